Source: an optimization exercise on an open RTL-to-GDS flow (aim: small area). Production flows keep margins and buffers that such runs may drop. RTL that was checked went through simulation tests only; none was proved equivalent to the original. Order is by start time. A run may have started before the one above it ended, and the first run may already hold edits. Some runs may be left out. An edit can pass the tests and still lose a function that they never use. Only the layout flow was run in runs 1 to 5, 10, 18, 19, 23, 31 to 38 and 40 to 42; the RTL was not checked for function there.

`flow/config.mk`:
```
export PLATFORM = sky130hd
export DESIGN_NAME = Multiplier32Bit
export DESIGN_NICKNAME = Multiplier32Bit
export VERILOG_FILES = /design/flow/design.v
export SDC_FILE = /design/flow/constraint.sdc
export NUM_CORES = 4
export LEC_CHECK = 0
export CAP_MARGIN = 20
export CORE_MARGIN = 2
export CORE_UTILIZATION = 40
export SLEW_MARGIN = 20
```
`flow/constraint.sdc`:
```
create_clock -name core_clock -period 10.0 [get_ports {clk}]
set_input_delay 2.0000 -clock core_clock [delete_from_list [all_inputs] [get_ports {clk}]]
set_output_delay 2.0000 -clock core_clock [all_outputs]
set_load 0.01 [all_outputs]
```
`flow/design.v`:
```
module Multiplier32Bit (
	input[31:0] multiplicand,
	input[31:0] multiplier,
	input clk,
	input enable,
	input reset_n,
	output[31:0] aBus,
	output valid
);
	wire[63:0] first, second;
	assign first = { { 32{multiplicand[31] } }, multiplicand };
	assign second = { { 32{multiplier[31] } }, multiplier };
	wire[63:0] resultFull;
	reg[31:0] resultHold;
	reg outputResult;
	reg validOutput;
	reg[2:0] delayCounter;
	assign resultFull = first * second;
	always @(posedge clk) begin
		if (enable) begin
			resultHold <= resultFull[31:0];
		end else if (delayCounter == 1) begin
			resultHold <= resultFull[31:0];
		end else begin
			resultHold <= resultHold;
		end
	end
	always @(posedge clk, negedge reset_n) begin
		if (reset_n == 0) begin
			outputResult <= 0;
		end else if (enable) begin
			outputResult <= 0;
		end else if (delayCounter == 1) begin
			outputResult <= 1;
		end else begin
			outputResult <= 0;
		end
	end
	always @(posedge clk, negedge reset_n) begin
		if (reset_n == 0) begin
			validOutput <= 0;
		end else begin
			if (validOutput == 0 && enable == 1) begin
				validOutput <= 1'b1;
			end else if (validOutput == 1 && delayCounter == 0) begin 
				validOutput <= 1'b0;
			end else begin
				validOutput <= validOutput;
			end
		end
	end
	always @(posedge clk, negedge reset_n) begin
		if (reset_n == 0) begin
			delayCounter <= 0;
		end else if (enable) begin
			if (multiplier[31:8] == 0 || multiplier[31:8] == 24'hFFFFFF) begin
				delayCounter <= 1;
			end else if (multiplier[31:16] == 0 || multiplier[31:16] == 16'hFFFF) begin
				delayCounter <= 2;
			end else if (multiplier[31:24] == 0 || multiplier[31:24] == 8'hFF) begin
				delayCounter <= 3;
			end else begin
				delayCounter <= 4;
			end 
		end else if (delayCounter != 0) begin
			delayCounter <= delayCounter - 1;
		end else begin
			delayCounter <= delayCounter;
		end
	end
	assign aBus = resultHold;
	assign valid = outputResult && delayCounter == 0;
endmodule
```
`flow/run.sh`:
```
#!/bin/bash
# synth_recipe.tcl (not shown) runs the flow's synth.tcl, then flattens the netlist and writes it again
# the make line also repeats each setting of config.mk as NAME=value (left out here)
make -C /OpenROAD-flow-scripts/flow DESIGN_CONFIG=/design/flow/config.mk WORK_HOME=/design/flow/orfs CLKGATE_MAP_FILE= SYNTH_SCRIPT=/design/flow/synth_recipe.tcl finish
```
==> run notes, run 1 <==
status=timing/DRC/antenna clean; DR vias/cell=4.90; commonest non-fill, non-tap cell in the layout=inv_1; number of flops mapped to enable cells by yosys=32; area occupied by multi-input gates=0.0147 mm2; vias in the first global route=13900; setup_tns=0 ns; FF-to-FF End=resultHold[22]; Synth Flop Type=edfxtp_1; Clock Latency Late Sink=0.32 ns; Final ANT Viol Nets=0; floorplan row count=76; Hold-fix buffers, CTS=0; Total Wirelength=46.0 mm; Slew @ Worst Pin=1.03 ns; io pins=100; dpl hpwl=38.9 mm; WL per Instance=18.2 um; DRC=0; post-CTS resize count=0; reg2reg path depth=4; CP Class=in2reg; Hold Fails Final Rpt=0; minimum clock period=9.17 ns; R2R setup slack=8.11 ns; period utilization=91.7%; largest net degree at the start of global routing=33; die height=214 um; Ys Warns=1; CTS tree=yes; slew margin rel.=31.2%; crit path DAT=9.22 ns; Setup Skew=0.0145 ns; Mapped Avg Cell Area=9.35 um2; CTS buffer count=5; Largest stage delay, worst path=0.89 ns; Max Clk Rate=109 MHz; most frequent cells in the layout=427 x inv_1, 408 x fa_1, 350 x and2_1, 188 x nand2_1, 153 x ha_1; die area=0.0458 mm2; Worst R2R Start=delayCounter[1]; Syn Nets=2516; Clock Tree Root=clkbuf_16; # Post-CTS Setup Buffers=0; register area=0.00106 mm2; synth-to-layout area growth=10.4%; via count=12400; most used cell, CP=fa_1; post-synthesis sequential area ratio=6.01%; die extent in x=214 um; Worst-path clk slew=0.08 ns; initial antenna violation count=1; share of cells above drive strength 1=2.88%; cells after synthesis=1888; Netlist Area Pre-Place=0.0177 mm2; grt ovf=0; final layout net count=2572; CP max-delay cell=clkdlybuf4s50_1; clk sinks=36; critical path startpoint=multiplier[5]; H-Tree Depth=2; Seq cells post-synth=36; maxcap violations=0; # fillers=4281; Final Cell Area=0.0195 mm2; CP max FO=19; Initial DRC Count=564; Max Root-Sink Buffers=2; Slew Limit Fails=0; I/O Buffers=99; CP required=10.05 ns; Critical Path End=resultHold[30]; gr usage total=21.1%; Cell variety after synth=43; drt pass-1 iters=5; final setup fails=0; RSZ-0062 raised after global routing=no; placed cell areas=0.0194 mm2; placer congestion estimate=0.831; Hold Crit Class=reg2reg; ys async rst share=11.1%; first-pass GRT wire length=75.7 mm; core area=0.0434 mm2; CP endpoint kind=flip-flop; critical path, cell by cell=clkdlybuf4s50_1, and2_1, fa_1, fa_1, inv_1, fa_1, fa_1, inv_1, ha_1, ha_1, fa_1, inv_1, fa_1, inv_1, ha_1, a2111oi_2, nand4_1, a31o_2, a31oi_4, o21a_1, o31ai_1, xor2_1; Initial Utilization=40.7%; CP Launch Type=input port
==> worst min path at each step <==
stage / start / end / slack [ns] / cells after the start
finish: delayCounter[1] / delayCounter[1] / 0.54 / 2
detailed placement: delayCounter[1] / delayCounter[1] / 0.53 / 2
global placement: delayCounter[1] / delayCounter[1] / 0.49 / 2
global route: delayCounter[1] / delayCounter[1] / 0.58 / 2
floorplan: delayCounter[1] / delayCounter[1] / 0.47 / 2
CTS: delayCounter[1] / delayCounter[1] / 0.55 / 2
==> critical path, delay by kind of cell <==
kind            cells  cell delay (ns)
compound gates      5             1.46
xor+xnor            1             0.16
fa+ha+maj           9             3.82
buf+inv             5             1.07
simple gates        2             0.67
==> per-stage QoR <==
step                std cells  hold WS [ns]  util [%]  worst slack (ns)
finish                   2531         0.540      45.0             0.828
global route             2531         0.582      45.0             0.461
CTS                      2530         0.549      45.0             0.833
detailed placement       2522         0.530      44.6             0.519
global placement         2522         0.490      44.6             0.646
floorplan                1888         0.472         -              1.68
==> logic make-up after synthesis <==
kind of cell	Yosys count	share of synthesized area, %
XOR/XNOR	84	4.17
AND/OR/NAND/NOR	610	18.6
buffers and inverters	519	11.1
AO/OA/AOI/OAI	78	3.05
adder cells (fa/ha/maj)	561	57.1
flip-flops	36	6.01
==> sequential cells by signal, summed over array words and instances (netlist names) <==
name and cells:
outputResult 1, delayCounter 3, resultHold 32
==> cell type report <==
type,count,area share [%]
antenna,1,0.0128
clock buffer,5,0.642
timing repair buffer,141,6.70
tap,585,3.75
sequential,36,5.44
multi-input combinational,1333,75.2
clock inverter,3,0.0706
inverter,427,8.22
==> metal layers <==
metal / GRT usage, % / part of all wire, % / vias up / routed length [um]
met5: 0 / 0 / - / 0
met3: 2.95 / 4.3 / 65 / 2000
met1: 27.4 / 43 / 6480 / 19700
met2: 37.1 / 50 / 243 / 23200
met4: 5.28 / 2.4 / 0 / 1090
li1: - / - / 5625 / -
==> cell usage after synthesis, drive strengths merged, types with 2 or more instances <==
| cell | number | area [um2] |
|---|---|---|
| nor2 | 17 | 63.8 |
| nor2b | 4 | 25.0 |
| nand2 | 188 | 706 |
| clkbuf | 88 | 330 |
| xor2 | 20 | 175 |
| a21oi | 25 | 125 |
| a221oi | 2 | 17.5 |
| and3 | 4 | 25.0 |
| o21bai | 5 | 37.5 |
| or4 | 2 | 15.0 |
| a21o | 11 | 82.6 |
| nand4 | 11 | 68.8 |
| nor4 | 6 | 37.5 |
| dfrtp | 4 | 100 |
| edfxtp | 32 | 961 |
| a211oi | 3 | 22.5 |
| ha | 153 | 1910 |
| nand3 | 5 | 25.0 |
| xnor2 | 64 | 561 |
| inv | 427 | 1600 |
| or3 | 2 | 12.5 |
| and2 | 350 | 2190 |
| nand2b | 5 | 31.3 |
| a2111oi | 2 | 30.0 |
| o31ai | 3 | 36.3 |
| a31oi | 4 | 40.0 |
| fa | 408 | 8170 |
| o21a | 4 | 30.0 |
| o21ai | 14 | 70.1 |
| nor3 | 14 | 75.1 |
| buf | 4 | 18.8 |
Power of run 1 is left out: the tool's default activity adds up to more than one toggle a clock period on the data nets, which glitch-free logic cannot reach.
==> run 2: changes to the inputs <==
==> flow/design.v (replaced) <==
module Multiplier32Bit (
	input[31:0] multiplicand,
	input[31:0] multiplier,
	input clk,
	input enable,
	input reset_n,
	output[31:0] aBus,
	output valid
);
	reg[31:0] acc;
	reg[2:0] cnt;      
	reg vld;
	wire[31:0] mc = multiplicand;
	wire[31:0] mp = multiplier;
	wire z1 = (mp[31:8] == 24'h0) || (mp[31:8] == 24'hFFFFFF);
	wire z2 = (mp[31:16] == 16'h0) || (mp[31:16] == 16'hFFFF);
	wire z3 = (mp[31:24] == 8'h0) || (mp[31:24] == 8'hFF);
	wire[2:0] d = z1 ? 3'd1 : z2 ? 3'd2 : z3 ? 3'd3 : 3'd4;
	wire[2:0] j = enable ? d : cnt - 3'd1;
	reg[6:0] w;
	always @(*) begin
		case (j)
			3'd0: w = {mp[5:0], 1'b0};
			3'd1: w = mp[11:5];
			3'd2: w = mp[17:11];
			3'd3: w = mp[23:17];
			default: w = mp[29:23];
		endcase
	end
	wire d3 = (d == 3'd3);
	wire d4 = (d == 3'd4);
	wire cp = d3 & mp[23] & ~mp[24];    
	wire cm = d3 & ~mp[23] & mp[24];    
	wire[1:0] v = {mp[31] ^ (mp[30] & mp[29]), mp[30] ^ mp[29]};
	wire[1:0] init4 = d4 ? {(mc[1] & v[0]) ^ (mc[0] & v[1]), mc[0] & v[0]} : 2'b0;
	wire[7:0] init3 = ({8{cp}} & mc[7:0]) | ({8{cm}} & ~mc[7:0]);
	wire[7:0] init = init3 | {6'd0, init4};
	wire[31:0] prev = enable ? {24'd0, init} : acc;
	wire cin = enable & cm;
	wire[32:0] mcx = {mc, 1'b0};
	wire[31:0] r0, r1, r2;
	wire n0, n1, n2;
	booth_row #(32) b0 (.mcx(mcx[32:0]), .b(w[2:0]), .row(r0), .neg(n0));
	booth_row #(30) b1 (.mcx(mcx[30:0]), .b(w[4:2]), .row(r1[31:2]), .neg(n1));
	booth_row #(28) b2 (.mcx(mcx[28:0]), .b(w[6:4]), .row(r2[31:4]), .neg(n2));
	assign r1[1:0] = 2'b0;
	assign r2[3:0] = 4'b0;
	wire[31:0] next = {prev[25:0], 6'd0} + r0 + r1 + r2 + {25'd0, cin, 1'b0, n2, 1'b0, n1, 1'b0, n0};
	always @(posedge clk) begin
		acc <= next;
	end
	always @(posedge clk, negedge reset_n) begin
		if (reset_n == 0) begin
			cnt <= 0;
			vld <= 0;
		end else if (enable) begin
			cnt <= d;
			vld <= 0;
		end else if (cnt != 0) begin
			cnt <= cnt - 3'd1;
			vld <= (cnt == 3'd1);
		end else begin
			vld <= 0;
		end
	end
	assign aBus = acc;
	assign valid = vld;
endmodule
module booth_row #(parameter W = 32) (
	input[W:0] mcx,
	input[2:0] b,
	output[W-1:0] row,
	output neg
);
	wire one = b[1] ^ b[0];
	wire two = (b[2] & ~b[1] & ~b[0]) | (~b[2] & b[1] & b[0]);
	assign neg = b[2];
	genvar i;
	generate
		for (i = 0; i < W; i = i + 1) begin : g
			assign row[i] = ((one & mcx[i+1]) | (two & mcx[i])) ^ neg;
		end
	endgenerate
endmodule
==> run notes, run 2 <==
die extent in x=142 um (-34%); most used cell, CP=fa_1; die area=0.0202 mm2 (-56%); most frequent cells in the layout=117 x inv_1, 104 x o21ai_0, 98 x clkdlybuf4s50_1, 88 x a21oi_1, 64 x ha_1; post-synthesis compound-gate area fraction=33.1% (+30 points); WL per Instance=18.4 um (+1.0%); slew margin rel.=42.5% (+11 points); clk sinks=36 (unchanged); H-Tree Depth=2 (unchanged); gr usage total=24.1% (+3.1 points); worst setup margin=0.444 ns (-0.384 ns); CP max FO=14 (-5); CTS buffer count=5 (unchanged); Cell variety after synth=79 (+84%); I/O Buffers=99 (unchanged); CTS tree=yes; initial antenna violation count=0 (-1); Clock Tree Root=clkbuf_16; grt ovf=0 (unchanged); post-synthesis sequential area ratio=9.68% (+3.7 points); Slew @ Worst Pin=0.862 ns (-0.170 ns); final non-filler cell total=1310 (-48%); status=timing/DRC/antenna clean; Seq cells post-synth=36 (unchanged); Max Clk Rate=105 MHz (-4.0%); Synth Flop Type=dfxtp_1; largest registers=acc x32, cnt x3, vld x1; CP Class=in2reg; Most flops, register=acc; Post-Synth Simple-Gate Area=12.7% (-5.9 points); drt pass-1 iters=5 (unchanged); Ys Warns=1 (unchanged); final layout net count=1260 (-51%); Post-Place Cells=1302 (-48%); Hold Fails Final Rpt=0 (unchanged); largest family of logic cells by synthesized area=compound AO/OA/AOI/OAI gates; Final ANT Viol Nets=0 (unchanged); DR vias/cell=5.80 (+18%); Initial DRC Count=691 (+23%); io pins=100 (unchanged); n_diodes=0 (-1); RSZ-0062 raised after global routing=no; dpl hpwl=18.7 mm (-52%); crit path DAT=9.73 ns (+0.51 ns); cell taking the most area after synthesis=fa_1; commonest non-fill, non-tap cell in the layout=inv_1; list of most frequent post-synthesis cells=117 x inv_1, 104 x o21ai_0, 88 x a21oi_1; final setup fails=0 (unchanged); period utilization=95.6% (+3.8 points); CP required=10.17 ns (+0.12 ns); minimum clock period=9.56 ns (+0.384 ns); area occupied by multi-input gates=0.00616 mm2 (-58%); Setup Skew=0.0114 ns (-0.00310 ns); cells after synthesis=1001 (-47%); placed cell areas=0.00898 mm2 (-54%); via count=7596 (-39%); Synth Area in XOR/XNOR=4.76% (+0.59 points); vias in the first global route=7167 (-48%); register area=741 um2 (-30%); Syn Nets=1186 (-53%); most frequent cell after synthesis=inv_1; setup_tns=0 ns (unchanged); Netlist Area Pre-Place=0.00765 mm2 (-57%); Final Cell Area=0.00914 mm2 (-53%); Synth Area in Adders=24.6% (-32 points); floorplan row count=50 (-34%); Total Wirelength=24.1 mm (-48%); maxcap violations=0 (unchanged); Mapped Avg Cell Area=7.64 um2 (-18%); largest cells by area after synthesis=fa_1 14%, ha_1 10%, dfxtp_1 8.4%, o21ai_0 6.8%, a21oi_1 5.8%; core area=0.0187 mm2 (-57%); Slew Limit Fails=0 (unchanged); CP endpoint kind=flip-flop; max FFs per register=32 (unchanged); die height=142 um (-34%); dpl ws=-0.0134 ns (-0.532 ns); ys async rst share=11.1% (unchanged); share of cells above drive strength 1=10.3% (+7.4 points); Initial Utilization=40.9% (+0.17 points); # fillers=1876 (-56%); placer congestion estimate=0.919 (+11%); CP Launch Type=input port; DRC=0 (unchanged); Worst-path clk slew=0.06 ns (-0.02 ns); Clock Latency Late Sink=0.30 ns (-0.02 ns); Largest stage delay, worst path=0.56 ns (-0.33 ns); largest net degree at the start of global routing=33 (unchanged); Synth top area share=14.1% (-32 points); Hold-fix buffers, CTS=0 (unchanged); CP max-delay cell=clkdlybuf4s50_1; first-pass GRT wire length=38.5 mm (-49%); Hold Crit Class=reg2reg; Max Root-Sink Buffers=2 (unchanged); post-synthesis mux area share=4.99% (+5.0 points); synth-to-layout area growth=19.4%; number of flops mapped to enable cells by yosys=0 (-100%); # Post-CTS Setup Buffers=0 (unchanged)
run 2: cell families after synthesis:
| logic type | after synthesis |
|---|---|
| adders and majority gates | 118 |
| and+or+nand+nor | 193 |
| DFF | 36 |
| muxes | 35 |
| buffers and inverters | 200 |
| xor gates and xnor gates | 40 |
| AOI/OAI and AO/OA | 379 |
run 2: per-stage QoR:
step                      hold WS [ns]  util (%)
after floorplan                  0.460         -
after global placement           0.480      48.0
after detailed placement         0.477      48.0
after CTS                        0.491      48.8
after global routing             0.526      48.8
final                            0.491      48.8
run 2: layout make-up:
class	count	area share [%]
Inverter	118	4.85
Tap cell	234	3.20
Sequential cell	36	8.11
Multi-Input combinational cell	765	67.4
Timing Repair Buffer	149	14.9
Clock inverter	3	0.205
Clock buffer	5	1.37
run 2: repair_timing:
item | 4_1_cts | 5_1_grt
endpoints found under the setup margin | 0 | 1
resized for setup | 0 | 3
endpoints found under the hold margin | 0 | 0
run 2: layer usage:
metal	vias up	track usage [%]	share of wire (%)
met5	-	0	0
met4	0	5.42	1.6
met3	22	2.83	6.7
met2	263	39.2	45
met1	3590	34.5	47
li1	3721	-	-
run 2: final timing paths:
kind / slack [ns] / to / start / depth (start not counted)
worst max-delay path: 0.44 / acc[31] / multiplier[24] / 29
worst min-delay path: 0.49 / cnt[1] / cnt[1] / 1
worst max register to register: 2.38 / acc[31] / cnt[0] / 28
worst min register to register: 0.49 / cnt[1] / cnt[1] / 1
max in group asynchronous: 7.91 / cnt[0] / reset_n / 1
min in group asynchronous: 1.91 / cnt[1] / reset_n / 1
run 2: worst max-delay path, delay by kind of cell:
kind / cells / cell delay [ns]
buffers and inverters: 4 / 0.91
adder cells (fa/ha/maj): 4 / 1.69
AO/OA/AOI/OAI: 14 / 3.03
XOR/XNOR: 2 / 0.53
AND/OR/NAND/NOR: 4 / 1.31
multiplexers: 1 / 0.24
Power of run 2 is left out for the same reason.
==> run 3: changes to the inputs <==
==> flow/flow/run.sh (new file) <==
#!/bin/bash
cp standard.sh standard_sh_copy.log
export BUFFER_PORTS_ARGS="-buffer_cell sky130_fd_sc_hd__buf_1"
bash standard.sh > standard.log 2>&1
==> flow/standard.sh (new file) <==
#!/bin/bash
# synth_recipe.tcl (not shown) runs the flow's synth.tcl, then flattens the netlist and writes it again
# the make line also repeats each setting of config.mk as NAME=value (left out here)
make -C /OpenROAD-flow-scripts/flow DESIGN_CONFIG=/design/flow/config.mk WORK_HOME=/design/flow/orfs CLKGATE_MAP_FILE= SYNTH_SCRIPT=/design/flow/synth_recipe.tcl "${@:-finish}"
removed: flow/run.sh
==> run notes, run 3 <==
status=timing/DRC/antenna clean; clk sinks=36 (unchanged); list of most frequent post-synthesis cells=117 x inv_1, 104 x o21ai_0, 88 x a21oi_1; core area=0.0187 mm2 (unchanged); register area=741 um2 (unchanged); slew margin rel.=34.7% (-7.8 points); period utilization=93.9% (-1.6 points); die area=0.0202 mm2 (unchanged); Netlist Area Pre-Place=0.00765 mm2 (unchanged); Mapped Avg Cell Area=7.64 um2 (unchanged); drt pass-1 iters=5 (unchanged); final setup fails=0 (unchanged); maxcap violations=0 (unchanged); Clock Latency Late Sink=0.30 ns (about the same); Setup Skew=0.0138 ns (+0.00243 ns); CP Class=in2reg; Slew @ Worst Pin=0.972 ns (+0.110 ns); DR vias/cell=5.87 (+1.2%); cell taking the most area after synthesis=fa_1; CP Launch Type=input port; Hold-fix buffers, CTS=0 (unchanged); largest registers=acc x32, cnt x3, vld x1; floorplan row count=50 (unchanged); Total Wirelength=23.8 mm (-1.3%); number of flops mapped to enable cells by yosys=0 (unchanged); post-synthesis sequential area ratio=9.68% (unchanged); synth-to-layout area growth=10.1%; Clock Tree Root=clkbuf_16; via count=7574 (-0.29%); dpl hpwl=18.5 mm (-1.3%); grt ovf=0 (unchanged); crit path DAT=9.56 ns (-0.17 ns); CTS buffer count=5 (unchanged); die height=142 um (unchanged); CP required=10.17 ns (about the same); max FFs per register=32 (unchanged); cells after synthesis=1001 (unchanged); most frequent cells in the layout=117 x inv_1, 104 x o21ai_0, 98 x buf_1, 88 x a21oi_1, 64 x ha_1; Hold Fails Final Rpt=0 (unchanged); CTS tree=yes; I/O Buffers=99 (unchanged); Syn Nets=1186 (unchanged); initial antenna violation count=0 (unchanged); WL per Instance=18.4 um (+0.16%); Largest stage delay, worst path=0.55 ns (about the same); Most flops, register=acc; n_diodes=0 (unchanged); Max Root-Sink Buffers=2 (unchanged); die extent in x=142 um (unchanged); Cell variety after synth=79 (unchanged); DRC=0 (unchanged); share of cells above drive strength 1=8.80% (-1.5 points); Max Clk Rate=106 MHz (+1.7%); largest net degree at the start of global routing=33 (unchanged); Synth top area share=14.1% (unchanged); CP max FO=15 (+1); Seq cells post-synth=36 (unchanged); first-pass GRT wire length=38.1 mm (-1.1%); CP max-delay cell=fa_1; setup_tns=0 ns (unchanged); Initial DRC Count=666 (-3.6%); final layout net count=1241 (-1.5%); placer congestion estimate=0.873 (-4.9%); Final ANT Viol Nets=0 (unchanged); area occupied by multi-input gates=0.00616 mm2 (about the same); largest cells by area after synthesis=fa_1 14%, ha_1 10%, dfxtp_1 8.4%, o21ai_0 6.8%, a21oi_1 5.8%; vias in the first global route=6980 (-2.6%); # fillers=1909 (+1.8%); CP endpoint kind=flip-flop; Synth Flop Type=dfxtp_1; Slew Limit Fails=0 (unchanged); Initial Utilization=40.9% (unchanged); ys async rst share=11.1% (unchanged); Ys Warns=1 (unchanged); most frequent cell after synthesis=inv_1; RSZ-0062 raised after global routing=no; minimum clock period=9.39 ns (-0.162 ns); gr usage total=23.6% (-0.52 points); io pins=100 (unchanged); Worst-path clk slew=0.06 ns (about the same); Hold Crit Class=reg2reg; commonest non-fill, non-tap cell in the layout=inv_1; H-Tree Depth=2 (unchanged)
run 3: cell counts after synthesis:
No cell type changed its count.
run 3: area by class of cell:
| type | instances | share of cell area (%) |
|---|---|---|
| Multi-Input combinational cell | 765 | 73.1 |
| Sequential cell | 36 | 8.79 |
| Timing Repair Buffer | 130 | 7.34 |
| Inverter | 118 | 5.26 |
| Tap cell | 234 | 3.48 |
| Clock buffer | 5 | 1.49 |
| Clock inverter | 3 | 0.505 |
run 3: cell families after synthesis:
family	Yosys count	share of synthesized area, %
compound gates	379	33.1
simple gates	193	12.7
xor+xnor	40	4.76
fa+ha+maj	118	24.6
flops	36	9.68
buf+inv	200	10.2
mux	35	4.99
run 3: what timing repair did:
| action | 4_1_cts | 5_1_grt |
|---|---|---|
| endpoints found under the setup margin | 0 | 1 |
| setup buffers | 0 | 0 |
| resized for setup | 0 | 2 |
run 3: critical path: cells and delay by family:
family	cells	cell delay (ns)
compound gates	15	3.46
xor+xnor	1	0.42
fa+ha+maj	4	1.61
buf+inv	2	0.14
mux	2	0.50
simple gates	4	1.41
run 3: stage by stage:
step                setup WS (ns)  hold slack (ns)  util (%)  instance area (um2)  instances
finish                      0.606            0.490      45.0                 8420       1291
floorplan                    1.24            0.460         -                 7650       1001
global placement            0.326            0.475      44.1                 8240       1283
detailed placement          0.227            0.479      44.1                 8240       1283
global route               0.0108            0.523      45.0                 8420       1291
CTS                         0.481            0.493      45.0                 8410       1291
run 3: final timing paths:
path                           startpoint       to  slack (ns)  depth (start not counted)
max in group asynchronous         reset_n      vld        8.27                          1
min                                cnt[1]   cnt[1]        0.49                          1
max reg2reg                        cnt[0]  acc[31]        2.25                         29
min in group asynchronous         reset_n   cnt[0]        1.53                          1
min reg2reg                        cnt[1]   cnt[1]        0.49                          1
max                        multiplier[16]  acc[31]        0.61                         28
run 3: layer usage:
layer	GRT usage, %	wire length, um	vias to the layer above
met4	3.70	189	0
met2	39.3	11200	278
met3	3.63	1570	15
li1	-	-	3676
met5	0	0	-
met1	33.1	10800	3605
Power of run 3 is left out for the same reason.
==> run 4: changes to the inputs <==
==> flow/design.v (replaced) <==
module Multiplier32Bit (
	input[31:0] multiplicand,
	input[31:0] multiplier,
	input clk,
	input enable,
	input reset_n,
	output[31:0] aBus,
	output valid
);
	reg[31:0] acc;     
	reg[2:0] cnt;      
	reg vld;
	wire[31:0] mc = multiplicand;
	wire[31:0] mp = multiplier;
	wire busy = (cnt != 3'd0);
	wire z1 = (mp[31:8] == 24'h0) || (mp[31:8] == 24'hFFFFFF);
	wire z2 = (mp[31:16] == 16'h0) || (mp[31:16] == 16'hFFFF);
	wire z3 = (mp[31:24] == 8'h0) || (mp[31:24] == 8'hFF);
	wire[2:0] d = z1 ? 3'd1 : z2 ? 3'd2 : z3 ? 3'd3 : 3'd4;
	reg[6:0] w;
	always @(*) begin
		case (busy ? cnt - 3'd1 : d)
			3'd0: w = {mp[5:0], 1'b0};
			3'd1: w = mp[11:5];
			3'd2: w = mp[17:11];
			3'd3: w = mp[23:17];
			default: w = mp[29:23];
		endcase
	end
	wire d3 = (d == 3'd3);
	wire d4 = (d == 3'd4);
	wire cp = d3 & mp[23] & ~mp[24];    
	wire cm = d3 & ~mp[23] & mp[24];    
	wire[7:0] mneg;                     
	assign mneg[0] = mc[0];
	genvar i;
	generate
		for (i = 1; i < 8; i = i + 1) begin : gn
			assign mneg[i] = mc[i] ^ (|mc[i-1:0]);
		end
	endgenerate
	wire[1:0] v = {mp[31] ^ (mp[30] & mp[29]), mp[30] ^ mp[29]};
	wire[1:0] init4 = d4 ? {(mc[1] & v[0]) ^ (mc[0] & v[1]), mc[0] & v[0]} : 2'b0;
	wire[7:0] init = ({8{cp}} & mc[7:0]) | ({8{cm}} & mneg) | {6'd0, init4};
	wire[25:0] prev = busy ? acc[25:0] : {18'd0, init};
	wire one0 = w[1] ^ w[0];
	wire two0 = (w[2] & ~w[1] & ~w[0]) | (~w[2] & w[1] & w[0]);
	wire n0 = w[2];
	wire one1 = w[3] ^ w[2];
	wire two1 = (w[4] & ~w[3] & ~w[2]) | (~w[4] & w[3] & w[2]);
	wire n1 = w[4];
	wire one2 = w[5] ^ w[4];
	wire two2 = (w[6] & ~w[5] & ~w[4]) | (~w[6] & w[5] & w[4]);
	wire n2 = w[6];
	wire[31:0] r0;
	wire[29:0] r1;
	wire[27:0] r2;
	wire x0 = one0 & mc[0];
	wire k0 = n0 & ~x0;
	assign r0[0] = x0;
	assign r1[0] = (one1 & mc[0]) ^ n1;
	assign r2[0] = (one2 & mc[0]) ^ n2;
	generate
		for (i = 1; i < 32; i = i + 1) begin : g0
			assign r0[i] = ((one0 & mc[i]) | (two0 & mc[i-1])) ^ n0;
		end
		for (i = 1; i < 30; i = i + 1) begin : g1
			assign r1[i] = ((one1 & mc[i]) | (two1 & mc[i-1])) ^ n1;
		end
		for (i = 1; i < 28; i = i + 1) begin : g2
			assign r2[i] = ((one2 & mc[i]) | (two2 & mc[i-1])) ^ n2;
		end
	endgenerate
	wire[31:0] next;
	wire s1;
	wire c2;
	wire s3;
	wire c4;
	wire s5;
	wire c6;
	wire s7;
	wire c8;
	wire s9;
	wire c10;
	wire s11;
	wire c12;
	wire s13;
	wire c14;
	wire s15;
	wire c16;
	wire s17;
	wire c18;
	wire s19;
	wire c20;
	wire s21;
	wire c22;
	wire s23;
	wire c24;
	wire s25;
	wire c26;
	wire s27;
	wire c28;
	wire s29;
	wire c30;
	wire s31;
	wire c32;
	wire s33;
	wire c34;
	wire s35;
	wire c36;
	wire s37;
	wire c38;
	wire s39;
	wire c40;
	wire s41;
	wire c42;
	wire s43;
	wire c44;
	wire s45;
	wire c46;
	wire s47;
	wire c48;
	wire s49;
	wire c50;
	wire s51;
	wire c52;
	wire s53;
	wire c54;
	wire s55;
	wire s56;
	wire c57;
	wire s58;
	wire c59;
	wire s60;
	wire c61;
	wire s62;
	wire c63;
	wire s64;
	wire c65;
	wire s66;
	wire c67;
	wire s68;
	wire c69;
	wire s70;
	wire c71;
	wire s72;
	wire c73;
	wire s74;
	wire c75;
	wire s76;
	wire c77;
	wire s78;
	wire c79;
	wire s80;
	wire c81;
	wire s82;
	wire c83;
	wire s84;
	wire c85;
	wire s86;
	wire c87;
	wire s88;
	wire c89;
	wire s90;
	wire c91;
	wire s92;
	wire c93;
	wire s94;
	wire c95;
	wire s96;
	wire c97;
	wire s98;
	wire c99;
	wire s100;
	wire c101;
	wire s102;
	wire c103;
	wire s104;
	wire c105;
	wire s106;
	wire c107;
	wire s108;
	wire c109;
	wire s110;
	wire c111;
	wire s112;
	wire c113;
	wire s114;
	wire s115;
	wire c116;
	wire s117;
	wire c118;
	wire s119;
	wire c120;
	wire s121;
	wire c122;
	wire s123;
	wire c124;
	wire s125;
	wire c126;
	wire s127;
	wire c128;
	wire s129;
	wire c130;
	wire s131;
	wire c132;
	wire s133;
	wire c134;
	wire s135;
	wire c136;
	wire s137;
	wire c138;
	wire s139;
	wire c140;
	wire s141;
	wire c142;
	wire s143;
	wire c144;
	wire s145;
	wire c146;
	wire s147;
	wire c148;
	wire s149;
	wire c150;
	wire s151;
	wire c152;
	wire bc153;
	wire s154;
	wire c155;
	wire s156;
	wire c157;
	wire s158;
	wire c159;
	wire s160;
	wire c161;
	wire s162;
	wire c163;
	wire s164;
	wire c165;
	wire s166;
	wire c167;
	wire s168;
	wire c169;
	wire s170;
	wire c171;
	wire s172;
	wire c173;
	wire s174;
	wire c175;
	wire s176;
	wire c177;
	wire bc178;
	wire s179;
	wire c180;
	wire s181;
	wire c182;
	wire s183;
	wire c184;
	wire s185;
	wire c186;
	wire s187;
	wire c188;
	wire s189;
	wire c190;
	wire s191;
	wire c192;
	wire s193;
	wire c194;
	wire s195;
	wire c196;
	wire s197;
	wire c198;
	wire s199;
	wire c200;
	wire s201;
	wire c202;
	wire bc203;
	wire s204;
	wire c205;
	wire s206;
	wire c207;
	wire s208;
	wire c209;
	wire s210;
	wire c211;
	wire s212;
	wire c213;
	wire s214;
	wire s215;
	wire c216;
	wire s217;
	wire c218;
	wire s219;
	wire c220;
	wire s221;
	wire c222;
	wire s223;
	wire c224;
	wire s225;
	assign s1 = r0[4] ^ r1[2];
	assign c2 = r0[4] & r1[2];
	assign s3 = r0[5] ^ r1[3];
	assign c4 = r0[5] & r1[3];
	assign s5 = r0[6] ^ r1[4] ^ r2[2];
	assign c6 = (r0[6] & r1[4]) | (r0[6] & r2[2]) | (r1[4] & r2[2]);
	assign s7 = r0[7] ^ r1[5] ^ r2[3];
	assign c8 = (r0[7] & r1[5]) | (r0[7] & r2[3]) | (r1[5] & r2[3]);
	assign s9 = r0[8] ^ r1[6] ^ r2[4];
	assign c10 = (r0[8] & r1[6]) | (r0[8] & r2[4]) | (r1[6] & r2[4]);
	assign s11 = r0[9] ^ r1[7] ^ r2[5];
	assign c12 = (r0[9] & r1[7]) | (r0[9] & r2[5]) | (r1[7] & r2[5]);
	assign s13 = r0[10] ^ r1[8] ^ r2[6];
	assign c14 = (r0[10] & r1[8]) | (r0[10] & r2[6]) | (r1[8] & r2[6]);
	assign s15 = r0[11] ^ r1[9] ^ r2[7];
	assign c16 = (r0[11] & r1[9]) | (r0[11] & r2[7]) | (r1[9] & r2[7]);
	assign s17 = r0[12] ^ r1[10] ^ r2[8];
	assign c18 = (r0[12] & r1[10]) | (r0[12] & r2[8]) | (r1[10] & r2[8]);
	assign s19 = r0[13] ^ r1[11] ^ r2[9];
	assign c20 = (r0[13] & r1[11]) | (r0[13] & r2[9]) | (r1[11] & r2[9]);
	assign s21 = r0[14] ^ r1[12] ^ r2[10];
	assign c22 = (r0[14] & r1[12]) | (r0[14] & r2[10]) | (r1[12] & r2[10]);
	assign s23 = r0[15] ^ r1[13] ^ r2[11];
	assign c24 = (r0[15] & r1[13]) | (r0[15] & r2[11]) | (r1[13] & r2[11]);
	assign s25 = r0[16] ^ r1[14] ^ r2[12];
	assign c26 = (r0[16] & r1[14]) | (r0[16] & r2[12]) | (r1[14] & r2[12]);
	assign s27 = r0[17] ^ r1[15] ^ r2[13];
	assign c28 = (r0[17] & r1[15]) | (r0[17] & r2[13]) | (r1[15] & r2[13]);
	assign s29 = r0[18] ^ r1[16] ^ r2[14];
	assign c30 = (r0[18] & r1[16]) | (r0[18] & r2[14]) | (r1[16] & r2[14]);
	assign s31 = r0[19] ^ r1[17] ^ r2[15];
	assign c32 = (r0[19] & r1[17]) | (r0[19] & r2[15]) | (r1[17] & r2[15]);
	assign s33 = r0[20] ^ r1[18] ^ r2[16];
	assign c34 = (r0[20] & r1[18]) | (r0[20] & r2[16]) | (r1[18] & r2[16]);
	assign s35 = r0[21] ^ r1[19] ^ r2[17];
	assign c36 = (r0[21] & r1[19]) | (r0[21] & r2[17]) | (r1[19] & r2[17]);
	assign s37 = r0[22] ^ r1[20] ^ r2[18];
	assign c38 = (r0[22] & r1[20]) | (r0[22] & r2[18]) | (r1[20] & r2[18]);
	assign s39 = r0[23] ^ r1[21] ^ r2[19];
	assign c40 = (r0[23] & r1[21]) | (r0[23] & r2[19]) | (r1[21] & r2[19]);
	assign s41 = r0[24] ^ r1[22] ^ r2[20];
	assign c42 = (r0[24] & r1[22]) | (r0[24] & r2[20]) | (r1[22] & r2[20]);
	assign s43 = r0[25] ^ r1[23] ^ r2[21];
	assign c44 = (r0[25] & r1[23]) | (r0[25] & r2[21]) | (r1[23] & r2[21]);
	assign s45 = r0[26] ^ r1[24] ^ r2[22];
	assign c46 = (r0[26] & r1[24]) | (r0[26] & r2[22]) | (r1[24] & r2[22]);
	assign s47 = r0[27] ^ r1[25] ^ r2[23];
	assign c48 = (r0[27] & r1[25]) | (r0[27] & r2[23]) | (r1[25] & r2[23]);
	assign s49 = r0[28] ^ r1[26] ^ r2[24];
	assign c50 = (r0[28] & r1[26]) | (r0[28] & r2[24]) | (r1[26] & r2[24]);
	assign s51 = r0[29] ^ r1[27] ^ r2[25];
	assign c52 = (r0[29] & r1[27]) | (r0[29] & r2[25]) | (r1[27] & r2[25]);
	assign s53 = r0[30] ^ r1[28] ^ r2[26];
	assign c54 = (r0[30] & r1[28]) | (r0[30] & r2[26]) | (r1[28] & r2[26]);
	assign s55 = r0[31] ^ r1[29] ^ r2[27];
	assign s56 = r0[2] ^ r1[0];
	assign c57 = r0[2] & r1[0];
	assign s58 = r0[3] ^ r1[1];
	assign c59 = r0[3] & r1[1];
	assign s60 = s1 ^ r2[0] ^ n2;
	assign c61 = (s1 & r2[0]) | (s1 & n2) | (r2[0] & n2);
	assign s62 = s3 ^ r2[1] ^ c2;
	assign c63 = (s3 & r2[1]) | (s3 & c2) | (r2[1] & c2);
	assign s64 = s5 ^ prev[0] ^ c4;
	assign c65 = (s5 & prev[0]) | (s5 & c4) | (prev[0] & c4);
	assign s66 = s7 ^ prev[1] ^ c6;
	assign c67 = (s7 & prev[1]) | (s7 & c6) | (prev[1] & c6);
	assign s68 = s9 ^ prev[2] ^ c8;
	assign c69 = (s9 & prev[2]) | (s9 & c8) | (prev[2] & c8);
	assign s70 = s11 ^ prev[3] ^ c10;
	assign c71 = (s11 & prev[3]) | (s11 & c10) | (prev[3] & c10);
	assign s72 = s13 ^ prev[4] ^ c12;
	assign c73 = (s13 & prev[4]) | (s13 & c12) | (prev[4] & c12);
	assign s74 = s15 ^ prev[5] ^ c14;
	assign c75 = (s15 & prev[5]) | (s15 & c14) | (prev[5] & c14);
	assign s76 = s17 ^ prev[6] ^ c16;
	assign c77 = (s17 & prev[6]) | (s17 & c16) | (prev[6] & c16);
	assign s78 = s19 ^ prev[7] ^ c18;
	assign c79 = (s19 & prev[7]) | (s19 & c18) | (prev[7] & c18);
	assign s80 = s21 ^ prev[8] ^ c20;
	assign c81 = (s21 & prev[8]) | (s21 & c20) | (prev[8] & c20);
	assign s82 = s23 ^ prev[9] ^ c22;
	assign c83 = (s23 & prev[9]) | (s23 & c22) | (prev[9] & c22);
	assign s84 = s25 ^ prev[10] ^ c24;
	assign c85 = (s25 & prev[10]) | (s25 & c24) | (prev[10] & c24);
	assign s86 = s27 ^ prev[11] ^ c26;
	assign c87 = (s27 & prev[11]) | (s27 & c26) | (prev[11] & c26);
	assign s88 = s29 ^ prev[12] ^ c28;
	assign c89 = (s29 & prev[12]) | (s29 & c28) | (prev[12] & c28);
	assign s90 = s31 ^ prev[13] ^ c30;
	assign c91 = (s31 & prev[13]) | (s31 & c30) | (prev[13] & c30);
	assign s92 = s33 ^ prev[14] ^ c32;
	assign c93 = (s33 & prev[14]) | (s33 & c32) | (prev[14] & c32);
	assign s94 = s35 ^ prev[15] ^ c34;
	assign c95 = (s35 & prev[15]) | (s35 & c34) | (prev[15] & c34);
	assign s96 = s37 ^ prev[16] ^ c36;
	assign c97 = (s37 & prev[16]) | (s37 & c36) | (prev[16] & c36);
	assign s98 = s39 ^ prev[17] ^ c38;
	assign c99 = (s39 & prev[17]) | (s39 & c38) | (prev[17] & c38);
	assign s100 = s41 ^ prev[18] ^ c40;
	assign c101 = (s41 & prev[18]) | (s41 & c40) | (prev[18] & c40);
	assign s102 = s43 ^ prev[19] ^ c42;
	assign c103 = (s43 & prev[19]) | (s43 & c42) | (prev[19] & c42);
	assign s104 = s45 ^ prev[20] ^ c44;
	assign c105 = (s45 & prev[20]) | (s45 & c44) | (prev[20] & c44);
	assign s106 = s47 ^ prev[21] ^ c46;
	assign c107 = (s47 & prev[21]) | (s47 & c46) | (prev[21] & c46);
	assign s108 = s49 ^ prev[22] ^ c48;
	assign c109 = (s49 & prev[22]) | (s49 & c48) | (prev[22] & c48);
	assign s110 = s51 ^ prev[23] ^ c50;
	assign c111 = (s51 & prev[23]) | (s51 & c50) | (prev[23] & c50);
	assign s112 = s53 ^ prev[24] ^ c52;
	assign c113 = (s53 & prev[24]) | (s53 & c52) | (prev[24] & c52);
	assign s114 = s55 ^ prev[25] ^ c54;
	assign s115 = k0 ^ r0[1];
	assign c116 = k0 & r0[1];
	assign s117 = s56 ^ n1 ^ c116;
	assign c118 = (s56 & n1) | (s56 & c116) | (n1 & c116);
	assign s119 = s58 ^ c57 ^ c118;
	assign c120 = (s58 & c57) | (s58 & c118) | (c57 & c118);
	assign s121 = s60 ^ c59 ^ c120;
	assign c122 = (s60 & c59) | (s60 & c120) | (c59 & c120);
	assign s123 = s62 ^ c61 ^ c122;
	assign c124 = (s62 & c61) | (s62 & c122) | (c61 & c122);
	assign s125 = s64 ^ c63 ^ c124;
	assign c126 = (s64 & c63) | (s64 & c124) | (c63 & c124);
	assign s127 = s66 ^ c65 ^ c126;
	assign c128 = (s66 & c65) | (s66 & c126) | (c65 & c126);
	assign s129 = s68 ^ c67;
	assign c130 = s68 & c67;
	assign s131 = s70 ^ c69 ^ c130;
	assign c132 = (s70 & c69) | (s70 & c130) | (c69 & c130);
	assign s133 = s72 ^ c71 ^ c132;
	assign c134 = (s72 & c71) | (s72 & c132) | (c71 & c132);
	assign s135 = s74 ^ c73 ^ c134;
	assign c136 = (s74 & c73) | (s74 & c134) | (c73 & c134);
	assign s137 = s76 ^ c75 ^ c136;
	assign c138 = (s76 & c75) | (s76 & c136) | (c75 & c136);
	assign s139 = s78 ^ c77 ^ c138;
	assign c140 = (s78 & c77) | (s78 & c138) | (c77 & c138);
	assign s141 = ~(s68 ^ c67);
	assign c142 = s68 | c67;
	assign s143 = s70 ^ c69 ^ c142;
	assign c144 = (s70 & c69) | (s70 & c142) | (c69 & c142);
	assign s145 = s72 ^ c71 ^ c144;
	assign c146 = (s72 & c71) | (s72 & c144) | (c71 & c144);
	assign s147 = s74 ^ c73 ^ c146;
	assign c148 = (s74 & c73) | (s74 & c146) | (c73 & c146);
	assign s149 = s76 ^ c75 ^ c148;
	assign c150 = (s76 & c75) | (s76 & c148) | (c75 & c148);
	assign s151 = s78 ^ c77 ^ c150;
	assign c152 = (s78 & c77) | (s78 & c150) | (c77 & c150);
	assign s154 = s80 ^ c79;
	assign c155 = s80 & c79;
	assign s156 = s82 ^ c81 ^ c155;
	assign c157 = (s82 & c81) | (s82 & c155) | (c81 & c155);
	assign s158 = s84 ^ c83 ^ c157;
	assign c159 = (s84 & c83) | (s84 & c157) | (c83 & c157);
	assign s160 = s86 ^ c85 ^ c159;
	assign c161 = (s86 & c85) | (s86 & c159) | (c85 & c159);
	assign s162 = s88 ^ c87 ^ c161;
	assign c163 = (s88 & c87) | (s88 & c161) | (c87 & c161);
	assign s164 = s90 ^ c89 ^ c163;
	assign c165 = (s90 & c89) | (s90 & c163) | (c89 & c163);
	assign s166 = ~(s80 ^ c79);
	assign c167 = s80 | c79;
	assign s168 = s82 ^ c81 ^ c167;
	assign c169 = (s82 & c81) | (s82 & c167) | (c81 & c167);
	assign s170 = s84 ^ c83 ^ c169;
	assign c171 = (s84 & c83) | (s84 & c169) | (c83 & c169);
	assign s172 = s86 ^ c85 ^ c171;
	assign c173 = (s86 & c85) | (s86 & c171) | (c85 & c171);
	assign s174 = s88 ^ c87 ^ c173;
	assign c175 = (s88 & c87) | (s88 & c173) | (c87 & c173);
	assign s176 = s90 ^ c89 ^ c175;
	assign c177 = (s90 & c89) | (s90 & c175) | (c89 & c175);
	assign s179 = s92 ^ c91;
	assign c180 = s92 & c91;
	assign s181 = s94 ^ c93 ^ c180;
	assign c182 = (s94 & c93) | (s94 & c180) | (c93 & c180);
	assign s183 = s96 ^ c95 ^ c182;
	assign c184 = (s96 & c95) | (s96 & c182) | (c95 & c182);
	assign s185 = s98 ^ c97 ^ c184;
	assign c186 = (s98 & c97) | (s98 & c184) | (c97 & c184);
	assign s187 = s100 ^ c99 ^ c186;
	assign c188 = (s100 & c99) | (s100 & c186) | (c99 & c186);
	assign s189 = s102 ^ c101 ^ c188;
	assign c190 = (s102 & c101) | (s102 & c188) | (c101 & c188);
	assign s191 = ~(s92 ^ c91);
	assign c192 = s92 | c91;
	assign s193 = s94 ^ c93 ^ c192;
	assign c194 = (s94 & c93) | (s94 & c192) | (c93 & c192);
	assign s195 = s96 ^ c95 ^ c194;
	assign c196 = (s96 & c95) | (s96 & c194) | (c95 & c194);
	assign s197 = s98 ^ c97 ^ c196;
	assign c198 = (s98 & c97) | (s98 & c196) | (c97 & c196);
	assign s199 = s100 ^ c99 ^ c198;
	assign c200 = (s100 & c99) | (s100 & c198) | (c99 & c198);
	assign s201 = s102 ^ c101 ^ c200;
	assign c202 = (s102 & c101) | (s102 & c200) | (c101 & c200);
	assign s204 = s104 ^ c103;
	assign c205 = s104 & c103;
	assign s206 = s106 ^ c105 ^ c205;
	assign c207 = (s106 & c105) | (s106 & c205) | (c105 & c205);
	assign s208 = s108 ^ c107 ^ c207;
	assign c209 = (s108 & c107) | (s108 & c207) | (c107 & c207);
	assign s210 = s110 ^ c109 ^ c209;
	assign c211 = (s110 & c109) | (s110 & c209) | (c109 & c209);
	assign s212 = s112 ^ c111 ^ c211;
	assign c213 = (s112 & c111) | (s112 & c211) | (c111 & c211);
	assign s214 = s114 ^ c113 ^ c213;
	assign s215 = ~(s104 ^ c103);
	assign c216 = s104 | c103;
	assign s217 = s106 ^ c105 ^ c216;
	assign c218 = (s106 & c105) | (s106 & c216) | (c105 & c216);
	assign s219 = s108 ^ c107 ^ c218;
	assign c220 = (s108 & c107) | (s108 & c218) | (c107 & c218);
	assign s221 = s110 ^ c109 ^ c220;
	assign c222 = (s110 & c109) | (s110 & c220) | (c109 & c220);
	assign s223 = s112 ^ c111 ^ c222;
	assign c224 = (s112 & c111) | (s112 & c222) | (c111 & c222);
	assign s225 = s114 ^ c113 ^ c224;
	assign next[0] = x0;
	assign next[1] = s115;
	assign next[2] = s117;
	assign next[3] = s119;
	assign next[4] = s121;
	assign next[5] = s123;
	assign next[6] = s125;
	assign next[7] = s127;
	assign next[8] = c128 ? s141 : s129;
	assign next[9] = c128 ? s143 : s131;
	assign next[10] = c128 ? s145 : s133;
	assign next[11] = c128 ? s147 : s135;
	assign next[12] = c128 ? s149 : s137;
	assign next[13] = c128 ? s151 : s139;
	assign bc153 = c128 ? c152 : c140;
	assign next[14] = bc153 ? s166 : s154;
	assign next[15] = bc153 ? s168 : s156;
	assign next[16] = bc153 ? s170 : s158;
	assign next[17] = bc153 ? s172 : s160;
	assign next[18] = bc153 ? s174 : s162;
	assign next[19] = bc153 ? s176 : s164;
	assign bc178 = bc153 ? c177 : c165;
	assign next[20] = bc178 ? s191 : s179;
	assign next[21] = bc178 ? s193 : s181;
	assign next[22] = bc178 ? s195 : s183;
	assign next[23] = bc178 ? s197 : s185;
	assign next[24] = bc178 ? s199 : s187;
	assign next[25] = bc178 ? s201 : s189;
	assign bc203 = bc178 ? c202 : c190;
	assign next[26] = bc203 ? s215 : s204;
	assign next[27] = bc203 ? s217 : s206;
	assign next[28] = bc203 ? s219 : s208;
	assign next[29] = bc203 ? s221 : s210;
	assign next[30] = bc203 ? s223 : s212;
	assign next[31] = bc203 ? s225 : s214;
	always @(posedge clk) begin
		acc <= next;
	end
	always @(posedge clk, negedge reset_n) begin
		if (reset_n == 0) begin
			cnt <= 0;
			vld <= 0;
		end else if (enable) begin
			cnt <= d;
			vld <= 0;
		end else if (busy) begin
			cnt <= cnt - 3'd1;
			vld <= (cnt == 3'd1);
		end else begin
			vld <= 0;
		end
	end
	assign aBus = acc;
	assign valid = vld;
endmodule
==> flow/run.sh (new file) <==
#!/bin/bash
# synth_recipe.tcl (not shown) runs the flow's synth.tcl, then flattens the netlist and writes it again
# the make line also repeats each setting of config.mk as NAME=value (left out here)
make -C /OpenROAD-flow-scripts/flow DESIGN_CONFIG=/design/flow/config.mk WORK_HOME=/design/flow/orfs CLKGATE_MAP_FILE= SYNTH_SCRIPT=/design/flow/synth_recipe.tcl finish
--- a/flow/config.mk
+++ b/flow/config.mk
@@ -6,4 +6,5 @@
 export NUM_CORES = 4
 export LEC_CHECK = 0
+export ABC_AREA = 1
 export CAP_MARGIN = 20
 export CORE_MARGIN = 2
removed: flow/flow/run.sh
removed: flow/standard.sh
==> run notes, run 4 <==
Worst-path clk slew=0.06 ns (about the same); largest cells by area after synthesis=fa_1 17%, xor2_1 13%, dfxtp_1 9.4%, inv_1 8.3%, o22ai_2 7.3%; minimum clock period=9.28 ns (-0.110 ns); Most flops, register=acc; placer congestion estimate=0.884 (+1.2%); synth-to-layout area growth=19.9%; most frequent cell after synthesis=inv_1; Ys Warns=1 (unchanged); grt ovf=0 (unchanged); n_diodes=0 (unchanged); list of most frequent post-synthesis cells=152 x inv_1, 113 x nand2_1, 103 x xor2_1; cells after synthesis=886 (-11%); initial antenna violation count=0 (unchanged); CP Class=in2reg; gr usage total=20.5% (-3.2 points); CP required=10.19 ns (+0.02 ns); clk sinks=36 (unchanged); most used cell, CP=nand2_1; maxcap violations=0 (unchanged); # Post-CTS Setup Buffers=0 (unchanged); io pins=100 (unchanged); Slew Limit Fails=0 (unchanged); Synth top area share=16.7% (+2.5 points); first-pass GRT wire length=29.7 mm (-22%); Cell variety after synth=45 (-43%); setup_tns=0 ns (unchanged); largest registers=acc x32, cnt x3, vld x1; Total Wirelength=17.7 mm (-26%); RSZ-0062 raised after global routing=no; most frequent cells in the layout=152 x inv_1, 113 x nand2_1, 103 x xor2_1, 99 x clkdlybuf4s50_1, 59 x nor2_1; Mapped Avg Cell Area=7.72 um2 (+1.0%); vias in the first global route=6054 (-13%); Seq cells post-synth=36 (unchanged); Hold Fails Final Rpt=0 (unchanged); H-Tree Depth=2 (unchanged); Max Root-Sink Buffers=2 (unchanged); ys async rst share=11.1% (unchanged); Syn Nets=1049 (-12%); largest net degree at the start of global routing=36 (+9.1%); CP Launch Type=input port; Slew @ Worst Pin=0.594 ns (-0.378 ns); WL per Instance=14.7 um (-20%); Hold-fix buffers, CTS=0 (unchanged); max FFs per register=32 (unchanged); Post-Place Cells=1190 (-7.2%); CP max FO=18 (+3); Initial Utilization=41.1% (+0.21 points); floorplan row count=47 (-6.0%); Hold Crit Class=reg2reg; via count=5959 (-21%); Largest stage delay, worst path=0.62 ns (+0.07 ns); commonest non-fill, non-tap cell in the layout=inv_1; die area=0.0182 mm2 (-10%); post-synthesis sequential area ratio=10.8% (+1.1 points); CTS tree=yes; DR vias/cell=4.97 (-15%); CP max-delay cell=clkdlybuf4s50_1; # fillers=1653 (-13%); final layout net count=1140 (-8.1%); share of cells above drive strength 1=13.2% (+4.4 points); final setup fails=0 (unchanged); status=timing/DRC/antenna clean; area occupied by multi-input gates=0.00524 mm2 (-15%); I/O Buffers=99 (unchanged); Netlist Area Pre-Place=0.00684 mm2 (-11%); crit path DAT=9.47 ns (-0.09 ns); register area=741 um2 (unchanged); period utilization=92.8% (-1.1 points); die height=135 um (-5.3%); CP endpoint kind=flip-flop; Max Clk Rate=108 MHz (+1.2%); Setup Skew=0.00841 ns (-0.00537 ns); number of flops mapped to enable cells by yosys=0 (unchanged); Initial DRC Count=280 (-58%); slew margin rel.=60.1% (+25 points); post-CTS resize count=0 (unchanged); final non-filler cell total=1198 (-7.2%); dpl hpwl=14.3 mm (-23%); cell taking the most area after synthesis=fa_1; die extent in x=135 um (-5.3%); Clock Tree Root=clkbuf_16; Final ANT Viol Nets=0 (unchanged); Clock Latency Late Sink=0.30 ns (about the same); drt pass-1 iters=4 (-1); DRC=0 (unchanged); core area=0.0166 mm2 (-11%); Synth Flop Type=dfxtp_1; CTS buffer count=5 (unchanged)
[run 4: through the flow]
stage	util, %	area [um2]	setup WS, ns	hold slack (ns)
after floorplan	-	6840	1.42	0.503
after global placement	48.2	8030	0.477	0.527
after detailed placement	48.2	8030	0.214	0.530
after CTS	49.2	8180	0.508	0.539
after global routing	49.3	8200	0.0803	0.578
final	49.3	8200	0.716	0.535
[run 4: worst paths after layout]
kind / startpoint / endpoint / slack, ns / cells past startpoint
max reg2reg: cnt[0] / acc[31] / 1.88 / 45
min reg2reg: cnt[2] / vld / 0.53 / 1
max in group asynchronous: reset_n / cnt[2] / 7.93 / 1
min: cnt[2] / vld / 0.53 / 1
min in group asynchronous: reset_n / cnt[0] / 1.90 / 1
max: multiplier[23] / acc[31] / 0.72 / 47
[run 4: cell families (layout without fill, tap and decap cells)]
group | Yosys count | after routing | share of synthesized area, %
buffers and inverters | 205 | 297 | 12.9
AOI/OAI and AO/OA | 161 | 161 | 17.7
muxes | 3 | 3 | 0.439
adders and majority gates | 96 | 96 | 23.8
and+or+nand+nor | 268 | 268 | 19.3
DFF | 36 | 36 | 10.8
xor gates and xnor gates | 117 | 117 | 15.0
[run 4: layer usage]
layer  track usage [%]  wire length, um  share of wire, %  up-vias
met4              5.61              302               1.7        0
met5                 0                0                 0        -
met2              34.0             8360                47      119
li1                  -                -                 -     3033
met1              27.9             8370                47     2789
met3              2.85              630               3.6       18
[run 4: cell type report]
cell class / instances / area share [%]
Multi-Input combinational cell: 645 / 63.9
Timing Repair Buffer: 119 / 13.9
Sequential cell: 36 / 9.03
Inverter: 170 / 7.86
Tap cell: 220 / 3.36
Clock buffer: 8 / 1.91
[run 4: worst max-delay path: cells and delay by family]
family          cells  cell delay (ns)
fa+ha+maj           7             2.68
simple gates       24             2.41
compound gates      7             1.11
buf+inv             8             1.10
xor+xnor            1             0.16
Power of run 4 is left out for the same reason.
==> run 5: changes to the inputs <==
==> flow/flow/run.sh (new file) <==
#!/bin/bash
export BUFFER_PORTS_ARGS="-buffer_cell sky130_fd_sc_hd__buf_1"
bash standard.sh RECOVER_POWER=100 finish > standard.log 2>&1
==> flow/standard.sh (new file) <==
#!/bin/bash
# synth_recipe.tcl (not shown) runs the flow's synth.tcl, then flattens the netlist and writes it again
# the make line also repeats each setting of config.mk as NAME=value (left out here)
make -C /OpenROAD-flow-scripts/flow DESIGN_CONFIG=/design/flow/config.mk WORK_HOME=/design/flow/orfs CLKGATE_MAP_FILE= SYNTH_SCRIPT=/design/flow/synth_recipe.tcl "${@:-finish}"
removed: flow/run.sh
==> run notes, run 5 <==
status=timing/DRC/antenna clean; core area=0.0166 mm2 (unchanged); largest cells by area after synthesis=fa_1 17%, xor2_1 13%, dfxtp_1 9.4%, inv_1 8.3%, o22ai_2 7.3%; die height=135 um (unchanged); period utilization=93.1% (+0.28 points); CTS tree=yes; final non-filler cell total=1190 (-0.67%); gr busiest metal=met2; post-synthesis sequential area ratio=10.8% (unchanged); die extent in x=135 um (unchanged); first-pass GRT wire length=28.5 mm (-4.1%); GRT met2 Usage=33.3% (-0.71 points); Setup Skew=0.00782 ns (-0.000592 ns); most used cell, CP=nand2_1; cells after synthesis=886 (unchanged); most frequent cells in the layout=152 x inv_1, 114 x nand2_1, 103 x xor2_1, 97 x buf_1, 60 x nor2_1; Hold Fails Final Rpt=0 (unchanged); post-layout util=45.0% (-4.3 points); synth-to-layout area growth=9.51%; Initial DRC Count=326 (+16%); grt ovf=0 (unchanged); Clock Latency Late Sink=0.30 ns (about the same); CP required=10.22 ns (+0.03 ns); n_diodes=0 (unchanged); CTS buffer count=5 (unchanged); via count=5980 (+0.35%); Most flops, register=acc; drt pass-1 iters=4 (unchanged); floorplan row count=47 (unchanged); commonest non-fill, non-tap cell in the layout=inv_1; Total Wirelength=17.3 mm (-2.3%); cell taking the most area after synthesis=fa_1; io pins=100 (unchanged); maxcap violations=0 (unchanged); Final ANT Viol Nets=0 (unchanged); CP max FO=22 (+4); Synth Flop Type=dfxtp_1; CP endpoint kind=flip-flop; largest net degree at the start of global routing=35 (-2.8%); DR vias/cell=5.03 (+1.0%); crit path DAT=9.53 ns (+0.06 ns); Mapped Avg Cell Area=7.72 um2 (unchanged); H-Tree Depth=2 (unchanged); met1 usage=26.2% (-1.7 points); die area=0.0182 mm2 (unchanged); ys async rst share=11.1% (unchanged); Initial Utilization=41.1% (unchanged); minimum clock period=9.31 ns (+0.0280 ns); largest registers=acc x32, cnt x3, vld x1; list of most frequent post-synthesis cells=152 x inv_1, 113 x nand2_1, 103 x xor2_1; initial antenna violation count=0 (unchanged); number of flops mapped to enable cells by yosys=0 (unchanged); Max Clk Rate=107 MHz (-0.30%); Cell variety after synth=45 (unchanged); WL per Instance=14.5 um (-1.7%); vias in the first global route=5757 (-4.9%); post-CTS resize count=0 (unchanged); Hold Crit Class=reg2reg; GR Layer Usage met3=2.63% (-0.23 points); setup_tns=0 ns (unchanged); Largest stage delay, worst path=0.49 ns (-0.13 ns); max FFs per register=32 (unchanged); Post-Place Cells=1182 (-0.67%); CP max-delay cell=fa_1; # Post-CTS Setup Buffers=0 (unchanged); Hold-fix buffers, CTS=0 (unchanged); CP Launch Type=input port; Max Root-Sink Buffers=2 (unchanged); final layout net count=1132 (-0.70%); slew margin rel.=57.2% (-2.9 points); final setup fails=0 (unchanged); RSZ-0062 raised after global routing=no; CP Class=in2reg; Slew @ Worst Pin=0.637 ns (+0.0431 ns); Slew Limit Fails=0 (unchanged); share of cells above drive strength 1=12.2% (-1.0 points); Clock Tree Root=clkbuf_16; Netlist Area Pre-Place=0.00684 mm2 (unchanged); Ys Warns=1 (unchanged); Worst-path clk slew=0.06 ns (about the same); placer congestion estimate=0.952 (+7.8%); I/O Buffers=99 (unchanged); gr usage total=19.6% (-0.91 points); most frequent cell after synthesis=inv_1; DRC=0 (unchanged); clk sinks=36 (unchanged); Synth top area share=16.7% (unchanged); Syn Nets=1049 (unchanged); Seq cells post-synth=36 (unchanged); dpl hpwl=14.0 mm (-1.9%)
run 5: cell families after synthesis:
| kind of cell | count (synthesis) | share of synthesized area [%] |
|---|---|---|
| multiplexers | 3 | 0.439 |
| AO/OA/AOI/OAI | 161 | 17.7 |
| flip-flops | 36 | 10.8 |
| AND/OR/NAND/NOR | 268 | 19.3 |
| XOR/XNOR | 117 | 15.0 |
| buffers and inverters | 205 | 12.9 |
| adder cells (fa/ha/maj) | 96 | 23.8 |
run 5: critical path: cells and delay by family:
family / cells / cell delay, ns
buffers and inverters: 8 / 1.02
adders and majority gates: 7 / 2.71
xor gates and xnor gates: 2 / 0.31
and+or+nand+nor: 15 / 1.53
AOI/OAI and AO/OA: 11 / 1.94
run 5: stage by stage:
stage                     hold slack, ns  setup WS, ns  cell area [um2]
final                              0.538         0.688             7490
after global routing               0.568        0.0310             7490
after CTS                          0.546         0.695             7500
after detailed placement           0.537         0.415             7350
after global placement             0.532         0.590             7350
after floorplan                    0.503          1.42             6840
run 5: final timing paths:
| check | to | startpoint | depth (start not counted) | slack (ns) |
|---|---|---|---|---|
| hold / removal | vld | cnt[2] | 1 | 0.54 |
| hold reg to reg | vld | cnt[2] | 1 | 0.54 |
| min in group asynchronous | vld | reset_n | 1 | 1.53 |
| setup reg to reg | acc[28] | cnt[0] | 43 | 1.86 |
| max in group asynchronous | cnt[2] | reset_n | 1 | 8.28 |
| setup / recovery | acc[28] | multiplier[29] | 43 | 0.69 |
run 5: cell type report:
| cell class | instances | area [um2] |
|---|---|---|
| timing repair buffer | 111 | 462 |
| multi-input combinational | 645 | 5220 |
| tap | 220 | 275 |
| clock buffer | 8 | 156 |
| inverter | 170 | 641 |
| sequential | 36 | 741 |
| fill | 1742 | 9150 |
run 5: per-layer routing:
layer	vias to the layer above	share of wire, %
met5	-	0
met4	0	1.8
met3	16	4.0
met2	119	48
met1	2831	47
li1	3014	-
Power of run 5 is left out for the same reason.
==> run 6: too many edits to list; what changed since run 5 <==
flow/design.v: 576 -> 518 lines; modules unchanged: 0
  Multiplier32Bit: edited, 576 -> 471 lines, not shown
  booth_cell: new, 12 lines, not shown
  aoi22: new, 9 lines, not shown
  xnor2: new, 7 lines
  full_adder: new, 10 lines, not shown
  half_adder: new, 9 lines, not shown
==> module xnor2 as of run 6 <==
module xnor2 (
	input a,
	input b,
	output y
);
	assign y = ~(a ^ b);
endmodule
==> flow/flow/run.sh (replaced) <==
#!/bin/bash
export BUFFER_PORTS_ARGS="-buffer_cell sky130_fd_sc_hd__buf_1"
export POST_FLOORPLAN_TCL="$PWD/flow/downsize.tcl"
bash standard.sh RECOVER_POWER=100 finish > standard.log 2>&1
==> flow/flow/downsize.tcl (new file) <==
# Sourced after floorplanning (POST_FLOORPLAN_TCL): set every logic cell to
# the smallest drive strength of its function. Placement-stage repair and
# timing repair size up again where timing or slew needs it.
set db [ord::get_db]
set n 0
foreach inst [[ord::get_db_block] getInsts] {
  set m [[$inst getMaster] getName]
  if {![regexp {^(sky130_fd_sc_hd__[a-z0-9]+)_([0-9]+)$} $m -> base drive]} { continue }
  if {[regexp {dfxtp|dfrtp|conb|tap|fill|decap|clkbuf|clkinv|clkdly|dly} $base]} { continue }
  foreach d {0 1 2} {
    if {$d >= $drive} { break }
    set cand "${base}_$d"
    if {[$db findMaster $cand] != "NULL" && [llength [get_lib_cells -quiet $cand]] > 0 && ![sta::is_dont_use [get_lib_cells $cand]]} {
      replace_cell [$inst getName] $cand
      incr n
      break
    }
  }
}
puts "downsize: $n cells set to their smallest drive strength"
--- a/flow/config.mk
+++ b/flow/config.mk
@@ -11,2 +11,4 @@
 export CORE_UTILIZATION = 40
 export SLEW_MARGIN = 20
+export SYNTH_HIERARCHICAL = 1
+export SYNTH_MINIMUM_KEEP_SIZE = 0
==> run notes, run 6 <==
list of most frequent post-synthesis cells=635 x nand2_1, 324 x inv_1, 96 x fa_1; Synth Area in Adders=28.4% (+4.6 points); die extent in x=142 um (+5.6%); die height=142 um (+5.6%); most frequent cell after synthesis=nand2_1; Syn Nets=1481 (+41%); Synth Flop Type=dfxtp_1; post-synthesis compound-gate area fraction=3.30% (-14 points); largest family of logic cells by synthesized area=simple AND/OR/NAND/NOR gates; floorplan row count=50 (+6.4%); Log Error=Error: floorplan.tcl, 161 invalid command name "sta::is_dont_use"; Synth top area share=31.2% (+14 points); cells after synthesis=1298 (+47%); status=did not finish; Post-Synth Simple-Gate Area=39.3% (+20 points); Seq cells post-synth=36 (unchanged); number of flops mapped to enable cells by yosys=0 (unchanged); ys async rst share=11.1% (unchanged); post-synthesis mux area share=1.46% (+1.0 points); Initial Utilization=40.9% (-0.23 points); Cell variety after synth=44 (-2.2%); Synth Area in XOR/XNOR=1.15% (-14 points); Netlist Area Pre-Place=0.00765 mm2 (+12%); Ys Warns=7 (+6); Mapped Avg Cell Area=5.89 um2 (-24%); largest cells by area after synthesis=nand2_1 31%, fa_1 25%, inv_1 16%, dfxtp_1 8.4%, ha_1 3.3%; Failed at=floorplan (2_1_floorplan); post-synthesis sequential area ratio=9.69% (-1.1 points); cell taking the most area after synthesis=nand2_1
-- run 6: changes by cell type after synthesis, moves of 39 or more --
cell     before  now
xor2_1      103    5
inv_1       152  324
fa_1         57   96
o22ai_1      44    1
nand2_1     113  635
o22ai_2      40    0
-- run 6: cells by family after synthesis --
| family | count (synthesis) |
|---|---|
| AOI/OAI and AO/OA | 40 |
| muxes | 10 |
| DFF | 36 |
| adders and majority gates | 116 |
| and+or+nand+nor | 751 |
| xor gates and xnor gates | 10 |
| buffers and inverters | 335 |
-- run 6: modules after synthesis (local to each module, per instance), a selection --
| module | flops+latches | cells |
|---|---|---|
| Multiplier32Bit | 36 | 410 |
| aoi22 | 0 | 4 |
| full_adder | 0 | 1 |
| half_adder | 0 | 1 |
| xnor2 | 0 | 5 |
==> run 7: changes to the inputs <==
--- a/flow/flow/downsize.tcl
+++ b/flow/flow/downsize.tcl
@@ -11,5 +11,5 @@
     if {$d >= $drive} { break }
     set cand "${base}_$d"
-    if {[$db findMaster $cand] != "NULL" && [llength [get_lib_cells -quiet $cand]] > 0 && ![sta::is_dont_use [get_lib_cells $cand]]} {
+    if {[$db findMaster $cand] != "NULL" && [llength [get_lib_cells -quiet $cand]] > 0 && [lsearch $::env(DONT_USE_CELLS) $cand] < 0} {
       replace_cell [$inst getName] $cand
       incr n
==> run notes, run 7 <==
status=timing/DRC/antenna clean; via count=7565; Syn Nets=1481 (unchanged); first-pass GRT wire length=34.4 mm; CP max-delay cell=fa_1; reg2reg path depth=40; largest registers=acc x32, cnt x3, vld x1; most frequent cell after synthesis=nand2_1; initial antenna violation count=0; FF-to-FF End=acc[30]; io pins=100; Cell variety after synth=44 (unchanged); placer congestion estimate=0.893; CP required=10.18 ns; Clock Tree Root=clkbuf_16; largest cells by area after synthesis=nand2_1 31%, fa_1 25%, inv_1 16%, dfxtp_1 8.4%, ha_1 3.3%; Slew @ Worst Pin=0.617 ns; Max Root-Sink Buffers=2; Worst Hold Path EP=vld; hold path cells=1; Total Wirelength=20.9 mm; CP Class=in2reg; die height=142 um (unchanged); post-layout util=45.5%; final non-filler cell total=1656; CP endpoint kind=flip-flop; Hold Fails Final Rpt=0; final layout net count=1604; Most flops, register=acc; Largest stage delay, worst path=0.50 ns; Max Clk Rate=106 MHz; CP Launch Type=input port; Worst R2R Start=cnt[0]; dpl hpwl=16.8 mm; DRC=0; cell taking the most area after synthesis=nand2_1; CTS buffer count=5; most used cell, CP=nand2_1; most frequent cells in the layout=643 x nand2_1, 326 x inv_1, 96 x fa_1, 96 x buf_1, 63 x nor2_1; clk sinks=36; vias in the first global route=7047; Initial Utilization=40.9% (unchanged); Netlist Area Pre-Place=0.00765 mm2 (unchanged); crit path DAT=9.59 ns; cells after synthesis=1298 (unchanged); Seq cells post-synth=36 (unchanged); commonest non-fill, non-tap cell in the layout=nand2_1; slew margin rel.=58.9%; Hold Crit Class=reg2reg; period utilization=94.1%; die area=0.0202 mm2; Synth top area share=31.2% (unchanged); Post-Place Cells=1646; maxcap violations=0; grt ovf=0; Mapped Avg Cell Area=5.89 um2 (unchanged); Ys Warns=7 (unchanged); CP max FO=14; Final ANT Viol Nets=0; die extent in x=142 um (unchanged); DR vias/cell=4.57; I/O Buffers=99; core area=0.0187 mm2; minimum clock period=9.41 ns; H-Tree Depth=2; largest net degree at the start of global routing=58; final setup fails=0; ys async rst share=11.1% (unchanged); R2R setup slack=1.76 ns; share of cells above drive strength 1=3.02%; gr usage total=21.5%; drt pass-1 iters=5; Synth Flop Type=dfxtp_1; max FFs per register=32; n_diodes=0; floorplan row count=50 (unchanged); number of flops mapped to enable cells by yosys=0 (unchanged); post-synthesis sequential area ratio=9.69% (unchanged); WL per Instance=12.6 um; HP Start=cnt[2]; synth-to-layout area growth=11.4%; Slew Limit Fails=0; list of most frequent post-synthesis cells=635 x nand2_1, 324 x inv_1, 96 x fa_1; Initial DRC Count=396; Worst-path clk slew=0.06 ns; CTS tree=yes; Clock Latency Late Sink=0.30 ns; Setup Skew=0.00539 ns
run 7: cell counts after synthesis:
Identical to the previous run, type by type.
run 7: critical path: cells and delay by family:
kind,cells,cell delay (ns)
AND/OR/NAND/NOR,24,2.63
multiplexers,1,0.36
buffers and inverters,8,0.89
adder cells (fa/ha/maj),8,3.00
AO/OA/AOI/OAI,3,0.68
run 7: worst max-delay path by stage:
stage                     depth (start not counted)  endpoint  slack [ns]            from
after floorplan                                  35   acc[27]        0.22  multiplier[31]
after global placement                           38   acc[31]       -0.18  multiplier[24]
after detailed placement                         37   acc[30]       -0.35  multiplier[24]
after CTS                                        38   acc[30]        0.10  multiplier[24]
after global routing                             44   acc[30]       -0.02  multiplier[24]
final                                            44   acc[30]        0.59  multiplier[24]
run 7: kinds of logic after synthesis:
group / share of synthesized area [%]
simple gates: 39.3
buf+inv: 16.7
fa+ha+maj: 28.4
compound gates: 3.31
flops: 9.69
xor+xnor: 1.15
mux: 1.46
run 7: modules after synthesis (local to each module, per instance), a selection:
module / area (um2) / flops+latches / cells inside / times used
Multiplier32Bit: 2670 / 36 / 410 / 1
xnor2: 18.8 / 0 / 5 / 87
half_adder: 12.5 / 0 / 1 / 9
full_adder: 20.0 / 0 / 1 / 96
aoi22: 15.0 / 0 / 4 / 87
run 7: stage by stage:
| stage | hold WS, ns | instance area, um2 | TNS (ns) | setup slack, ns |
|---|---|---|---|---|
| 5_1_grt | 0.525 | 8520 | -0.0712 | -0.0203 |
| 4_1_cts | 0.505 | 8470 | 0 | 0.105 |
| 2_1_floorplan | 0.444 | 7650 | 0 | 0.218 |
| 3_5_place_dp | 0.491 | 8320 | -1.80 | -0.349 |
| 6_report | 0.502 | 8520 | 0 | 0.587 |
| 3_3_place_gp | 0.486 | 8320 | -0.850 | -0.177 |
run 7: area by class of cell:
cell class	count	area, um2
clock buffer	8	146
fill	2037	10200
inverter	327	1230
multi-input combinational	927	5550
sequential	36	741
tap	234	293
timing repair buffer	124	559
run 7: repair_timing:
item | in CTS | in global routing
buffers inserted | 0 | 2
hold buffers | 0 | 0
resized for setup | 1 | 8
endpoints found under the setup margin | 5 | 12
run 7: routing by layer:
| metal | vias up | routed length [um] | global-route usage [%] |
|---|---|---|---|
| met3 | 24 | 919 | 3.10 |
| met2 | 180 | 9840 | 37.0 |
| met5 | - | 0 | 0 |
| li1 | 3958 | - | - |
| met1 | 3403 | 9840 | 28.8 |
| met4 | 0 | 325 | 4.58 |
Power of run 7 is left out for the same reason.
==> run 8: changes to the inputs <==
--- a/flow/config.mk
+++ b/flow/config.mk
@@ -6,5 +6,4 @@
 export NUM_CORES = 4
 export LEC_CHECK = 0
-export ABC_AREA = 1
 export CAP_MARGIN = 20
 export CORE_MARGIN = 2
==> run notes, run 8 <==
status=timing/DRC/antenna clean; Most flops, register=acc; Hold Crit Class=reg2reg; RSZ-0062 raised after global routing=no; slew margin rel.=32.1% (-27 points); cells after synthesis=566 (-56%); Netlist Area Pre-Place=0.00648 mm2 (-15%); dpl hpwl=14.1 mm (-16%); vias in the first global route=5377 (-24%); Slew Limit Fails=0 (unchanged); maxcap violations=0 (unchanged); Mapped Avg Cell Area=11.5 um2 (+94%); share of cells above drive strength 1=6.79% (+3.8 points); most frequent cells in the layout=96 x fa_1, 96 x buf_1, 92 x xnor2_1, 88 x a22oi_1, 32 x dfxtp_1; Setup Skew=0.00806 ns (+0.00267 ns); I/O Buffers=99 (unchanged); setup_tns=0 ns (unchanged); gr usage total=19.8% (-1.7 points); Seq cells post-synth=36 (unchanged); Clock Tree Root=clkbuf_16; synth-to-layout area growth=7.72%; Total Wirelength=17.0 mm (-19%); clk sinks=36 (unchanged); CTS buffer count=5 (unchanged); number of flops mapped to enable cells by yosys=0 (unchanged); worst setup margin=0.510 ns (-0.0772 ns); Ys Warns=7 (unchanged); core area=0.0159 mm2 (-15%); CP required=10.16 ns (-0.02 ns); DRC=0 (unchanged); io pins=100 (unchanged); Hold Fails Final Rpt=0 (unchanged); R2R setup slack=1.66 ns (-0.10 ns); largest net degree at the start of global routing=31 (-47%); H-Tree Depth=2 (unchanged); Final ANT Viol Nets=0 (unchanged); dpl ws=0.0868 ns (+0.435 ns); CP Class=in2reg; drt pass-1 iters=8 (+3); post-synthesis sequential area ratio=11.4% (+1.7 points); Max Clk Rate=105 MHz (-0.81%); Worst-path clk slew=0.06 ns (about the same); Cell variety after synth=64 (+45%); minimum clock period=9.49 ns (+0.0772 ns); placer congestion estimate=0.892 (-0.15%); largest cells by area after synthesis=fa_1 30%, a22oi_2 17%, xnor2_1 13%, dfxtp_1 9.9%, ha_1 3.9%; CP Launch Type=input port; die height=131 um (-7.7%); initial antenna violation count=0 (unchanged); list of most frequent post-synthesis cells=96 x fa_1, 93 x xnor2_1, 88 x a22oi_2; CP endpoint kind=flip-flop; Slew @ Worst Pin=1.01 ns (+0.393 ns); final layout net count=874 (-46%); CP max FO=13 (-1); Max Root-Sink Buffers=2 (unchanged); period utilization=94.9% (+0.77 points); floorplan row count=46 (-8.0%); Initial DRC Count=359 (-9.3%); DR vias/cell=5.60 (+23%); max FFs per register=32 (unchanged); via count=5085 (-33%); die extent in x=131 um (-7.7%); CTS tree=yes; crit path DAT=9.66 ns (+0.07 ns); n_diodes=0 (unchanged); grt ovf=0 (unchanged); Initial Utilization=40.8% (-0.067 points); die area=0.0172 mm2 (-15%); cell taking the most area after synthesis=fa_1; final setup fails=0 (unchanged); ys async rst share=11.1% (unchanged); Syn Nets=749 (-49%); Synth Flop Type=dfxtp_1; Clock Latency Late Sink=0.29 ns (about the same); Synth top area share=29.6% (-1.5 points); most frequent cell after synthesis=fa_1; largest registers=acc x32, cnt x3, vld x1; WL per Instance=18.8 um (+49%); first-pass GRT wire length=27.8 mm (-19%)
run 8: changes by cell type in the layout (fill, tap and decap cells not counted), moves of 6 or more:
| cell | before | now |
|---|---|---|
| a21oi_1 | 5 | 11 |
| o21ai_0 | 17 | 11 |
| a22oi_1 | 1 | 88 |
| nand3_1 | 15 | 4 |
| nand2_1 | 643 | 18 |
| and2_0 | 0 | 22 |
| a211oi_1 | 1 | 7 |
| mux2_1 | 9 | 23 |
| xnor2_1 | 5 | 92 |
| nor2_1 | 63 | 15 |
| nand4_1 | 15 | 6 |
| mux2i_1 | 1 | 12 |
| inv_1 | 326 | 21 |
run 8: worst max-delay path, cell delays in order:
cell and delay, ns:
buf_1 0.26, nand4_1 0.16, nor4_1 0.28, buf_4 0.17, a211oi_1 0.08, buf_4 0.18
o311ai_0 0.42, a21oi_1 0.21, a211o_2 0.43, xnor2_2 0.54, a22oi_1 0.20, xnor2_1 0.24
fa_1 0.49, fa_1 0.46, inv_1 0.07, ha_1 0.14, inv_1 0.05, fa_1 0.39
fa_1 0.39, fa_1 0.40, fa_1 0.39, fa_1 0.40, mux2i_2 0.26, mux2i_2 0.32
mux2i_1 0.21, buf_4 0.18, mux2_1 0.33
run 8: stage by stage:
| step | instances | util, % | cell area, um2 | hold slack, ns |
|---|---|---|---|---|
| 6_report | 908 | 44.0 | 6980 | 0.559 |
| 2_1_floorplan | 566 | - | 6660 | 0.502 |
| 4_1_cts | 908 | 43.9 | 6970 | 0.563 |
| 3_5_place_dp | 900 | 42.9 | 6820 | 0.551 |
| 3_3_place_gp | 900 | 42.9 | 6820 | 0.536 |
| 5_1_grt | 908 | 44.0 | 6980 | 0.594 |
run 8: final cells by class:
type,count,area [um2]
clock buffer,6,139
tap,216,270
multi-input combinational,499,5160
timing repair buffer,128,583
inverter,21,78.8
sequential,36,741
fill,1601,8900
clock inverter,2,13.8
run 8: worst paths after layout:
| kind | startpoint | cells past startpoint | endpoint |
|---|---|---|---|
| min | cnt[2] | 1 | vld |
| max reg2reg | cnt[0] | 28 | acc[30] |
| max in group asynchronous | reset_n | 1 | cnt[2] |
| max | multiplier[25] | 27 | acc[30] |
| min reg2reg | cnt[2] | 1 | vld |
| min in group asynchronous | reset_n | 1 | vld |
run 8: cell families (layout without fill, tap and decap cells):
family          Yosys count  count (layout)  share of synthesized area, %
compound gates          157             157                          25.5
fa+ha+maj               116             116                          33.5
xor+xnor                 98              98                          13.4
simple gates             91              91                          7.91
mux                      37              37                          6.21
flops                    36              36                          11.4
buf+inv                  31             157                          2.06
run 8: routing by layer:
metal	track usage (%)	share of wire [%]
met1	26.6	45
met4	5.19	1.6
met3	1.93	4.5
met5	0	0
met2	34.3	49
run 8: modules after synthesis (local to each module, per instance), excerpt:
module	cells inside	flip-flops and latches	times used
half_adder	1	0	9
xnor2	1	0	87
full_adder	1	0	96
Multiplier32Bit	287	36	1
aoi22	1	0	87
run 8: repair_timing:
action,CTS,global route
buffers inserted,0,0
resized for setup,0,4
hold buffers,0,0
endpoints found under the setup margin,0,5
Power of run 8 is left out for the same reason.
## Run 9: large edit since run 8, in outline
flow/design.v: 518 -> 558 lines; modules unchanged: 5
  Multiplier32Bit: edited, 471 -> 481 lines, not shown
  xor2: new, 7 lines
  and2: new, 7 lines
  ao21: new, 8 lines
  inc_cell: new, 8 lines
==> module xor2 as of run 9 <==
module xor2 (
	input a,
	input b,
	output y
);
	assign y = a ^ b;
endmodule
==> module and2 as of run 9 <==
module and2 (
	input a,
	input b,
	output y
);
	assign y = a & b;
endmodule
==> module ao21 as of run 9 <==
module ao21 (
	input a1,
	input a2,
	input b,
	output y
);
	assign y = (a1 & a2) | b;
endmodule
==> module inc_cell as of run 9 <==
module inc_cell (
	input s,
	input t,
	input c,
	output y
);
	assign y = s ^ (t & c);
endmodule
==> run notes, run 9 <==
status=timing/DRC/antenna clean; vias in the first global route=5026 (-6.5%); cells after synthesis=581 (+2.7%); io pins=100 (unchanged); largest cells by area after synthesis=fa_1 26%, a22oi_2 18%, xnor2_1 17%, dfxtp_1 11%, and2_1 4.2%; Setup Skew=0.00712 ns (-0.000946 ns); CTS buffer count=5 (unchanged); Slew Limit Fails=0 (unchanged); Clock Tree Root=clkbuf_16; core area=0.0150 mm2 (-5.4%); synth-to-layout area growth=5.51%; CTS tree=yes; Max Clk Rate=105 MHz (-0.27%); share of cells above drive strength 1=4.04% (-2.8 points); register area=741 um2 (unchanged); Clock Latency Late Sink=0.28 ns (about the same); post-CTS resize count=0 (unchanged); die extent in x=127 um (-3.0%); minimum clock period=9.52 ns (+0.0257 ns); largest net degree at the start of global routing=35 (+13%); # fillers=1537 (-4.0%); Initial DRC Count=411 (+14%); Most flops, register=acc; most frequent cells in the layout=114 x xnor2_1, 97 x buf_1, 90 x a22oi_1, 78 x fa_1, 43 x and2_0; Netlist Area Pre-Place=0.00608 mm2 (-6.2%); maxcap violations=0 (unchanged); I/O Buffers=99 (unchanged); Hold Fails Final Rpt=0 (unchanged); GRT met2 Usage=35.2% (+0.87 points); CP required=10.16 ns (about the same); CP Launch Type=input port; die area=0.0162 mm2 (-6.0%); period utilization=95.2% (+0.26 points); met1 usage=26.8% (+0.19 points); Hold Crit Class=reg2reg; Cell variety after synth=57 (-11%); Final ANT Viol Nets=0 (unchanged); Synth top area share=25.7% (-4.0 points); Syn Nets=741 (-1.1%); final layout net count=853 (-2.4%); gr usage total=19.9% (+0.13 points); setup_tns=0 ns (unchanged); cell taking the most area after synthesis=fa_1; list of most frequent post-synthesis cells=115 x xnor2_1, 87 x a22oi_2, 78 x fa_1; DR vias/cell=5.68 (+1.4%); Worst-path clk slew=0.06 ns (about the same); WL per Instance=18.1 um (-3.4%); most frequent cell after synthesis=xnor2_1; final setup fails=0 (unchanged); crit path DAT=9.68 ns (+0.02 ns); clk sinks=36 (unchanged); commonest non-fill, non-tap cell in the layout=xnor2_1; grt ovf=0 (unchanged); number of flops mapped to enable cells by yosys=0 (unchanged); CP max FO=8 (-5); Max Root-Sink Buffers=2 (unchanged); Mapped Avg Cell Area=10.5 um2 (-8.6%); dpl hpwl=12.8 mm (-8.8%); H-Tree Depth=2 (unchanged); Hold-fix buffers, CTS=0 (unchanged); RSZ-0062 raised after global routing=no; n_diodes=0 (unchanged); drt pass-1 iters=6 (-2); area occupied by multi-input gates=0.00476 mm2 (-7.7%); placer congestion estimate=0.922 (+3.4%); Seq cells post-synth=36 (unchanged); floorplan row count=45 (-2.2%); max FFs per register=32 (unchanged); initial antenna violation count=0 (unchanged); R2R setup slack=1.96 ns (+0.30 ns); Ys Warns=7 (unchanged); # Post-CTS Setup Buffers=0 (unchanged); gr busiest metal=met2; Initial Utilization=40.5% (-0.34 points); die height=127 um (-3.0%); ys async rst share=11.1% (unchanged); via count=5005 (-1.6%); largest registers=acc x32, cnt x3, vld x1; slew margin rel.=36.5% (+4.4 points); GR Layer Usage met3=1.80% (-0.13 points); CP endpoint kind=flip-flop; Synth Flop Type=dfxtp_1; post-synthesis sequential area ratio=12.2% (+0.75 points); DRC=0 (unchanged); CP Class=in2reg; first-pass GRT wire length=25.8 mm (-7.0%); Slew @ Worst Pin=0.953 ns (-0.0567 ns); Total Wirelength=16.0 mm (-6.3%)
-- run 9: final timing paths --
check,to,cells past startpoint,from
setup / recovery,acc[31],26,multiplier[29]
hold / removal,cnt[0],3,cnt[0]
setup reg to reg,acc[31],26,cnt[0]
hold reg to reg,cnt[0],3,cnt[0]
max in group asynchronous,cnt[1],1,reset_n
min in group asynchronous,vld,1,reset_n
-- run 9: cells by family (layout without fill, tap and decap cells) --
| kind of cell | after synthesis | count (layout) | synth area share, % |
|---|---|---|---|
| compound gates | 161 | 161 | 26.2 |
| simple gates | 144 | 144 | 13.0 |
| xor+xnor | 122 | 122 | 17.7 |
| fa+ha+maj | 93 | 93 | 28.7 |
| flops | 36 | 36 | 12.2 |
| buf+inv | 23 | 135 | 1.83 |
| mux | 2 | 2 | 0.329 |
-- run 9: area by class of cell --
cell class	count	share of cell area, %
multi-input cells	522	74.2
flip-flops and latches	36	11.5
repair buffers	120	8.07
well taps	188	3.66
clock buffers	6	2.01
inverters	8	0.468
clock inverters	1	0.0780
-- run 9: critical path, cell delays in order --
cell,delay (ns)
buf_1,0.11
nor4_1,0.47
nand4_1,0.23
clkbuf_1,0.21
o21ai_0,0.28
a311oi_1,0.09
nor2_1,0.46
nand2b_1,0.13
mux2i_2,0.37
buf_4,0.26
a22oi_1,0.10
xnor2_1,0.21
fa_1,0.47
fa_1,0.49
ha_1,0.22
fa_1,0.39
fa_1,0.39
fa_1,0.41
fa_1,0.40
fa_1,0.40
fa_1,0.39
fa_1,0.52
and2_0,0.14
a21o_1,0.28
nand2_1,0.11
xnor2_1,0.14
-- run 9: metrics by stage --
stage / cell area [um2] / hold WS, ns / worst slack, ns / std cells / util, %
after floorplan: 6130 / 0.598 / 0.0432 / 581 / -
after global placement: 6300 / 0.655 / 0.436 / 874 / 41.9
after detailed placement: 6300 / 0.673 / 0.312 / 874 / 41.9
after CTS: 6440 / 0.679 / 0.586 / 881 / 42.8
after global routing: 6420 / 0.712 / 0.0531 / 881 / 42.7
final: 6420 / 0.673 / 0.484 / 881 / 42.7
-- run 9: per-module statistics from Yosys, one instance, submodules excluded, excerpt --
module,flops+latches,times used,cell area (um2)
Multiplier32Bit,36,1,2170
and2,0,20,6.26
ao21,0,2,7.51
aoi22,0,87,12.5
full_adder,0,78,20.0
half_adder,0,6,12.5
inc_cell,0,21,12.5
xnor2,0,87,8.76
xor2,0,3,8.76
-- run 9: per-layer routing --
layer,part of all wire (%),up-vias
li1,-,2313
met1,44,2484
met2,49,179
met3,5.4,29
met4,1.6,0
met5,0,-
Power of run 9 is left out for the same reason.
--- run 10: outline of the changes from run 9 ---
flow/design.v: 558 -> 542 lines; modules unchanged: 9
  Multiplier32Bit: edited, 481 -> 465 lines, shown in part
==> module Multiplier32Bit, changes in run 10, first 30 of 197 lines <==
@@ -287,12 +287,4 @@
 	wire t_208;
 	wire t_209;
-	wire t_210;
-	wire t_211;
-	wire t_212;
-	wire t_213;
-	wire t_214;
-	wire t_215;
-	wire t_216;
-	wire t_217;
 	half_adder ut_1 (.a(r0[5]), .b(r1[3]), .s(t_1), .co(t_2));
 	full_adder ut_3 (.a(r0[6]), .b(r1[4]), .c(r2[2]), .s(t_3), .co(t_4));
@@ -358,74 +350,66 @@
 	full_adder ut_121 (.a(t_60), .b(t_59), .c(t_120), .s(t_121), .co(t_122));
 	full_adder ut_123 (.a(t_62), .b(t_61), .c(t_122), .s(t_123), .co(t_124));
-	half_adder ut_125 (.a(t_64), .b(t_63), .s(t_125), .co(t_126));
+	full_adder ut_125 (.a(t_64), .b(t_63), .c(t_124), .s(t_125), .co(t_126));
 	full_adder ut_127 (.a(t_66), .b(t_65), .c(t_126), .s(t_127), .co(t_128));
 	full_adder ut_129 (.a(t_68), .b(t_67), .c(t_128), .s(t_129), .co(t_130));
 	full_adder ut_131 (.a(t_70), .b(t_69), .c(t_130), .s(t_131), .co(t_132));
-	full_adder ut_133 (.a(t_72), .b(t_71), .c(t_132), .s(t_133), .co(t_134));
+	half_adder ut_133 (.a(t_72), .b(t_71), .s(t_133), .co(t_134));
 	full_adder ut_135 (.a(t_74), .b(t_73), .c(t_134), .s(t_135), .co(t_136));
 	full_adder ut_137 (.a(t_76), .b(t_75), .c(t_136), .s(t_137), .co(t_138));
 	full_adder ut_139 (.a(t_78), .b(t_77), .c(t_138), .s(t_139), .co(t_140));
-	xor2 ut_141 (.a(t_125), .b(t_124), .y(t_141));
-	inc_cell ut_142 (.s(t_127), .t(t_125), .c(t_124), .y(t_142));
-	and2 ut_143 (.a(t_125), .b(t_127), .y(t_143));
-	inc_cell ut_144 (.s(t_129), .t(t_143), .c(t_124), .y(t_144));
==> run notes, run 10 <==
CP Launch Type=input port; Max Root-Sink Buffers=2 (unchanged); period utilization=97.2% (+2.0 points); status=timing/DRC/antenna clean; Ys Warns=7 (unchanged); Max Clk Rate=103 MHz (-2.1%); via count=4976 (-0.58%); commonest non-fill, non-tap cell in the layout=xnor2_1; largest registers=acc x32, cnt x3, vld x1; Setup Skew=0.00772 ns (+0.000602 ns); vias in the first global route=5128 (+2.0%); slew margin rel.=60.6% (+24 points); met1 usage=26.4% (-0.37 points); share of cells above drive strength 1=9.05% (+5.0 points); die extent in x=127 um (-0.52%); largest cells by area after synthesis=fa_1 26%, a22oi_2 18%, xnor2_1 16%, dfxtp_1 11%, and2_1 3.9%; maxcap violations=0 (unchanged); list of most frequent post-synthesis cells=112 x xnor2_1, 87 x a22oi_2, 79 x fa_1; Syn Nets=730 (-1.5%); largest net degree at the start of global routing=29 (-17%); DR vias/cell=5.58 (-1.7%); core area=0.0146 mm2 (-2.6%); die height=127 um (-0.52%); Mapped Avg Cell Area=10.6 um2 (+0.84%); n_diodes=0 (unchanged); synth-to-layout area growth=10.4%; final layout net count=867 (+1.6%); Final Cell Area=0.00664 mm2 (+3.5%); crit path DAT=9.88 ns (+0.20 ns); Largest stage delay, worst path=0.53 ns (about the same); most frequent cells in the layout=111 x xnor2_1, 98 x buf_1, 90 x a22oi_1, 79 x fa_1, 43 x buf_4; # fillers=1443 (-6.1%); most frequent cell after synthesis=xnor2_1; Final ANT Viol Nets=0 (unchanged); Hold Crit Class=reg2reg; clk sinks=36 (unchanged); Hold-fix buffers, CTS=0 (unchanged); CP max FO=10 (+2); most used cell, CP=fa_1; Worst-path clk slew=0.06 ns (about the same); Most flops, register=acc; minimum clock period=9.72 ns (+0.202 ns); Slew Limit Fails=0 (unchanged); GRT met2 Usage=36.4% (+1.2 points); dpl hpwl=13.1 mm (+2.0%); gr usage total=20.4% (+0.46 points); CP Class=in2reg; Clock Latency Late Sink=0.28 ns (about the same); Netlist Area Pre-Place=0.00602 mm2 (-1.1%); H-Tree Depth=2 (unchanged); CP endpoint kind=flip-flop; cell taking the most area after synthesis=fa_1; die area=0.0160 mm2 (-1.0%); post-synthesis sequential area ratio=12.3% (+0.13 points); max FFs per register=32 (unchanged); CTS buffer count=5 (unchanged); DRC=0 (unchanged); floorplan row count=44 (-2.2%); placed cell areas=0.00644 mm2 (+2.2%); CP max-delay cell=fa_1; Initial DRC Count=279 (-32%); CTS tree=yes; grt ovf=0 (unchanged); first-pass GRT wire length=26.4 mm (+2.0%); Hold Fails Final Rpt=0 (unchanged); Clock Tree Root=clkbuf_16; io pins=100 (unchanged); cells after synthesis=570 (-1.9%); Synth Flop Type=dfxtp_1; number of flops mapped to enable cells by yosys=0 (unchanged); Total Wirelength=16.1 mm (+1.0%); drt pass-1 iters=5 (-1); initial antenna violation count=0 (unchanged); WL per Instance=18.1 um (-0.13%); final setup fails=0 (unchanged); Initial Utilization=41.1% (+0.63 points); GR Layer Usage met3=1.86% (+0.055 points); placer congestion estimate=0.881 (-4.5%); ys async rst share=11.1% (unchanged); CP required=10.16 ns (about the same); Seq cells post-synth=36 (unchanged); Synth top area share=26.3% (+0.61 points); I/O Buffers=99 (unchanged); Slew @ Worst Pin=0.591 ns (-0.362 ns); gr busiest metal=met2; Cell variety after synth=57 (unchanged)
[run 10: kinds of logic after synthesis]
logic type / Yosys count / synth area share, %
xor gates and xnor gates: 118 / 17.3
muxes: 2 / 0.333
DFF: 36 / 12.3
AOI/OAI and AO/OA: 160 / 26.4
buffers and inverters: 23 / 1.85
adders and majority gates: 93 / 29.2
and+or+nand+nor: 138 / 12.6
[run 10: routing by layer]
| layer | vias up | part of all wire [%] | routed length, um |
|---|---|---|---|
| met4 | 0 | 2.1 | 331 |
| met1 | 2473 | 42 | 6820 |
| li1 | 2322 | - | - |
| met3 | 26 | 4.4 | 715 |
| met5 | - | 0 | 0 |
| met2 | 155 | 51 | 8270 |
[run 10: cell type report]
| type | instances | area [um2] | area share, % |
|---|---|---|---|
| multi-input cells | 511 | 4740 | 71.3 |
| repair buffers | 145 | 754 | 11.4 |
| flip-flops and latches | 36 | 741 | 11.1 |
| well taps | 184 | 230 | 3.47 |
| clock buffers | 7 | 153 | 2.30 |
| inverters | 8 | 30.0 | 0.452 |
[run 10: Yosys stat by module (local to each module, per instance), a selection]
module,cells,copies in the design
and2,1,17
ao21,1,1
xor2,1,2
aoi22,1,87
Multiplier32Bit,256,1
full_adder,1,79
half_adder,1,5
inc_cell,2,18
xnor2,1,87
[run 10: worst paths after layout]
path / from / to / slack, ns / depth (start not counted)
worst max-delay path: multiplier[24] / acc[29] / 0.28 / 29
worst max register to register: cnt[0] / acc[29] / 1.53 / 26
max in group asynchronous: reset_n / cnt[0] / 8.27 / 1
worst min-delay path: cnt[1] / cnt[1] / 0.66 / 2
worst min register to register: cnt[1] / cnt[1] / 0.66 / 2
min in group asynchronous: reset_n / vld / 1.54 / 1
[run 10: critical path, delay by kind of cell]
family                   cells  cell delay [ns]
AND/OR/NAND/NOR              5             0.83
AO/OA/AOI/OAI                6             1.13
buffers and inverters        4             0.58
XOR/XNOR                     2             0.38
adder cells (fa/ha/maj)     12             4.94
[run 10: what timing repair did]
action                                  CTS  global route
gates resized for setup                   0             7
endpoints found under the setup margin    0            10
buffers inserted                          0             2
[run 10: metrics by stage]
stage | hold slack, ns | setup WS (ns) | setup TNS (ns) | util (%) | cells
6_report | 0.665 | 0.282 | 0 | 45.4 | 891
3_5_place_dp | 0.656 | -0.239 | -2.19 | 44.0 | 882
5_1_grt | 0.702 | -0.0460 | -0.128 | 45.4 | 891
4_1_cts | 0.668 | 0.0524 | 0 | 45.1 | 889
2_1_floorplan | 0.598 | 0.0110 | 0 | - | 570
3_3_place_gp | 0.628 | -0.0334 | -0.252 | 44.0 | 882
Power of run 10 is left out for the same reason.
==> run 11: changes to the inputs <==
==> flow/design.v: back to that of run 9 <==
--- a/flow/config.mk
+++ b/flow/config.mk
@@ -9,4 +9,5 @@
 export CORE_MARGIN = 2
 export CORE_UTILIZATION = 40
+export CTS_BUF_LIST = sky130_fd_sc_hd__clkbuf_8
 export SLEW_MARGIN = 20
 export SYNTH_HIERARCHICAL = 1
==> run notes, run 11 <==
status=timing/DRC/antenna clean; cell taking the most area after synthesis=fa_1; Clock Latency Late Sink=0.30 ns (+0.02 ns); Worst-path clk slew=0.08 ns (+0.02 ns); list of most frequent post-synthesis cells=115 x xnor2_1, 87 x a22oi_2, 78 x fa_1; core area=0.0150 mm2 (+2.7%); DRC=0 (unchanged); setup_tns=0 ns (unchanged); DR vias/cell=5.62 (+0.69%); largest registers=acc x32, cnt x3, vld x1; Final ANT Viol Nets=0 (unchanged); n_diodes=0 (unchanged); Critical Path End=acc[31]; CTS buffer count=5 (unchanged); Hold-fix buffers, CTS=0 (unchanged); max FFs per register=32 (unchanged); Ys Warns=7 (unchanged); maxcap violations=0 (unchanged); Clock Tree Root=clkbuf_8; drt pass-1 iters=7 (+2); largest net degree at the start of global routing=35 (+21%); cells after synthesis=581 (+1.9%); Hold Crit Class=reg2reg; ys async rst share=11.1% (unchanged); Total Wirelength=15.9 mm (-1.6%); Worst R2R Start=cnt[0]; Max Root-Sink Buffers=2 (unchanged); CP Launch Type=input port; Syn Nets=741 (+1.5%); clk sinks=36 (unchanged); R2R setup slack=1.98 ns (+0.45 ns); initial antenna violation count=0 (unchanged); max layer used=met4; metal3 WL=898 um (+26%); kind of cell adding the most delay to the critical path=adder cells; Slew @ Worst Pin=0.949 ns (+0.358 ns); CTS tree=yes; Final Cell Area=0.00636 mm2 (-4.2%); vias in the first global route=5025 (-2.0%); Buf/Inv on CP=3 (-1); post-CTS resize count=0 (unchanged); Seq cells post-synth=36 (unchanged); period utilization=94.6% (-2.6 points); Met2 Routed Length=7.82 mm (-5.4%); slew margin rel.=36.8% (-24 points); placer congestion estimate=0.922 (+4.7%); Synth Flop Type=dfxtp_1; # Post-CTS Setup Buffers=0 (unchanged); synth-to-layout area growth=4.59%; commonest non-fill, non-tap cell in the layout=xnor2_1; final setup fails=0 (unchanged); die extent in x=127 um (+0.52%); CP max-delay cell=fa_1; Mapped Avg Cell Area=10.5 um2 (-0.83%); floorplan row count=45 (+2.3%); CP required=10.17 ns (about the same); reg2reg path depth=26 (unchanged); number of flops mapped to enable cells by yosys=0 (unchanged); grt ovf=0 (unchanged); critical path startpoint=multiplier[29]; final layout net count=853 (-1.6%); Post-Place Cells=874 (-0.91%); placed cell areas=0.00630 mm2 (-2.2%); die height=127 um (+0.52%); RSZ-0062 raised after global routing=no; HP Start=cnt[0]; Slew Limit Fails=0 (unchanged); first-pass GRT wire length=25.8 mm (-2.1%); CP endpoint kind=flip-flop; I/O Buffers=99 (unchanged); CP max FO=8 (-2); final non-filler cell total=881 (-1.1%); H-Tree Depth=2 (unchanged); die area=0.0162 mm2 (+1.0%); minimum clock period=9.46 ns (-0.257 ns); dpl hpwl=12.8 mm (-2.0%); Initial DRC Count=452 (+62%); via count=4954 (-0.44%); CP Class=in2reg; # fillers=1543 (+6.9%); Synth top area share=25.7% (-0.61 points); share of cells above drive strength 1=4.04% (-5.0 points); post-synthesis sequential area ratio=12.2% (-0.13 points); Hold Fails Final Rpt=0 (unchanged); FF-to-FF End=acc[31]; most frequent cell after synthesis=xnor2_1; largest cells by area after synthesis=fa_1 26%, a22oi_2 18%, xnor2_1 17%, dfxtp_1 11%, and2_1 4.2%; Crit path depth=26 (-10%); WL per Instance=18.0 um (-0.44%); crit path DAT=9.64 ns (-0.24 ns); Setup Skew=0.0114 ns (+0.00370 ns); most used cell, CP=fa_1; Largest stage delay, worst path=0.52 ns (about the same); Cell variety after synth=57 (unchanged); gr usage total=19.9% (-0.49 points); Initial Utilization=40.5% (-0.63 points); Most flops, register=acc; routed length on met1=6.93 mm (+1.5%); most frequent cells in the layout=114 x xnor2_1, 97 x buf_1, 90 x a22oi_1, 78 x fa_1, 43 x and2_0; io pins=100 (unchanged); Netlist Area Pre-Place=0.00608 mm2 (+1.1%); Max Clk Rate=106 MHz (+2.7%)
[run 11: stage by stage]
step	util [%]	hold slack, ns	worst slack, ns
final	42.3	0.676	0.540
after floorplan	-	0.598	0.0432
after CTS	42.5	0.682	0.605
after global placement	41.9	0.655	0.436
after global routing	42.3	0.719	0.0755
after detailed placement	41.9	0.673	0.312
[run 11: area by class of cell]
cell class / count / area (um2) / share of cell area, %
multi-input cells: 522 / 4760 / 74.8
flip-flops and latches: 36 / 741 / 11.6
repair buffers: 120 / 518 / 8.14
well taps: 188 / 235 / 3.70
clock buffers: 5 / 68.8 / 1.08
inverters: 8 / 30.0 / 0.472
clock inverters: 2 / 8.76 / 0.138
[run 11: kinds of logic (layout without fill, tap and decap cells)]
family          after synthesis  after routing  synth area share (%)
compound gates              161            161                  26.2
simple gates                144            144                  13.0
xor+xnor                    122            122                  17.7
fa+ha+maj                    93             93                  28.7
flops                        36             36                  12.2
buf+inv                      23            135                  1.83
mux                           2              2                 0.329
[run 11: routing by layer]
layer  track usage [%]  vias to the layer above
met5                 0                        -
met4              4.07                        0
met3              1.80                       18
met2              35.0                      192
met1              26.8                     2432
li1                  -                     2312
[run 11: how the worst min path moves through the flow]
stage                     slack [ns]      to  cells after the start
after global routing            0.72  cnt[1]                      2
after global placement          0.65  cnt[1]                      2
final                           0.68  cnt[0]                      3
after floorplan                 0.60  cnt[1]                      2
after detailed placement        0.67  cnt[0]                      3
after CTS                       0.68  cnt[0]                      3
[run 11: worst register-to-register path: cells and delay by family (launching register included)]
kind	cells	cell delay, ns
AOI/OAI and AO/OA	3	0.65
xor gates and xnor gates	2	0.36
adders and majority gates	11	4.43
buffers and inverters	2	0.38
DFF	1	0.44
muxes	1	0.35
and+or+nand+nor	7	1.30
[run 11: modules after synthesis, one instance, submodules excluded, a selection]
module	cells	cell area, um2	flip-flops and latches	times used
Multiplier32Bit	256	2170	36	1
ao21	1	7.51	0	2
aoi22	1	12.5	0	87
full_adder	1	20.0	0	78
half_adder	1	12.5	0	6
inc_cell	2	12.5	0	21
xnor2	1	8.76	0	87
Power of run 11 is left out for the same reason.
==> run 12: changes to the inputs <==
--- a/flow/design.v
+++ b/flow/design.v
@@ -9,49 +9,93 @@
 );
 	reg[31:0] acc;     
-	reg[2:0] cnt;      
+	reg[3:0] q;        
 	reg vld;
 	wire[31:0] mc = multiplicand;
 	wire[31:0] mp = multiplier;
-	wire busy = (cnt != 3'd0);
-	wire z1 = (mp[31:8] == 24'h0) || (mp[31:8] == 24'hFFFFFF);
-	wire z2 = (mp[31:16] == 16'h0) || (mp[31:16] == 16'hFFFF);
-	wire z3 = (mp[31:24] == 8'h0) || (mp[31:24] == 8'hFF);
-	wire[2:0] d = z1 ? 3'd1 : z2 ? 3'd2 : z3 ? 3'd3 : 3'd4;
-	wire[6:0] wi = z1 ? mp[11:5] : z2 ? mp[17:11] : z3 ? mp[23:17] : mp[29:23];
-	reg[6:0] wb;
-	always @(*) begin
-		case (cnt)
-			3'd1: wb = {mp[5:0], 1'b0};
-			3'd2: wb = mp[11:5];
-			3'd3: wb = mp[17:11];
-			default: wb = mp[23:17];
-		endcase
-	end
-	wire[6:0] w = busy ? wb : wi;
+	genvar i;
+	wire[3:1] a, o;
+	generate
+		for (i = 1; i < 4; i = i + 1) begin : gz
+			wire a_lo, a_hi, o_lo, o_hi;
+			nand4 u0 (.a(mp[8*i]), .b(mp[8*i+1]), .c(mp[8*i+2]), .d(mp[8*i+3]), .y(a_lo));
+			nand4 u1 (.a(mp[8*i+4]), .b(mp[8*i+5]), .c(mp[8*i+6]), .d(mp[8*i+7]), .y(a_hi));
+			nor2 u2 (.a(a_lo), .b(a_hi), .y(a[i]));
+			nor4 u3 (.a(mp[8*i]), .b(mp[8*i+1]), .c(mp[8*i+2]), .d(mp[8*i+3]), .y(o_lo));
+			nor4 u4 (.a(mp[8*i+4]), .b(mp[8*i+5]), .c(mp[8*i+6]), .d(mp[8*i+7]), .y(o_hi));
+			and2 u5 (.a(o_lo), .b(o_hi), .y(o[i]));
+		end
+	endgenerate
+	wire z1 = (a[3] & a[2] & a[1]) | (o[3] & o[2] & o[1]);   
+	wire z2 = (a[3] & a[2]) | (o[3] & o[2]);                 
+	wire z3 = a[3] | o[3];                                   
+	wire idle = ~|q;
+	wire busy = ~idle;
+	wire[4:0] s;
+	assign s[0] = q[0];
+	assign s[1] = q[1] | (idle & z1);
+	assign s[2] = q[2] | (idle & z2 & ~z1);
+	assign s[3] = q[3] | (idle & z3 & ~z2);
+	assign s[4] = idle & ~z3;
+	wire[6:0] w;
+	generate
+		for (i = 0; i < 7; i = i + 1) begin : gw
+			wire x, y;
+			if (i == 0) begin : b0
+				aoi22 u0 (.a1(s[1]), .a2(mp[5]), .b1(s[2]), .b2(mp[11]), .y(x));
+			end else begin : bn
+				aoi222 u0 (.a1(s[0]), .a2(mp[i-1]), .b1(s[1]), .b2(mp[i+5]), .c1(s[2]), .c2(mp[i+11]), .y(x));
+			end
+			aoi22 u1 (.a1(s[3]), .a2(mp[i+17]), .b1(s[4]), .b2(mp[i+23]), .y(y));
+			nand2 u2 (.a(x), .b(y), .y(w[i]));
+		end
+	endgenerate
 	wire d3 = ~z2 & z3;
 	wire d4 = ~z3;
-	wire cp = d3 & mp[23] & ~mp[24];    
-	wire cm = d3 & ~mp[23] & mp[24];    
-	wire[7:0] mneg;                     
+	wire cp = idle & d3 & mp[23] & ~mp[24];    
+	wire cm = idle & d3 & ~mp[23] & mp[24];    
+	wire[7:0] orc;                             
+	wire[7:0] mneg;                            
+	assign orc[1] = mc[0];
 	assign mneg[0] = mc[0];
-	genvar i;
 	generate
 		for (i = 1; i < 8; i = i + 1) begin : gn
-			assign mneg[i] = mc[i] ^ (|mc[i-1:0]);
+			if (i > 1) begin : bo
+				or2 u0 (.a(orc[i-1]), .b(mc[i-1]), .y(orc[i]));
+			end
+			xor2 u1 (.a(mc[i]), .b(orc[i]), .y(mneg[i]));
 		end
 	endgenerate
 	wire[1:0] v = {mp[31] ^ (mp[30] & mp[29]), mp[30] ^ mp[29]};
-	wire[1:0] init4 = d4 ? {(mc[1] & v[0]) ^ (mc[0] & v[1]), mc[0] & v[0]} : 2'b0;
-	wire[7:0] init = ({8{cp}} & mc[7:0]) | ({8{cm}} & mneg) | {6'd0, init4};
-	wire[25:0] prev = busy ? acc[25:0] : {18'd0, init};
-	wire one0 = w[1] ^ w[0];
-	wire two0 = (w[2] & ~w[1] & ~w[0]) | (~w[2] & w[1] & w[0]);
-	wire n0 = w[2];
-	wire one1 = w[3] ^ w[2];
-	wire two1 = (w[4] & ~w[3] & ~w[2]) | (~w[4] & w[3] & w[2]);
-	wire n1 = w[4];
-	wire one2 = w[5] ^ w[4];
-	wire two2 = (w[6] & ~w[5] & ~w[4]) | (~w[6] & w[5] & w[4]);
-	wire n2 = w[6];
+	wire[1:0] init4 = {(mc[1] & v[0]) ^ (mc[0] & v[1]), mc[0] & v[0]};
+	wire[1:0] i4_n = ~({2{idle & d4}} & init4);
+	wire[25:0] prev;
+	generate
+		for (i = 0; i < 26; i = i + 1) begin : gp
+			if (i < 8) begin : lo
+				wire x;
+				aoi222 u0 (.a1(busy), .a2(acc[i]), .b1(cp), .b2(mc[i]), .c1(cm), .c2(mneg[i]), .y(x));
+				if (i < 2) begin : b4
+					nand2 u1 (.a(x), .b(i4_n[i]), .y(prev[i]));
+				end else begin : bx
+					inv u1 (.a(x), .y(prev[i]));
+				end
+			end else begin : hi
+				and2 u0 (.a(busy), .b(acc[i]), .y(prev[i]));
+			end
+		end
+	endgenerate
+	wire[2:0] one, two, neg;
+	generate
+		for (i = 0; i < 3; i = i + 1) begin : ge
+			wire t;
+			xor2 u0 (.a(w[2*i]), .b(w[2*i+1]), .y(one[i]));
+			xnor2 u1 (.a(w[2*i+2]), .b(w[2*i+1]), .y(t));
+			nor2 u2 (.a(t), .b(one[i]), .y(two[i]));
+			assign neg[i] = w[2*i+2];
+		end
+	endgenerate
+	wire one0 = one[0], two0 = two[0], n0 = neg[0];
+	wire one1 = one[1], two1 = two[1], n1 = neg[1];
+	wire one2 = one[2], two2 = two[2], n2 = neg[2];
 	wire[31:0] r0;
 	wire[29:0] r1;
@@ -465,14 +509,12 @@
 	always @(posedge clk, negedge reset_n) begin
 		if (reset_n == 0) begin
-			cnt <= 0;
+			q <= 4'd0;
 			vld <= 0;
 		end else if (enable) begin
-			cnt <= d;
+			q <= {~z3, z3 & ~z2, z2 & ~z1, z1};
 			vld <= 0;
-		end else if (busy) begin
-			cnt <= cnt - 3'd1;
-			vld <= (cnt == 3'd1);
 		end else begin
-			vld <= 0;
+			q <= {1'b0, q[3:1]};
+			vld <= q[0];
 		end
 	end
@@ -557,2 +599,58 @@
 	assign co = a & b;
 endmodule
+module nand4 (
+	input a,
+	input b,
+	input c,
+	input d,
+	output y
+);
+	assign y = ~(a & b & c & d);
+endmodule
+module nor4 (
+	input a,
+	input b,
+	input c,
+	input d,
+	output y
+);
+	assign y = ~(a | b | c | d);
+endmodule
+module nand2 (
+	input a,
+	input b,
+	output y
+);
+	assign y = ~(a & b);
+endmodule
+module nor2 (
+	input a,
+	input b,
+	output y
+);
+	assign y = ~(a | b);
+endmodule
+module or2 (
+	input a,
+	input b,
+	output y
+);
+	assign y = a | b;
+endmodule
+module inv (
+	input a,
+	output y
+);
+	assign y = ~a;
+endmodule
+module aoi222 (
+	input a1,
+	input a2,
+	input b1,
+	input b2,
+	input c1,
+	input c2,
+	output y
+);
+	assign y = ~((a1 & a2) | (b1 & b2) | (c1 & c2));
+endmodule
==> run notes, run 12 <==
die height=123 um (-3.1%); register area=766 um2 (+3.4%); Hold-fix buffers, CTS=0 (unchanged); list of most frequent post-synthesis cells=115 x xnor2_1, 95 x a22oi_2, 78 x fa_1; Netlist Area Pre-Place=0.00570 mm2 (-6.4%); status=timing/DRC/antenna clean; area occupied by multi-input gates=0.00439 mm2 (-7.8%); GRT met2 Usage=30.8% (-4.2 points); Cell variety after synth=33 (-42%); DRC=0 (unchanged); largest cells by area after synthesis=fa_1 27%, a22oi_2 21%, xnor2_1 18%, dfxtp_1 11%, and2_1 4.9%; CP Class=in2reg; largest net degree at the start of global routing=31 (-11%); Initial DRC Count=383 (-15%); vias in the first global route=4214 (-16%); Total Wirelength=14.3 mm (-10%); cells after synthesis=498 (-14%); post-synthesis sequential area ratio=13.4% (+1.3 points); share of cells above drive strength 1=4.67% (+0.63 points); Final ANT Viol Nets=0 (unchanged); Syn Nets=650 (-12%); number of flops mapped to enable cells by yosys=0 (unchanged); Initial Utilization=41.0% (+0.56 points); setup_tns=0 ns (unchanged); Synth top area share=27.4% (+1.8 points); CP max-delay cell=fa_1; slew margin rel.=24.1% (-13 points); dpl hpwl=11.4 mm (-11%); placer congestion estimate=0.919 (-0.38%); Setup Skew=0.00901 ns (-0.00240 ns); CTS buffer count=5 (unchanged); period utilization=95.2% (+0.63 points); Hold Crit Class=reg2reg; # fillers=1415 (-8.3%); final layout net count=772 (-9.5%); Clock Tree Root=clkbuf_8; Most flops, register=acc; drt pass-1 iters=8 (+1); first-pass GRT wire length=22.1 mm (-14%); final setup fails=0 (unchanged); GR Layer Usage met3=3.83% (+2.0 points); CP Launch Type=input port; WL per Instance=17.8 um (-1.2%); # Post-CTS Setup Buffers=0 (unchanged); synth-to-layout area growth=5.60%; gr busiest metal=met2; Max Root-Sink Buffers=2 (unchanged); Ys Warns=7 (unchanged); H-Tree Depth=2 (unchanged); n_diodes=0 (unchanged); initial antenna violation count=0 (unchanged); max FFs per register=32 (unchanged); DR vias/cell=5.47 (-2.6%); minimum clock period=9.52 ns (+0.0628 ns); commonest non-fill, non-tap cell in the layout=xnor2_1; core area=0.0139 mm2 (-7.7%); CTS tree=yes; Largest stage delay, worst path=0.55 ns (+0.03 ns); Worst-path clk slew=0.08 ns (about the same); maxcap violations=0 (unchanged); io pins=100 (unchanged); die area=0.0152 mm2 (-6.2%); Slew @ Worst Pin=1.14 ns (+0.187 ns); most frequent cells in the layout=115 x xnor2_1, 97 x buf_1, 95 x a22oi_1, 78 x fa_1, 45 x and2_0; Mapped Avg Cell Area=11.4 um2 (+9.2%); CP endpoint kind=flip-flop; crit path DAT=9.72 ns (+0.08 ns); met1 usage=25.9% (-0.91 points); clk sinks=37 (+2.8%); Clock Latency Late Sink=0.31 ns (about the same); gr usage total=19.0% (-0.85 points); Slew Limit Fails=0 (unchanged); Seq cells post-synth=37 (+2.8%); Hold Fails Final Rpt=0 (unchanged); Synth Flop Type=dfxtp_1; CP max FO=17 (+9); CP required=10.20 ns (+0.03 ns); die extent in x=123 um (-3.1%); grt ovf=0 (unchanged); via count=4385 (-11%); Max Clk Rate=105 MHz (-0.66%); RSZ-0062 raised after global routing=no; ys async rst share=13.5% (+2.4 points); largest registers=acc x32, q x4, vld x1; most frequent cell after synthesis=xnor2_1; post-CTS resize count=0 (unchanged); I/O Buffers=99 (unchanged); most used cell, CP=fa_1; floorplan row count=43 (-4.4%); cell taking the most area after synthesis=fa_1
-- run 12: cell type report --
| type | instances | area share (%) |
|---|---|---|
| inverter | 6 | 0.374 |
| timing repair buffer | 116 | 8.45 |
| multi-input combinational | 454 | 73.0 |
| clock inverter | 1 | 0.0832 |
| tap | 180 | 3.74 |
| sequential | 37 | 12.7 |
| clock buffer | 7 | 1.60 |
-- run 12: worst paths after layout --
kind	startpoint	endpoint	slack (ns)	cells after the start
hold reg to reg	q[1]	q[0]	0.56	2
setup reg to reg	q[3]	acc[30]	1.57	25
max in group asynchronous	reset_n	q[2]	8.28	1
hold / removal	q[1]	q[0]	0.56	2
setup / recovery	multiplier[24]	acc[30]	0.48	29
min in group asynchronous	reset_n	q[1]	1.52	1
-- run 12: modules after synthesis (local to each module, per instance), a selection --
module           times used  cell area, um2  cells inside
Multiplier32Bit           1            1060            78
aoi22                    95            12.5             1
full_adder               78            20.0             1
nor4                      6            12.5             1
nand2                     9            3.75             1
xnor2                    90            8.76             1
inv                       6            3.75             1
and2                     41            6.26             1
aoi222                   14            10.0             1
or2                       6            6.26             1
inc_cell                 21            12.5             2
nand4                     6            6.26             1
ao21                      2            7.51             1
half_adder                6            12.5             1
xor2                     13            8.76             1
nor2                      6            3.75             1
-- run 12: cell families after synthesis --
kind of cell,count (synthesis),synth area share (%)
adder cells (fa/ha/maj),85,29.0
flip-flops,37,13.4
multiplexers,1,0.198
AND/OR/NAND/NOR,118,12.2
buffers and inverters,7,0.483
XOR/XNOR,131,20.1
AO/OA/AOI/OAI,119,24.5
-- run 12: stage by stage --
| stage | worst slack [ns] | instance area (um2) | utilization [%] | cells | hold WS, ns |
|---|---|---|---|---|---|
| 3_5_place_dp | 0.247 | 5930 | 42.7 | 793 | 0.553 |
| 3_3_place_gp | 0.307 | 5930 | 42.7 | 793 | 0.521 |
| 4_1_cts | 0.571 | 6030 | 43.4 | 801 | 0.564 |
| 5_1_grt | 0.0493 | 6010 | 43.3 | 801 | 0.595 |
| 2_1_floorplan | 0.0189 | 5820 | - | 498 | 0.489 |
| 6_report | 0.477 | 6010 | 43.3 | 801 | 0.562 |
-- run 12: critical path, delay by kind of cell --
family,cells,cell delay (ns)
simple gates,8,1.52
compound gates,5,1.15
buf+inv,3,0.61
fa+ha+maj,10,3.89
xor+xnor,3,0.56
-- run 12: metal layers --
| metal | wire (um) | vias to the layer above |
|---|---|---|
| met5 | 0 | - |
| met4 | 270 | 0 |
| met3 | 877 | 17 |
| met2 | 6900 | 155 |
| met1 | 6210 | 2167 |
| li1 | - | 2046 |
Power of run 12 is not shown: the default activity estimate is doubtful for this run.
==> run 13: changes to the inputs <==
==> flow/flow/run.sh (replaced) <==
#!/bin/bash
export BUFFER_PORTS_ARGS="-buffer_cell sky130_fd_sc_hd__buf_1"
export CTS_ARGS="-sink_clustering_enable -repair_clock_nets -dont_use_dummy_load -buf_list {sky130_fd_sc_hd__clkbuf_4 sky130_fd_sc_hd__clkbuf_8}"
export POST_FLOORPLAN_TCL="$PWD/flow/downsize.tcl"
bash standard.sh RECOVER_POWER=100 finish > standard.log 2>&1
==> run notes, run 13 <==
Clock Tree Root=clkbuf_8; die extent in x=123 um (unchanged); Most flops, register=acc; minimum clock period=9.49 ns (-0.0348 ns); clk sinks=37 (unchanged); CTS tree=yes; CP max-delay cell=fa_1; Final ANT Viol Nets=0 (unchanged); Hold-fix buffers, CTS=0 (unchanged); RSZ-0062 raised after global routing=no; Synth Flop Type=dfxtp_1; via count=4373 (-0.27%); period utilization=94.9% (-0.35 points); CP Class=in2reg; n_diodes=0 (unchanged); CP required=10.19 ns (about the same); largest cells by area after synthesis=fa_1 27%, a22oi_2 21%, xnor2_1 18%, dfxtp_1 11%, and2_1 4.9%; number of flops mapped to enable cells by yosys=0 (unchanged); Hold Crit Class=reg2reg; Seq cells post-synth=37 (unchanged); Max Root-Sink Buffers=2 (unchanged); Initial Utilization=41.0% (unchanged); CP max FO=17 (unchanged); CTS buffer count=5 (unchanged); ys async rst share=13.5% (unchanged); status=timing/DRC/antenna clean; register area=766 um2 (unchanged); Post-Place Cells=793 (unchanged); placed cell areas=0.00593 mm2 (unchanged); cell taking the most area after synthesis=fa_1; DRC=0 (unchanged); post-synthesis sequential area ratio=13.4% (unchanged); CP Launch Type=input port; drt pass-1 iters=6 (-2); Mapped Avg Cell Area=11.4 um2 (unchanged); Largest stage delay, worst path=0.55 ns (about the same); maxcap violations=0 (unchanged); Worst-path clk slew=0.07 ns (about the same); area occupied by multi-input gates=0.00440 mm2 (+0.23%); # Post-CTS Setup Buffers=0 (unchanged); most frequent cell after synthesis=xnor2_1; Clock Latency Late Sink=0.31 ns (about the same); Hold WS=0.555 ns (-0.00729 ns); crit path DAT=9.68 ns (-0.04 ns); # fillers=1422 (+0.49%); Slew Limit Fails=0 (unchanged); share of cells above drive strength 1=4.37% (-0.30 points); io pins=100 (unchanged); largest net degree at the start of global routing=31 (unchanged); Final Cell Area=0.00599 mm2 (-0.44%); Syn Nets=650 (unchanged); Synth top area share=27.4% (unchanged); post-CTS resize count=0 (unchanged); commonest non-fill, non-tap cell in the layout=xnor2_1; dpl hpwl=11.4 mm (unchanged); H-Tree Depth=2 (unchanged); Netlist Area Pre-Place=0.00570 mm2 (unchanged); Slew @ Worst Pin=1.18 ns (+0.0409 ns); Ys Warns=7 (unchanged); die height=123 um (unchanged); I/O Buffers=99 (unchanged); CP endpoint kind=flip-flop; slew margin rel.=21.4% (-2.7 points); first-pass GRT wire length=22.1 mm (-0.19%); final non-filler cell total=798 (-0.37%); setup_tns=0 ns (unchanged); Cell variety after synth=33 (unchanged); DR vias/cell=5.48 (+0.10%); final setup fails=0 (unchanged); initial antenna violation count=0 (unchanged); Total Wirelength=14.2 mm (-0.22%); floorplan row count=43 (unchanged); Hold Fails Final Rpt=0 (unchanged); synth-to-layout area growth=5.14%; Max Clk Rate=105 MHz (+0.37%); grt ovf=0 (unchanged); largest registers=acc x32, q x4, vld x1; vias in the first global route=4215 (+0.024%); final layout net count=772 (unchanged); cells after synthesis=498 (unchanged); gr usage total=19.0% (-0.059 points); most frequent cells in the layout=115 x xnor2_1, 97 x buf_1, 95 x a22oi_1, 78 x fa_1, 45 x and2_0; WL per Instance=17.8 um (+0.16%); Setup Skew=0.00912 ns (+0.000102 ns); placer congestion estimate=0.919 (unchanged); die area=0.0152 mm2 (unchanged); list of most frequent post-synthesis cells=115 x xnor2_1, 95 x a22oi_2, 78 x fa_1; core area=0.0139 mm2 (unchanged); Initial DRC Count=390 (+1.8%); most used cell, CP=fa_1; max FFs per register=32 (unchanged)
-- run 13: Yosys stat by module, one instance, submodules excluded, a selection --
module	flip-flops and latches	times used	cells
inv	0	6	1
aoi22	0	95	1
Multiplier32Bit	37	1	78
half_adder	0	6	1
inc_cell	0	21	2
nor2	0	6	1
nand4	0	6	1
ao21	0	2	1
or2	0	6	1
aoi222	0	14	1
xor2	0	13	1
and2	0	41	1
nand2	0	9	1
nor4	0	6	1
-- run 13: area by class of cell --
class / instances / share of cell area (%)
inverter: 6 / 0.376
multi-input combinational: 454 / 73.5
sequential: 37 / 12.8
tap: 180 / 3.76
clock buffer: 5 / 1.15
timing repair buffer: 116 / 8.42
-- run 13: cell families (layout without fill, tap and decap cells) --
family                     after synthesis  after routing  synth area share, %
AOI/OAI and AO/OA                      119            119                 24.5
adders and majority gates               85             85                 29.0
and+or+nand+nor                        118            118                 12.2
muxes                                    1              1                0.198
DFF                                     37             37                 13.4
buffers and inverters                    7            127                0.483
xor gates and xnor gates               131            131                 20.1
-- run 13: critical path, delay by kind of cell --
kind                     cells  cell delay (ns)
adder cells (fa/ha/maj)     10             3.90
buffers and inverters        4             0.90
XOR/XNOR                     3             0.55
AND/OR/NAND/NOR              8             1.51
AO/OA/AOI/OAI                4             0.83
-- run 13: stage by stage --
stage / worst slack, ns / utilization (%)
after global routing: 0.0577 / 43.1
final: 0.512 / 43.1
after detailed placement: 0.247 / 42.7
after CTS: 0.569 / 43.2
after global placement: 0.307 / 42.7
after floorplan: 0.0189 / -
-- run 13: path summary, 6_finish.rpt --
path                                 from       to  slack, ns  cells past startpoint
setup / recovery           multiplier[29]  acc[22]       0.51                     29
hold / removal                       q[1]     q[0]       0.55                      2
setup reg to reg                     q[3]  acc[22]       1.59                     23
hold reg to reg                      q[1]     q[0]       0.55                      2
max in group asynchronous         reset_n     q[1]       8.27                      1
min in group asynchronous         reset_n     q[3]       1.53                      1
-- run 13: routing by layer --
layer	track usage, %	vias up	wire length (um)
met5	0	-	0
met4	5.18	0	236
met3	3.83	14	914
met2	30.8	154	6920
met1	25.8	2166	6170
li1	-	2039	-
Power of run 13 is not shown: the default activity estimate is doubtful for this run.
==> run 14: changes to the inputs <==
==> flow/flow/run.sh (replaced) <==
#!/bin/bash
export BUFFER_PORTS_ARGS="-buffer_cell sky130_fd_sc_hd__buf_1"
export CTS_ARGS="-sink_clustering_enable -repair_clock_nets -dont_use_dummy_load -buf_list sky130_fd_sc_hd__clkbuf_8"
export POST_FLOORPLAN_TCL="$PWD/flow/downsize.tcl"
bash standard.sh RECOVER_POWER=100 finish > standard.log 2>&1
==> run notes, run 14 <==
status=timing/DRC/antenna clean; HP Start=q[1]; Slew @ Worst Pin=1.18 ns (unchanged); Clock Tree Root=clkbuf_8; CP Launch Type=input port; Synth top area share=27.4% (unchanged); most frequent cell after synthesis=xnor2_1; Initial Utilization=41.0% (unchanged); Max Clk Rate=105 MHz (unchanged); CP max-delay cell=fa_1; Ys Warns=7 (unchanged); ys async rst share=13.5% (unchanged); list of most frequent post-synthesis cells=115 x xnor2_1, 95 x a22oi_2, 78 x fa_1; maxcap violations=0 (unchanged); Setup Skew=0.00912 ns (unchanged); Max Root-Sink Buffers=2 (unchanged); die extent in x=123 um (unchanged); max FFs per register=32 (unchanged); grt ovf=0 (unchanged); largest cells by area after synthesis=fa_1 27%, a22oi_2 21%, xnor2_1 18%, dfxtp_1 11%, and2_1 4.9%; largest registers=acc x32, q x4, vld x1; Synth Flop Type=dfxtp_1; gr usage total=19.0% (unchanged); DRC=0 (unchanged); R2R setup slack=1.59 ns (about the same); minimum clock period=9.49 ns (unchanged); FF-to-FF End=acc[22]; Hold-fix buffers, CTS=0 (unchanged); crit path DAT=9.68 ns (about the same); reg2reg path depth=23 (unchanged); Most flops, register=acc; period utilization=94.9% (unchanged); initial antenna violation count=0 (unchanged); setup_tns=0 ns (unchanged); most used cell, CP=fa_1; most frequent cells in the layout=115 x xnor2_1, 97 x buf_1, 95 x a22oi_1, 78 x fa_1, 45 x and2_0; Hold Fails Final Rpt=0 (unchanged); drt pass-1 iters=6 (unchanged); io pins=100 (unchanged); Final ANT Viol Nets=0 (unchanged); Seq cells post-synth=37 (unchanged); Hold Crit Class=reg2reg; core area=0.0139 mm2 (unchanged); CTS tree=yes; CTS buffer count=5 (unchanged); slew margin rel.=21.4% (unchanged); RSZ-0062 raised after global routing=no; commonest non-fill, non-tap cell in the layout=xnor2_1; Largest stage delay, worst path=0.55 ns (about the same); # fillers=1422 (unchanged); post-CTS resize count=0 (unchanged); first-pass GRT wire length=22.1 mm (unchanged); final setup fails=0 (unchanged); n_diodes=0 (unchanged); number of flops mapped to enable cells by yosys=0 (unchanged); die height=123 um (unchanged); # Post-CTS Setup Buffers=0 (unchanged); gr busiest metal=met2; Worst-path clk slew=0.07 ns (about the same); Mapped Avg Cell Area=11.4 um2 (unchanged); Worst R2R Start=q[3]; CP endpoint kind=flip-flop; cells after synthesis=498 (unchanged); share of cells above drive strength 1=4.37% (unchanged); post-synthesis sequential area ratio=13.4% (unchanged); clk sinks=37 (unchanged); placer congestion estimate=0.919 (unchanged); final layout net count=772 (unchanged); CP required=10.19 ns (about the same); Cell variety after synth=33 (unchanged); die area=0.0152 mm2 (unchanged); GRT met2 Usage=30.8% (unchanged); largest net degree at the start of global routing=31 (unchanged); Netlist Area Pre-Place=0.00570 mm2 (unchanged); I/O Buffers=99 (unchanged); dpl hpwl=11.4 mm (unchanged); CP max FO=17 (unchanged); Initial DRC Count=390 (unchanged); vias in the first global route=4215 (unchanged); Total Wirelength=14.2 mm (unchanged); Slew Limit Fails=0 (unchanged); Clock Latency Late Sink=0.31 ns (about the same); via count=4373 (unchanged); WL per Instance=17.8 um (unchanged); cell taking the most area after synthesis=fa_1; Worst Hold Path EP=q[0]; DR vias/cell=5.48 (unchanged); H-Tree Depth=2 (unchanged); CP Class=in2reg; hold path cells=2 (unchanged); Syn Nets=650 (unchanged); GR Layer Usage met3=3.83% (unchanged); met1 usage=25.8% (unchanged); floorplan row count=43 (unchanged); synth-to-layout area growth=5.14% (unchanged)
==> run 14: cell counts in the layout (fill, tap and decap cells not counted) <==
Identical to the previous run, type by type.
==> run 14: logic make-up after synthesis <==
| logic type | synth area share (%) |
|---|---|
| buffers and inverters | 0.483 |
| muxes | 0.198 |
| DFF | 13.4 |
| AOI/OAI and AO/OA | 24.5 |
| xor gates and xnor gates | 20.1 |
| adders and majority gates | 29.0 |
| and+or+nand+nor | 12.2 |
==> run 14: area by class of cell <==
| class | instances | area (um2) | share of cell area [%] |
|---|---|---|---|
| Clock buffer | 5 | 68.8 | 1.15 |
| Timing Repair Buffer | 116 | 504 | 8.42 |
| Sequential cell | 37 | 766 | 12.8 |
| Tap cell | 180 | 225 | 3.76 |
| Multi-Input combinational cell | 454 | 4400 | 73.5 |
| Inverter | 6 | 22.5 | 0.376 |
==> run 14: through the flow <==
step	utilization, %	cells	hold slack (ns)	setup slack (ns)	area (um2)
floorplan	-	498	0.489	0.0189	5820
global placement	42.7	793	0.521	0.307	5930
detailed placement	42.7	793	0.553	0.247	5930
CTS	43.2	798	0.553	0.569	6000
global route	43.1	798	0.595	0.0577	5990
finish	43.1	798	0.555	0.512	5990
==> run 14: worst max path at each step <==
stage	startpoint	endpoint	slack, ns	depth (start not counted)
after global placement	multiplier[25]	acc[31]	0.31	29
final	multiplier[29]	acc[22]	0.51	29
after global routing	multiplier[24]	acc[22]	0.06	29
after floorplan	multiplier[27]	acc[31]	0.02	25
after detailed placement	multiplier[29]	acc[30]	0.25	29
after CTS	multiplier[24]	acc[30]	0.57	27
==> run 14: layer usage <==
layer	wire [um]	up-vias	share of wire (%)
li1	-	2039	-
met1	6170	2166	43
met2	6920	154	49
met3	914	14	6.4
met4	236	0	1.7
met5	0	-	0
==> run 14: critical path, delay by kind of cell <==
kind                     cells  cell delay (ns)
AO/OA/AOI/OAI                4             0.83
XOR/XNOR                     3             0.55
adder cells (fa/ha/maj)     10             3.90
buffers and inverters        4             0.90
AND/OR/NAND/NOR              8             1.51
==> run 14: Yosys stat by module (local to each module, per instance), a selection <==
module | cells | flip-flops and latches
Multiplier32Bit | 78 | 37
and2 | 1 | 0
ao21 | 1 | 0
aoi22 | 1 | 0
aoi222 | 1 | 0
full_adder | 1 | 0
nand2 | 1 | 0
nand4 | 1 | 0
nor2 | 1 | 0
or2 | 1 | 0
xor2 | 1 | 0
Power of run 14 is not shown: the default activity estimate is doubtful for this run.
==> run 15: changes to the inputs <==
==> flow/flow/run.sh (replaced) <==
#!/bin/bash
export BUFFER_PORTS_ARGS="-buffer_cell sky130_fd_sc_hd__buf_1"
export CTS_ARGS="-sink_clustering_enable -repair_clock_nets -dont_use_dummy_load -buf_list sky130_fd_sc_hd__clkbuf_8 -sink_clustering_size 20 -sink_clustering_max_diameter 300"
export POST_FLOORPLAN_TCL="$PWD/flow/downsize.tcl"
bash standard.sh RECOVER_POWER=100 finish > standard.log 2>&1
==> run notes, run 15 <==
n_diodes=0 (unchanged); CP Launch Type=input port; most frequent cell after synthesis=xnor2_1; first-pass GRT wire length=22.1 mm (unchanged); vias in the first global route=4215 (unchanged); Netlist Area Pre-Place=0.00570 mm2 (unchanged); synth-to-layout area growth=5.14% (unchanged); Worst-path clk slew=0.07 ns (about the same); Seq cells post-synth=37 (unchanged); critical path startpoint=multiplier[29]; most used cell, CP=fa_1; Clock Latency Late Sink=0.31 ns (about the same); cells after synthesis=498 (unchanged); cell taking the most area after synthesis=fa_1; setup_tns=0 ns (unchanged); CP max FO=17 (unchanged); Initial Utilization=41.0% (unchanged); CP required=10.19 ns (about the same); Ys Warns=7 (unchanged); CP endpoint kind=flip-flop; Slew Limit Fails=0 (unchanged); largest net degree at the start of global routing=31 (unchanged); dpl hpwl=11.4 mm (unchanged); post-CTS resize count=0 (unchanged); RSZ-0062 raised after global routing=no; Max Clk Rate=105 MHz (unchanged); Setup Skew=0.00912 ns (unchanged); Worst R2R Start=q[3]; placer congestion estimate=0.919 (unchanged); initial antenna violation count=0 (unchanged); H-Tree Depth=2 (unchanged); Hold Crit Class=reg2reg; final layout net count=772 (unchanged); Clock Tree Root=clkbuf_8; Critical Path End=acc[22]; Syn Nets=650 (unchanged); Mapped Avg Cell Area=11.4 um2 (unchanged); I/O Buffers=99 (unchanged); core area=0.0139 mm2 (unchanged); most frequent cells in the layout=115 x xnor2_1, 97 x buf_1, 95 x a22oi_1, 78 x fa_1, 45 x and2_0; Cell variety after synth=33 (unchanged); Synth Flop Type=dfxtp_1; Max Root-Sink Buffers=2 (unchanged); GRT met2 Usage=30.8% (unchanged); WL per Instance=17.8 um (unchanged); crit path DAT=9.68 ns (about the same); Hold Fails Final Rpt=0 (unchanged); list of most frequent post-synthesis cells=115 x xnor2_1, 95 x a22oi_2, 78 x fa_1; CP max-delay cell=fa_1; commonest non-fill, non-tap cell in the layout=xnor2_1; slew margin rel.=21.4% (unchanged); largest registers=acc x32, q x4, vld x1; clk sinks=37 (unchanged); Total Wirelength=14.2 mm (unchanged); gr busiest metal=met2; grt ovf=0 (unchanged); floorplan row count=43 (unchanged); maxcap violations=0 (unchanged); Slew @ Worst Pin=1.18 ns (unchanged); reg2reg path depth=23 (unchanged); minimum clock period=9.49 ns (unchanged); status=timing/DRC/antenna clean; Synth top area share=27.4% (unchanged); ys async rst share=13.5% (unchanged); largest cells by area after synthesis=fa_1 27%, a22oi_2 21%, xnor2_1 18%, dfxtp_1 11%, and2_1 4.9%; # Post-CTS Setup Buffers=0 (unchanged); DRC=0 (unchanged); die height=123 um (unchanged); die extent in x=123 um (unchanged); die area=0.0152 mm2 (unchanged); met1 usage=25.8% (unchanged); CP Class=in2reg; Most flops, register=acc; Hold-fix buffers, CTS=0 (unchanged); CTS tree=yes; gr usage total=19.0% (unchanged); R2R setup slack=1.59 ns (about the same); io pins=100 (unchanged); via count=4373 (unchanged); number of flops mapped to enable cells by yosys=0 (unchanged); DR vias/cell=5.48 (unchanged); post-synthesis sequential area ratio=13.4% (unchanged); CTS buffer count=5 (unchanged); share of cells above drive strength 1=4.37% (unchanged); max FFs per register=32 (unchanged); FF-to-FF End=acc[22]; Initial DRC Count=390 (unchanged); Largest stage delay, worst path=0.55 ns (about the same); drt pass-1 iters=6 (unchanged); period utilization=94.9% (unchanged); Final ANT Viol Nets=0 (unchanged); GR Layer Usage met3=3.83% (unchanged); final setup fails=0 (unchanged)
## run 15: cell counts after synthesis
Identical to the previous run, type by type.
## run 15: routing by layer
layer	wire [um]	vias up
met5	0	-
met4	236	0
met3	914	14
met2	6920	154
met1	6170	2166
li1	-	2039
## run 15: layout make-up
cell class,count,area (um2)
multi-input combinational,454,4400
fill,1422,7890
inverter,6,22.5
tap,180,225
timing repair buffer,116,504
clock buffer,5,68.8
sequential,37,766
## run 15: per-stage QoR
| stage | util (%) | cells | hold WS [ns] | setup slack, ns | cell area (um2) |
|---|---|---|---|---|---|
| 2_1_floorplan | - | 498 | 0.489 | 0.0189 | 5820 |
| 3_3_place_gp | 42.7 | 793 | 0.521 | 0.307 | 5930 |
| 3_5_place_dp | 42.7 | 793 | 0.553 | 0.247 | 5930 |
| 4_1_cts | 43.2 | 798 | 0.553 | 0.569 | 6000 |
| 5_1_grt | 43.1 | 798 | 0.595 | 0.0577 | 5990 |
| 6_report | 43.1 | 798 | 0.555 | 0.512 | 5990 |
## run 15: worst min path at each step
stage               start    to  slack, ns  cells past startpoint
floorplan            q[3]  q[2]       0.49                      1
global placement     q[1]  q[0]       0.52                      2
finish               q[1]  q[0]       0.55                      2
detailed placement   q[1]  q[0]       0.55                      2
global route         q[3]  q[2]       0.59                      1
CTS                  q[1]  q[0]       0.55                      2
## run 15: logic make-up after synthesis
family | synth area share [%]
xor+xnor | 20.1
compound gates | 24.5
simple gates | 12.2
fa+ha+maj | 29.0
flops | 13.4
buf+inv | 0.483
mux | 0.198
## run 15: critical path: cells and delay by family
kind	cells	cell delay (ns)
AOI/OAI and AO/OA	4	0.83
buffers and inverters	4	0.90
adders and majority gates	10	3.90
xor gates and xnor gates	3	0.55
and+or+nand+nor	8	1.51
## run 15: Yosys stat by module, one instance, submodules excluded, a selection
module | cell area, um2 | cells
nand4 | 6.26 | 1
aoi22 | 12.5 | 1
inc_cell | 12.5 | 2
xor2 | 8.76 | 1
Multiplier32Bit | 1060 | 78
and2 | 6.26 | 1
Power of run 15 is not shown: the default activity estimate is doubtful for this run.
==> run 16: changes to the inputs <==
==> flow/flow/run.sh (replaced) <==
#!/bin/bash
export BUFFER_PORTS_ARGS="-buffer_cell sky130_fd_sc_hd__buf_1"
export CTS_ARGS="-sink_clustering_enable -repair_clock_nets -dont_use_dummy_load -buf_list sky130_fd_sc_hd__clkbuf_16 -sink_clustering_size 40 -sink_clustering_max_diameter 400"
export POST_FLOORPLAN_TCL="$PWD/flow/downsize.tcl"
bash standard.sh RECOVER_POWER=100 finish > standard.log 2>&1
==> run notes, run 16 <==
status=timing/DRC/antenna clean; CTS tree=yes; dpl hpwl=11.4 mm (unchanged); die height=123 um (unchanged); setup_tns=0 ns (unchanged); H-Tree Depth=2 (unchanged); io pins=100 (unchanged); CP Launch Type=input port; Cell variety after synth=33 (unchanged); slew margin rel.=24.0% (+2.6 points); Syn Nets=650 (unchanged); Total Wirelength=14.3 mm (+0.35%); commonest non-fill, non-tap cell in the layout=xnor2_1; max FFs per register=32 (unchanged); most frequent cell after synthesis=xnor2_1; DR vias/cell=5.47 (-0.11%); largest net degree at the start of global routing=31 (unchanged); RSZ-0062 raised after global routing=no; post-synthesis sequential area ratio=13.4% (unchanged); Initial DRC Count=361 (-7.4%); I/O Buffers=99 (unchanged); final setup fails=0 (unchanged); DRC=0 (unchanged); number of flops mapped to enable cells by yosys=0 (unchanged); most used cell, CP=fa_1; Clock Tree Root=clkbuf_16; n_diodes=0 (unchanged); Netlist Area Pre-Place=0.00570 mm2 (unchanged); Initial Utilization=41.0% (unchanged); # Post-CTS Setup Buffers=0 (unchanged); Clock Latency Late Sink=0.29 ns (-0.02 ns); Seq cells post-synth=37 (unchanged); Hold WS=0.543 ns (-0.0118 ns); CP required=10.18 ns (about the same); Critical Path End=acc[22]; crit path DAT=9.72 ns (+0.04 ns); drt pass-1 iters=6 (unchanged); synth-to-layout area growth=6.13%; worst setup margin=0.453 ns (-0.0586 ns); Slew @ Worst Pin=1.14 ns (-0.0385 ns); CP endpoint kind=flip-flop; period utilization=95.5% (+0.59 points); minimum clock period=9.55 ns (+0.0586 ns); largest registers=acc x32, q x4, vld x1; Post-Place Cells=793 (unchanged); Setup Skew=0.00566 ns (-0.00345 ns); critical path startpoint=multiplier[24]; dpl ws=0.247 ns (unchanged); post-CTS resize count=0 (unchanged); maxcap violations=0 (unchanged); core area=0.0139 mm2 (unchanged); R2R setup slack=1.59 ns (about the same); gr usage total=19.0% (+0.049 points); final layout net count=772 (unchanged); CP Class=in2reg; vias in the first global route=4224 (+0.21%); GRT met2 Usage=31.0% (+0.17 points); Hold Crit Class=reg2reg; list of most frequent post-synthesis cells=115 x xnor2_1, 95 x a22oi_2, 78 x fa_1; Hold Fails Final Rpt=0 (unchanged); Most flops, register=acc; Hold-fix buffers, CTS=0 (unchanged); CP max FO=17 (unchanged); cell taking the most area after synthesis=fa_1; Synth Flop Type=dfxtp_1; placer congestion estimate=0.919 (unchanged); Final ANT Viol Nets=0 (unchanged); grt ovf=0 (unchanged); die extent in x=123 um (unchanged); Mapped Avg Cell Area=11.4 um2 (unchanged); CP max-delay cell=fa_1; ys async rst share=13.5% (unchanged); CTS buffer count=5 (unchanged); GR Layer Usage met3=3.97% (+0.14 points); share of cells above drive strength 1=4.37% (unchanged); initial antenna violation count=0 (unchanged); cells after synthesis=498 (unchanged); met1 usage=25.7% (-0.088 points); Worst R2R Start=q[3]; clk sinks=37 (unchanged); final non-filler cell total=798 (unchanged); Largest stage delay, worst path=0.55 ns (about the same); Slew Limit Fails=0 (unchanged); Ys Warns=7 (unchanged); most frequent cells in the layout=115 x xnor2_1, 97 x buf_1, 95 x a22oi_1, 78 x fa_1, 45 x and2_0; largest cells by area after synthesis=fa_1 27%, a22oi_2 21%, xnor2_1 18%, dfxtp_1 11%, and2_1 4.9%; WL per Instance=17.9 um (+0.35%); die area=0.0152 mm2 (unchanged); Max Root-Sink Buffers=2 (unchanged); Synth top area share=27.4% (unchanged); first-pass GRT wire length=22.1 mm (+0.15%); Worst-path clk slew=0.06 ns (about the same); gr busiest metal=met2; floorplan row count=43 (unchanged); Max Clk Rate=105 MHz (-0.61%); FF-to-FF End=acc[22]; reg2reg path depth=23 (unchanged); via count=4368 (-0.11%)
[run 16: cell counts after synthesis]
Identical to the previous run, type by type.
[run 16: cells by family (layout without fill, tap and decap cells)]
logic type / count (synthesis) / in the layout / share of synthesized area (%)
adder cells (fa/ha/maj): 85 / 85 / 29.0
buffers and inverters: 7 / 127 / 0.483
multiplexers: 1 / 1 / 0.198
XOR/XNOR: 131 / 131 / 20.1
AND/OR/NAND/NOR: 118 / 118 / 12.2
flip-flops: 37 / 37 / 13.4
AO/OA/AOI/OAI: 119 / 119 / 24.5
[run 16: critical path, delay by kind of cell]
| family | cells | cell delay [ns] |
|---|---|---|
| buffers and inverters | 4 | 0.93 |
| XOR/XNOR | 3 | 0.55 |
| AND/OR/NAND/NOR | 8 | 1.52 |
| AO/OA/AOI/OAI | 4 | 0.82 |
| adder cells (fa/ha/maj) | 10 | 3.91 |
[run 16: modules after synthesis, one instance, submodules excluded, a selection]
module           flops+latches  area, um2  times used
and2                         0       6.26          41
nor4                         0       12.5           6
Multiplier32Bit             37       1060           1
aoi222                       0       10.0          14
inc_cell                     0       12.5          21
or2                          0       6.26           6
nand4                        0       6.26           6
nand2                        0       3.75           9
inv                          0       3.75           6
half_adder                   0       12.5           6
aoi22                        0       12.5          95
xor2                         0       8.76          13
full_adder                   0       20.0          78
ao21                         0       7.51           2
[run 16: area by class of cell]
class | instances | area [um2]
inverters | 6 | 22.5
flip-flops and latches | 37 | 766
well taps | 180 | 225
fillers | 1413 | 7840
clock buffers | 5 | 125
multi-input cells | 454 | 4400
repair buffers | 116 | 504
[run 16: through the flow]
stage                     utilization, %  area [um2]
after global routing                43.5        6040
after floorplan                        -        5820
after detailed placement            42.7        5930
after CTS                           43.6        6050
final                               43.5        6040
after global placement              42.7        5930
[run 16: worst min path at each step]
| stage | start | end | slack [ns] | cells past startpoint |
|---|---|---|---|---|
| after CTS | q[1] | q[0] | 0.55 | 2 |
| after global routing | q[3] | q[2] | 0.59 | 1 |
| final | q[1] | q[0] | 0.54 | 2 |
| after global placement | q[1] | q[0] | 0.52 | 2 |
| after floorplan | q[3] | q[2] | 0.49 | 1 |
| after detailed placement | q[1] | q[0] | 0.55 | 2 |
[run 16: metal layers]
| layer | up-vias | wire length (um) |
|---|---|---|
| li1 | 2039 | - |
| met1 | 2189 | 6240 |
| met2 | 126 | 6940 |
| met3 | 14 | 874 |
| met4 | 0 | 230 |
| met5 | - | 0 |
Power of run 16 is not shown: the default activity estimate is doubtful for this run.
==> run 17: changes to the inputs <==
==> flow/flow/run.sh (replaced) <==
#!/bin/bash
export BUFFER_PORTS_ARGS="-buffer_cell sky130_fd_sc_hd__buf_1"
export CTS_ARGS="-sink_clustering_enable -repair_clock_nets -dont_use_dummy_load -buf_list sky130_fd_sc_hd__clkbuf_8"
export POST_FLOORPLAN_TCL="$PWD/flow/downsize.tcl"
bash standard.sh RECOVER_POWER=100 finish > standard.log 2>&1
==> run notes, run 17 <==
Most flops, register=acc; largest registers=acc x32, q x4, vld x1; post-synthesis sequential area ratio=13.4% (unchanged); largest cells by area after synthesis=fa_1 27%, a22oi_2 21%, xnor2_1 18%, dfxtp_1 11%, and2_1 4.9%; final setup fails=0 (unchanged); Worst R2R Start=q[3]; first-pass GRT wire length=22.1 mm (-0.15%); core area=0.0139 mm2 (unchanged); most used cell, CP=fa_1; met1 usage=25.8% (+0.088 points); RSZ-0062 raised after global routing=no; Setup Skew=0.00912 ns (+0.00345 ns); Post-Synth Simple-Gate Area=12.2% (unchanged); CP max-delay cell=fa_1; CP endpoint kind=flip-flop; dpl hpwl=11.4 mm (unchanged); grt ovf=0 (unchanged); # Post-CTS Setup Buffers=0 (unchanged); reg2reg path depth=23 (unchanged); Slew Limit Fails=0 (unchanged); Synth top area share=27.4% (unchanged); Clock Latency Late Sink=0.31 ns (+0.02 ns); Max Clk Rate=105 MHz (+0.62%); Slew @ Worst Pin=1.18 ns (+0.0385 ns); Clock Tree Root=clkbuf_8; die area=0.0152 mm2 (unchanged); vias in the first global route=4215 (-0.21%); initial antenna violation count=0 (unchanged); R2R setup slack=1.59 ns (about the same); CTS buffer count=5 (unchanged); Initial Utilization=41.0% (unchanged); die height=123 um (unchanged); largest net degree at the start of global routing=31 (unchanged); io pins=100 (unchanged); Synth Flop Type=dfxtp_1; GRT met2 Usage=30.8% (-0.17 points); WL per Instance=17.8 um (-0.35%); period utilization=94.9% (-0.59 points); Largest stage delay, worst path=0.55 ns (about the same); CP max FO=17 (unchanged); slew margin rel.=21.4% (-2.6 points); clk sinks=37 (unchanged); post-CTS resize count=0 (unchanged); Total Wirelength=14.2 mm (-0.35%); cell taking the most area after synthesis=fa_1; HP Start=q[1]; DR vias/cell=5.48 (+0.11%); number of flops mapped to enable cells by yosys=0 (unchanged); Final ANT Viol Nets=0 (unchanged); post-synthesis compound-gate area fraction=24.5% (unchanged); ys async rst share=13.5% (unchanged); Hold Fails Final Rpt=0 (unchanged); drt pass-1 iters=6 (unchanged); CTS tree=yes; Cell variety after synth=33 (unchanged); Worst-path clk slew=0.07 ns (about the same); H-Tree Depth=2 (unchanged); Mapped Avg Cell Area=11.4 um2 (unchanged); hold path cells=2 (unchanged); Max Root-Sink Buffers=2 (unchanged); commonest non-fill, non-tap cell in the layout=xnor2_1; synth-to-layout area growth=5.14%; setup_tns=0 ns (unchanged); I/O Buffers=99 (unchanged); DRC=0 (unchanged); CP Launch Type=input port; Initial DRC Count=390 (+8.0%); most frequent cells in the layout=115 x xnor2_1, 97 x buf_1, 95 x a22oi_1, 78 x fa_1, 45 x and2_0; CP Class=in2reg; Ys Warns=7 (unchanged); Hold Crit Class=reg2reg; Hold-fix buffers, CTS=0 (unchanged); maxcap violations=0 (unchanged); n_diodes=0 (unchanged); Worst Hold Path EP=q[0]; placer congestion estimate=0.919 (unchanged); final layout net count=772 (unchanged); max FFs per register=32 (unchanged); floorplan row count=43 (unchanged); Synth Area in Adders=29.0% (unchanged); GR Layer Usage met3=3.83% (-0.14 points); status=timing/DRC/antenna clean; die extent in x=123 um (unchanged); share of cells above drive strength 1=4.37% (unchanged); crit path DAT=9.68 ns (-0.04 ns); CP required=10.19 ns (about the same); minimum clock period=9.49 ns (-0.0586 ns); FF-to-FF End=acc[22]; cells after synthesis=498 (unchanged); post-synthesis mux area share=0.198% (unchanged); Seq cells post-synth=37 (unchanged); most frequent cell after synthesis=xnor2_1; Syn Nets=650 (unchanged); largest family of logic cells by synthesized area=adder cells; gr busiest metal=met2; Netlist Area Pre-Place=0.00570 mm2 (unchanged); Synth Area in XOR/XNOR=20.1% (unchanged); via count=4373 (+0.11%); list of most frequent post-synthesis cells=115 x xnor2_1, 95 x a22oi_2, 78 x fa_1; gr usage total=19.0% (-0.049 points)
==> run 17: cell counts after synthesis <==
No cell type changed its count.
==> run 17: critical path: cells and delay by family <==
family                     cells  cell delay, ns
adders and majority gates     10            3.90
buffers and inverters          4            0.90
and+or+nand+nor                8            1.51
xor gates and xnor gates       3            0.55
AOI/OAI and AO/OA              4            0.83
==> run 17: metal layers <==
layer	wire length, um	up-vias
li1	-	2039
met1	6170	2166
met2	6920	154
met3	914	14
met4	236	0
met5	0	-
==> run 17: cell type report <==
cell class	instances	area, um2
inverter	6	22.5
clock buffer	5	68.8
multi-input combinational	454	4400
fill	1422	7890
sequential	37	766
tap	180	225
timing repair buffer	116	504
==> run 17: modules after synthesis (local to each module, per instance), a selection <==
module,flip-flops and latches,cell area (um2),copies in the design
full_adder,0,20.0,78
aoi22,0,12.5,95
nor4,0,12.5,6
half_adder,0,12.5,6
xnor2,0,8.76,90
and2,0,6.26,41
nand4,0,6.26,6
nand2,0,3.75,9
nor2,0,3.75,6
==> run 17: worst max path at each step <==
stage | depth (start not counted) | from | endpoint | slack [ns]
floorplan | 25 | multiplier[27] | acc[31] | 0.02
detailed placement | 29 | multiplier[29] | acc[30] | 0.25
global placement | 29 | multiplier[25] | acc[31] | 0.31
finish | 29 | multiplier[29] | acc[22] | 0.51
global route | 29 | multiplier[24] | acc[22] | 0.06
CTS | 27 | multiplier[24] | acc[30] | 0.57
==> run 17: cells by family (layout without fill, tap and decap cells) <==
group	Yosys count	in the layout
XOR/XNOR	131	131
AO/OA/AOI/OAI	119	119
AND/OR/NAND/NOR	118	118
adder cells (fa/ha/maj)	85	85
flip-flops	37	37
buffers and inverters	7	127
multiplexers	1	1
==> run 17: per-stage QoR <==
step | instances | worst slack (ns) | hold WS [ns] | area (um2) | utilization (%)
final | 798 | 0.512 | 0.555 | 5990 | 43.1
after global routing | 798 | 0.0577 | 0.595 | 5990 | 43.1
after CTS | 798 | 0.569 | 0.553 | 6000 | 43.2
after global placement | 793 | 0.307 | 0.521 | 5930 | 42.7
after floorplan | 498 | 0.0189 | 0.489 | 5820 | -
after detailed placement | 793 | 0.247 | 0.553 | 5930 | 42.7
Power of run 17 is not shown: the default activity estimate is doubtful for this run.
--- run 18: outline of the changes from run 17 ---
flow/design.v: 656 -> 652 lines; modules unchanged: 16
  Multiplier32Bit: edited, 523 -> 519 lines, not shown
==> run notes, run 18 <==
RSZ-0062 raised after global routing=no; cells after synthesis=495 (-0.60%); minimum clock period=9.55 ns (+0.0627 ns); setup_tns=0 ns (unchanged); Netlist Area Pre-Place=0.00568 mm2 (-0.33%); die height=123 um (-0.16%); Setup Skew=0.0178 ns (+0.00868 ns); via count=4418 (+1.0%); grt ovf=0 (unchanged); Synth top area share=27.5% (+0.091 points); die extent in x=123 um (-0.16%); clk sinks=37 (unchanged); Most flops, register=acc; Clock Latency Late Sink=0.32 ns (about the same); Synth Flop Type=dfxtp_1; Ys Warns=7 (unchanged); placer congestion estimate=0.882 (-4.0%); Seq cells post-synth=37 (unchanged); Hold Fails Final Rpt=0 (unchanged); CP required=10.21 ns (+0.02 ns); final layout net count=771 (-0.13%); commonest non-fill, non-tap cell in the layout=xnor2_1; floorplan row count=43 (unchanged); I/O Buffers=99 (unchanged); # fillers=1424 (+0.14%); share of cells above drive strength 1=5.02% (+0.66 points); H-Tree Depth=2 (unchanged); DR vias/cell=5.54 (+1.2%); Total Wirelength=14.8 mm (+3.7%); cell taking the most area after synthesis=fa_1; most frequent cells in the layout=114 x xnor2_1, 97 x buf_1, 95 x a22oi_1, 78 x fa_1, 44 x and2_0; CP Class=in2reg; CP max FO=8 (-9); Final ANT Viol Nets=0 (unchanged); Mapped Avg Cell Area=11.5 um2 (+0.27%); # Post-CTS Setup Buffers=0 (unchanged); register area=766 um2 (unchanged); area occupied by multi-input gates=0.00439 mm2 (-0.28%); CP Launch Type=input port; n_diodes=0 (unchanged); CTS buffer count=5 (unchanged); vias in the first global route=4415 (+4.7%); core area=0.0139 mm2 (unchanged); number of flops mapped to enable cells by yosys=0 (unchanged); CTS tree=yes; maxcap violations=0 (unchanged); WL per Instance=18.5 um (+3.9%); max FFs per register=32 (unchanged); largest registers=acc x32, q x4, vld x1; initial antenna violation count=0 (unchanged); largest cells by area after synthesis=fa_1 28%, a22oi_2 21%, xnor2_1 18%, dfxtp_1 11%, and2_1 4.8%; CP endpoint kind=flip-flop; first-pass GRT wire length=23.7 mm (+7.2%); die area=0.0152 mm2 (-0.32%); Syn Nets=647 (-0.46%); ys async rst share=13.5% (unchanged); Slew @ Worst Pin=1.02 ns (-0.159 ns); Clock Tree Root=clkbuf_8; Initial DRC Count=324 (-17%); Post-Place Cells=792 (-0.13%); crit path DAT=9.76 ns (+0.08 ns); gr usage total=20.5% (+1.5 points); largest net degree at the start of global routing=29 (-6.5%); period utilization=95.5% (+0.63 points); list of most frequent post-synthesis cells=114 x xnor2_1, 95 x a22oi_2, 78 x fa_1; Max Clk Rate=105 MHz (-0.66%); drt pass-1 iters=6 (unchanged); Slew Limit Fails=0 (unchanged); final setup fails=0 (unchanged); dpl hpwl=12.0 mm (+5.1%); Cell variety after synth=33 (unchanged); R2R setup slack=1.65 ns (+0.06 ns); final non-filler cell total=797 (-0.13%); Hold Crit Class=reg2reg; most frequent cell after synthesis=xnor2_1; synth-to-layout area growth=5.31%; Max Root-Sink Buffers=2 (unchanged); slew margin rel.=31.7% (+10 points); Initial Utilization=40.9% (-0.14 points); post-synthesis sequential area ratio=13.5% (+0.044 points); io pins=100 (unchanged); status=timing/DRC/antenna clean; Worst-path clk slew=0.08 ns (about the same); DRC=0 (unchanged)
[run 18: cell types whose count changed after synthesis, sizes merged]
cell | previous run | this run
xnor2 | 115 | 114
and2 | 45 | 44
nand2 | 31 | 30
[run 18: final timing paths]
kind                                start       to  cells after the start
setup reg to reg                     q[3]  acc[18]                     24
max in group asynchronous         reset_n     q[3]                      1
hold reg to reg                      q[1]     q[0]                      2
min in group asynchronous         reset_n      vld                      1
hold / removal                       q[1]     q[0]                      2
setup / recovery           multiplier[24]  acc[18]                     27
[run 18: final cells by class]
class	instances	share of cell area (%)
Clock buffer	5	1.15
Tap cell	180	3.77
Timing Repair Buffer	118	8.48
Multi-Input combinational cell	451	73.4
Sequential cell	37	12.8
Inverter	6	0.377
[run 18: per-module statistics from Yosys, one instance, submodules excluded, a selection]
module           cell area [um2]  cells inside
Multiplier32Bit             1060            78
and2                        6.26             1
ao21                        7.51             1
aoi22                       12.5             1
aoi222                      10.0             1
half_adder                  12.5             1
inc_cell                    12.5             2
inv                         3.75             1
nand2                       3.75             1
nor4                        12.5             1
or2                         6.26             1
xnor2                       8.76             1
xor2                        8.76             1
[run 18: per-stage QoR]
stage	area (um2)	utilization, %	hold WS [ns]	setup slack (ns)
2_1_floorplan	5800	-	0.489	0.0161
5_1_grt	5980	43.1	0.584	0.0417
4_1_cts	5980	43.1	0.547	0.509
6_report	5980	43.1	0.553	0.449
3_3_place_gp	5910	42.6	0.524	0.329
3_5_place_dp	5910	42.6	0.536	0.179
[run 18: kinds of logic after synthesis]
| family | after synthesis | share of synthesized area [%] |
|---|---|---|
| buf+inv | 7 | 0.485 |
| xor+xnor | 130 | 20.1 |
| compound gates | 119 | 24.6 |
| fa+ha+maj | 85 | 29.1 |
| simple gates | 116 | 12.1 |
| flops | 37 | 13.5 |
| mux | 1 | 0.198 |
[run 18: what timing repair did]
| item | in CTS | in global routing |
|---|---|---|
| resized for setup | 0 | 1 |
| endpoints found under the setup margin | 0 | 1 |
| hold buffers | 0 | 0 |
[run 18: critical path: stages]
cell and delay (ns):
buf_1 0.20, nor4_1 0.08, and2_0 0.23, a22o_1 0.29, and2b_1 0.17, a21o_1 0.26
a222oi_1 0.51, nand2_2 0.17, xor2_1 0.22, nor2_2 0.31, a22oi_1 0.14, xnor2_1 0.22
fa_1 0.46, fa_1 0.44, ha_1 0.22, fa_1 0.38, fa_1 0.38, fa_1 0.40
fa_1 0.39, fa_1 0.41, fa_1 0.41, fa_1 0.55, and2_0 0.13, a21o_1 0.23
clkbuf_1 0.28, nand2_1 0.11, xnor2_1 0.14
[run 18: metal layers]
metal | share of wire, % | wire length (um) | global-route usage [%]
met5 | 0 | 0 | 0
met4 | 1.7 | 255 | 5.18
met3 | 4.8 | 709 | 4.11
met2 | 50 | 7320 | 32.7
met1 | 44 | 6480 | 28.5
Power of run 18 is not shown: the default activity estimate is doubtful for this run.
--- run 19: outline of the changes from run 18 ---
flow/design.v: 652 -> 648 lines; modules unchanged: 16
  Multiplier32Bit: edited, 519 -> 515 lines, not shown
==> run notes, run 19 <==
most used cell, CP=fa_1; initial antenna violation count=0 (unchanged); CTS tree=yes; Max Clk Rate=105 MHz (+0.36%); core area=0.0138 mm2 (-0.39%); die extent in x=123 um (-0.16%); gr busiest metal=met2; kind of cell adding the most delay to the critical path=adder cells; n_diodes=0 (unchanged); cells after synthesis=492 (-0.61%); status=timing/DRC/antenna clean; Post-Place Cells=790 (-0.25%); maxcap violations=0 (unchanged); first-pass GRT wire length=22.5 mm (-4.8%); DR vias/cell=5.61 (+1.3%); minimum clock period=9.52 ns (-0.0343 ns); I/O Buffers=99 (unchanged); CP Launch Type=input port; slew margin rel.=42.4% (+11 points); ys async rst share=13.5% (unchanged); via count=4463 (+1.0%); placed cell areas=0.00591 mm2 (about the same); Ys Warns=7 (unchanged); Hold-fix buffers, CTS=0 (unchanged); final setup fails=0 (unchanged); Seq cells post-synth=37 (unchanged); Final ANT Viol Nets=0 (unchanged); met1 usage=27.2% (-1.3 points); number of flops mapped to enable cells by yosys=0 (unchanged); GR Layer Usage met3=4.29% (+0.18 points); CP required=10.23 ns (+0.02 ns); largest net degree at the start of global routing=29 (unchanged); CP max-delay cell=fa_1; gr usage total=19.4% (-1.1 points); WL per Instance=17.8 um (-4.0%); Slew @ Worst Pin=0.857 ns (-0.159 ns); most frequent cells in the layout=113 x xnor2_1, 97 x buf_1, 95 x a22oi_1, 78 x fa_1, 43 x and2_0; crit path DAT=9.75 ns (about the same); Hold Crit Class=reg2reg; Initial DRC Count=331 (+2.2%); Slew Limit Fails=0 (unchanged); largest cells by area after synthesis=fa_1 28%, a22oi_2 21%, xnor2_1 17%, dfxtp_1 11%, and2_1 4.8%; Hold Fails Final Rpt=0 (unchanged); DRC=0 (unchanged); most frequent cell after synthesis=xnor2_1; Setup Skew=0.00814 ns (-0.00966 ns); dpl ws=0.00740 ns (-0.172 ns); share of cells above drive strength 1=5.20% (+0.18 points); drt pass-1 iters=5 (-1); Syn Nets=644 (-0.46%); cell taking the most area after synthesis=fa_1; GRT met2 Usage=30.6% (-2.1 points); clk sinks=37 (unchanged); commonest non-fill, non-tap cell in the layout=xnor2_1; RSZ-0062 raised after global routing=no; Netlist Area Pre-Place=0.00566 mm2 (-0.33%); CTS buffer count=5 (unchanged); worst setup margin=0.483 ns (+0.0343 ns); CP max FO=28 (+20); final non-filler cell total=795 (-0.25%); floorplan row count=43 (unchanged); Most flops, register=acc; largest registers=acc x32, q x4, vld x1; die height=123 um (-0.16%); Synth Flop Type=dfxtp_1; period utilization=95.2% (-0.34 points); Mapped Avg Cell Area=11.5 um2 (+0.28%); # fillers=1339 (-6.0%); CP endpoint kind=flip-flop; placer congestion estimate=0.965 (+9.4%); max FFs per register=32 (unchanged); post-CTS resize count=0 (unchanged); Final Cell Area=0.00598 mm2 (about the same); H-Tree Depth=2 (unchanged); area occupied by multi-input gates=0.00437 mm2 (-0.48%); CP Class=in2reg; register area=766 um2 (unchanged); Clock Latency Late Sink=0.31 ns (about the same); dpl hpwl=11.3 mm (-6.0%); Cell variety after synth=33 (unchanged); Synth top area share=27.6% (+0.091 points); Max Root-Sink Buffers=2 (unchanged); Total Wirelength=14.1 mm (-4.2%); Largest stage delay, worst path=0.51 ns (-0.04 ns); synth-to-layout area growth=5.71%; Buf/Inv on CP=2 (unchanged); die area=0.0151 mm2 (-0.32%); vias in the first global route=4297 (-2.7%); list of most frequent post-synthesis cells=113 x xnor2_1, 95 x a22oi_2, 78 x fa_1; # Post-CTS Setup Buffers=0 (unchanged); Clock Tree Root=clkbuf_8; Initial Utilization=40.9% (about the same); post-synthesis sequential area ratio=13.5% (+0.045 points); Worst-path clk slew=0.06 ns (-0.02 ns); io pins=100 (unchanged); final layout net count=769 (-0.26%); grt ovf=0 (unchanged); setup_tns=0 ns (unchanged)
[run 19: changes by cell type after synthesis]
cell / delta
nand2_1: -1
xnor2_1: -1
and2_1: -1
[run 19: modules after synthesis (local to each module, per instance), excerpt]
module | flip-flops and latches | times used
aoi222 | 0 | 14
half_adder | 0 | 6
nor2 | 0 | 6
ao21 | 0 | 2
nor4 | 0 | 6
nand4 | 0 | 6
or2 | 0 | 6
inv | 0 | 6
and2 | 0 | 39
xor2 | 0 | 13
Multiplier32Bit | 37 | 1
[run 19: final timing paths]
| path | startpoint | endpoint | slack (ns) | cells after the start |
|---|---|---|---|---|
| max | multiplier[29] | acc[29] | 0.48 | 27 |
| min | q[3] | q[2] | 0.55 | 1 |
| max reg2reg | q[3] | acc[29] | 1.58 | 23 |
| min reg2reg | q[3] | q[2] | 0.55 | 1 |
| max in group asynchronous | reset_n | q[3] | 8.26 | 1 |
| min in group asynchronous | reset_n | vld | 1.53 | 1 |
[run 19: area by class of cell]
class,count,share of cell area (%)
Clock buffer,5,1.15
Multi-Input combinational cell,448,73.0
Sequential cell,37,12.8
Tap cell,180,3.77
Inverter,6,0.377
Timing Repair Buffer,119,8.87
[run 19: cells by family (layout without fill, tap and decap cells)]
group           count (synthesis)  count (layout)  share of synthesized area [%]
mux                             1               1                          0.199
fa+ha+maj                      85              85                           29.1
buf+inv                         7             130                          0.486
flops                          37              37                           13.5
compound gates                119             119                           24.7
simple gates                  114             114                           12.0
xor+xnor                      129             129                           20.0
[run 19: per-stage QoR]
step | utilization, % | hold slack (ns)
2_1_floorplan | - | 0.489
3_3_place_gp | 42.8 | 0.535
3_5_place_dp | 42.8 | 0.529
4_1_cts | 43.3 | 0.542
5_1_grt | 43.3 | 0.570
6_report | 43.3 | 0.552
[run 19: metal layers]
layer | wire [um] | up-vias
li1 | - | 2023
met1 | 6180 | 2233
met2 | 6780 | 182
met3 | 970 | 25
met4 | 221 | 0
met5 | 0 | -
Power of run 19 is not shown: the default activity estimate is doubtful for this run.
==> run 20: changes to the inputs <==
==> flow/design.v: back to that of run 12 <==
==> flow/flow/run.sh (replaced) <==
#!/bin/bash
export BUFFER_PORTS_ARGS="-buffer_cell sky130_fd_sc_hd__buf_1"
export CTS_ARGS="-sink_clustering_enable -repair_clock_nets -dont_use_dummy_load -buf_list sky130_fd_sc_hd__clkbuf_4"
export POST_FLOORPLAN_TCL="$PWD/flow/downsize.tcl"
bash standard.sh RECOVER_POWER=100 finish > standard.log 2>&1
==> run notes, run 20 <==
status=timing/DRC/antenna clean; final setup fails=0 (unchanged); drt pass-1 iters=6 (+1); Worst-path clk slew=0.11 ns (+0.05 ns); CP max-delay cell=fa_1; CP max FO=17 (-39%); Total Wirelength=14.2 mm (+0.56%); most frequent cell after synthesis=xnor2_1; Max Root-Sink Buffers=2 (unchanged); CP Launch Type=input port; DRC=0 (unchanged); post-synthesis mux area share=0.198% (-0.0013 points); CP endpoint kind=flip-flop; cells after synthesis=498 (+1.2%); ys async rst share=13.5% (unchanged); Netlist Area Pre-Place=0.00570 mm2 (+0.66%); Synth Flop Type=dfxtp_1; post-synthesis sequential area ratio=13.4% (-0.089 points); via count=4356 (-2.4%); core area=0.0139 mm2 (+0.39%); largest family of logic cells by synthesized area=adder cells; die area=0.0152 mm2 (+0.64%); Slew @ Worst Pin=1.15 ns (+0.294 ns); CTS tree=yes; FF-to-FF End=acc[22]; floorplan row count=43 (unchanged); HP Start=q[1]; cell taking the most area after synthesis=fa_1; Hold Fails Final Rpt=0 (unchanged); Clock Tree Root=clkbuf_4; period utilization=94.4% (-0.78 points); Post-Synth Simple-Gate Area=12.2% (+0.27 points); Syn Nets=650 (+0.93%); WL per Instance=17.8 um (about the same); # Post-CTS Setup Buffers=0 (unchanged); placer congestion estimate=0.919 (-4.7%); reg2reg path depth=23 (unchanged); most used cell, CP=fa_1; post-CTS resize count=0 (unchanged); vias in the first global route=4209 (-2.0%); H-Tree Depth=2 (unchanged); DR vias/cell=5.45 (-2.9%); Synth Area in XOR/XNOR=20.1% (+0.18 points); share of cells above drive strength 1=4.21% (-1.0 points); kind of cell adding the most delay to the critical path=adder cells; most frequent cells in the layout=115 x xnor2_1, 97 x buf_1, 95 x a22oi_1, 78 x fa_1, 45 x and2_0; list of most frequent post-synthesis cells=115 x xnor2_1, 95 x a22oi_2, 78 x fa_1; Ys Warns=7 (unchanged); Synth top area share=27.4% (-0.18 points); Worst R2R Start=q[3]; CTS buffer count=5 (unchanged); io pins=100 (unchanged); Mapped Avg Cell Area=11.4 um2 (-0.55%); number of flops mapped to enable cells by yosys=0 (unchanged); Max Clk Rate=106 MHz (+0.82%); Synth Area in Adders=29.0% (-0.19 points); Initial DRC Count=322 (-2.7%); largest registers=acc x32, q x4, vld x1; grt ovf=0 (unchanged); initial antenna violation count=0 (unchanged); Clock Latency Late Sink=0.38 ns (+0.07 ns); max FFs per register=32 (unchanged); Hold-fix buffers, CTS=0 (unchanged); CP Class=in2reg; crit path DAT=9.71 ns (-0.04 ns); minimum clock period=9.44 ns (-0.0778 ns); R2R setup slack=1.59 ns (about the same); dpl hpwl=11.4 mm (+1.2%); Setup Skew=0.00851 ns (+0.000362 ns); hold path cells=2 (+1); Slew Limit Fails=0 (unchanged); RSZ-0062 raised after global routing=no; die height=123 um (+0.32%); Worst Hold Path EP=q[0]; Buf/Inv on CP=4 (+2); CP required=10.28 ns (+0.05 ns); largest net degree at the start of global routing=31 (+6.9%); gr usage total=18.9% (-0.45 points); slew margin rel.=23.1% (-19 points); Cell variety after synth=33 (unchanged); first-pass GRT wire length=22.0 mm (-2.2%); Hold Crit Class=reg2reg; post-synthesis compound-gate area fraction=24.5% (-0.16 points); Largest stage delay, worst path=0.55 ns (+0.04 ns); Final ANT Viol Nets=0 (unchanged); setup_tns=0 ns (unchanged); Seq cells post-synth=37 (unchanged); commonest non-fill, non-tap cell in the layout=xnor2_1; final layout net count=772 (+0.39%); I/O Buffers=99 (unchanged); maxcap violations=0 (unchanged); Initial Utilization=41.0% (+0.11 points); Most flops, register=acc; clk sinks=37 (unchanged); die extent in x=123 um (+0.32%); synth-to-layout area growth=4.59%; largest cells by area after synthesis=fa_1 27%, a22oi_2 21%, xnor2_1 18%, dfxtp_1 11%, and2_1 4.9%
==> run 20: cell count changes after synthesis, sizes merged <==
cell / change
nand2: +2
xnor2: +2
and2: +2
==> run 20: layout make-up <==
class	instances	area (um2)
Timing Repair Buffer	116	504
Sequential cell	37	766
Clock buffer	5	37.5
Multi-Input combinational cell	454	4400
Inverter	6	22.5
Tap cell	180	225
Antenna cell	1	2.50
Fill cell	1422	7920
==> run 20: per-module statistics from Yosys, one instance, submodules excluded, excerpt <==
| module | area (um2) | copies in the design | flip-flops and latches |
|---|---|---|---|
| inc_cell | 12.5 | 21 | 0 |
| ao21 | 7.51 | 2 | 0 |
| aoi222 | 10.0 | 14 | 0 |
| xnor2 | 8.76 | 90 | 0 |
| xor2 | 8.76 | 13 | 0 |
| nand4 | 6.26 | 6 | 0 |
| or2 | 6.26 | 6 | 0 |
| aoi22 | 12.5 | 95 | 0 |
| full_adder | 20.0 | 78 | 0 |
| inv | 3.75 | 6 | 0 |
| Multiplier32Bit | 1060 | 1 | 37 |
| half_adder | 12.5 | 6 | 0 |
| nor2 | 3.75 | 6 | 0 |
==> run 20: worst min-delay path, delay by kind of cell (launching register included) <==
kind	cells	cell delay (ns)
simple gates	1	0.05
flops	1	0.38
compound gates	1	0.10
==> run 20: kinds of logic (layout without fill, tap and decap cells) <==
logic type | after synthesis | after routing
compound gates | 119 | 119
xor+xnor | 131 | 131
fa+ha+maj | 85 | 85
buf+inv | 7 | 127
flops | 37 | 37
mux | 1 | 1
other cells | 0 | 1
simple gates | 118 | 118
==> run 20: metrics by stage <==
stage | instances | cell area [um2] | utilization (%) | hold slack, ns | setup WS (ns)
floorplan | 498 | 5820 | - | 0.489 | 0.0189
global placement | 793 | 5930 | 42.7 | 0.521 | 0.307
detailed placement | 793 | 5930 | 42.7 | 0.553 | 0.247
CTS | 798 | 5970 | 43.0 | 0.564 | 0.660
global route | 798 | 5950 | 42.9 | 0.606 | 0.108
finish | 799 | 5960 | 42.9 | 0.567 | 0.561
==> run 20: routing by layer <==
metal  track usage (%)  vias up  part of all wire [%]
met2              30.7      147                    48
met3              3.46       12                   5.8
met5                 0        -                     0
li1                  -     2038                     -
met4              5.18        0                   1.6
met1              26.0     2159                    44
==> run 20: worst max path at each step <==
| stage | start | end | slack, ns | cells past startpoint |
|---|---|---|---|---|
| after floorplan | multiplier[27] | acc[31] | 0.02 | 25 |
| after global placement | multiplier[25] | acc[31] | 0.31 | 29 |
| after detailed placement | multiplier[29] | acc[30] | 0.25 | 29 |
| after CTS | multiplier[24] | acc[30] | 0.66 | 27 |
| after global routing | multiplier[24] | acc[22] | 0.11 | 29 |
| final | multiplier[29] | acc[22] | 0.56 | 29 |
Power of run 20 is not shown: the default activity estimate is doubtful for this run.
==> run 21: changes to the inputs <==
==> flow/flow/run.sh (replaced) <==
#!/bin/bash
export BUFFER_PORTS_ARGS="-buffer_cell sky130_fd_sc_hd__buf_1"
export CTS_ARGS="-sink_clustering_enable -repair_clock_nets -dont_use_dummy_load -buf_list sky130_fd_sc_hd__clkbuf_8"
export POST_FLOORPLAN_TCL="$PWD/flow/downsize.tcl"
bash standard.sh RECOVER_POWER=100 finish > standard.log 2>&1
--- a/flow/config.mk
+++ b/flow/config.mk
@@ -8,5 +8,5 @@
 export CAP_MARGIN = 20
 export CORE_MARGIN = 2
-export CORE_UTILIZATION = 40
+export CORE_UTILIZATION = 60
 export CTS_BUF_LIST = sky130_fd_sc_hd__clkbuf_8
 export SLEW_MARGIN = 20
==> run notes, run 21 <==
status=timing/DRC/antenna clean; # Post-CTS Setup Buffers=0 (unchanged); post-synthesis mux area share=0.198% (unchanged); Synth top area share=27.4% (unchanged); via count=4405 (+1.1%); met1 usage=36.2% (+10 points); reg2reg path depth=25 (+8.7%); Netlist Area Pre-Place=0.00570 mm2 (unchanged); final setup fails=0 (unchanged); largest cells by area after synthesis=fa_1 27%, a22oi_2 21%, xnor2_1 18%, dfxtp_1 11%, and2_1 4.9%; Seq cells post-synth=37 (unchanged); setup_tns=0 ns (unchanged); HP Start=q[3]; FF-to-FF End=acc[24]; Synth Flop Type=dfxtp_1; WL per Instance=17.8 um (+0.21%); die height=101 um (-18%); CTS buffer count=5 (unchanged); Clock Latency Late Sink=0.29 ns (-0.09 ns); R2R setup slack=1.84 ns (+0.25 ns); ys async rst share=13.5% (unchanged); placer congestion estimate=0.964 (+5.0%); Worst-path clk slew=0.07 ns (-0.04 ns); cells after synthesis=498 (unchanged); post-synthesis compound-gate area fraction=24.5% (unchanged); die area=0.0103 mm2 (-32%); DRC=0 (unchanged); CP Launch Type=input port; Hold-fix buffers, CTS=0 (unchanged); Ys Warns=7 (unchanged); floorplan row count=35 (-19%); minimum clock period=9.53 ns (+0.0860 ns); CP Class=in2reg; list of most frequent post-synthesis cells=115 x xnor2_1, 95 x a22oi_2, 78 x fa_1; final non-filler cell total=751 (-6.0%); final layout net count=776 (+0.52%); GRT met2 Usage=45.7% (+15 points); CTS tree=yes; Synth Area in XOR/XNOR=20.1% (unchanged); H-Tree Depth=2 (unchanged); dpl hpwl=10.7 mm (-5.7%); gr busiest metal=met2; area occupied by multi-input gates=0.00441 mm2 (+0.28%); hold path cells=1 (-1); Max Root-Sink Buffers=2 (unchanged); vias in the first global route=4355 (+3.5%); Hold Crit Class=reg2reg; share of cells above drive strength 1=5.47% (+1.3 points); Worst Hold Path EP=q[2]; RSZ-0062 raised after global routing=no; I/O Buffers=99 (unchanged); drt pass-1 iters=7 (+1); Slew Limit Fails=0 (unchanged); Syn Nets=650 (unchanged); post-CTS resize count=0 (unchanged); Final ANT Viol Nets=0 (unchanged); clk sinks=37 (unchanged); Post-Place Cells=746 (-5.9%); max FFs per register=32 (unchanged); cell taking the most area after synthesis=fa_1; post-synthesis sequential area ratio=13.4% (unchanged); register area=766 um2 (unchanged); largest net degree at the start of global routing=29 (-6.5%); DR vias/cell=5.87 (+7.6%); Setup Skew=0.00828 ns (-0.000223 ns); io pins=100 (unchanged); period utilization=95.3% (+0.86 points); CP endpoint kind=flip-flop; grt ovf=0 (unchanged); Slew @ Worst Pin=0.942 ns (-0.209 ns); CP max FO=18 (+1); largest registers=acc x32, q x4, vld x1; most frequent cell after synthesis=xnor2_1; core area=0.00924 mm2 (-33%); slew margin rel.=37.0% (+14 points); most frequent cells in the layout=115 x xnor2_1, 97 x buf_1, 95 x a22oi_1, 78 x fa_1, 45 x and2_0; largest family of logic cells by synthesized area=adder cells; # fillers=817 (-43%); Mapped Avg Cell Area=11.4 um2 (unchanged); Total Wirelength=13.4 mm (-5.8%); Clock Tree Root=clkbuf_8; Initial Utilization=61.6% (+21 points); Hold Fails Final Rpt=0 (unchanged); number of flops mapped to enable cells by yosys=0 (unchanged); die extent in x=101 um (-18%); GR Layer Usage met3=3.04% (-0.42 points); n_diodes=0 (-1); Initial DRC Count=375 (+16%); maxcap violations=0 (unchanged); Worst R2R Start=q[0]; first-pass GRT wire length=21.6 mm (-1.8%); Synth Area in Adders=29.0% (unchanged); commonest non-fill, non-tap cell in the layout=xnor2_1; Max Clk Rate=105 MHz (-0.90%); gr usage total=26.7% (+7.8 points); initial antenna violation count=0 (unchanged); synth-to-layout area growth=4.79%; CP required=10.17 ns (-0.11 ns); Post-Synth Simple-Gate Area=12.2% (unchanged); crit path DAT=9.70 ns (about the same); Cell variety after synth=33 (unchanged); Most flops, register=acc
-- run 21: cell counts after synthesis --
Identical to the previous run, type by type.
-- run 21: kinds of logic after synthesis --
logic type | count (synthesis)
XOR/XNOR | 131
AO/OA/AOI/OAI | 119
AND/OR/NAND/NOR | 118
adder cells (fa/ha/maj) | 85
flip-flops | 37
buffers and inverters | 7
multiplexers | 1
-- run 21: how the worst max path moves through the flow --
stage,startpoint,endpoint,cells after the start
2_1_floorplan,multiplier[27],acc[31],25
5_1_grt,multiplier[24],acc[29],27
4_1_cts,multiplier[29],acc[29],28
3_3_place_gp,multiplier[29],acc[30],28
6_report,multiplier[29],acc[29],27
3_5_place_dp,multiplier[29],acc[29],27
-- run 21: final cells by class --
type,instances,share of cell area [%]
clock buffer,5,1.15
inverter,6,0.377
multi-input combinational,454,73.9
sequential,37,12.8
tap,129,2.70
timing repair buffer,120,9.01
-- run 21: routing by layer --
layer | share of wire (%) | wire length (um) | vias up
li1 | - | - | 2047
met1 | 42 | 5690 | 2179
met2 | 50 | 6740 | 157
met3 | 5.4 | 719 | 22
met4 | 1.9 | 255 | 0
met5 | 0 | 0 | -
-- run 21: worst max-delay path, stage by stage --
cell	delay [ns]
buf_1	0.11
nor4_1	0.32
and2_0	0.29
nor2_1	0.11
or3_1	0.44
or2b_1	0.32
a22oi_1	0.13
nand2_1	0.19
xor2_2	0.22
buf_4	0.26
buf_4	0.26
a22oi_1	0.13
xnor2_1	0.24
fa_1	0.45
fa_1	0.48
ha_1	0.23
fa_1	0.40
fa_1	0.41
fa_1	0.39
fa_1	0.41
fa_1	0.41
fa_1	0.39
fa_1	0.53
and2_0	0.13
a21o_2	0.22
nand2_1	0.09
xnor2_1	0.12
-- run 21: modules after synthesis, one instance, submodules excluded, excerpt --
module | cells inside | area [um2] | flops+latches | times used
and2 | 1 | 6.26 | 0 | 41
full_adder | 1 | 20.0 | 0 | 78
inc_cell | 2 | 12.5 | 0 | 21
inv | 1 | 3.75 | 0 | 6
nand4 | 1 | 6.26 | 0 | 6
xnor2 | 1 | 8.76 | 0 | 90
-- run 21: metrics by stage --
step                      hold slack (ns)  utilization, %  cell area [um2]  setup WS (ns)
after CTS                           0.539            64.5             5960          0.305
after detailed placement            0.518            63.8             5900         0.0147
after global placement              0.502            63.8             5900          0.108
final                               0.537            64.6             5970          0.475
after global routing                0.592            64.6             5970         0.0554
after floorplan                     0.489               -             5820         0.0189
Power of run 21 is not shown: the default activity estimate is doubtful for this run.
==> run 22: changes to the inputs <==
--- a/flow/config.mk
+++ b/flow/config.mk
@@ -8,5 +8,5 @@
 export CAP_MARGIN = 20
 export CORE_MARGIN = 2
-export CORE_UTILIZATION = 60
+export CORE_UTILIZATION = 75
 export CTS_BUF_LIST = sky130_fd_sc_hd__clkbuf_8
 export SLEW_MARGIN = 20
==> run notes, run 22 <==
most used cell, CP=fa_1; Final ANT Viol Nets=0 (unchanged); kind of cell adding the most delay to the critical path=adder cells; Hold Crit Class=reg2reg; Worst-path clk slew=0.06 ns (about the same); Final Cell Area=0.00590 mm2 (-1.2%); synth-to-layout area growth=3.54%; Clock Tree Root=clkbuf_8; Netlist Area Pre-Place=0.00570 mm2 (unchanged); share of cells above drive strength 1=5.18% (-0.29 points); die area=0.00831 mm2 (-19%); Largest stage delay, worst path=0.57 ns (+0.04 ns); largest registers=acc x32, q x4, vld x1; commonest non-fill, non-tap cell in the layout=xnor2_1; RSZ-0062 raised after global routing=no; grt ovf=0 (unchanged); crit path DAT=9.76 ns (+0.06 ns); placer congestion estimate=0.999 (+3.6%); gr usage total=33.2% (+6.5 points); Hold WS=0.565 ns (+0.0280 ns); largest cells by area after synthesis=fa_1 27%, a22oi_2 21%, xnor2_1 18%, dfxtp_1 11%, and2_1 4.9%; Synth top area share=27.4% (unchanged); post-synthesis sequential area ratio=13.4% (unchanged); CP Class=in2reg; period utilization=96.0% (+0.73 points); Slew Limit Fails=0 (unchanged); final setup fails=0 (unchanged); via count=4584 (+4.1%); Max Clk Rate=104 MHz (-0.76%); final layout net count=772 (-0.52%); cell taking the most area after synthesis=fa_1; most frequent cell after synthesis=xnor2_1; Buf/Inv on CP=1 (-2); io pins=100 (unchanged); first-pass GRT wire length=22.0 mm (+1.9%); Clock Latency Late Sink=0.30 ns (about the same); number of flops mapped to enable cells by yosys=0 (unchanged); CP Launch Type=input port; minimum clock period=9.60 ns (+0.0726 ns); drt pass-1 iters=7 (unchanged); clk sinks=37 (unchanged); cells after synthesis=498 (unchanged); dpl hpwl=10.6 mm (-0.92%); floorplan row count=31 (-11%); Hold Fails Final Rpt=0 (unchanged); # fillers=503 (-38%); die extent in x=91.1 um (-10%); ys async rst share=13.5% (unchanged); Initial DRC Count=482 (+29%); setup_tns=0 ns (unchanged); Mapped Avg Cell Area=11.4 um2 (unchanged); DR vias/cell=6.39 (+9.0%); Seq cells post-synth=37 (unchanged); Max Root-Sink Buffers=2 (unchanged); vias in the first global route=4549 (+4.5%); DRC=0 (unchanged); CP max-delay cell=fa_1; post-layout util=80.9% (+16 points); list of most frequent post-synthesis cells=115 x xnor2_1, 95 x a22oi_2, 78 x fa_1; maxcap violations=0 (unchanged); largest net degree at the start of global routing=33 (+14%); n_diodes=0 (unchanged); core area=0.00729 mm2 (-21%); Synth Flop Type=dfxtp_1; Ys Warns=7 (unchanged); max FFs per register=32 (unchanged); most frequent cells in the layout=115 x xnor2_1, 97 x buf_1, 95 x a22oi_1, 78 x fa_1, 44 x and2_0; Initial Utilization=78.1% (+16 points); Most flops, register=acc; CP max FO=10 (-8); H-Tree Depth=2 (unchanged); Total Wirelength=13.4 mm (-0.11%); die height=91.1 um (-10%); slew margin rel.=33.3% (-3.8 points); Cell variety after synth=33 (unchanged); I/O Buffers=99 (unchanged); Syn Nets=650 (unchanged); CP endpoint kind=flip-flop; WL per Instance=18.7 um (+4.6%); CP required=10.16 ns (about the same); initial antenna violation count=0 (unchanged); Setup Skew=0.0175 ns (+0.00925 ns); Slew @ Worst Pin=0.999 ns (+0.0564 ns); CTS tree=yes; placed cell areas=0.00582 mm2 (-1.4%); status=timing/DRC/antenna clean; CTS buffer count=5 (unchanged)
[run 22: cell counts after synthesis]
No cell type changed its count.
[run 22: per-stage QoR]
step	setup slack (ns)	std cells
floorplan	0.0189	498
global placement	0.0352	712
detailed placement	-0.218	712
CTS	0.0680	717
global route	0.0212	717
finish	0.402	717
[run 22: Yosys stat by module (local to each module, per instance), excerpt]
module           times used  flip-flops and latches  area (um2)  cells
nand4                     6                       0        6.26      1
full_adder               78                       0        20.0      1
Multiplier32Bit           1                      37        1060     78
nand2                     9                       0        3.75      1
inc_cell                 21                       0        12.5      2
xnor2                    90                       0        8.76      1
aoi222                   14                       0        10.0      1
aoi22                    95                       0        12.5      1
and2                     41                       0        6.26      1
[run 22: final cells by class]
type | count | area [um2] | area share [%]
Tap cell | 99 | 124 | 2.10
Clock buffer | 5 | 68.8 | 1.17
Sequential cell | 37 | 766 | 13.0
Multi-Input combinational cell | 454 | 4410 | 74.8
Timing Repair Buffer | 116 | 507 | 8.59
Inverter | 6 | 22.5 | 0.382
[run 22: routing by layer]
metal,global-route usage (%),vias up,wire length (um)
li1,-,2035,-
met1,44.1,2287,5350
met2,56.1,224,6790
met3,5.48,38,872
met4,10.2,0,373
met5,0,-,0
[run 22: worst paths after layout]
check	from	endpoint	slack, ns	cells past startpoint
min in group asynchronous	reset_n	q[2]	1.54	1
max in group asynchronous	reset_n	q[1]	8.26	1
min	q[3]	q[2]	0.56	1
min reg2reg	q[3]	q[2]	0.56	1
max reg2reg	q[3]	acc[24]	1.59	23
max	multiplier[23]	acc[24]	0.40	26
[run 22: cell families after synthesis]
kind of cell    Yosys count  synth area share [%]
buf+inv                   7                 0.483
compound gates          119                  24.5
flops                    37                  13.4
mux                       1                 0.198
xor+xnor                131                  20.1
fa+ha+maj                85                  29.0
simple gates            118                  12.2
[run 22: timing repair]
action / 4_1_cts / 5_1_grt
buffers inserted: 0 / 0
setup endpoints to repair: 0 / 15
hold buffers: 0 / 0
gates resized for setup: 0 / 7
Power of run 22 is not shown: the default activity estimate is doubtful for this run.
==> run 23: changes to the inputs <==
--- a/flow/design.v
+++ b/flow/design.v
@@ -37,15 +37,14 @@
 	assign s[3] = q[3] | (idle & z3 & ~z2);
 	assign s[4] = idle & ~z3;
-	wire[6:0] w;
+	wire[6:0] w, wx, wy;
 	generate
 		for (i = 0; i < 7; i = i + 1) begin : gw
-			wire x, y;
 			if (i == 0) begin : b0
-				aoi22 u0 (.a1(s[1]), .a2(mp[5]), .b1(s[2]), .b2(mp[11]), .y(x));
+				aoi22 u0 (.a1(s[1]), .a2(mp[5]), .b1(s[2]), .b2(mp[11]), .y(wx[i]));
 			end else begin : bn
-				aoi222 u0 (.a1(s[0]), .a2(mp[i-1]), .b1(s[1]), .b2(mp[i+5]), .c1(s[2]), .c2(mp[i+11]), .y(x));
+				aoi222 u0 (.a1(s[0]), .a2(mp[i-1]), .b1(s[1]), .b2(mp[i+5]), .c1(s[2]), .c2(mp[i+11]), .y(wx[i]));
 			end
-			aoi22 u1 (.a1(s[3]), .a2(mp[i+17]), .b1(s[4]), .b2(mp[i+23]), .y(y));
-			nand2 u2 (.a(x), .b(y), .y(w[i]));
+			aoi22 u1 (.a1(s[3]), .a2(mp[i+17]), .b1(s[4]), .b2(mp[i+23]), .y(wy[i]));
+			nand2 u2 (.a(wx[i]), .b(wy[i]), .y(w[i]));
 		end
 	endgenerate
@@ -85,12 +84,20 @@
 		end
 	endgenerate
-	wire[2:0] one, two, neg;
+	wire[2:0] one, two, neg, oneh, twoh, negh;
+	wire[6:0] wh;
 	generate
+		for (i = 0; i < 7; i = i + 1) begin : gwh
+			nand2 u (.a(wx[i]), .b(wy[i]), .y(wh[i]));
+		end
 		for (i = 0; i < 3; i = i + 1) begin : ge
-			wire t;
+			wire t, th;
 			xor2 u0 (.a(w[2*i]), .b(w[2*i+1]), .y(one[i]));
 			xnor2 u1 (.a(w[2*i+2]), .b(w[2*i+1]), .y(t));
 			nor2 u2 (.a(t), .b(one[i]), .y(two[i]));
 			assign neg[i] = w[2*i+2];
+			xor2 u3 (.a(wh[2*i]), .b(wh[2*i+1]), .y(oneh[i]));
+			xnor2 u4 (.a(wh[2*i+2]), .b(wh[2*i+1]), .y(th));
+			nor2 u5 (.a(th), .b(oneh[i]), .y(twoh[i]));
+			assign negh[i] = wh[2*i+2];
 		end
 	endgenerate
@@ -112,11 +119,11 @@
 	generate
 		for (i = 1; i < 32; i = i + 1) begin : g0
-			booth_cell u (.one(one0), .two(two0), .neg(n0), .a(mc[i]), .b(mc[i-1]), .p(r0[i]));
+			booth_cell u (.one(i < 16 ? one[0] : oneh[0]), .two(i < 16 ? two[0] : twoh[0]), .neg(i < 16 ? neg[0] : negh[0]), .a(mc[i]), .b(mc[i-1]), .p(r0[i]));
 		end
 		for (i = 1; i < 30; i = i + 1) begin : g1
-			booth_cell u (.one(one1), .two(two1), .neg(n1), .a(mc[i]), .b(mc[i-1]), .p(r1[i]));
+			booth_cell u (.one(i < 16 ? one[1] : oneh[1]), .two(i < 16 ? two[1] : twoh[1]), .neg(i < 16 ? neg[1] : negh[1]), .a(mc[i]), .b(mc[i-1]), .p(r1[i]));
 		end
 		for (i = 1; i < 28; i = i + 1) begin : g2
-			booth_cell u (.one(one2), .two(two2), .neg(n2), .a(mc[i]), .b(mc[i-1]), .p(r2[i]));
+			booth_cell u (.one(i < 16 ? one[2] : oneh[2]), .two(i < 16 ? two[2] : twoh[2]), .neg(i < 16 ? neg[2] : negh[2]), .a(mc[i]), .b(mc[i-1]), .p(r2[i]));
 		end
 	endgenerate
==> flow/flow/run.sh (replaced) <==
#!/bin/bash
export BUFFER_PORTS_ARGS="-buffer_cell sky130_fd_sc_hd__buf_1"
export CTS_ARGS="-sink_clustering_enable -repair_clock_nets -dont_use_dummy_load -buf_list sky130_fd_sc_hd__clkbuf_4"
export POST_FLOORPLAN_TCL="$PWD/flow/downsize.tcl"
bash standard.sh RECOVER_POWER=100 finish > standard.log 2>&1
--- a/flow/config.mk
+++ b/flow/config.mk
@@ -8,5 +8,5 @@
 export CAP_MARGIN = 20
 export CORE_MARGIN = 2
-export CORE_UTILIZATION = 75
+export CORE_UTILIZATION = 40
 export CTS_BUF_LIST = sky130_fd_sc_hd__clkbuf_8
 export SLEW_MARGIN = 20
==> run notes, run 23 <==
core area=0.0140 mm2 (+92%); HP Start=q[3]; critical path startpoint=multiplier[24]; synth-to-layout area growth=4.76%; Worst-path clk slew=0.11 ns (+0.05 ns); CTS tree=yes; Most flops, register=acc; Hold WS=0.547 ns (-0.0182 ns); CP Launch Type=input port; CP required=10.26 ns (+0.10 ns); Hold Fails Final Rpt=0 (unchanged); Initial Utilization=41.4% (-37 points); clk sinks=37 (unchanged); Max Clk Rate=105 MHz (+1.2%); floorplan row count=43 (+39%); Hold Crit Class=reg2reg; drt pass-1 iters=6 (-1); Max Root-Sink Buffers=2 (unchanged); cell taking the most area after synthesis=fa_1; I/O Buffers=99 (unchanged); first-pass GRT wire length=23.6 mm (+6.9%); Final ANT Viol Nets=0 (unchanged); initial antenna violation count=0 (unchanged); die height=124 um (+36%); io pins=100 (unchanged); minimum clock period=9.48 ns (-0.118 ns); CTS buffer count=5 (unchanged); via count=4527 (-1.2%); Slew Limit Fails=0 (unchanged); Synth top area share=27.0% (-0.43 points); Mapped Avg Cell Area=11.3 um2 (-1.6%); CP max FO=15 (+5); Clock Latency Late Sink=0.39 ns (+0.09 ns); die extent in x=124 um (+36%); H-Tree Depth=2 (unchanged); DR vias/cell=5.53 (-14%); final layout net count=792 (+2.6%); most frequent cells in the layout=118 x xnor2_1, 97 x buf_1, 95 x a22oi_1, 78 x fa_1, 45 x and2_0; Synth Flop Type=dfxtp_1; grt ovf=0 (unchanged); largest cells by area after synthesis=fa_1 27%, a22oi_2 21%, xnor2_1 18%, dfxtp_1 11%, and2_1 4.9%; share of cells above drive strength 1=4.23% (-0.95 points); slew margin rel.=30.6% (-2.7 points); DRC=0 (unchanged); status=timing/DRC/antenna clean; Total Wirelength=14.2 mm (+5.8%); Seq cells post-synth=37 (unchanged); post-synthesis sequential area ratio=13.2% (-0.21 points); largest registers=acc x32, q x4, vld x1; max FFs per register=32 (unchanged); period utilization=94.8% (-1.2 points); final setup fails=0 (unchanged); commonest non-fill, non-tap cell in the layout=xnor2_1; vias in the first global route=4608 (+1.3%); Clock Tree Root=clkbuf_4; list of most frequent post-synthesis cells=118 x xnor2_1, 95 x a22oi_2, 78 x fa_1; dpl ws=0.100 ns (+0.318 ns); most frequent cell after synthesis=xnor2_1; placer congestion estimate=0.864 (-13%); Worst R2R Start=q[3]; Ys Warns=7 (unchanged); RSZ-0062 raised after global routing=no; die area=0.0154 mm2 (+86%); CP Class=in2reg; gr usage total=18.7% (-15 points); Slew @ Worst Pin=1.04 ns (+0.0427 ns); number of flops mapped to enable cells by yosys=0 (unchanged); ys async rst share=13.5% (unchanged); dpl hpwl=11.2 mm (+5.6%); Setup Skew=0.0249 ns (+0.00739 ns); crit path DAT=9.74 ns (-0.02 ns); Cell variety after synth=33 (unchanged); Syn Nets=666 (+2.5%); CP endpoint kind=flip-flop; cells after synthesis=514 (+3.2%); setup_tns=0 ns (unchanged); maxcap violations=0 (unchanged); Netlist Area Pre-Place=0.00579 mm2 (+1.6%); worst setup margin=0.521 ns (+0.118 ns); largest net degree at the start of global routing=31 (-6.1%); Initial DRC Count=341 (-29%); WL per Instance=17.3 um (-7.4%)
run 23: cell types whose count changed after synthesis, sizes merged:
cell / change
nand2: +7
nor2: +3
xnor2: +3
xor2: +3
run 23: worst max-delay path: stages:
cell and delay, ns:
buf_1 0.22, nor4_1 0.09, and2_0 0.22, a22o_1 0.27, and2b_1 0.17, a21o_1 0.25, a222oi_1 0.45, nand2_1 0.17
xor2_1 0.21, nor2_1 0.20, buf_12 0.18, a22oi_1 0.09, xnor2_1 0.18, fa_1 0.51, fa_1 0.49, ha_1 0.22
fa_1 0.37, fa_1 0.39, fa_1 0.43, fa_1 0.40, fa_1 0.40, fa_1 0.39, fa_1 0.52, and2_0 0.13
a21o_1 0.22, a21o_1 0.32, nand2_1 0.11, xnor2_1 0.14
run 23: through the flow:
step / instances / utilization [%] / area, um2
after floorplan: 514 / - / 5860
after global placement: 813 / 43.0 / 6020
after detailed placement: 813 / 43.0 / 6020
after CTS: 818 / 43.3 / 6050
after global routing: 818 / 43.3 / 6060
final: 819 / 43.3 / 6060
run 23: kinds of logic (layout without fill, tap and decap cells):
kind of cell | after synthesis | after routing | share of synthesized area, %
DFF | 37 | 37 | 13.2
muxes | 1 | 1 | 0.195
xor gates and xnor gates | 137 | 137 | 20.7
AOI/OAI and AO/OA | 119 | 119 | 24.2
other | 0 | 1 | 0
buffers and inverters | 7 | 131 | 0.476
and+or+nand+nor | 128 | 128 | 12.7
adders and majority gates | 85 | 85 | 28.5
run 23: layout make-up:
class / count / area, um2
timing repair buffer: 120 / 531
fill: 1379 / 7930
multi-input combinational: 470 / 4480
tap: 180 / 225
sequential: 37 / 766
inverter: 6 / 22.5
clock buffer: 5 / 37.5
antenna: 1 / 2.50
run 23: per-module statistics from Yosys, one instance, submodules excluded, a selection:
module	flops+latches	area [um2]
aoi222	0	10.0
Multiplier32Bit	37	1060
aoi22	0	12.5
xor2	0	8.76
nand2	0	3.75
half_adder	0	12.5
nor4	0	12.5
nor2	0	3.75
inv	0	3.75
full_adder	0	20.0
run 23: what timing repair did:
action	in CTS	in global routing
resized for setup	0	2
endpoints found under the hold margin	0	0
setup buffers	0	0
hold buffers	0	0
setup endpoints to repair	0	7
run 23: layer usage:
metal,global-route usage [%],part of all wire [%]
met5,0,0
met2,30.8,47
met1,25.1,44
met4,5.88,1.8
met3,3.26,6.6
run 23: final timing paths:
kind,endpoint,slack (ns),depth (start not counted)
min reg2reg,q[2],0.55,1
max in group asynchronous,q[3],8.35,1
min,q[2],0.55,1
max reg2reg,acc[29],1.36,23
min in group asynchronous,q[2],1.44,1
max,acc[29],0.52,28
Power of run 23 is not shown: the default activity estimate is doubtful for this run.
==> run 24: changes to the inputs <==
==> flow/design.v: back to that of run 12 <==
==> flow/flow/run.sh (replaced) <==
#!/bin/bash
export BUFFER_PORTS_ARGS="-buffer_cell sky130_fd_sc_hd__buf_1"
export CTS_ARGS="-sink_clustering_enable -repair_clock_nets -dont_use_dummy_load -buf_list sky130_fd_sc_hd__clkbuf_8"
export POST_FLOORPLAN_TCL="$PWD/flow/downsize.tcl"
bash standard.sh RECOVER_POWER=100 finish > standard.log 2>&1
--- a/flow/config.mk
+++ b/flow/config.mk
@@ -10,4 +10,5 @@
 export CORE_UTILIZATION = 40
 export CTS_BUF_LIST = sky130_fd_sc_hd__clkbuf_8
+export GPL_TIMING_DRIVEN = 0
 export SLEW_MARGIN = 20
 export SYNTH_HIERARCHICAL = 1
==> run notes, run 24 <==
status=timing/DRC/antenna clean; Max Clk Rate=104 MHz (-1.2%); Worst-path clk slew=0.07 ns (-0.04 ns); CP max FO=20 (+5); initial antenna violation count=0 (unchanged); Netlist Area Pre-Place=0.00570 mm2 (-1.6%); DRC=0 (unchanged); Clock Latency Late Sink=0.30 ns (-0.09 ns); Mapped Avg Cell Area=11.4 um2 (+1.6%); most used cell, CP=fa_1; Cell variety after synth=33 (unchanged); Slew Limit Fails=0 (unchanged); gr usage total=20.0% (+1.3 points); maxcap violations=0 (unchanged); post-synthesis compound-gate area fraction=24.5% (+0.38 points); CP required=10.18 ns (-0.08 ns); Hold-fix buffers, CTS=0 (unchanged); cell taking the most area after synthesis=fa_1; Synth Area in Adders=29.0% (+0.45 points); CP max-delay cell=fa_1; placed cell areas=0.00597 mm2 (-0.73%); n_diodes=0 (-1); vias in the first global route=4546 (-1.3%); final layout net count=785 (-0.88%); crit path DAT=9.78 ns (+0.04 ns); die area=0.0152 mm2 (-1.5%); most frequent cells in the layout=112 x xnor2_1, 96 x buf_1, 94 x a22oi_1, 78 x fa_1, 44 x and2_0; I/O Buffers=99 (unchanged); die height=123 um (-0.76%); post-synthesis mux area share=0.198% (+0.0031 points); Ys Warns=7 (unchanged); post-synthesis sequential area ratio=13.4% (+0.21 points); Slew @ Worst Pin=1.31 ns (+0.273 ns); via count=4585 (+1.3%); list of most frequent post-synthesis cells=115 x xnor2_1, 95 x a22oi_2, 78 x fa_1; commonest non-fill, non-tap cell in the layout=xnor2_1; synth-to-layout area growth=9.93%; die extent in x=123 um (-0.76%); WL per Instance=18.2 um (+5.5%); Setup Skew=0.00436 ns (-0.0206 ns); Post-Synth Simple-Gate Area=12.2% (-0.46 points); final setup fails=0 (unchanged); cells after synthesis=498 (-3.1%); # fillers=1377 (-0.15%); Largest stage delay, worst path=0.51 ns (about the same); largest registers=acc x32, q x4, vld x1; slew margin rel.=12.0% (-19 points); Initial Utilization=41.0% (-0.33 points); minimum clock period=9.60 ns (+0.118 ns); Hold Fails Final Rpt=0 (unchanged); Final ANT Viol Nets=0 (unchanged); register area=766 um2 (unchanged); max FFs per register=32 (unchanged); kind of cell adding the most delay to the critical path=adder cells; largest cells by area after synthesis=fa_1 27%, a22oi_2 21%, xnor2_1 18%, dfxtp_1 11%, and2_1 4.9%; Synth Flop Type=dfxtp_1; CTS tree=yes; largest family of logic cells by synthesized area=adder cells; Max Root-Sink Buffers=2 (unchanged); Synth Area in XOR/XNOR=20.1% (-0.59 points); largest net degree at the start of global routing=31 (unchanged); Synth top area share=27.4% (+0.43 points); Hold Crit Class=reg2reg; most frequent cell after synthesis=xnor2_1; io pins=100 (unchanged); ys async rst share=13.5% (unchanged); core area=0.0139 mm2 (-0.77%); clk sinks=37 (unchanged); Seq cells post-synth=37 (unchanged); DR vias/cell=5.65 (+2.3%); grt ovf=0 (unchanged); CP Class=in2reg; Buf/Inv on CP=3 (+1); floorplan row count=43 (unchanged); Total Wirelength=14.8 mm (+4.5%); dpl hpwl=11.0 mm (-1.8%); CP Launch Type=input port; number of flops mapped to enable cells by yosys=0 (unchanged); placer congestion estimate=0.892 (+3.2%); Initial DRC Count=418 (+23%); CP endpoint kind=flip-flop; first-pass GRT wire length=23.6 mm (unchanged); Clock Tree Root=clkbuf_8; Final Cell Area=0.00626 mm2 (+3.3%); drt pass-1 iters=5 (-1); Most flops, register=acc; H-Tree Depth=2 (unchanged); CTS buffer count=5 (unchanged); share of cells above drive strength 1=8.08% (+3.9 points); area occupied by multi-input gates=0.00453 mm2 (+1.2%); Syn Nets=650 (-2.4%); period utilization=96.0% (+1.2 points)
## run 24: cell count changes after synthesis
cell / change
nand2_1: -7
nor2_1: -3
xor2_1: -3
xnor2_1: -3
## run 24: per-module statistics from Yosys (local to each module, per instance), excerpt
module           flip-flops and latches  cells inside  copies in the design  area [um2]
Multiplier32Bit                      37            78                     1        1060
and2                                  0             1                    41        6.26
ao21                                  0             1                     2        7.51
aoi22                                 0             1                    95        12.5
aoi222                                0             1                    14        10.0
half_adder                            0             1                     6        12.5
inc_cell                              0             2                    21        12.5
inv                                   0             1                     6        3.75
nand2                                 0             1                     9        3.75
nor2                                  0             1                     6        3.75
nor4                                  0             1                     6        12.5
or2                                   0             1                     6        6.26
xnor2                                 0             1                    90        8.76
## run 24: cells by family after synthesis
kind of cell,count (synthesis)
xor gates and xnor gates,131
buffers and inverters,7
AOI/OAI and AO/OA,119
and+or+nand+nor,118
muxes,1
adders and majority gates,85
DFF,37
## run 24: routing by layer
layer	part of all wire (%)	global-route usage, %	wire (um)	up-vias
met3	4.8	2.81	704	32
met2	50	33.7	7400	169
met1	43	26.4	6310	2311
met4	2.6	6.68	390	0
met5	0	0	0	-
li1	-	-	-	2073
## run 24: final timing paths
| path | depth (start not counted) | slack (ns) | to | from |
|---|---|---|---|---|
| worst max-delay path | 27 | 0.40 | acc[24] | multiplier[29] |
| worst min-delay path | 1 | 0.57 | q[2] | q[3] |
| worst max register to register | 24 | 1.56 | acc[24] | q[3] |
| worst min register to register | 1 | 0.57 | q[2] | q[3] |
| max in group asynchronous | 1 | 8.26 | q[3] | reset_n |
| min in group asynchronous | 1 | 1.53 | vld | reset_n |
## run 24: repair_timing
item	CTS	global route
setup buffers	17	3
gates resized for setup	4	6
cloned	3	0
pin swaps	6	3
setup endpoints to repair	16	16
## run 24: metrics by stage
step	instances	util [%]	setup TNS (ns)	worst slack [ns]	hold WS, ns
finish	811	45.1	0	0.403	0.569
global route	811	45.1	-0.000724	-0.000724	0.602
CTS	808	44.7	0	0.0521	0.557
detailed placement	783	43.0	-13.42	-1.02	0.535
global placement	777	41.5	-91.04	-4.39	0.506
floorplan	498	-	0	0.0189	0.489
## run 24: area by class of cell
cell class,instances,share of cell area [%]
multi-input cells,457,72.4
flip-flops and latches,37,12.2
repair buffers,125,10.3
well taps,180,3.60
clock buffers,5,1.10
inverters,6,0.360
plain buffers,1,0.0799
Power of run 24 is not shown: the default activity estimate is doubtful for this run.
==> run 25: changes to the inputs <==
==> flow/flow/run.sh (replaced) <==
#!/bin/bash
export BUFFER_PORTS_ARGS="-buffer_cell sky130_fd_sc_hd__buf_1"
export CTS_ARGS="-sink_clustering_enable -repair_clock_nets -dont_use_dummy_load -buf_list sky130_fd_sc_hd__clkbuf_4"
export POST_FLOORPLAN_TCL="$PWD/flow/downsize.tcl"
bash standard.sh RECOVER_POWER=100 finish > standard.log 2>&1
==> run notes, run 25 <==
Synth top area share=27.4% (unchanged); max FFs per register=32 (unchanged); Seq cells post-synth=37 (unchanged); status=timing/DRC/antenna clean; vias in the first global route=4574 (+0.62%); Initial Utilization=41.0% (unchanged); Final ANT Viol Nets=0 (unchanged); DR vias/cell=5.64 (-0.25%); Synth Flop Type=dfxtp_1; R2R setup slack=1.59 ns (+0.03 ns); most used cell, CP=fa_1; Worst R2R Start=q[3]; Buf/Inv on CP=5 (+2); CP required=10.26 ns (+0.08 ns); largest cells by area after synthesis=fa_1 27%, a22oi_2 21%, xnor2_1 18%, dfxtp_1 11%, and2_1 4.9%; share of cells above drive strength 1=8.04% (-0.038 points); most frequent cell after synthesis=xnor2_1; commonest non-fill, non-tap cell in the layout=xnor2_1; Cell variety after synth=33 (unchanged); reg2reg path depth=26 (+8.3%); final layout net count=788 (+0.38%); CP Launch Type=input port; Met2 Routed Length=7.41 mm (+0.18%); placed cell areas=0.00597 mm2 (unchanged); DRC=0 (unchanged); final setup fails=0 (unchanged); minimum clock period=9.57 ns (-0.0230 ns); floorplan row count=43 (unchanged); Syn Nets=650 (unchanged); Slew @ Worst Pin=1.33 ns (+0.0119 ns); max layer used=met4; drt pass-1 iters=7 (+2); core area=0.0139 mm2 (unchanged); I/O Buffers=99 (unchanged); WL per Instance=18.2 um (-0.43%); largest registers=acc x32, q x4, vld x1; ys async rst share=13.5% (unchanged); metal3 WL=871 um (+24%); H-Tree Depth=2 (unchanged); cell taking the most area after synthesis=fa_1; synth-to-layout area growth=9.67%; Hold Fails Final Rpt=0 (unchanged); kind of cell adding the most delay to the critical path=adder cells; Ys Warns=7 (unchanged); critical path startpoint=multiplier[29]; clk sinks=37 (unchanged); Clock Tree Root=clkbuf_4; # fillers=1381 (+0.29%); placer congestion estimate=0.892 (unchanged); Initial DRC Count=427 (+2.2%); Slew Limit Fails=0 (unchanged); CP Class=in2reg; Max Root-Sink Buffers=2 (unchanged); Largest stage delay, worst path=0.53 ns (+0.02 ns); die extent in x=123 um (unchanged); Critical Path End=acc[31]; FF-to-FF End=acc[31]; initial antenna violation count=1 (+1); Clock Latency Late Sink=0.36 ns (+0.06 ns); Netlist Area Pre-Place=0.00570 mm2 (unchanged); Total Wirelength=14.8 mm (about the same); RSZ-0062 raised after global routing=no; Crit path depth=29 (+7.4%); CTS buffer count=5 (unchanged); hold path cells=1 (unchanged); routed length on met1=6.12 mm (-2.9%); CP max FO=18 (-10%); Hold-fix buffers, CTS=0 (unchanged); CTS tree=yes; dpl hpwl=11.0 mm (unchanged); most frequent cells in the layout=113 x xnor2_1, 96 x buf_1, 95 x a22oi_1, 78 x fa_1, 44 x and2_0; Final Cell Area=0.00625 mm2 (-0.24%); largest net degree at the start of global routing=31 (unchanged); maxcap violations=0 (unchanged); grt ovf=0 (unchanged); die area=0.0152 mm2 (unchanged); period utilization=95.7% (-0.23 points); CP max-delay cell=fa_1; crit path DAT=9.84 ns (+0.06 ns); slew margin rel.=11.2% (-0.80 points); setup_tns=0 ns (unchanged); io pins=100 (unchanged); via count=4596 (+0.24%); die height=123 um (unchanged); cells after synthesis=498 (unchanged); Max Clk Rate=104 MHz (+0.24%); post-synthesis sequential area ratio=13.4% (unchanged); Hold Crit Class=reg2reg; Mapped Avg Cell Area=11.4 um2 (unchanged); list of most frequent post-synthesis cells=115 x xnor2_1, 95 x a22oi_2, 78 x fa_1; gr usage total=20.1% (+0.078 points); CP endpoint kind=flip-flop; Worst-path clk slew=0.11 ns (+0.04 ns); first-pass GRT wire length=23.7 mm (+0.35%); number of flops mapped to enable cells by yosys=0 (unchanged); Most flops, register=acc; Setup Skew=0.00743 ns (+0.00308 ns)
run 25: cell counts after synthesis:
No cell type changed its count.
run 25: stage by stage:
step	hold slack, ns	std cells	worst slack [ns]	util (%)
floorplan	0.489	498	0.0189	-
global placement	0.506	777	-4.39	41.5
detailed placement	0.535	783	-1.02	43.0
CTS	0.567	811	0.0349	44.6
global route	0.614	815	0.0367	45.0
finish	0.570	815	0.426	45.0
run 25: cells by family (layout without fill, tap and decap cells):
| group | Yosys count | in the layout | synth area share [%] |
|---|---|---|---|
| XOR/XNOR | 131 | 131 | 20.1 |
| AO/OA/AOI/OAI | 119 | 119 | 24.5 |
| AND/OR/NAND/NOR | 118 | 121 | 12.2 |
| adder cells (fa/ha/maj) | 85 | 85 | 29.0 |
| flip-flops | 37 | 37 | 13.4 |
| buffers and inverters | 7 | 140 | 0.483 |
| multiplexers | 1 | 1 | 0.198 |
| other | 0 | 1 | 0 |
run 25: Yosys stat by module, one instance, submodules excluded, excerpt:
module | cell area [um2] | flops+latches | cells inside | times used
and2 | 6.26 | 0 | 1 | 41
inv | 3.75 | 0 | 1 | 6
or2 | 6.26 | 0 | 1 | 6
xor2 | 8.76 | 0 | 1 | 13
nor2 | 3.75 | 0 | 1 | 6
aoi222 | 10.0 | 0 | 1 | 14
inc_cell | 12.5 | 0 | 2 | 21
nand2 | 3.75 | 0 | 1 | 9
full_adder | 20.0 | 0 | 1 | 78
xnor2 | 8.76 | 0 | 1 | 90
nor4 | 12.5 | 0 | 1 | 6
nand4 | 6.26 | 0 | 1 | 6
ao21 | 7.51 | 0 | 1 | 2
Multiplier32Bit | 1060 | 37 | 78 | 1
aoi22 | 12.5 | 0 | 1 | 95
half_adder | 12.5 | 0 | 1 | 6
run 25: cell type report:
| class | instances | area, um2 | share of cell area, % |
|---|---|---|---|
| diodes | 1 | 2.50 | 0.0401 |
| plain buffers | 1 | 5.00 | 0.0801 |
| clock buffers | 5 | 37.5 | 0.601 |
| well taps | 180 | 225 | 3.61 |
| inverters | 6 | 22.5 | 0.361 |
| flip-flops and latches | 37 | 766 | 12.3 |
| multi-input cells | 457 | 4530 | 72.5 |
| repair buffers | 128 | 658 | 10.5 |
run 25: how the worst min path moves through the flow:
stage / startpoint / end / slack [ns]
2_1_floorplan: q[3] / q[2] / 0.49
3_3_place_gp: q[3] / q[2] / 0.51
3_5_place_dp: q[3] / q[2] / 0.53
4_1_cts: q[3] / q[2] / 0.57
5_1_grt: q[3] / q[2] / 0.61
6_report: q[3] / q[2] / 0.57
run 25: metal layers:
metal	vias to the layer above	GRT usage, %
met5	-	0
met4	0	6.75
met3	30	2.86
met2	174	33.8
met1	2310	26.5
li1	2082	-
run 25: timing repair:
| action | CTS | global route |
|---|---|---|
| pin swaps | 5 | 3 |
| setup buffers | 20 | 3 |
| cloned | 3 | 0 |
| gates resized for setup | 3 | 6 |
| endpoints found under the hold margin | 0 | 0 |
| endpoints found under the setup margin | 16 | 16 |
Power of run 25 is not shown: the default activity estimate is doubtful for this run.
==> run 26: changes to the inputs <==
--- a/flow/config.mk
+++ b/flow/config.mk
@@ -10,5 +10,4 @@
 export CORE_UTILIZATION = 40
 export CTS_BUF_LIST = sky130_fd_sc_hd__clkbuf_8
-export GPL_TIMING_DRIVEN = 0
 export SLEW_MARGIN = 20
 export SYNTH_HIERARCHICAL = 1
==> run notes, run 26 <==
ys async rst share=13.5% (unchanged); final layout net count=772 (-2.0%); Netlist Area Pre-Place=0.00570 mm2 (unchanged); kind of cell adding the most delay to the critical path=adder cells; CP Class=in2reg; status=timing/DRC/antenna clean; die height=123 um (unchanged); cells after synthesis=498 (unchanged); Mapped Avg Cell Area=11.4 um2 (unchanged); H-Tree Depth=2 (unchanged); largest net degree at the start of global routing=31 (unchanged); dpl hpwl=11.4 mm (+3.2%); Syn Nets=650 (unchanged); commonest non-fill, non-tap cell in the layout=xnor2_1; vias in the first global route=4209 (-8.0%); Max Root-Sink Buffers=2 (unchanged); CTS buffer count=5 (unchanged); number of flops mapped to enable cells by yosys=0 (unchanged); Ys Warns=7 (unchanged); Final Cell Area=0.00596 mm2 (-4.6%); die extent in x=123 um (unchanged); drt pass-1 iters=6 (-1); Buf/Inv on CP=4 (-1); grt ovf=0 (unchanged); die area=0.0152 mm2 (unchanged); post-CTS resize count=0 (-3); gr usage total=18.9% (-1.2 points); Max Clk Rate=106 MHz (+1.4%); via count=4356 (-5.2%); Worst-path clk slew=0.11 ns (about the same); CP endpoint kind=flip-flop; Clock Latency Late Sink=0.38 ns (+0.02 ns); Hold Crit Class=reg2reg; most frequent cell after synthesis=xnor2_1; met1 usage=26.0% (-0.58 points); period utilization=94.4% (-1.3 points); Synth top area share=27.4% (unchanged); CP max FO=17 (-1); DRC=0 (unchanged); Largest stage delay, worst path=0.55 ns (+0.02 ns); final setup fails=0 (unchanged); synth-to-layout area growth=4.59%; most frequent cells in the layout=115 x xnor2_1, 97 x buf_1, 95 x a22oi_1, 78 x fa_1, 45 x and2_0; Initial DRC Count=322 (-25%); Seq cells post-synth=37 (unchanged); maxcap violations=0 (unchanged); share of cells above drive strength 1=4.21% (-3.8 points); list of most frequent post-synthesis cells=115 x xnor2_1, 95 x a22oi_2, 78 x fa_1; floorplan row count=43 (unchanged); Setup Skew=0.00851 ns (+0.00107 ns); RSZ-0062 raised after global routing=no; placer congestion estimate=0.919 (+3.0%); gr busiest metal=met2; CP Launch Type=input port; core area=0.0139 mm2 (unchanged); most used cell, CP=fa_1; largest registers=acc x32, q x4, vld x1; Total Wirelength=14.2 mm (-3.9%); largest cells by area after synthesis=fa_1 27%, a22oi_2 21%, xnor2_1 18%, dfxtp_1 11%, and2_1 4.9%; Cell variety after synth=33 (unchanged); slew margin rel.=23.1% (+12 points); I/O Buffers=99 (unchanged); Synth Flop Type=dfxtp_1; io pins=100 (unchanged); GR Layer Usage met3=3.46% (+0.60 points); # fillers=1422 (+3.0%); minimum clock period=9.44 ns (-0.135 ns); Hold-fix buffers, CTS=0 (unchanged); clk sinks=37 (unchanged); max FFs per register=32 (unchanged); # Post-CTS Setup Buffers=0 (-100%); Final ANT Viol Nets=0 (unchanged); Initial Utilization=41.0% (unchanged); post-synthesis sequential area ratio=13.4% (unchanged); Clock Tree Root=clkbuf_4; placed cell areas=0.00593 mm2 (-0.73%); Slew @ Worst Pin=1.15 ns (-0.176 ns); Hold Fails Final Rpt=0 (unchanged); CTS tree=yes; crit path DAT=9.71 ns (-0.13 ns); Most flops, register=acc; CP required=10.28 ns (+0.02 ns); cell taking the most area after synthesis=fa_1; CP max-delay cell=fa_1; DR vias/cell=5.45 (-3.3%); Slew Limit Fails=0 (unchanged); GRT met2 Usage=30.7% (-3.1 points); initial antenna violation count=0 (-1); first-pass GRT wire length=22.0 mm (-6.9%); setup_tns=0 ns (unchanged); WL per Instance=17.8 um (-2.0%)
-- run 26: cell types whose count changed in the layout (fill, tap and decap cells not counted), sizes merged --
cell    change
buf        -12
clkbuf      -1
nor2        -3
-- run 26: layout make-up --
class | instances | area, um2 | share of cell area, %
inverter | 6 | 22.5 | 0.378
tap | 180 | 225 | 3.78
sequential | 37 | 766 | 12.9
timing repair buffer | 116 | 504 | 8.46
clock buffer | 5 | 37.5 | 0.630
antenna | 1 | 2.50 | 0.0420
multi-input combinational | 454 | 4400 | 73.9
-- run 26: stage by stage --
stage | setup slack [ns] | hold slack, ns | util (%) | instances
2_1_floorplan | 0.0189 | 0.489 | - | 498
3_3_place_gp | 0.307 | 0.521 | 42.7 | 793
3_5_place_dp | 0.247 | 0.553 | 42.7 | 793
4_1_cts | 0.660 | 0.564 | 43.0 | 798
5_1_grt | 0.108 | 0.606 | 42.9 | 798
6_report | 0.561 | 0.567 | 42.9 | 799
-- run 26: final timing paths --
kind | slack (ns) | cells past startpoint | startpoint | to
max reg2reg | 1.59 | 23 | q[3] | acc[22]
min | 0.57 | 2 | q[1] | q[0]
min reg2reg | 0.57 | 2 | q[1] | q[0]
max in group asynchronous | 8.36 | 1 | reset_n | q[2]
min in group asynchronous | 1.44 | 1 | reset_n | q[1]
max | 0.56 | 29 | multiplier[29] | acc[22]
-- run 26: modules after synthesis (local to each module, per instance), excerpt --
module | cells inside | flops+latches | area [um2]
or2 | 1 | 0 | 6.26
nor2 | 1 | 0 | 3.75
and2 | 1 | 0 | 6.26
inc_cell | 2 | 0 | 12.5
full_adder | 1 | 0 | 20.0
ao21 | 1 | 0 | 7.51
aoi22 | 1 | 0 | 12.5
nor4 | 1 | 0 | 12.5
xor2 | 1 | 0 | 8.76
half_adder | 1 | 0 | 12.5
-- run 26: logic make-up (layout without fill, tap and decap cells) --
kind of cell | count (synthesis) | count (layout) | share of synthesized area, %
other cells | 0 | 1 | 0
compound gates | 119 | 119 | 24.5
flops | 37 | 37 | 13.4
xor+xnor | 131 | 131 | 20.1
simple gates | 118 | 118 | 12.2
fa+ha+maj | 85 | 85 | 29.0
buf+inv | 7 | 127 | 0.483
mux | 1 | 1 | 0.198
-- run 26: tightest hold or removal path, cell delays in order, from the launching register on --
cell and delay (ns):
dfrtp_1 0.38, nor2_1 0.05, a21oi_1 0.10
-- run 26: layer usage --
metal	up-vias	part of all wire, %
met3	12	5.8
met4	0	1.6
met1	2159	44
met2	147	48
met5	-	0
li1	2038	-
Power of run 26 is not shown: the default activity estimate is doubtful for this run.
==> run 27: changes to the inputs <==
==> flow/flow/run.sh (replaced) <==
#!/bin/bash
export BUFFER_PORTS_ARGS="-buffer_cell sky130_fd_sc_hd__buf_1"
export CTS_ARGS="-repair_clock_nets -dont_use_dummy_load -buf_list sky130_fd_sc_hd__clkbuf_4"
export POST_FLOORPLAN_TCL="$PWD/flow/downsize.tcl"
bash standard.sh RECOVER_POWER=100 finish > standard.log 2>&1
==> run notes, run 27 <==
Setup Skew=0.00851 ns (unchanged); Hold Crit Class=reg2reg; Total Wirelength=14.2 mm (unchanged); H-Tree Depth=2 (unchanged); Syn Nets=650 (unchanged); Hold-fix buffers, CTS=0 (unchanged); first-pass GRT wire length=22.0 mm (unchanged); Largest stage delay, worst path=0.55 ns (about the same); CP required=10.28 ns (about the same); FF-to-FF End=acc[22]; floorplan row count=43 (unchanged); R2R setup slack=1.59 ns (about the same); largest cells by area after synthesis=fa_1 27%, a22oi_2 21%, xnor2_1 18%, dfxtp_1 11%, and2_1 4.9%; Worst Hold Path EP=q[0]; reg2reg path depth=23 (unchanged); Final ANT Viol Nets=0 (unchanged); I/O Buffers=99 (unchanged); setup_tns=0 ns (unchanged); ys async rst share=13.5% (unchanged); CP max-delay cell=fa_1; DRC=0 (unchanged); Synth top area share=27.4% (unchanged); Worst-path clk slew=0.11 ns (about the same); cells after synthesis=498 (unchanged); minimum clock period=9.44 ns (unchanged); number of flops mapped to enable cells by yosys=0 (unchanged); grt ovf=0 (unchanged); largest net degree at the start of global routing=31 (unchanged); DR vias/cell=5.45 (unchanged); placer congestion estimate=0.919 (unchanged); Post-Place Cells=793 (unchanged); most frequent cell after synthesis=xnor2_1; CTS buffer count=5 (unchanged); initial antenna violation count=0 (unchanged); crit path DAT=9.71 ns (about the same); die height=123 um (unchanged); Cell variety after synth=33 (unchanged); die area=0.0152 mm2 (unchanged); dpl ws=0.247 ns (unchanged); CTS tree=yes; die extent in x=123 um (unchanged); vias in the first global route=4209 (unchanged); gr usage total=18.9% (unchanged); synth-to-layout area growth=4.59% (unchanged); list of most frequent post-synthesis cells=115 x xnor2_1, 95 x a22oi_2, 78 x fa_1; Max Root-Sink Buffers=2 (unchanged); Initial DRC Count=322 (unchanged); CP max FO=17 (unchanged); io pins=100 (unchanged); dpl hpwl=11.4 mm (unchanged); # Post-CTS Setup Buffers=0 (unchanged); post-synthesis sequential area ratio=13.4% (unchanged); drt pass-1 iters=6 (unchanged); final layout net count=772 (unchanged); Max Clk Rate=106 MHz (unchanged); maxcap violations=0 (unchanged); RSZ-0062 raised after global routing=no; Clock Tree Root=clkbuf_4; final non-filler cell total=799 (unchanged); Most flops, register=acc; most frequent cells in the layout=115 x xnor2_1, 97 x buf_1, 95 x a22oi_1, 78 x fa_1, 45 x and2_0; clk sinks=37 (unchanged); WL per Instance=17.8 um (unchanged); HP Start=q[1]; final setup fails=0 (unchanged); cell taking the most area after synthesis=fa_1; status=timing/DRC/antenna clean; largest registers=acc x32, q x4, vld x1; share of cells above drive strength 1=4.21% (unchanged); Hold Fails Final Rpt=0 (unchanged); CP Class=in2reg; slew margin rel.=23.1% (unchanged); Initial Utilization=41.0% (unchanged); core area=0.0139 mm2 (unchanged); worst setup margin=0.561 ns (unchanged); most used cell, CP=fa_1; Slew Limit Fails=0 (unchanged); Mapped Avg Cell Area=11.4 um2 (unchanged); max FFs per register=32 (unchanged); via count=4356 (unchanged); commonest non-fill, non-tap cell in the layout=xnor2_1; period utilization=94.4% (unchanged); post-CTS resize count=0 (unchanged); Ys Warns=7 (unchanged); CP Launch Type=input port; CP endpoint kind=flip-flop; Slew @ Worst Pin=1.15 ns (unchanged); hold path cells=2 (unchanged); Seq cells post-synth=37 (unchanged); Synth Flop Type=dfxtp_1; Worst R2R Start=q[3]; Clock Latency Late Sink=0.38 ns (about the same); Netlist Area Pre-Place=0.00570 mm2 (unchanged)
[run 27: cell counts after synthesis]
Identical to the previous run, type by type.
[run 27: metal layers]
metal	global-route usage [%]	share of wire (%)	up-vias
met4	5.18	1.6	0
li1	-	-	2038
met1	26.0	44	2159
met3	3.46	5.8	12
met5	0	0	-
met2	30.7	48	147
[run 27: area by class of cell]
type                    instances  area (um2)
fillers                      1422        7920
multi-input cells             454        4400
flip-flops and latches         37         766
repair buffers                116         504
well taps                     180         225
clock buffers                   5        37.5
inverters                       6        22.5
diodes                          1        2.50
[run 27: through the flow]
step                      instance area [um2]  hold slack, ns  utilization, %
after floorplan                          5820           0.489               -
after global placement                   5930           0.521            42.7
after detailed placement                 5930           0.553            42.7
after CTS                                5970           0.564            43.0
after global routing                     5950           0.606            42.9
final                                    5960           0.567            42.9
[run 27: how the worst max path moves through the flow]
stage	start	to	slack, ns	cells after the start
3_5_place_dp	multiplier[29]	acc[30]	0.25	29
5_1_grt	multiplier[24]	acc[22]	0.11	29
4_1_cts	multiplier[24]	acc[30]	0.66	27
2_1_floorplan	multiplier[27]	acc[31]	0.02	25
3_3_place_gp	multiplier[25]	acc[31]	0.31	29
6_report	multiplier[29]	acc[22]	0.56	29
[run 27: cell families (layout without fill, tap and decap cells)]
kind of cell / after synthesis / in the layout / share of synthesized area, %
XOR/XNOR: 131 / 131 / 20.1
AO/OA/AOI/OAI: 119 / 119 / 24.5
AND/OR/NAND/NOR: 118 / 118 / 12.2
adder cells (fa/ha/maj): 85 / 85 / 29.0
flip-flops: 37 / 37 / 13.4
buffers and inverters: 7 / 127 / 0.483
multiplexers: 1 / 1 / 0.198
other: 0 / 1 / 0
[run 27: modules after synthesis (local to each module, per instance), excerpt]
module      cells inside  copies in the design  flip-flops and latches
full_adder             1                    78                       0
inc_cell               2                    21                       0
aoi22                  1                    95                       0
half_adder             1                     6                       0
nor4                   1                     6                       0
aoi222                 1                    14                       0
xnor2                  1                    90                       0
xor2                   1                    13                       0
nand4                  1                     6                       0
and2                   1                    41                       0
or2                    1                     6                       0
nor2                   1                     6                       0
inv                    1                     6                       0
nand2                  1                     9                       0
[run 27: worst max-delay path, delay by kind of cell]
family	cells	cell delay, ns
AOI/OAI and AO/OA	4	0.79
xor gates and xnor gates	3	0.55
adders and majority gates	10	3.90
buffers and inverters	4	0.91
and+or+nand+nor	8	1.55
Power of run 27 is not shown: the default activity estimate is doubtful for this run.
==> run 28: changes to the inputs <==
==> flow/flow/run.sh (replaced) <==
#!/bin/bash
export BUFFER_PORTS_ARGS="-buffer_cell sky130_fd_sc_hd__buf_1"
export CTS_ARGS="-sink_clustering_enable -sink_clustering_levels 1 -repair_clock_nets -dont_use_dummy_load -buf_list sky130_fd_sc_hd__clkbuf_8"
export POST_FLOORPLAN_TCL="$PWD/flow/downsize.tcl"
bash standard.sh RECOVER_POWER=100 finish > standard.log 2>&1
==> run notes, run 28 <==
final layout net count=772 (unchanged); CP Class=in2reg; Total Wirelength=14.2 mm (about the same); Critical Path End=acc[22]; largest cells by area after synthesis=fa_1 27%, a22oi_2 21%, xnor2_1 18%, dfxtp_1 11%, and2_1 4.9%; Worst R2R Start=q[3]; first-pass GRT wire length=22.1 mm (+0.19%); kind of cell adding the most delay to the critical path=adder cells; Most flops, register=acc; # Post-CTS Setup Buffers=0 (unchanged); CP required=10.19 ns (-0.09 ns); vias in the first global route=4215 (+0.14%); die height=123 um (unchanged); slew margin rel.=21.4% (-1.7 points); largest net degree at the start of global routing=31 (unchanged); period utilization=94.9% (+0.49 points); post-synthesis sequential area ratio=13.4% (unchanged); Netlist Area Pre-Place=0.00570 mm2 (unchanged); CTS tree=yes; setup_tns=0 ns (unchanged); Largest stage delay, worst path=0.55 ns (about the same); CP Launch Type=input port; reg2reg path depth=23 (unchanged); largest registers=acc x32, q x4, vld x1; clk sinks=37 (unchanged); Synth top area share=27.4% (unchanged); Crit path depth=29 (unchanged); RSZ-0062 raised after global routing=no; Worst-path clk slew=0.07 ns (-0.04 ns); ys async rst share=13.5% (unchanged); maxcap violations=0 (unchanged); placed cell areas=0.00593 mm2 (unchanged); CP endpoint kind=flip-flop; n_diodes=0 (-1); list of most frequent post-synthesis cells=115 x xnor2_1, 95 x a22oi_2, 78 x fa_1; Hold Crit Class=reg2reg; Slew @ Worst Pin=1.18 ns (+0.0250 ns); I/O Buffers=99 (unchanged); Clock Latency Late Sink=0.31 ns (-0.07 ns); die extent in x=123 um (unchanged); initial antenna violation count=0 (unchanged); Final ANT Viol Nets=0 (unchanged); Final Cell Area=0.00599 mm2 (+0.53%); Max Root-Sink Buffers=2 (unchanged); crit path DAT=9.68 ns (-0.03 ns); Clock Tree Root=clkbuf_8; synth-to-layout area growth=5.14%; CP max-delay cell=fa_1; drt pass-1 iters=6 (unchanged); H-Tree Depth=2 (unchanged); io pins=100 (unchanged); most used cell, CP=fa_1; DR vias/cell=5.48 (+0.52%); DRC=0 (unchanged); Max Clk Rate=105 MHz (-0.52%); cell taking the most area after synthesis=fa_1; status=timing/DRC/antenna clean; Hold Fails Final Rpt=0 (unchanged); R2R setup slack=1.59 ns (about the same); final setup fails=0 (unchanged); minimum clock period=9.49 ns (+0.0493 ns); Initial Utilization=41.0% (unchanged); number of flops mapped to enable cells by yosys=0 (unchanged); grt ovf=0 (unchanged); CTS buffer count=5 (unchanged); share of cells above drive strength 1=4.37% (+0.16 points); cells after synthesis=498 (unchanged); core area=0.0139 mm2 (unchanged); Seq cells post-synth=37 (unchanged); commonest non-fill, non-tap cell in the layout=xnor2_1; dpl hpwl=11.4 mm (unchanged); WL per Instance=17.8 um (+0.18%); Syn Nets=650 (unchanged); gr usage total=19.0% (+0.049 points); Synth Flop Type=dfxtp_1; Hold-fix buffers, CTS=0 (unchanged); critical path startpoint=multiplier[29]; die area=0.0152 mm2 (unchanged); max FFs per register=32 (unchanged); Cell variety after synth=33 (unchanged); Mapped Avg Cell Area=11.4 um2 (unchanged); Ys Warns=7 (unchanged); Setup Skew=0.00912 ns (+0.000610 ns); placer congestion estimate=0.919 (unchanged); FF-to-FF End=acc[22]; most frequent cell after synthesis=xnor2_1; Slew Limit Fails=0 (unchanged); most frequent cells in the layout=115 x xnor2_1, 97 x buf_1, 95 x a22oi_1, 78 x fa_1, 45 x and2_0; CP max FO=17 (unchanged); Initial DRC Count=390 (+21%); post-CTS resize count=0 (unchanged); Buf/Inv on CP=4 (unchanged); via count=4373 (+0.39%); floorplan row count=43 (unchanged)
[run 28: cell counts after synthesis]
No cell type changed its count.
[run 28: layout make-up]
cell class	count	area (um2)
Clock buffer	5	68.8
Fill cell	1422	7890
Inverter	6	22.5
Multi-Input combinational cell	454	4400
Sequential cell	37	766
Tap cell	180	225
Timing Repair Buffer	116	504
[run 28: kinds of logic (layout without fill, tap and decap cells)]
logic type                 Yosys count  after routing  share of synthesized area, %
xor gates and xnor gates           131            131                          20.1
AOI/OAI and AO/OA                  119            119                          24.5
and+or+nand+nor                    118            118                          12.2
adders and majority gates           85             85                          29.0
DFF                                 37             37                          13.4
buffers and inverters                7            127                         0.483
muxes                                1              1                         0.198
[run 28: per-module statistics from Yosys, one instance, submodules excluded, excerpt]
module,cells inside,times used
nor2,1,6
half_adder,1,6
or2,1,6
ao21,1,2
xnor2,1,90
aoi222,1,14
aoi22,1,95
nand2,1,9
and2,1,41
[run 28: routing by layer]
layer  vias to the layer above  wire, um  GRT usage (%)
li1                       2039         -              -
met1                      2166      6170           25.8
met2                       154      6920           30.8
met3                        14       914           3.83
met4                         0       236           5.18
met5                         -         0              0
[run 28: worst min-delay path, cell delays in order (launching register included)]
cell and delay (ns):
dfrtp_1 0.37, nor2_1 0.05, a21oi_1 0.10
[run 28: worst min path at each step]
| stage | startpoint | end | slack [ns] | cells past startpoint |
|---|---|---|---|---|
| after CTS | q[1] | q[0] | 0.55 | 2 |
| after detailed placement | q[1] | q[0] | 0.55 | 2 |
| after global routing | q[3] | q[2] | 0.59 | 1 |
| after global placement | q[1] | q[0] | 0.52 | 2 |
| after floorplan | q[3] | q[2] | 0.49 | 1 |
| final | q[1] | q[0] | 0.55 | 2 |
[run 28: metrics by stage]
| step | setup slack [ns] | utilization (%) | std cells | hold slack [ns] |
|---|---|---|---|---|
| 6_report | 0.512 | 43.1 | 798 | 0.555 |
| 5_1_grt | 0.0577 | 43.1 | 798 | 0.595 |
| 4_1_cts | 0.569 | 43.2 | 798 | 0.553 |
| 3_5_place_dp | 0.247 | 42.7 | 793 | 0.553 |
| 3_3_place_gp | 0.307 | 42.7 | 793 | 0.521 |
| 2_1_floorplan | 0.0189 | - | 498 | 0.489 |
Power of run 28 is not shown: the default activity estimate is doubtful for this run.
==> run 29: changes to the inputs <==
--- a/flow/design.v
+++ b/flow/design.v
@@ -80,6 +80,8 @@
 					inv u1 (.a(x), .y(prev[i]));
 				end
-			end else begin : hi
+			end else if (i < 20) begin : mid
 				and2 u0 (.a(busy), .b(acc[i]), .y(prev[i]));
+			end else begin : hi
+				assign prev[i] = acc[i];
 			end
 		end
==> flow/flow/run.sh (replaced) <==
#!/bin/bash
export BUFFER_PORTS_ARGS="-buffer_cell sky130_fd_sc_hd__buf_1"
export CTS_ARGS="-sink_clustering_enable -repair_clock_nets -dont_use_dummy_load -root_buf sky130_fd_sc_hd__clkbuf_8 -buf_list sky130_fd_sc_hd__clkbuf_4"
export POST_FLOORPLAN_TCL="$PWD/flow/downsize.tcl"
bash standard.sh RECOVER_POWER=100 finish > standard.log 2>&1
==> run notes, run 29 <==
final non-filler cell total=792 (-0.75%); kind of cell adding the most delay to the critical path=adder cells; minimum clock period=9.53 ns (+0.0438 ns); period utilization=95.3% (+0.44 points); synth-to-layout area growth=4.19%; maxcap violations=0 (unchanged); Initial Utilization=41.1% (+0.054 points); largest registers=acc x32, q x4, vld x1; post-synthesis sequential area ratio=13.4% (-0.018 points); io pins=100 (unchanged); Synth Area in XOR/XNOR=20.1% (-0.027 points); CTS tree=yes; Largest stage delay, worst path=0.55 ns (about the same); Max Root-Sink Buffers=2 (unchanged); Cell variety after synth=34 (+3.0%); Post-Place Cells=787 (-0.76%); # fillers=1399 (-1.6%); Most flops, register=acc; post-synthesis mux area share=0.197% (-0.00026 points); Max Clk Rate=105 MHz (-0.46%); max FFs per register=32 (unchanged); Final ANT Viol Nets=0 (unchanged); # Post-CTS Setup Buffers=0 (unchanged); most used cell, CP=fa_1; Total Wirelength=14.1 mm (-0.63%); RSZ-0062 raised after global routing=no; most frequent cell after synthesis=xnor2_1; final setup fails=0 (unchanged); n_diodes=0 (unchanged); initial antenna violation count=0 (unchanged); Setup Skew=0.0112 ns (+0.00209 ns); placer congestion estimate=0.867 (-5.6%); cell taking the most area after synthesis=fa_1; CP endpoint kind=flip-flop; vias in the first global route=4421 (+4.9%); largest net degree at the start of global routing=31 (unchanged); GR Layer Usage met3=2.72% (-1.1 points); Synth Area in Adders=28.9% (-0.038 points); Initial DRC Count=359 (-7.9%); Netlist Area Pre-Place=0.00570 mm2 (+0.13%); gr usage total=19.4% (+0.36 points); die extent in x=123 um (about the same); met1 usage=26.5% (+0.67 points); Synth Flop Type=dfxtp_1; slew margin rel.=32.4% (+11 points); Post-Synth Simple-Gate Area=11.6% (-0.67 points); Slew Limit Fails=0 (unchanged); DR vias/cell=5.57 (+1.6%); gr busiest metal=met2; floorplan row count=43 (unchanged); die height=123 um (about the same); dpl hpwl=11.3 mm (-0.36%); Syn Nets=650 (unchanged); Worst-path clk slew=0.08 ns (about the same); status=timing/DRC/antenna clean; Hold Fails Final Rpt=0 (unchanged); largest cells by area after synthesis=fa_1 27%, a22oi_2 21%, xnor2_1 18%, dfxtp_1 11%, and2_1 4.3%; Ys Warns=7 (unchanged); commonest non-fill, non-tap cell in the layout=xnor2_1; post-synthesis compound-gate area fraction=24.5% (-0.032 points); most frequent cells in the layout=115 x xnor2_1, 97 x buf_1, 95 x a22oi_1, 78 x fa_1, 39 x and2_0; crit path DAT=9.73 ns (+0.05 ns); final layout net count=766 (-0.78%); clk sinks=37 (unchanged); H-Tree Depth=2 (unchanged); Seq cells post-synth=37 (unchanged); first-pass GRT wire length=22.7 mm (+2.9%); Slew @ Worst Pin=1.01 ns (-0.164 ns); CTS buffer count=5 (unchanged); WL per Instance=17.9 um (+0.13%); CP max-delay cell=fa_1; cells after synthesis=498 (unchanged); drt pass-1 iters=8 (+2); GRT met2 Usage=32.1% (+1.3 points); ys async rst share=13.5% (unchanged); Clock Latency Late Sink=0.31 ns (about the same); Buf/Inv on CP=2 (-2); Hold Crit Class=reg2reg; list of most frequent post-synthesis cells=115 x xnor2_1, 95 x a22oi_2, 78 x fa_1; I/O Buffers=99 (unchanged); setup_tns=0 ns (unchanged); Mapped Avg Cell Area=11.5 um2 (+0.13%); Synth top area share=27.4% (-0.036 points); CP required=10.19 ns (about the same); post-layout util=42.8% (-0.33 points); share of cells above drive strength 1=4.41% (+0.043 points); die area=0.0152 mm2 (+0.13%); grt ovf=0 (unchanged); core area=0.0139 mm2 (unchanged); CP Class=in2reg; CP Launch Type=input port; DRC=0 (unchanged); Clock Tree Root=clkbuf_8; CP max FO=30 (+13); number of flops mapped to enable cells by yosys=0 (unchanged); via count=4411 (+0.87%); largest family of logic cells by synthesized area=adder cells
run 29: cell type report:
class                   instances  area [um2]  area share (%)
well taps                     180         225            3.79
multi-input cells             448        4360            73.4
repair buffers                116         495            8.34
flip-flops and latches         37         766            12.9
clock buffers                   5        68.8            1.16
inverters                       6        22.5           0.379
run 29: path summary, 6_finish.rpt:
path | start | to | slack (ns) | depth (start not counted)
setup reg to reg | q[3] | acc[25] | 1.41 | 23
max in group asynchronous | reset_n | q[2] | 8.28 | 1
hold reg to reg | q[3] | q[2] | 0.56 | 1
setup / recovery | multiplier[23] | acc[25] | 0.47 | 26
min in group asynchronous | reset_n | q[3] | 1.52 | 1
hold / removal | q[3] | q[2] | 0.56 | 1
run 29: modules after synthesis, one instance, submodules excluded, excerpt:
| module | cell area [um2] | cells | flip-flops and latches | copies in the design |
|---|---|---|---|---|
| or2 | 6.26 | 1 | 0 | 6 |
| aoi22 | 12.5 | 1 | 0 | 95 |
| Multiplier32Bit | 1110 | 84 | 37 | 1 |
| inc_cell | 12.5 | 2 | 0 | 21 |
| full_adder | 20.0 | 1 | 0 | 78 |
| nor4 | 12.5 | 1 | 0 | 6 |
| nor2 | 3.75 | 1 | 0 | 6 |
| inv | 3.75 | 1 | 0 | 6 |
| and2 | 6.26 | 1 | 0 | 35 |
run 29: cells by family (layout without fill, tap and decap cells):
| family | count (synthesis) | in the layout |
|---|---|---|
| buffers and inverters | 13 | 127 |
| muxes | 1 | 1 |
| DFF | 37 | 37 |
| adders and majority gates | 85 | 85 |
| AOI/OAI and AO/OA | 119 | 119 |
| and+or+nand+nor | 112 | 112 |
| xor gates and xnor gates | 131 | 131 |
run 29: stage by stage:
stage          worst slack (ns)  instance area (um2)  hold slack, ns
2_1_floorplan            0.0189                 5830           0.489
3_3_place_gp              0.296                 5880           0.529
3_5_place_dp              0.200                 5880           0.531
4_1_cts                   0.524                 5950           0.562
5_1_grt                 0.00251                 5940           0.608
6_report                  0.468                 5940           0.560
run 29: timing repair:
| action | in CTS | in global routing |
|---|---|---|
| endpoints found under the setup margin | 0 | 4 |
| resized for setup | 0 | 1 |
| hold buffers | 0 | 0 |
run 29: metal layers:
metal / vias up / wire [um] / share of wire, %
met5: - / 0 / 0
met4: 0 / 311 / 2.2
met3: 21 / 838 / 5.9
met2: 174 / 6830 / 48
met1: 2191 / 6170 / 44
li1: 2025 / - / -
run 29: worst reg2reg max path, cell delays in order (launching register included):
cell and delay, ns:
dfrtp_1 0.41, or4_1 0.96, nor3_1 0.87, a22oi_1 0.18, nand2_2 0.19, xor2_2 0.22
buf_4 0.35, a22oi_1 0.18, xnor2_1 0.22, fa_1 0.46, fa_1 0.44, ha_1 0.22
fa_1 0.38, fa_1 0.40, fa_1 0.40, fa_1 0.40, fa_1 0.39, fa_1 0.40
fa_1 0.55, and2_0 0.13, a21o_1 0.18, a21o_1 0.30, nand2_1 0.12, xnor2_1 0.14
Power of run 29 is not shown: the default activity estimate is doubtful for this run.
==> run 30: changes to the inputs <==
==> flow/flow/run.sh (replaced) <==
#!/bin/bash
export BUFFER_PORTS_ARGS="-buffer_cell sky130_fd_sc_hd__buf_1"
export CTS_ARGS="-sink_clustering_enable -repair_clock_nets -dont_use_dummy_load -buf_list sky130_fd_sc_hd__clkbuf_8"
export POST_FLOORPLAN_TCL="$PWD/flow/downsize.tcl"
bash standard.sh RECOVER_POWER=100 finish > standard.log 2>&1
==> run notes, run 30 <==
via count=4411 (unchanged); dpl hpwl=11.3 mm (unchanged); Total Wirelength=14.1 mm (unchanged); Initial DRC Count=359 (unchanged); CP endpoint kind=flip-flop; Mapped Avg Cell Area=11.5 um2 (unchanged); HP Start=q[3]; Synth top area share=27.4% (unchanged); die extent in x=123 um (unchanged); synth-to-layout area growth=4.19% (unchanged); status=timing/DRC/antenna clean; Synth Flop Type=dfxtp_1; share of cells above drive strength 1=4.41% (unchanged); clk sinks=37 (unchanged); R2R setup slack=1.41 ns (about the same); Final ANT Viol Nets=0 (unchanged); Hold Fails Final Rpt=0 (unchanged); Seq cells post-synth=37 (unchanged); Worst Hold Path EP=q[2]; DR vias/cell=5.57 (unchanged); largest cells by area after synthesis=fa_1 27%, a22oi_2 21%, xnor2_1 18%, dfxtp_1 11%, and2_1 4.3%; final setup fails=0 (unchanged); Clock Tree Root=clkbuf_8; Slew @ Worst Pin=1.01 ns (unchanged); number of flops mapped to enable cells by yosys=0 (unchanged); Hold-fix buffers, CTS=0 (unchanged); maxcap violations=0 (unchanged); CTS tree=yes; placer congestion estimate=0.867 (unchanged); Largest stage delay, worst path=0.55 ns (about the same); Initial Utilization=41.1% (unchanged); I/O Buffers=99 (unchanged); Max Root-Sink Buffers=2 (unchanged); Buf/Inv on CP=2 (unchanged); cells after synthesis=498 (unchanged); Cell variety after synth=34 (unchanged); io pins=100 (unchanged); vias in the first global route=4421 (unchanged); post-synthesis sequential area ratio=13.4% (unchanged); drt pass-1 iters=8 (unchanged); most used cell, CP=fa_1; CP max-delay cell=fa_1; most frequent cells in the layout=115 x xnor2_1, 97 x buf_1, 95 x a22oi_1, 78 x fa_1, 39 x and2_0; final layout net count=766 (unchanged); Hold Crit Class=reg2reg; largest registers=acc x32, q x4, vld x1; CP max FO=30 (unchanged); list of most frequent post-synthesis cells=115 x xnor2_1, 95 x a22oi_2, 78 x fa_1; H-Tree Depth=2 (unchanged); kind of cell adding the most delay to the critical path=adder cells; first-pass GRT wire length=22.7 mm (unchanged); reg2reg path depth=23 (unchanged); DRC=0 (unchanged); period utilization=95.3% (unchanged); grt ovf=0 (unchanged); Setup Skew=0.0112 ns (unchanged); die area=0.0152 mm2 (unchanged); minimum clock period=9.53 ns (unchanged); Syn Nets=650 (unchanged); most frequent cell after synthesis=xnor2_1; RSZ-0062 raised after global routing=no; largest net degree at the start of global routing=31 (unchanged); max FFs per register=32 (unchanged); die height=123 um (unchanged); slew margin rel.=32.4% (unchanged); cell taking the most area after synthesis=fa_1; commonest non-fill, non-tap cell in the layout=xnor2_1; n_diodes=0 (unchanged); post-layout util=42.8% (unchanged); CP Launch Type=input port; Max Clk Rate=105 MHz (unchanged); Worst-path clk slew=0.08 ns (about the same); crit path DAT=9.73 ns (about the same); floorplan row count=43 (unchanged); initial antenna violation count=0 (unchanged); CTS buffer count=5 (unchanged); post-CTS resize count=0 (unchanged); # Post-CTS Setup Buffers=0 (unchanged); CP Class=in2reg; ys async rst share=13.5% (unchanged); setup_tns=0 ns (unchanged); core area=0.0139 mm2 (unchanged); Netlist Area Pre-Place=0.00570 mm2 (unchanged); CP required=10.19 ns (about the same); Clock Latency Late Sink=0.31 ns (about the same); Worst R2R Start=q[3]; hold path cells=1 (unchanged); Slew Limit Fails=0 (unchanged); Ys Warns=7 (unchanged); WL per Instance=17.9 um (unchanged); FF-to-FF End=acc[25]; gr usage total=19.4% (unchanged); Most flops, register=acc; Crit path depth=26 (unchanged)
[run 30: cell counts after synthesis]
No cell type changed its count.
[run 30: Yosys stat by module, one instance, submodules excluded, a selection]
| module | flops+latches | area, um2 |
|---|---|---|
| aoi22 | 0 | 12.5 |
| inc_cell | 0 | 12.5 |
| xnor2 | 0 | 8.76 |
| nand4 | 0 | 6.26 |
| nor2 | 0 | 3.75 |
| and2 | 0 | 6.26 |
[run 30: cell type report]
| class | count | area (um2) |
|---|---|---|
| clock buffers | 5 | 68.8 |
| fillers | 1399 | 7940 |
| inverters | 6 | 22.5 |
| multi-input cells | 448 | 4360 |
| flip-flops and latches | 37 | 766 |
| well taps | 180 | 225 |
| repair buffers | 116 | 495 |
[run 30: how the worst max path moves through the flow]
stage / from / end / slack, ns
after floorplan: multiplier[27] / acc[31] / 0.02
after global placement: multiplier[23] / acc[31] / 0.30
after detailed placement: multiplier[24] / acc[29] / 0.20
after CTS: multiplier[24] / acc[25] / 0.52
after global routing: multiplier[24] / acc[29] / 0.003
final: multiplier[23] / acc[25] / 0.47
[run 30: metrics by stage]
stage | instances | instance area, um2 | setup slack (ns) | hold WS (ns)
2_1_floorplan | 498 | 5830 | 0.0189 | 0.489
3_3_place_gp | 787 | 5880 | 0.296 | 0.529
3_5_place_dp | 787 | 5880 | 0.200 | 0.531
4_1_cts | 792 | 5950 | 0.524 | 0.562
5_1_grt | 792 | 5940 | 0.00251 | 0.608
6_report | 792 | 5940 | 0.468 | 0.560
[run 30: cell families after synthesis]
| family | after synthesis | share of synthesized area (%) |
|---|---|---|
| flip-flops | 37 | 13.4 |
| buffers and inverters | 13 | 1.27 |
| AND/OR/NAND/NOR | 112 | 11.6 |
| adder cells (fa/ha/maj) | 85 | 28.9 |
| AO/OA/AOI/OAI | 119 | 24.5 |
| XOR/XNOR | 131 | 20.1 |
| multiplexers | 1 | 0.197 |
[run 30: layer usage]
layer  vias to the layer above  global-route usage (%)  part of all wire [%]
met5                         -                       0                     0
met4                         0                    5.11                   2.2
met3                        21                    2.72                   5.9
met1                      2191                    26.5                    44
met2                       174                    32.1                    48
li1                       2025                       -                     -
Power of run 30 is not shown: the default activity estimate is doubtful for this run.
==> run 31: changes to the inputs <==
--- a/flow/design.v
+++ b/flow/design.v
@@ -124,4 +124,5 @@
 	endgenerate
 	wire[31:0] next;
+	wire pend_c;       
 	wire t_1;
 	wire t_2;
@@ -331,14 +332,4 @@
 	wire t_206;
 	wire t_207;
-	wire t_208;
-	wire t_209;
-	wire t_210;
-	wire t_211;
-	wire t_212;
-	wire t_213;
-	wire t_214;
-	wire t_215;
-	wire t_216;
-	wire t_217;
 	half_adder ut_1 (.a(r0[5]), .b(r1[3]), .s(t_1), .co(t_2));
 	full_adder ut_3 (.a(r0[6]), .b(r1[4]), .c(r2[2]), .s(t_3), .co(t_4));
@@ -454,24 +445,14 @@
 	half_adder ut_189 (.a(t_96), .b(t_95), .s(t_189), .co(t_190));
 	full_adder ut_191 (.a(t_98), .b(t_97), .c(t_190), .s(t_191), .co(t_192));
-	full_adder ut_193 (.a(t_100), .b(t_99), .c(t_192), .s(t_193), .co(t_194));
-	full_adder ut_195 (.a(t_102), .b(t_101), .c(t_194), .s(t_195), .co(t_196));
-	full_adder ut_197 (.a(t_104), .b(t_103), .c(t_196), .s(t_197), .co(t_198));
-	full_adder ut_199 (.a(t_106), .b(t_105), .c(t_198), .s(t_199), .co(t_200));
-	full_adder ut_201 (.a(t_108), .b(t_107), .c(t_200), .s(t_201), .co(t_202));
-	assign t_203 = t_110 ^ t_109 ^ t_202;
-	xor2 ut_204 (.a(t_189), .b(t_188), .y(t_204));
-	inc_cell ut_205 (.s(t_191), .t(t_189), .c(t_188), .y(t_205));
-	and2 ut_206 (.a(t_189), .b(t_191), .y(t_206));
-	inc_cell ut_207 (.s(t_193), .t(t_206), .c(t_188), .y(t_207));
-	and2 ut_208 (.a(t_206), .b(t_193), .y(t_208));
-	inc_cell ut_209 (.s(t_195), .t(t_208), .c(t_188), .y(t_209));
-	and2 ut_210 (.a(t_208), .b(t_195), .y(t_210));
-	inc_cell ut_211 (.s(t_197), .t(t_210), .c(t_188), .y(t_211));
-	and2 ut_212 (.a(t_210), .b(t_197), .y(t_212));
-	inc_cell ut_213 (.s(t_199), .t(t_212), .c(t_188), .y(t_213));
-	and2 ut_214 (.a(t_212), .b(t_199), .y(t_214));
-	inc_cell ut_215 (.s(t_201), .t(t_214), .c(t_188), .y(t_215));
-	and2 ut_216 (.a(t_214), .b(t_201), .y(t_216));
-	inc_cell ut_217 (.s(t_203), .t(t_216), .c(t_188), .y(t_217));
+	xor2 ut_193 (.a(t_189), .b(t_188), .y(t_193));
+	inc_cell ut_194 (.s(t_191), .t(t_189), .c(t_188), .y(t_194));
+	and2 ut_195 (.a(t_189), .b(t_191), .y(t_195));
+	ao21 ut_196 (.a1(t_195), .a2(t_188), .b(t_192), .y(t_196));
+	half_adder ut_197 (.a(t_100), .b(t_99), .s(t_197), .co(t_198));
+	full_adder ut_199 (.a(t_102), .b(t_101), .c(t_198), .s(t_199), .co(t_200));
+	full_adder ut_201 (.a(t_104), .b(t_103), .c(t_200), .s(t_201), .co(t_202));
+	full_adder ut_203 (.a(t_106), .b(t_105), .c(t_202), .s(t_203), .co(t_204));
+	full_adder ut_205 (.a(t_108), .b(t_107), .c(t_204), .s(t_205), .co(t_206));
+	assign t_207 = t_110 ^ t_109 ^ t_206;
 	assign next[0] = r0[0];
 	assign next[1] = t_111;
@@ -498,15 +479,27 @@
 	assign next[22] = t_184;
 	assign next[23] = t_186;
-	assign next[24] = t_204;
-	assign next[25] = t_205;
-	assign next[26] = t_207;
-	assign next[27] = t_209;
-	assign next[28] = t_211;
-	assign next[29] = t_213;
-	assign next[30] = t_215;
-	assign next[31] = t_217;
+	assign next[24] = t_193;
+	assign next[25] = t_194;
+	assign next[26] = t_197;
+	assign next[27] = t_199;
+	assign next[28] = t_201;
+	assign next[29] = t_203;
+	assign next[30] = t_205;
+	assign next[31] = t_207;
+	assign pend_c = t_196;
+	reg pend;
 	always @(posedge clk) begin
 		acc <= next;
+		pend <= pend_c;
 	end
+	wire[31:26] top;
+	wire[31:27] tc;
+	half_adder uh26 (.a(acc[26]), .b(pend), .s(top[26]), .co(tc[27]));
+	generate
+		for (i = 27; i < 31; i = i + 1) begin : gh
+			half_adder u (.a(acc[i]), .b(tc[i]), .s(top[i]), .co(tc[i+1]));
+		end
+	endgenerate
+	xor2 uh31 (.a(acc[31]), .b(tc[31]), .y(top[31]));
 	always @(posedge clk, negedge reset_n) begin
 		if (reset_n == 0) begin
@@ -521,5 +514,5 @@
 		end
 	end
-	assign aBus = acc;
+	assign aBus = {top, acc[25:0]};
 	assign valid = vld;
 endmodule
==> run notes, run 31 <==
core area=0.0144 mm2 (+3.5%); CP required=10.23 ns (+0.04 ns); io pins=100 (unchanged); largest cells by area after synthesis=fa_1 26%, a22oi_2 20%, xnor2_1 16%, dfxtp_1 11%, and2_1 3.6%; post-synthesis sequential area ratio=13.5% (+0.032 points); Synth top area share=26.4% (-0.98 points); minimum clock period=9.37 ns (-0.158 ns); Cell variety after synth=34 (unchanged); list of most frequent post-synthesis cells=109 x xnor2_1, 95 x a22oi_2, 77 x fa_1; setup_tns=0 ns (unchanged); dpl hpwl=11.2 mm (-1.2%); FF-to-FF End=acc[25]; Clock Tree Root=clkbuf_8; CP max FO=10 (-67%); Max Clk Rate=107 MHz (+1.7%); Post-Place Cells=782 (-0.64%); Seq cells post-synth=38 (+2.7%); max FFs per register=32 (unchanged); commonest non-fill, non-tap cell in the layout=xnor2_1; Max Root-Sink Buffers=2 (unchanged); Netlist Area Pre-Place=0.00584 mm2 (+2.4%); share of cells above drive strength 1=4.81% (+0.40 points); R2R setup slack=1.68 ns (+0.27 ns); CP max-delay cell=fa_1; Mapped Avg Cell Area=11.5 um2 (+0.16%); ys async rst share=13.2% (-0.36 points); CTS tree=yes; final layout net count=762 (-0.52%); # Post-CTS Setup Buffers=0 (unchanged); most frequent cells in the layout=109 x xnor2_1, 96 x buf_1, 95 x a22oi_1, 77 x fa_1, 34 x and2_0; cells after synthesis=509 (+2.2%); gr busiest metal=met2; Total Wirelength=14.1 mm (-0.28%); reg2reg path depth=23 (unchanged); Synth Flop Type=dfxtp_1; floorplan row count=44 (+2.3%); I/O Buffers=99 (unchanged); slew margin rel.=23.7% (-8.7 points); WL per Instance=17.9 um (+0.36%); RSZ-0062 raised after global routing=no; final non-filler cell total=787 (-0.63%); Crit path depth=27 (+3.8%); Buf/Inv on CP=2 (unchanged); DR vias/cell=5.54 (-0.51%); Most flops, register=acc; largest registers=acc x32, q x4; via count=4361 (-1.1%); Hold Fails Final Rpt=0 (unchanged); crit path DAT=9.60 ns (-0.13 ns); H-Tree Depth=2 (unchanged); CP Class=in2reg; most used cell, CP=fa_1; Worst R2R Start=q[3]; synth-to-layout area growth=1.67%; post-CTS resize count=0 (unchanged); grt ovf=0 (unchanged); critical path startpoint=multiplier[24]; largest net degree at the start of global routing=33 (+6.5%); Syn Nets=666 (+2.5%); Largest stage delay, worst path=0.53 ns (-0.02 ns); Worst-path clk slew=0.08 ns (about the same); cell taking the most area after synthesis=fa_1; met1 usage=26.1% (-0.36 points); Initial DRC Count=390 (+8.6%); kind of cell adding the most delay to the critical path=adder cells; CP Launch Type=input port; Final ANT Viol Nets=0 (unchanged); first-pass GRT wire length=23.7 mm (+4.3%); initial antenna violation count=0 (unchanged); placer congestion estimate=0.959 (+11%); Hold-fix buffers, CTS=0 (unchanged); DRC=0 (unchanged); Critical Path End=acc[25]; number of flops mapped to enable cells by yosys=0 (unchanged); Clock Latency Late Sink=0.33 ns (+0.02 ns); GRT met2 Usage=30.1% (-2.1 points); die area=0.0156 mm2 (+2.3%); Ys Warns=7 (unchanged); Initial Utilization=40.6% (-0.45 points); Hold Crit Class=reg2reg; gr usage total=18.7% (-0.64 points); CTS buffer count=5 (unchanged); Setup Skew=0.0158 ns (+0.00456 ns); die height=125 um (+1.1%); final setup fails=0 (unchanged); drt pass-1 iters=5 (-3); status=timing/DRC/antenna clean; n_diodes=0 (unchanged); maxcap violations=0 (unchanged); Slew Limit Fails=0 (unchanged); most frequent cell after synthesis=xnor2_1; die extent in x=125 um (+1.1%); period utilization=93.7% (-1.6 points); CP endpoint kind=flip-flop; GR Layer Usage met3=3.09% (+0.37 points); Slew @ Worst Pin=1.14 ns (+0.130 ns); clk sinks=38 (+2.7%); # fillers=1444 (+3.2%); vias in the first global route=4668 (+5.6%)
run 31: cell types whose count changed after synthesis:
cell / change
buf_4: +20
ha_1: +6
nand2_1: -6
xnor2_1: -6
and2_1: -5
a21o_1: +1
dfxtp_1: +1
fa_1: -1
xor2_1: +1
run 31: modules after synthesis (local to each module, per instance), a selection:
| module | times used | area (um2) | cells | flops+latches |
|---|---|---|---|---|
| and2 | 30 | 6.26 | 1 | 0 |
| ao21 | 3 | 7.51 | 1 | 0 |
| aoi222 | 14 | 10.0 | 1 | 0 |
| full_adder | 77 | 20.0 | 1 | 0 |
| nand2 | 9 | 3.75 | 1 | 0 |
| nand4 | 6 | 6.26 | 1 | 0 |
| nor4 | 6 | 12.5 | 1 | 0 |
run 31: worst min path at each step:
| stage | endpoint | cells after the start | from | slack (ns) |
|---|---|---|---|---|
| 4_1_cts | q[0] | 2 | q[1] | 0.54 |
| 2_1_floorplan | q[2] | 1 | q[3] | 0.49 |
| 3_5_place_dp | q[2] | 1 | q[3] | 0.53 |
| 6_report | q[0] | 2 | q[1] | 0.53 |
| 5_1_grt | q[2] | 1 | q[3] | 0.58 |
| 3_3_place_gp | q[0] | 2 | q[1] | 0.52 |
run 31: cells by family (layout without fill, tap and decap cells):
| kind of cell | Yosys count | count (layout) | share of synthesized area [%] |
|---|---|---|---|
| xor gates and xnor gates | 126 | 126 | 18.9 |
| AOI/OAI and AO/OA | 120 | 120 | 24.1 |
| and+or+nand+nor | 101 | 101 | 10.4 |
| adders and majority gates | 90 | 90 | 29.2 |
| DFF | 38 | 38 | 13.5 |
| buffers and inverters | 33 | 127 | 3.81 |
| muxes | 1 | 1 | 0.193 |
run 31: per-layer routing:
metal / routed length, um / vias to the layer above
li1: - / 1991
met1: 6400 / 2200
met2: 6650 / 154
met3: 832 / 16
met4: 229 / 0
met5: 0 / -
run 31: layout make-up:
cell class	count	area, um2	area share (%)
Clock buffer	5	68.8	1.16
Inverter	6	22.5	0.379
Multi-Input combinational cell	438	4330	72.9
Sequential cell	38	786	13.2
Tap cell	184	230	3.88
Timing Repair Buffer	116	499	8.41
run 31: tightest hold or removal path, stage by stage, from the launching register on:
cell	delay, ns
dfrtp_1	0.35
nor2_1	0.04
a21oi_1	0.10
run 31: stage by stage:
step	hold slack, ns	worst slack (ns)	instance area, um2	util (%)
2_1_floorplan	0.489	0.0326	5960	-
3_3_place_gp	0.518	0.427	5870	40.8
3_5_place_dp	0.530	0.368	5870	40.8
4_1_cts	0.543	0.705	5940	41.3
5_1_grt	0.582	0.202	5940	41.3
6_report	0.535	0.626	5940	41.3
Power of run 31 is not shown: the default activity estimate is doubtful for this run.
==> run 32: too many edits to list; what changed since run 31 <==
flow/design.v: 651 -> 643 lines; modules unchanged: 16
  Multiplier32Bit: edited, 518 -> 510 lines, not shown
==> run notes, run 32 <==
Setup Skew=0.0101 ns (-0.00565 ns); # Post-CTS Setup Buffers=0 (unchanged); via count=4298 (-1.4%); WL per Instance=18.2 um (+1.8%); maxcap violations=0 (unchanged); clk sinks=38 (unchanged); number of flops mapped to enable cells by yosys=0 (unchanged); placed cell areas=0.00583 mm2 (-0.64%); period utilization=95.1% (+1.4 points); Synth top area share=26.6% (+0.17 points); grt ovf=0 (unchanged); CP endpoint kind=flip-flop; Synth Area in Adders=29.4% (+0.19 points); H-Tree Depth=2 (unchanged); final layout net count=756 (-0.79%); Ys Warns=7 (unchanged); I/O Buffers=99 (unchanged); Syn Nets=660 (-0.90%); Initial DRC Count=487 (+25%); setup_tns=0 ns (unchanged); Clock Latency Late Sink=0.30 ns (-0.03 ns); die extent in x=124 um (-0.31%); CTS tree=yes; post-synthesis mux area share=0.194% (+0.0012 points); Max Root-Sink Buffers=2 (unchanged); Synth Flop Type=dfxtp_1; Netlist Area Pre-Place=0.00580 mm2 (-0.64%); core area=0.0144 mm2 (unchanged); Slew @ Worst Pin=0.888 ns (-0.253 ns); final setup fails=0 (unchanged); first-pass GRT wire length=23.3 mm (-1.5%); drt pass-1 iters=6 (+1); largest cells by area after synthesis=fa_1 27%, a22oi_2 20%, xnor2_1 16%, dfxtp_1 11%, and2_1 3.5%; minimum clock period=9.51 ns (+0.136 ns); most frequent cells in the layout=107 x xnor2_1, 97 x buf_1, 95 x a22oi_1, 77 x fa_1, 33 x dfxtp_1; commonest non-fill, non-tap cell in the layout=xnor2_1; status=timing/DRC/antenna clean; CP max-delay cell=fa_1; Seq cells post-synth=38 (unchanged); cell taking the most area after synthesis=fa_1; Hold Crit Class=reg2reg; slew margin rel.=40.8% (+17 points); Worst R2R Start=q[0]; Final Cell Area=0.00589 mm2 (-0.72%); Cell variety after synth=34 (unchanged); HP Start=q[3]; Worst-path clk slew=0.08 ns (about the same); ys async rst share=13.2% (unchanged); share of cells above drive strength 1=4.69% (-0.12 points); cells after synthesis=503 (-1.2%); placer congestion estimate=0.876 (-8.7%); crit path DAT=9.71 ns (+0.11 ns); die height=124 um (-0.31%); CP required=10.20 ns (-0.03 ns); DRC=0 (unchanged); DR vias/cell=5.50 (-0.69%); CP Class=in2reg; Mapped Avg Cell Area=11.5 um2 (+0.54%); list of most frequent post-synthesis cells=107 x xnor2_1, 95 x a22oi_2, 77 x fa_1; Most flops, register=acc; worst setup margin=0.490 ns (-0.136 ns); dpl hpwl=11.3 mm (+0.50%); vias in the first global route=4285 (-8.2%); Slew Limit Fails=0 (unchanged); critical path startpoint=multiplier[24]; # fillers=1431 (-0.90%); gr usage total=18.7% (-0.033 points); n_diodes=0 (unchanged); Hold Fails Final Rpt=0 (unchanged); CP max FO=7 (-3); Initial Utilization=40.4% (-0.26 points); Synth Area in XOR/XNOR=18.7% (-0.18 points); die area=0.0155 mm2 (-0.62%); post-synthesis sequential area ratio=13.5% (+0.087 points); post-synthesis compound-gate area fraction=24.2% (+0.16 points); largest net degree at the start of global routing=29 (-12%); CP Launch Type=input port; Clock Tree Root=clkbuf_8; largest family of logic cells by synthesized area=adder cells; post-CTS resize count=0 (unchanged); dpl ws=0.247 ns (-0.121 ns); RSZ-0062 raised after global routing=no; initial antenna violation count=0 (unchanged); CTS buffer count=5 (unchanged); synth-to-layout area growth=1.60% (about the same); floorplan row count=44 (unchanged); most used cell, CP=fa_1; Largest stage delay, worst path=0.52 ns (about the same); Max Clk Rate=105 MHz (-1.4%); most frequent cell after synthesis=xnor2_1; max FFs per register=32 (unchanged); Final ANT Viol Nets=0 (unchanged); largest registers=acc x32, q x4; Post-Synth Simple-Gate Area=10.1% (-0.28 points); Total Wirelength=14.2 mm (+1.0%); Hold-fix buffers, CTS=0 (unchanged); io pins=100 (unchanged)
==> run 32: cell count changes after synthesis <==
cell / change
and2_1: -2
nand2_1: -2
xnor2_1: -2
==> run 32: layout make-up <==
class	instances	area (um2)	area share, %
Multi-Input combinational cell	432	4290	72.7
Inverter	6	22.5	0.382
Clock buffer	5	68.8	1.17
Tap cell	184	230	3.91
Sequential cell	38	786	13.3
Timing Repair Buffer	116	499	8.47
==> run 32: logic make-up after synthesis <==
family | after synthesis
compound gates | 120
fa+ha+maj | 90
buf+inv | 33
flops | 38
xor+xnor | 124
mux | 1
simple gates | 97
==> run 32: critical path, delay by kind of cell <==
kind / cells / cell delay (ns)
compound gates: 6 / 1.68
xor+xnor: 3 / 0.58
fa+ha+maj: 10 / 4.08
buf+inv: 1 / 0.18
simple gates: 7 / 1.18
==> run 32: Yosys stat by module (local to each module, per instance), excerpt <==
module / flops+latches / cells inside
full_adder: 0 / 1
nor2: 0 / 1
nor4: 0 / 1
ao21: 0 / 1
inc_cell: 0 / 2
aoi222: 0 / 1
xor2: 0 / 1
xnor2: 0 / 1
half_adder: 0 / 1
==> run 32: final timing paths <==
path                       endpoint  slack [ns]  cells past startpoint
max                         acc[25]        0.49                     27
min                            q[2]        0.54                      1
max reg2reg                 acc[25]        1.63                     24
min reg2reg                    q[2]        0.54                      1
max in group asynchronous      q[1]        8.25                      1
min in group asynchronous       vld        1.54                      1
==> run 32: through the flow <==
step | hold slack, ns | cells | util [%]
after floorplan | 0.489 | 503 | -
after global placement | 0.519 | 776 | 40.6
after detailed placement | 0.532 | 776 | 40.6
after CTS | 0.548 | 781 | 41.1
after global routing | 0.569 | 781 | 41.0
final | 0.540 | 781 | 41.0
==> run 32: per-layer routing <==
layer  routed length, um  global-route usage, %  vias up
met4                 154                   3.64        0
met3                 865                   3.44       11
li1                    -                      -     1978
met1                6450                   26.9     2150
met5                   0                      0        -
met2                6780                   29.5      159
Power of run 32 is not shown: the default activity estimate is doubtful for this run.
==> run 33: changes to the inputs <==
--- a/flow/design.v
+++ b/flow/design.v
@@ -326,6 +326,4 @@
 	wire t_200;
 	wire t_201;
-	wire t_202;
-	wire t_203;
 	half_adder ut_1 (.a(r0[5]), .b(r1[3]), .s(t_1), .co(t_2));
 	full_adder ut_3 (.a(r0[6]), .b(r1[4]), .c(r2[2]), .s(t_3), .co(t_4));
@@ -393,6 +391,6 @@
 	full_adder ut_125 (.a(t_64), .b(t_63), .c(t_124), .s(t_125), .co(t_126));
 	full_adder ut_127 (.a(t_66), .b(t_65), .c(t_126), .s(t_127), .co(t_128));
-	half_adder ut_129 (.a(t_68), .b(t_67), .s(t_129), .co(t_130));
-	full_adder ut_131 (.a(t_70), .b(t_69), .c(t_130), .s(t_131), .co(t_132));
+	full_adder ut_129 (.a(t_68), .b(t_67), .c(t_128), .s(t_129), .co(t_130));
+	half_adder ut_131 (.a(t_70), .b(t_69), .s(t_131), .co(t_132));
 	full_adder ut_133 (.a(t_72), .b(t_71), .c(t_132), .s(t_133), .co(t_134));
 	full_adder ut_135 (.a(t_74), .b(t_73), .c(t_134), .s(t_135), .co(t_136));
@@ -401,50 +399,48 @@
 	full_adder ut_141 (.a(t_80), .b(t_79), .c(t_140), .s(t_141), .co(t_142));
 	full_adder ut_143 (.a(t_82), .b(t_81), .c(t_142), .s(t_143), .co(t_144));
-	xor2 ut_145 (.a(t_129), .b(t_128), .y(t_145));
-	inc_cell ut_146 (.s(t_131), .t(t_129), .c(t_128), .y(t_146));
-	and2 ut_147 (.a(t_129), .b(t_131), .y(t_147));
-	inc_cell ut_148 (.s(t_133), .t(t_147), .c(t_128), .y(t_148));
-	and2 ut_149 (.a(t_147), .b(t_133), .y(t_149));
-	inc_cell ut_150 (.s(t_135), .t(t_149), .c(t_128), .y(t_150));
+	full_adder ut_145 (.a(t_84), .b(t_83), .c(t_144), .s(t_145), .co(t_146));
+	xor2 ut_147 (.a(t_131), .b(t_130), .y(t_147));
+	inc_cell ut_148 (.s(t_133), .t(t_131), .c(t_130), .y(t_148));
+	and2 ut_149 (.a(t_131), .b(t_133), .y(t_149));
+	inc_cell ut_150 (.s(t_135), .t(t_149), .c(t_130), .y(t_150));
 	and2 ut_151 (.a(t_149), .b(t_135), .y(t_151));
-	inc_cell ut_152 (.s(t_137), .t(t_151), .c(t_128), .y(t_152));
+	inc_cell ut_152 (.s(t_137), .t(t_151), .c(t_130), .y(t_152));
 	and2 ut_153 (.a(t_151), .b(t_137), .y(t_153));
-	inc_cell ut_154 (.s(t_139), .t(t_153), .c(t_128), .y(t_154));
+	inc_cell ut_154 (.s(t_139), .t(t_153), .c(t_130), .y(t_154));
 	and2 ut_155 (.a(t_153), .b(t_139), .y(t_155));
-	inc_cell ut_156 (.s(t_141), .t(t_155), .c(t_128), .y(t_156));
+	inc_cell ut_156 (.s(t_141), .t(t_155), .c(t_130), .y(t_156));
 	and2 ut_157 (.a(t_155), .b(t_141), .y(t_157));
-	inc_cell ut_158 (.s(t_143), .t(t_157), .c(t_128), .y(t_158));
+	inc_cell ut_158 (.s(t_143), .t(t_157), .c(t_130), .y(t_158));
 	and2 ut_159 (.a(t_157), .b(t_143), .y(t_159));
-	ao21 ut_160 (.a1(t_159), .a2(t_128), .b(t_144), .y(t_160));
-	half_adder ut_161 (.a(t_84), .b(t_83), .s(t_161), .co(t_162));
-	full_adder ut_163 (.a(t_86), .b(t_85), .c(t_162), .s(t_163), .co(t_164));
+	inc_cell ut_160 (.s(t_145), .t(t_159), .c(t_130), .y(t_160));
+	and2 ut_161 (.a(t_159), .b(t_145), .y(t_161));
+	ao21 ut_162 (.a1(t_161), .a2(t_130), .b(t_146), .y(t_162));
+	half_adder ut_163 (.a(t_86), .b(t_85), .s(t_163), .co(t_164));
 	full_adder ut_165 (.a(t_88), .b(t_87), .c(t_164), .s(t_165), .co(t_166));
 	full_adder ut_167 (.a(t_90), .b(t_89), .c(t_166), .s(t_167), .co(t_168));
 	full_adder ut_169 (.a(t_92), .b(t_91), .c(t_168), .s(t_169), .co(t_170));
 	full_adder ut_171 (.a(t_94), .b(t_93), .c(t_170), .s(t_171), .co(t_172));
-	xor2 ut_173 (.a(t_161), .b(t_160), .y(t_173));
-	inc_cell ut_174 (.s(t_163), .t(t_161), .c(t_160), .y(t_174));
-	and2 ut_175 (.a(t_161), .b(t_163), .y(t_175));
-	inc_cell ut_176 (.s(t_165), .t(t_175), .c(t_160), .y(t_176));
-	and2 ut_177 (.a(t_175), .b(t_165), .y(t_177));
-	inc_cell ut_178 (.s(t_167), .t(t_177), .c(t_160), .y(t_178));
-	and2 ut_179 (.a(t_177), .b(t_167), .y(t_179));
-	inc_cell ut_180 (.s(t_169), .t(t_179), .c(t_160), .y(t_180));
-	and2 ut_181 (.a(t_179), .b(t_169), .y(t_181));
-	inc_cell ut_182 (.s(t_171), .t(t_181), .c(t_160), .y(t_182));
-	and2 ut_183 (.a(t_181), .b(t_171), .y(t_183));
-	ao21 ut_184 (.a1(t_183), .a2(t_160), .b(t_172), .y(t_184));
-	half_adder ut_185 (.a(t_96), .b(t_95), .s(t_185), .co(t_186));
-	full_adder ut_187 (.a(t_98), .b(t_97), .c(t_186), .s(t_187), .co(t_188));
-	xor2 ut_189 (.a(t_185), .b(t_184), .y(t_189));
-	inc_cell ut_190 (.s(t_187), .t(t_185), .c(t_184), .y(t_190));
-	and2 ut_191 (.a(t_185), .b(t_187), .y(t_191));
-	ao21 ut_192 (.a1(t_191), .a2(t_184), .b(t_188), .y(t_192));
-	half_adder ut_193 (.a(t_100), .b(t_99), .s(t_193), .co(t_194));
-	full_adder ut_195 (.a(t_102), .b(t_101), .c(t_194), .s(t_195), .co(t_196));
-	full_adder ut_197 (.a(t_104), .b(t_103), .c(t_196), .s(t_197), .co(t_198));
-	full_adder ut_199 (.a(t_106), .b(t_105), .c(t_198), .s(t_199), .co(t_200));
-	full_adder ut_201 (.a(t_108), .b(t_107), .c(t_200), .s(t_201), .co(t_202));
-	assign t_203 = t_110 ^ t_109 ^ t_202;
+	xor2 ut_173 (.a(t_163), .b(t_162), .y(t_173));
+	inc_cell ut_174 (.s(t_165), .t(t_163), .c(t_162), .y(t_174));
+	and2 ut_175 (.a(t_163), .b(t_165), .y(t_175));
+	inc_cell ut_176 (.s(t_167), .t(t_175), .c(t_162), .y(t_176));
+	and2 ut_177 (.a(t_175), .b(t_167), .y(t_177));
+	inc_cell ut_178 (.s(t_169), .t(t_177), .c(t_162), .y(t_178));
+	and2 ut_179 (.a(t_177), .b(t_169), .y(t_179));
+	inc_cell ut_180 (.s(t_171), .t(t_179), .c(t_162), .y(t_180));
+	and2 ut_181 (.a(t_179), .b(t_171), .y(t_181));
+	ao21 ut_182 (.a1(t_181), .a2(t_162), .b(t_172), .y(t_182));
+	half_adder ut_183 (.a(t_96), .b(t_95), .s(t_183), .co(t_184));
+	full_adder ut_185 (.a(t_98), .b(t_97), .c(t_184), .s(t_185), .co(t_186));
+	xor2 ut_187 (.a(t_183), .b(t_182), .y(t_187));
+	inc_cell ut_188 (.s(t_185), .t(t_183), .c(t_182), .y(t_188));
+	and2 ut_189 (.a(t_183), .b(t_185), .y(t_189));
+	ao21 ut_190 (.a1(t_189), .a2(t_182), .b(t_186), .y(t_190));
+	half_adder ut_191 (.a(t_100), .b(t_99), .s(t_191), .co(t_192));
+	full_adder ut_193 (.a(t_102), .b(t_101), .c(t_192), .s(t_193), .co(t_194));
+	full_adder ut_195 (.a(t_104), .b(t_103), .c(t_194), .s(t_195), .co(t_196));
+	full_adder ut_197 (.a(t_106), .b(t_105), .c(t_196), .s(t_197), .co(t_198));
+	full_adder ut_199 (.a(t_108), .b(t_107), .c(t_198), .s(t_199), .co(t_200));
+	assign t_201 = t_110 ^ t_109 ^ t_200;
 	assign next[0] = r0[0];
 	assign next[1] = t_111;
@@ -457,6 +453,6 @@
 	assign next[8] = t_125;
 	assign next[9] = t_127;
-	assign next[10] = t_145;
-	assign next[11] = t_146;
+	assign next[10] = t_129;
+	assign next[11] = t_147;
 	assign next[12] = t_148;
 	assign next[13] = t_150;
@@ -465,19 +461,19 @@
 	assign next[16] = t_156;
 	assign next[17] = t_158;
-	assign next[18] = t_173;
-	assign next[19] = t_174;
-	assign next[20] = t_176;
-	assign next[21] = t_178;
-	assign next[22] = t_180;
-	assign next[23] = t_182;
-	assign next[24] = t_189;
-	assign next[25] = t_190;
-	assign next[26] = t_193;
-	assign next[27] = t_195;
-	assign next[28] = t_197;
-	assign next[29] = t_199;
-	assign next[30] = t_201;
-	assign next[31] = t_203;
-	assign pend_c = t_192;
+	assign next[18] = t_160;
+	assign next[19] = t_173;
+	assign next[20] = t_174;
+	assign next[21] = t_176;
+	assign next[22] = t_178;
+	assign next[23] = t_180;
+	assign next[24] = t_187;
+	assign next[25] = t_188;
+	assign next[26] = t_191;
+	assign next[27] = t_193;
+	assign next[28] = t_195;
+	assign next[29] = t_197;
+	assign next[30] = t_199;
+	assign next[31] = t_201;
+	assign pend_c = t_190;
 	reg pend;
 	always @(posedge clk) begin
==> run notes, run 33 <==
status=timing/DRC/antenna clean; WL per Instance=18.3 um (+0.41%); Max Clk Rate=106 MHz (+1.1%); Initial DRC Count=458 (-6.0%); maxcap violations=0 (unchanged); placer congestion estimate=0.905 (+3.3%); Cell variety after synth=34 (unchanged); core area=0.0140 mm2 (-2.6%); Final ANT Viol Nets=0 (unchanged); # fillers=1386 (-3.1%); kind of cell adding the most delay to the critical path=adder cells; most used cell, CP=fa_1; largest net degree at the start of global routing=33 (+14%); n_diodes=0 (unchanged); RSZ-0062 raised after global routing=no; Initial Utilization=41.3% (+0.96 points); CP endpoint kind=flip-flop; largest cells by area after synthesis=fa_1 27%, a22oi_2 21%, xnor2_1 16%, dfxtp_1 11%, buf_4 3.4%; # Post-CTS Setup Buffers=0 (unchanged); H-Tree Depth=2 (unchanged); cell taking the most area after synthesis=fa_1; die extent in x=124 um (-0.16%); ys async rst share=13.2% (unchanged); commonest non-fill, non-tap cell in the layout=xnor2_1; clk sinks=38 (unchanged); Netlist Area Pre-Place=0.00578 mm2 (-0.32%); Synth Flop Type=dfxtp_1; Setup Skew=0.0185 ns (+0.00836 ns); CTS tree=yes; I/O Buffers=99 (unchanged); minimum clock period=9.41 ns (-0.0996 ns); worst setup margin=0.589 ns (+0.0996 ns); initial antenna violation count=0 (unchanged); first-pass GRT wire length=23.1 mm (-0.91%); CP max-delay cell=fa_1; max FFs per register=32 (unchanged); final setup fails=0 (unchanged); Clock Tree Root=clkbuf_8; final layout net count=754 (-0.26%); number of flops mapped to enable cells by yosys=0 (unchanged); Synth top area share=26.7% (+0.086 points); drt pass-1 iters=5 (-1); gr usage total=18.3% (-0.38 points); post-layout util=42.0% (+1.0 points); Ys Warns=7 (unchanged); Clock Latency Late Sink=0.31 ns (about the same); grt ovf=0 (unchanged); Hold Crit Class=reg2reg; slew margin rel.=43.6% (+2.8 points); via count=4350 (+1.2%); post-synthesis sequential area ratio=13.6% (+0.044 points); share of cells above drive strength 1=5.04% (+0.35 points); die height=124 um (-0.16%); CP max FO=32 (+25); dpl ws=0.238 ns (-0.00840 ns); Slew @ Worst Pin=0.846 ns (-0.0421 ns); CP required=10.20 ns (about the same); die area=0.0154 mm2 (-0.31%); Max Root-Sink Buffers=2 (unchanged); Buf/Inv on CP=2 (+1); CP Class=in2reg; dpl hpwl=11.2 mm (-0.86%); largest registers=acc x32, q x4; Syn Nets=657 (-0.45%); Hold-fix buffers, CTS=0 (unchanged); Seq cells post-synth=38 (unchanged); io pins=100 (unchanged); Slew Limit Fails=0 (unchanged); synth-to-layout area growth=1.69% (about the same); Mapped Avg Cell Area=11.6 um2 (+0.27%); vias in the first global route=4385 (+2.3%); post-CTS resize count=0 (unchanged); CP Launch Type=input port; DR vias/cell=5.61 (+2.0%); cells after synthesis=500 (-0.60%); Most flops, register=acc; CTS buffer count=5 (unchanged); list of most frequent post-synthesis cells=106 x xnor2_1, 95 x a22oi_2, 77 x fa_1; crit path DAT=9.62 ns (-0.09 ns); Hold Fails Final Rpt=0 (unchanged); setup_tns=0 ns (unchanged); Total Wirelength=14.2 mm (-0.36%); most frequent cell after synthesis=xnor2_1; Worst-path clk slew=0.09 ns (about the same); period utilization=94.1% (-1.0 points); DRC=0 (unchanged); floorplan row count=43 (-2.3%); most frequent cells in the layout=106 x xnor2_1, 97 x buf_1, 95 x a22oi_1, 77 x fa_1, 33 x dfxtp_1; Largest stage delay, worst path=0.53 ns (about the same); Hold WS=0.535 ns (-0.00549 ns)
-- run 33: cell types whose count changed after synthesis --
cell	previous run	this run
and2_1	32	31
nand2_1	23	22
xnor2_1	107	106
-- run 33: cell type report --
class | instances | area, um2 | area share (%)
clock buffers | 5 | 68.8 | 1.17
inverters | 6 | 22.5 | 0.383
multi-input cells | 429 | 4270 | 72.6
flip-flops and latches | 38 | 786 | 13.4
well taps | 180 | 225 | 3.83
repair buffers | 117 | 507 | 8.62
-- run 33: metal layers --
metal / wire length (um) / track usage (%)
met5: 0 / 0
met4: 259 / 4.56
met3: 744 / 2.45
met2: 7000 / 29.9
met1: 6200 / 25.7
-- run 33: worst paths after layout --
check | from | end | slack, ns | cells after the start
min | q[3] | q[2] | 0.53 | 1
max reg2reg | q[3] | acc[25] | 1.64 | 24
min reg2reg | q[3] | q[2] | 0.53 | 1
max in group asynchronous | reset_n | q[3] | 8.22 | 1
max | multiplier[24] | acc[25] | 0.59 | 27
min in group asynchronous | reset_n | vld | 1.55 | 1
-- run 33: Yosys stat by module, one instance, submodules excluded, excerpt --
| module | area, um2 | times used |
|---|---|---|
| aoi22 | 12.5 | 95 |
| xor2 | 8.76 | 14 |
| nand4 | 6.26 | 6 |
| aoi222 | 10.0 | 14 |
| Multiplier32Bit | 1280 | 1 |
| and2 | 6.26 | 27 |
| or2 | 6.26 | 6 |
| nor4 | 12.5 | 6 |
| inc_cell | 12.5 | 12 |
| nor2 | 3.75 | 6 |
-- run 33: kinds of logic (layout without fill, tap and decap cells) --
logic type	after synthesis	in the layout	synth area share (%)
buffers and inverters	33	128	3.85
AOI/OAI and AO/OA	120	120	24.3
muxes	1	1	0.195
DFF	38	38	13.6
and+or+nand+nor	95	95	9.95
adders and majority gates	90	90	29.5
xor gates and xnor gates	123	123	18.6
-- run 33: metrics by stage --
stage,cells,cell area (um2)
detailed placement,770,5820
finish,775,5880
global route,775,5880
global placement,770,5820
floorplan,500,5900
CTS,775,5890
Power of run 33 is not shown: the default activity estimate is doubtful for this run.
==> run 34: changes to the inputs <==
--- a/flow/design.v
+++ b/flow/design.v
@@ -322,8 +322,4 @@
 	wire t_196;
 	wire t_197;
-	wire t_198;
-	wire t_199;
-	wire t_200;
-	wire t_201;
 	half_adder ut_1 (.a(r0[5]), .b(r1[3]), .s(t_1), .co(t_2));
 	full_adder ut_3 (.a(r0[6]), .b(r1[4]), .c(r2[2]), .s(t_3), .co(t_4));
@@ -392,7 +388,7 @@
 	full_adder ut_127 (.a(t_66), .b(t_65), .c(t_126), .s(t_127), .co(t_128));
 	full_adder ut_129 (.a(t_68), .b(t_67), .c(t_128), .s(t_129), .co(t_130));
-	half_adder ut_131 (.a(t_70), .b(t_69), .s(t_131), .co(t_132));
+	full_adder ut_131 (.a(t_70), .b(t_69), .c(t_130), .s(t_131), .co(t_132));
 	full_adder ut_133 (.a(t_72), .b(t_71), .c(t_132), .s(t_133), .co(t_134));
-	full_adder ut_135 (.a(t_74), .b(t_73), .c(t_134), .s(t_135), .co(t_136));
+	half_adder ut_135 (.a(t_74), .b(t_73), .s(t_135), .co(t_136));
 	full_adder ut_137 (.a(t_76), .b(t_75), .c(t_136), .s(t_137), .co(t_138));
 	full_adder ut_139 (.a(t_78), .b(t_77), .c(t_138), .s(t_139), .co(t_140));
@@ -400,47 +396,43 @@
 	full_adder ut_143 (.a(t_82), .b(t_81), .c(t_142), .s(t_143), .co(t_144));
 	full_adder ut_145 (.a(t_84), .b(t_83), .c(t_144), .s(t_145), .co(t_146));
-	xor2 ut_147 (.a(t_131), .b(t_130), .y(t_147));
-	inc_cell ut_148 (.s(t_133), .t(t_131), .c(t_130), .y(t_148));
-	and2 ut_149 (.a(t_131), .b(t_133), .y(t_149));
-	inc_cell ut_150 (.s(t_135), .t(t_149), .c(t_130), .y(t_150));
-	and2 ut_151 (.a(t_149), .b(t_135), .y(t_151));
-	inc_cell ut_152 (.s(t_137), .t(t_151), .c(t_130), .y(t_152));
-	and2 ut_153 (.a(t_151), .b(t_137), .y(t_153));
-	inc_cell ut_154 (.s(t_139), .t(t_153), .c(t_130), .y(t_154));
-	and2 ut_155 (.a(t_153), .b(t_139), .y(t_155));
-	inc_cell ut_156 (.s(t_141), .t(t_155), .c(t_130), .y(t_156));
-	and2 ut_157 (.a(t_155), .b(t_141), .y(t_157));
-	inc_cell ut_158 (.s(t_143), .t(t_157), .c(t_130), .y(t_158));
-	and2 ut_159 (.a(t_157), .b(t_143), .y(t_159));
-	inc_cell ut_160 (.s(t_145), .t(t_159), .c(t_130), .y(t_160));
-	and2 ut_161 (.a(t_159), .b(t_145), .y(t_161));
-	ao21 ut_162 (.a1(t_161), .a2(t_130), .b(t_146), .y(t_162));
-	half_adder ut_163 (.a(t_86), .b(t_85), .s(t_163), .co(t_164));
-	full_adder ut_165 (.a(t_88), .b(t_87), .c(t_164), .s(t_165), .co(t_166));
-	full_adder ut_167 (.a(t_90), .b(t_89), .c(t_166), .s(t_167), .co(t_168));
-	full_adder ut_169 (.a(t_92), .b(t_91), .c(t_168), .s(t_169), .co(t_170));
-	full_adder ut_171 (.a(t_94), .b(t_93), .c(t_170), .s(t_171), .co(t_172));
-	xor2 ut_173 (.a(t_163), .b(t_162), .y(t_173));
-	inc_cell ut_174 (.s(t_165), .t(t_163), .c(t_162), .y(t_174));
-	and2 ut_175 (.a(t_163), .b(t_165), .y(t_175));
-	inc_cell ut_176 (.s(t_167), .t(t_175), .c(t_162), .y(t_176));
-	and2 ut_177 (.a(t_175), .b(t_167), .y(t_177));
-	inc_cell ut_178 (.s(t_169), .t(t_177), .c(t_162), .y(t_178));
-	and2 ut_179 (.a(t_177), .b(t_169), .y(t_179));
-	inc_cell ut_180 (.s(t_171), .t(t_179), .c(t_162), .y(t_180));
-	and2 ut_181 (.a(t_179), .b(t_171), .y(t_181));
-	ao21 ut_182 (.a1(t_181), .a2(t_162), .b(t_172), .y(t_182));
-	half_adder ut_183 (.a(t_96), .b(t_95), .s(t_183), .co(t_184));
-	full_adder ut_185 (.a(t_98), .b(t_97), .c(t_184), .s(t_185), .co(t_186));
-	xor2 ut_187 (.a(t_183), .b(t_182), .y(t_187));
-	inc_cell ut_188 (.s(t_185), .t(t_183), .c(t_182), .y(t_188));
-	and2 ut_189 (.a(t_183), .b(t_185), .y(t_189));
-	ao21 ut_190 (.a1(t_189), .a2(t_182), .b(t_186), .y(t_190));
-	half_adder ut_191 (.a(t_100), .b(t_99), .s(t_191), .co(t_192));
-	full_adder ut_193 (.a(t_102), .b(t_101), .c(t_192), .s(t_193), .co(t_194));
-	full_adder ut_195 (.a(t_104), .b(t_103), .c(t_194), .s(t_195), .co(t_196));
-	full_adder ut_197 (.a(t_106), .b(t_105), .c(t_196), .s(t_197), .co(t_198));
-	full_adder ut_199 (.a(t_108), .b(t_107), .c(t_198), .s(t_199), .co(t_200));
-	assign t_201 = t_110 ^ t_109 ^ t_200;
+	full_adder ut_147 (.a(t_86), .b(t_85), .c(t_146), .s(t_147), .co(t_148));
+	full_adder ut_149 (.a(t_88), .b(t_87), .c(t_148), .s(t_149), .co(t_150));
+	full_adder ut_151 (.a(t_90), .b(t_89), .c(t_150), .s(t_151), .co(t_152));
+	xor2 ut_153 (.a(t_135), .b(t_134), .y(t_153));
+	inc_cell ut_154 (.s(t_137), .t(t_135), .c(t_134), .y(t_154));
+	and2 ut_155 (.a(t_135), .b(t_137), .y(t_155));
+	inc_cell ut_156 (.s(t_139), .t(t_155), .c(t_134), .y(t_156));
+	and2 ut_157 (.a(t_155), .b(t_139), .y(t_157));
+	inc_cell ut_158 (.s(t_141), .t(t_157), .c(t_134), .y(t_158));
+	and2 ut_159 (.a(t_157), .b(t_141), .y(t_159));
+	inc_cell ut_160 (.s(t_143), .t(t_159), .c(t_134), .y(t_160));
+	and2 ut_161 (.a(t_159), .b(t_143), .y(t_161));
+	inc_cell ut_162 (.s(t_145), .t(t_161), .c(t_134), .y(t_162));
+	and2 ut_163 (.a(t_161), .b(t_145), .y(t_163));
+	inc_cell ut_164 (.s(t_147), .t(t_163), .c(t_134), .y(t_164));
+	and2 ut_165 (.a(t_163), .b(t_147), .y(t_165));
+	inc_cell ut_166 (.s(t_149), .t(t_165), .c(t_134), .y(t_166));
+	and2 ut_167 (.a(t_165), .b(t_149), .y(t_167));
+	inc_cell ut_168 (.s(t_151), .t(t_167), .c(t_134), .y(t_168));
+	and2 ut_169 (.a(t_167), .b(t_151), .y(t_169));
+	ao21 ut_170 (.a1(t_169), .a2(t_134), .b(t_152), .y(t_170));
+	half_adder ut_171 (.a(t_92), .b(t_91), .s(t_171), .co(t_172));
+	full_adder ut_173 (.a(t_94), .b(t_93), .c(t_172), .s(t_173), .co(t_174));
+	xor2 ut_175 (.a(t_171), .b(t_170), .y(t_175));
+	inc_cell ut_176 (.s(t_173), .t(t_171), .c(t_170), .y(t_176));
+	and2 ut_177 (.a(t_171), .b(t_173), .y(t_177));
+	ao21 ut_178 (.a1(t_177), .a2(t_170), .b(t_174), .y(t_178));
+	half_adder ut_179 (.a(t_96), .b(t_95), .s(t_179), .co(t_180));
+	full_adder ut_181 (.a(t_98), .b(t_97), .c(t_180), .s(t_181), .co(t_182));
+	xor2 ut_183 (.a(t_179), .b(t_178), .y(t_183));
+	inc_cell ut_184 (.s(t_181), .t(t_179), .c(t_178), .y(t_184));
+	and2 ut_185 (.a(t_179), .b(t_181), .y(t_185));
+	ao21 ut_186 (.a1(t_185), .a2(t_178), .b(t_182), .y(t_186));
+	half_adder ut_187 (.a(t_100), .b(t_99), .s(t_187), .co(t_188));
+	full_adder ut_189 (.a(t_102), .b(t_101), .c(t_188), .s(t_189), .co(t_190));
+	full_adder ut_191 (.a(t_104), .b(t_103), .c(t_190), .s(t_191), .co(t_192));
+	full_adder ut_193 (.a(t_106), .b(t_105), .c(t_192), .s(t_193), .co(t_194));
+	full_adder ut_195 (.a(t_108), .b(t_107), .c(t_194), .s(t_195), .co(t_196));
+	assign t_197 = t_110 ^ t_109 ^ t_196;
 	assign next[0] = r0[0];
 	assign next[1] = t_111;
@@ -454,26 +446,26 @@
 	assign next[9] = t_127;
 	assign next[10] = t_129;
-	assign next[11] = t_147;
-	assign next[12] = t_148;
-	assign next[13] = t_150;
-	assign next[14] = t_152;
-	assign next[15] = t_154;
-	assign next[16] = t_156;
-	assign next[17] = t_158;
-	assign next[18] = t_160;
-	assign next[19] = t_173;
-	assign next[20] = t_174;
-	assign next[21] = t_176;
-	assign next[22] = t_178;
-	assign next[23] = t_180;
-	assign next[24] = t_187;
-	assign next[25] = t_188;
-	assign next[26] = t_191;
-	assign next[27] = t_193;
-	assign next[28] = t_195;
-	assign next[29] = t_197;
-	assign next[30] = t_199;
-	assign next[31] = t_201;
-	assign pend_c = t_190;
+	assign next[11] = t_131;
+	assign next[12] = t_133;
+	assign next[13] = t_153;
+	assign next[14] = t_154;
+	assign next[15] = t_156;
+	assign next[16] = t_158;
+	assign next[17] = t_160;
+	assign next[18] = t_162;
+	assign next[19] = t_164;
+	assign next[20] = t_166;
+	assign next[21] = t_168;
+	assign next[22] = t_175;
+	assign next[23] = t_176;
+	assign next[24] = t_183;
+	assign next[25] = t_184;
+	assign next[26] = t_187;
+	assign next[27] = t_189;
+	assign next[28] = t_191;
+	assign next[29] = t_193;
+	assign next[30] = t_195;
+	assign next[31] = t_197;
+	assign pend_c = t_186;
 	reg pend;
 	always @(posedge clk) begin
==> run notes, run 34 <==
kind of cell adding the most delay to the critical path=adder cells; Initial DRC Count=353 (-23%); minimum clock period=9.60 ns (+0.194 ns); CTS buffer count=5 (unchanged); CP endpoint kind=flip-flop; dpl hpwl=11.1 mm (-0.99%); Seq cells post-synth=38 (unchanged); Hold WS=0.541 ns (+0.00654 ns); largest registers=acc x32, q x4; ys async rst share=13.2% (unchanged); Clock Tree Root=clkbuf_8; Buf/Inv on CP=2 (unchanged); CTS tree=yes; WL per Instance=18.0 um (-1.5%); Most flops, register=acc; CP required=10.20 ns (about the same); Hold Crit Class=reg2reg; gr usage total=19.0% (+0.74 points); cells after synthesis=494 (-1.2%); Netlist Area Pre-Place=0.00574 mm2 (-0.65%); largest net degree at the start of global routing=29 (-12%); max FFs per register=32 (unchanged); post-synthesis sequential area ratio=13.7% (+0.089 points); first-pass GRT wire length=22.5 mm (-2.7%); Hold-fix buffers, CTS=0 (unchanged); die area=0.0153 mm2 (-0.63%); largest cells by area after synthesis=fa_1 27%, a22oi_2 21%, xnor2_1 16%, dfxtp_1 12%, buf_4 3.4%; most frequent cell after synthesis=xnor2_1; Crit path depth=28 (+3.7%); Final ANT Viol Nets=0 (unchanged); register area=786 um2 (unchanged); post-layout util=42.5% (+0.44 points); Mapped Avg Cell Area=11.6 um2 (+0.56%); CP max-delay cell=fa_1; list of most frequent post-synthesis cells=104 x xnor2_1, 95 x a22oi_2, 77 x fa_1; floorplan row count=43 (unchanged); Worst R2R Start=q[3]; R2R setup slack=1.44 ns (-0.20 ns); status=timing/DRC/antenna clean; via count=4321 (-0.67%); crit path DAT=9.80 ns (+0.18 ns); clk sinks=38 (unchanged); Ys Warns=7 (unchanged); n_diodes=0 (unchanged); critical path startpoint=multiplier[23]; H-Tree Depth=2 (unchanged); number of flops mapped to enable cells by yosys=0 (unchanged); core area=0.0139 mm2 (-0.38%); Post-Place Cells=771 (+0.13%); Cell variety after synth=34 (unchanged); grt ovf=0 (unchanged); die height=124 um (-0.31%); # fillers=1390 (+0.29%); Critical Path End=acc[24]; hold path cells=1 (unchanged); placer congestion estimate=0.976 (+7.9%); most used cell, CP=fa_1; Syn Nets=651 (-0.91%); cell taking the most area after synthesis=fa_1; Setup Skew=0.0156 ns (-0.00285 ns); CP Class=in2reg; I/O Buffers=99 (unchanged); die extent in x=124 um (-0.31%); share of cells above drive strength 1=6.87% (+1.8 points); reg2reg path depth=26 (+8.3%); final setup fails=0 (unchanged); Synth top area share=26.8% (+0.17 points); commonest non-fill, non-tap cell in the layout=xnor2_1; Initial Utilization=41.2% (-0.11 points); slew margin rel.=41.7% (-1.8 points); DR vias/cell=5.56 (-0.92%); io pins=100 (unchanged); Hold Fails Final Rpt=0 (unchanged); RSZ-0062 raised after global routing=no; Max Root-Sink Buffers=2 (unchanged); Max Clk Rate=104 MHz (-2.0%); initial antenna violation count=0 (unchanged); period utilization=96.0% (+1.9 points); CP max FO=22 (-31%); Synth Flop Type=dfxtp_1; Total Wirelength=14.0 mm (-1.3%); Largest stage delay, worst path=0.54 ns (about the same); most frequent cells in the layout=104 x xnor2_1, 96 x buf_1, 95 x a22oi_1, 76 x fa_1, 33 x dfxtp_1; CP Launch Type=input port; drt pass-1 iters=5 (unchanged); area occupied by multi-input gates=0.00425 mm2 (-0.50%); maxcap violations=0 (unchanged); synth-to-layout area growth=3.03%; final layout net count=756 (+0.27%); DRC=0 (unchanged); Worst-path clk slew=0.08 ns (about the same); final non-filler cell total=777 (+0.26%); FF-to-FF End=acc[24]; Slew @ Worst Pin=0.874 ns (+0.0276 ns); vias in the first global route=4394 (+0.21%); Clock Latency Late Sink=0.30 ns (about the same); Slew Limit Fails=0 (unchanged)
[run 34: area by class of cell]
| cell class | count | share of cell area, % |
|---|---|---|
| Timing Repair Buffer | 125 | 9.58 |
| Tap cell | 180 | 3.81 |
| Sequential cell | 38 | 13.3 |
| Multi-Input combinational cell | 423 | 71.8 |
| Clock buffer | 5 | 1.16 |
| Inverter | 6 | 0.381 |
[run 34: worst min-delay path by stage]
| stage | endpoint | slack, ns | start |
|---|---|---|---|
| 2_1_floorplan | q[2] | 0.49 | q[3] |
| 3_5_place_dp | q[2] | 0.52 | q[3] |
| 3_3_place_gp | q[2] | 0.52 | q[3] |
| 6_report | q[2] | 0.54 | q[3] |
| 5_1_grt | q[2] | 0.57 | q[3] |
| 4_1_cts | q[2] | 0.54 | q[3] |
[run 34: kinds of logic (layout without fill, tap and decap cells)]
group,Yosys count,in the layout,share of synthesized area [%]
multiplexers,1,1,0.196
AND/OR/NAND/NOR,91,91,9.67
adder cells (fa/ha/maj),90,90,29.7
AO/OA/AOI/OAI,120,120,24.5
flip-flops,38,38,13.7
buffers and inverters,33,136,3.88
XOR/XNOR,121,121,18.4
[run 34: worst reg2reg max path, delay by kind of cell, from the launching register on]
| family | cells | cell delay [ns] |
|---|---|---|
| adders and majority gates | 11 | 4.37 |
| DFF | 1 | 0.39 |
| xor gates and xnor gates | 3 | 0.57 |
| and+or+nand+nor | 6 | 2.14 |
| AOI/OAI and AO/OA | 4 | 0.67 |
| buffers and inverters | 2 | 0.34 |
[run 34: timing repair]
action / CTS / global route
endpoints found under the setup margin: 0 / 4
gates resized for setup: 0 / 6
endpoints found under the hold margin: 0 / 0
buffers inserted: 0 / 1
[run 34: through the flow]
stage	setup WS [ns]	TNS (ns)	cell area (um2)
6_report	0.396	0	5920
4_1_cts	0.236	0	5900
2_1_floorplan	-0.0926	-0.247	5880
3_5_place_dp	-0.0557	-0.144	5830
3_3_place_gp	0.0800	0	5830
5_1_grt	0.0273	0	5920
[run 34: Yosys stat by module (local to each module, per instance), a selection]
module / cells inside / copies in the design / cell area, um2
inv: 1 / 6 / 3.75
xor2: 1 / 14 / 8.76
or2: 1 / 6 / 6.26
nor2: 1 / 6 / 3.75
aoi22: 1 / 95 / 12.5
nand4: 1 / 6 / 6.26
ao21: 1 / 3 / 7.51
xnor2: 1 / 90 / 8.76
nor4: 1 / 6 / 12.5
nand2: 1 / 9 / 3.75
[run 34: metal layers]
| layer | vias up | GRT usage (%) | share of wire [%] |
|---|---|---|---|
| met4 | 0 | 5.11 | 1.8 |
| met5 | - | 0 | 0 |
| met3 | 17 | 2.88 | 6.1 |
| li1 | 1968 | - | - |
| met1 | 2179 | 28.1 | 45 |
| met2 | 157 | 29.0 | 47 |
Power of run 34 is not shown: the default activity estimate is doubtful for this run.
==> run 35: changes to the inputs <==
--- a/flow/design.v
+++ b/flow/design.v
@@ -322,4 +322,6 @@
 	wire t_196;
 	wire t_197;
+	wire t_198;
+	wire t_199;
 	half_adder ut_1 (.a(r0[5]), .b(r1[3]), .s(t_1), .co(t_2));
 	full_adder ut_3 (.a(r0[6]), .b(r1[4]), .c(r2[2]), .s(t_3), .co(t_4));
@@ -389,6 +391,6 @@
 	full_adder ut_129 (.a(t_68), .b(t_67), .c(t_128), .s(t_129), .co(t_130));
 	full_adder ut_131 (.a(t_70), .b(t_69), .c(t_130), .s(t_131), .co(t_132));
-	full_adder ut_133 (.a(t_72), .b(t_71), .c(t_132), .s(t_133), .co(t_134));
-	half_adder ut_135 (.a(t_74), .b(t_73), .s(t_135), .co(t_136));
+	half_adder ut_133 (.a(t_72), .b(t_71), .s(t_133), .co(t_134));
+	full_adder ut_135 (.a(t_74), .b(t_73), .c(t_134), .s(t_135), .co(t_136));
 	full_adder ut_137 (.a(t_76), .b(t_75), .c(t_136), .s(t_137), .co(t_138));
 	full_adder ut_139 (.a(t_78), .b(t_77), .c(t_138), .s(t_139), .co(t_140));
@@ -397,42 +399,44 @@
 	full_adder ut_145 (.a(t_84), .b(t_83), .c(t_144), .s(t_145), .co(t_146));
 	full_adder ut_147 (.a(t_86), .b(t_85), .c(t_146), .s(t_147), .co(t_148));
-	full_adder ut_149 (.a(t_88), .b(t_87), .c(t_148), .s(t_149), .co(t_150));
-	full_adder ut_151 (.a(t_90), .b(t_89), .c(t_150), .s(t_151), .co(t_152));
-	xor2 ut_153 (.a(t_135), .b(t_134), .y(t_153));
-	inc_cell ut_154 (.s(t_137), .t(t_135), .c(t_134), .y(t_154));
-	and2 ut_155 (.a(t_135), .b(t_137), .y(t_155));
-	inc_cell ut_156 (.s(t_139), .t(t_155), .c(t_134), .y(t_156));
-	and2 ut_157 (.a(t_155), .b(t_139), .y(t_157));
-	inc_cell ut_158 (.s(t_141), .t(t_157), .c(t_134), .y(t_158));
-	and2 ut_159 (.a(t_157), .b(t_141), .y(t_159));
-	inc_cell ut_160 (.s(t_143), .t(t_159), .c(t_134), .y(t_160));
-	and2 ut_161 (.a(t_159), .b(t_143), .y(t_161));
-	inc_cell ut_162 (.s(t_145), .t(t_161), .c(t_134), .y(t_162));
-	and2 ut_163 (.a(t_161), .b(t_145), .y(t_163));
-	inc_cell ut_164 (.s(t_147), .t(t_163), .c(t_134), .y(t_164));
-	and2 ut_165 (.a(t_163), .b(t_147), .y(t_165));
-	inc_cell ut_166 (.s(t_149), .t(t_165), .c(t_134), .y(t_166));
-	and2 ut_167 (.a(t_165), .b(t_149), .y(t_167));
-	inc_cell ut_168 (.s(t_151), .t(t_167), .c(t_134), .y(t_168));
-	and2 ut_169 (.a(t_167), .b(t_151), .y(t_169));
-	ao21 ut_170 (.a1(t_169), .a2(t_134), .b(t_152), .y(t_170));
-	half_adder ut_171 (.a(t_92), .b(t_91), .s(t_171), .co(t_172));
-	full_adder ut_173 (.a(t_94), .b(t_93), .c(t_172), .s(t_173), .co(t_174));
-	xor2 ut_175 (.a(t_171), .b(t_170), .y(t_175));
-	inc_cell ut_176 (.s(t_173), .t(t_171), .c(t_170), .y(t_176));
-	and2 ut_177 (.a(t_171), .b(t_173), .y(t_177));
-	ao21 ut_178 (.a1(t_177), .a2(t_170), .b(t_174), .y(t_178));
-	half_adder ut_179 (.a(t_96), .b(t_95), .s(t_179), .co(t_180));
-	full_adder ut_181 (.a(t_98), .b(t_97), .c(t_180), .s(t_181), .co(t_182));
-	xor2 ut_183 (.a(t_179), .b(t_178), .y(t_183));
-	inc_cell ut_184 (.s(t_181), .t(t_179), .c(t_178), .y(t_184));
-	and2 ut_185 (.a(t_179), .b(t_181), .y(t_185));
-	ao21 ut_186 (.a1(t_185), .a2(t_178), .b(t_182), .y(t_186));
-	half_adder ut_187 (.a(t_100), .b(t_99), .s(t_187), .co(t_188));
-	full_adder ut_189 (.a(t_102), .b(t_101), .c(t_188), .s(t_189), .co(t_190));
-	full_adder ut_191 (.a(t_104), .b(t_103), .c(t_190), .s(t_191), .co(t_192));
-	full_adder ut_193 (.a(t_106), .b(t_105), .c(t_192), .s(t_193), .co(t_194));
-	full_adder ut_195 (.a(t_108), .b(t_107), .c(t_194), .s(t_195), .co(t_196));
-	assign t_197 = t_110 ^ t_109 ^ t_196;
+	xor2 ut_149 (.a(t_133), .b(t_132), .y(t_149));
+	inc_cell ut_150 (.s(t_135), .t(t_133), .c(t_132), .y(t_150));
+	and2 ut_151 (.a(t_133), .b(t_135), .y(t_151));
+	inc_cell ut_152 (.s(t_137), .t(t_151), .c(t_132), .y(t_152));
+	and2 ut_153 (.a(t_151), .b(t_137), .y(t_153));
+	inc_cell ut_154 (.s(t_139), .t(t_153), .c(t_132), .y(t_154));
+	and2 ut_155 (.a(t_153), .b(t_139), .y(t_155));
+	inc_cell ut_156 (.s(t_141), .t(t_155), .c(t_132), .y(t_156));
+	and2 ut_157 (.a(t_155), .b(t_141), .y(t_157));
+	inc_cell ut_158 (.s(t_143), .t(t_157), .c(t_132), .y(t_158));
+	and2 ut_159 (.a(t_157), .b(t_143), .y(t_159));
+	inc_cell ut_160 (.s(t_145), .t(t_159), .c(t_132), .y(t_160));
+	and2 ut_161 (.a(t_159), .b(t_145), .y(t_161));
+	inc_cell ut_162 (.s(t_147), .t(t_161), .c(t_132), .y(t_162));
+	and2 ut_163 (.a(t_161), .b(t_147), .y(t_163));
+	ao21 ut_164 (.a1(t_163), .a2(t_132), .b(t_148), .y(t_164));
+	half_adder ut_165 (.a(t_88), .b(t_87), .s(t_165), .co(t_166));
+	full_adder ut_167 (.a(t_90), .b(t_89), .c(t_166), .s(t_167), .co(t_168));
+	full_adder ut_169 (.a(t_92), .b(t_91), .c(t_168), .s(t_169), .co(t_170));
+	full_adder ut_171 (.a(t_94), .b(t_93), .c(t_170), .s(t_171), .co(t_172));
+	xor2 ut_173 (.a(t_165), .b(t_164), .y(t_173));
+	inc_cell ut_174 (.s(t_167), .t(t_165), .c(t_164), .y(t_174));
+	and2 ut_175 (.a(t_165), .b(t_167), .y(t_175));
+	inc_cell ut_176 (.s(t_169), .t(t_175), .c(t_164), .y(t_176));
+	and2 ut_177 (.a(t_175), .b(t_169), .y(t_177));
+	inc_cell ut_178 (.s(t_171), .t(t_177), .c(t_164), .y(t_178));
+	and2 ut_179 (.a(t_177), .b(t_171), .y(t_179));
+	ao21 ut_180 (.a1(t_179), .a2(t_164), .b(t_172), .y(t_180));
+	half_adder ut_181 (.a(t_96), .b(t_95), .s(t_181), .co(t_182));
+	full_adder ut_183 (.a(t_98), .b(t_97), .c(t_182), .s(t_183), .co(t_184));
+	xor2 ut_185 (.a(t_181), .b(t_180), .y(t_185));
+	inc_cell ut_186 (.s(t_183), .t(t_181), .c(t_180), .y(t_186));
+	and2 ut_187 (.a(t_181), .b(t_183), .y(t_187));
+	ao21 ut_188 (.a1(t_187), .a2(t_180), .b(t_184), .y(t_188));
+	half_adder ut_189 (.a(t_100), .b(t_99), .s(t_189), .co(t_190));
+	full_adder ut_191 (.a(t_102), .b(t_101), .c(t_190), .s(t_191), .co(t_192));
+	full_adder ut_193 (.a(t_104), .b(t_103), .c(t_192), .s(t_193), .co(t_194));
+	full_adder ut_195 (.a(t_106), .b(t_105), .c(t_194), .s(t_195), .co(t_196));
+	full_adder ut_197 (.a(t_108), .b(t_107), .c(t_196), .s(t_197), .co(t_198));
+	assign t_199 = t_110 ^ t_109 ^ t_198;
 	assign next[0] = r0[0];
 	assign next[1] = t_111;
@@ -447,25 +451,25 @@
 	assign next[10] = t_129;
 	assign next[11] = t_131;
-	assign next[12] = t_133;
-	assign next[13] = t_153;
-	assign next[14] = t_154;
-	assign next[15] = t_156;
-	assign next[16] = t_158;
-	assign next[17] = t_160;
-	assign next[18] = t_162;
-	assign next[19] = t_164;
-	assign next[20] = t_166;
-	assign next[21] = t_168;
-	assign next[22] = t_175;
-	assign next[23] = t_176;
-	assign next[24] = t_183;
-	assign next[25] = t_184;
-	assign next[26] = t_187;
-	assign next[27] = t_189;
-	assign next[28] = t_191;
-	assign next[29] = t_193;
-	assign next[30] = t_195;
-	assign next[31] = t_197;
-	assign pend_c = t_186;
+	assign next[12] = t_149;
+	assign next[13] = t_150;
+	assign next[14] = t_152;
+	assign next[15] = t_154;
+	assign next[16] = t_156;
+	assign next[17] = t_158;
+	assign next[18] = t_160;
+	assign next[19] = t_162;
+	assign next[20] = t_173;
+	assign next[21] = t_174;
+	assign next[22] = t_176;
+	assign next[23] = t_178;
+	assign next[24] = t_185;
+	assign next[25] = t_186;
+	assign next[26] = t_189;
+	assign next[27] = t_191;
+	assign next[28] = t_193;
+	assign next[29] = t_195;
+	assign next[30] = t_197;
+	assign next[31] = t_199;
+	assign pend_c = t_188;
 	reg pend;
 	always @(posedge clk) begin
==> run notes, run 35 <==
cells after synthesis=497 (+0.61%); largest registers=acc x32, q x4; maxcap violations=0 (unchanged); final setup fails=0 (unchanged); list of most frequent post-synthesis cells=105 x xnor2_1, 95 x a22oi_2, 77 x fa_1; Initial DRC Count=406 (+15%); commonest non-fill, non-tap cell in the layout=xnor2_1; io pins=100 (unchanged); Cell variety after synth=34 (unchanged); floorplan row count=43 (unchanged); clk sinks=38 (unchanged); Max Clk Rate=105 MHz (+0.67%); placer congestion estimate=0.952 (-2.4%); HP Start=q[1]; Largest stage delay, worst path=0.54 ns (about the same); most used cell, CP=fa_1; CP max FO=30 (+36%); most frequent cells in the layout=105 x xnor2_1, 96 x buf_1, 95 x a22oi_1, 77 x fa_1, 33 x dfxtp_1; Worst R2R Start=q[3]; I/O Buffers=99 (unchanged); period utilization=95.4% (-0.64 points); CTS buffer count=5 (unchanged); core area=0.0140 mm2 (+0.39%); # Post-CTS Setup Buffers=0 (unchanged); CTS tree=yes; status=timing/DRC/antenna clean; H-Tree Depth=2 (unchanged); CP endpoint kind=flip-flop; Slew @ Worst Pin=1.04 ns (+0.170 ns); slew margin rel.=30.3% (-11 points); critical path startpoint=multiplier[24]; Mapped Avg Cell Area=11.6 um2 (-0.28%); CP Class=in2reg; CP required=10.21 ns (about the same); Critical Path End=acc[25]; metal3 WL=776 um (-9.7%); synth-to-layout area growth=1.74%; first-pass GRT wire length=22.9 mm (+1.6%); max layer used=met4; largest cells by area after synthesis=fa_1 27%, a22oi_2 21%, xnor2_1 16%, dfxtp_1 11%, buf_4 3.4%; routed length on met1=6.08 mm (-4.2%); vias in the first global route=4316 (-1.8%); Max Root-Sink Buffers=2 (unchanged); share of cells above drive strength 1=4.90% (-2.0 points); Clock Latency Late Sink=0.31 ns (about the same); DRC=0 (unchanged); Total Wirelength=14.4 mm (+2.4%); most frequent cell after synthesis=xnor2_1; final layout net count=751 (-0.66%); R2R setup slack=1.68 ns (+0.24 ns); grt ovf=0 (unchanged); Met2 Routed Length=7.25 mm (+11%); CP Launch Type=input port; DR vias/cell=5.50 (-1.1%); dpl hpwl=11.6 mm (+5.2%); largest net degree at the start of global routing=33 (+14%); die extent in x=124 um (+0.16%); Worst-path clk slew=0.08 ns (about the same); reg2reg path depth=23 (-12%); WL per Instance=18.6 um (+3.1%); Seq cells post-synth=38 (unchanged); Hold Crit Class=reg2reg; Syn Nets=654 (+0.46%); crit path DAT=9.75 ns (-0.05 ns); Initial Utilization=41.2% (about the same); n_diodes=0 (unchanged); drt pass-1 iters=8 (+3); Ys Warns=7 (unchanged); gr usage total=19.5% (+0.49 points); Hold Fails Final Rpt=0 (unchanged); Most flops, register=acc; Clock Tree Root=clkbuf_8; Hold-fix buffers, CTS=0 (unchanged); max FFs per register=32 (unchanged); # fillers=1387 (-0.22%); setup_tns=0 ns (unchanged); die area=0.0154 mm2 (+0.31%); via count=4247 (-1.7%); FF-to-FF End=pend; initial antenna violation count=0 (unchanged); die height=124 um (+0.16%); Synth top area share=26.7% (-0.087 points); number of flops mapped to enable cells by yosys=0 (unchanged); Synth Flop Type=dfxtp_1; Setup Skew=0.0126 ns (-0.00308 ns); cell taking the most area after synthesis=fa_1; minimum clock period=9.54 ns (-0.0641 ns); CP max-delay cell=fa_1; Final ANT Viol Nets=0 (unchanged); Netlist Area Pre-Place=0.00576 mm2 (+0.33%); RSZ-0062 raised after global routing=no; ys async rst share=13.2% (unchanged); post-synthesis sequential area ratio=13.6% (-0.045 points); Slew Limit Fails=0 (unchanged)
-- run 35: critical path: cells and delay by family --
| family | cells | cell delay [ns] |
|---|---|---|
| adders and majority gates | 10 | 4.09 |
| and+or+nand+nor | 6 | 0.83 |
| buffers and inverters | 2 | 0.55 |
| AOI/OAI and AO/OA | 6 | 1.61 |
| xor gates and xnor gates | 3 | 0.62 |
-- run 35: Yosys stat by module, one instance, submodules excluded, excerpt --
module	cell area [um2]	flip-flops and latches
Multiplier32Bit	1280	38
aoi222	10.0	0
half_adder	12.5	0
inc_cell	12.5	0
inv	3.75	0
nand4	6.26	0
xor2	8.76	0
-- run 35: layer usage --
layer	global-route usage (%)	up-vias
li1	-	1960
met1	26.2	2143
met2	32.7	128
met3	2.88	16
met4	5.90	0
met5	0	-
-- run 35: worst min path at each step --
stage               endpoint  depth (start not counted)
floorplan               q[2]                          1
global placement        q[2]                          1
detailed placement      q[2]                          1
CTS                     q[2]                          1
global route            q[2]                          1
finish                  q[0]                          2
-- run 35: timing repair --
item,in CTS,in global routing
setup endpoints to repair,0,2
resized for setup,0,1
hold endpoints to repair,0,0
-- run 35: logic make-up after synthesis --
| family | after synthesis | share of synthesized area [%] |
|---|---|---|
| AOI/OAI and AO/OA | 120 | 24.4 |
| xor gates and xnor gates | 122 | 18.5 |
| adders and majority gates | 90 | 29.6 |
| buffers and inverters | 33 | 3.86 |
| DFF | 38 | 13.6 |
| muxes | 1 | 0.195 |
| and+or+nand+nor | 93 | 9.81 |
-- run 35: metrics by stage --
stage          setup WS, ns  hold WS (ns)  std cells  util, %  cell area [um2]
3_3_place_gp          0.345         0.531        767     41.4             5800
6_report              0.460         0.543        772     41.9             5860
2_1_floorplan        0.0251         0.489        497        -             5880
3_5_place_dp          0.112         0.530        767     41.4             5800
5_1_grt             0.00416         0.587        772     41.9             5860
4_1_cts               0.440         0.553        772     41.9             5870
-- run 35: layout make-up --
class | instances | area (um2) | share of cell area, %
clock buffers | 5 | 68.8 | 1.17
inverters | 6 | 22.5 | 0.384
multi-input cells | 426 | 4250 | 72.6
flip-flops and latches | 38 | 786 | 13.4
well taps | 180 | 225 | 3.84
repair buffers | 117 | 507 | 8.64
Power of run 35 is not shown: the default activity estimate is doubtful for this run.
==> run 36: changes to the inputs <==
--- a/flow/design.v
+++ b/flow/design.v
@@ -419,18 +419,18 @@
 	full_adder ut_169 (.a(t_92), .b(t_91), .c(t_168), .s(t_169), .co(t_170));
 	full_adder ut_171 (.a(t_94), .b(t_93), .c(t_170), .s(t_171), .co(t_172));
-	xor2 ut_173 (.a(t_165), .b(t_164), .y(t_173));
-	inc_cell ut_174 (.s(t_167), .t(t_165), .c(t_164), .y(t_174));
-	and2 ut_175 (.a(t_165), .b(t_167), .y(t_175));
-	inc_cell ut_176 (.s(t_169), .t(t_175), .c(t_164), .y(t_176));
-	and2 ut_177 (.a(t_175), .b(t_169), .y(t_177));
-	inc_cell ut_178 (.s(t_171), .t(t_177), .c(t_164), .y(t_178));
-	and2 ut_179 (.a(t_177), .b(t_171), .y(t_179));
-	ao21 ut_180 (.a1(t_179), .a2(t_164), .b(t_172), .y(t_180));
-	half_adder ut_181 (.a(t_96), .b(t_95), .s(t_181), .co(t_182));
-	full_adder ut_183 (.a(t_98), .b(t_97), .c(t_182), .s(t_183), .co(t_184));
-	xor2 ut_185 (.a(t_181), .b(t_180), .y(t_185));
-	inc_cell ut_186 (.s(t_183), .t(t_181), .c(t_180), .y(t_186));
-	and2 ut_187 (.a(t_181), .b(t_183), .y(t_187));
-	ao21 ut_188 (.a1(t_187), .a2(t_180), .b(t_184), .y(t_188));
+	full_adder ut_173 (.a(t_96), .b(t_95), .c(t_172), .s(t_173), .co(t_174));
+	full_adder ut_175 (.a(t_98), .b(t_97), .c(t_174), .s(t_175), .co(t_176));
+	xor2 ut_177 (.a(t_165), .b(t_164), .y(t_177));
+	inc_cell ut_178 (.s(t_167), .t(t_165), .c(t_164), .y(t_178));
+	and2 ut_179 (.a(t_165), .b(t_167), .y(t_179));
+	inc_cell ut_180 (.s(t_169), .t(t_179), .c(t_164), .y(t_180));
+	and2 ut_181 (.a(t_179), .b(t_169), .y(t_181));
+	inc_cell ut_182 (.s(t_171), .t(t_181), .c(t_164), .y(t_182));
+	and2 ut_183 (.a(t_181), .b(t_171), .y(t_183));
+	inc_cell ut_184 (.s(t_173), .t(t_183), .c(t_164), .y(t_184));
+	and2 ut_185 (.a(t_183), .b(t_173), .y(t_185));
+	inc_cell ut_186 (.s(t_175), .t(t_185), .c(t_164), .y(t_186));
+	and2 ut_187 (.a(t_185), .b(t_175), .y(t_187));
+	ao21 ut_188 (.a1(t_187), .a2(t_164), .b(t_176), .y(t_188));
 	half_adder ut_189 (.a(t_100), .b(t_99), .s(t_189), .co(t_190));
 	full_adder ut_191 (.a(t_102), .b(t_101), .c(t_190), .s(t_191), .co(t_192));
@@ -459,9 +459,9 @@
 	assign next[18] = t_160;
 	assign next[19] = t_162;
-	assign next[20] = t_173;
-	assign next[21] = t_174;
-	assign next[22] = t_176;
-	assign next[23] = t_178;
-	assign next[24] = t_185;
+	assign next[20] = t_177;
+	assign next[21] = t_178;
+	assign next[22] = t_180;
+	assign next[23] = t_182;
+	assign next[24] = t_184;
 	assign next[25] = t_186;
 	assign next[26] = t_189;
==> run notes, run 36 <==
most frequent cells in the layout=106 x xnor2_1, 97 x buf_1, 95 x a22oi_1, 78 x fa_1, 33 x dfxtp_1; Hold Crit Class=reg2reg; Netlist Area Pre-Place=0.00577 mm2 (+0.17%); Hold Fails Final Rpt=0 (unchanged); Syn Nets=655 (+0.15%); vias in the first global route=4339 (+0.53%); Seq cells post-synth=38 (unchanged); # Post-CTS Setup Buffers=0 (unchanged); status=timing/DRC/antenna clean; WL per Instance=17.9 um (-3.7%); Mapped Avg Cell Area=11.6 um2 (about the same); Max Clk Rate=106 MHz (+0.71%); CP max FO=21 (-30%); placer congestion estimate=0.916 (-3.8%); I/O Buffers=99 (unchanged); grt ovf=0 (unchanged); Largest stage delay, worst path=0.56 ns (+0.02 ns); CP required=10.23 ns (+0.02 ns); RSZ-0062 raised after global routing=no; Ys Warns=7 (unchanged); commonest non-fill, non-tap cell in the layout=xnor2_1; Final ANT Viol Nets=0 (unchanged); Setup Skew=0.0118 ns (-0.000747 ns); post-CTS resize count=0 (unchanged); Critical Path End=acc[24]; CP endpoint kind=flip-flop; Clock Tree Root=clkbuf_8; Worst R2R Start=q[3]; first-pass GRT wire length=22.2 mm (-3.1%); # fillers=1419 (+2.3%); Clock Latency Late Sink=0.30 ns (about the same); ys async rst share=13.2% (unchanged); io pins=100 (unchanged); initial antenna violation count=0 (unchanged); cells after synthesis=498 (+0.20%); final layout net count=750 (-0.13%); CTS buffer count=5 (unchanged); Synth top area share=27.0% (+0.30 points); FF-to-FF End=acc[24]; DR vias/cell=5.52 (+0.34%); post-synthesis sequential area ratio=13.6% (-0.024 points); drt pass-1 iters=7 (-1); critical path startpoint=multiplier[29]; H-Tree Depth=2 (unchanged); die area=0.0154 mm2 (+0.17%); Worst-path clk slew=0.08 ns (about the same); floorplan row count=43 (unchanged); most used cell, CP=fa_1; share of cells above drive strength 1=4.57% (-0.33 points); largest cells by area after synthesis=fa_1 27%, a22oi_2 21%, xnor2_1 16%, dfxtp_1 11%, buf_4 3.4%; core area=0.0140 mm2 (unchanged); Synth Flop Type=dfxtp_1; crit path DAT=9.70 ns (-0.05 ns); reg2reg path depth=23 (unchanged); number of flops mapped to enable cells by yosys=0 (unchanged); CP Class=in2reg; slew margin rel.=43.3% (+13 points); max FFs per register=32 (unchanged); most frequent cell after synthesis=xnor2_1; Initial Utilization=41.3% (+0.072 points); CP max-delay cell=fa_1; final non-filler cell total=771 (-0.13%); final setup fails=0 (unchanged); Slew @ Worst Pin=0.850 ns (-0.194 ns); CP Launch Type=input port; Post-Place Cells=766 (-0.13%); Slew Limit Fails=0 (unchanged); list of most frequent post-synthesis cells=106 x xnor2_1, 95 x a22oi_2, 78 x fa_1; die extent in x=124 um (about the same); Cell variety after synth=34 (unchanged); dpl hpwl=11.0 mm (-5.1%); Max Root-Sink Buffers=2 (unchanged); Total Wirelength=13.8 mm (-3.8%); n_diodes=0 (unchanged); largest registers=acc x32, q x4; die height=124 um (about the same); maxcap violations=0 (unchanged); Hold-fix buffers, CTS=0 (unchanged); CTS tree=yes; DRC=0 (unchanged); period utilization=94.7% (-0.67 points); post-layout util=41.9% (about the same); via count=4256 (+0.21%); clk sinks=38 (unchanged); minimum clock period=9.47 ns (-0.0675 ns); gr usage total=18.6% (-0.97 points); setup_tns=0 ns (unchanged); synth-to-layout area growth=1.47%; Most flops, register=acc; Initial DRC Count=319 (-21%); R2R setup slack=1.60 ns (-0.08 ns); cell taking the most area after synthesis=fa_1; largest net degree at the start of global routing=31 (-6.1%)
==> run 36: cell types whose count changed after synthesis <==
cell / change
a21o_1: -1
and2_1: +1
fa_1: +1
ha_1: -1
nand2_1: +1
xnor2_1: +1
xor2_1: -1
==> run 36: critical path: cells and delay by family <==
family                     cells  cell delay (ns)
buffers and inverters          2             0.46
adders and majority gates     11             4.38
AOI/OAI and AO/OA              4             0.94
and+or+nand+nor                6             1.29
xor gates and xnor gates       3             0.64
==> run 36: worst min-delay path by stage <==
stage	end	depth (start not counted)	start	slack, ns
floorplan	q[2]	1	q[3]	0.49
global placement	q[0]	2	q[1]	0.53
detailed placement	q[2]	1	q[3]	0.52
CTS	q[2]	1	q[3]	0.53
global route	q[2]	1	q[3]	0.56
finish	q[2]	1	q[3]	0.53
==> run 36: stage by stage <==
step	worst slack [ns]	area (um2)	hold slack (ns)
after CTS	0.452	5860	0.534
final	0.527	5860	0.533
after global routing	0.0628	5860	0.563
after detailed placement	0.128	5790	0.519
after floorplan	0.0785	5870	0.489
after global placement	0.255	5790	0.525
==> run 36: kinds of logic after synthesis <==
group	count (synthesis)	share of synthesized area, %
AOI/OAI and AO/OA	119	24.2
xor gates and xnor gates	122	18.5
adders and majority gates	90	29.6
buffers and inverters	33	3.86
DFF	38	13.6
muxes	1	0.195
and+or+nand+nor	95	9.97
==> run 36: Yosys stat by module, one instance, submodules excluded, a selection <==
module,times used,flip-flops and latches,cells,area (um2)
full_adder,78,0,1,20.0
nor4,6,0,1,12.5
half_adder,11,0,1,12.5
aoi222,14,0,1,10.0
xor2,13,0,1,8.76
ao21,2,0,1,7.51
and2,27,0,1,6.26
==> run 36: cell type report <==
type	instances	area, um2	area share, %
multi-input cells	427	4260	72.8
well taps	180	225	3.84
clock buffers	5	68.8	1.17
inverters	6	22.5	0.384
flip-flops and latches	38	786	13.4
repair buffers	115	492	8.39
==> run 36: layer usage <==
layer | vias to the layer above | share of wire (%) | track usage, %
met3 | 15 | 6.4 | 3.62
met1 | 2129 | 44 | 26.6
met4 | 0 | 1.5 | 4.28
li1 | 1953 | - | -
met2 | 159 | 48 | 29.0
met5 | - | 0 | 0
Power of run 36 is not shown: the default activity estimate is doubtful for this run.
==> run 37: changes to the inputs <==
--- a/flow/design.v
+++ b/flow/design.v
@@ -322,6 +322,4 @@
 	wire t_196;
 	wire t_197;
-	wire t_198;
-	wire t_199;
 	half_adder ut_1 (.a(r0[5]), .b(r1[3]), .s(t_1), .co(t_2));
 	full_adder ut_3 (.a(r0[6]), .b(r1[4]), .c(r2[2]), .s(t_3), .co(t_4));
@@ -391,6 +389,6 @@
 	full_adder ut_129 (.a(t_68), .b(t_67), .c(t_128), .s(t_129), .co(t_130));
 	full_adder ut_131 (.a(t_70), .b(t_69), .c(t_130), .s(t_131), .co(t_132));
-	half_adder ut_133 (.a(t_72), .b(t_71), .s(t_133), .co(t_134));
-	full_adder ut_135 (.a(t_74), .b(t_73), .c(t_134), .s(t_135), .co(t_136));
+	full_adder ut_133 (.a(t_72), .b(t_71), .c(t_132), .s(t_133), .co(t_134));
+	half_adder ut_135 (.a(t_74), .b(t_73), .s(t_135), .co(t_136));
 	full_adder ut_137 (.a(t_76), .b(t_75), .c(t_136), .s(t_137), .co(t_138));
 	full_adder ut_139 (.a(t_78), .b(t_77), .c(t_138), .s(t_139), .co(t_140));
@@ -398,45 +396,43 @@
 	full_adder ut_143 (.a(t_82), .b(t_81), .c(t_142), .s(t_143), .co(t_144));
 	full_adder ut_145 (.a(t_84), .b(t_83), .c(t_144), .s(t_145), .co(t_146));
-	full_adder ut_147 (.a(t_86), .b(t_85), .c(t_146), .s(t_147), .co(t_148));
-	xor2 ut_149 (.a(t_133), .b(t_132), .y(t_149));
-	inc_cell ut_150 (.s(t_135), .t(t_133), .c(t_132), .y(t_150));
-	and2 ut_151 (.a(t_133), .b(t_135), .y(t_151));
-	inc_cell ut_152 (.s(t_137), .t(t_151), .c(t_132), .y(t_152));
-	and2 ut_153 (.a(t_151), .b(t_137), .y(t_153));
-	inc_cell ut_154 (.s(t_139), .t(t_153), .c(t_132), .y(t_154));
-	and2 ut_155 (.a(t_153), .b(t_139), .y(t_155));
-	inc_cell ut_156 (.s(t_141), .t(t_155), .c(t_132), .y(t_156));
-	and2 ut_157 (.a(t_155), .b(t_141), .y(t_157));
-	inc_cell ut_158 (.s(t_143), .t(t_157), .c(t_132), .y(t_158));
-	and2 ut_159 (.a(t_157), .b(t_143), .y(t_159));
-	inc_cell ut_160 (.s(t_145), .t(t_159), .c(t_132), .y(t_160));
-	and2 ut_161 (.a(t_159), .b(t_145), .y(t_161));
-	inc_cell ut_162 (.s(t_147), .t(t_161), .c(t_132), .y(t_162));
-	and2 ut_163 (.a(t_161), .b(t_147), .y(t_163));
-	ao21 ut_164 (.a1(t_163), .a2(t_132), .b(t_148), .y(t_164));
-	half_adder ut_165 (.a(t_88), .b(t_87), .s(t_165), .co(t_166));
-	full_adder ut_167 (.a(t_90), .b(t_89), .c(t_166), .s(t_167), .co(t_168));
-	full_adder ut_169 (.a(t_92), .b(t_91), .c(t_168), .s(t_169), .co(t_170));
-	full_adder ut_171 (.a(t_94), .b(t_93), .c(t_170), .s(t_171), .co(t_172));
-	full_adder ut_173 (.a(t_96), .b(t_95), .c(t_172), .s(t_173), .co(t_174));
-	full_adder ut_175 (.a(t_98), .b(t_97), .c(t_174), .s(t_175), .co(t_176));
-	xor2 ut_177 (.a(t_165), .b(t_164), .y(t_177));
-	inc_cell ut_178 (.s(t_167), .t(t_165), .c(t_164), .y(t_178));
-	and2 ut_179 (.a(t_165), .b(t_167), .y(t_179));
-	inc_cell ut_180 (.s(t_169), .t(t_179), .c(t_164), .y(t_180));
-	and2 ut_181 (.a(t_179), .b(t_169), .y(t_181));
-	inc_cell ut_182 (.s(t_171), .t(t_181), .c(t_164), .y(t_182));
-	and2 ut_183 (.a(t_181), .b(t_171), .y(t_183));
-	inc_cell ut_184 (.s(t_173), .t(t_183), .c(t_164), .y(t_184));
-	and2 ut_185 (.a(t_183), .b(t_173), .y(t_185));
-	inc_cell ut_186 (.s(t_175), .t(t_185), .c(t_164), .y(t_186));
-	and2 ut_187 (.a(t_185), .b(t_175), .y(t_187));
-	ao21 ut_188 (.a1(t_187), .a2(t_164), .b(t_176), .y(t_188));
-	half_adder ut_189 (.a(t_100), .b(t_99), .s(t_189), .co(t_190));
-	full_adder ut_191 (.a(t_102), .b(t_101), .c(t_190), .s(t_191), .co(t_192));
-	full_adder ut_193 (.a(t_104), .b(t_103), .c(t_192), .s(t_193), .co(t_194));
-	full_adder ut_195 (.a(t_106), .b(t_105), .c(t_194), .s(t_195), .co(t_196));
-	full_adder ut_197 (.a(t_108), .b(t_107), .c(t_196), .s(t_197), .co(t_198));
-	assign t_199 = t_110 ^ t_109 ^ t_198;
+	xor2 ut_147 (.a(t_135), .b(t_134), .y(t_147));
+	inc_cell ut_148 (.s(t_137), .t(t_135), .c(t_134), .y(t_148));
+	and2 ut_149 (.a(t_135), .b(t_137), .y(t_149));
+	inc_cell ut_150 (.s(t_139), .t(t_149), .c(t_134), .y(t_150));
+	and2 ut_151 (.a(t_149), .b(t_139), .y(t_151));
+	inc_cell ut_152 (.s(t_141), .t(t_151), .c(t_134), .y(t_152));
+	and2 ut_153 (.a(t_151), .b(t_141), .y(t_153));
+	inc_cell ut_154 (.s(t_143), .t(t_153), .c(t_134), .y(t_154));
+	and2 ut_155 (.a(t_153), .b(t_143), .y(t_155));
+	inc_cell ut_156 (.s(t_145), .t(t_155), .c(t_134), .y(t_156));
+	and2 ut_157 (.a(t_155), .b(t_145), .y(t_157));
+	ao21 ut_158 (.a1(t_157), .a2(t_134), .b(t_146), .y(t_158));
+	half_adder ut_159 (.a(t_86), .b(t_85), .s(t_159), .co(t_160));
+	full_adder ut_161 (.a(t_88), .b(t_87), .c(t_160), .s(t_161), .co(t_162));
+	full_adder ut_163 (.a(t_90), .b(t_89), .c(t_162), .s(t_163), .co(t_164));
+	full_adder ut_165 (.a(t_92), .b(t_91), .c(t_164), .s(t_165), .co(t_166));
+	full_adder ut_167 (.a(t_94), .b(t_93), .c(t_166), .s(t_167), .co(t_168));
+	full_adder ut_169 (.a(t_96), .b(t_95), .c(t_168), .s(t_169), .co(t_170));
+	full_adder ut_171 (.a(t_98), .b(t_97), .c(t_170), .s(t_171), .co(t_172));
+	xor2 ut_173 (.a(t_159), .b(t_158), .y(t_173));
+	inc_cell ut_174 (.s(t_161), .t(t_159), .c(t_158), .y(t_174));
+	and2 ut_175 (.a(t_159), .b(t_161), .y(t_175));
+	inc_cell ut_176 (.s(t_163), .t(t_175), .c(t_158), .y(t_176));
+	and2 ut_177 (.a(t_175), .b(t_163), .y(t_177));
+	inc_cell ut_178 (.s(t_165), .t(t_177), .c(t_158), .y(t_178));
+	and2 ut_179 (.a(t_177), .b(t_165), .y(t_179));
+	inc_cell ut_180 (.s(t_167), .t(t_179), .c(t_158), .y(t_180));
+	and2 ut_181 (.a(t_179), .b(t_167), .y(t_181));
+	inc_cell ut_182 (.s(t_169), .t(t_181), .c(t_158), .y(t_182));
+	and2 ut_183 (.a(t_181), .b(t_169), .y(t_183));
+	inc_cell ut_184 (.s(t_171), .t(t_183), .c(t_158), .y(t_184));
+	and2 ut_185 (.a(t_183), .b(t_171), .y(t_185));
+	ao21 ut_186 (.a1(t_185), .a2(t_158), .b(t_172), .y(t_186));
+	half_adder ut_187 (.a(t_100), .b(t_99), .s(t_187), .co(t_188));
+	full_adder ut_189 (.a(t_102), .b(t_101), .c(t_188), .s(t_189), .co(t_190));
+	full_adder ut_191 (.a(t_104), .b(t_103), .c(t_190), .s(t_191), .co(t_192));
+	full_adder ut_193 (.a(t_106), .b(t_105), .c(t_192), .s(t_193), .co(t_194));
+	full_adder ut_195 (.a(t_108), .b(t_107), .c(t_194), .s(t_195), .co(t_196));
+	assign t_197 = t_110 ^ t_109 ^ t_196;
 	assign next[0] = r0[0];
 	assign next[1] = t_111;
@@ -451,25 +447,25 @@
 	assign next[10] = t_129;
 	assign next[11] = t_131;
-	assign next[12] = t_149;
-	assign next[13] = t_150;
-	assign next[14] = t_152;
-	assign next[15] = t_154;
-	assign next[16] = t_156;
-	assign next[17] = t_158;
-	assign next[18] = t_160;
-	assign next[19] = t_162;
-	assign next[20] = t_177;
-	assign next[21] = t_178;
-	assign next[22] = t_180;
-	assign next[23] = t_182;
-	assign next[24] = t_184;
-	assign next[25] = t_186;
-	assign next[26] = t_189;
-	assign next[27] = t_191;
-	assign next[28] = t_193;
-	assign next[29] = t_195;
-	assign next[30] = t_197;
-	assign next[31] = t_199;
-	assign pend_c = t_188;
+	assign next[12] = t_133;
+	assign next[13] = t_147;
+	assign next[14] = t_148;
+	assign next[15] = t_150;
+	assign next[16] = t_152;
+	assign next[17] = t_154;
+	assign next[18] = t_156;
+	assign next[19] = t_173;
+	assign next[20] = t_174;
+	assign next[21] = t_176;
+	assign next[22] = t_178;
+	assign next[23] = t_180;
+	assign next[24] = t_182;
+	assign next[25] = t_184;
+	assign next[26] = t_187;
+	assign next[27] = t_189;
+	assign next[28] = t_191;
+	assign next[29] = t_193;
+	assign next[30] = t_195;
+	assign next[31] = t_197;
+	assign pend_c = t_186;
 	reg pend;
 	always @(posedge clk) begin
==> run notes, run 37 <==
slew margin rel.=39.8% (-3.5 points); largest registers=acc x32, q x4; cells after synthesis=495 (-0.60%); Setup Skew=0.0169 ns (+0.00510 ns); status=timing/DRC/antenna clean; final setup fails=0 (unchanged); drt pass-1 iters=7 (unchanged); setup_tns=0 ns (unchanged); grt ovf=0 (unchanged); period utilization=95.7% (+1.0 points); # Post-CTS Setup Buffers=0 (unchanged); Synth Flop Type=dfxtp_1; CP max FO=13 (-38%); Worst-path clk slew=0.08 ns (about the same); largest net degree at the start of global routing=33 (+6.5%); Cell variety after synth=34 (unchanged); Most flops, register=acc; Buf/Inv on CP=2 (unchanged); reg2reg path depth=23 (unchanged); Largest stage delay, worst path=0.55 ns (about the same); worst setup margin=0.428 ns (-0.0998 ns); Seq cells post-synth=38 (unchanged); n_diodes=0 (unchanged); CP endpoint kind=flip-flop; kind of cell adding the most delay to the critical path=adder cells; WL per Instance=18.4 um (+2.5%); CP Launch Type=input port; die area=0.0154 mm2 (-0.31%); commonest non-fill, non-tap cell in the layout=xnor2_1; core area=0.0140 mm2 (unchanged); Hold Fails Final Rpt=0 (unchanged); Slew @ Worst Pin=0.903 ns (+0.0529 ns); max FFs per register=32 (unchanged); Clock Latency Late Sink=0.31 ns (about the same); share of cells above drive strength 1=4.75% (+0.19 points); Total Wirelength=14.1 mm (+2.3%); post-synthesis sequential area ratio=13.7% (+0.044 points); cell taking the most area after synthesis=fa_1; Hold Crit Class=reg2reg; Max Root-Sink Buffers=2 (unchanged); Mapped Avg Cell Area=11.6 um2 (+0.28%); Max Clk Rate=104 MHz (-1.0%); synth-to-layout area growth=1.52% (about the same); Initial Utilization=41.1% (-0.13 points); minimum clock period=9.57 ns (+0.0998 ns); io pins=100 (unchanged); placer congestion estimate=0.917 (about the same); die height=124 um (-0.16%); dpl ws=0.0823 ns (-0.0457 ns); most frequent cells in the layout=105 x xnor2_1, 97 x buf_1, 95 x a22oi_1, 78 x fa_1, 33 x dfxtp_1; RSZ-0062 raised after global routing=no; Hold WS=0.547 ns (+0.0144 ns); most used cell, CP=fa_1; post-CTS resize count=0 (unchanged); Netlist Area Pre-Place=0.00575 mm2 (-0.33%); CTS buffer count=5 (unchanged); crit path DAT=9.76 ns (+0.06 ns); I/O Buffers=99 (unchanged); Syn Nets=652 (-0.46%); HP Start=q[1]; initial antenna violation count=0 (unchanged); DR vias/cell=5.60 (+1.4%); CP required=10.18 ns (-0.05 ns); Ys Warns=7 (unchanged); DRC=0 (unchanged); list of most frequent post-synthesis cells=105 x xnor2_1, 95 x a22oi_2, 78 x fa_1; ys async rst share=13.2% (unchanged); maxcap violations=0 (unchanged); hold path cells=2 (+1); first-pass GRT wire length=22.3 mm (+0.84%); number of flops mapped to enable cells by yosys=0 (unchanged); H-Tree Depth=2 (unchanged); FF-to-FF End=acc[19]; die extent in x=124 um (-0.16%); CP Class=in2reg; Clock Tree Root=clkbuf_8; Worst Hold Path EP=q[0]; most frequent cell after synthesis=xnor2_1; Initial DRC Count=321 (+0.63%); post-layout util=41.8% (-0.12 points); Final ANT Viol Nets=0 (unchanged); # fillers=1398 (-1.5%); Synth top area share=27.1% (+0.088 points); Worst R2R Start=q[3]; CP max-delay cell=fa_1; final layout net count=748 (-0.27%); clk sinks=38 (unchanged); via count=4306 (+1.2%); dpl hpwl=11.2 mm (+1.5%); floorplan row count=43 (unchanged); Hold-fix buffers, CTS=0 (unchanged); R2R setup slack=1.41 ns (-0.19 ns); Slew Limit Fails=0 (unchanged); largest cells by area after synthesis=fa_1 27%, a22oi_2 21%, xnor2_1 16%, dfxtp_1 11%, buf_4 3.4%; gr usage total=18.8% (+0.27 points); vias in the first global route=4347 (+0.18%); CTS tree=yes
[run 37: worst register-to-register path, stage by stage (launching register included)]
cell,delay [ns]
dfrtp_1,0.41
or4_1,0.96
or3_1,0.54
or2b_1,0.32
a22oi_1,0.13
nand2_1,0.16
xor2_2,0.26
nor2_2,0.08
buf_4,0.19
a22oi_1,0.20
xnor2_1,0.12
fa_1,0.48
fa_1,0.40
fa_1,0.39
fa_1,0.39
fa_1,0.38
fa_1,0.39
fa_1,0.39
fa_1,0.40
fa_1,0.40
fa_1,0.41
fa_1,0.55
a21o_1,0.34
xor2_1,0.20
[run 37: cell type report]
type	count	area, um2	share of cell area, %
timing repair buffer	116	499	8.55
inverter	6	22.5	0.386
clock buffer	5	68.8	1.18
multi-input combinational	424	4240	72.6
sequential	38	786	13.5
tap	180	225	3.86
[run 37: cell families after synthesis]
| family | count (synthesis) | synth area share [%] |
|---|---|---|
| AO/OA/AOI/OAI | 119 | 24.3 |
| XOR/XNOR | 121 | 18.4 |
| adder cells (fa/ha/maj) | 90 | 29.7 |
| buffers and inverters | 33 | 3.87 |
| flip-flops | 38 | 13.7 |
| multiplexers | 1 | 0.196 |
| AND/OR/NAND/NOR | 93 | 9.83 |
[run 37: worst max-delay path by stage]
stage	start	endpoint	slack, ns	cells after the start
2_1_floorplan	multiplier[27]	acc[19]	0.02	24
3_3_place_gp	multiplier[24]	acc[19]	0.28	26
3_5_place_dp	multiplier[24]	acc[19]	0.08	26
4_1_cts	multiplier[24]	acc[19]	0.44	26
5_1_grt	multiplier[29]	acc[24]	0.01	27
6_report	multiplier[29]	acc[19]	0.43	26
[run 37: layer usage]
metal	GRT usage [%]	up-vias	share of wire (%)
met2	29.9	165	47
met3	2.93	19	5.9
met4	6.25	0	2.2
met1	26.3	2169	45
met5	0	-	0
li1	-	1953	-
[run 37: Yosys stat by module, one instance, submodules excluded, excerpt]
module           cells inside  copies in the design
Multiplier32Bit           105                     1
and2                        1                    26
ao21                        1                     2
aoi22                       1                    95
aoi222                      1                    14
full_adder                  1                    78
half_adder                  1                    11
inc_cell                    2                    11
inv                         1                     6
nand2                       1                     9
nand4                       1                     6
nor2                        1                     6
nor4                        1                     6
or2                         1                     6
xor2                        1                    13
[run 37: through the flow]
| step | instances | instance area, um2 |
|---|---|---|
| 6_report | 769 | 5840 |
| 3_3_place_gp | 764 | 5780 |
| 4_1_cts | 769 | 5850 |
| 5_1_grt | 769 | 5840 |
| 2_1_floorplan | 495 | 5860 |
| 3_5_place_dp | 764 | 5780 |
Power of run 37 is not shown: the default activity estimate is doubtful for this run.
==> run 38: changes to the inputs <==
--- a/flow/design.v
+++ b/flow/design.v
@@ -320,6 +320,4 @@
 	wire t_194;
 	wire t_195;
-	wire t_196;
-	wire t_197;
 	half_adder ut_1 (.a(r0[5]), .b(r1[3]), .s(t_1), .co(t_2));
 	full_adder ut_3 (.a(r0[6]), .b(r1[4]), .c(r2[2]), .s(t_3), .co(t_4));
@@ -390,49 +388,47 @@
 	full_adder ut_131 (.a(t_70), .b(t_69), .c(t_130), .s(t_131), .co(t_132));
 	full_adder ut_133 (.a(t_72), .b(t_71), .c(t_132), .s(t_133), .co(t_134));
-	half_adder ut_135 (.a(t_74), .b(t_73), .s(t_135), .co(t_136));
-	full_adder ut_137 (.a(t_76), .b(t_75), .c(t_136), .s(t_137), .co(t_138));
+	full_adder ut_135 (.a(t_74), .b(t_73), .c(t_134), .s(t_135), .co(t_136));
+	half_adder ut_137 (.a(t_76), .b(t_75), .s(t_137), .co(t_138));
 	full_adder ut_139 (.a(t_78), .b(t_77), .c(t_138), .s(t_139), .co(t_140));
 	full_adder ut_141 (.a(t_80), .b(t_79), .c(t_140), .s(t_141), .co(t_142));
 	full_adder ut_143 (.a(t_82), .b(t_81), .c(t_142), .s(t_143), .co(t_144));
 	full_adder ut_145 (.a(t_84), .b(t_83), .c(t_144), .s(t_145), .co(t_146));
-	xor2 ut_147 (.a(t_135), .b(t_134), .y(t_147));
-	inc_cell ut_148 (.s(t_137), .t(t_135), .c(t_134), .y(t_148));
-	and2 ut_149 (.a(t_135), .b(t_137), .y(t_149));
-	inc_cell ut_150 (.s(t_139), .t(t_149), .c(t_134), .y(t_150));
-	and2 ut_151 (.a(t_149), .b(t_139), .y(t_151));
-	inc_cell ut_152 (.s(t_141), .t(t_151), .c(t_134), .y(t_152));
-	and2 ut_153 (.a(t_151), .b(t_141), .y(t_153));
-	inc_cell ut_154 (.s(t_143), .t(t_153), .c(t_134), .y(t_154));
-	and2 ut_155 (.a(t_153), .b(t_143), .y(t_155));
-	inc_cell ut_156 (.s(t_145), .t(t_155), .c(t_134), .y(t_156));
-	and2 ut_157 (.a(t_155), .b(t_145), .y(t_157));
-	ao21 ut_158 (.a1(t_157), .a2(t_134), .b(t_146), .y(t_158));
-	half_adder ut_159 (.a(t_86), .b(t_85), .s(t_159), .co(t_160));
-	full_adder ut_161 (.a(t_88), .b(t_87), .c(t_160), .s(t_161), .co(t_162));
-	full_adder ut_163 (.a(t_90), .b(t_89), .c(t_162), .s(t_163), .co(t_164));
-	full_adder ut_165 (.a(t_92), .b(t_91), .c(t_164), .s(t_165), .co(t_166));
-	full_adder ut_167 (.a(t_94), .b(t_93), .c(t_166), .s(t_167), .co(t_168));
-	full_adder ut_169 (.a(t_96), .b(t_95), .c(t_168), .s(t_169), .co(t_170));
-	full_adder ut_171 (.a(t_98), .b(t_97), .c(t_170), .s(t_171), .co(t_172));
-	xor2 ut_173 (.a(t_159), .b(t_158), .y(t_173));
-	inc_cell ut_174 (.s(t_161), .t(t_159), .c(t_158), .y(t_174));
-	and2 ut_175 (.a(t_159), .b(t_161), .y(t_175));
-	inc_cell ut_176 (.s(t_163), .t(t_175), .c(t_158), .y(t_176));
+	xor2 ut_147 (.a(t_137), .b(t_136), .y(t_147));
+	inc_cell ut_148 (.s(t_139), .t(t_137), .c(t_136), .y(t_148));
+	and2 ut_149 (.a(t_137), .b(t_139), .y(t_149));
+	inc_cell ut_150 (.s(t_141), .t(t_149), .c(t_136), .y(t_150));
+	and2 ut_151 (.a(t_149), .b(t_141), .y(t_151));
+	inc_cell ut_152 (.s(t_143), .t(t_151), .c(t_136), .y(t_152));
+	and2 ut_153 (.a(t_151), .b(t_143), .y(t_153));
+	inc_cell ut_154 (.s(t_145), .t(t_153), .c(t_136), .y(t_154));
+	and2 ut_155 (.a(t_153), .b(t_145), .y(t_155));
+	ao21 ut_156 (.a1(t_155), .a2(t_136), .b(t_146), .y(t_156));
+	half_adder ut_157 (.a(t_86), .b(t_85), .s(t_157), .co(t_158));
+	full_adder ut_159 (.a(t_88), .b(t_87), .c(t_158), .s(t_159), .co(t_160));
+	full_adder ut_161 (.a(t_90), .b(t_89), .c(t_160), .s(t_161), .co(t_162));
+	full_adder ut_163 (.a(t_92), .b(t_91), .c(t_162), .s(t_163), .co(t_164));
+	full_adder ut_165 (.a(t_94), .b(t_93), .c(t_164), .s(t_165), .co(t_166));
+	full_adder ut_167 (.a(t_96), .b(t_95), .c(t_166), .s(t_167), .co(t_168));
+	full_adder ut_169 (.a(t_98), .b(t_97), .c(t_168), .s(t_169), .co(t_170));
+	xor2 ut_171 (.a(t_157), .b(t_156), .y(t_171));
+	inc_cell ut_172 (.s(t_159), .t(t_157), .c(t_156), .y(t_172));
+	and2 ut_173 (.a(t_157), .b(t_159), .y(t_173));
+	inc_cell ut_174 (.s(t_161), .t(t_173), .c(t_156), .y(t_174));
+	and2 ut_175 (.a(t_173), .b(t_161), .y(t_175));
+	inc_cell ut_176 (.s(t_163), .t(t_175), .c(t_156), .y(t_176));
 	and2 ut_177 (.a(t_175), .b(t_163), .y(t_177));
-	inc_cell ut_178 (.s(t_165), .t(t_177), .c(t_158), .y(t_178));
+	inc_cell ut_178 (.s(t_165), .t(t_177), .c(t_156), .y(t_178));
 	and2 ut_179 (.a(t_177), .b(t_165), .y(t_179));
-	inc_cell ut_180 (.s(t_167), .t(t_179), .c(t_158), .y(t_180));
+	inc_cell ut_180 (.s(t_167), .t(t_179), .c(t_156), .y(t_180));
 	and2 ut_181 (.a(t_179), .b(t_167), .y(t_181));
-	inc_cell ut_182 (.s(t_169), .t(t_181), .c(t_158), .y(t_182));
+	inc_cell ut_182 (.s(t_169), .t(t_181), .c(t_156), .y(t_182));
 	and2 ut_183 (.a(t_181), .b(t_169), .y(t_183));
-	inc_cell ut_184 (.s(t_171), .t(t_183), .c(t_158), .y(t_184));
-	and2 ut_185 (.a(t_183), .b(t_171), .y(t_185));
-	ao21 ut_186 (.a1(t_185), .a2(t_158), .b(t_172), .y(t_186));
-	half_adder ut_187 (.a(t_100), .b(t_99), .s(t_187), .co(t_188));
-	full_adder ut_189 (.a(t_102), .b(t_101), .c(t_188), .s(t_189), .co(t_190));
-	full_adder ut_191 (.a(t_104), .b(t_103), .c(t_190), .s(t_191), .co(t_192));
-	full_adder ut_193 (.a(t_106), .b(t_105), .c(t_192), .s(t_193), .co(t_194));
-	full_adder ut_195 (.a(t_108), .b(t_107), .c(t_194), .s(t_195), .co(t_196));
-	assign t_197 = t_110 ^ t_109 ^ t_196;
+	ao21 ut_184 (.a1(t_183), .a2(t_156), .b(t_170), .y(t_184));
+	half_adder ut_185 (.a(t_100), .b(t_99), .s(t_185), .co(t_186));
+	full_adder ut_187 (.a(t_102), .b(t_101), .c(t_186), .s(t_187), .co(t_188));
+	full_adder ut_189 (.a(t_104), .b(t_103), .c(t_188), .s(t_189), .co(t_190));
+	full_adder ut_191 (.a(t_106), .b(t_105), .c(t_190), .s(t_191), .co(t_192));
+	full_adder ut_193 (.a(t_108), .b(t_107), .c(t_192), .s(t_193), .co(t_194));
+	assign t_195 = t_110 ^ t_109 ^ t_194;
 	assign next[0] = r0[0];
 	assign next[1] = t_111;
@@ -448,24 +444,24 @@
 	assign next[11] = t_131;
 	assign next[12] = t_133;
-	assign next[13] = t_147;
-	assign next[14] = t_148;
-	assign next[15] = t_150;
-	assign next[16] = t_152;
-	assign next[17] = t_154;
-	assign next[18] = t_156;
-	assign next[19] = t_173;
-	assign next[20] = t_174;
-	assign next[21] = t_176;
-	assign next[22] = t_178;
-	assign next[23] = t_180;
-	assign next[24] = t_182;
-	assign next[25] = t_184;
-	assign next[26] = t_187;
-	assign next[27] = t_189;
-	assign next[28] = t_191;
-	assign next[29] = t_193;
-	assign next[30] = t_195;
-	assign next[31] = t_197;
-	assign pend_c = t_186;
+	assign next[13] = t_135;
+	assign next[14] = t_147;
+	assign next[15] = t_148;
+	assign next[16] = t_150;
+	assign next[17] = t_152;
+	assign next[18] = t_154;
+	assign next[19] = t_171;
+	assign next[20] = t_172;
+	assign next[21] = t_174;
+	assign next[22] = t_176;
+	assign next[23] = t_178;
+	assign next[24] = t_180;
+	assign next[25] = t_182;
+	assign next[26] = t_185;
+	assign next[27] = t_187;
+	assign next[28] = t_189;
+	assign next[29] = t_191;
+	assign next[30] = t_193;
+	assign next[31] = t_195;
+	assign pend_c = t_184;
 	reg pend;
 	always @(posedge clk) begin
==> run notes, run 38 <==
Syn Nets=649 (-0.46%); Final ANT Viol Nets=0 (unchanged); gr usage total=18.3% (-0.48 points); Post-Place Cells=763 (-0.13%); initial antenna violation count=0 (unchanged); maxcap violations=0 (unchanged); Most flops, register=acc; WL per Instance=18.0 um (-2.1%); crit path DAT=9.83 ns (+0.07 ns); floorplan row count=43 (unchanged); io pins=100 (unchanged); Slew Limit Fails=0 (unchanged); n_diodes=0 (unchanged); Setup Skew=0.0147 ns (-0.00223 ns); Max Root-Sink Buffers=2 (unchanged); status=timing/DRC/antenna clean; post-synthesis sequential area ratio=13.7% (+0.045 points); Initial Utilization=41.2% (about the same); most used cell, CP=fa_1; GR Layer Usage met3=2.06% (-0.87 points); CP max-delay cell=a222oi_1; Cell variety after synth=34 (unchanged); minimum clock period=9.66 ns (+0.0828 ns); Clock Latency Late Sink=0.30 ns (about the same); RSZ-0062 raised after global routing=no; # fillers=1398 (unchanged); gr busiest metal=met2; Slew @ Worst Pin=0.975 ns (+0.0722 ns); H-Tree Depth=2 (unchanged); final setup fails=0 (unchanged); slew margin rel.=34.9% (-5.0 points); final layout net count=747 (-0.13%); Mapped Avg Cell Area=11.7 um2 (+0.28%); most frequent cells in the layout=103 x xnor2_1, 96 x buf_1, 95 x a22oi_1, 77 x fa_1, 33 x dfxtp_1; Hold-fix buffers, CTS=0 (unchanged); Hold Crit Class=reg2reg; largest registers=acc x32, q x4; placer congestion estimate=0.927 (+1.1%); Hold Fails Final Rpt=0 (unchanged); max FFs per register=32 (unchanged); Synth Flop Type=dfxtp_1; drt pass-1 iters=6 (-1); CP Class=in2reg; Largest stage delay, worst path=0.44 ns (-0.11 ns); DRC=0 (unchanged); Synth top area share=27.2% (+0.089 points); synth-to-layout area growth=2.90%; ys async rst share=13.2% (unchanged); die area=0.0153 mm2 (-0.31%); CTS tree=yes; cell taking the most area after synthesis=fa_1; Initial DRC Count=264 (-18%); Seq cells post-synth=38 (unchanged); vias in the first global route=4210 (-3.2%); CP max FO=8 (-5); share of cells above drive strength 1=5.95% (+1.2 points); setup_tns=0 ns (unchanged); grt ovf=0 (unchanged); Netlist Area Pre-Place=0.00574 mm2 (-0.33%); die extent in x=124 um (-0.16%); CP endpoint kind=flip-flop; die height=124 um (-0.16%); list of most frequent post-synthesis cells=104 x xnor2_1, 95 x a22oi_2, 78 x fa_1; cells after synthesis=492 (-0.61%); placed cell areas=0.00579 mm2 (+0.15%); clk sinks=38 (unchanged); Ys Warns=7 (unchanged); core area=0.0139 mm2 (-0.38%); dpl ws=-0.125 ns (-0.208 ns); Total Wirelength=13.8 mm (-2.2%); first-pass GRT wire length=21.9 mm (-2.0%); final non-filler cell total=768 (-0.13%); Max Clk Rate=104 MHz (-0.86%); period utilization=96.6% (+0.83 points); I/O Buffers=99 (unchanged); CP Launch Type=input port; number of flops mapped to enable cells by yosys=0 (unchanged); CP required=10.18 ns (about the same); # Post-CTS Setup Buffers=0 (unchanged); Worst-path clk slew=0.07 ns (about the same); DR vias/cell=5.48 (-2.2%); largest cells by area after synthesis=fa_1 27%, a22oi_2 21%, xnor2_1 16%, dfxtp_1 12%, buf_4 3.4%; largest net degree at the start of global routing=32 (-3.0%); via count=4206 (-2.3%); Final Cell Area=0.00590 mm2 (+1.0%); dpl hpwl=11.0 mm (-1.8%); met1 usage=25.6% (-0.71 points); worst setup margin=0.345 ns (-0.0828 ns); commonest non-fill, non-tap cell in the layout=xnor2_1; Clock Tree Root=clkbuf_8; CTS buffer count=5 (unchanged); GRT met2 Usage=30.8% (+0.96 points); most frequent cell after synthesis=xnor2_1; post-CTS resize count=0 (unchanged)
run 38: cells by family (layout without fill, tap and decap cells):
kind of cell,count (synthesis),after routing,synth area share [%]
muxes,1,1,0.196
buffers and inverters,33,129,3.88
xor gates and xnor gates,120,120,18.3
and+or+nand+nor,91,91,9.69
adders and majority gates,90,90,29.8
AOI/OAI and AO/OA,119,119,24.4
DFF,38,38,13.7
run 38: worst paths after layout:
kind	from	end	slack, ns	cells after the start
worst max register to register	q[3]	acc[19]	1.44	24
max in group asynchronous	reset_n	q[1]	8.24	1
worst max-delay path	multiplier[25]	acc[19]	0.34	27
worst min-delay path	q[1]	q[0]	0.55	2
worst min register to register	q[1]	q[0]	0.55	2
min in group asynchronous	reset_n	vld	1.55	1
run 38: through the flow:
step,util (%),hold slack (ns)
after floorplan,-,0.489
after global placement,41.5,0.518
after detailed placement,41.5,0.527
after CTS,42.0,0.552
after global routing,42.4,0.579
final,42.4,0.548
run 38: critical path, delay by kind of cell:
family / cells / cell delay (ns)
AOI/OAI and AO/OA: 5 / 1.33
and+or+nand+nor: 5 / 0.83
adders and majority gates: 13 / 4.93
buffers and inverters: 1 / 0.15
xor gates and xnor gates: 3 / 0.57
run 38: per-layer routing:
layer	wire, um	up-vias
li1	-	1941
met1	6150	2109
met2	6760	144
met3	747	12
met4	151	0
met5	0	-
run 38: Yosys stat by module, one instance, submodules excluded, excerpt:
module / cells inside / cell area [um2] / times used
and2: 1 / 6.26 / 25
ao21: 1 / 7.51 / 2
aoi22: 1 / 12.5 / 95
aoi222: 1 / 10.0 / 14
full_adder: 1 / 20.0 / 78
inc_cell: 2 / 12.5 / 10
nand2: 1 / 3.75 / 9
nand4: 1 / 6.26 / 6
nor2: 1 / 3.75 / 6
nor4: 1 / 12.5 / 6
xnor2: 1 / 8.76 / 90
xor2: 1 / 8.76 / 13
run 38: area by class of cell:
cell class	count	area (um2)	area share, %
flip-flops and latches	38	786	13.3
well taps	180	225	3.82
clock buffers	5	68.8	1.17
multi-input cells	421	4260	72.2
inverters	6	22.5	0.382
repair buffers	118	537	9.09
Power of run 38 is not shown: the default activity estimate is doubtful for this run.
==> run 39: changes to the inputs <==
--- a/flow/design.v
+++ b/flow/design.v
@@ -320,4 +320,8 @@
 	wire t_194;
 	wire t_195;
+	wire t_196;
+	wire t_197;
+	wire t_198;
+	wire t_199;
 	half_adder ut_1 (.a(r0[5]), .b(r1[3]), .s(t_1), .co(t_2));
 	full_adder ut_3 (.a(r0[6]), .b(r1[4]), .c(r2[2]), .s(t_3), .co(t_4));
@@ -387,48 +391,52 @@
 	full_adder ut_129 (.a(t_68), .b(t_67), .c(t_128), .s(t_129), .co(t_130));
 	full_adder ut_131 (.a(t_70), .b(t_69), .c(t_130), .s(t_131), .co(t_132));
-	full_adder ut_133 (.a(t_72), .b(t_71), .c(t_132), .s(t_133), .co(t_134));
+	half_adder ut_133 (.a(t_72), .b(t_71), .s(t_133), .co(t_134));
 	full_adder ut_135 (.a(t_74), .b(t_73), .c(t_134), .s(t_135), .co(t_136));
-	half_adder ut_137 (.a(t_76), .b(t_75), .s(t_137), .co(t_138));
+	full_adder ut_137 (.a(t_76), .b(t_75), .c(t_136), .s(t_137), .co(t_138));
 	full_adder ut_139 (.a(t_78), .b(t_77), .c(t_138), .s(t_139), .co(t_140));
 	full_adder ut_141 (.a(t_80), .b(t_79), .c(t_140), .s(t_141), .co(t_142));
 	full_adder ut_143 (.a(t_82), .b(t_81), .c(t_142), .s(t_143), .co(t_144));
-	full_adder ut_145 (.a(t_84), .b(t_83), .c(t_144), .s(t_145), .co(t_146));
-	xor2 ut_147 (.a(t_137), .b(t_136), .y(t_147));
-	inc_cell ut_148 (.s(t_139), .t(t_137), .c(t_136), .y(t_148));
-	and2 ut_149 (.a(t_137), .b(t_139), .y(t_149));
-	inc_cell ut_150 (.s(t_141), .t(t_149), .c(t_136), .y(t_150));
-	and2 ut_151 (.a(t_149), .b(t_141), .y(t_151));
-	inc_cell ut_152 (.s(t_143), .t(t_151), .c(t_136), .y(t_152));
-	and2 ut_153 (.a(t_151), .b(t_143), .y(t_153));
-	inc_cell ut_154 (.s(t_145), .t(t_153), .c(t_136), .y(t_154));
-	and2 ut_155 (.a(t_153), .b(t_145), .y(t_155));
-	ao21 ut_156 (.a1(t_155), .a2(t_136), .b(t_146), .y(t_156));
-	half_adder ut_157 (.a(t_86), .b(t_85), .s(t_157), .co(t_158));
-	full_adder ut_159 (.a(t_88), .b(t_87), .c(t_158), .s(t_159), .co(t_160));
-	full_adder ut_161 (.a(t_90), .b(t_89), .c(t_160), .s(t_161), .co(t_162));
-	full_adder ut_163 (.a(t_92), .b(t_91), .c(t_162), .s(t_163), .co(t_164));
-	full_adder ut_165 (.a(t_94), .b(t_93), .c(t_164), .s(t_165), .co(t_166));
-	full_adder ut_167 (.a(t_96), .b(t_95), .c(t_166), .s(t_167), .co(t_168));
-	full_adder ut_169 (.a(t_98), .b(t_97), .c(t_168), .s(t_169), .co(t_170));
-	xor2 ut_171 (.a(t_157), .b(t_156), .y(t_171));
-	inc_cell ut_172 (.s(t_159), .t(t_157), .c(t_156), .y(t_172));
-	and2 ut_173 (.a(t_157), .b(t_159), .y(t_173));
-	inc_cell ut_174 (.s(t_161), .t(t_173), .c(t_156), .y(t_174));
-	and2 ut_175 (.a(t_173), .b(t_161), .y(t_175));
-	inc_cell ut_176 (.s(t_163), .t(t_175), .c(t_156), .y(t_176));
-	and2 ut_177 (.a(t_175), .b(t_163), .y(t_177));
-	inc_cell ut_178 (.s(t_165), .t(t_177), .c(t_156), .y(t_178));
-	and2 ut_179 (.a(t_177), .b(t_165), .y(t_179));
-	inc_cell ut_180 (.s(t_167), .t(t_179), .c(t_156), .y(t_180));
-	and2 ut_181 (.a(t_179), .b(t_167), .y(t_181));
-	inc_cell ut_182 (.s(t_169), .t(t_181), .c(t_156), .y(t_182));
-	and2 ut_183 (.a(t_181), .b(t_169), .y(t_183));
-	ao21 ut_184 (.a1(t_183), .a2(t_156), .b(t_170), .y(t_184));
-	half_adder ut_185 (.a(t_100), .b(t_99), .s(t_185), .co(t_186));
-	full_adder ut_187 (.a(t_102), .b(t_101), .c(t_186), .s(t_187), .co(t_188));
-	full_adder ut_189 (.a(t_104), .b(t_103), .c(t_188), .s(t_189), .co(t_190));
-	full_adder ut_191 (.a(t_106), .b(t_105), .c(t_190), .s(t_191), .co(t_192));
-	full_adder ut_193 (.a(t_108), .b(t_107), .c(t_192), .s(t_193), .co(t_194));
-	assign t_195 = t_110 ^ t_109 ^ t_194;
+	xor2 ut_145 (.a(t_133), .b(t_132), .y(t_145));
+	inc_cell ut_146 (.s(t_135), .t(t_133), .c(t_132), .y(t_146));
+	and2 ut_147 (.a(t_133), .b(t_135), .y(t_147));
+	inc_cell ut_148 (.s(t_137), .t(t_147), .c(t_132), .y(t_148));
+	and2 ut_149 (.a(t_147), .b(t_137), .y(t_149));
+	inc_cell ut_150 (.s(t_139), .t(t_149), .c(t_132), .y(t_150));
+	and2 ut_151 (.a(t_149), .b(t_139), .y(t_151));
+	inc_cell ut_152 (.s(t_141), .t(t_151), .c(t_132), .y(t_152));
+	and2 ut_153 (.a(t_151), .b(t_141), .y(t_153));
+	inc_cell ut_154 (.s(t_143), .t(t_153), .c(t_132), .y(t_154));
+	and2 ut_155 (.a(t_153), .b(t_143), .y(t_155));
+	ao21 ut_156 (.a1(t_155), .a2(t_132), .b(t_144), .y(t_156));
+	half_adder ut_157 (.a(t_84), .b(t_83), .s(t_157), .co(t_158));
+	full_adder ut_159 (.a(t_86), .b(t_85), .c(t_158), .s(t_159), .co(t_160));
+	full_adder ut_161 (.a(t_88), .b(t_87), .c(t_160), .s(t_161), .co(t_162));
+	full_adder ut_163 (.a(t_90), .b(t_89), .c(t_162), .s(t_163), .co(t_164));
+	full_adder ut_165 (.a(t_92), .b(t_91), .c(t_164), .s(t_165), .co(t_166));
+	full_adder ut_167 (.a(t_94), .b(t_93), .c(t_166), .s(t_167), .co(t_168));
+	full_adder ut_169 (.a(t_96), .b(t_95), .c(t_168), .s(t_169), .co(t_170));
+	full_adder ut_171 (.a(t_98), .b(t_97), .c(t_170), .s(t_171), .co(t_172));
+	xor2 ut_173 (.a(t_157), .b(t_156), .y(t_173));
+	inc_cell ut_174 (.s(t_159), .t(t_157), .c(t_156), .y(t_174));
+	and2 ut_175 (.a(t_157), .b(t_159), .y(t_175));
+	inc_cell ut_176 (.s(t_161), .t(t_175), .c(t_156), .y(t_176));
+	and2 ut_177 (.a(t_175), .b(t_161), .y(t_177));
+	inc_cell ut_178 (.s(t_163), .t(t_177), .c(t_156), .y(t_178));
+	and2 ut_179 (.a(t_177), .b(t_163), .y(t_179));
+	inc_cell ut_180 (.s(t_165), .t(t_179), .c(t_156), .y(t_180));
+	and2 ut_181 (.a(t_179), .b(t_165), .y(t_181));
+	inc_cell ut_182 (.s(t_167), .t(t_181), .c(t_156), .y(t_182));
+	and2 ut_183 (.a(t_181), .b(t_167), .y(t_183));
+	inc_cell ut_184 (.s(t_169), .t(t_183), .c(t_156), .y(t_184));
+	and2 ut_185 (.a(t_183), .b(t_169), .y(t_185));
+	inc_cell ut_186 (.s(t_171), .t(t_185), .c(t_156), .y(t_186));
+	and2 ut_187 (.a(t_185), .b(t_171), .y(t_187));
+	ao21 ut_188 (.a1(t_187), .a2(t_156), .b(t_172), .y(t_188));
+	half_adder ut_189 (.a(t_100), .b(t_99), .s(t_189), .co(t_190));
+	full_adder ut_191 (.a(t_102), .b(t_101), .c(t_190), .s(t_191), .co(t_192));
+	full_adder ut_193 (.a(t_104), .b(t_103), .c(t_192), .s(t_193), .co(t_194));
+	full_adder ut_195 (.a(t_106), .b(t_105), .c(t_194), .s(t_195), .co(t_196));
+	full_adder ut_197 (.a(t_108), .b(t_107), .c(t_196), .s(t_197), .co(t_198));
+	assign t_199 = t_110 ^ t_109 ^ t_198;
 	assign next[0] = r0[0];
 	assign next[1] = t_111;
@@ -443,25 +451,25 @@
 	assign next[10] = t_129;
 	assign next[11] = t_131;
-	assign next[12] = t_133;
-	assign next[13] = t_135;
-	assign next[14] = t_147;
-	assign next[15] = t_148;
-	assign next[16] = t_150;
-	assign next[17] = t_152;
-	assign next[18] = t_154;
-	assign next[19] = t_171;
-	assign next[20] = t_172;
-	assign next[21] = t_174;
-	assign next[22] = t_176;
-	assign next[23] = t_178;
-	assign next[24] = t_180;
-	assign next[25] = t_182;
-	assign next[26] = t_185;
-	assign next[27] = t_187;
-	assign next[28] = t_189;
-	assign next[29] = t_191;
-	assign next[30] = t_193;
-	assign next[31] = t_195;
-	assign pend_c = t_184;
+	assign next[12] = t_145;
+	assign next[13] = t_146;
+	assign next[14] = t_148;
+	assign next[15] = t_150;
+	assign next[16] = t_152;
+	assign next[17] = t_154;
+	assign next[18] = t_173;
+	assign next[19] = t_174;
+	assign next[20] = t_176;
+	assign next[21] = t_178;
+	assign next[22] = t_180;
+	assign next[23] = t_182;
+	assign next[24] = t_184;
+	assign next[25] = t_186;
+	assign next[26] = t_189;
+	assign next[27] = t_191;
+	assign next[28] = t_193;
+	assign next[29] = t_195;
+	assign next[30] = t_197;
+	assign next[31] = t_199;
+	assign pend_c = t_188;
 	reg pend;
 	always @(posedge clk) begin
==> run notes, run 39 <==
status=timing/DRC/antenna clean; number of flops mapped to enable cells by yosys=0 (unchanged); DR vias/cell=5.49 (+0.18%); Initial DRC Count=458 (+73%); crit path DAT=9.47 ns (-0.36 ns); final non-filler cell total=769 (+0.13%); via count=4219 (+0.31%); max FFs per register=32 (unchanged); post-synthesis sequential area ratio=13.6% (-0.089 points); # fillers=1374 (-1.7%); CP max FO=20 (+12); Netlist Area Pre-Place=0.00577 mm2 (+0.65%); WL per Instance=17.6 um (-2.2%); post-CTS resize count=0 (unchanged); Max Clk Rate=108 MHz (+3.8%); hold path cells=1 (-1); most frequent cell after synthesis=xnor2_1; Synth top area share=27.0% (-0.18 points); Hold Fails Final Rpt=0 (unchanged); largest registers=acc x32, q x4; CP max-delay cell=fa_1; Cell variety after synth=34 (unchanged); share of cells above drive strength 1=4.07% (-1.9 points); minimum clock period=9.30 ns (-0.356 ns); H-Tree Depth=2 (unchanged); slew margin rel.=36.4% (+1.5 points); CP required=10.17 ns (about the same); FF-to-FF End=acc[18]; clk sinks=38 (unchanged); Clock Latency Late Sink=0.30 ns (about the same); HP Start=q[3]; Seq cells post-synth=38 (unchanged); placer congestion estimate=0.872 (-5.9%); drt pass-1 iters=6 (unchanged); CP Launch Type=input port; CTS tree=yes; Largest stage delay, worst path=0.51 ns (+0.07 ns); first-pass GRT wire length=21.7 mm (-1.1%); CP endpoint kind=flip-flop; maxcap violations=0 (unchanged); synth-to-layout area growth=1.06%; largest cells by area after synthesis=fa_1 27%, a22oi_2 21%, xnor2_1 16%, dfxtp_1 11%, buf_4 3.4%; list of most frequent post-synthesis cells=106 x xnor2_1, 95 x a22oi_2, 78 x fa_1; initial antenna violation count=0 (unchanged); Ys Warns=7 (unchanged); n_diodes=0 (unchanged); Final ANT Viol Nets=0 (unchanged); Worst R2R Start=q[3]; Hold-fix buffers, CTS=0 (unchanged); Most flops, register=acc; cells after synthesis=498 (+1.2%); Post-Place Cells=764 (+0.13%); die height=124 um (+0.32%); # Post-CTS Setup Buffers=0 (unchanged); commonest non-fill, non-tap cell in the layout=xnor2_1; Clock Tree Root=clkbuf_8; die extent in x=124 um (+0.32%); Worst-path clk slew=0.07 ns (about the same); Mapped Avg Cell Area=11.6 um2 (-0.56%); dpl ws=0.456 ns (+0.582 ns); Setup Skew=0.0152 ns (+0.000546 ns); RSZ-0062 raised after global routing=no; Worst Hold Path EP=q[2]; io pins=100 (unchanged); period utilization=93.0% (-3.6 points); placed cell areas=0.00578 mm2 (-0.22%); most used cell, CP=fa_1; Syn Nets=655 (+0.92%); cell taking the most area after synthesis=fa_1; die area=0.0154 mm2 (+0.63%); DRC=0 (unchanged); Initial Utilization=41.3% (+0.11 points); CTS buffer count=5 (unchanged); largest net degree at the start of global routing=33 (+3.1%); grt ovf=0 (unchanged); Hold Crit Class=reg2reg; ys async rst share=13.2% (unchanged); vias in the first global route=4242 (+0.76%); gr usage total=18.0% (-0.36 points); CP Class=in2reg; dpl hpwl=10.8 mm (-1.6%); floorplan row count=43 (unchanged); most frequent cells in the layout=106 x xnor2_1, 97 x buf_1, 95 x a22oi_1, 78 x fa_1, 33 x dfxtp_1; Total Wirelength=13.5 mm (-2.0%); Max Root-Sink Buffers=2 (unchanged); Slew Limit Fails=0 (unchanged); final layout net count=748 (+0.13%); reg2reg path depth=22 (-8.3%); worst setup margin=0.701 ns (+0.356 ns); core area=0.0140 mm2 (+0.39%); Final Cell Area=0.00583 mm2 (-1.1%); I/O Buffers=99 (unchanged); R2R setup slack=1.81 ns (+0.37 ns); setup_tns=0 ns (unchanged); Synth Flop Type=dfxtp_1; final setup fails=0 (unchanged); Slew @ Worst Pin=0.953 ns (-0.0224 ns)
-- run 39: cell types whose count changed after synthesis, sizes merged --
cell,delta
and2,+2
nand2,+2
xnor2,+2
-- run 39: modules after synthesis (local to each module, per instance), excerpt --
module	copies in the design	area [um2]	cells
or2	6	6.26	1
full_adder	78	20.0	1
inc_cell	12	12.5	2
nor4	6	12.5	1
and2	27	6.26	1
xor2	13	8.76	1
aoi222	14	10.0	1
ao21	2	7.51	1
half_adder	11	12.5	1
xnor2	90	8.76	1
aoi22	95	12.5	1
inv	6	3.75	1
-- run 39: critical path: cells and delay by family --
family / cells / cell delay [ns]
adders and majority gates: 11 / 4.27
buffers and inverters: 2 / 0.49
xor gates and xnor gates: 3 / 0.67
AOI/OAI and AO/OA: 5 / 1.38
and+or+nand+nor: 4 / 0.64
-- run 39: layer usage --
layer / share of wire [%] / routed length, um / GRT usage (%) / vias up
li1: - / - / - / 1953
met1: 43 / 5800 / 24.8 / 2085
met2: 49 / 6670 / 29.9 / 164
met3: 6.4 / 870 / 2.93 / 17
met4: 1.3 / 181 / 3.79 / 0
met5: 0 / 0 / 0 / -
-- run 39: logic make-up after synthesis --
| kind of cell | Yosys count | synth area share [%] |
|---|---|---|
| xor+xnor | 122 | 18.5 |
| flops | 38 | 13.6 |
| simple gates | 95 | 9.97 |
| buf+inv | 33 | 3.86 |
| fa+ha+maj | 90 | 29.6 |
| compound gates | 119 | 24.2 |
| mux | 1 | 0.195 |
-- run 39: area by class of cell --
cell class	instances	area, um2	share of cell area [%]
Tap cell	180	225	3.86
Multi-Input combinational cell	427	4260	73.0
Clock buffer	5	68.8	1.18
Sequential cell	38	786	13.5
Inverter	6	22.5	0.386
Timing Repair Buffer	113	473	8.11
-- run 39: how the worst max path moves through the flow --
stage | start | cells past startpoint | slack, ns | end
after floorplan | multiplier[25] | 24 | -0.01 | acc[18]
after global placement | multiplier[17] | 25 | 0.56 | acc[18]
after detailed placement | multiplier[24] | 25 | 0.46 | acc[18]
after CTS | multiplier[24] | 25 | 0.79 | acc[18]
after global routing | multiplier[29] | 26 | 0.26 | acc[25]
final | multiplier[24] | 25 | 0.70 | acc[18]
-- run 39: per-stage QoR --
stage / hold slack, ns / util [%]
after detailed placement: 0.528 / 41.3
after global placement: 0.520 / 41.3
after global routing: 0.598 / 41.7
final: 0.547 / 41.7
after CTS: 0.549 / 41.8
after floorplan: 0.489 / -
Power of run 39 is not shown: the default activity estimate is doubtful for this run.
==> run 40: changes to the inputs <==
--- a/flow/design.v
+++ b/flow/design.v
@@ -397,40 +397,40 @@
 	full_adder ut_141 (.a(t_80), .b(t_79), .c(t_140), .s(t_141), .co(t_142));
 	full_adder ut_143 (.a(t_82), .b(t_81), .c(t_142), .s(t_143), .co(t_144));
-	xor2 ut_145 (.a(t_133), .b(t_132), .y(t_145));
-	inc_cell ut_146 (.s(t_135), .t(t_133), .c(t_132), .y(t_146));
-	and2 ut_147 (.a(t_133), .b(t_135), .y(t_147));
-	inc_cell ut_148 (.s(t_137), .t(t_147), .c(t_132), .y(t_148));
-	and2 ut_149 (.a(t_147), .b(t_137), .y(t_149));
-	inc_cell ut_150 (.s(t_139), .t(t_149), .c(t_132), .y(t_150));
-	and2 ut_151 (.a(t_149), .b(t_139), .y(t_151));
-	inc_cell ut_152 (.s(t_141), .t(t_151), .c(t_132), .y(t_152));
-	and2 ut_153 (.a(t_151), .b(t_141), .y(t_153));
-	inc_cell ut_154 (.s(t_143), .t(t_153), .c(t_132), .y(t_154));
-	and2 ut_155 (.a(t_153), .b(t_143), .y(t_155));
-	ao21 ut_156 (.a1(t_155), .a2(t_132), .b(t_144), .y(t_156));
-	half_adder ut_157 (.a(t_84), .b(t_83), .s(t_157), .co(t_158));
-	full_adder ut_159 (.a(t_86), .b(t_85), .c(t_158), .s(t_159), .co(t_160));
-	full_adder ut_161 (.a(t_88), .b(t_87), .c(t_160), .s(t_161), .co(t_162));
-	full_adder ut_163 (.a(t_90), .b(t_89), .c(t_162), .s(t_163), .co(t_164));
-	full_adder ut_165 (.a(t_92), .b(t_91), .c(t_164), .s(t_165), .co(t_166));
-	full_adder ut_167 (.a(t_94), .b(t_93), .c(t_166), .s(t_167), .co(t_168));
-	full_adder ut_169 (.a(t_96), .b(t_95), .c(t_168), .s(t_169), .co(t_170));
-	full_adder ut_171 (.a(t_98), .b(t_97), .c(t_170), .s(t_171), .co(t_172));
-	xor2 ut_173 (.a(t_157), .b(t_156), .y(t_173));
-	inc_cell ut_174 (.s(t_159), .t(t_157), .c(t_156), .y(t_174));
-	and2 ut_175 (.a(t_157), .b(t_159), .y(t_175));
-	inc_cell ut_176 (.s(t_161), .t(t_175), .c(t_156), .y(t_176));
-	and2 ut_177 (.a(t_175), .b(t_161), .y(t_177));
-	inc_cell ut_178 (.s(t_163), .t(t_177), .c(t_156), .y(t_178));
-	and2 ut_179 (.a(t_177), .b(t_163), .y(t_179));
-	inc_cell ut_180 (.s(t_165), .t(t_179), .c(t_156), .y(t_180));
-	and2 ut_181 (.a(t_179), .b(t_165), .y(t_181));
-	inc_cell ut_182 (.s(t_167), .t(t_181), .c(t_156), .y(t_182));
-	and2 ut_183 (.a(t_181), .b(t_167), .y(t_183));
-	inc_cell ut_184 (.s(t_169), .t(t_183), .c(t_156), .y(t_184));
-	and2 ut_185 (.a(t_183), .b(t_169), .y(t_185));
-	inc_cell ut_186 (.s(t_171), .t(t_185), .c(t_156), .y(t_186));
-	and2 ut_187 (.a(t_185), .b(t_171), .y(t_187));
-	ao21 ut_188 (.a1(t_187), .a2(t_156), .b(t_172), .y(t_188));
+	full_adder ut_145 (.a(t_84), .b(t_83), .c(t_144), .s(t_145), .co(t_146));
+	xor2 ut_147 (.a(t_133), .b(t_132), .y(t_147));
+	inc_cell ut_148 (.s(t_135), .t(t_133), .c(t_132), .y(t_148));
+	and2 ut_149 (.a(t_133), .b(t_135), .y(t_149));
+	inc_cell ut_150 (.s(t_137), .t(t_149), .c(t_132), .y(t_150));
+	and2 ut_151 (.a(t_149), .b(t_137), .y(t_151));
+	inc_cell ut_152 (.s(t_139), .t(t_151), .c(t_132), .y(t_152));
+	and2 ut_153 (.a(t_151), .b(t_139), .y(t_153));
+	inc_cell ut_154 (.s(t_141), .t(t_153), .c(t_132), .y(t_154));
+	and2 ut_155 (.a(t_153), .b(t_141), .y(t_155));
+	inc_cell ut_156 (.s(t_143), .t(t_155), .c(t_132), .y(t_156));
+	and2 ut_157 (.a(t_155), .b(t_143), .y(t_157));
+	inc_cell ut_158 (.s(t_145), .t(t_157), .c(t_132), .y(t_158));
+	and2 ut_159 (.a(t_157), .b(t_145), .y(t_159));
+	ao21 ut_160 (.a1(t_159), .a2(t_132), .b(t_146), .y(t_160));
+	half_adder ut_161 (.a(t_86), .b(t_85), .s(t_161), .co(t_162));
+	full_adder ut_163 (.a(t_88), .b(t_87), .c(t_162), .s(t_163), .co(t_164));
+	full_adder ut_165 (.a(t_90), .b(t_89), .c(t_164), .s(t_165), .co(t_166));
+	full_adder ut_167 (.a(t_92), .b(t_91), .c(t_166), .s(t_167), .co(t_168));
+	full_adder ut_169 (.a(t_94), .b(t_93), .c(t_168), .s(t_169), .co(t_170));
+	full_adder ut_171 (.a(t_96), .b(t_95), .c(t_170), .s(t_171), .co(t_172));
+	full_adder ut_173 (.a(t_98), .b(t_97), .c(t_172), .s(t_173), .co(t_174));
+	xor2 ut_175 (.a(t_161), .b(t_160), .y(t_175));
+	inc_cell ut_176 (.s(t_163), .t(t_161), .c(t_160), .y(t_176));
+	and2 ut_177 (.a(t_161), .b(t_163), .y(t_177));
+	inc_cell ut_178 (.s(t_165), .t(t_177), .c(t_160), .y(t_178));
+	and2 ut_179 (.a(t_177), .b(t_165), .y(t_179));
+	inc_cell ut_180 (.s(t_167), .t(t_179), .c(t_160), .y(t_180));
+	and2 ut_181 (.a(t_179), .b(t_167), .y(t_181));
+	inc_cell ut_182 (.s(t_169), .t(t_181), .c(t_160), .y(t_182));
+	and2 ut_183 (.a(t_181), .b(t_169), .y(t_183));
+	inc_cell ut_184 (.s(t_171), .t(t_183), .c(t_160), .y(t_184));
+	and2 ut_185 (.a(t_183), .b(t_171), .y(t_185));
+	inc_cell ut_186 (.s(t_173), .t(t_185), .c(t_160), .y(t_186));
+	and2 ut_187 (.a(t_185), .b(t_173), .y(t_187));
+	ao21 ut_188 (.a1(t_187), .a2(t_160), .b(t_174), .y(t_188));
 	half_adder ut_189 (.a(t_100), .b(t_99), .s(t_189), .co(t_190));
 	full_adder ut_191 (.a(t_102), .b(t_101), .c(t_190), .s(t_191), .co(t_192));
@@ -451,12 +451,12 @@
 	assign next[10] = t_129;
 	assign next[11] = t_131;
-	assign next[12] = t_145;
-	assign next[13] = t_146;
-	assign next[14] = t_148;
-	assign next[15] = t_150;
-	assign next[16] = t_152;
-	assign next[17] = t_154;
-	assign next[18] = t_173;
-	assign next[19] = t_174;
+	assign next[12] = t_147;
+	assign next[13] = t_148;
+	assign next[14] = t_150;
+	assign next[15] = t_152;
+	assign next[16] = t_154;
+	assign next[17] = t_156;
+	assign next[18] = t_158;
+	assign next[19] = t_175;
 	assign next[20] = t_176;
 	assign next[21] = t_178;
==> run notes, run 40 <==
HP Start=q[3]; synth-to-layout area growth=1.02% (about the same); Initial Utilization=41.3% (unchanged); Hold Crit Class=reg2reg; # Post-CTS Setup Buffers=0 (unchanged); Total Wirelength=13.9 mm (+3.1%); grt ovf=0 (unchanged); Clock Tree Root=clkbuf_8; drt pass-1 iters=5 (-1); io pins=100 (unchanged); CP Launch Type=input port; die area=0.0154 mm2 (unchanged); area occupied by multi-input gates=0.00426 mm2 (about the same); Max Clk Rate=107 MHz (-0.52%); CP max FO=13 (-35%); DRC=0 (unchanged); share of cells above drive strength 1=3.90% (-0.17 points); dpl hpwl=11.1 mm (+2.6%); post-synthesis compound-gate area fraction=24.2% (unchanged); Synth Flop Type=dfxtp_1; CP required=10.20 ns (+0.03 ns); Cell variety after synth=34 (unchanged); commonest non-fill, non-tap cell in the layout=xnor2_1; n_diodes=0 (unchanged); cell taking the most area after synthesis=fa_1; period utilization=93.5% (+0.49 points); Ys Warns=7 (unchanged); die height=124 um (unchanged); largest cells by area after synthesis=fa_1 27%, a22oi_2 21%, xnor2_1 16%, dfxtp_1 11%, buf_4 3.4%; WL per Instance=18.1 um (+3.1%); cells after synthesis=498 (unchanged); Mapped Avg Cell Area=11.6 um2 (unchanged); H-Tree Depth=2 (unchanged); RSZ-0062 raised after global routing=no; slew margin rel.=30.2% (-6.1 points); critical path startpoint=multiplier[29]; status=timing/DRC/antenna clean; # fillers=1405 (+2.3%); core area=0.0140 mm2 (unchanged); Netlist Area Pre-Place=0.00577 mm2 (unchanged); gr usage total=19.1% (+1.1 points); ys async rst share=13.2% (unchanged); Syn Nets=655 (unchanged); most frequent cell after synthesis=xnor2_1; Synth Area in XOR/XNOR=18.5% (unchanged); list of most frequent post-synthesis cells=106 x xnor2_1, 95 x a22oi_2, 78 x fa_1; register area=786 um2 (unchanged); CP endpoint kind=flip-flop; largest net degree at the start of global routing=33 (unchanged); final setup fails=0 (unchanged); Synth Area in Adders=29.6% (unchanged); Post-Synth Simple-Gate Area=9.97% (unchanged); largest family of logic cells by synthesized area=adder cells; number of flops mapped to enable cells by yosys=0 (unchanged); Most flops, register=acc; vias in the first global route=4377 (+3.2%); final layout net count=748 (unchanged); crit path DAT=9.54 ns (+0.07 ns); Final ANT Viol Nets=0 (unchanged); maxcap violations=0 (unchanged); I/O Buffers=99 (unchanged); Worst R2R Start=q[3]; Slew @ Worst Pin=1.04 ns (+0.0916 ns); setup_tns=0 ns (unchanged); Clock Latency Late Sink=0.31 ns (about the same); CTS buffer count=5 (unchanged); placer congestion estimate=0.907 (+4.0%); Max Root-Sink Buffers=2 (unchanged); post-synthesis mux area share=0.195% (unchanged); Slew Limit Fails=0 (unchanged); Setup Skew=0.0143 ns (-0.000966 ns); post-CTS resize count=0 (unchanged); Hold Fails Final Rpt=0 (unchanged); DR vias/cell=5.57 (+1.5%); largest registers=acc x32, q x4; Seq cells post-synth=38 (unchanged); clk sinks=38 (unchanged); most frequent cells in the layout=106 x xnor2_1, 97 x buf_1, 95 x a22oi_1, 78 x fa_1, 33 x dfxtp_1; Hold-fix buffers, CTS=0 (unchanged); via count=4281 (+1.5%); first-pass GRT wire length=22.8 mm (+5.3%); minimum clock period=9.35 ns (+0.0491 ns); Worst-path clk slew=0.08 ns (about the same); CTS tree=yes; max FFs per register=32 (unchanged); Initial DRC Count=332 (-28%); die extent in x=124 um (unchanged); post-synthesis sequential area ratio=13.6% (unchanged); CP Class=in2reg; Synth top area share=27.0% (unchanged); floorplan row count=43 (unchanged); initial antenna violation count=0 (unchanged)
[run 40: cell counts after synthesis]
No cell type changed its count.
[run 40: cell families (layout without fill, tap and decap cells)]
group,after synthesis,count (layout)
XOR/XNOR,122,122
AND/OR/NAND/NOR,95,95
buffers and inverters,33,124
flip-flops,38,38
adder cells (fa/ha/maj),90,90
AO/OA/AOI/OAI,119,119
multiplexers,1,1
[run 40: through the flow]
stage	cells	setup slack [ns]	hold WS, ns	util (%)	cell area [um2]
2_1_floorplan	498	0.0255	0.489	-	5860
3_3_place_gp	764	0.620	0.523	41.3	5780
3_5_place_dp	764	0.422	0.515	41.3	5780
4_1_cts	769	0.795	0.536	41.8	5850
5_1_grt	769	0.309	0.570	41.7	5830
6_report	769	0.652	0.531	41.7	5830
[run 40: layer usage]
layer	GRT usage, %	share of wire [%]	vias to the layer above
met5	0	0	-
met4	3.44	0.80	0
met3	3.25	5.8	12
met2	30.7	49	142
met1	27.2	44	2175
li1	-	-	1952
[run 40: area by class of cell]
| class | instances | area share [%] |
|---|---|---|
| clock buffer | 5 | 1.18 |
| inverter | 6 | 0.386 |
| multi-input combinational | 427 | 73.0 |
| sequential | 38 | 13.5 |
| tap | 180 | 3.86 |
| timing repair buffer | 113 | 8.11 |
[run 40: final timing paths]
kind	slack, ns	to	cells after the start
worst max-delay path	0.65	acc[19]	25
worst min-delay path	0.53	q[2]	1
worst max register to register	1.75	acc[19]	21
worst min register to register	0.53	q[2]	1
max in group asynchronous	8.24	q[2]	1
min in group asynchronous	1.54	vld	1
[run 40: per-module statistics from Yosys (local to each module, per instance), excerpt]
module           area (um2)  times used
Multiplier32Bit        1280           1
full_adder             20.0          78
aoi22                  12.5          95
half_adder             12.5          11
nor4                   12.5           6
inc_cell               12.5          12
aoi222                 10.0          14
xnor2                  8.76          90
xor2                   8.76          13
ao21                   7.51           2
nand4                  6.26           6
and2                   6.26          27
or2                    6.26           6
nand2                  3.75           9
nor2                   3.75           6
[run 40: worst max-delay path: stages]
cell and delay [ns]:
buf_1 0.12, nor4_1 0.36, and2_0 0.29, nor2_1 0.10
or3_1 0.41, or2b_1 0.30, a22oi_1 0.13, nand2_1 0.16
xor2_1 0.31, buf_4 0.25, a22oi_1 0.11, xnor2_1 0.17
ha_1 0.23, fa_1 0.40, fa_1 0.40, fa_1 0.39
fa_1 0.40, fa_1 0.39, fa_1 0.39, fa_1 0.39
fa_1 0.39, fa_1 0.40, fa_1 0.54, a21o_1 0.32
xor2_1 0.19
Power of run 40 is not shown: the default activity estimate is doubtful for this run.
==> run 41: changes to the inputs <==
--- a/flow/design.v
+++ b/flow/design.v
@@ -324,4 +324,6 @@
 	wire t_198;
 	wire t_199;
+	wire t_200;
+	wire t_201;
 	half_adder ut_1 (.a(r0[5]), .b(r1[3]), .s(t_1), .co(t_2));
 	full_adder ut_3 (.a(r0[6]), .b(r1[4]), .c(r2[2]), .s(t_3), .co(t_4));
@@ -390,53 +392,55 @@
 	full_adder ut_127 (.a(t_66), .b(t_65), .c(t_126), .s(t_127), .co(t_128));
 	full_adder ut_129 (.a(t_68), .b(t_67), .c(t_128), .s(t_129), .co(t_130));
-	full_adder ut_131 (.a(t_70), .b(t_69), .c(t_130), .s(t_131), .co(t_132));
-	half_adder ut_133 (.a(t_72), .b(t_71), .s(t_133), .co(t_134));
+	half_adder ut_131 (.a(t_70), .b(t_69), .s(t_131), .co(t_132));
+	full_adder ut_133 (.a(t_72), .b(t_71), .c(t_132), .s(t_133), .co(t_134));
 	full_adder ut_135 (.a(t_74), .b(t_73), .c(t_134), .s(t_135), .co(t_136));
 	full_adder ut_137 (.a(t_76), .b(t_75), .c(t_136), .s(t_137), .co(t_138));
 	full_adder ut_139 (.a(t_78), .b(t_77), .c(t_138), .s(t_139), .co(t_140));
 	full_adder ut_141 (.a(t_80), .b(t_79), .c(t_140), .s(t_141), .co(t_142));
-	full_adder ut_143 (.a(t_82), .b(t_81), .c(t_142), .s(t_143), .co(t_144));
-	full_adder ut_145 (.a(t_84), .b(t_83), .c(t_144), .s(t_145), .co(t_146));
-	xor2 ut_147 (.a(t_133), .b(t_132), .y(t_147));
-	inc_cell ut_148 (.s(t_135), .t(t_133), .c(t_132), .y(t_148));
-	and2 ut_149 (.a(t_133), .b(t_135), .y(t_149));
-	inc_cell ut_150 (.s(t_137), .t(t_149), .c(t_132), .y(t_150));
-	and2 ut_151 (.a(t_149), .b(t_137), .y(t_151));
-	inc_cell ut_152 (.s(t_139), .t(t_151), .c(t_132), .y(t_152));
-	and2 ut_153 (.a(t_151), .b(t_139), .y(t_153));
-	inc_cell ut_154 (.s(t_141), .t(t_153), .c(t_132), .y(t_154));
-	and2 ut_155 (.a(t_153), .b(t_141), .y(t_155));
-	inc_cell ut_156 (.s(t_143), .t(t_155), .c(t_132), .y(t_156));
-	and2 ut_157 (.a(t_155), .b(t_143), .y(t_157));
-	inc_cell ut_158 (.s(t_145), .t(t_157), .c(t_132), .y(t_158));
-	and2 ut_159 (.a(t_157), .b(t_145), .y(t_159));
-	ao21 ut_160 (.a1(t_159), .a2(t_132), .b(t_146), .y(t_160));
-	half_adder ut_161 (.a(t_86), .b(t_85), .s(t_161), .co(t_162));
-	full_adder ut_163 (.a(t_88), .b(t_87), .c(t_162), .s(t_163), .co(t_164));
-	full_adder ut_165 (.a(t_90), .b(t_89), .c(t_164), .s(t_165), .co(t_166));
-	full_adder ut_167 (.a(t_92), .b(t_91), .c(t_166), .s(t_167), .co(t_168));
-	full_adder ut_169 (.a(t_94), .b(t_93), .c(t_168), .s(t_169), .co(t_170));
-	full_adder ut_171 (.a(t_96), .b(t_95), .c(t_170), .s(t_171), .co(t_172));
-	full_adder ut_173 (.a(t_98), .b(t_97), .c(t_172), .s(t_173), .co(t_174));
-	xor2 ut_175 (.a(t_161), .b(t_160), .y(t_175));
-	inc_cell ut_176 (.s(t_163), .t(t_161), .c(t_160), .y(t_176));
-	and2 ut_177 (.a(t_161), .b(t_163), .y(t_177));
-	inc_cell ut_178 (.s(t_165), .t(t_177), .c(t_160), .y(t_178));
-	and2 ut_179 (.a(t_177), .b(t_165), .y(t_179));
-	inc_cell ut_180 (.s(t_167), .t(t_179), .c(t_160), .y(t_180));
-	and2 ut_181 (.a(t_179), .b(t_167), .y(t_181));
-	inc_cell ut_182 (.s(t_169), .t(t_181), .c(t_160), .y(t_182));
-	and2 ut_183 (.a(t_181), .b(t_169), .y(t_183));
-	inc_cell ut_184 (.s(t_171), .t(t_183), .c(t_160), .y(t_184));
-	and2 ut_185 (.a(t_183), .b(t_171), .y(t_185));
-	inc_cell ut_186 (.s(t_173), .t(t_185), .c(t_160), .y(t_186));
-	and2 ut_187 (.a(t_185), .b(t_173), .y(t_187));
-	ao21 ut_188 (.a1(t_187), .a2(t_160), .b(t_174), .y(t_188));
-	half_adder ut_189 (.a(t_100), .b(t_99), .s(t_189), .co(t_190));
-	full_adder ut_191 (.a(t_102), .b(t_101), .c(t_190), .s(t_191), .co(t_192));
-	full_adder ut_193 (.a(t_104), .b(t_103), .c(t_192), .s(t_193), .co(t_194));
-	full_adder ut_195 (.a(t_106), .b(t_105), .c(t_194), .s(t_195), .co(t_196));
-	full_adder ut_197 (.a(t_108), .b(t_107), .c(t_196), .s(t_197), .co(t_198));
-	assign t_199 = t_110 ^ t_109 ^ t_198;
+	xor2 ut_143 (.a(t_131), .b(t_130), .y(t_143));
+	inc_cell ut_144 (.s(t_133), .t(t_131), .c(t_130), .y(t_144));
+	and2 ut_145 (.a(t_131), .b(t_133), .y(t_145));
+	inc_cell ut_146 (.s(t_135), .t(t_145), .c(t_130), .y(t_146));
+	and2 ut_147 (.a(t_145), .b(t_135), .y(t_147));
+	inc_cell ut_148 (.s(t_137), .t(t_147), .c(t_130), .y(t_148));
+	and2 ut_149 (.a(t_147), .b(t_137), .y(t_149));
+	inc_cell ut_150 (.s(t_139), .t(t_149), .c(t_130), .y(t_150));
+	and2 ut_151 (.a(t_149), .b(t_139), .y(t_151));
+	inc_cell ut_152 (.s(t_141), .t(t_151), .c(t_130), .y(t_152));
+	and2 ut_153 (.a(t_151), .b(t_141), .y(t_153));
+	ao21 ut_154 (.a1(t_153), .a2(t_130), .b(t_142), .y(t_154));
+	half_adder ut_155 (.a(t_82), .b(t_81), .s(t_155), .co(t_156));
+	full_adder ut_157 (.a(t_84), .b(t_83), .c(t_156), .s(t_157), .co(t_158));
+	full_adder ut_159 (.a(t_86), .b(t_85), .c(t_158), .s(t_159), .co(t_160));
+	full_adder ut_161 (.a(t_88), .b(t_87), .c(t_160), .s(t_161), .co(t_162));
+	full_adder ut_163 (.a(t_90), .b(t_89), .c(t_162), .s(t_163), .co(t_164));
+	full_adder ut_165 (.a(t_92), .b(t_91), .c(t_164), .s(t_165), .co(t_166));
+	full_adder ut_167 (.a(t_94), .b(t_93), .c(t_166), .s(t_167), .co(t_168));
+	full_adder ut_169 (.a(t_96), .b(t_95), .c(t_168), .s(t_169), .co(t_170));
+	full_adder ut_171 (.a(t_98), .b(t_97), .c(t_170), .s(t_171), .co(t_172));
+	xor2 ut_173 (.a(t_155), .b(t_154), .y(t_173));
+	inc_cell ut_174 (.s(t_157), .t(t_155), .c(t_154), .y(t_174));
+	and2 ut_175 (.a(t_155), .b(t_157), .y(t_175));
+	inc_cell ut_176 (.s(t_159), .t(t_175), .c(t_154), .y(t_176));
+	and2 ut_177 (.a(t_175), .b(t_159), .y(t_177));
+	inc_cell ut_178 (.s(t_161), .t(t_177), .c(t_154), .y(t_178));
+	and2 ut_179 (.a(t_177), .b(t_161), .y(t_179));
+	inc_cell ut_180 (.s(t_163), .t(t_179), .c(t_154), .y(t_180));
+	and2 ut_181 (.a(t_179), .b(t_163), .y(t_181));
+	inc_cell ut_182 (.s(t_165), .t(t_181), .c(t_154), .y(t_182));
+	and2 ut_183 (.a(t_181), .b(t_165), .y(t_183));
+	inc_cell ut_184 (.s(t_167), .t(t_183), .c(t_154), .y(t_184));
+	and2 ut_185 (.a(t_183), .b(t_167), .y(t_185));
+	inc_cell ut_186 (.s(t_169), .t(t_185), .c(t_154), .y(t_186));
+	and2 ut_187 (.a(t_185), .b(t_169), .y(t_187));
+	inc_cell ut_188 (.s(t_171), .t(t_187), .c(t_154), .y(t_188));
+	and2 ut_189 (.a(t_187), .b(t_171), .y(t_189));
+	ao21 ut_190 (.a1(t_189), .a2(t_154), .b(t_172), .y(t_190));
+	half_adder ut_191 (.a(t_100), .b(t_99), .s(t_191), .co(t_192));
+	full_adder ut_193 (.a(t_102), .b(t_101), .c(t_192), .s(t_193), .co(t_194));
+	full_adder ut_195 (.a(t_104), .b(t_103), .c(t_194), .s(t_195), .co(t_196));
+	full_adder ut_197 (.a(t_106), .b(t_105), .c(t_196), .s(t_197), .co(t_198));
+	full_adder ut_199 (.a(t_108), .b(t_107), .c(t_198), .s(t_199), .co(t_200));
+	assign t_201 = t_110 ^ t_109 ^ t_200;
 	assign next[0] = r0[0];
 	assign next[1] = t_111;
@@ -450,26 +454,26 @@
 	assign next[9] = t_127;
 	assign next[10] = t_129;
-	assign next[11] = t_131;
-	assign next[12] = t_147;
-	assign next[13] = t_148;
-	assign next[14] = t_150;
-	assign next[15] = t_152;
-	assign next[16] = t_154;
-	assign next[17] = t_156;
-	assign next[18] = t_158;
-	assign next[19] = t_175;
-	assign next[20] = t_176;
-	assign next[21] = t_178;
-	assign next[22] = t_180;
-	assign next[23] = t_182;
-	assign next[24] = t_184;
-	assign next[25] = t_186;
-	assign next[26] = t_189;
-	assign next[27] = t_191;
-	assign next[28] = t_193;
-	assign next[29] = t_195;
-	assign next[30] = t_197;
-	assign next[31] = t_199;
-	assign pend_c = t_188;
+	assign next[11] = t_143;
+	assign next[12] = t_144;
+	assign next[13] = t_146;
+	assign next[14] = t_148;
+	assign next[15] = t_150;
+	assign next[16] = t_152;
+	assign next[17] = t_173;
+	assign next[18] = t_174;
+	assign next[19] = t_176;
+	assign next[20] = t_178;
+	assign next[21] = t_180;
+	assign next[22] = t_182;
+	assign next[23] = t_184;
+	assign next[24] = t_186;
+	assign next[25] = t_188;
+	assign next[26] = t_191;
+	assign next[27] = t_193;
+	assign next[28] = t_195;
+	assign next[29] = t_197;
+	assign next[30] = t_199;
+	assign next[31] = t_201;
+	assign pend_c = t_190;
 	reg pend;
 	always @(posedge clk) begin
==> run notes, run 41 <==
Clock Latency Late Sink=0.31 ns (about the same); CTS buffer count=5 (unchanged); Mapped Avg Cell Area=11.6 um2 (-0.28%); # fillers=1413 (+0.57%); list of most frequent post-synthesis cells=107 x xnor2_1, 95 x a22oi_2, 78 x fa_1; H-Tree Depth=2 (unchanged); largest net degree at the start of global routing=33 (unchanged); minimum clock period=9.34 ns (-0.00625 ns); final setup fails=0 (unchanged); Seq cells post-synth=38 (unchanged); die area=0.0155 mm2 (+0.31%); final layout net count=752 (+0.53%); Ys Warns=7 (unchanged); Syn Nets=658 (+0.46%); first-pass GRT wire length=22.5 mm (-1.4%); via count=4325 (+1.0%); Worst-path clk slew=0.08 ns (about the same); Initial DRC Count=405 (+22%); CP Launch Type=input port; Max Root-Sink Buffers=2 (unchanged); floorplan row count=43 (unchanged); number of flops mapped to enable cells by yosys=0 (unchanged); die height=124 um (+0.16%); worst setup margin=0.658 ns (+0.00625 ns); WL per Instance=18.1 um (-0.25%); period utilization=93.4% (about the same); dpl ws=0.424 ns (+0.00169 ns); CP endpoint kind=flip-flop; Most flops, register=acc; setup_tns=0 ns (unchanged); RSZ-0062 raised after global routing=no; Synth top area share=27.0% (-0.088 points); cell taking the most area after synthesis=fa_1; status=timing/DRC/antenna clean; CTS tree=yes; Final ANT Viol Nets=0 (unchanged); final non-filler cell total=773 (+0.52%); Cell variety after synth=34 (unchanged); Synth Flop Type=dfxtp_1; Hold-fix buffers, CTS=0 (unchanged); CP max FO=14 (+1); Slew @ Worst Pin=1.03 ns (-0.0157 ns); largest cells by area after synthesis=fa_1 27%, a22oi_2 21%, xnor2_1 16%, dfxtp_1 11%, and2_1 3.5%; CP required=10.21 ns (about the same); drt pass-1 iters=6 (+1); register area=786 um2 (unchanged); max FFs per register=32 (unchanged); vias in the first global route=4245 (-3.0%); Hold Fails Final Rpt=0 (unchanged); post-CTS resize count=0 (unchanged); commonest non-fill, non-tap cell in the layout=xnor2_1; crit path DAT=9.55 ns (about the same); Setup Skew=0.0138 ns (-0.000471 ns); ys async rst share=13.2% (unchanged); I/O Buffers=99 (unchanged); Hold Crit Class=reg2reg; # Post-CTS Setup Buffers=0 (unchanged); n_diodes=0 (unchanged); CP Class=in2reg; grt ovf=0 (unchanged); Netlist Area Pre-Place=0.00579 mm2 (+0.33%); io pins=100 (unchanged); DRC=0 (unchanged); largest registers=acc x32, q x4; post-synthesis sequential area ratio=13.6% (-0.044 points); most frequent cell after synthesis=xnor2_1; dpl hpwl=11.0 mm (-0.67%); core area=0.0140 mm2 (unchanged); gr usage total=17.9% (-1.2 points); most frequent cells in the layout=107 x xnor2_1, 97 x buf_1, 95 x a22oi_1, 78 x fa_1, 33 x dfxtp_1; Initial Utilization=41.4% (+0.13 points); area occupied by multi-input gates=0.00428 mm2 (+0.50%); Clock Tree Root=clkbuf_8; cells after synthesis=501 (+0.60%); Slew Limit Fails=0 (unchanged); slew margin rel.=31.3% (+1.0 points); initial antenna violation count=0 (unchanged); Max Clk Rate=107 MHz (about the same); Total Wirelength=14.0 mm (+0.27%); R2R setup slack=2.06 ns (+0.31 ns); share of cells above drive strength 1=4.38% (+0.48 points); die extent in x=124 um (+0.16%); placer congestion estimate=0.893 (-1.5%); synth-to-layout area growth=1.25%; maxcap violations=0 (unchanged); clk sinks=38 (unchanged); DR vias/cell=5.60 (+0.51%); Post-Place Cells=768 (+0.52%)
run 41: metrics by stage:
step                hold slack (ns)  utilization (%)  cell area (um2)
CTS                           0.538             42.0             5870
detailed placement            0.521             41.5             5810
finish                        0.538             41.9             5860
global route                  0.575             41.9             5860
floorplan                     0.489                -             5900
global placement              0.518             41.5             5810
run 41: cell families after synthesis:
logic type      Yosys count  share of synthesized area, %
fa+ha+maj                90                          29.6
simple gates             97                          10.1
flops                    38                          13.6
mux                       1                         0.194
buf+inv                  33                          3.85
compound gates          119                          24.1
xor+xnor                123                          18.6
run 41: worst paths after layout:
kind	from	endpoint	depth (start not counted)
max	multiplier[29]	pend	26
min	q[3]	q[2]	1
max reg2reg	q[3]	pend	24
min reg2reg	q[3]	q[2]	1
max in group asynchronous	reset_n	q[1]	1
min in group asynchronous	reset_n	vld	1
run 41: final cells by class:
| type | instances | share of cell area [%] |
|---|---|---|
| Multi-Input combinational cell | 430 | 72.9 |
| Clock buffer | 5 | 1.17 |
| Sequential cell | 38 | 13.4 |
| Inverter | 6 | 0.384 |
| Timing Repair Buffer | 114 | 8.26 |
| Tap cell | 180 | 3.84 |
run 41: worst max-delay path: stages:
cell and delay (ns):
buf_1 0.12, nor4_1 0.30, and2_0 0.27, a22o_1 0.23, or3_1 0.17, or2b_1 0.32
a22oi_1 0.24, nand2_2 0.12, buf_4 0.24, xnor2_1 0.15, nor2_1 0.26, a22oi_1 0.13
xnor2_1 0.21, fa_1 0.47, fa_1 0.51, ha_1 0.23, fa_1 0.38, fa_1 0.41
fa_1 0.40, fa_1 0.40, fa_1 0.40, fa_1 0.39, fa_1 0.39, fa_1 0.47
and2_0 0.15, a21o_1 0.17
run 41: routing by layer:
layer	routed length, um	global-route usage (%)	vias up	share of wire [%]
li1	-	-	1961	-
met4	82	2.78	0	0.59
met5	0	0	-	0
met3	709	2.66	7	5.1
met2	7160	30.9	153	51
met1	6030	24.2	2204	43
run 41: per-module statistics from Yosys (local to each module, per instance), a selection:
module      cell area (um2)  flops+latches
and2                   6.26              0
aoi22                  12.5              0
full_adder             20.0              0
nand2                  3.75              0
nand4                  6.26              0
nor2                   3.75              0
nor4                   12.5              0
Power of run 41 is not shown: the default activity estimate is doubtful for this run.
--- run 42: outline of the changes from run 41 ---
flow/design.v: 639 -> 653 lines; modules unchanged: 16
  Multiplier32Bit: edited, 506 -> 513 lines, not shown
  and2b: new, 7 lines
==> module and2b as of run 42 <==
module and2b (
	input an,
	input b,
	output y
);
	assign y = ~an & b;
endmodule
==> run notes, run 42 <==
status=timing/DRC/antenna clean; Setup Skew=0.0207 ns (+0.00693 ns); share of cells above drive strength 1=2.70% (-1.7 points); core area=0.0144 mm2 (+2.7%); crit path DAT=9.53 ns (-0.02 ns); via count=4242 (-1.9%); Most flops, register=acc; CP required=10.17 ns (-0.04 ns); maxcap violations=0 (unchanged); drt pass-1 iters=5 (-1); Hold Crit Class=reg2reg; Total Wirelength=13.7 mm (-1.7%); cells after synthesis=505 (+0.80%); CTS buffer count=5 (unchanged); max FFs per register=32 (unchanged); minimum clock period=9.36 ns (+0.0153 ns); die area=0.0156 mm2 (+0.63%); setup_tns=0 ns (unchanged); Ys Warns=7 (unchanged); Mapped Avg Cell Area=11.5 um2 (-0.15%); Final ANT Viol Nets=0 (unchanged); gr usage total=17.8% (-0.044 points); Clock Latency Late Sink=0.31 ns (about the same); die extent in x=125 um (+0.31%); Syn Nets=662 (+0.61%); CTS tree=yes; Netlist Area Pre-Place=0.00583 mm2 (+0.65%); vias in the first global route=4312 (+1.6%); H-Tree Depth=2 (unchanged); clk sinks=38 (unchanged); period utilization=93.6% (+0.15 points); post-synthesis sequential area ratio=13.5% (-0.087 points); final layout net count=752 (unchanged); CP endpoint kind=flip-flop; placer congestion estimate=0.840 (-6.0%); n_diodes=0 (unchanged); DR vias/cell=5.46 (-2.4%); I/O Buffers=99 (unchanged); floorplan row count=44 (+2.3%); die height=125 um (+0.31%); cell taking the most area after synthesis=fa_1; Max Root-Sink Buffers=2 (unchanged); Initial DRC Count=257 (-37%); Slew @ Worst Pin=1.01 ns (-0.0165 ns); Cell variety after synth=35 (+2.9%); Slew Limit Fails=0 (unchanged); dpl hpwl=11.0 mm (-0.37%); DRC=0 (unchanged); number of flops mapped to enable cells by yosys=0 (unchanged); final setup fails=0 (unchanged); grt ovf=0 (unchanged); post-CTS resize count=0 (unchanged); commonest non-fill, non-tap cell in the layout=xnor2_1; slew margin rel.=32.4% (+1.1 points); ys async rst share=13.2% (unchanged); CP max FO=26 (+12); Worst-path clk slew=0.09 ns (about the same); WL per Instance=17.7 um (-2.3%); most frequent cell after synthesis=xnor2_1; Synth Flop Type=dfxtp_1; largest cells by area after synthesis=fa_1 27%, a22oi_2 20%, xnor2_1 16%, dfxtp_1 11%, buf_4 3.3%; first-pass GRT wire length=22.4 mm (-0.28%); RSZ-0062 raised after global routing=no; largest registers=acc x32, q x4; Max Clk Rate=107 MHz (-0.16%); largest net degree at the start of global routing=27 (-18%); Hold-fix buffers, CTS=0 (unchanged); initial antenna violation count=0 (unchanged); most frequent cells in the layout=108 x xnor2_1, 97 x buf_1, 95 x a22oi_1, 78 x fa_1, 33 x dfxtp_1; CP Launch Type=input port; synth-to-layout area growth=0.258%; Initial Utilization=40.6% (-0.83 points); Hold Fails Final Rpt=0 (unchanged); Clock Tree Root=clkbuf_8; Seq cells post-synth=38 (unchanged); # Post-CTS Setup Buffers=0 (unchanged); io pins=100 (unchanged); CP Class=in2reg; Synth top area share=26.8% (-0.17 points); list of most frequent post-synthesis cells=108 x xnor2_1, 95 x a22oi_2, 78 x fa_1
==> run 42: changes by cell type after synthesis, sizes merged <==
| cell | change |
|---|---|
| nor2 | +2 |
| and2 | -1 |
| xor2 | +2 |
| nand2 | -1 |
| nor2b | +1 |
| xnor2 | +1 |
==> run 42: layout make-up <==
cell class,count,area [um2]
Fill cell,1446,8520
Sequential cell,38,786
Clock buffer,5,68.8
Timing Repair Buffer,110,454
Tap cell,184,230
Multi-Input combinational cell,434,4280
Inverter,6,22.5
==> run 42: logic make-up after synthesis <==
logic type,Yosys count,share of synthesized area [%]
XOR/XNOR,126,18.9
AO/OA/AOI/OAI,119,24.0
flip-flops,38,13.5
buffers and inverters,33,3.82
AND/OR/NAND/NOR,98,10.2
multiplexers,1,0.193
adder cells (fa/ha/maj),90,29.4
==> run 42: critical path: stages <==
cell	delay [ns]
buf_1	0.13
nor4_1	0.32
and2_0	0.26
nor2_1	0.09
or3_1	0.41
or2b_1	0.30
a22oi_1	0.13
nand2_1	0.15
xor2_1	0.19
buf_4	0.31
a22oi_1	0.15
xnor2_1	0.17
ha_1	0.22
fa_1	0.40
fa_1	0.39
fa_1	0.39
fa_1	0.41
fa_1	0.40
fa_1	0.41
fa_1	0.40
fa_1	0.40
fa_1	0.39
fa_1	0.54
a21o_1	0.33
xor2_1	0.20
==> run 42: final timing paths <==
path	from	endpoint	slack [ns]	cells past startpoint
worst min-delay path	q[3]	q[2]	0.54	1
worst min register to register	q[3]	q[2]	0.54	1
min in group asynchronous	reset_n	q[1]	1.52	1
worst max register to register	q[3]	acc[18]	1.62	21
worst max-delay path	multiplier[29]	acc[18]	0.64	25
max in group asynchronous	reset_n	q[2]	8.27	1
==> run 42: per-module statistics from Yosys, one instance, submodules excluded, a selection <==
module / flops+latches / cells / cell area, um2 / times used
nand2: 0 / 1 / 3.75 / 9
or2: 0 / 1 / 6.26 / 6
ao21: 0 / 1 / 7.51 / 2
xnor2: 0 / 1 / 8.76 / 92
and2: 0 / 1 / 6.26 / 27
xor2: 0 / 1 / 8.76 / 15
and2b: 0 / 1 / 13.8 / 1
inv: 0 / 1 / 3.75 / 6
nor2: 0 / 1 / 3.75 / 8
nand4: 0 / 1 / 6.26 / 6
Multiplier32Bit: 38 / 105 / 1280 / 1
full_adder: 0 / 1 / 20.0 / 78
nor4: 0 / 1 / 12.5 / 6
aoi222: 0 / 1 / 10.0 / 14
half_adder: 0 / 1 / 12.5 / 11
==> run 42: routing by layer <==
layer | GRT usage (%) | vias to the layer above | wire (um)
met2 | 29.5 | 157 | 6680
met3 | 2.71 | 31 | 666
met5 | 0 | - | 0
met4 | 5.88 | 0 | 386
li1 | - | 1974 | -
met1 | 23.9 | 2080 | 6010
==> run 42: per-stage QoR <==
step           instances  util (%)  setup slack (ns)  area (um2)  hold WS (ns)
3_5_place_dp         772      40.2             0.357        5780         0.528
6_report             777      40.7             0.643        5840         0.543
3_3_place_gp         772      40.2             0.525        5780         0.510
4_1_cts              777      40.7             0.659        5850         0.551
5_1_grt              777      40.7             0.139        5840         0.571
2_1_floorplan        505         -            0.0383        5900         0.489
Power of run 42 is not shown: the default activity estimate is doubtful for this run.

[separate check: timing with driven ports]
No port has a modelled driver above. Below, the same layouts with a new extraction and two added sets of constraints.
Step 1: set_driving_cell puts a clkbuf_16 on clk and a buf_2 on each other input, an assumption about the parent block.
Step 2 adds t to the input delays and takes it off the output delays; t is the mean of the earliest and latest rising clock arrival at the registers after step 1. Input paths then give back, and output paths get back, about the clock's delay inside the block.
Slacks: no drivers / after step 1 / after step 2; pairs: no drivers / after step 1.
run | shift t [ns] | setup slack, ns | latest minus earliest clock arrival (ns)
run 1 | 0.362 | 0.828 / 0.860 / 0.498 | 0.016 / 0.016
run 2 | 0.343 | 0.444 / 0.469 / 0.126 | 0.011 / 0.012
run 3 | 0.342 | 0.606 / 0.631 / 0.289 | 0.014 / 0.014
run 4 | 0.338 | 0.716 / 0.738 / 0.400 | 0.009 / 0.008
run 5 | 0.334 | 0.688 / 0.705 / 0.371 | 0.008 / 0.008
run 7 | 0.335 | 0.587 / 0.607 / 0.272 | 0.005 / 0.006
run 8 | 0.320 | 0.510 / 0.524 / 0.204 | 0.008 / 0.008
run 9 | 0.318 | 0.484 / 0.503 / 0.185 | 0.007 / 0.008
run 10 | 0.315 | 0.282 / 0.300 / -0.015 | 0.007 / 0.008
run 11 | 0.326 | 0.540 / 0.555 / 0.230 | 0.012 / 0.011
run 12 | 0.345 | 0.477 / 0.492 / 0.147 | 0.009 / 0.009
run 13 | 0.339 | 0.512 / 0.528 / 0.190 | 0.009 / 0.009
run 14 | 0.339 | 0.512 / 0.528 / 0.190 | 0.009 / 0.009
run 15 | 0.339 | 0.512 / 0.528 / 0.190 | 0.009 / 0.009
run 16 | 0.328 | 0.453 / 0.475 / 0.147 | 0.005 / 0.006
run 17 | 0.339 | 0.512 / 0.528 / 0.190 | 0.009 / 0.009
run 18 | 0.349 | 0.449 / 0.460 / 0.112 | 0.017 / 0.017
run 19 | 0.343 | 0.483 / 0.497 / 0.154 | 0.008 / 0.008
run 20 | 0.409 | 0.561 / 0.575 / 0.166 | 0.009 / 0.008
run 21 | 0.316 | 0.475 / 0.486 / 0.170 | 0.008 / 0.008
run 22 | 0.323 | 0.402 / 0.402 / 0.080 | 0.017 / 0.017
run 23 | 0.414 | 0.521 / 0.521 / 0.106 | 0.025 / 0.025
run 24 | 0.334 | 0.403 / 0.421 / 0.088 | 0.005 / 0.005
run 25 | 0.397 | 0.426 / 0.443 / 0.047 | 0.007 / 0.007
run 26 | 0.409 | 0.561 / 0.575 / 0.166 | 0.009 / 0.008
run 27 | 0.409 | 0.561 / 0.575 / 0.166 | 0.009 / 0.008
run 28 | 0.339 | 0.512 / 0.528 / 0.190 | 0.009 / 0.009
run 29 | 0.340 | 0.468 / 0.478 / 0.138 | 0.011 / 0.012
run 30 | 0.340 | 0.468 / 0.478 / 0.138 | 0.011 / 0.012
run 31 | 0.354 | 0.626 / 0.636 / 0.282 | 0.016 / 0.016
run 32 | 0.333 | 0.490 / 0.500 / 0.167 | 0.010 / 0.011
run 33 | 0.334 | 0.589 / 0.598 / 0.264 | 0.018 / 0.019
run 34 | 0.332 | 0.396 / 0.408 / 0.076 | 0.016 / 0.016
run 35 | 0.344 | 0.460 / 0.474 / 0.130 | 0.012 / 0.013
run 36 | 0.326 | 0.527 / 0.540 / 0.214 | 0.012 / 0.012
run 37 | 0.335 | 0.428 / 0.442 / 0.108 | 0.017 / 0.017
run 38 | 0.322 | 0.345 / 0.352 / 0.030 | 0.014 / 0.015
run 39 | 0.323 | 0.701 / 0.706 / 0.383 | 0.015 / 0.016
run 40 | 0.334 | 0.652 / 0.665 / 0.331 | 0.014 / 0.014
run 41 | 0.336 | 0.658 / 0.672 / 0.336 | 0.013 / 0.013
run 42 | 0.333 | 0.643 / 0.654 / 0.321 | 0.020 / 0.021
Met with ideal ports but missed after step 2: setup timing in run 10. For run 23, which loses most, drivers alone change the setup slack by 0.000 ns; drivers and shift together by -0.415 ns.
